Context: an optimization exercise on an open-source flow, tuned for small area, a short achievable clock period and few clock cycles per item. The choices shown serve that exercise and are no tape-out recipe. RTL that was checked went through simulation tests only; none was proved equivalent to the original. The runs stand in the order in which they began. Some may have run side by side, so a run need not build on the results above it, and the first need not be the original design. Some runs may be left out. An edit can pass the tests and still lose a function that they never use. No functional check of the RTL was part of runs 6, 11, 12, 14, 15, 18, 21, 23, 26, 27, 30 and 32 to 37. Power and IR drop assume default switching activity.

===== design/flow/design.v =====
`timescale 1ns / 1ps
module mac_pe_8_bit #(
    parameter W = 8
)(
    input  wire clk,
    input  wire clear,
    input  wire signed [W-1:0] a,
    input  wire signed [W-1:0] b,
    output reg  signed [2*W-1:0] product
);
    wire signed [2*W-1:0] mul = a * b;
    wire signed [2*W-1:0] acc = clear ? {2*W{1'b0}} : product;
    always @(posedge clk)
        product <= acc + mul;
endmodule
`timescale 1ns / 1ps
module array #(
    parameter W = 8
)(
    input  wire clk,
    input  wire rst,
    input  wire start,
    input  wire signed [3*W-1:0] a,
    input  wire signed [3*W-1:0] b,
    output wire signed [9*2*W-1:0] result,
    output reg  result_valid
);
    reg beat1, beat2;
    always @(posedge clk) begin
        if (rst) begin
            beat1        <= 1'b0;
            beat2        <= 1'b0;
            result_valid <= 1'b0;
        end else begin
            beat1        <= start;
            beat2        <= beat1;
            result_valid <= beat2;
        end
    end
    genvar i, j;
    generate
        for (i = 0; i < 3; i = i + 1) begin : row
            for (j = 0; j < 3; j = j + 1) begin : col
                mac_pe_8_bit PE (
                    .clk    (clk),
                    .clear  (start),
                    .a      (a[i*W +: W]),
                    .b      (b[j*W +: W]),
                    .product(result[(i*3 + j)*2*W +: 2*W])
                );
            end
        end
    endgenerate
endmodule

===== design/flow/run.sh =====
#!/bin/bash
# synth_recipe.tcl (not shown) runs the flow's synth.tcl, then flattens the netlist and writes it again
# the make line also repeats each setting of config.mk as NAME=value (left out here)
make -C /OpenROAD-flow-scripts/flow DESIGN_CONFIG=/design/flow/config.mk WORK_HOME=/design/flow/orfs CLKGATE_MAP_FILE= SYNTH_SCRIPT=/design/flow/synth_recipe.tcl finish

===== design/flow/config.mk =====
export PLATFORM = sky130hd
export DESIGN_NAME = array
export DESIGN_NICKNAME = array
export VERILOG_FILES = /design/flow/design.v
export SDC_FILE = /design/flow/constraint.sdc
export NUM_CORES = 4
export LEC_CHECK = 0
export CAP_MARGIN = 20
export CORE_MARGIN = 2
export CORE_UTILIZATION = 40
export SLEW_MARGIN = 20

===== design/flow/constraint.sdc =====
create_clock -name core_clock -period 6.5 [get_ports {clk}]
set_input_delay 1.3000 -clock core_clock [delete_from_list [all_inputs] [get_ports {clk}]]
set_output_delay 1.3000 -clock core_clock [all_outputs]
set_load 0.01 [all_outputs]

==> qor.yml, run 1 <==
power_and_ir_drop:
  p_switching_mw: 9.70
  total_power_mw: 19.9
  pwr-share-comb_pct: 85.0
  power_density_mw_per_mm2: 574
  leakage_nw: 17.3
  pwr-share-seq_pct: 9.8
  ir_drop_v: 0.000354
  p_clk_share_pct: 5.2
  switching_share_pct: 48.7
  p_int_mw: 10.2
placement:
  portBuffers: 195
  place_area_sq_mm: 0.0342
  pre_cts_slack_ns: 0.0347
  dp_hpwl_um: 59600
  routabilityCongestion: 0.843
setup_path:
  slowest_stage: "a2111oi_1"
  start_kind: "primary input"
  crit_path_end_kind: "register"
  path_common_cell: "fa_1"
  path_class: "primary input to register"
  path_buf_inv: 5
  cp_max_fo: 8
  cpLargestDelayFamily: "adder cells"
  worstPathArrival_ns: 6.40
  crit_chain: "clkdlybuf4s50_1 > buf_4 > nand2_1 > fa_1 > inv_1 > fa_1 > inv_1 > fa_1 > fa_1 > fa_1 > inv_1 > ha_1 > o21a_1 > a2111oi_1 > o31ai_1 > o22ai_1 > xnor2_1"
  required_ns: 6.93
  cpPeakStageDelay_ns: 0.59
timing:
  timing.final.ws_setup_ns: 0.535
  tns_ns: 0
  fin_skew_ns: 0.0115
  slew_violations: 0
  final_hold_viol_count: 0
  min_period_ns: 5.97
  whs_ns: 0.443
  slew_headroom_pct: 62.2
  timing.fmax_mhz: 168
  setup_viol: 0
  rsz0062_at_grt: "no"
  period_share_pct: 91.8
  worst_pin_slew_ns: 0.566
synth:
  synth.avg_cell_area_sq_um: 9.69
  synthCells: 3112
  synth_most_common_cell: "fa_1"
  synth_area_leaders: "fa_1 (42%), ha_1 (14%), dfxtp_1 (9.8%), inv_1 (7.9%), and2_1 (5.8%)"
  ys_warn_count: 2
  yosysUniqueCellTypes: 49
  async_flop_share_pct: 0
  synth_enable_flop_cells: 0
  synthFlopType: "dfxtp_1"
  synthTopCellsByCount: "fa_1 (639), inv_1 (632), ha_1 (333)"
  mappedNetlistArea_sq_mm: 0.0301
  yosysSeqAreaShare_pct: 9.76
  yosysTopAreaCell: "fa_1"
  ys_ff_latch: 147
  post-synth-top-area-fraction_pct: 42.4
  synth_fp_nets: 4135
finish:
  syn2layout_area_growth_pct: 15.3
  drive_above_1_share_pct: 4.47
  multi_input_area_sq_mm: 0.0244
  antennaDiodeCount: 0
  stdcell_area_sq_mm: 0.0347
  final_nets: 4342
  seqCellArea_sq_mm: 0.00294
  fill_cells: 7127
drt:
  routedWlPerCell_um: 16.6
  post_drt_via_cell_ratio: 4.79
  drt_pass1_iterations: 5
  drc: 0
  ant_nets: 0
  wirelength_um: 71400
  vias: 20600
  drtIter0Drc: 838
cts:
  clk_transition_reported_paths_ns: 0.07
  cts_hold_buf: 0
  cts_resized: 0
  h-tree-depth: 4
  root_buffer: "clkbuf_16"
  clockBufferDepth: 2
  numCtsBuffers: 17
  clk_latency_ns: 0.50
  post_cts.repair.setup_buffers: 0
  cts_sinks: 147
  tritoncts: "yes"
outcome:
  status: "no timing/DRC/antenna violations"
floorplanning:
  fp.dieH_um: 279
  die_area_sq_mm: 0.0776
  start_util_pct: 40.4
  die_w_um: 279
  ioPinCount: 196
  rows: 100
  coreArea_sq_mm: 0.0746
worst_hold_path:
  hold_class: "register to register"
grt:
  grt_pass1_wl_um: 120000
  track_usage_pct: 19.8
  gr-total-overflow: 0
  antenna_found_initial: 3
  grt_max_degree: 35
  grt_pass1_vias: 22400
flow_run:
  cap_violations: 0
flip-flops by register name (all words and copies together) (netlist names):
signal and cells:
beat1 1, row.col.PE.product 144, result_valid 1, beat2 1
cells in the final DEF, fill, tap and decap left out, drive strengths merged, types with 7 or more instances in the layout:
cell type	Yosys	final
fa	639	639
inv	632	638
ha	333	333
and2	281	281
nand2	262	262
clkdlybuf4s50	0	194
xnor2	155	155
dfxtp	147	147
buf	4	105
nand2b	97	97
nor2b	96	96
nor2	86	86
a21oi	55	55
o21ai	36	36
xor2	22	22
a21o	19	19
a211oi	18	18
clkbuf	107	18
nor3	17	17
nand3	13	13
o21bai	13	13
a31oi	10	10
nor4	8	8
nand4	7	7
layer usage:
layer	routed length, um	global-route usage, %	part of all wire [%]
met5	28	0	0.039
met3	3170	3.44	4.4
met2	35700	34.1	50
met4	864	3.80	1.2
met1	31600	26.3	44
worst register-to-register path, cell delays in order (launching register included):
cell       delay [ns]
dfxtp_1          0.44
nand2b_1         0.12
fa_1             0.54
inv_1            0.05
fa_1             0.50
inv_1            0.06
fa_1             0.54
inv_1            0.06
fa_1             0.39
fa_1             0.47
ha_1             0.34
o21a_1           0.16
a2111oi_2        0.47
o31ai_1          0.21
o31ai_2          0.23
xnor2_1          0.10
final timing paths:
| kind | end | cells after the start | start | slack (ns) |
|---|---|---|---|---|
| hold reg to reg | beat2 | 1 | beat1 | 0.44 |
| setup reg to reg | row[0].col[2].PE.product[15] | 15 | row[0].col[2].PE.product[6] | 1.70 |
| hold / removal | beat2 | 1 | beat1 | 0.44 |
| setup / recovery | row[2].col[1].PE.product[15] | 17 | a[23] | 0.53 |
power groups by stage:
stage	Sequential [mW]	Combinational, mW	Clock, mW
3_5_place_dp	1.99	17.0	0
6_report	1.95	16.9	1.04
3_3_place_gp	2.00	16.8	0
5_1_grt	2.02	19.6	1.10
2_1_floorplan	2.05	12.7	0
4_1_cts	1.98	17.2	1.08
stage by stage:
step	instances	utilization (%)
2_1_floorplan	3112	-
3_3_place_gp	4269	45.8
3_5_place_dp	4269	45.8
4_1_cts	4301	46.6
5_1_grt	4301	46.6
6_report	4301	46.6
layout make-up:
class	instances	area share, %
Sequential cell	147	8.47
Inverter	633	6.84
Clock buffer	18	1.26
Timing Repair Buffer	299	9.30
Clock inverter	14	0.403
Multi-Input combinational cell	2221	70.2
Tap cell	969	3.49
cells by family (layout without fill, tap and decap cells):
group                    count (synthesis)  count (layout)  share of synthesized area [%]
AO/OA/AOI/OAI                          193             193                           4.23
flip-flops                             147             147                           9.76
XOR/XNOR                               177             177                           5.14
AND/OR/NAND/NOR                        876             876                           15.2
multiplexers                             3               3                          0.108
adder cells (fa/ha/maj)                972             972                           56.3
buffers and inverters                  744             964                           9.27
Testbench counts, summed over its fixed seeds: cycles 14,408, items 4,800.
==> run 2, diff against run 1 <==
==> design/flow/design.v (replaced) <==
`timescale 1ns / 1ps
module mac_pe_8_bit #(
    parameter W = 8
)(
    input  wire clk,
    input  wire clear,
    input  wire [W-1:0] a,
    input  wire [W-1:0] b,
    output reg  [2*W-1:0] product
);
    wire pp_0_0 = a[0] & b[0];
    wire pp_0_1 = a[0] & b[1];
    wire pp_0_2 = a[0] & b[2];
    wire pp_0_3 = a[0] & b[3];
    wire pp_0_4 = a[0] & b[4];
    wire pp_0_5 = a[0] & b[5];
    wire pp_0_6 = a[0] & b[6];
    wire pp_0_7 = ~(a[0] & b[7]);
    wire pp_1_0 = a[1] & b[0];
    wire pp_1_1 = a[1] & b[1];
    wire pp_1_2 = a[1] & b[2];
    wire pp_1_3 = a[1] & b[3];
    wire pp_1_4 = a[1] & b[4];
    wire pp_1_5 = a[1] & b[5];
    wire pp_1_6 = a[1] & b[6];
    wire pp_1_7 = ~(a[1] & b[7]);
    wire pp_2_0 = a[2] & b[0];
    wire pp_2_1 = a[2] & b[1];
    wire pp_2_2 = a[2] & b[2];
    wire pp_2_3 = a[2] & b[3];
    wire pp_2_4 = a[2] & b[4];
    wire pp_2_5 = a[2] & b[5];
    wire pp_2_6 = a[2] & b[6];
    wire pp_2_7 = ~(a[2] & b[7]);
    wire pp_3_0 = a[3] & b[0];
    wire pp_3_1 = a[3] & b[1];
    wire pp_3_2 = a[3] & b[2];
    wire pp_3_3 = a[3] & b[3];
    wire pp_3_4 = a[3] & b[4];
    wire pp_3_5 = a[3] & b[5];
    wire pp_3_6 = a[3] & b[6];
    wire pp_3_7 = ~(a[3] & b[7]);
    wire pp_4_0 = a[4] & b[0];
    wire pp_4_1 = a[4] & b[1];
    wire pp_4_2 = a[4] & b[2];
    wire pp_4_3 = a[4] & b[3];
    wire pp_4_4 = a[4] & b[4];
    wire pp_4_5 = a[4] & b[5];
    wire pp_4_6 = a[4] & b[6];
    wire pp_4_7 = ~(a[4] & b[7]);
    wire pp_5_0 = a[5] & b[0];
    wire pp_5_1 = a[5] & b[1];
    wire pp_5_2 = a[5] & b[2];
    wire pp_5_3 = a[5] & b[3];
    wire pp_5_4 = a[5] & b[4];
    wire pp_5_5 = a[5] & b[5];
    wire pp_5_6 = a[5] & b[6];
    wire pp_5_7 = ~(a[5] & b[7]);
    wire pp_6_0 = a[6] & b[0];
    wire pp_6_1 = a[6] & b[1];
    wire pp_6_2 = a[6] & b[2];
    wire pp_6_3 = a[6] & b[3];
    wire pp_6_4 = a[6] & b[4];
    wire pp_6_5 = a[6] & b[5];
    wire pp_6_6 = a[6] & b[6];
    wire pp_6_7 = ~(a[6] & b[7]);
    wire pp_7_0 = ~(a[7] & b[0]);
    wire pp_7_1 = ~(a[7] & b[1]);
    wire pp_7_2 = ~(a[7] & b[2]);
    wire pp_7_3 = ~(a[7] & b[3]);
    wire pp_7_4 = ~(a[7] & b[4]);
    wire pp_7_5 = ~(a[7] & b[5]);
    wire pp_7_6 = ~(a[7] & b[6]);
    wire pp_7_7 = a[7] & b[7];
    wire acc_0 = ~clear & product[0];
    wire acc_1 = ~clear & product[1];
    wire acc_2 = ~clear & product[2];
    wire acc_3 = ~clear & product[3];
    wire acc_4 = ~clear & product[4];
    wire acc_5 = ~clear & product[5];
    wire acc_6 = ~clear & product[6];
    wire acc_7 = ~clear & product[7];
    wire acc_8 = clear | product[8];
    wire acc_9 = clear | product[9];
    wire acc_10 = ~clear & product[10];
    wire acc_11 = ~clear & product[11];
    wire acc_12 = ~clear & product[12];
    wire acc_13 = ~clear & product[13];
    wire acc_14 = ~clear & product[14];
    wire acc_15 = clear | product[15];
    wire s0, c0;
    ha_cell u1 (.x(pp_0_5), .y(pp_1_4), .s(s0), .co(c0));
    wire s1, c1;
    fa_cell u2 (.x(pp_0_6), .y(pp_1_5), .z(pp_2_4), .s(s1), .co(c1));
    wire s2, c2;
    ha_cell u3 (.x(pp_3_3), .y(pp_4_2), .s(s2), .co(c2));
    wire s3, c3;
    fa_cell u4 (.x(pp_0_7), .y(pp_1_6), .z(pp_2_5), .s(s3), .co(c3));
    wire s4, c4;
    fa_cell u5 (.x(pp_3_4), .y(pp_4_3), .z(pp_5_2), .s(s4), .co(c4));
    wire s5, c5;
    ha_cell u6 (.x(pp_6_1), .y(pp_7_0), .s(s5), .co(c5));
    wire s6, c6;
    fa_cell u7 (.x(pp_1_7), .y(pp_2_6), .z(pp_3_5), .s(s6), .co(c6));
    wire s7, c7;
    fa_cell u8 (.x(pp_4_4), .y(pp_5_3), .z(pp_6_2), .s(s7), .co(c7));
    wire s8, c8;
    ha_cell u9 (.x(pp_7_1), .y(acc_8), .s(s8), .co(c8));
    wire s9, c9;
    fa_cell u10 (.x(pp_2_7), .y(pp_3_6), .z(pp_4_5), .s(s9), .co(c9));
    wire s10, c10;
    fa_cell u11 (.x(pp_5_4), .y(pp_6_3), .z(pp_7_2), .s(s10), .co(c10));
    wire s11, c11;
    fa_cell u12 (.x(pp_3_7), .y(pp_4_6), .z(pp_5_5), .s(s11), .co(c11));
    wire s12, c12;
    ha_cell u13 (.x(pp_0_3), .y(pp_1_2), .s(s12), .co(c12));
    wire s13, c13;
    fa_cell u14 (.x(pp_0_4), .y(pp_1_3), .z(pp_2_2), .s(s13), .co(c13));
    wire s14, c14;
    ha_cell u15 (.x(pp_3_1), .y(pp_4_0), .s(s14), .co(c14));
    wire s15, c15;
    fa_cell u16 (.x(pp_2_3), .y(pp_3_2), .z(pp_4_1), .s(s15), .co(c15));
    wire s16, c16;
    fa_cell u17 (.x(pp_5_0), .y(acc_5), .z(s0), .s(s16), .co(c16));
    wire s17, c17;
    fa_cell u18 (.x(pp_5_1), .y(pp_6_0), .z(acc_6), .s(s17), .co(c17));
    wire s18, c18;
    fa_cell u19 (.x(s1), .y(s2), .z(c0), .s(s18), .co(c18));
    wire s19, c19;
    fa_cell u20 (.x(acc_7), .y(s3), .z(s4), .s(s19), .co(c19));
    wire s20, c20;
    fa_cell u21 (.x(s5), .y(c1), .z(c2), .s(s20), .co(c20));
    wire s21, c21;
    fa_cell u22 (.x(s6), .y(s7), .z(s8), .s(s21), .co(c21));
    wire s22, c22;
    fa_cell u23 (.x(c3), .y(c4), .z(c5), .s(s22), .co(c22));
    wire s23, c23;
    fa_cell u24 (.x(acc_9), .y(s9), .z(s10), .s(s23), .co(c23));
    wire s24, c24;
    fa_cell u25 (.x(c6), .y(c7), .z(c8), .s(s24), .co(c24));
    wire s25, c25;
    fa_cell u26 (.x(pp_6_4), .y(pp_7_3), .z(acc_10), .s(s25), .co(c25));
    wire s26, c26;
    fa_cell u27 (.x(s11), .y(c9), .z(c10), .s(s26), .co(c26));
    wire s27, c27;
    fa_cell u28 (.x(pp_4_7), .y(pp_5_6), .z(pp_6_5), .s(s27), .co(c27));
    wire s28, c28;
    fa_cell u29 (.x(pp_7_4), .y(acc_11), .z(c11), .s(s28), .co(c28));
    wire s29, c29;
    fa_cell u30 (.x(pp_5_7), .y(pp_6_6), .z(pp_7_5), .s(s29), .co(c29));
    wire s30, c30;
    ha_cell u31 (.x(pp_0_2), .y(pp_1_1), .s(s30), .co(c30));
    wire s31, c31;
    fa_cell u32 (.x(pp_2_1), .y(pp_3_0), .z(acc_3), .s(s31), .co(c31));
    wire s32, c32;
    fa_cell u33 (.x(acc_4), .y(s13), .z(s14), .s(s32), .co(c32));
    wire s33, c33;
    fa_cell u34 (.x(s15), .y(s16), .z(c13), .s(s33), .co(c33));
    wire s34, c34;
    fa_cell u35 (.x(s17), .y(s18), .z(c15), .s(s34), .co(c34));
    wire s35, c35;
    fa_cell u36 (.x(s19), .y(s20), .z(c17), .s(s35), .co(c35));
    wire s36, c36;
    fa_cell u37 (.x(s21), .y(s22), .z(c19), .s(s36), .co(c36));
    wire s37, c37;
    fa_cell u38 (.x(s23), .y(s24), .z(c21), .s(s37), .co(c37));
    wire s38, c38;
    fa_cell u39 (.x(s25), .y(s26), .z(c23), .s(s38), .co(c38));
    wire s39, c39;
    fa_cell u40 (.x(s27), .y(s28), .z(c25), .s(s39), .co(c39));
    wire s40, c40;
    fa_cell u41 (.x(acc_12), .y(s29), .z(c27), .s(s40), .co(c40));
    wire s41, c41;
    fa_cell u42 (.x(pp_6_7), .y(pp_7_6), .z(acc_13), .s(s41), .co(c41));
    wire s42, c42;
    ha_cell u43 (.x(pp_0_1), .y(pp_1_0), .s(s42), .co(c42));
    wire s43, c43;
    fa_cell u44 (.x(pp_2_0), .y(acc_2), .z(s30), .s(s43), .co(c43));
    wire s44, c44;
    fa_cell u45 (.x(s12), .y(s31), .z(c30), .s(s44), .co(c44));
    wire s45, c45;
    fa_cell u46 (.x(c12), .y(s32), .z(c31), .s(s45), .co(c45));
    wire s46, c46;
    fa_cell u47 (.x(c14), .y(s33), .z(c32), .s(s46), .co(c46));
    wire s47, c47;
    fa_cell u48 (.x(c16), .y(s34), .z(c33), .s(s47), .co(c47));
    wire s48, c48;
    fa_cell u49 (.x(c18), .y(s35), .z(c34), .s(s48), .co(c48));
    wire s49, c49;
    fa_cell u50 (.x(c20), .y(s36), .z(c35), .s(s49), .co(c49));
    wire s50, c50;
    fa_cell u51 (.x(c22), .y(s37), .z(c36), .s(s50), .co(c50));
    wire s51, c51;
    fa_cell u52 (.x(c24), .y(s38), .z(c37), .s(s51), .co(c51));
    wire s52, c52;
    fa_cell u53 (.x(c26), .y(s39), .z(c38), .s(s52), .co(c52));
    wire s53, c53;
    fa_cell u54 (.x(c28), .y(s40), .z(c39), .s(s53), .co(c53));
    wire s54, c54;
    fa_cell u55 (.x(c29), .y(s41), .z(c40), .s(s54), .co(c54));
    wire s55, c55;
    fa_cell u56 (.x(pp_7_7), .y(acc_14), .z(c41), .s(s55), .co(c55));
    wire [15:0] row0 = {acc_15, s55, s54, s53, s52, s51, s50, s49, s48, s47, s46, s45, s44, s43, acc_1, pp_0_0};
    wire [15:0] row1 = {c55, c54, c53, c52, c51, c50, c49, c48, c47, c46, c45, c44, c43, c42, s42, acc_0};
    always @(posedge clk)
        product <= row0 + row1;
endmodule
module fa_cell (input wire x, input wire y, input wire z, output wire s, output wire co);
    assign s  = x ^ y ^ z;
    assign co = (x & y) | (x & z) | (y & z);
endmodule
module ha_cell (input wire x, input wire y, output wire s, output wire co);
    assign s  = x ^ y;
    assign co = x & y;
endmodule
`timescale 1ns / 1ps
module array #(
    parameter W = 8
)(
    input  wire clk,
    input  wire rst,
    input  wire start,
    input  wire signed [3*W-1:0] a,
    input  wire signed [3*W-1:0] b,
    output wire signed [9*2*W-1:0] result,
    output reg  result_valid
);
    reg beat1, beat2;
    reg accumulate;
    always @(posedge clk) begin
        if (rst) begin
            beat1        <= 1'b0;
            beat2        <= 1'b0;
            accumulate   <= 1'b0;
            result_valid <= 1'b0;
        end else begin
            beat1        <= start;
            beat2        <= beat1;
            accumulate   <= start | beat1;
            result_valid <= beat2;
        end
    end
    genvar i, j;
    generate
        for (i = 0; i < 3; i = i + 1) begin : row
            for (j = 0; j < 3; j = j + 1) begin : col
                mac_pe_8_bit PE (
                    .clk    (clk),
                    .clear  (~accumulate),
                    .a      (a[i*W +: W]),
                    .b      (b[j*W +: W]),
                    .product(result[(i*3 + j)*2*W +: 2*W])
                );
            end
        end
    endgenerate
endmodule
--- a/design/flow/config.mk
+++ b/design/flow/config.mk
@@ -9,3 +9,5 @@
 export CORE_MARGIN = 2
 export CORE_UTILIZATION = 40
 export SLEW_MARGIN = 20
+export SYNTH_HIERARCHICAL = 1
+export SYNTH_MINIMUM_KEEP_SIZE = 0
==> qor.yml, run 2 <==
synth:
  synth_fp_nets: 2976  # was 4135
  yosysTopAreaCell: "fa_1"  # unchanged
  yosysUniqueCellTypes: 33  # was 49
  synthFlopType: "dfxtp_1"  # unchanged
  ys_warn_count: 8  # was 2
  synth_enable_flop_cells: 0  # unchanged
  ys_ff_latch: 148  # was 147
  synth.avg_cell_area_sq_um: 10.2  # was 9.69 sq um
  synthCells: 2277  # was 3112
  synth_most_common_cell: "and2_1"  # was fa_1
  async_flop_share_pct: 0  # unchanged
  post-synth-top-area-fraction_pct: 38.1  # was 42.4%
  synthTopCellsByCount: "and2_1 (450), fa_1 (441), nand2_1 (252)"  # was fa_1 (639), inv_1 (632), ha_1 (333)
  mappedNetlistArea_sq_mm: 0.0232  # was 0.0301 sq mm
  yosysSeqAreaShare_pct: 12.8  # was 9.76%
  synth_area_leaders: "fa_1 (38%), dfxtp_1 (13%), and2_1 (12%), ha_1 (11%), nand2_1 (4.1%)"  # was fa_1 (42%), ha_1 (14%), dfxtp_1 (9.8%), inv_1 (7.9%), and2_1 (5.8%)
power_and_ir_drop:
  power_density_mw_per_mm2: 491  # was 574 mW/mm^2
  pwr-share-comb_pct: 78.9  # was 85.0%
  pwr-share-seq_pct: 13.6  # was 9.8%
  switching_share_pct: 48.5  # was 48.7%
  leakage_nw: 12.0  # was 17.3 nW
  total_power_mw: 13.4  # was 19.9 mW
  ir_drop_v: 0.000350  # was 0.000354 V
  p_clk_share_pct: 7.5  # was 5.2%
  p_int_mw: 6.88  # was 10.2 mW
  p_switching_mw: 6.48  # was 9.70 mW
timing:
  min_period_ns: 5.66  # was 5.97 ns
  rsz0062_at_grt: "no"  # unchanged
  tns_ns: 0  # unchanged
  timing.final.ws_setup_ns: 0.836  # was 0.535 ns
  period_share_pct: 87.1  # was 91.8%
  final_hold_viol_count: 0  # unchanged
  fin_skew_ns: 0.0121  # was 0.0115 ns
  slew_headroom_pct: 42.0  # was 62.2%
  slew_violations: 0  # unchanged
  whs_ns: 0.461  # was 0.443 ns
  timing.fmax_mhz: 177  # was 168 MHz
  setup_viol: 0  # unchanged
  worst_pin_slew_ns: 0.867  # was 0.566 ns
finish:
  final_util_pct: 47.3  # was 46.6%
  stdcell_area_sq_mm: 0.0272  # was 0.0347 sq mm
  final_common_cell: "and2_1"  # was fa_1
  largest_register: "row.col.PE.product"  # unchanged
  multi_input_area_sq_mm: 0.0201  # was 0.0244 sq mm
  final_nets: 3255  # was 4342
  final_cell_mix: "and2_1 (450), fa_1 (441), nand2_1 (252)"  # was fa_1 (639), inv_1 (632), ha_1 (333)
  largest_reg_flops: 144  # unchanged
  instances_no_fill: 3334  # was 4301
  drive_above_1_share_pct: 6.82  # was 4.47%
  fill_cells: 5481  # was 7127
  syn2layout_area_growth_pct: 17.4  # was 15.3%
  seqCellArea_sq_mm: 0.00296  # was 0.00294 sq mm
setup_path:
  path_class: "primary input to register"  # unchanged
  path_buf_inv: 1  # was 5
  worstPathArrival_ns: 6.03  # was 6.40 ns
  ff2ff_setup_slack_ns: 1.97  # was 1.70 ns
  cpLargestDelayFamily: "adder cells"  # unchanged
  crit_path_end_kind: "register"  # unchanged
  crit_chain: "clkdlybuf4s50_1 > and2_1 > fa_1 > fa_1 > fa_1 > fa_1 > ha_1 > nand2_1 > a211oi_1 > nor2_1 > o31ai_1 > xnor2_1"  # was clkdlybuf4s50_1 > buf_4 > nand2_1 > fa_1 > inv_1 > fa_1 > inv_1 > fa_1 > fa_1 > fa_1 > inv_1 > ha_1 > o21a_1 > a2111oi_1 > o31ai_1 > o22ai_1 > xnor2_1
  cp_max_fo: 15  # was 8
  path_common_cell: "fa_1"  # unchanged
  start_kind: "primary input"  # unchanged
  cpPeakStageDelay_ns: 0.87  # was 0.59 ns
  slowest_stage: "clkdlybuf4s50_1"  # was a2111oi_1
  required_ns: 6.87  # was 6.93 ns
drt:
  ant_nets: 0  # unchanged
  vias: 17400  # was 20600
  post_drt_via_cell_ratio: 5.23  # was 4.79
  wirelength_um: 64100  # was 71400 um
  routedWlPerCell_um: 19.2  # was 16.6 um
  drc: 0  # unchanged
  drtIter0Drc: 673  # was 838
  drt_pass1_iterations: 5  # unchanged
cts:
  clockBufferDepth: 2  # unchanged
  clk_latency_ns: 0.50  # about the same
  post_cts.repair.setup_buffers: 0  # unchanged
  h-tree-depth: 4  # unchanged
  cts_hold_buf: 0  # unchanged
  cts_resized: 0  # unchanged
  root_buffer: "clkbuf_16"  # unchanged
  clk_transition_reported_paths_ns: 0.06  # was 0.07 ns
  cts_sinks: 148  # was 147
  numCtsBuffers: 17  # unchanged
  tritoncts: "yes"  # unchanged
placement:
  dp_hpwl_um: 50000  # was 59600 um
  place_inst: 3302  # was 4269
  routabilityCongestion: 0.883  # was 0.843
  portBuffers: 195  # unchanged
  place_area_sq_mm: 0.0267  # was 0.0342 sq mm
  pre_cts_slack_ns: 0.327  # was 0.0347 ns
floorplanning:
  coreArea_sq_mm: 0.0575  # was 0.0746 sq mm
  start_util_pct: 40.3  # was 40.4%
  fp.dieH_um: 245  # was 279 um
  rows: 88  # was 100
  die_w_um: 245  # was 279 um
  die_area_sq_mm: 0.0599  # was 0.0776 sq mm
  ioPinCount: 196  # unchanged
grt:
  grt_max_degree: 47  # was 35
  gr-total-overflow: 0  # unchanged
  track_usage_pct: 22.4  # was 19.8%
  antenna_found_initial: 2  # was 3
  grt_pass1_vias: 19500  # was 22400
  grt_pass1_wl_um: 105000  # was 120000 um
flow_run:
  cap_violations: 0  # unchanged
outcome:
  status: "no timing/DRC/antenna violations"  # unchanged
worst_hold_path:
  hold_class: "register to register"  # unchanged
## run 2: logic make-up after synthesis
group,count (synthesis),share of synthesized area (%)
and+or+nand+nor,966,22.7
adders and majority gates,648,49.2
AOI/OAI and AO/OA,352,9.85
DFF,148,12.8
xor gates and xnor gates,117,4.42
buffers and inverters,37,0.599
muxes,9,0.437
## run 2: path summary, 6_finish.rpt
kind | end | depth (start not counted) | startpoint
setup / recovery | row[2].col[2].PE.product[15] | 12 | a[17]
hold / removal | result_valid | 1 | beat2
setup reg to reg | row[2].col[1].PE.product[14] | 13 | accumulate
hold reg to reg | result_valid | 1 | beat2
## run 2: layout make-up
cell class,count,area share (%)
timing repair buffer,278,9.51
multi-input combinational,2092,73.8
tap,765,3.52
inverter,19,0.271
antenna,2,0.0184
clock inverter,9,0.303
sequential,148,10.9
clock buffer,21,1.69
## run 2: power groups by stage
stage                     clock (mW)  combinational [mW]  sequential (mW)
after floorplan                    0                7.48             1.89
after global placement             0                10.4             1.85
after detailed placement           0                10.5             1.85
after CTS                       1.03                10.6             1.84
after global routing            1.05                11.9             1.87
final                          0.999                10.5             1.82
## run 2: Yosys stat by module (local to each module, per instance)
module | area, sq um | flops+latches
ha_cell | 12.5 | 0
mac_pe_8_bit | 1500 | 16
fa_cell | 20.0 | 0
array | 113 | 4
## run 2: worst register-to-register path, cell delays in order (launching register included)
cell and delay (ns):
dfxtp_1 0.32, inv_4 0.44, buf_12 0.38, or2_2 0.21
ha_1 0.25, fa_1 0.54, fa_1 0.45, fa_1 0.49
ha_1 0.37, nand2_1 0.06, o21ai_0 0.29, a21oi_1 0.18
a221oi_2 0.29, o311ai_1 0.14
## run 2: routing by layer
metal / GRT usage, % / wire [um] / up-vias
li1: - / - / 8172
met1: 29.1 / 28600 / 8913
met2: 38.6 / 32000 / 299
met3: 3.78 / 2370 / 60
met4: 6.06 / 1110 / 2
met5: 0 / 13 / -
Testbench counts for the RTL of run 2, summed over its fixed seeds: cycles 14,408, items 4,800.
==> run 3, diff against run 2 <==
==> design/flow/design.v (replaced) <==
`timescale 1ns / 1ps
module booth_enc #(
    parameter W = 8
)(
    input  wire [W-1:0]   b,
    output wire [W/2-1:0] one,
    output wire [W/2-1:0] two,
    output wire [W/2-1:0] neg
);
    wire [W:0] bx = {b, 1'b0};
    genvar i;
    generate
        for (i = 0; i < W/2; i = i + 1) begin : dig
            assign one[i] = bx[2*i+1] ^ bx[2*i];
            assign two[i] = (bx[2*i+2] & ~bx[2*i+1] & ~bx[2*i]) |
                            (~bx[2*i+2] & bx[2*i+1] & bx[2*i]);
            assign neg[i] = bx[2*i+2];
        end
    endgenerate
endmodule
module mac_pe_8_bit #(
    parameter W = 8
)(
    input  wire clk,
    input  wire clear,
    input  wire [W-1:0] a,
    input  wire [W/2-1:0] one,
    input  wire [W/2-1:0] two,
    input  wire [W/2-1:0] neg,
    output reg  [2*W-1:0] product
);
    wire pp_0_0 = ((one[0] & a[0])) ^ neg[0];
    wire pp_0_1 = ((one[0] & a[1]) | (two[0] & a[0])) ^ neg[0];
    wire pp_0_2 = ((one[0] & a[2]) | (two[0] & a[1])) ^ neg[0];
    wire pp_0_3 = ((one[0] & a[3]) | (two[0] & a[2])) ^ neg[0];
    wire pp_0_4 = ((one[0] & a[4]) | (two[0] & a[3])) ^ neg[0];
    wire pp_0_5 = ((one[0] & a[5]) | (two[0] & a[4])) ^ neg[0];
    wire pp_0_6 = ((one[0] & a[6]) | (two[0] & a[5])) ^ neg[0];
    wire pp_0_7 = ((one[0] & a[7]) | (two[0] & a[6])) ^ neg[0];
    wire pp_0_8 = ~(((one[0] & a[7]) | (two[0] & a[7])) ^ neg[0]);
    wire pp_1_0 = ((one[1] & a[0])) ^ neg[1];
    wire pp_1_1 = ((one[1] & a[1]) | (two[1] & a[0])) ^ neg[1];
    wire pp_1_2 = ((one[1] & a[2]) | (two[1] & a[1])) ^ neg[1];
    wire pp_1_3 = ((one[1] & a[3]) | (two[1] & a[2])) ^ neg[1];
    wire pp_1_4 = ((one[1] & a[4]) | (two[1] & a[3])) ^ neg[1];
    wire pp_1_5 = ((one[1] & a[5]) | (two[1] & a[4])) ^ neg[1];
    wire pp_1_6 = ((one[1] & a[6]) | (two[1] & a[5])) ^ neg[1];
    wire pp_1_7 = ((one[1] & a[7]) | (two[1] & a[6])) ^ neg[1];
    wire pp_1_8 = ~(((one[1] & a[7]) | (two[1] & a[7])) ^ neg[1]);
    wire pp_2_0 = ((one[2] & a[0])) ^ neg[2];
    wire pp_2_1 = ((one[2] & a[1]) | (two[2] & a[0])) ^ neg[2];
    wire pp_2_2 = ((one[2] & a[2]) | (two[2] & a[1])) ^ neg[2];
    wire pp_2_3 = ((one[2] & a[3]) | (two[2] & a[2])) ^ neg[2];
    wire pp_2_4 = ((one[2] & a[4]) | (two[2] & a[3])) ^ neg[2];
    wire pp_2_5 = ((one[2] & a[5]) | (two[2] & a[4])) ^ neg[2];
    wire pp_2_6 = ((one[2] & a[6]) | (two[2] & a[5])) ^ neg[2];
    wire pp_2_7 = ((one[2] & a[7]) | (two[2] & a[6])) ^ neg[2];
    wire pp_2_8 = ~(((one[2] & a[7]) | (two[2] & a[7])) ^ neg[2]);
    wire pp_3_0 = ((one[3] & a[0])) ^ neg[3];
    wire pp_3_1 = ((one[3] & a[1]) | (two[3] & a[0])) ^ neg[3];
    wire pp_3_2 = ((one[3] & a[2]) | (two[3] & a[1])) ^ neg[3];
    wire pp_3_3 = ((one[3] & a[3]) | (two[3] & a[2])) ^ neg[3];
    wire pp_3_4 = ((one[3] & a[4]) | (two[3] & a[3])) ^ neg[3];
    wire pp_3_5 = ((one[3] & a[5]) | (two[3] & a[4])) ^ neg[3];
    wire pp_3_6 = ((one[3] & a[6]) | (two[3] & a[5])) ^ neg[3];
    wire pp_3_7 = ((one[3] & a[7]) | (two[3] & a[6])) ^ neg[3];
    wire pp_3_8 = ~(((one[3] & a[7]) | (two[3] & a[7])) ^ neg[3]);
    wire acc_0 = ~clear & product[0];
    wire acc_1 = ~clear & product[1];
    wire acc_2 = ~clear & product[2];
    wire acc_3 = ~clear & product[3];
    wire acc_4 = ~clear & product[4];
    wire acc_5 = ~clear & product[5];
    wire acc_6 = ~clear & product[6];
    wire acc_7 = ~clear & product[7];
    wire acc_8 = clear | product[8];
    wire acc_9 = ~clear & product[9];
    wire acc_10 = ~clear & product[10];
    wire acc_11 = ~clear & product[11];
    wire acc_12 = ~clear & product[12];
    wire acc_13 = ~clear & product[13];
    wire acc_14 = ~clear & product[14];
    wire acc_15 = ~clear & product[15];
    wire s0, c0;
    ha_cell u1 (.x(pp_0_4), .y(pp_1_2), .s(s0), .co(c0));
    wire s1, c1;
    ha_cell u2 (.x(pp_0_5), .y(pp_1_3), .s(s1), .co(c1));
    wire s2, c2;
    fa_cell u3 (.x(pp_0_6), .y(pp_1_4), .z(pp_2_2), .s(s2), .co(c2));
    wire s3, c3;
    ha_cell u4 (.x(pp_3_0), .y(neg[3]), .s(s3), .co(c3));
    wire s4, c4;
    fa_cell u5 (.x(pp_0_7), .y(pp_1_5), .z(pp_2_3), .s(s4), .co(c4));
    wire s5, c5;
    ha_cell u6 (.x(pp_3_1), .y(acc_7), .s(s5), .co(c5));
    wire s6, c6;
    fa_cell u7 (.x(pp_0_8), .y(pp_1_6), .z(pp_2_4), .s(s6), .co(c6));
    wire s7, c7;
    ha_cell u8 (.x(pp_3_2), .y(acc_8), .s(s7), .co(c7));
    wire s8, c8;
    fa_cell u9 (.x(pp_1_7), .y(pp_2_5), .z(pp_3_3), .s(s8), .co(c8));
    wire s9, c9;
    ha_cell u10 (.x(pp_1_8), .y(pp_2_6), .s(s9), .co(c9));
    wire s10, c10;
    ha_cell u11 (.x(pp_0_2), .y(pp_1_0), .s(s10), .co(c10));
    wire s11, c11;
    ha_cell u12 (.x(pp_0_3), .y(pp_1_1), .s(s11), .co(c11));
    wire s12, c12;
    fa_cell u13 (.x(pp_2_0), .y(neg[2]), .z(acc_4), .s(s12), .co(c12));
    wire s13, c13;
    fa_cell u14 (.x(pp_2_1), .y(acc_5), .z(s1), .s(s13), .co(c13));
    wire s14, c14;
    fa_cell u15 (.x(acc_6), .y(s2), .z(s3), .s(s14), .co(c14));
    wire s15, c15;
    fa_cell u16 (.x(s4), .y(s5), .z(c2), .s(s15), .co(c15));
    wire s16, c16;
    fa_cell u17 (.x(s6), .y(s7), .z(c4), .s(s16), .co(c16));
    wire s17, c17;
    fa_cell u18 (.x(acc_9), .y(s8), .z(c6), .s(s17), .co(c17));
    wire s18, c18;
    fa_cell u19 (.x(pp_3_4), .y(acc_10), .z(s9), .s(s18), .co(c18));
    wire s19, c19;
    fa_cell u20 (.x(pp_2_7), .y(pp_3_5), .z(acc_11), .s(s19), .co(c19));
    wire s20, c20;
    ha_cell u21 (.x(pp_2_8), .y(pp_3_6), .s(s20), .co(c20));
    wire s21, c21;
    ha_cell u22 (.x(pp_0_0), .y(neg[0]), .s(s21), .co(c21));
    wire s22, c22;
    ha_cell u23 (.x(pp_0_1), .y(acc_1), .s(s22), .co(c22));
    wire s23, c23;
    fa_cell u24 (.x(neg[1]), .y(acc_2), .z(s10), .s(s23), .co(c23));
    wire s24, c24;
    fa_cell u25 (.x(acc_3), .y(s11), .z(c10), .s(s24), .co(c24));
    wire s25, c25;
    fa_cell u26 (.x(s0), .y(s12), .z(c11), .s(s25), .co(c25));
    wire s26, c26;
    fa_cell u27 (.x(c0), .y(s13), .z(c12), .s(s26), .co(c26));
    wire s27, c27;
    fa_cell u28 (.x(c1), .y(s14), .z(c13), .s(s27), .co(c27));
    wire s28, c28;
    fa_cell u29 (.x(c3), .y(s15), .z(c14), .s(s28), .co(c28));
    wire s29, c29;
    fa_cell u30 (.x(c5), .y(s16), .z(c15), .s(s29), .co(c29));
    wire s30, c30;
    fa_cell u31 (.x(c7), .y(s17), .z(c16), .s(s30), .co(c30));
    wire s31, c31;
    fa_cell u32 (.x(c8), .y(s18), .z(c17), .s(s31), .co(c31));
    wire s32, c32;
    fa_cell u33 (.x(c9), .y(s19), .z(c18), .s(s32), .co(c32));
    wire s33, c33;
    fa_cell u34 (.x(acc_12), .y(s20), .z(c19), .s(s33), .co(c33));
    wire s34, c34;
    fa_cell u35 (.x(pp_3_7), .y(acc_13), .z(c20), .s(s34), .co(c34));
    wire s35, c35;
    ha_cell u36 (.x(pp_3_8), .y(acc_14), .s(s35), .co(c35));
    wire [15:0] row0 = {acc_15, s35, s34, s33, s32, s31, s30, s29, s28, s27, s26, s25, s24, s23, s22, acc_0};
    wire [15:0] row1 = {c35, c34, c33, c32, c31, c30, c29, c28, c27, c26, c25, c24, c23, c22, c21, s21};
    always @(posedge clk)
        product <= row0 + row1;
endmodule
module fa_cell (input wire x, input wire y, input wire z, output wire s, output wire co);
    assign s  = x ^ y ^ z;
    assign co = (x & y) | (x & z) | (y & z);
endmodule
module ha_cell (input wire x, input wire y, output wire s, output wire co);
    assign s  = x ^ y;
    assign co = x & y;
endmodule
`timescale 1ns / 1ps
module array #(
    parameter W = 8
)(
    input  wire clk,
    input  wire rst,
    input  wire start,
    input  wire signed [3*W-1:0] a,
    input  wire signed [3*W-1:0] b,
    output wire signed [9*2*W-1:0] result,
    output reg  result_valid
);
    reg beat1, beat2;
    reg accumulate;
    always @(posedge clk) begin
        if (rst) begin
            beat1        <= 1'b0;
            beat2        <= 1'b0;
            accumulate   <= 1'b0;
            result_valid <= 1'b0;
        end else begin
            beat1        <= start;
            beat2        <= beat1;
            accumulate   <= start | beat1;
            result_valid <= beat2;
        end
    end
    genvar i, j;
    generate
        for (j = 0; j < 3; j = j + 1) begin : enc
            wire [W/2-1:0] one, two, neg;
            booth_enc #(.W(W)) E (
                .b  (b[j*W +: W]),
                .one(one),
                .two(two),
                .neg(neg)
            );
        end
        for (i = 0; i < 3; i = i + 1) begin : row
            for (j = 0; j < 3; j = j + 1) begin : col
                mac_pe_8_bit PE (
                    .clk    (clk),
                    .clear  (~accumulate),
                    .a      (a[i*W +: W]),
                    .one    (enc[j].one),
                    .two    (enc[j].two),
                    .neg    (enc[j].neg),
                    .product(result[(i*3 + j)*2*W +: 2*W])
                );
            end
        end
    endgenerate
endmodule
==> qor.yml, run 3 <==
grt:
  busiest_layer: "met2"  # unchanged
  use_met3_pct: 3.18  # was 3.78%
  gr-total-overflow: 0  # unchanged
  grt_pass1_wl_um: 101000  # was 105000 um
  track_usage_pct: 22.2  # was 22.4%
  grt_max_degree: 65  # was 47
  use_met1_pct: 29.9  # was 29.1%
  antenna_found_initial: 2  # unchanged
  grt_use_met2_pct: 36.0  # was 38.6%
  grt_pass1_vias: 18000  # was 19500
setup_path:
  startpoint: "b[2]"  # was a[17]
  r2r_cells: 12  # was 13
  crit_path_end_kind: "register"  # unchanged
  r2r_start: "accumulate"  # unchanged
  start_kind: "primary input"  # unchanged
  required_ns: 6.87  # about the same
  cpPeakStageDelay_ns: 0.52  # was 0.87 ns
  cp_max_fo: 24  # was 15
  worstReg2RegEnd: "row[0].col[0].PE.product[13]"  # was row[2].col[1].PE.product[14]
  crit_chain: "clkdlybuf4s50_1 > nand2b_1 > o22ai_1 > buf_4 > a22oi_1 > xnor2_1 > fa_1 > fa_1 > fa_1 > ha_1 > a21oi_1 > nand2_1 > a31oi_2 > o21bai_2 > xor2_1"  # was clkdlybuf4s50_1 > and2_1 > fa_1 > fa_1 > fa_1 > fa_1 > ha_1 > nand2_1 > a211oi_1 > nor2_1 > o31ai_1 > xnor2_1
  ff2ff_setup_slack_ns: 2.34  # was 1.97 ns
  path_common_cell: "fa_1"  # unchanged
  path_class: "primary input to register"  # unchanged
  endpoint: "row[0].col[0].PE.product[13]"  # was row[2].col[2].PE.product[15]
  slowest_stage: "fa_1"  # was clkdlybuf4s50_1
  worstPathArrival_ns: 5.72  # was 6.03 ns
finish:
  instances_no_fill: 3193  # was 3334
  final_cell_mix: "xnor2_1 (360), a22oi_1 (252), ha_1 (243)"  # was and2_1 (450), fa_1 (441), nand2_1 (252)
  final_nets: 2950  # was 3255
  syn2layout_area_growth_pct: 14.2  # was 17.4%
  largest_register: "row.col.PE.product"  # unchanged
  drive_above_1_share_pct: 8.76  # was 6.82%
  fill_cells: 5240  # was 5481
  largest_reg_flops: 144  # unchanged
  final_common_cell: "xnor2_1"  # was and2_1
drt:
  post_drt_via_cell_ratio: 5.51  # was 5.23
  drtIter0Drc: 1077  # was 673
  drt_pass1_iterations: 6  # was 5
  routedWlPerCell_um: 19.6  # was 19.2 um
  vias: 17600  # was 17400
  ant_nets: 0  # unchanged
  wirelength_um: 62600  # was 64100 um
  drc: 0  # unchanged
outcome:
  status: "no timing/DRC/antenna violations"  # unchanged
floorplanning:
  rows: 86  # was 88
  fp.dieH_um: 240  # was 245 um
  die_area_sq_mm: 0.0576  # was 0.0599 sq mm
  coreArea_sq_mm: 0.0551  # was 0.0575 sq mm
  start_util_pct: 40.4  # was 40.3%
  ioPinCount: 196  # unchanged
  die_w_um: 240  # was 245 um
synth:
  yosysUniqueCellTypes: 39  # was 33
  post-synth-top-area-fraction_pct: 20.2  # was 38.1%
  synth_enable_flop_cells: 0  # unchanged
  yosysTopAreaCell: "fa_1"  # unchanged
  yosysSeqAreaShare_pct: 13.3  # was 12.8%
  async_flop_share_pct: 0  # unchanged
  ys_ff_latch: 148  # unchanged
  synthTopCellsByCount: "xnor2_1 (360), a22oi_1 (252), ha_1 (243)"  # was and2_1 (450), fa_1 (441), nand2_1 (252)
  ys_warn_count: 8  # unchanged
  synth_area_leaders: "fa_1 (20%), xnor2_1 (14%), ha_1 (14%), dfxtp_1 (13%), a22oi_1 (8.5%)"  # was fa_1 (38%), dfxtp_1 (13%), and2_1 (12%), ha_1 (11%), nand2_1 (4.1%)
  synth_most_common_cell: "xnor2_1"  # was and2_1
  synth_fp_nets: 2877  # was 2976
  synthCells: 2358  # was 2277
  synth.avg_cell_area_sq_um: 9.45  # was 10.2 sq um
  mappedNetlistArea_sq_mm: 0.0223  # was 0.0232 sq mm
  synthFlopType: "dfxtp_1"  # unchanged
cts:
  clockBufferDepth: 2  # unchanged
  tritoncts: "yes"  # unchanged
  clk_latency_ns: 0.49  # was 0.50 ns
  cts_sinks: 148  # unchanged
  numCtsBuffers: 17  # unchanged
  clk_transition_reported_paths_ns: 0.06  # about the same
  cts_hold_buf: 0  # unchanged
  post_cts.repair.setup_buffers: 0  # unchanged
  cts_resized: 0  # unchanged
  root_buffer: "clkbuf_16"  # unchanged
  h-tree-depth: 4  # unchanged
placement:
  dp_hpwl_um: 46600  # was 50000 um
  place_inst: 3160  # was 3302
  portBuffers: 195  # unchanged
  routabilityCongestion: 0.879  # was 0.883
power_and_ir_drop:
  ir_drop_v: 0.000346  # was 0.000350 V
  leakage_nw: 10.5  # was 12.0 nW
  total_power_mw: 14.5  # was 13.4 mW
  power_density_mw_per_mm2: 570  # was 491 mW/mm^2
timing:
  slew_headroom_pct: 40.8  # was 42.0%
  worst_pin_slew_ns: 0.885  # was 0.867 ns
  whs_ns: 0.445  # was 0.461 ns
  rsz0062_at_grt: "no"  # unchanged
  timing.fmax_mhz: 187  # was 177 MHz
  final_hold_viol_count: 0  # unchanged
  min_period_ns: 5.35  # was 5.66 ns
  fin_skew_ns: 0.0105  # was 0.0121 ns
  slew_violations: 0  # unchanged
  setup_viol: 0  # unchanged
  tns_ns: 0  # unchanged
  period_share_pct: 82.3  # was 87.1%
worst_hold_path:
  hold_class: "register to register"  # unchanged
flow_run:
  cap_violations: 0  # unchanged
## run 3: cells by family (layout without fill, tap and decap cells)
| kind of cell | after synthesis | in the layout | synth area share (%) |
|---|---|---|---|
| AO/OA/AOI/OAI | 586 | 586 | 19.1 |
| XOR/XNOR | 459 | 459 | 18.0 |
| adder cells (fa/ha/maj) | 468 | 468 | 33.9 |
| buffers and inverters | 250 | 336 | 4.72 |
| flip-flops | 148 | 148 | 13.3 |
| multiplexers | 18 | 18 | 0.859 |
| other | 0 | 1 | 0 |
| AND/OR/NAND/NOR | 429 | 429 | 10.1 |
## run 3: where the power goes
part           total [mW]  internal [mW]  leakage (nW)  switching [mW]
clock                1.06          0.597         0.283           0.460
combinational        11.6           5.31          8.99            6.26
sequential           1.87           1.55          1.25           0.319
## run 3: worst min path at each step
stage	from	end	slack [ns]	depth (start not counted)
after CTS	beat2	result_valid	0.45	1
after floorplan	beat2	result_valid	0.41	1
final	beat2	result_valid	0.44	1
after global placement	beat2	result_valid	0.43	1
after global routing	beat2	result_valid	0.47	1
after detailed placement	beat2	result_valid	0.43	1
## run 3: worst max-delay path, delay by kind of cell
kind	cells	cell delay, ns
adders and majority gates	4	1.91
AOI/OAI and AO/OA	5	1.05
buffers and inverters	2	0.81
and+or+nand+nor	2	0.32
xor gates and xnor gates	2	0.32
## run 3: metrics by stage
step | cell area (sq um) | utilization (%) | worst slack [ns]
6_report | 25400 | 46.2 | 1.15
5_1_grt | 25400 | 46.2 | 0.917
4_1_cts | 25400 | 46.2 | 1.24
3_5_place_dp | 24800 | 45.1 | 0.713
3_3_place_gp | 24800 | 45.1 | 0.789
2_1_floorplan | 22300 | - | 1.59
## run 3: cell type report
class / count / area, sq um / area share, %
Multi-Input combinational cell: 1960 / 18300 / 72.1
Sequential cell: 148 / 2960 / 11.6
Timing Repair Buffer: 267 / 2470 / 9.71
Tap cell: 748 / 936 / 3.68
Clock buffer: 22 / 474 / 1.86
Inverter: 37 / 141 / 0.556
Clock inverter: 10 / 123 / 0.482
Antenna cell: 1 / 2.50 / 0.00984
## run 3: layer usage
layer / part of all wire [%] / vias up
met2: 47 / 536
li1: - / 8288
met1: 45 / 8704
met5: 0 / -
met4: 2.9 / 0
met3: 4.7 / 75
## run 3: per-module statistics from Yosys, one instance, submodules excluded, excerpt
module        copies in the design  area [sq um]  cells
mac_pe_8_bit                     9          1790    219
array                            1           113      9
fa_cell                        216          20.0      1
ha_cell                        108          12.5      1
Testbench counts for the RTL of run 3, summed over its fixed seeds: cycles 14,408, items 4,800.
==> run 4, diff against run 3 <==
--- a/design/flow/config.mk
+++ b/design/flow/config.mk
@@ -8,6 +8,7 @@
 export CAP_MARGIN = 20
 export CORE_MARGIN = 2
 export CORE_UTILIZATION = 40
+export SETUP_SLACK_MARGIN = 3
 export SLEW_MARGIN = 20
 export SYNTH_HIERARCHICAL = 1
 export SYNTH_MINIMUM_KEEP_SIZE = 0
==> qor.yml, run 4 <==
outcome:
  status: "no timing/DRC/antenna violations"  # unchanged
finish:
  multi_input_area_sq_mm: 0.0216  # was 0.0183 sq mm
  final_util_pct: 58.0  # was 46.2%
  drive_above_1_share_pct: 33.2  # was 8.76%
  final_common_cell: "xnor2_1"  # unchanged
  seqCellArea_sq_mm: 0.00296  # unchanged
  final_cell_mix: "xnor2_1 (322), fa_1 (195), a22oi_1 (185)"  # was xnor2_1 (360), a22oi_1 (252), ha_1 (243)
  syn2layout_area_growth_pct: 43.5  # was 14.2%
  antennaDiodeCount: 0  # was 1
  largest_register: "row.col.PE.product"  # unchanged
  instances_no_fill: 3423  # was 3193
  fill_cells: 4520  # was 5240
  final_nets: 3183  # was 2950
  largest_reg_flops: 144  # unchanged
  stdcell_area_sq_mm: 0.0320  # was 0.0254 sq mm
setup_path:
  ff2ff_setup_slack_ns: 2.54  # was 2.34 ns
  cpPeakStageDelay_ns: 0.54  # was 0.52 ns
  cpLargestDelayFamily: "adder cells"  # unchanged
  crit_path_end_kind: "register"  # unchanged
  path_class: "primary input to register"  # unchanged
  path_buf_inv: 4  # was 2
  start_kind: "primary input"  # unchanged
  worstReg2RegEnd: "row[0].col[0].PE.product[13]"  # unchanged
  crit_chain: "buf_16 > buf_12 > nand3b_1 > o21ai_4 > buf_12 > buf_16 > a22oi_2 > xnor2_1 > fa_1 > fa_1 > fa_1 > ha_4 > and3_4 > and2_4 > a31oi_4 > o21bai_2 > xor2_1"  # was clkdlybuf4s50_1 > nand2b_1 > o22ai_1 > buf_4 > a22oi_1 > xnor2_1 > fa_1 > fa_1 > fa_1 > ha_1 > a21oi_1 > nand2_1 > a31oi_2 > o21bai_2 > xor2_1
  r2r_start: "accumulate"  # unchanged
  required_ns: 6.90  # was 6.87 ns
  worstPathArrival_ns: 5.01  # was 5.72 ns
  cp_max_fo: 6  # was 24
  r2r_cells: 12  # unchanged
  path_common_cell: "fa_1"  # unchanged
  slowest_stage: "fa_1"  # unchanged
cts:
  clockBufferDepth: 2  # unchanged
  tritoncts: "yes"  # unchanged
  root_buffer: "clkbuf_16"  # unchanged
  clk_latency_ns: 0.51  # was 0.49 ns
  cts_sinks: 148  # unchanged
  cts_hold_buf: 0  # unchanged
  clk_transition_reported_paths_ns: 0.07  # was 0.06 ns
  numCtsBuffers: 17  # unchanged
  h-tree-depth: 4  # unchanged
grt:
  grt_pass1_wl_um: 119000  # was 101000 um
  gr-total-overflow: 0  # unchanged
  grt_max_degree: 62  # was 65
  track_usage_pct: 26.9  # was 22.2%
  antenna_found_initial: 0  # was 2
  grt_pass1_vias: 20300  # was 18000
timing:
  rsz0062_at_grt: "yes"  # was no
  slew_violations: 0  # unchanged
  whs_ns: 0.464  # was 0.445 ns
  timing.final.ws_setup_ns: 1.89  # was 1.15 ns
  final_hold_viol_count: 0  # unchanged
  timing.fmax_mhz: 217  # was 187 MHz
  tns_ns: 0  # unchanged
  period_share_pct: 70.8  # was 82.3%
  min_period_ns: 4.61  # was 5.35 ns
  setup_viol: 0  # unchanged
  worst_pin_slew_ns: 0.737  # was 0.885 ns
  fin_skew_ns: 0.0206  # was 0.0105 ns
  slew_headroom_pct: 50.9  # was 40.8%
synth:
  synth_most_common_cell: "xnor2_1"  # unchanged
  mappedNetlistArea_sq_mm: 0.0223  # unchanged
  yosysUniqueCellTypes: 39  # unchanged
  ys_ff_latch: 148  # unchanged
  synth_enable_flop_cells: 0  # unchanged
  ys_warn_count: 8  # unchanged
  post-synth-top-area-fraction_pct: 20.2  # unchanged
  yosysSeqAreaShare_pct: 13.3  # unchanged
  synthCells: 2358  # unchanged
  synth_area_leaders: "fa_1 (20%), xnor2_1 (14%), ha_1 (14%), dfxtp_1 (13%), a22oi_1 (8.5%)"  # unchanged
  async_flop_share_pct: 0  # unchanged
  synth_fp_nets: 2877  # unchanged
  synthTopCellsByCount: "xnor2_1 (360), a22oi_1 (252), ha_1 (243)"  # unchanged
  yosysTopAreaCell: "fa_1"  # unchanged
  synthFlopType: "dfxtp_1"  # unchanged
  synth.avg_cell_area_sq_um: 9.45  # unchanged
drt:
  drtIter0Drc: 1204  # was 1077
  drc: 0  # unchanged
  ant_nets: 0  # unchanged
  routedWlPerCell_um: 22.8  # was 19.6 um
  wirelength_um: 78000  # was 62600 um
  post_drt_via_cell_ratio: 5.68  # was 5.51
  drt_pass1_iterations: 5  # was 6
  vias: 19400  # was 17600
worst_hold_path:
  hp-start: "beat2"  # unchanged
  min_to: "result_valid"  # unchanged
  worstHoldPathCells: 1  # unchanged
  hold_class: "register to register"  # unchanged
placement:
  portBuffers: 195  # unchanged
  place_inst: 3167  # was 3160
  dp_hpwl_um: 48000  # was 46600 um
  place_area_sq_mm: 0.0261  # was 0.0248 sq mm
  pre_cts_slack_ns: 0.607  # was 0.713 ns
  routabilityCongestion: 0.873  # was 0.879
floorplanning:
  start_util_pct: 40.4  # unchanged
  ioPinCount: 196  # unchanged
  fp.dieH_um: 240  # unchanged
  die_area_sq_mm: 0.0576  # unchanged
  coreArea_sq_mm: 0.0551  # unchanged
  die_w_um: 240  # unchanged
  rows: 86  # unchanged
power_and_ir_drop:
  total_power_mw: 21.1  # was 14.5 mW
  ir_drop_v: 0.000321  # was 0.000346 V
  power_density_mw_per_mm2: 662  # was 570 mW/mm^2
  leakage_nw: 12.9  # was 10.5 nW
flow_run:
  cap_violations: 0  # unchanged
==> run 4: logic make-up after synthesis <==
family	after synthesis	share of synthesized area, %
muxes	18	0.859
buffers and inverters	250	4.72
AOI/OAI and AO/OA	586	19.1
DFF	148	13.3
xor gates and xnor gates	459	18.0
adders and majority gates	468	33.9
and+or+nand+nor	429	10.1
==> run 4: worst max path at each step <==
stage	from	to	slack [ns]	cells past startpoint
3_5_place_dp	b[18]	row[2].col[2].PE.product[13]	0.61	15
4_1_cts	b[19]	row[2].col[2].PE.product[11]	1.95	17
5_1_grt	b[3]	row[2].col[0].PE.product[13]	1.77	17
3_3_place_gp	b[18]	row[2].col[2].PE.product[13]	0.63	15
2_1_floorplan	b[4]	row[0].col[0].PE.product[13]	1.89	14
6_report	b[3]	row[2].col[0].PE.product[13]	1.89	17
==> run 4: per-module statistics from Yosys (local to each module, per instance), a selection <==
module        cells inside  cell area [sq um]  flip-flops and latches
mac_pe_8_bit           219               1790                      16
array                    9                113                       4
fa_cell                  1               20.0                       0
ha_cell                  1               12.5                       0
==> run 4: per-layer routing <==
| layer | share of wire (%) | routed length (um) | up-vias | track usage (%) |
|---|---|---|---|---|
| met3 | 7.6 | 5970 | 177 | 7.11 |
| met5 | 0 | 0 | - | 0 |
| met4 | 4.2 | 3310 | 0 | 10.4 |
| li1 | - | - | 8786 | - |
| met1 | 43 | 33300 | 9776 | 35.1 |
| met2 | 45 | 35500 | 704 | 42.5 |
==> run 4: where the power goes <==
| group | internal (mW) | leakage [nW] | switching (mW) | total [mW] |
|---|---|---|---|---|
| registers | 1.55 | 1.25 | 0.326 | 1.88 |
| clock network | 0.559 | 0.262 | 0.468 | 1.03 |
| logic | 9.51 | 11.4 | 8.73 | 18.2 |
==> run 4: worst register-to-register path: stages (launching register included) <==
cell      delay [ns]
dfxtp_1         0.32
inv_4           0.52
buf_12          0.38
or2_2           0.27
ha_1            0.25
fa_1            0.51
fa_1            0.56
ha_4            0.23
a21oi_2         0.16
o21ai_1         0.15
a31oi_4         0.23
o21bai_2        0.11
xor2_1          0.17
==> run 4: what timing repair did <==
action	CTS	global route
gates cloned	35	2
resized for setup	455	235
pin swaps	241	203
setup buffers	135	54
endpoints found under the setup margin	124	108
==> run 4: area by class of cell <==
class | count | share of cell area [%]
Clock inverter | 8 | 0.243
Multi-Input combinational cell | 1964 | 67.5
Clock buffer | 22 | 1.52
Inverter | 37 | 0.442
Timing Repair Buffer | 496 | 18.1
Tap cell | 748 | 2.93
Sequential cell | 148 | 9.27
==> run 5, diff against run 4 <==
--- a/design/flow/config.mk
+++ b/design/flow/config.mk
@@ -8,7 +8,7 @@
 export CAP_MARGIN = 20
 export CORE_MARGIN = 2
 export CORE_UTILIZATION = 40
-export SETUP_SLACK_MARGIN = 3
+export SETUP_SLACK_MARGIN = 1.5
 export SLEW_MARGIN = 20
 export SYNTH_HIERARCHICAL = 1
 export SYNTH_MINIMUM_KEEP_SIZE = 0
==> qor.yml, run 5 <==
synth:
  async_flop_share_pct: 0  # unchanged
  yosysUniqueCellTypes: 39  # unchanged
  synth_enable_flop_cells: 0  # unchanged
  yosysTopAreaCell: "fa_1"  # unchanged
  synth_fp_nets: 2877  # unchanged
  yosysSeqAreaShare_pct: 13.3  # unchanged
  synthTopCellsByCount: "xnor2_1 (360), a22oi_1 (252), ha_1 (243)"  # unchanged
  mappedNetlistArea_sq_mm: 0.0223  # unchanged
  synth_area_leaders: "fa_1 (20%), xnor2_1 (14%), ha_1 (14%), dfxtp_1 (13%), a22oi_1 (8.5%)"  # unchanged
  synthCells: 2358  # unchanged
  post-synth-top-area-fraction_pct: 20.2  # unchanged
  ys_ff_latch: 148  # unchanged
  synthFlopType: "dfxtp_1"  # unchanged
  synth.avg_cell_area_sq_um: 9.45  # unchanged
  synth_most_common_cell: "xnor2_1"  # unchanged
  ys_warn_count: 8  # unchanged
worst_hold_path:
  hold_class: "register to register"  # unchanged
  worstHoldPathCells: 1  # unchanged
floorplanning:
  coreArea_sq_mm: 0.0551  # unchanged
  die_w_um: 240  # unchanged
  rows: 86  # unchanged
  die_area_sq_mm: 0.0576  # unchanged
  fp.dieH_um: 240  # unchanged
  ioPinCount: 196  # unchanged
  start_util_pct: 40.4  # unchanged
timing:
  slew_violations: 0  # unchanged
  period_share_pct: 75.4  # was 70.8%
  tns_ns: 0  # unchanged
  timing.fmax_mhz: 204  # was 217 MHz
  setup_viol: 0  # unchanged
  rsz0062_at_grt: "yes"  # unchanged
  worst_pin_slew_ns: 0.925  # was 0.737 ns
  slew_headroom_pct: 38.3  # was 50.9%
  final_hold_viol_count: 0  # unchanged
  fin_skew_ns: 0.0104  # was 0.0206 ns
  min_period_ns: 4.90  # was 4.61 ns
power_and_ir_drop:
  ir_drop_v: 0.000372  # was 0.000321 V
  power_density_mw_per_mm2: 585  # was 662 mW/mm^2
  leakage_nw: 10.8  # was 12.9 nW
setup_path:
  worstPathArrival_ns: 5.29  # was 5.01 ns
  start_kind: "primary input"  # unchanged
  cpPeakStageDelay_ns: 0.52  # was 0.54 ns
  crit_chain: "clkbuf_4 > nand3b_1 > o21ai_4 > buf_6 > buf_4 > a22oi_1 > xnor2_1 > fa_1 > fa_1 > fa_1 > ha_1 > and3_1 > and2_1 > a31oi_4 > o21bai_2 > xor2_1"  # was buf_16 > buf_12 > nand3b_1 > o21ai_4 > buf_12 > buf_16 > a22oi_2 > xnor2_1 > fa_1 > fa_1 > fa_1 > ha_4 > and3_4 > and2_4 > a31oi_4 > o21bai_2 > xor2_1
  crit_path_end_kind: "register"  # unchanged
  r2r_cells: 12  # unchanged
  worst-path-stages: 16  # was 17
  path_common_cell: "fa_1"  # unchanged
  cp_max_fo: 16  # was 6
  required_ns: 6.89  # was 6.90 ns
  slowest_stage: "fa_1"  # unchanged
  ff2ff_setup_slack_ns: 2.42  # was 2.54 ns
  cpLargestDelayFamily: "adder cells"  # unchanged
  path_class: "primary input to register"  # unchanged
  path_buf_inv: 3  # was 4
grt:
  grt_max_degree: 65  # was 62
  gr-total-overflow: 0  # unchanged
  grt_pass1_vias: 18300  # was 20300
  grt_pass1_wl_um: 103000  # was 119000 um
  track_usage_pct: 22.9  # was 26.9%
  antenna_found_initial: 3  # was 0
placement:
  dp_hpwl_um: 46600  # was 48000 um
  routabilityCongestion: 0.879  # was 0.873
  portBuffers: 195  # unchanged
  place_inst: 3160  # was 3167
cts:
  root_buffer: "clkbuf_16"  # unchanged
  tritoncts: "yes"  # unchanged
  numCtsBuffers: 17  # unchanged
  clk_latency_ns: 0.49  # was 0.51 ns
  clockBufferDepth: 2  # unchanged
  cts_sinks: 148  # unchanged
  clk_transition_reported_paths_ns: 0.07  # about the same
  h-tree-depth: 4  # unchanged
drt:
  drc: 0  # unchanged
  ant_nets: 0  # unchanged
  drt_pass1_iterations: 5  # unchanged
  post_drt_via_cell_ratio: 5.53  # was 5.68
  drtIter0Drc: 1176  # was 1204
  wirelength_um: 65000  # was 78000 um
  vias: 17800  # was 19400
  routedWlPerCell_um: 20.2  # was 22.8 um
finish:
  final_nets: 2979  # was 3183
  largest_reg_flops: 144  # unchanged
  final_cell_mix: "xnor2_1 (360), a22oi_1 (251), fa_1 (224)"  # was xnor2_1 (322), fa_1 (195), a22oi_1 (185)
  largest_register: "row.col.PE.product"  # unchanged
  final_common_cell: "xnor2_1"  # unchanged
  syn2layout_area_growth_pct: 17.9  # was 43.5%
  drive_above_1_share_pct: 12.0  # was 33.2%
  instances_no_fill: 3223  # was 3423
outcome:
  status: "no timing/DRC/antenna violations"  # unchanged
flow_run:
  cap_violations: 0  # unchanged
==> run 5: stage by stage <==
step                      hold slack, ns  worst slack (ns)  instance area, sq um  power, mW  util, %
after global routing               0.465              1.50                 26300       16.9     47.7
after global placement             0.428             0.789                 24800       13.2     45.1
final                              0.445              1.60                 26300       15.4     47.7
after CTS                          0.448              1.48                 26000       15.1     47.2
after detailed placement           0.429             0.713                 24800       13.3     45.1
after floorplan                    0.414              1.59                 22300       10.3        -
==> run 5: worst paths after layout <==
kind,from,to
worst min-delay path,beat2,result_valid
worst max-delay path,b[13],row[2].col[1].PE.product[13]
worst max register to register,accumulate,row[0].col[0].PE.product[13]
worst min register to register,beat2,result_valid
==> run 5: modules after synthesis (local to each module, per instance), a selection <==
module	copies in the design	cells inside	flops+latches	area, sq um
fa_cell	216	1	0	20.0
mac_pe_8_bit	9	219	16	1790
array	1	9	4	113
ha_cell	108	1	0	12.5
==> run 5: final cells by class <==
cell class	instances	area [sq um]
sequential	148	2960
inverter	37	141
antenna	2	5.00
tap	748	936
timing repair buffer	296	2800
clock buffer	22	474
multi-input combinational	1960	18800
clock inverter	10	123
fill	5159	28800
==> run 5: kinds of logic after synthesis <==
group	after synthesis	share of synthesized area [%]
adders and majority gates	468	33.9
DFF	148	13.3
AOI/OAI and AO/OA	586	19.1
and+or+nand+nor	429	10.1
xor gates and xnor gates	459	18.0
muxes	18	0.859
buffers and inverters	250	4.72
==> run 5: power by group <==
part / total (mW) / switching, mW / internal [mW]
registers: 1.87 / 0.320 / 1.55
logic: 12.4 / 6.59 / 5.86
clock network: 1.06 / 0.461 / 0.597
total: 15.4 / 7.37 / 8.01
==> run 5: per-layer routing <==
layer	track usage [%]	wire length [um]	up-vias	part of all wire, %
li1	-	-	8348	-
met1	30.5	29000	8826	45
met2	37.3	30600	552	47
met3	3.38	3140	110	4.8
met4	9.00	2290	0	3.5
met5	0	0	-	0
==> run 5: what timing repair did <==
item | in CTS | in global routing
setup buffers | 13 | 2
pin swaps | 26 | 49
resized for setup | 76 | 57
setup endpoints to repair | 48 | 68
cloned | 12 | 2
hold buffers | 0 | 0
hold endpoints to repair | 0 | 0
==> run 6, diff against run 5 <==
--- a/design/flow/design.v
+++ b/design/flow/design.v
@@ -195,24 +195,22 @@
     end
     genvar i, j;
     generate
-        for (j = 0; j < 3; j = j + 1) begin : enc
-            wire [W/2-1:0] one, two, neg;
-            booth_enc #(.W(W)) E (
-                .b  (b[j*W +: W]),
-                .one(one),
-                .two(two),
-                .neg(neg)
-            );
-        end
         for (i = 0; i < 3; i = i + 1) begin : row
             for (j = 0; j < 3; j = j + 1) begin : col
+                wire [W/2-1:0] one, two, neg;
+                booth_enc #(.W(W)) E (
+                    .b  (b[j*W +: W]),
+                    .one(one),
+                    .two(two),
+                    .neg(neg)
+                );
                 mac_pe_8_bit PE (
                     .clk    (clk),
                     .clear  (~accumulate),
                     .a      (a[i*W +: W]),
-                    .one    (enc[j].one),
-                    .two    (enc[j].two),
-                    .neg    (enc[j].neg),
+                    .one    (one),
+                    .two    (two),
+                    .neg    (neg),
                     .product(result[(i*3 + j)*2*W +: 2*W])
                 );
             end
==> qor.yml, run 6 <==
drt:
  ant_nets: 0  # unchanged
  wirelength_um: 59500  # was 65000 um
  drc: 0  # unchanged
  routedWlPerCell_um: 17.9  # was 20.2 um
  post_drt_via_cell_ratio: 5.44  # was 5.53
  vias: 18000  # was 17800
  drtIter0Drc: 1082  # was 1176
  drt_pass1_iterations: 5  # unchanged
synth:
  synth_most_common_cell: "xnor2_1"  # unchanged
  synthTopCellsByCount: "xnor2_1 (360), a22oi_1 (252), ha_1 (243)"  # unchanged
  synth_enable_flop_cells: 0  # unchanged
  synth_fp_nets: 2985  # was 2877
  mappedNetlistArea_sq_mm: 0.0230  # was 0.0223 sq mm
  ys_warn_count: 8  # unchanged
  post-synth-top-area-fraction_pct: 19.6  # was 20.2%
  ys_ff_latch: 148  # unchanged
  async_flop_share_pct: 0  # unchanged
  synth_area_leaders: "fa_1 (20%), xnor2_1 (14%), ha_1 (13%), dfxtp_1 (13%), a22oi_1 (8.2%)"  # was fa_1 (20%), xnor2_1 (14%), ha_1 (14%), dfxtp_1 (13%), a22oi_1 (8.5%)
  yosysUniqueCellTypes: 39  # unchanged
  synthFlopType: "dfxtp_1"  # unchanged
  synth.avg_cell_area_sq_um: 9.33  # was 9.45 sq um
  synthCells: 2466  # was 2358
  yosysTopAreaCell: "fa_1"  # unchanged
  yosysSeqAreaShare_pct: 12.9  # was 13.3%
setup_path:
  ff2ff_setup_slack_ns: 2.33  # was 2.42 ns
  start_kind: "primary input"  # unchanged
  cpPeakStageDelay_ns: 0.53  # was 0.52 ns
  cp_max_fo: 24  # was 16
  slowest_stage: "fa_1"  # unchanged
  r2r_cells: 12  # unchanged
  cpLargestDelayFamily: "adder cells"  # unchanged
  worstPathArrival_ns: 5.25  # was 5.29 ns
  crit_path_end_kind: "register"  # unchanged
  path_buf_inv: 2  # was 3
  path_class: "primary input to register"  # unchanged
  crit_chain: "clkdlybuf4s50_1 > buf_4 > a22oi_1 > xnor2_1 > fa_1 > fa_1 > fa_1 > ha_1 > and3_1 > and2_1 > a31oi_4 > o21bai_2 > xor2_1"  # was clkbuf_4 > nand3b_1 > o21ai_4 > buf_6 > buf_4 > a22oi_1 > xnor2_1 > fa_1 > fa_1 > fa_1 > ha_1 > and3_1 > and2_1 > a31oi_4 > o21bai_2 > xor2_1
  path_common_cell: "fa_1"  # unchanged
  worstReg2RegEnd: "row[2].col[2].PE.product[13]"  # was row[0].col[0].PE.product[13]
  required_ns: 6.88  # was 6.89 ns
  r2r_start: "accumulate"  # unchanged
finish:
  final_util_pct: 47.1  # was 47.7%
  antennaDiodeCount: 0  # was 2
  final_cell_mix: "xnor2_1 (360), a22oi_1 (252), ha_1 (239)"  # was xnor2_1 (360), a22oi_1 (251), fa_1 (224)
  multi_input_area_sq_mm: 0.0192  # was 0.0188 sq mm
  syn2layout_area_growth_pct: 15.8  # was 17.9%
  drive_above_1_share_pct: 12.0  # about the same
  fill_cells: 5416  # was 5159
  largest_reg_flops: 144  # unchanged
  largest_register: "row.col.PE.product"  # unchanged
  final_common_cell: "xnor2_1"  # unchanged
  seqCellArea_sq_mm: 0.00296  # unchanged
  final_nets: 3067  # was 2979
power_and_ir_drop:
  power_density_mw_per_mm2: 554  # was 585 mW/mm^2
  leakage_nw: 11.0  # was 10.8 nW
  total_power_mw: 14.8  # was 15.4 mW
  ir_drop_v: 0.000262  # was 0.000372 V
cts:
  tritoncts: "yes"  # unchanged
  cts_sinks: 148  # unchanged
  numCtsBuffers: 17  # unchanged
  cts_hold_buf: 0  # unchanged
  clockBufferDepth: 2  # unchanged
  clk_latency_ns: 0.50  # was 0.49 ns
  h-tree-depth: 4  # unchanged
  clk_transition_reported_paths_ns: 0.07  # about the same
  root_buffer: "clkbuf_16"  # unchanged
floorplanning:
  rows: 87  # was 86
  fp.dieH_um: 244  # was 240 um
  die_w_um: 244  # was 240 um
  ioPinCount: 196  # unchanged
  coreArea_sq_mm: 0.0566  # was 0.0551 sq mm
  die_area_sq_mm: 0.0595  # was 0.0576 sq mm
  start_util_pct: 40.7  # was 40.4%
timing:
  worst_pin_slew_ns: 0.986  # was 0.925 ns
  tns_ns: 0  # unchanged
  timing.fmax_mhz: 206  # was 204 MHz
  slew_violations: 0  # unchanged
  rsz0062_at_grt: "yes"  # unchanged
  min_period_ns: 4.86  # was 4.90 ns
  setup_viol: 0  # unchanged
  fin_skew_ns: 0.00877  # was 0.0104 ns
  period_share_pct: 74.8  # was 75.4%
  final_hold_viol_count: 0  # unchanged
  slew_headroom_pct: 34.3  # was 38.3%
grt:
  track_usage_pct: 20.3  # was 22.9%
  antenna_found_initial: 0  # was 3
  grt_pass1_vias: 18300  # about the same
  grt_pass1_wl_um: 97200  # was 103000 um
  grt_max_degree: 69  # was 65
  gr-total-overflow: 0  # unchanged
placement:
  portBuffers: 195  # unchanged
  routabilityCongestion: 0.898  # was 0.879
  dp_hpwl_um: 47400  # was 46600 um
worst_hold_path:
  hp-start: "beat2"  # unchanged
  worstHoldPathCells: 1  # unchanged
  hold_class: "register to register"  # unchanged
  min_to: "result_valid"  # unchanged
outcome:
  status: "no timing/DRC/antenna violations"  # unchanged
flow_run:
  cap_violations: 0  # unchanged
-- run 6: cell count changes in the layout (fill, tap and decap cells not counted), sizes merged, moves of 12 or more --
cell and change:
buf +17, xor2 +18, nand3b +12, clkdlybuf4s50 -12
nand2b +18, o21ai +12
-- run 6: how the worst max path moves through the flow --
stage | endpoint | startpoint | slack, ns | cells after the start
3_5_place_dp | row[1].col[0].PE.product[13] | b[4] | 0.35 | 14
3_3_place_gp | row[1].col[0].PE.product[13] | b[4] | 0.44 | 14
4_1_cts | row[0].col[1].PE.product[13] | b[8] | 1.47 | 13
5_1_grt | row[0].col[1].PE.product[13] | b[13] | 1.47 | 16
6_report | row[2].col[2].PE.product[13] | a[19] | 1.64 | 13
2_1_floorplan | row[0].col[0].PE.product[13] | b[2] | 1.67 | 14
-- run 6: area by class of cell --
type,instances,area share [%]
flip-flops and latches,148,11.1
multi-input cells,2038,72.0
inverters,37,0.530
repair buffers,306,10.4
clock inverters,11,0.746
clock buffers,20,1.68
well taps,756,3.55
-- run 6: stage by stage --
stage	worst slack, ns	area, sq um	cells	hold WS [ns]
floorplan	1.67	23000	2466	0.414
global placement	0.440	25500	3279	0.420
detailed placement	0.354	25500	3279	0.438
CTS	1.47	26400	3312	0.453
global route	1.47	26700	3316	0.475
finish	1.64	26700	3316	0.447
-- run 6: cells by family (layout without fill, tap and decap cells) --
group / after synthesis / count (layout) / synth area share (%)
muxes: 18 / 18 / 0.832
DFF: 148 / 148 / 12.9
and+or+nand+nor: 471 / 471 / 10.9
buffers and inverters: 280 / 374 / 5.54
AOI/OAI and AO/OA: 604 / 604 / 18.9
xor gates and xnor gates: 477 / 477 / 18.2
adders and majority gates: 468 / 468 / 32.8
-- run 6: report_power, final --
group | total, mW | internal [mW] | switching [mW] | leakage (nW)
Clock | 1.15 | 0.691 | 0.464 | 0.304
Sequential | 1.83 | 1.55 | 0.275 | 1.25
Combinational | 11.8 | 5.41 | 6.37 | 9.49
-- run 6: layer usage --
metal  up-vias  part of all wire [%]  global-route usage, %
met4         0                   1.8                   5.69
met3        60                   4.1                   3.19
met1      8910                    46                   27.3
met2       435                    48                   33.6
met5         -                     0                      0
li1       8639                     -                      -
-- run 6: modules after synthesis, one instance, submodules excluded, a selection --
module        cells  flip-flops and latches  copies in the design
array             9                       4                     1
ha_cell           1                       0                   108
fa_cell           1                       0                   216
mac_pe_8_bit    219                      16                     9
-- run 6: what timing repair did --
| action | 4_1_cts | 5_1_grt |
|---|---|---|
| pin swaps | 2 | 18 |
| resized for setup | 94 | 96 |
| endpoints found under the setup margin | 76 | 55 |
| buffers inserted | 2 | 4 |
| hold endpoints to repair | 0 | 0 |
==> run 7, diff against run 6 <==
--- a/design/flow/design.v
+++ b/design/flow/design.v
@@ -195,22 +195,24 @@
     end
     genvar i, j;
     generate
+        for (j = 0; j < 3; j = j + 1) begin : enc
+            wire [W/2-1:0] one, two, neg;
+            booth_enc #(.W(W)) E (
+                .b  (b[j*W +: W]),
+                .one(one),
+                .two(two),
+                .neg(neg)
+            );
+        end
         for (i = 0; i < 3; i = i + 1) begin : row
             for (j = 0; j < 3; j = j + 1) begin : col
-                wire [W/2-1:0] one, two, neg;
-                booth_enc #(.W(W)) E (
-                    .b  (b[j*W +: W]),
-                    .one(one),
-                    .two(two),
-                    .neg(neg)
-                );
                 mac_pe_8_bit PE (
                     .clk    (clk),
                     .clear  (~accumulate),
                     .a      (a[i*W +: W]),
-                    .one    (one),
-                    .two    (two),
-                    .neg    (neg),
+                    .one    (enc[j].one),
+                    .two    (enc[j].two),
+                    .neg    (enc[j].neg),
                     .product(result[(i*3 + j)*2*W +: 2*W])
                 );
             end
--- a/design/flow/config.mk
+++ b/design/flow/config.mk
@@ -8,7 +8,7 @@
 export CAP_MARGIN = 20
 export CORE_MARGIN = 2
 export CORE_UTILIZATION = 40
-export SETUP_SLACK_MARGIN = 1.5
+export SETUP_SLACK_MARGIN = 2
 export SLEW_MARGIN = 20
 export SYNTH_HIERARCHICAL = 1
 export SYNTH_MINIMUM_KEEP_SIZE = 0
==> qor.yml, run 7 <==
outcome:
  status: "no timing/DRC/antenna violations"  # unchanged
setup_path:
  path_common_cell: "fa_1"  # unchanged
  worstPathArrival_ns: 4.99  # was 5.25 ns
  cpLargestDelayFamily: "adder cells"  # unchanged
  crit_path_end_kind: "register"  # unchanged
  path_class: "primary input to register"  # unchanged
  required_ns: 6.89  # was 6.88 ns
  start_kind: "primary input"  # unchanged
  slowest_stage: "fa_2"  # was fa_1
  cpPeakStageDelay_ns: 0.59  # was 0.53 ns
  crit_chain: "buf_8 > nand2b_4 > o21ai_4 > buf_6 > buf_4 > a22oi_2 > xnor2_1 > fa_1 > fa_1 > fa_2 > ha_4 > a21oi_2 > o211ai_2 > a31oi_4 > o21bai_2 > xor2_1"  # was clkdlybuf4s50_1 > buf_4 > a22oi_1 > xnor2_1 > fa_1 > fa_1 > fa_1 > ha_1 > and3_1 > and2_1 > a31oi_4 > o21bai_2 > xor2_1
  cp_max_fo: 4  # was 24
  path_buf_inv: 3  # was 2
synth:
  synthFlopType: "dfxtp_1"  # unchanged
  post-synth-top-area-fraction_pct: 20.2  # was 19.6%
  async_flop_share_pct: 0  # unchanged
  ys_warn_count: 8  # unchanged
  ys_ff_latch: 148  # unchanged
  yosysUniqueCellTypes: 39  # unchanged
  synthCells: 2358  # was 2466
  synthTopCellsByCount: "xnor2_1 (360), a22oi_1 (252), ha_1 (243)"  # unchanged
  yosysSeqAreaShare_pct: 13.3  # was 12.9%
  synth.avg_cell_area_sq_um: 9.45  # was 9.33 sq um
  yosysTopAreaCell: "fa_1"  # unchanged
  mappedNetlistArea_sq_mm: 0.0223  # was 0.0230 sq mm
  synth_area_leaders: "fa_1 (20%), xnor2_1 (14%), ha_1 (14%), dfxtp_1 (13%), a22oi_1 (8.5%)"  # was fa_1 (20%), xnor2_1 (14%), ha_1 (13%), dfxtp_1 (13%), a22oi_1 (8.2%)
  synth_enable_flop_cells: 0  # unchanged
  synth_fp_nets: 2877  # was 2985
  synth_most_common_cell: "xnor2_1"  # unchanged
floorplanning:
  start_util_pct: 40.4  # was 40.7%
  rows: 86  # was 87
  fp.dieH_um: 240  # was 244 um
  die_w_um: 240  # was 244 um
  die_area_sq_mm: 0.0576  # was 0.0595 sq mm
  ioPinCount: 196  # unchanged
  coreArea_sq_mm: 0.0551  # was 0.0566 sq mm
cts:
  numCtsBuffers: 17  # unchanged
  h-tree-depth: 4  # unchanged
  root_buffer: "clkbuf_16"  # unchanged
  clk_transition_reported_paths_ns: 0.07  # about the same
  cts_hold_buf: 0  # unchanged
  cts_sinks: 148  # unchanged
  clockBufferDepth: 2  # unchanged
  clk_latency_ns: 0.51  # was 0.50 ns
  tritoncts: "yes"  # unchanged
finish:
  multi_input_area_sq_mm: 0.0203  # was 0.0192 sq mm
  final_cell_mix: "xnor2_1 (335), a22oi_1 (212), fa_1 (204)"  # was xnor2_1 (360), a22oi_1 (252), ha_1 (239)
  seqCellArea_sq_mm: 0.00296  # unchanged
  largest_register: "row.col.PE.product"  # unchanged
  largest_reg_flops: 144  # unchanged
  final_common_cell: "xnor2_1"  # unchanged
  syn2layout_area_growth_pct: 32.6  # was 15.8%
  stdcell_area_sq_mm: 0.0295  # was 0.0267 sq mm
  fill_cells: 4931  # was 5416
  antennaDiodeCount: 0  # unchanged
  final_util_pct: 53.6  # was 47.1%
  drive_above_1_share_pct: 23.9  # was 12.0%
  final_nets: 3090  # was 3067
drt:
  routedWlPerCell_um: 21.8  # was 17.9 um
  drt_pass1_iterations: 6  # was 5
  drtIter0Drc: 1278  # was 1082
  vias: 18600  # was 18000
  ant_nets: 0  # unchanged
  drc: 0  # unchanged
  wirelength_um: 72800  # was 59500 um
  post_drt_via_cell_ratio: 5.59  # was 5.44
worst_hold_path:
  hold_class: "register to register"  # unchanged
grt:
  track_usage_pct: 24.7  # was 20.3%
  grt_max_degree: 73  # was 69
  gr-total-overflow: 0  # unchanged
  antenna_found_initial: 2  # was 0
  grt_pass1_wl_um: 109000  # was 97200 um
  grt_pass1_vias: 19100  # was 18300
power_and_ir_drop:
  ir_drop_v: 0.000332  # was 0.000262 V
  power_density_mw_per_mm2: 606  # was 554 mW/mm^2
  total_power_mw: 17.9  # was 14.8 mW
  leakage_nw: 12.0  # was 11.0 nW
timing:
  fin_skew_ns: 0.0133  # was 0.00877 ns
  period_share_pct: 70.8  # was 74.8%
  timing.fmax_mhz: 217  # was 206 MHz
  worst_pin_slew_ns: 0.717  # was 0.986 ns
  tns_ns: 0  # unchanged
  slew_violations: 0  # unchanged
  final_hold_viol_count: 0  # unchanged
  rsz0062_at_grt: "yes"  # unchanged
  slew_headroom_pct: 52.2  # was 34.3%
  min_period_ns: 4.60  # was 4.86 ns
  setup_viol: 0  # unchanged
placement:
  portBuffers: 195  # unchanged
  routabilityCongestion: 0.856  # was 0.898
  place_area_sq_mm: 0.0257  # was 0.0255 sq mm
  dp_hpwl_um: 46600  # was 47400 um
flow_run:
  cap_violations: 0  # unchanged
[run 7: cell count changes after synthesis, sizes merged]
cell    change
xor2       -18
nand2b     -18
nor2b       -6
buf        -30
nand3b     -12
o21ai      -12
nand2       -6
o22ai       -6
[run 7: Yosys stat by module, one instance, submodules excluded, excerpt]
module | cell area [sq um] | times used | cells inside
fa_cell | 20.0 | 216 | 1
array | 113 | 1 | 9
ha_cell | 12.5 | 108 | 1
mac_pe_8_bit | 1790 | 9 | 219
[run 7: metrics by stage]
stage | hold WS [ns] | setup slack (ns) | instances
floorplan | 0.414 | 1.89 | 2358
global placement | 0.422 | 0.799 | 3160
detailed placement | 0.436 | 0.724 | 3160
CTS | 0.454 | 2.00 | 3269
global route | 0.467 | 1.81 | 3332
finish | 0.448 | 1.90 | 3332
[run 7: worst reg2reg max path: stages, from the launching register on]
cell and delay (ns):
dfxtp_1 0.33, inv_4 0.32, buf_4 0.56, nor2b_1 0.18, ha_1 0.34, fa_1 0.56, fa_1 0.46, ha_4 0.27
and3_4 0.16, and2_4 0.16, a31oi_4 0.23, o21ai_2 0.09, xnor2_1 0.12
[run 7: repair_timing]
item	4_1_cts	5_1_grt
cloned	27	3
buffers inserted	50	60
pin swaps	70	177
endpoints found under the hold margin	0	0
resized for setup	231	185
endpoints found under the setup margin	90	70
[run 7: logic make-up after synthesis]
logic type | synth area share (%)
XOR/XNOR | 18.0
adder cells (fa/ha/maj) | 33.9
multiplexers | 0.859
flip-flops | 13.3
buffers and inverters | 4.72
AND/OR/NAND/NOR | 10.1
AO/OA/AOI/OAI | 19.1
[run 7: power breakdown]
group          total (mW)  leakage [nW]  internal (mW)  switching, mW
clock                1.03         0.257          0.537          0.496
sequential           1.85          1.25           1.55          0.302
combinational        15.0          10.5           7.56           7.43
total                17.9          12.0           9.65           8.23
[run 7: final timing paths]
check                  start                      endpoint  slack, ns  cells past startpoint
setup / recovery        b[4]  row[1].col[0].PE.product[13]       1.90                     16
setup reg to reg  accumulate  row[0].col[0].PE.product[15]       2.58                     12
hold / removal         beat2                  result_valid       0.45                      1
hold reg to reg        beat2                  result_valid       0.45                      1
[run 7: area by class of cell]
class | count | area share [%]
flip-flops and latches | 148 | 10.0
multi-input cells | 1963 | 68.6
well taps | 748 | 3.17
repair buffers | 404 | 15.7
inverters | 37 | 0.479
clock inverters | 14 | 0.445
clock buffers | 18 | 1.49
[run 7: per-layer routing]
metal / vias to the layer above / GRT usage [%] / share of wire, %
li1: 8606 / - / -
met1: 9218 / 32.0 / 43
met2: 638 / 40.0 / 47
met3: 162 / 4.91 / 5.8
met4: 4 / 10.8 / 4.4
met5: - / 0 / 0.037
Testbench counts for the RTL of run 7, summed over its fixed seeds: cycles 14,408, items 4,800.
==> run 8, diff against run 7 <==
--- a/design/flow/config.mk
+++ b/design/flow/config.mk
@@ -7,8 +7,8 @@
 export LEC_CHECK = 0
 export CAP_MARGIN = 20
 export CORE_MARGIN = 2
-export CORE_UTILIZATION = 40
-export SETUP_SLACK_MARGIN = 2
+export CORE_UTILIZATION = 60
+export SETUP_SLACK_MARGIN = 1.5
 export SLEW_MARGIN = 20
 export SYNTH_HIERARCHICAL = 1
 export SYNTH_MINIMUM_KEEP_SIZE = 0
==> qor.yml, run 8 <==
timing:
  tns_ns: 0  # unchanged
  final_hold_viol_count: 0  # unchanged
  rsz0062_at_grt: "no"  # was yes
  fin_skew_ns: 0.00836  # was 0.0133 ns
  slew_violations: 0  # unchanged
  setup_viol: 0  # unchanged
  period_share_pct: 75.8  # was 70.8%
  timing.fmax_mhz: 203  # was 217 MHz
  min_period_ns: 4.92  # was 4.60 ns
  worst_pin_slew_ns: 0.908  # was 0.717 ns
  slew_headroom_pct: 39.4  # was 52.2%
power_and_ir_drop:
  power_density_mw_per_mm2: 598  # was 606 mW/mm^2
  p_int_mw: 8.29  # was 9.65 mW
  pwr-share-comb_pct: 81.4  # was 83.8%
  p_switching_mw: 7.42  # was 8.23 mW
  p_clk_share_pct: 6.9  # was 5.8%
  pwr-share-seq_pct: 11.6  # was 10.4%
  total_power_mw: 15.7  # was 17.9 mW
  leakage_nw: 11.0  # was 12.0 nW
  switching_share_pct: 47.2  # was 46.0%
  ir_drop_v: 0.000599  # was 0.000332 V
finish:
  final_common_cell: "xnor2_1"  # unchanged
  drive_above_1_share_pct: 13.9  # was 23.9%
  final_cell_mix: "xnor2_1 (359), a22oi_1 (251), fa_1 (222)"  # was xnor2_1 (335), a22oi_1 (212), fa_1 (204)
  instances_no_fill: 2962  # was 3332
  largest_register: "row.col.PE.product"  # unchanged
  final_nets: 2998  # was 3090
  syn2layout_area_growth_pct: 17.9  # was 32.6%
  largest_reg_flops: 144  # unchanged
cts:
  clk_transition_reported_paths_ns: 0.06  # was 0.07 ns
  h-tree-depth: 4  # unchanged
  clockBufferDepth: 2  # unchanged
  numCtsBuffers: 17  # unchanged
  clk_latency_ns: 0.46  # was 0.51 ns
  cts_hold_buf: 0  # unchanged
  tritoncts: "yes"  # unchanged
  root_buffer: "clkbuf_16"  # unchanged
  cts_sinks: 148  # unchanged
synth:
  ys_warn_count: 8  # unchanged
  yosysTopAreaCell: "fa_1"  # unchanged
  yosysUniqueCellTypes: 39  # unchanged
  ys_ff_latch: 148  # unchanged
  synth_most_common_cell: "xnor2_1"  # unchanged
  synthFlopType: "dfxtp_1"  # unchanged
  async_flop_share_pct: 0  # unchanged
  synth.avg_cell_area_sq_um: 9.45  # unchanged
  synthTopCellsByCount: "xnor2_1 (360), a22oi_1 (252), ha_1 (243)"  # unchanged
  yosysSeqAreaShare_pct: 13.3  # unchanged
  synth_fp_nets: 2877  # unchanged
  synth_area_leaders: "fa_1 (20%), xnor2_1 (14%), ha_1 (14%), dfxtp_1 (13%), a22oi_1 (8.5%)"  # unchanged
  synth_enable_flop_cells: 0  # unchanged
  post-synth-top-area-fraction_pct: 20.2  # unchanged
  mappedNetlistArea_sq_mm: 0.0223  # unchanged
  synthCells: 2358  # unchanged
floorplanning:
  fp.dieH_um: 197  # was 240 um
  rows: 70  # was 86
  coreArea_sq_mm: 0.0366  # was 0.0551 sq mm
  ioPinCount: 196  # unchanged
  die_area_sq_mm: 0.0387  # was 0.0576 sq mm
  start_util_pct: 60.8  # was 40.4%
  die_w_um: 197  # was 240 um
setup_path:
  required_ns: 6.84  # was 6.89 ns
  r2r_cells: 12  # unchanged
  crit_path_end_kind: "register"  # unchanged
  worstPathArrival_ns: 5.26  # was 4.99 ns
  cpLargestDelayFamily: "adder cells"  # unchanged
  crit_chain: "clkdlybuf4s50_1 > buf_6 > a22oi_1 > xnor2_1 > fa_1 > fa_1 > fa_1 > ha_4 > and3_1 > and2_1 > a31oi_4 > o21bai_2 > xor2_1"  # was buf_8 > nand2b_4 > o21ai_4 > buf_6 > buf_4 > a22oi_2 > xnor2_1 > fa_1 > fa_1 > fa_2 > ha_4 > a21oi_2 > o211ai_2 > a31oi_4 > o21bai_2 > xor2_1
  r2r_start: "accumulate"  # unchanged
  start_kind: "primary input"  # unchanged
  path_buf_inv: 2  # was 3
  path_class: "primary input to register"  # unchanged
  cpPeakStageDelay_ns: 0.60  # was 0.59 ns
  cp_max_fo: 27  # was 4
  path_common_cell: "fa_1"  # unchanged
  ff2ff_setup_slack_ns: 2.44  # was 2.58 ns
  slowest_stage: "fa_1"  # was fa_2
  worstReg2RegEnd: "row[2].col[1].PE.product[13]"  # was row[0].col[0].PE.product[15]
drt:
  post_drt_via_cell_ratio: 6.09  # was 5.59
  drt_pass1_iterations: 6  # unchanged
  vias: 18000  # was 18600
  ant_nets: 0  # unchanged
  drc: 0  # unchanged
  routedWlPerCell_um: 20.7  # was 21.8 um
  drtIter0Drc: 1275  # was 1278
  wirelength_um: 61200  # was 72800 um
grt:
  grt_pass1_wl_um: 98300  # was 109000 um
  antenna_found_initial: 3  # was 2
  track_usage_pct: 31.7  # was 24.7%
  gr-total-overflow: 0  # unchanged
  grt_pass1_vias: 18500  # was 19100
  grt_max_degree: 75  # was 73
placement:
  routabilityCongestion: 0.933  # was 0.856
  place_inst: 2885  # was 3160
  portBuffers: 195  # unchanged
  dp_hpwl_um: 43000  # was 46600 um
flow_run:
  cap_violations: 0  # unchanged
outcome:
  status: "no timing/DRC/antenna violations"  # unchanged
worst_hold_path:
  hp-start: "beat2"  # unchanged
  worstHoldPathCells: 1  # unchanged
  hold_class: "register to register"  # unchanged
  min_to: "result_valid"  # unchanged
-- run 8: through the flow --
step,setup slack [ns],cell area (sq um),hold WS (ns),utilization [%]
final,1.58,26300,0.444,71.7
after global routing,1.48,26300,0.479,71.7
after floorplan,1.59,22300,0.414,-
after CTS,1.50,25800,0.451,70.4
after detailed placement,0.703,24500,0.435,66.9
after global placement,0.783,24500,0.433,66.9
-- run 8: cells by family after synthesis --
kind of cell               Yosys count  share of synthesized area [%]
AOI/OAI and AO/OA                  586                           19.1
muxes                               18                          0.859
xor gates and xnor gates           459                           18.0
buffers and inverters              250                           4.72
DFF                                148                           13.3
and+or+nand+nor                    429                           10.1
adders and majority gates          468                           33.9
-- run 8: worst max-delay path by stage --
stage,startpoint,endpoint,slack [ns],cells after the start
after floorplan,b[2],row[0].col[0].PE.product[13],1.59,14
after global placement,b[2],row[0].col[0].PE.product[13],0.78,15
after detailed placement,b[2],row[0].col[0].PE.product[13],0.70,15
after CTS,b[4],row[1].col[0].PE.product[13],1.50,15
after global routing,b[18],row[0].col[2].PE.product[13],1.48,15
final,b[0],row[0].col[0].PE.product[13],1.58,13
-- run 8: modules after synthesis, one instance, submodules excluded, a selection --
module        flip-flops and latches  copies in the design  area, sq um
mac_pe_8_bit                      16                     9         1790
ha_cell                            0                   108         12.5
array                              4                     1          113
fa_cell                            0                   216         20.0
-- run 8: worst register-to-register path: cells and delay by family, from the launching register on --
kind	cells	cell delay (ns)
compound gates	2	0.33
xor+xnor	1	0.13
fa+ha+maj	4	1.69
buf+inv	2	0.82
flops	1	0.32
simple gates	3	0.64
-- run 8: power groups by stage --
stage / combinational (mW) / clock (mW) / sequential (mW)
after global placement: 11.2 / 0 / 1.84
after detailed placement: 11.4 / 0 / 1.84
after global routing: 14.1 / 1.14 / 1.88
final: 12.8 / 1.09 / 1.83
after floorplan: 8.37 / 0 / 1.97
after CTS: 12.2 / 1.11 / 1.83
-- run 8: routing by layer --
layer  GRT usage, %  vias up  share of wire [%]
li1               -     8397                  -
met4           9.64        2                2.0
met3           4.84       84                6.5
met5              0        -              0.028
met1           44.3     8882                 45
met2           51.1      670                 46
-- run 8: area by class of cell --
class | count | area (sq um)
Inverter | 37 | 141
Clock buffer | 19 | 433
Timing Repair Buffer | 315 | 2910
Antenna cell | 2 | 5.00
Clock inverter | 13 | 183
Sequential cell | 148 | 2960
Multi-Input combinational cell | 1960 | 19000
Fill cell | 2777 | 10400
Tap cell | 468 | 586
-- run 8: what timing repair did --
action,4_1_cts,5_1_grt
buffers inserted,17,9
endpoints found under the hold margin,0,0
gates resized for setup,102,104
endpoints found under the setup margin,63,62
pin swaps,28,82
cloned,12,5
==> run 9, diff against run 8 <==
--- a/design/flow/config.mk
+++ b/design/flow/config.mk
@@ -7,8 +7,8 @@
 export LEC_CHECK = 0
 export CAP_MARGIN = 20
 export CORE_MARGIN = 2
-export CORE_UTILIZATION = 60
-export SETUP_SLACK_MARGIN = 1.5
+export CORE_UTILIZATION = 40
+export SETUP_SLACK_MARGIN = 1.0
 export SLEW_MARGIN = 20
 export SYNTH_HIERARCHICAL = 1
 export SYNTH_MINIMUM_KEEP_SIZE = 0
==> qor.yml, run 9 <==
synth:
  yosysTopAreaCell: "fa_1"  # unchanged
  synth_enable_flop_cells: 0  # unchanged
  post-synth-top-area-fraction_pct: 20.2  # unchanged
  synthCells: 2358  # unchanged
  ys_ff_latch: 148  # unchanged
  yosysSeqAreaShare_pct: 13.3  # unchanged
  synth_area_leaders: "fa_1 (20%), xnor2_1 (14%), ha_1 (14%), dfxtp_1 (13%), a22oi_1 (8.5%)"  # unchanged
  synth_fp_nets: 2877  # unchanged
  mappedNetlistArea_sq_mm: 0.0223  # unchanged
  ys_warn_count: 8  # unchanged
  synth_most_common_cell: "xnor2_1"  # unchanged
  synth.avg_cell_area_sq_um: 9.45  # unchanged
  synthFlopType: "dfxtp_1"  # unchanged
  async_flop_share_pct: 0  # unchanged
  synthTopCellsByCount: "xnor2_1 (360), a22oi_1 (252), ha_1 (243)"  # unchanged
  yosysUniqueCellTypes: 39  # unchanged
floorplanning:
  die_w_um: 240  # was 197 um
  fp.dieH_um: 240  # was 197 um
  rows: 86  # was 70
  die_area_sq_mm: 0.0576  # was 0.0387 sq mm
  coreArea_sq_mm: 0.0551  # was 0.0366 sq mm
  ioPinCount: 196  # unchanged
  start_util_pct: 40.4  # was 60.8%
drt:
  wirelength_um: 62700  # was 61200 um
  drt_pass1_iterations: 5  # was 6
  drtIter0Drc: 1155  # was 1275
  post_drt_via_cell_ratio: 5.48  # was 6.09
  vias: 17500  # was 18000
  routedWlPerCell_um: 19.6  # was 20.7 um
  ant_nets: 0  # unchanged
  drc: 0  # unchanged
setup_path:
  ff2ff_setup_slack_ns: 2.37  # was 2.44 ns
  worstPathArrival_ns: 5.64  # was 5.26 ns
  r2r_cells: 12  # unchanged
  cpPeakStageDelay_ns: 0.56  # was 0.60 ns
  path_class: "primary input to register"  # unchanged
  crit_chain: "clkdlybuf4s50_1 > xor2_2 > buf_4 > a22oi_1 > xnor2_1 > ha_1 > fa_1 > fa_1 > ha_1 > a21oi_1 > o21ai_0 > a31oi_2 > o21bai_2 > xor2_1"  # was clkdlybuf4s50_1 > buf_6 > a22oi_1 > xnor2_1 > fa_1 > fa_1 > fa_1 > ha_4 > and3_1 > and2_1 > a31oi_4 > o21bai_2 > xor2_1
  cp_max_fo: 12  # was 27
  slowest_stage: "xor2_2"  # was fa_1
  required_ns: 6.87  # was 6.84 ns
  crit_path_end_kind: "register"  # unchanged
  start_kind: "primary input"  # unchanged
grt:
  gr-total-overflow: 0  # unchanged
  track_usage_pct: 22.2  # was 31.7%
  busiest_layer: "met2"  # unchanged
  use_met3_pct: 3.18  # was 4.84%
  grt_pass1_wl_um: 101000  # was 98300 um
  grt_pass1_vias: 18000  # was 18500
  antenna_found_initial: 2  # was 3
  grt_use_met2_pct: 36.0  # was 51.1%
  grt_max_degree: 65  # was 75
  use_met1_pct: 29.9  # was 44.3%
timing:
  timing.fmax_mhz: 190  # was 203 MHz
  setup_viol: 0  # unchanged
  fin_skew_ns: 0.0105  # was 0.00836 ns
  slew_headroom_pct: 39.6  # was 39.4%
  tns_ns: 0  # unchanged
  slew_violations: 0  # unchanged
  worst_pin_slew_ns: 0.903  # was 0.908 ns
  rsz0062_at_grt: "no"  # unchanged
  min_period_ns: 5.27  # was 4.92 ns
  final_hold_viol_count: 0  # unchanged
  period_share_pct: 81.1  # was 75.8%
finish:
  seqCellArea_sq_mm: 0.00296  # unchanged
  largest_reg_flops: 144  # unchanged
  stdcell_area_sq_mm: 0.0255  # was 0.0263 sq mm
  final_nets: 2951  # was 2998
  largest_register: "row.col.PE.product"  # unchanged
  syn2layout_area_growth_pct: 14.5  # was 17.9%
  fill_cells: 5241  # was 2777
  final_common_cell: "xnor2_1"  # unchanged
  multi_input_area_sq_mm: 0.0184  # was 0.0190 sq mm
  drive_above_1_share_pct: 8.88  # was 13.9%
  final_cell_mix: "xnor2_1 (360), a22oi_1 (252), ha_1 (243)"  # was xnor2_1 (359), a22oi_1 (251), fa_1 (222)
placement:
  dp_hpwl_um: 46600  # was 43000 um
  portBuffers: 195  # unchanged
  place_area_sq_mm: 0.0248  # was 0.0245 sq mm
  routabilityCongestion: 0.879  # was 0.933
power_and_ir_drop:
  power_density_mw_per_mm2: 571  # was 598 mW/mm^2
  leakage_nw: 10.5  # was 11.0 nW
  ir_drop_v: 0.000355  # was 0.000599 V
cts:
  clk_latency_ns: 0.49  # was 0.46 ns
  clockBufferDepth: 2  # unchanged
  tritoncts: "yes"  # unchanged
  post_cts.repair.setup_buffers: 0  # was 17
  numCtsBuffers: 17  # unchanged
  root_buffer: "clkbuf_16"  # unchanged
  cts_hold_buf: 0  # unchanged
  h-tree-depth: 4  # unchanged
  cts_sinks: 148  # unchanged
  clk_transition_reported_paths_ns: 0.06  # about the same
flow_run:
  cap_violations: 0  # unchanged
worst_hold_path:
  worstHoldPathCells: 1  # unchanged
  hold_class: "register to register"  # unchanged
outcome:
  status: "no timing/DRC/antenna violations"  # unchanged
## run 9: changes by cell type in the layout (fill, tap and decap cells not counted), sizes merged, moves of 2 or more
cell,before,now
buf,129,85
bufinv,4,2
clkbuf,30,22
clkdlybuf4s50,158,183
clkinv,7,3
clkinvlp,1,3
dlygate4sd2,9,0
dlymetal6s2s,7,0
## run 9: per-layer routing
metal  vias up  share of wire [%]
met2       479                 47
met3        78                4.4
met1      8668                 45
met4         0                2.9
li1       8289                  -
met5         -                  0
## run 9: cells by family after synthesis
family / share of synthesized area, %
AOI/OAI and AO/OA: 19.1
muxes: 0.859
DFF: 13.3
xor gates and xnor gates: 18.0
adders and majority gates: 33.9
and+or+nand+nor: 10.1
buffers and inverters: 4.72
## run 9: per-module statistics from Yosys, one instance, submodules excluded, a selection
module / area (sq um) / copies in the design / flops+latches / cells
ha_cell: 12.5 / 108 / 0 / 1
array: 113 / 1 / 4 / 9
fa_cell: 20.0 / 216 / 0 / 1
mac_pe_8_bit: 1790 / 9 / 16 / 219
## run 9: where the power goes
part	internal, mW	total (mW)	leakage [nW]	switching [mW]
Clock	0.597	1.06	0.283	0.462
Combinational	5.33	11.6	9.00	6.30
Sequential	1.55	1.87	1.25	0.320
## run 9: layout make-up
| cell class | instances | area share (%) |
|---|---|---|
| Sequential cell | 148 | 11.6 |
| Multi-Input combinational cell | 1960 | 72.0 |
| Clock buffer | 22 | 1.86 |
| Tap cell | 748 | 3.67 |
| Timing Repair Buffer | 268 | 9.76 |
| Inverter | 37 | 0.554 |
| Clock inverter | 10 | 0.481 |
| Antenna cell | 1 | 0.00981 |
## run 9: through the flow
stage	util [%]	power (mW)	instances	setup slack, ns	hold slack (ns)
after floorplan	-	10.3	2358	1.59	0.414
after CTS	46.2	14.5	3192	1.24	0.448
after global routing	46.3	16.1	3193	1.01	0.465
after global placement	45.1	13.2	3160	0.789	0.428
after detailed placement	45.1	13.3	3160	0.713	0.429
final	46.3	14.6	3194	1.23	0.445
## run 9: final timing paths
check,end,start
worst max register to register,row[0].col[0].PE.product[13],accumulate
worst min-delay path,result_valid,beat2
worst min register to register,result_valid,beat2
worst max-delay path,row[2].col[0].PE.product[13],b[6]
## run 9: critical path: cells and delay by family
family | cells | cell delay, ns
AOI/OAI and AO/OA | 5 | 0.86
xor gates and xnor gates | 3 | 0.97
adders and majority gates | 4 | 1.67
buffers and inverters | 2 | 0.83
## run 9: repair_timing
action,in CTS,in global routing
gates resized for setup,0,10
endpoints found under the hold margin,0,0
setup endpoints to repair,0,9
==> run 10, diff against run 9 <==
==> design/flow/flow/run.sh (new file) <==
#!/bin/bash
# The standard layout (standard.sh, standard synthesis unchanged), with
# the port buffers that ORFS inserts before global placement made of the
# smallest plain buffer instead of ORFS's default choice; repair steps resize
# them where timing needs it.
set -euo pipefail
bash standard.sh "BUFFER_PORTS_ARGS=-buffer_cell sky130_fd_sc_hd__buf_1" finish > standard.log 2>&1
==> design/flow/standard.sh (new file) <==
#!/bin/bash
# synth_recipe.tcl (not shown) runs the flow's synth.tcl, then flattens the netlist and writes it again
# the make line also repeats each setting of config.mk as NAME=value (left out here)
make -C /OpenROAD-flow-scripts/flow DESIGN_CONFIG=/design/flow/config.mk WORK_HOME=/design/flow/orfs CLKGATE_MAP_FILE= SYNTH_SCRIPT=/design/flow/synth_recipe.tcl "${@:-finish}"
--- a/design/flow/config.mk
+++ b/design/flow/config.mk
@@ -8,7 +8,7 @@
 export CAP_MARGIN = 20
 export CORE_MARGIN = 2
 export CORE_UTILIZATION = 40
-export SETUP_SLACK_MARGIN = 1.0
+export SETUP_SLACK_MARGIN = 1.5
 export SLEW_MARGIN = 20
 export SYNTH_HIERARCHICAL = 1
 export SYNTH_MINIMUM_KEEP_SIZE = 0
removed: design/flow/run.sh
==> qor.yml, run 10 <==
synth:
  synthCells: 2358  # unchanged
  synthTopCellsByCount: "xnor2_1 (360), a22oi_1 (252), ha_1 (243)"  # unchanged
  synth.avg_cell_area_sq_um: 9.45  # unchanged
  synth_enable_flop_cells: 0  # unchanged
  synth_fp_nets: 2877  # unchanged
  mappedNetlistArea_sq_mm: 0.0223  # unchanged
  yosysTopAreaCell: "fa_1"  # unchanged
  yosysUniqueCellTypes: 39  # unchanged
  yosysSeqAreaShare_pct: 13.3  # unchanged
  synthFlopType: "dfxtp_1"  # unchanged
  synth_area_leaders: "fa_1 (20%), xnor2_1 (14%), ha_1 (14%), dfxtp_1 (13%), a22oi_1 (8.5%)"  # unchanged
  ys_ff_latch: 148  # unchanged
  ys_warn_count: 8  # unchanged
  post-synth-top-area-fraction_pct: 20.2  # unchanged
  synth_most_common_cell: "xnor2_1"  # unchanged
  async_flop_share_pct: 0  # unchanged
finish:
  syn2layout_area_growth_pct: 11.8  # was 14.5%
  stdcell_area_sq_mm: 0.0249  # was 0.0255 sq mm
  largest_register: "row.col.PE.product"  # unchanged
  final_common_cell: "xnor2_1"  # unchanged
  seqCellArea_sq_mm: 0.00296  # unchanged
  fill_cells: 5395  # was 5241
  antennaDiodeCount: 0  # was 1
  final_nets: 2988  # was 2951
  drive_above_1_share_pct: 11.1  # was 8.88%
  largest_reg_flops: 144  # unchanged
  instances_no_fill: 3230  # was 3194
  multi_input_area_sq_mm: 0.0185  # was 0.0184 sq mm
  final_cell_mix: "xnor2_1 (358), a22oi_1 (252), ha_1 (239)"  # was xnor2_1 (360), a22oi_1 (252), ha_1 (243)
  final_util_pct: 45.2  # was 46.3%
power_and_ir_drop:
  p_int_mw: 7.09  # was 7.48 mW
  p_switching_mw: 7.20  # was 7.09 mW
  ir_drop_v: 0.000224  # was 0.000355 V
  total_power_mw: 14.3  # was 14.6 mW
  pwr-share-comb_pct: 79.5  # was 79.9%
  leakage_nw: 10.3  # was 10.5 nW
  switching_share_pct: 50.4  # was 48.6%
  power_density_mw_per_mm2: 574  # was 571 mW/mm^2
  pwr-share-seq_pct: 12.8  # was 12.9%
  p_clk_share_pct: 7.7  # was 7.3%
grt:
  grt_pass1_vias: 18100  # was 18000
  grt_pass1_wl_um: 99300  # was 101000 um
  gr-total-overflow: 0  # unchanged
  track_usage_pct: 21.9  # was 22.2%
  grt_max_degree: 86  # was 65
  antenna_found_initial: 0  # was 2
outcome:
  status: "no timing/DRC/antenna violations"  # unchanged
timing:
  tns_ns: 0  # unchanged
  timing.fmax_mhz: 205  # was 190 MHz
  min_period_ns: 4.88  # was 5.27 ns
  slew_headroom_pct: 43.7  # was 39.6%
  slew_violations: 0  # unchanged
  setup_viol: 0  # unchanged
  worst_pin_slew_ns: 0.845  # was 0.903 ns
  final_hold_viol_count: 0  # unchanged
  fin_skew_ns: 0.0133  # was 0.0105 ns
  rsz0062_at_grt: "yes"  # was no
  period_share_pct: 75.0  # was 81.1%
  timing.final.ws_setup_ns: 1.62  # was 1.23 ns
  whs_ns: 0.463  # was 0.445 ns
placement:
  portBuffers: 195  # unchanged
  place_area_sq_mm: 0.0238  # was 0.0248 sq mm
  place_inst: 3181  # was 3160
  pre_cts_slack_ns: 0.741  # was 0.713 ns
  dp_hpwl_um: 47600  # was 46600 um
  routabilityCongestion: 0.929  # was 0.879
drt:
  vias: 17700  # was 17500
  post_drt_via_cell_ratio: 5.49  # was 5.48
  ant_nets: 0  # unchanged
  wirelength_um: 63200  # was 62700 um
  drt_pass1_iterations: 5  # unchanged
  drc: 0  # unchanged
  drtIter0Drc: 1049  # was 1155
  routedWlPerCell_um: 19.6  # about the same
cts:
  clk_transition_reported_paths_ns: 0.07  # was 0.06 ns
  cts_hold_buf: 0  # unchanged
  root_buffer: "clkbuf_16"  # unchanged
  clockBufferDepth: 2  # unchanged
  clk_latency_ns: 0.50  # was 0.49 ns
  cts_sinks: 148  # unchanged
  h-tree-depth: 4  # unchanged
  tritoncts: "yes"  # unchanged
  numCtsBuffers: 17  # unchanged
setup_path:
  worstPathArrival_ns: 5.26  # was 5.64 ns
  cpPeakStageDelay_ns: 0.52  # was 0.56 ns
  ff2ff_setup_slack_ns: 2.42  # was 2.37 ns
  crit_chain: "buf_1 > xor2_2 > buf_4 > a22oi_1 > xnor2_1 > fa_1 > fa_1 > fa_1 > ha_1 > and3_1 > and2_1 > a31oi_4 > o21bai_2 > xor2_1"  # was clkdlybuf4s50_1 > xor2_2 > buf_4 > a22oi_1 > xnor2_1 > ha_1 > fa_1 > fa_1 > ha_1 > a21oi_1 > o21ai_0 > a31oi_2 > o21bai_2 > xor2_1
  crit_path_end_kind: "register"  # unchanged
  cpLargestDelayFamily: "adder cells"  # unchanged
  path_buf_inv: 2  # unchanged
  start_kind: "primary input"  # unchanged
  path_common_cell: "fa_1"
  cp_max_fo: 7  # was 12
  slowest_stage: "fa_1"  # was xor2_2
  required_ns: 6.88  # was 6.87 ns
  path_class: "primary input to register"  # unchanged
floorplanning:
  ioPinCount: 196  # unchanged
  die_w_um: 240  # unchanged
  coreArea_sq_mm: 0.0551  # unchanged
  start_util_pct: 40.4  # unchanged
  fp.dieH_um: 240  # unchanged
  die_area_sq_mm: 0.0576  # unchanged
  rows: 86  # unchanged
flow_run:
  cap_violations: 0  # unchanged
worst_hold_path:
  hold_class: "register to register"  # unchanged
run 10: cell count changes in the layout (fill, tap and decap cells not counted), sizes merged:
| cell | before | now |
|---|---|---|
| clkbuf | 22 | 35 |
| bufinv | 2 | 4 |
| buf | 85 | 290 |
| clkdlybuf4s50 | 183 | 0 |
| inv | 39 | 38 |
| clkinvlp | 3 | 5 |
| diode | 1 | 0 |
| clkinv | 3 | 2 |
run 10: repair_timing:
action / in CTS / in global routing
endpoints found under the hold margin: 0 / 0
resized for setup: 13 / 62
setup endpoints to repair: 24 / 51
gates cloned: 0 / 3
setup buffers: 0 / 14
pin swaps: 0 / 7
run 10: final cells by class:
type | instances | area share (%)
Tap cell | 748 | 3.76
Clock buffer | 20 | 1.75
Sequential cell | 148 | 11.9
Timing Repair Buffer | 305 | 6.87
Clock inverter | 12 | 0.724
Inverter | 37 | 0.568
Multi-Input combinational cell | 1960 | 74.4
run 10: routing by layer:
layer,global-route usage (%),share of wire (%)
met4,8.56,3.2
met2,36.1,48
met5,0,0
met1,28.4,45
met3,4.02,4.5
run 10: cell families after synthesis:
group                      count (synthesis)  share of synthesized area [%]
AOI/OAI and AO/OA                        586                           19.1
xor gates and xnor gates                 459                           18.0
adders and majority gates                468                           33.9
buffers and inverters                    250                           4.72
DFF                                      148                           13.3
muxes                                     18                          0.859
and+or+nand+nor                          429                           10.1
run 10: final timing paths:
kind	depth (start not counted)	to	startpoint
worst min-delay path	1	result_valid	beat2
worst max-delay path	14	row[0].col[2].PE.product[13]	b[20]
worst max register to register	12	row[1].col[2].PE.product[13]	accumulate
worst min register to register	1	result_valid	beat2
run 10: Yosys stat by module, one instance, submodules excluded, excerpt:
module,area [sq um],flip-flops and latches,cells inside,copies in the design
mac_pe_8_bit,1790,16,219,9
array,113,4,9,1
fa_cell,20.0,0,1,216
ha_cell,12.5,0,1,108
run 10: power by group through the flow:
| stage | Clock (mW) | Combinational [mW] | Sequential (mW) |
|---|---|---|---|
| floorplan | 0 | 8.37 | 1.97 |
| global placement | 0 | 10.7 | 1.84 |
| detailed placement | 0 | 10.9 | 1.84 |
| CTS | 1.14 | 11.1 | 1.83 |
| global route | 1.16 | 12.7 | 1.88 |
| finish | 1.10 | 11.4 | 1.83 |
run 10: worst register-to-register path: cells and delay by family, from the launching register on:
kind | cells | cell delay, ns
adders and majority gates | 4 | 1.72
xor gates and xnor gates | 1 | 0.14
AOI/OAI and AO/OA | 2 | 0.29
and+or+nand+nor | 3 | 0.64
DFF | 1 | 0.32
buffers and inverters | 2 | 0.84
==> run 11, diff against run 10 <==
--- a/design/flow/design.v
+++ b/design/flow/design.v
@@ -82,78 +82,78 @@
     wire acc_14 = ~clear & product[14];
     wire acc_15 = ~clear & product[15];
     wire s0, c0;
-    ha_cell u1 (.x(pp_0_4), .y(pp_1_2), .s(s0), .co(c0));
+    ha_cell u0 (.x(acc_4), .y(neg[2]), .s(s0), .co(c0));
     wire s1, c1;
-    ha_cell u2 (.x(pp_0_5), .y(pp_1_3), .s(s1), .co(c1));
+    ha_cell u1 (.x(acc_5), .y(pp_0_5), .s(s1), .co(c1));
     wire s2, c2;
-    fa_cell u3 (.x(pp_0_6), .y(pp_1_4), .z(pp_2_2), .s(s2), .co(c2));
+    xfa_cell u2 (.x(acc_6), .y(neg[3]), .z(pp_0_6), .s(s2), .co(c2));
     wire s3, c3;
-    ha_cell u4 (.x(pp_3_0), .y(neg[3]), .s(s3), .co(c3));
+    ha_cell u3 (.x(pp_1_4), .y(pp_2_2), .s(s3), .co(c3));
     wire s4, c4;
-    fa_cell u5 (.x(pp_0_7), .y(pp_1_5), .z(pp_2_3), .s(s4), .co(c4));
+    xfa_cell u4 (.x(acc_7), .y(pp_0_7), .z(pp_1_5), .s(s4), .co(c4));
     wire s5, c5;
-    ha_cell u6 (.x(pp_3_1), .y(acc_7), .s(s5), .co(c5));
+    ha_cell u5 (.x(pp_2_3), .y(pp_3_1), .s(s5), .co(c5));
     wire s6, c6;
-    fa_cell u7 (.x(pp_0_8), .y(pp_1_6), .z(pp_2_4), .s(s6), .co(c6));
+    xfa_cell u6 (.x(acc_8), .y(pp_0_8), .z(pp_1_6), .s(s6), .co(c6));
     wire s7, c7;
-    ha_cell u8 (.x(pp_3_2), .y(acc_8), .s(s7), .co(c7));
+    ha_cell u7 (.x(pp_2_4), .y(pp_3_2), .s(s7), .co(c7));
     wire s8, c8;
-    fa_cell u9 (.x(pp_1_7), .y(pp_2_5), .z(pp_3_3), .s(s8), .co(c8));
+    fa_cell u8 (.x(acc_9), .y(pp_1_7), .z(pp_2_5), .s(s8), .co(c8));
     wire s9, c9;
-    ha_cell u10 (.x(pp_1_8), .y(pp_2_6), .s(s9), .co(c9));
+    ha_cell u9 (.x(acc_10), .y(pp_1_8), .s(s9), .co(c9));
     wire s10, c10;
-    ha_cell u11 (.x(pp_0_2), .y(pp_1_0), .s(s10), .co(c10));
+    ha_cell u10 (.x(acc_2), .y(neg[1]), .s(s10), .co(c10));
     wire s11, c11;
-    ha_cell u12 (.x(pp_0_3), .y(pp_1_1), .s(s11), .co(c11));
+    ha_cell u11 (.x(acc_3), .y(pp_0_3), .s(s11), .co(c11));
     wire s12, c12;
-    fa_cell u13 (.x(pp_2_0), .y(neg[2]), .z(acc_4), .s(s12), .co(c12));
+    xfa_cell u12 (.x(s0), .y(pp_0_4), .z(pp_1_2), .s(s12), .co(c12));
     wire s13, c13;
-    fa_cell u14 (.x(pp_2_1), .y(acc_5), .z(s1), .s(s13), .co(c13));
+    fa_cell u13 (.x(c0), .y(pp_1_3), .z(pp_2_1), .s(s13), .co(c13));
     wire s14, c14;
-    fa_cell u15 (.x(acc_6), .y(s2), .z(s3), .s(s14), .co(c14));
+    xfa_cell u14 (.x(pp_3_0), .y(s2), .z(c1), .s(s14), .co(c14));
     wire s15, c15;
-    fa_cell u16 (.x(s4), .y(s5), .z(c2), .s(s15), .co(c15));
+    xfa_cell u15 (.x(c3), .y(s4), .z(s5), .s(s15), .co(c15));
     wire s16, c16;
-    fa_cell u17 (.x(s6), .y(s7), .z(c4), .s(s16), .co(c16));
+    xfa_cell u16 (.x(c5), .y(s6), .z(s7), .s(s16), .co(c16));
     wire s17, c17;
-    fa_cell u18 (.x(acc_9), .y(s8), .z(c6), .s(s17), .co(c17));
+    xfa_cell u17 (.x(pp_3_3), .y(c7), .z(c6), .s(s17), .co(c17));
     wire s18, c18;
-    fa_cell u19 (.x(pp_3_4), .y(acc_10), .z(s9), .s(s18), .co(c18));
+    xfa_cell u18 (.x(pp_2_6), .y(pp_3_4), .z(s9), .s(s18), .co(c18));
     wire s19, c19;
-    fa_cell u20 (.x(pp_2_7), .y(pp_3_5), .z(acc_11), .s(s19), .co(c19));
+    fa_cell u19 (.x(acc_11), .y(pp_2_7), .z(pp_3_5), .s(s19), .co(c19));
     wire s20, c20;
-    ha_cell u21 (.x(pp_2_8), .y(pp_3_6), .s(s20), .co(c20));
+    ha_cell u20 (.x(acc_12), .y(pp_2_8), .s(s20), .co(c20));
     wire s21, c21;
-    ha_cell u22 (.x(pp_0_0), .y(neg[0]), .s(s21), .co(c21));
+    ha_cell u21 (.x(acc_0), .y(neg[0]), .s(s21), .co(c21));
     wire s22, c22;
-    ha_cell u23 (.x(pp_0_1), .y(acc_1), .s(s22), .co(c22));
+    ha_cell u22 (.x(acc_1), .y(pp_0_1), .s(s22), .co(c22));
     wire s23, c23;
-    fa_cell u24 (.x(neg[1]), .y(acc_2), .z(s10), .s(s23), .co(c23));
+    fa_cell u23 (.x(s10), .y(pp_0_2), .z(pp_1_0), .s(s23), .co(c23));
     wire s24, c24;
-    fa_cell u25 (.x(acc_3), .y(s11), .z(c10), .s(s24), .co(c24));
+    xfa_cell u24 (.x(c10), .y(pp_1_1), .z(s11), .s(s24), .co(c24));
     wire s25, c25;
-    fa_cell u26 (.x(s0), .y(s12), .z(c11), .s(s25), .co(c25));
+    fa_cell u25 (.x(pp_2_0), .y(c11), .z(s12), .s(s25), .co(c25));
     wire s26, c26;
-    fa_cell u27 (.x(c0), .y(s13), .z(c12), .s(s26), .co(c26));
+    xfa_cell u26 (.x(s1), .y(c12), .z(s13), .s(s26), .co(c26));
     wire s27, c27;
-    fa_cell u28 (.x(c1), .y(s14), .z(c13), .s(s27), .co(c27));
+    xfa_cell u27 (.x(s3), .y(c13), .z(s14), .s(s27), .co(c27));
     wire s28, c28;
-    fa_cell u29 (.x(c3), .y(s15), .z(c14), .s(s28), .co(c28));
+    xfa_cell u28 (.x(c2), .y(c14), .z(s15), .s(s28), .co(c28));
     wire s29, c29;
-    fa_cell u30 (.x(c5), .y(s16), .z(c15), .s(s29), .co(c29));
+    xfa_cell u29 (.x(c4), .y(s16), .z(c15), .s(s29), .co(c29));
     wire s30, c30;
-    fa_cell u31 (.x(c7), .y(s17), .z(c16), .s(s30), .co(c30));
+    xfa_cell u30 (.x(s8), .y(s17), .z(c16), .s(s30), .co(c30));
     wire s31, c31;
-    fa_cell u32 (.x(c8), .y(s18), .z(c17), .s(s31), .co(c31));
+    xfa_cell u31 (.x(c8), .y(s18), .z(c17), .s(s31), .co(c31));
     wire s32, c32;
-    fa_cell u33 (.x(c9), .y(s19), .z(c18), .s(s32), .co(c32));
+    xfa_cell u32 (.x(c9), .y(s19), .z(c18), .s(s32), .co(c32));
     wire s33, c33;
-    fa_cell u34 (.x(acc_12), .y(s20), .z(c19), .s(s33), .co(c33));
+    fa_cell u33 (.x(pp_3_6), .y(s20), .z(c19), .s(s33), .co(c33));
     wire s34, c34;
-    fa_cell u35 (.x(pp_3_7), .y(acc_13), .z(c20), .s(s34), .co(c34));
+    fa_cell u34 (.x(acc_13), .y(pp_3_7), .z(c20), .s(s34), .co(c34));
     wire s35, c35;
-    ha_cell u36 (.x(pp_3_8), .y(acc_14), .s(s35), .co(c35));
-    wire [15:0] row0 = {acc_15, s35, s34, s33, s32, s31, s30, s29, s28, s27, s26, s25, s24, s23, s22, acc_0};
+    ha_cell u35 (.x(acc_14), .y(pp_3_8), .s(s35), .co(c35));
+    wire [15:0] row0 = {acc_15, s35, s34, s33, s32, s31, s30, s29, s28, s27, s26, s25, s24, s23, s22, pp_0_0};
     wire [15:0] row1 = {c35, c34, c33, c32, c31, c30, c29, c28, c27, c26, c25, c24, c23, c22, c21, s21};
     always @(posedge clk)
         product <= row0 + row1;
@@ -165,6 +165,18 @@
 module ha_cell (input wire x, input wire y, output wire s, output wire co);
     assign s  = x ^ y;
     assign co = x & y;
+endmodule
+module xfa_cell (input wire x, input wire y, input wire z, output wire s, output wire co);
+    wire t;
+    xor_cell u0 (.x(x), .y(y), .o(t));
+    xor_cell u1 (.x(t), .y(z), .o(s));
+    maj_cell u2 (.x(x), .y(y), .z(z), .o(co));
+endmodule
+module xor_cell (input wire x, input wire y, output wire o);
+    assign o = x ^ y;
+endmodule
+module maj_cell (input wire x, input wire y, input wire z, output wire o);
+    assign o = (x & y) | (x & z) | (y & z);
 endmodule
 `timescale 1ns / 1ps
 module array #(
==> design/flow/run.sh (new file) <==
#!/bin/bash
# synth_recipe.tcl (not shown) runs the flow's synth.tcl, then flattens the netlist and writes it again
# the make line also repeats each setting of config.mk as NAME=value (left out here)
make -C /OpenROAD-flow-scripts/flow DESIGN_CONFIG=/design/flow/config.mk WORK_HOME=/design/flow/orfs CLKGATE_MAP_FILE= SYNTH_SCRIPT=/design/flow/synth_recipe.tcl finish
removed: design/flow/flow/run.sh
removed: design/flow/standard.sh
==> qor.yml, run 11 <==
outcome:
  status: "no timing/DRC/antenna violations"  # unchanged
setup_path:
  worstReg2RegEnd: "row[0].col[2].PE.product[13]"  # was row[1].col[2].PE.product[13]
  r2r_cells: 14  # was 12
  crit_path_end_kind: "register"  # unchanged
  start_kind: "primary input"  # unchanged
  cp_max_fo: 16  # was 7
  worstPathArrival_ns: 5.28  # was 5.26 ns
  required_ns: 6.94  # was 6.88 ns
  endpoint: "row[2].col[0].PE.product[13]"  # was row[0].col[2].PE.product[13]
  startpoint: "a[18]"  # was b[20]
  r2r_start: "accumulate"  # unchanged
  path_class: "primary input to register"  # unchanged
  ff2ff_setup_slack_ns: 2.30  # was 2.42 ns
placement:
  routabilityCongestion: 0.869  # was 0.929
  portBuffers: 195  # unchanged
  place_area_sq_mm: 0.0265  # was 0.0238 sq mm
  place_inst: 3506  # was 3181
  pre_cts_slack_ns: 0.816  # was 0.741 ns
  dp_hpwl_um: 51400  # was 47600 um
power_and_ir_drop:
  ir_drop_v: 0.000348  # was 0.000224 V
  power_density_mw_per_mm2: 588  # was 574 mW/mm^2
  leakage_nw: 11.1  # was 10.3 nW
synth:
  ys_warn_count: 8  # unchanged
  synthTopCellsByCount: "xnor2_1 (378), xor2_1 (378), a22oi_1 (252)"  # was xnor2_1 (360), a22oi_1 (252), ha_1 (243)
  synth.avg_cell_area_sq_um: 8.91  # was 9.45 sq um
  yosysTopAreaCell: "xnor2_1"  # was fa_1
  synthFlopType: "dfxtp_1"  # unchanged
  synth_fp_nets: 3039  # was 2877
  yosysUniqueCellTypes: 45  # was 39
  synth_enable_flop_cells: 0  # unchanged
  yosysSeqAreaShare_pct: 12.4  # was 13.3%
  synthCells: 2673  # was 2358
  mappedNetlistArea_sq_mm: 0.0238  # was 0.0223 sq mm
  synth_area_leaders: "xnor2_1 (14%), xor2_1 (14%), ha_1 (13%), dfxtp_1 (12%), a22oi_1 (7.9%)"  # was fa_1 (20%), xnor2_1 (14%), ha_1 (14%), dfxtp_1 (13%), a22oi_1 (8.5%)
  ys_ff_latch: 148  # unchanged
  async_flop_share_pct: 0  # unchanged
  post-synth-top-area-fraction_pct: 13.9  # was 20.2%
floorplanning:
  start_util_pct: 40.4  # about the same
  die_area_sq_mm: 0.0615  # was 0.0576 sq mm
  ioPinCount: 196  # unchanged
  coreArea_sq_mm: 0.0589  # was 0.0551 sq mm
  rows: 89  # was 86
  fp.dieH_um: 248  # was 240 um
  die_w_um: 248  # was 240 um
finish:
  drive_above_1_share_pct: 15.6  # was 11.1%
  final_cell_mix: "xnor2_1 (378), xor2_1 (369), a22oi_1 (252)"  # was xnor2_1 (358), a22oi_1 (252), ha_1 (239)
  instances_no_fill: 3560  # was 3230
  final_nets: 3138  # was 2988
  largest_register: "row.col.PE.product"  # unchanged
  largest_reg_flops: 144  # unchanged
  syn2layout_area_growth_pct: 15.3  # was 11.8%
  stdcell_area_sq_mm: 0.0275  # was 0.0249 sq mm
  fill_cells: 5577  # was 5395
  final_common_cell: "xnor2_1"  # unchanged
grt:
  use_met1_pct: 28.7  # was 28.4%
  antenna_found_initial: 2  # was 0
  grt_pass1_vias: 20100  # was 18100
  busiest_layer: "met2"  # unchanged
  track_usage_pct: 22.5  # was 21.9%
  gr-total-overflow: 0  # unchanged
  grt_use_met2_pct: 38.0  # was 36.1%
  grt_pass1_wl_um: 109000  # was 99300 um
  use_met3_pct: 3.19  # was 4.02%
  grt_max_degree: 53  # was 86
flow_run:
  cap_violations: 0  # unchanged
timing:
  setup_viol: 0  # unchanged
  slew_headroom_pct: 29.7  # was 43.7%
  timing.final.ws_setup_ns: 1.67  # was 1.62 ns
  timing.fmax_mhz: 207  # was 205 MHz
  period_share_pct: 74.4  # was 75.0%
  whs_ns: 0.464  # was 0.463 ns
  final_hold_viol_count: 0  # unchanged
  worst_pin_slew_ns: 1.05  # was 0.845 ns
  tns_ns: 0  # unchanged
  rsz0062_at_grt: "no"  # was yes
  fin_skew_ns: 0.0131  # was 0.0133 ns
  min_period_ns: 4.83  # was 4.88 ns
  slew_violations: 0  # unchanged
cts:
  cts_hold_buf: 0  # unchanged
  clk_latency_ns: 0.52  # was 0.50 ns
  root_buffer: "clkbuf_16"  # unchanged
  tritoncts: "yes"  # unchanged
  numCtsBuffers: 17  # unchanged
  clockBufferDepth: 2  # unchanged
  cts_sinks: 148  # unchanged
  clk_transition_reported_paths_ns: 0.06  # was 0.07 ns
  h-tree-depth: 4  # unchanged
drt:
  drt_pass1_iterations: 6  # was 5
  post_drt_via_cell_ratio: 5.66  # was 5.49
  drtIter0Drc: 1365  # was 1049
  wirelength_um: 69900  # was 63200 um
  vias: 20100  # was 17700
  drc: 0  # unchanged
  ant_nets: 0  # unchanged
  routedWlPerCell_um: 19.6  # about the same
worst_hold_path:
  worstHoldPathCells: 1  # unchanged
  hold_class: "register to register"  # unchanged
run 11: stage by stage:
stage	util (%)	power (mW)
finish	46.7	16.2
global route	46.7	17.5
CTS	46.1	16.0
detailed placement	45.0	14.8
global placement	45.0	14.5
floorplan	-	11.8
run 11: repair_timing:
| item | 4_1_cts | 5_1_grt |
|---|---|---|
| buffers inserted | 0 | 18 |
| resized for setup | 3 | 51 |
| cloned | 0 | 2 |
| endpoints found under the setup margin | 7 | 55 |
| pin swaps | 0 | 20 |
run 11: cells by family after synthesis:
family	synth area share [%]
xor gates and xnor gates	27.8
AOI/OAI and AO/OA	20.0
adders and majority gates	26.0
and+or+nand+nor	9.28
buffers and inverters	4.46
DFF	12.4
run 11: power by group:
group          leakage [nW]  internal [mW]  switching [mW]
Clock                 0.294          0.631           0.480
Sequential             1.25           1.56           0.315
Combinational          9.53           6.09            7.09
Total                  11.1           8.28            7.89
run 11: worst min path at each step:
stage,startpoint,to,slack (ns)
floorplan,beat2,result_valid,0.41
global placement,beat2,result_valid,0.43
detailed placement,beat2,result_valid,0.46
CTS,beat2,result_valid,0.47
global route,beat2,result_valid,0.48
finish,beat2,result_valid,0.46
run 11: critical path, cell delays in order:
cell	delay, ns
clkdlybuf4s50_1	1.10
a22oi_1	0.23
xnor2_1	0.22
ha_1	0.23
xor2_1	0.20
xor2_1	0.26
xor2_1	0.21
xor2_1	0.18
ha_1	0.33
a21oi_1	0.21
o21ai_1	0.18
a221oi_1	0.37
o311a_1	0.24
run 11: routing by layer:
metal,up-vias,share of wire [%],routed length [um]
met3,112,5.0,3520
li1,9584,-,-
met2,602,48,33500
met4,0,3.4,2360
met1,9838,44,30600
met5,-,0,0
run 11: layout make-up:
| class | instances | area (sq um) | share of cell area [%] |
|---|---|---|---|
| clock buffers | 20 | 467 | 1.70 |
| diodes | 2 | 5.00 | 0.0182 |
| flip-flops and latches | 148 | 2960 | 10.8 |
| repair buffers | 302 | 2800 | 10.2 |
| well taps | 773 | 967 | 3.52 |
| multi-input cells | 2266 | 20000 | 72.7 |
| clock inverters | 12 | 153 | 0.555 |
| inverters | 37 | 141 | 0.514 |
run 11: per-module statistics from Yosys, one instance, submodules excluded, excerpt:
module / cells inside / flops+latches / copies in the design / cell area, sq um
maj_cell: 1 / 0 / 153 / 11.3
xor_cell: 1 / 0 / 306 / 8.76
mac_pe_8_bit: 220 / 16 / 9 / 1810
array: 9 / 4 / 1 / 113
fa_cell: 1 / 0 / 63 / 20.0
ha_cell: 1 / 0 / 108 / 12.5
==> run 12, diff against run 11 <==
--- a/design/flow/design.v
+++ b/design/flow/design.v
@@ -14,7 +14,7 @@
             assign one[i] = bx[2*i+1] ^ bx[2*i];
             assign two[i] = (bx[2*i+2] & ~bx[2*i+1] & ~bx[2*i]) |
                             (~bx[2*i+2] & bx[2*i+1] & bx[2*i]);
-            assign neg[i] = bx[2*i+2];
+            assign neg[i] = bx[2*i+2] & ~(bx[2*i+1] & bx[2*i]);
         end
     endgenerate
 endmodule
@@ -29,42 +29,142 @@
     input  wire [W/2-1:0] neg,
     output reg  [2*W-1:0] product
 );
-    wire pp_0_0 = ((one[0] & a[0])) ^ neg[0];
-    wire pp_0_1 = ((one[0] & a[1]) | (two[0] & a[0])) ^ neg[0];
-    wire pp_0_2 = ((one[0] & a[2]) | (two[0] & a[1])) ^ neg[0];
-    wire pp_0_3 = ((one[0] & a[3]) | (two[0] & a[2])) ^ neg[0];
-    wire pp_0_4 = ((one[0] & a[4]) | (two[0] & a[3])) ^ neg[0];
-    wire pp_0_5 = ((one[0] & a[5]) | (two[0] & a[4])) ^ neg[0];
-    wire pp_0_6 = ((one[0] & a[6]) | (two[0] & a[5])) ^ neg[0];
-    wire pp_0_7 = ((one[0] & a[7]) | (two[0] & a[6])) ^ neg[0];
-    wire pp_0_8 = ~(((one[0] & a[7]) | (two[0] & a[7])) ^ neg[0]);
-    wire pp_1_0 = ((one[1] & a[0])) ^ neg[1];
-    wire pp_1_1 = ((one[1] & a[1]) | (two[1] & a[0])) ^ neg[1];
-    wire pp_1_2 = ((one[1] & a[2]) | (two[1] & a[1])) ^ neg[1];
-    wire pp_1_3 = ((one[1] & a[3]) | (two[1] & a[2])) ^ neg[1];
-    wire pp_1_4 = ((one[1] & a[4]) | (two[1] & a[3])) ^ neg[1];
-    wire pp_1_5 = ((one[1] & a[5]) | (two[1] & a[4])) ^ neg[1];
-    wire pp_1_6 = ((one[1] & a[6]) | (two[1] & a[5])) ^ neg[1];
-    wire pp_1_7 = ((one[1] & a[7]) | (two[1] & a[6])) ^ neg[1];
-    wire pp_1_8 = ~(((one[1] & a[7]) | (two[1] & a[7])) ^ neg[1]);
-    wire pp_2_0 = ((one[2] & a[0])) ^ neg[2];
-    wire pp_2_1 = ((one[2] & a[1]) | (two[2] & a[0])) ^ neg[2];
-    wire pp_2_2 = ((one[2] & a[2]) | (two[2] & a[1])) ^ neg[2];
-    wire pp_2_3 = ((one[2] & a[3]) | (two[2] & a[2])) ^ neg[2];
-    wire pp_2_4 = ((one[2] & a[4]) | (two[2] & a[3])) ^ neg[2];
-    wire pp_2_5 = ((one[2] & a[5]) | (two[2] & a[4])) ^ neg[2];
-    wire pp_2_6 = ((one[2] & a[6]) | (two[2] & a[5])) ^ neg[2];
-    wire pp_2_7 = ((one[2] & a[7]) | (two[2] & a[6])) ^ neg[2];
-    wire pp_2_8 = ~(((one[2] & a[7]) | (two[2] & a[7])) ^ neg[2]);
-    wire pp_3_0 = ((one[3] & a[0])) ^ neg[3];
-    wire pp_3_1 = ((one[3] & a[1]) | (two[3] & a[0])) ^ neg[3];
-    wire pp_3_2 = ((one[3] & a[2]) | (two[3] & a[1])) ^ neg[3];
-    wire pp_3_3 = ((one[3] & a[3]) | (two[3] & a[2])) ^ neg[3];
-    wire pp_3_4 = ((one[3] & a[4]) | (two[3] & a[3])) ^ neg[3];
-    wire pp_3_5 = ((one[3] & a[5]) | (two[3] & a[4])) ^ neg[3];
-    wire pp_3_6 = ((one[3] & a[6]) | (two[3] & a[5])) ^ neg[3];
-    wire pp_3_7 = ((one[3] & a[7]) | (two[3] & a[6])) ^ neg[3];
-    wire pp_3_8 = ~(((one[3] & a[7]) | (two[3] & a[7])) ^ neg[3]);
+    wire x_0_0;
+    xor_cell ux_0_0 (.x(a[0]), .y(neg[0]), .o(x_0_0));
+    wire x_0_1;
+    xor_cell ux_0_1 (.x(a[1]), .y(neg[0]), .o(x_0_1));
+    wire x_0_2;
+    xor_cell ux_0_2 (.x(a[2]), .y(neg[0]), .o(x_0_2));
+    wire x_0_3;
+    xor_cell ux_0_3 (.x(a[3]), .y(neg[0]), .o(x_0_3));
+    wire x_0_4;
+    xor_cell ux_0_4 (.x(a[4]), .y(neg[0]), .o(x_0_4));
+    wire x_0_5;
+    xor_cell ux_0_5 (.x(a[5]), .y(neg[0]), .o(x_0_5));
+    wire x_0_6;
+    xor_cell ux_0_6 (.x(a[6]), .y(neg[0]), .o(x_0_6));
+    wire x_0_7;
+    xor_cell ux_0_7 (.x(a[7]), .y(neg[0]), .o(x_0_7));
+    wire pp_0_0;
+    ao22_cell up_0_0 (.a1(one[0]), .a2(x_0_0), .b1(two[0]), .b2(neg[0]), .o(pp_0_0));
+    wire pp_0_1;
+    ao22_cell up_0_1 (.a1(one[0]), .a2(x_0_1), .b1(two[0]), .b2(x_0_0), .o(pp_0_1));
+    wire pp_0_2;
+    ao22_cell up_0_2 (.a1(one[0]), .a2(x_0_2), .b1(two[0]), .b2(x_0_1), .o(pp_0_2));
+    wire pp_0_3;
+    ao22_cell up_0_3 (.a1(one[0]), .a2(x_0_3), .b1(two[0]), .b2(x_0_2), .o(pp_0_3));
+    wire pp_0_4;
+    ao22_cell up_0_4 (.a1(one[0]), .a2(x_0_4), .b1(two[0]), .b2(x_0_3), .o(pp_0_4));
+    wire pp_0_5;
+    ao22_cell up_0_5 (.a1(one[0]), .a2(x_0_5), .b1(two[0]), .b2(x_0_4), .o(pp_0_5));
+    wire pp_0_6;
+    ao22_cell up_0_6 (.a1(one[0]), .a2(x_0_6), .b1(two[0]), .b2(x_0_5), .o(pp_0_6));
+    wire pp_0_7;
+    ao22_cell up_0_7 (.a1(one[0]), .a2(x_0_7), .b1(two[0]), .b2(x_0_6), .o(pp_0_7));
+    wire pp_0_8;
+    oai21_cell up_0_8 (.a1(one[0]), .a2(two[0]), .b1(x_0_7), .o(pp_0_8));
+    wire x_1_0;
+    xor_cell ux_1_0 (.x(a[0]), .y(neg[1]), .o(x_1_0));
+    wire x_1_1;
+    xor_cell ux_1_1 (.x(a[1]), .y(neg[1]), .o(x_1_1));
+    wire x_1_2;
+    xor_cell ux_1_2 (.x(a[2]), .y(neg[1]), .o(x_1_2));
+    wire x_1_3;
+    xor_cell ux_1_3 (.x(a[3]), .y(neg[1]), .o(x_1_3));
+    wire x_1_4;
+    xor_cell ux_1_4 (.x(a[4]), .y(neg[1]), .o(x_1_4));
+    wire x_1_5;
+    xor_cell ux_1_5 (.x(a[5]), .y(neg[1]), .o(x_1_5));
+    wire x_1_6;
+    xor_cell ux_1_6 (.x(a[6]), .y(neg[1]), .o(x_1_6));
+    wire x_1_7;
+    xor_cell ux_1_7 (.x(a[7]), .y(neg[1]), .o(x_1_7));
+    wire pp_1_0;
+    ao22_cell up_1_0 (.a1(one[1]), .a2(x_1_0), .b1(two[1]), .b2(neg[1]), .o(pp_1_0));
+    wire pp_1_1;
+    ao22_cell up_1_1 (.a1(one[1]), .a2(x_1_1), .b1(two[1]), .b2(x_1_0), .o(pp_1_1));
+    wire pp_1_2;
+    ao22_cell up_1_2 (.a1(one[1]), .a2(x_1_2), .b1(two[1]), .b2(x_1_1), .o(pp_1_2));
+    wire pp_1_3;
+    ao22_cell up_1_3 (.a1(one[1]), .a2(x_1_3), .b1(two[1]), .b2(x_1_2), .o(pp_1_3));
+    wire pp_1_4;
+    ao22_cell up_1_4 (.a1(one[1]), .a2(x_1_4), .b1(two[1]), .b2(x_1_3), .o(pp_1_4));
+    wire pp_1_5;
+    ao22_cell up_1_5 (.a1(one[1]), .a2(x_1_5), .b1(two[1]), .b2(x_1_4), .o(pp_1_5));
+    wire pp_1_6;
+    ao22_cell up_1_6 (.a1(one[1]), .a2(x_1_6), .b1(two[1]), .b2(x_1_5), .o(pp_1_6));
+    wire pp_1_7;
+    ao22_cell up_1_7 (.a1(one[1]), .a2(x_1_7), .b1(two[1]), .b2(x_1_6), .o(pp_1_7));
+    wire pp_1_8;
+    oai21_cell up_1_8 (.a1(one[1]), .a2(two[1]), .b1(x_1_7), .o(pp_1_8));
+    wire x_2_0;
+    xor_cell ux_2_0 (.x(a[0]), .y(neg[2]), .o(x_2_0));
+    wire x_2_1;
+    xor_cell ux_2_1 (.x(a[1]), .y(neg[2]), .o(x_2_1));
+    wire x_2_2;
+    xor_cell ux_2_2 (.x(a[2]), .y(neg[2]), .o(x_2_2));
+    wire x_2_3;
+    xor_cell ux_2_3 (.x(a[3]), .y(neg[2]), .o(x_2_3));
+    wire x_2_4;
+    xor_cell ux_2_4 (.x(a[4]), .y(neg[2]), .o(x_2_4));
+    wire x_2_5;
+    xor_cell ux_2_5 (.x(a[5]), .y(neg[2]), .o(x_2_5));
+    wire x_2_6;
+    xor_cell ux_2_6 (.x(a[6]), .y(neg[2]), .o(x_2_6));
+    wire x_2_7;
+    xor_cell ux_2_7 (.x(a[7]), .y(neg[2]), .o(x_2_7));
+    wire pp_2_0;
+    ao22_cell up_2_0 (.a1(one[2]), .a2(x_2_0), .b1(two[2]), .b2(neg[2]), .o(pp_2_0));
+    wire pp_2_1;
+    ao22_cell up_2_1 (.a1(one[2]), .a2(x_2_1), .b1(two[2]), .b2(x_2_0), .o(pp_2_1));
+    wire pp_2_2;
+    ao22_cell up_2_2 (.a1(one[2]), .a2(x_2_2), .b1(two[2]), .b2(x_2_1), .o(pp_2_2));
+    wire pp_2_3;
+    ao22_cell up_2_3 (.a1(one[2]), .a2(x_2_3), .b1(two[2]), .b2(x_2_2), .o(pp_2_3));
+    wire pp_2_4;
+    ao22_cell up_2_4 (.a1(one[2]), .a2(x_2_4), .b1(two[2]), .b2(x_2_3), .o(pp_2_4));
+    wire pp_2_5;
+    ao22_cell up_2_5 (.a1(one[2]), .a2(x_2_5), .b1(two[2]), .b2(x_2_4), .o(pp_2_5));
+    wire pp_2_6;
+    ao22_cell up_2_6 (.a1(one[2]), .a2(x_2_6), .b1(two[2]), .b2(x_2_5), .o(pp_2_6));
+    wire pp_2_7;
+    ao22_cell up_2_7 (.a1(one[2]), .a2(x_2_7), .b1(two[2]), .b2(x_2_6), .o(pp_2_7));
+    wire pp_2_8;
+    oai21_cell up_2_8 (.a1(one[2]), .a2(two[2]), .b1(x_2_7), .o(pp_2_8));
+    wire x_3_0;
+    xor_cell ux_3_0 (.x(a[0]), .y(neg[3]), .o(x_3_0));
+    wire x_3_1;
+    xor_cell ux_3_1 (.x(a[1]), .y(neg[3]), .o(x_3_1));
+    wire x_3_2;
+    xor_cell ux_3_2 (.x(a[2]), .y(neg[3]), .o(x_3_2));
+    wire x_3_3;
+    xor_cell ux_3_3 (.x(a[3]), .y(neg[3]), .o(x_3_3));
+    wire x_3_4;
+    xor_cell ux_3_4 (.x(a[4]), .y(neg[3]), .o(x_3_4));
+    wire x_3_5;
+    xor_cell ux_3_5 (.x(a[5]), .y(neg[3]), .o(x_3_5));
+    wire x_3_6;
+    xor_cell ux_3_6 (.x(a[6]), .y(neg[3]), .o(x_3_6));
+    wire x_3_7;
+    xor_cell ux_3_7 (.x(a[7]), .y(neg[3]), .o(x_3_7));
+    wire pp_3_0;
+    ao22_cell up_3_0 (.a1(one[3]), .a2(x_3_0), .b1(two[3]), .b2(neg[3]), .o(pp_3_0));
+    wire pp_3_1;
+    ao22_cell up_3_1 (.a1(one[3]), .a2(x_3_1), .b1(two[3]), .b2(x_3_0), .o(pp_3_1));
+    wire pp_3_2;
+    ao22_cell up_3_2 (.a1(one[3]), .a2(x_3_2), .b1(two[3]), .b2(x_3_1), .o(pp_3_2));
+    wire pp_3_3;
+    ao22_cell up_3_3 (.a1(one[3]), .a2(x_3_3), .b1(two[3]), .b2(x_3_2), .o(pp_3_3));
+    wire pp_3_4;
+    ao22_cell up_3_4 (.a1(one[3]), .a2(x_3_4), .b1(two[3]), .b2(x_3_3), .o(pp_3_4));
+    wire pp_3_5;
+    ao22_cell up_3_5 (.a1(one[3]), .a2(x_3_5), .b1(two[3]), .b2(x_3_4), .o(pp_3_5));
+    wire pp_3_6;
+    ao22_cell up_3_6 (.a1(one[3]), .a2(x_3_6), .b1(two[3]), .b2(x_3_5), .o(pp_3_6));
+    wire pp_3_7;
+    ao22_cell up_3_7 (.a1(one[3]), .a2(x_3_7), .b1(two[3]), .b2(x_3_6), .o(pp_3_7));
+    wire pp_3_8;
+    oai21_cell up_3_8 (.a1(one[3]), .a2(two[3]), .b1(x_3_7), .o(pp_3_8));
     wire acc_0 = ~clear & product[0];
     wire acc_1 = ~clear & product[1];
     wire acc_2 = ~clear & product[2];
@@ -172,6 +272,12 @@
     xor_cell u1 (.x(t), .y(z), .o(s));
     maj_cell u2 (.x(x), .y(y), .z(z), .o(co));
 endmodule
+module ao22_cell (input wire a1, input wire a2, input wire b1, input wire b2, output wire o);
+    assign o = (a1 & a2) | (b1 & b2);
+endmodule
+module oai21_cell (input wire a1, input wire a2, input wire b1, output wire o);
+    assign o = ~((a1 | a2) & b1);
+endmodule
 module xor_cell (input wire x, input wire y, output wire o);
     assign o = x ^ y;
 endmodule
==> design/flow/flow/run.sh (new file) <==
#!/bin/bash
# The standard layout (standard.sh, standard synthesis unchanged), with
# the port buffers that ORFS inserts before global placement made of the
# smallest plain buffer instead of ORFS's default choice; repair steps resize
# them where timing needs it.
set -euo pipefail
bash standard.sh "BUFFER_PORTS_ARGS=-buffer_cell sky130_fd_sc_hd__buf_1" finish > standard.log 2>&1
==> design/flow/standard.sh (new file) <==
#!/bin/bash
# synth_recipe.tcl (not shown) runs the flow's synth.tcl, then flattens the netlist and writes it again
# the make line also repeats each setting of config.mk as NAME=value (left out here)
make -C /OpenROAD-flow-scripts/flow DESIGN_CONFIG=/design/flow/config.mk WORK_HOME=/design/flow/orfs CLKGATE_MAP_FILE= SYNTH_SCRIPT=/design/flow/synth_recipe.tcl "${@:-finish}"
removed: design/flow/run.sh
==> qor.yml, run 12 <==
timing:
  slew_headroom_pct: 23.5  # was 29.7%
  final_hold_viol_count: 0  # unchanged
  setup_viol: 0  # unchanged
  timing.fmax_mhz: 208  # was 207 MHz
  rsz0062_at_grt: "no"  # unchanged
  worst_pin_slew_ns: 1.15  # was 1.05 ns
  slew_violations: 0  # unchanged
  timing.final.ws_setup_ns: 1.69  # was 1.67 ns
  fin_skew_ns: 0.0135  # was 0.0131 ns
  period_share_pct: 74.0  # was 74.4%
  min_period_ns: 4.81  # was 4.83 ns
  tns_ns: 0  # unchanged
  whs_ns: 0.448  # was 0.464 ns
synth:
  post-synth-top-area-fraction_pct: 24.8  # was 13.9%
  synth_fp_nets: 2832  # was 3039
  synth_xor_area_share_pct: 26.9  # was 27.8%
  synth_enable_flop_cells: 0  # unchanged
  ys_ff_latch: 148  # unchanged
  synth.area.mux_share_pct: 0  # unchanged
  synthFlopType: "dfxtp_1"  # unchanged
  async_flop_share_pct: 0  # unchanged
  synth.avg_cell_area_sq_um: 9.43  # was 8.91 sq um
  synthCells: 2457  # was 2673
  mappedNetlistArea_sq_mm: 0.0232  # was 0.0238 sq mm
  yosysSeqAreaShare_pct: 12.8  # was 12.4%
  ys_warn_count: 8  # unchanged
  synth_fa_ha_area_share_pct: 27.3  # was 26.0%
  synth_most_common_cell: "xor2_1"
  synth_top_family_by_area: "adder cells"  # was XOR/XNOR gates
  synth_area_leaders: "xor2_1 (25%), ha_1 (14%), dfxtp_1 (13%), a22o_1 (11%), maj3_2 (7.4%)"  # was xnor2_1 (14%), xor2_1 (14%), ha_1 (13%), dfxtp_1 (12%), a22oi_1 (7.9%)
  synth-compound-area-share_pct: 22.6  # was 20.0%
  yosysTopAreaCell: "xor2_1"  # was xnor2_1
  yosysUniqueCellTypes: 42  # was 45
  synthTopCellsByCount: "xor2_1 (657), a22o_1 (288), ha_1 (252)"  # was xnor2_1 (378), xor2_1 (378), a22oi_1 (252)
  synth-simple-area-share_pct: 9.84  # was 9.28%
drt:
  post_drt_via_cell_ratio: 5.68  # was 5.66
  drtIter0Drc: 1178  # was 1365
  drt_pass1_iterations: 5  # was 6
  ant_nets: 0  # unchanged
  wirelength_um: 69500  # was 69900 um
  routedWlPerCell_um: 19.7  # was 19.6 um
  drc: 0  # unchanged
  vias: 20000  # was 20100
finish:
  syn2layout_area_growth_pct: 13.5  # was 15.3%
  largest_register: "row.col.PE.product"  # unchanged
  seqCellArea_sq_mm: 0.00296  # unchanged
  final_util_pct: 45.8  # was 46.7%
  final_common_cell: "xor2_1"  # was xnor2_1
  final_nets: 3120  # was 3138
  final_cell_mix: "xor2_1 (657), a22o_1 (288), ha_1 (248)"  # was xnor2_1 (378), xor2_1 (369), a22oi_1 (252)
  drive_above_1_share_pct: 13.8  # was 15.6%
  largest_reg_flops: 144  # unchanged
  multi_input_area_sq_mm: 0.0202  # was 0.0200 sq mm
  fill_cells: 5632  # was 5577
floorplanning:
  fp.dieH_um: 245  # was 248 um
  ioPinCount: 196  # unchanged
  coreArea_sq_mm: 0.0575  # was 0.0589 sq mm
  die_w_um: 245  # was 248 um
  die_area_sq_mm: 0.0598  # was 0.0615 sq mm
  rows: 88  # was 89
  start_util_pct: 40.3  # was 40.4%
setup_path:
  start_kind: "primary input"  # unchanged
  slowest_stage: "nor2b_2"  # was clkdlybuf4s50_1
  startpoint: "b[2]"  # was a[18]
  cpPeakStageDelay_ns: 0.70  # was 1.10 ns
  path_buf_inv: 1  # unchanged
  required_ns: 6.87  # was 6.94 ns
  r2r_start: "accumulate"  # unchanged
  crit_path_end_kind: "register"  # unchanged
  path_common_cell: "xor2_1"  # unchanged
  cpLargestDelayFamily: "simple AND/OR/NAND/NOR gates"  # was compound AO/OA/AOI/OAI gates
  worstPathArrival_ns: 5.19  # was 5.28 ns
  crit_chain: "buf_1 > ha_1 > nor2b_2 > xor2_1 > a22o_1 > xor2_1 > xor2_1 > xor2_1 > maj3_2 > ha_1 > and3_1 > a221o_1 > nor4_2 > a211oi_2 > xor2_1"  # was clkdlybuf4s50_1 > a22oi_1 > xnor2_1 > ha_1 > xor2_1 > xor2_1 > xor2_1 > xor2_1 > ha_1 > a21oi_1 > o21ai_1 > a221oi_1 > o311a_1
  cp_max_fo: 10  # was 16
  path_class: "primary input to register"  # unchanged
power_and_ir_drop:
  leakage_nw: 12.1  # was 11.1 nW
  power_density_mw_per_mm2: 507  # was 588 mW/mm^2
  ir_drop_v: 0.000324  # was 0.000348 V
cts:
  clk_latency_ns: 0.50  # was 0.52 ns
  numCtsBuffers: 17  # unchanged
  h-tree-depth: 4  # unchanged
  cts_sinks: 148  # unchanged
  clockBufferDepth: 2  # unchanged
  clk_transition_reported_paths_ns: 0.06  # about the same
  root_buffer: "clkbuf_16"  # unchanged
  tritoncts: "yes"  # unchanged
grt:
  gr-total-overflow: 0  # unchanged
  track_usage_pct: 22.4  # was 22.5%
  antenna_found_initial: 7  # was 2
  grt_pass1_wl_um: 106000  # was 109000 um
  grt_pass1_vias: 19900  # was 20100
  grt_max_degree: 58  # was 53
placement:
  dp_hpwl_um: 52900  # was 51400 um
  pre_cts_slack_ns: 1.02  # was 0.816 ns
  portBuffers: 195  # unchanged
  routabilityCongestion: 0.880  # was 0.869
flow_run:
  cap_violations: 0  # unchanged
worst_hold_path:
  hold_class: "register to register"  # unchanged
  hp-start: "beat2"  # unchanged
outcome:
  status: "no timing/DRC/antenna violations"  # unchanged
## run 12: cell types whose count changed in the layout (fill, tap and decap cells not counted), sizes merged, moves of 33 or more
cell	change
a22o	+288
a22oi	-252
buf	+168
clkdlybuf4s50	-172
nand2	-33
xnor2	-324
xor2	+279
## run 12: cell families (layout without fill, tap and decap cells)
logic type | count (synthesis) | in the layout
simple gates | 393 | 397
buf+inv | 34 | 328
other cells | 0 | 5
compound gates | 694 | 694
flops | 148 | 148
fa+ha+maj | 477 | 477
xor+xnor | 711 | 711
## run 12: layout make-up
| class | instances | area share, % |
|---|---|---|
| flip-flops and latches | 148 | 11.3 |
| inverters | 10 | 0.152 |
| clock inverters | 9 | 0.595 |
| repair buffers | 289 | 5.72 |
| clock buffers | 20 | 1.70 |
| diodes | 5 | 0.0476 |
| well taps | 765 | 3.64 |
| multi-input cells | 2279 | 76.9 |
## run 12: final timing paths
check / slack (ns) / endpoint / cells past startpoint
max: 1.69 / row[2].col[0].PE.product[12] / 15
min: 0.45 / result_valid / 1
min reg2reg: 0.45 / result_valid / 1
max reg2reg: 2.33 / row[2].col[0].PE.product[12] / 15
## run 12: routing by layer
layer | GRT usage, % | share of wire [%] | vias up
met4 | 8.16 | 2.8 | 6
met5 | 0 | 0.059 | -
li1 | - | - | 9647
met2 | 37.6 | 47 | 554
met1 | 28.3 | 44 | 9727
met3 | 4.43 | 6.2 | 98
## run 12: Yosys stat by module (local to each module, per instance), excerpt
module	flip-flops and latches	cells
maj_cell	0	1
oai21_cell	0	1
ha_cell	0	1
ao22_cell	0	1
xor_cell	0	1
mac_pe_8_bit	16	128
fa_cell	0	1
array	4	9
## run 12: repair_timing
item / in CTS / in global routing
setup endpoints to repair: 2 / 41
resized for setup: 0 / 12
pin swaps: 0 / 0
setup buffers: 2 / 19
cloned: 0 / 4
hold buffers: 0 / 0
## run 12: power breakdown
part | total [mW] | switching, mW | leakage, nW | internal, mW
clock network | 1.10 | 0.460 | 0.284 | 0.644
logic | 10.4 | 5.89 | 10.5 | 4.52
registers | 1.84 | 0.331 | 1.25 | 1.50
## run 12: metrics by stage
stage	total power [mW]	std cells	cell area, sq um
final	13.3	3525	26300
after floorplan	9.92	2457	23300
after detailed placement	12.1	3466	25400
after global placement	11.9	3466	25400
after global routing	14.6	3520	26300
after CTS	13.3	3497	26000
## run 12: worst reg2reg max path: stages (launching register included)
cell	delay [ns]
dfxtp_1	0.32
inv_4	0.53
buf_4	0.43
or2_2	0.19
xor2_1	0.18
xor2_1	0.24
xor2_1	0.21
xor2_1	0.24
xor2_1	0.19
xor2_1	0.19
ha_1	0.33
and3_1	0.21
a221o_1	0.38
nor4_2	0.18
a211oi_2	0.08
xor2_1	0.14
==> run 13, diff against run 12 <==
==> design/flow/design.v: back to that of run 3 <==
--- a/design/flow/config.mk
+++ b/design/flow/config.mk
@@ -8,7 +8,7 @@
 export CAP_MARGIN = 20
 export CORE_MARGIN = 2
 export CORE_UTILIZATION = 40
-export SETUP_SLACK_MARGIN = 1.5
+export SETUP_SLACK_MARGIN = 2.0
 export SLEW_MARGIN = 20
 export SYNTH_HIERARCHICAL = 1
 export SYNTH_MINIMUM_KEEP_SIZE = 0
==> qor.yml, run 13 <==
synth:
  post-synth-top-area-fraction_pct: 20.2  # was 24.8%
  yosysTopAreaCell: "fa_1"  # was xor2_1
  synth_most_common_cell: "xnor2_1"  # was xor2_1
  synth.avg_cell_area_sq_um: 9.45  # was 9.43 sq um
  ys_warn_count: 8  # unchanged
  synthCells: 2358  # was 2457
  synthTopCellsByCount: "xnor2_1 (360), a22oi_1 (252), ha_1 (243)"  # was xor2_1 (657), a22o_1 (288), ha_1 (252)
  yosysUniqueCellTypes: 39  # was 42
  synthFlopType: "dfxtp_1"  # unchanged
  ys_ff_latch: 148  # unchanged
  yosysSeqAreaShare_pct: 13.3  # was 12.8%
  synth_enable_flop_cells: 0  # unchanged
  mappedNetlistArea_sq_mm: 0.0223  # was 0.0232 sq mm
  async_flop_share_pct: 0  # unchanged
  synth_fp_nets: 2877  # was 2832
  synth_area_leaders: "fa_1 (20%), xnor2_1 (14%), ha_1 (14%), dfxtp_1 (13%), a22oi_1 (8.5%)"  # was xor2_1 (25%), ha_1 (14%), dfxtp_1 (13%), a22o_1 (11%), maj3_2 (7.4%)
outcome:
  status: "no timing/DRC/antenna violations"  # unchanged
timing:
  fin_skew_ns: 0.0194  # was 0.0135 ns
  timing.final.ws_setup_ns: 1.97  # was 1.69 ns
  worst_pin_slew_ns: 0.675  # was 1.15 ns
  period_share_pct: 69.6  # was 74.0%
  rsz0062_at_grt: "yes"  # was no
  min_period_ns: 4.53  # was 4.81 ns
  slew_violations: 0  # unchanged
  final_hold_viol_count: 0  # unchanged
  tns_ns: 0  # unchanged
  setup_viol: 0  # unchanged
  slew_headroom_pct: 55.0  # was 23.5%
  timing.fmax_mhz: 221  # was 208 MHz
setup_path:
  r2r_cells: 12  # was 15
  path_class: "primary input to register"  # unchanged
  worstPathArrival_ns: 4.92  # was 5.19 ns
  required_ns: 6.89  # was 6.87 ns
  cp_max_fo: 14  # was 10
  start_kind: "primary input"  # unchanged
  crit_path_end_kind: "register"  # unchanged
finish:
  final_nets: 3073  # was 3120
  fill_cells: 4950  # was 5632
  final_common_cell: "xnor2_1"  # was xor2_1
  largest_reg_flops: 144  # unchanged
  final_util_pct: 50.4  # was 45.8%
  syn2layout_area_growth_pct: 24.7  # was 13.5%
  final_cell_mix: "xnor2_1 (338), a22oi_1 (217), fa_1 (209)"  # was xor2_1 (657), a22o_1 (288), ha_1 (248)
  drive_above_1_share_pct: 22.8  # was 13.8%
  antennaDiodeCount: 0  # was 5
  multi_input_area_sq_mm: 0.0202  # about the same
  seqCellArea_sq_mm: 0.00296  # unchanged
  largest_register: "row.col.PE.product"  # unchanged
cts:
  h-tree-depth: 4  # unchanged
  numCtsBuffers: 17  # unchanged
  clk_transition_reported_paths_ns: 0.07  # was 0.06 ns
  clockBufferDepth: 2  # unchanged
  clk_latency_ns: 0.51  # was 0.50 ns
  tritoncts: "yes"  # unchanged
  root_buffer: "clkbuf_16"  # unchanged
  cts_hold_buf: 0  # unchanged
  cts_sinks: 148  # unchanged
grt:
  grt_pass1_wl_um: 102000  # was 106000 um
  grt_pass1_vias: 18800  # was 19900
  track_usage_pct: 22.7  # was 22.4%
  antenna_found_initial: 1  # was 7
  grt_max_degree: 78  # was 58
  gr-total-overflow: 0  # unchanged
drt:
  wirelength_um: 66800  # was 69500 um
  routedWlPerCell_um: 20.2  # was 19.7 um
  vias: 18300  # was 20000
  drc: 0  # unchanged
  drt_pass1_iterations: 5  # unchanged
  post_drt_via_cell_ratio: 5.51  # was 5.68
  drtIter0Drc: 972  # was 1178
  ant_nets: 0  # unchanged
placement:
  portBuffers: 195  # unchanged
  dp_hpwl_um: 46400  # was 52900 um
  pre_cts_slack_ns: 0.824  # was 1.02 ns
  routabilityCongestion: 0.885  # was 0.880
floorplanning:
  die_w_um: 240  # was 245 um
  ioPinCount: 196  # unchanged
  fp.dieH_um: 240  # was 245 um
  start_util_pct: 40.4  # was 40.3%
  die_area_sq_mm: 0.0576  # was 0.0598 sq mm
  rows: 86  # was 88
  coreArea_sq_mm: 0.0551  # was 0.0575 sq mm
power_and_ir_drop:
  leakage_nw: 11.2  # was 12.1 nW
  power_density_mw_per_mm2: 600  # was 507 mW/mm^2
  ir_drop_v: 0.000302  # was 0.000324 V
flow_run:
  cap_violations: 0  # unchanged
worst_hold_path:
  hold_class: "register to register"  # unchanged
  worstHoldPathCells: 1  # unchanged
-- run 13: cell count changes after synthesis, moves of 153 or more --
| cell | delta |
|---|---|
| maj3_2 | -153 |
| a22oi_1 | +252 |
| fa_1 | +153 |
| xnor2_1 | +306 |
| a22o_1 | -288 |
| xor2_1 | -558 |
-- run 13: area by class of cell --
class                           count  area share [%]
Inverter                           37           0.509
Multi-Input combinational cell   1962            72.7
Clock inverter                     11           0.297
Clock buffer                       21            1.62
Timing Repair Buffer              388            10.9
Tap cell                          748            3.37
Sequential cell                   148            10.7
-- run 13: through the flow --
stage / std cells / hold WS, ns / power, mW / cell area (sq um)
2_1_floorplan: 2358 / 0.414 / 11.9 / 23300
3_3_place_gp: 3159 / 0.422 / 14.2 / 24600
3_5_place_dp: 3159 / 0.440 / 14.4 / 24600
4_1_cts: 3241 / 0.454 / 15.7 / 26200
5_1_grt: 3315 / 0.471 / 18.2 / 27800
6_report: 3315 / 0.451 / 16.7 / 27800
-- run 13: critical path, cell delays in order --
cell	delay, ns
clkbuf_16	0.14
buf_12	0.13
xor2_4	0.23
buf_12	0.19
a22oi_1	0.09
xnor2_1	0.27
fa_1	0.50
fa_1	0.53
fa_1	0.46
ha_4	0.26
and3_4	0.19
and2_4	0.16
a31oi_4	0.22
o21bai_2	0.09
xor2_1	0.15
-- run 13: final timing paths --
kind                            startpoint                            to  slack [ns]
worst min-delay path                 beat2                  result_valid        0.45
worst min register to register       beat2                  result_valid        0.45
worst max-delay path                 b[11]  row[1].col[1].PE.product[13]        1.97
worst max register to register  accumulate  row[1].col[2].PE.product[13]        2.61
-- run 13: cell families after synthesis --
logic type	synth area share (%)
AOI/OAI and AO/OA	19.1
adders and majority gates	33.9
and+or+nand+nor	10.1
muxes	0.859
xor gates and xnor gates	18.0
buffers and inverters	4.72
DFF	13.3
-- run 13: modules after synthesis, one instance, submodules excluded, a selection --
module / cell area [sq um] / copies in the design / cells inside / flops+latches
array: 113 / 1 / 9 / 4
fa_cell: 20.0 / 216 / 1 / 0
ha_cell: 12.5 / 108 / 1 / 0
mac_pe_8_bit: 1790 / 9 / 219 / 16
-- run 13: power breakdown --
part           leakage (nW)  internal (mW)  switching (mW)
registers              1.25           1.55           0.275
logic                  9.67           6.70            7.17
clock network         0.245          0.496           0.478
-- run 13: repair_timing --
item,in CTS,in global routing
setup buffers,41,65
setup endpoints to repair,84,65
gates cloned,9,9
pin swaps,48,156
gates resized for setup,106,216
-- run 13: routing by layer --
| metal | part of all wire [%] | global-route usage [%] |
|---|---|---|
| met5 | 0.016 | 0 |
| met4 | 3.4 | 9.43 |
| met3 | 5.4 | 3.95 |
| met2 | 47 | 36.9 |
| met1 | 44 | 29.7 |
Testbench counts for the RTL of run 13, summed over its fixed seeds: cycles 14,408, items 4,800.
==> run 14, diff against run 13 <==
==> design/flow/design.v: back to that of run 11 <==
==> qor.yml, run 14 <==
drt:
  routedWlPerCell_um: 20.0  # was 20.2 um
  wirelength_um: 72400  # was 66800 um
  drt_pass1_iterations: 6  # was 5
  post_drt_via_cell_ratio: 5.70  # was 5.51
  drc: 0  # unchanged
  drtIter0Drc: 1446  # was 972
  ant_nets: 0  # unchanged
  vias: 20600  # was 18300
finish:
  fill_cells: 5571  # was 4950
  drive_above_1_share_pct: 20.1  # was 22.8%
  syn2layout_area_growth_pct: 15.7  # was 24.7%
  largest_register: "row.col.PE.product"  # unchanged
  final_common_cell: "xnor2_1"  # unchanged
  final_cell_mix: "xnor2_1 (374), xor2_1 (363), a22oi_1 (252)"  # was xnor2_1 (338), a22oi_1 (217), fa_1 (209)
  final_nets: 3189  # was 3073
  seqCellArea_sq_mm: 0.00296  # unchanged
  multi_input_area_sq_mm: 0.0205  # was 0.0202 sq mm
  largest_reg_flops: 144  # unchanged
floorplanning:
  start_util_pct: 40.4  # about the same
  ioPinCount: 196  # unchanged
  rows: 89  # was 86
  fp.dieH_um: 248  # was 240 um
  die_area_sq_mm: 0.0615  # was 0.0576 sq mm
  coreArea_sq_mm: 0.0589  # was 0.0551 sq mm
  die_w_um: 248  # was 240 um
cts:
  root_buffer: "clkbuf_16"  # unchanged
  tritoncts: "yes"  # unchanged
  clockBufferDepth: 2  # unchanged
  h-tree-depth: 4  # unchanged
  cts_sinks: 148  # unchanged
  clk_latency_ns: 0.51  # about the same
  clk_transition_reported_paths_ns: 0.07  # about the same
  cts_hold_buf: 0  # unchanged
  numCtsBuffers: 17  # unchanged
timing:
  slew_headroom_pct: 46.0  # was 55.0%
  final_hold_viol_count: 0  # unchanged
  timing.fmax_mhz: 226  # was 221 MHz
  period_share_pct: 68.0  # was 69.6%
  rsz0062_at_grt: "yes"  # unchanged
  worst_pin_slew_ns: 0.810  # was 0.675 ns
  whs_ns: 0.459  # was 0.451 ns
  min_period_ns: 4.42  # was 4.53 ns
  slew_violations: 0  # unchanged
  tns_ns: 0  # unchanged
  setup_viol: 0  # unchanged
  timing.final.ws_setup_ns: 2.08  # was 1.97 ns
  fin_skew_ns: 0.0199  # was 0.0194 ns
worst_hold_path:
  hold_class: "register to register"  # unchanged
synth:
  synth_area_leaders: "xnor2_1 (14%), xor2_1 (14%), ha_1 (13%), dfxtp_1 (12%), a22oi_1 (7.9%)"  # was fa_1 (20%), xnor2_1 (14%), ha_1 (14%), dfxtp_1 (13%), a22oi_1 (8.5%)
  async_flop_share_pct: 0  # unchanged
  synth.avg_cell_area_sq_um: 8.91  # was 9.45 sq um
  synthFlopType: "dfxtp_1"  # unchanged
  ys_warn_count: 8  # unchanged
  synth_fp_nets: 3039  # was 2877
  yosysUniqueCellTypes: 45  # was 39
  synthCells: 2673  # was 2358
  synth_enable_flop_cells: 0  # unchanged
  mappedNetlistArea_sq_mm: 0.0238  # was 0.0223 sq mm
  yosysTopAreaCell: "xnor2_1"  # was fa_1
  ys_ff_latch: 148  # unchanged
  post-synth-top-area-fraction_pct: 13.9  # was 20.2%
  synthTopCellsByCount: "xnor2_1 (378), xor2_1 (378), a22oi_1 (252)"  # was xnor2_1 (360), a22oi_1 (252), ha_1 (243)
  yosysSeqAreaShare_pct: 12.4  # was 13.3%
setup_path:
  slowest_stage: "a221o_1"  # was fa_1
  cpPeakStageDelay_ns: 0.36  # was 0.53 ns
  r2r_start: "accumulate"  # unchanged
  crit_chain: "buf_2 > nand2b_1 > o22ai_4 > buf_8 > a22oi_1 > xnor2_1 > buf_4 > maj3_2 > maj3_2 > maj3_2 > ha_2 > a21o_2 > a21o_1 > a221o_1 > a21oi_2 > xnor2_1"  # was clkbuf_16 > buf_12 > xor2_4 > buf_12 > a22oi_1 > xnor2_1 > fa_1 > fa_1 > fa_1 > ha_4 > and3_4 > and2_4 > a31oi_4 > o21bai_2 > xor2_1
  cp_max_fo: 16  # was 14
  path_class: "primary input to register"  # unchanged
  endpoint: "row[1].col[0].PE.product[14]"  # was row[1].col[1].PE.product[13]
  start_kind: "primary input"  # unchanged
  worstReg2RegEnd: "row[0].col[1].PE.product[11]"  # was row[1].col[2].PE.product[13]
  worstPathArrival_ns: 4.84  # was 4.92 ns
  startpoint: "b[2]"  # was b[11]
  path_buf_inv: 3  # unchanged
  r2r_cells: 13  # was 12
  worst-path-stages: 16  # was 15
  required_ns: 6.92  # was 6.89 ns
  crit_path_end_kind: "register"  # unchanged
  ff2ff_setup_slack_ns: 2.45  # was 2.61 ns
  cpLargestDelayFamily: "adder cells"  # unchanged
  path_common_cell: "maj3_2"  # was fa_1
grt:
  antenna_found_initial: 2  # was 1
  use_met3_pct: 3.54  # was 3.95%
  grt_pass1_wl_um: 107000  # was 102000 um
  grt_pass1_vias: 19700  # was 18800
  busiest_layer: "met2"  # unchanged
  grt_max_degree: 55  # was 78
  track_usage_pct: 21.9  # was 22.7%
  gr-total-overflow: 0  # unchanged
  grt_use_met2_pct: 36.0  # was 36.9%
  use_met1_pct: 28.7  # was 29.7%
power_and_ir_drop:
  ir_drop_v: 0.000302  # about the same
  leakage_nw: 11.0  # was 11.2 nW
  power_density_mw_per_mm2: 585  # was 600 mW/mm^2
outcome:
  status: "no timing/DRC/antenna violations"  # unchanged
placement:
  dp_hpwl_um: 50400  # was 46400 um
  routabilityCongestion: 0.867  # was 0.885
  pre_cts_slack_ns: 0.747  # was 0.824 ns
  portBuffers: 195  # unchanged
flow_run:
  cap_violations: 0  # unchanged
-- run 14: changes by cell type after synthesis, sizes merged, moves of 27 or more --
cell and change:
fa -153, nand2 -27, maj3 +153, xor2 +279, nand2b -27, clkbuf +36, buf -27
-- run 14: how the worst min path moves through the flow --
stage / startpoint / depth (start not counted) / slack [ns] / end
2_1_floorplan: beat2 / 1 / 0.41 / result_valid
3_3_place_gp: beat2 / 1 / 0.43 / result_valid
3_5_place_dp: beat2 / 1 / 0.44 / result_valid
4_1_cts: beat2 / 1 / 0.46 / result_valid
5_1_grt: beat2 / 1 / 0.49 / result_valid
6_report: beat2 / 1 / 0.46 / result_valid
-- run 14: final cells by class --
class / count / area share, %
clock buffers: 22 / 1.72
clock inverters: 9 / 0.463
well taps: 773 / 3.51
inverters: 37 / 0.513
diodes: 1 / 0.00908
multi-input cells: 2268 / 74.3
flip-flops and latches: 148 / 10.7
repair buffers: 351 / 8.77
-- run 14: cell families (layout without fill, tap and decap cells) --
family | count (synthesis) | count (layout) | share of synthesized area (%)
other | 0 | 1 | 0
adders and majority gates | 468 | 468 | 26.0
and+or+nand+nor | 393 | 393 | 9.28
xor gates and xnor gates | 756 | 758 | 27.8
buffers and inverters | 259 | 419 | 4.46
AOI/OAI and AO/OA | 649 | 649 | 20.0
DFF | 148 | 148 | 12.4
-- run 14: what timing repair did --
action                     4_1_cts  5_1_grt
pin swaps                       13       58
setup endpoints to repair       66       64
cloned                           3       16
setup buffers                   15       48
gates resized for setup         74      153
-- run 14: Yosys stat by module, one instance, submodules excluded, excerpt --
module / flip-flops and latches / area [sq um] / copies in the design
maj_cell: 0 / 11.3 / 153
xor_cell: 0 / 8.76 / 306
fa_cell: 0 / 20.0 / 63
mac_pe_8_bit: 16 / 1810 / 9
array: 4 / 113 / 1
ha_cell: 0 / 12.5 / 108
-- run 14: metrics by stage --
| step | instance area [sq um] | total power [mW] | util, % | cells |
|---|---|---|---|---|
| 2_1_floorplan | 23800 | 11.8 | - | 2673 |
| 3_3_place_gp | 25300 | 13.9 | 43.0 | 3495 |
| 3_5_place_dp | 25300 | 14.2 | 43.0 | 3495 |
| 4_1_cts | 26500 | 15.5 | 45.0 | 3544 |
| 5_1_grt | 27600 | 17.5 | 46.8 | 3609 |
| 6_report | 27600 | 16.1 | 46.8 | 3609 |
-- run 14: metal layers --
layer  part of all wire [%]  vias up  wire length, um
met1                     44    10100            31900
li1                       -     9708                -
met3                    5.3      134             3810
met4                    3.6        0             2630
met2                     47      654            34000
met5                      0        -                0
-- run 14: power breakdown --
group / switching (mW) / leakage (nW) / total, mW / internal [mW]
Sequential: 0.287 / 1.25 / 1.85 / 1.56
Combinational: 7.31 / 9.47 / 13.2 / 5.88
Clock: 0.472 / 0.288 / 1.10 / 0.629
==> run 15: too many edits to list; what changed since run 14 <==
design/flow/design.v: 233 -> 339 lines; modules unchanged: 6
  booth_enc: edited, 19 -> 19 lines
  mac_pe_8_bit: edited, 140 -> 240 lines, shown in part
  ao22_cell: new, 3 lines
  oai21_cell: new, 3 lines
==> module booth_enc, changes in run 15 <==
@@ -13,7 +13,7 @@
             assign one[i] = bx[2*i+1] ^ bx[2*i];
             assign two[i] = (bx[2*i+2] & ~bx[2*i+1] & ~bx[2*i]) |
                             (~bx[2*i+2] & bx[2*i+1] & bx[2*i]);
-            assign neg[i] = bx[2*i+2];
+            assign neg[i] = bx[2*i+2] & ~(bx[2*i+1] & bx[2*i]);
         end
     endgenerate
 endmodule
==> module mac_pe_8_bit as of run 15, first 30 of 240 lines <==
module mac_pe_8_bit #(
    parameter W = 8
)(
    input  wire clk,
    input  wire clear,
    input  wire [W-1:0] a,
    input  wire [W/2-1:0] one,
    input  wire [W/2-1:0] two,
    input  wire [W/2-1:0] neg,
    output reg  [2*W-1:0] product
);
    wire x_0_0;
    xor_cell ux_0_0 (.x(a[0]), .y(neg[0]), .o(x_0_0));
    wire x_0_1;
    xor_cell ux_0_1 (.x(a[1]), .y(neg[0]), .o(x_0_1));
    wire x_0_2;
    xor_cell ux_0_2 (.x(a[2]), .y(neg[0]), .o(x_0_2));
    wire x_0_3;
    xor_cell ux_0_3 (.x(a[3]), .y(neg[0]), .o(x_0_3));
    wire x_0_4;
    xor_cell ux_0_4 (.x(a[4]), .y(neg[0]), .o(x_0_4));
    wire x_0_5;
    xor_cell ux_0_5 (.x(a[5]), .y(neg[0]), .o(x_0_5));
    wire x_0_6;
    xor_cell ux_0_6 (.x(a[6]), .y(neg[0]), .o(x_0_6));
    wire x_0_7;
    xor_cell ux_0_7 (.x(a[7]), .y(neg[0]), .o(x_0_7));
    wire pp_0_0;
    ao22_cell up_0_0 (.a1(one[0]), .a2(x_0_0), .b1(two[0]), .b2(neg[0]), .o(pp_0_0));
    wire pp_0_1;
==> module ao22_cell as of run 15 <==
module ao22_cell (input wire a1, input wire a2, input wire b1, input wire b2, output wire o);
    assign o = (a1 & a2) | (b1 & b2);
endmodule
==> module oai21_cell as of run 15 <==
module oai21_cell (input wire a1, input wire a2, input wire b1, output wire o);
    assign o = ~((a1 | a2) & b1);
endmodule
--- a/design/flow/config.mk
+++ b/design/flow/config.mk
@@ -8,7 +8,7 @@
 export CAP_MARGIN = 20
 export CORE_MARGIN = 2
 export CORE_UTILIZATION = 40
-export SETUP_SLACK_MARGIN = 2.0
+export SETUP_SLACK_MARGIN = 1.5
 export SLEW_MARGIN = 20
 export SYNTH_HIERARCHICAL = 1
 export SYNTH_MINIMUM_KEEP_SIZE = 0
==> qor.yml, run 15 <==
placement:
  pre_cts_slack_ns: 0.811  # was 0.747 ns
  dp_hpwl_um: 49200  # was 50400 um
  portBuffers: 195  # unchanged
  routabilityCongestion: 0.887  # was 0.867
timing:
  worst_pin_slew_ns: 1.10  # was 0.810 ns
  setup_viol: 0  # unchanged
  slew_violations: 0  # unchanged
  rsz0062_at_grt: "no"  # was yes
  period_share_pct: 76.2  # was 68.0%
  timing.fmax_mhz: 202  # was 226 MHz
  slew_headroom_pct: 26.7  # was 46.0%
  tns_ns: 0  # unchanged
  fin_skew_ns: 0.00944  # was 0.0199 ns
  timing.final.ws_setup_ns: 1.55  # was 2.08 ns
  min_period_ns: 4.95  # was 4.42 ns
  final_hold_viol_count: 0  # unchanged
cts:
  cts_sinks: 148  # unchanged
  clk_transition_reported_paths_ns: 0.06  # was 0.07 ns
  h-tree-depth: 4  # unchanged
  numCtsBuffers: 17  # unchanged
  clk_latency_ns: 0.50  # was 0.51 ns
  cts_hold_buf: 0  # unchanged
  root_buffer: "clkbuf_16"  # unchanged
  clockBufferDepth: 2  # unchanged
  tritoncts: "yes"  # unchanged
worst_hold_path:
  hold_class: "register to register"  # unchanged
flow_run:
  cap_violations: 0  # unchanged
power_and_ir_drop:
  ir_drop_v: 0.000315  # was 0.000302 V
  power_density_mw_per_mm2: 521  # was 585 mW/mm^2
  total_power_mw: 13.3  # was 16.1 mW
  leakage_nw: 11.2  # was 11.0 nW
finish:
  drive_above_1_share_pct: 12.3  # was 20.1%
  largest_reg_flops: 144  # unchanged
  fill_cells: 5092  # was 5571
  largest_register: "row.col.PE.product"  # unchanged
  syn2layout_area_growth_pct: 17.3  # was 15.7%
  antennaDiodeCount: 0  # was 1
  final_common_cell: "xor2_1"  # was xnor2_1
  final_cell_mix: "xor2_1 (351), a22o_1 (288), fa_1 (204), ha_1 (204), buf_1 (190)"  # was xnor2_1 (374), xor2_1 (363), a22oi_1 (252)
  final_util_pct: 47.5  # was 46.8%
  final_nets: 2969  # was 3189
floorplanning:
  start_util_pct: 40.5  # was 40.4%
  die_w_um: 238  # was 248 um
  coreArea_sq_mm: 0.0539  # was 0.0589 sq mm
  fp.dieH_um: 238  # was 248 um
  rows: 85  # was 89
  ioPinCount: 196  # unchanged
  die_area_sq_mm: 0.0564  # was 0.0615 sq mm
drt:
  drt_pass1_iterations: 5  # was 6
  wirelength_um: 62700  # was 72400 um
  vias: 18100  # was 20600
  drc: 0  # unchanged
  routedWlPerCell_um: 19.9  # was 20.0 um
  ant_nets: 0  # unchanged
  drtIter0Drc: 1166  # was 1446
  post_drt_via_cell_ratio: 5.74  # was 5.70
grt:
  grt_pass1_vias: 18300  # was 19700
  antenna_found_initial: 0  # was 2
  grt_max_degree: 52  # was 55
  gr-total-overflow: 0  # unchanged
  track_usage_pct: 22.5  # was 21.9%
  grt_pass1_wl_um: 99800  # was 107000 um
synth:
  synth_fp_nets: 2679  # was 3039
  synth.area.mux_share_pct: 0  # unchanged
  synth-simple-area-share_pct: 10.4  # was 9.28%
  synthTopCellsByCount: "xor2_1 (351), a22o_1 (288), ha_1 (252)"  # was xnor2_1 (378), xor2_1 (378), a22oi_1 (252)
  synth_xor_area_share_pct: 16.3  # was 27.8%
  synth_area_leaders: "fa_1 (21%), ha_1 (14%), xor2_1 (14%), dfxtp_1 (14%), a22o_1 (12%)"  # was xnor2_1 (14%), xor2_1 (14%), ha_1 (13%), dfxtp_1 (12%), a22oi_1 (7.9%)
  synthFlopType: "dfxtp_1"  # unchanged
  mappedNetlistArea_sq_mm: 0.0218  # was 0.0238 sq mm
  yosysUniqueCellTypes: 41  # was 45
  yosysTopAreaCell: "fa_1"  # was xnor2_1
  synthCells: 2151  # was 2673
  synth_most_common_cell: "xor2_1"
  synth-compound-area-share_pct: 24.0  # was 20.0%
  yosysSeqAreaShare_pct: 13.6  # was 12.4%
  async_flop_share_pct: 0  # unchanged
  ys_ff_latch: 148  # unchanged
  synth_fa_ha_area_share_pct: 35.1  # was 26.0%
  synth_enable_flop_cells: 0  # unchanged
  post-synth-top-area-fraction_pct: 20.6  # was 13.9%
  synth_top_family_by_area: "adder cells"  # was XOR/XNOR gates
  synth.avg_cell_area_sq_um: 10.1  # was 8.91 sq um
  ys_warn_count: 8  # unchanged
setup_path:
  ff2ff_setup_slack_ns: 2.08  # was 2.45 ns
  start_kind: "primary input"  # unchanged
  worstPathArrival_ns: 5.32  # was 4.84 ns
  cp_max_fo: 7  # was 16
  required_ns: 6.87  # was 6.92 ns
  path_class: "primary input to register"  # unchanged
  crit_path_end_kind: "register"  # unchanged
outcome:
  status: "no timing/DRC/antenna violations"  # unchanged
## run 15: changes by cell type after synthesis, sizes merged, moves of 27 or more
cell    previous run  this run
xor2             378       351
inv               37        10
fa                72       225
nand2            102        69
a22o               0       288
buf               33         6
clkbuf           189        18
a22oi            252         0
maj3             153         0
a21oi             99       126
xnor2            378        54
and3               9        36
## run 15: routing by layer
| layer | up-vias | wire (um) | GRT usage [%] |
|---|---|---|---|
| li1 | 8563 | - | - |
| met1 | 8897 | 27600 | 29.0 |
| met2 | 533 | 29900 | 37.4 |
| met3 | 86 | 3690 | 4.89 |
| met4 | 0 | 1470 | 7.39 |
| met5 | - | 0 | 0 |
## run 15: power breakdown
| part | internal (mW) | switching (mW) |
|---|---|---|
| Sequential | 1.50 | 0.259 |
| Combinational | 4.86 | 5.64 |
| Clock | 0.639 | 0.448 |
| Total | 7.00 | 6.34 |
## run 15: worst paths after layout
| kind | start | end | cells past startpoint |
|---|---|---|---|
| max reg2reg | accumulate | row[0].col[0].PE.product[12] | 12 |
| max | a[5] | row[0].col[1].PE.product[12] | 13 |
| min reg2reg | beat2 | result_valid | 1 |
| min | beat2 | result_valid | 1 |
## run 15: cells by family (layout without fill, tap and decap cells)
| logic type | Yosys count | in the layout |
|---|---|---|
| compound gates | 694 | 694 |
| fa+ha+maj | 477 | 477 |
| flops | 148 | 148 |
| xor+xnor | 405 | 405 |
| simple gates | 393 | 395 |
| buf+inv | 34 | 335 |
## run 15: critical path, stage by stage
cell and delay, ns:
buf_1 0.69, buf_4 0.27, xor2_1 0.09, a22o_1 0.26, fa_2 0.36, fa_2 0.54, fa_1 0.45, ha_4 0.29
and3_4 0.15, a221o_1 0.35, nor4_2 0.34, a211oi_2 0.07, xor2_1 0.15
## run 15: metrics by stage
| stage | cells | cell area, sq um | hold WS, ns |
|---|---|---|---|
| after floorplan | 2151 | 22600 | 0.414 |
| after global placement | 3098 | 24700 | 0.421 |
| after detailed placement | 3098 | 24700 | 0.429 |
| after CTS | 3135 | 25400 | 0.445 |
| final | 3150 | 25600 | 0.440 |
| after global routing | 3150 | 25600 | 0.463 |
## run 15: cell type report
type	count	area [sq um]	share of cell area (%)
clock buffer	19	433	1.69
clock inverter	13	184	0.719
inverter	10	40.0	0.156
multi-input combinational	1971	19500	76.3
sequential	148	2960	11.6
tap	696	871	3.40
timing repair buffer	293	1560	6.11
## run 15: repair_timing
item | 4_1_cts | 5_1_grt
endpoints found under the setup margin | 9 | 47
gates cloned | 2 | 0
hold endpoints to repair | 0 | 0
gates resized for setup | 1 | 14
buffers inserted | 3 | 15
pin swaps | 0 | 0
==> run 16, diff against run 15 <==
==> design/flow/design.v: back to that of run 3 <==
--- a/design/flow/config.mk
+++ b/design/flow/config.mk
@@ -8,7 +8,7 @@
 export CAP_MARGIN = 20
 export CORE_MARGIN = 2
 export CORE_UTILIZATION = 40
-export SETUP_SLACK_MARGIN = 1.5
+export SETUP_SLACK_MARGIN = 1.75
 export SLEW_MARGIN = 20
 export SYNTH_HIERARCHICAL = 1
 export SYNTH_MINIMUM_KEEP_SIZE = 0
==> qor.yml, run 16 <==
outcome:
  status: "no timing/DRC/antenna violations"  # unchanged
floorplanning:
  ioPinCount: 196  # unchanged
  die_w_um: 240  # was 238 um
  die_area_sq_mm: 0.0576  # was 0.0564 sq mm
  fp.dieH_um: 240  # was 238 um
  rows: 86  # was 85
  coreArea_sq_mm: 0.0551  # was 0.0539 sq mm
  start_util_pct: 40.4  # was 40.5%
grt:
  track_usage_pct: 21.9  # was 22.5%
  gr-total-overflow: 0  # unchanged
  grt_pass1_vias: 18100  # was 18300
  grt_pass1_wl_um: 99000  # was 99800 um
  grt_max_degree: 52  # unchanged
  antenna_found_initial: 2  # was 0
finish:
  drive_above_1_share_pct: 13.8  # was 12.3%
  final_cell_mix: "xnor2_1 (360), a22oi_1 (252), fa_1 (224)"  # was xor2_1 (351), a22o_1 (288), fa_1 (204), ha_1 (204), buf_1 (190)
  antennaDiodeCount: 0  # unchanged
  final_nets: 2991  # was 2969
  final_common_cell: "xnor2_1"  # was xor2_1
  largest_register: "row.col.PE.product"  # unchanged
  largest_reg_flops: 144  # unchanged
  syn2layout_area_growth_pct: 14.6  # was 17.3%
timing:
  slew_violations: 0  # unchanged
  min_period_ns: 4.71  # was 4.95 ns
  rsz0062_at_grt: "yes"  # was no
  final_hold_viol_count: 0  # unchanged
  whs_ns: 0.444  # was 0.440 ns
  fin_skew_ns: 0.0242  # was 0.00944 ns
  setup_viol: 0  # unchanged
  tns_ns: 0  # unchanged
  timing.fmax_mhz: 212  # was 202 MHz
  slew_headroom_pct: 25.5  # was 26.7%
  period_share_pct: 72.4  # was 76.2%
  worst_pin_slew_ns: 1.12  # was 1.10 ns
synth:
  synth-simple-area-share_pct: 10.1  # was 10.4%
  mappedNetlistArea_sq_mm: 0.0223  # was 0.0218 sq mm
  synth_fp_nets: 2877  # was 2679
  synthTopCellsByCount: "xnor2_1 (360), a22oi_1 (252), ha_1 (243)"  # was xor2_1 (351), a22o_1 (288), ha_1 (252)
  synth_area_leaders: "fa_1 (20%), xnor2_1 (14%), ha_1 (14%), dfxtp_1 (13%), a22oi_1 (8.5%)"  # was fa_1 (21%), ha_1 (14%), xor2_1 (14%), dfxtp_1 (14%), a22o_1 (12%)
  synth_xor_area_share_pct: 18.0  # was 16.3%
  ys_warn_count: 8  # unchanged
  synth_top_family_by_area: "adder cells"  # unchanged
  synth_fa_ha_area_share_pct: 33.9  # was 35.1%
  synthFlopType: "dfxtp_1"  # unchanged
  yosysTopAreaCell: "fa_1"  # unchanged
  synthCells: 2358  # was 2151
  ys_ff_latch: 148  # unchanged
  synth.area.mux_share_pct: 0.859  # was 0%
  synth_most_common_cell: "xnor2_1"  # was xor2_1
  synth-compound-area-share_pct: 19.1  # was 24.0%
  synth_enable_flop_cells: 0  # unchanged
  synth.avg_cell_area_sq_um: 9.45  # was 10.1 sq um
  async_flop_share_pct: 0  # unchanged
  yosysUniqueCellTypes: 39  # was 41
  post-synth-top-area-fraction_pct: 20.2  # was 20.6%
  yosysSeqAreaShare_pct: 13.3  # was 13.6%
power_and_ir_drop:
  leakage_nw: 10.3  # was 11.2 nW
  ir_drop_v: 0.000313  # was 0.000315 V
  power_density_mw_per_mm2: 595  # was 521 mW/mm^2
drt:
  drc: 0  # unchanged
  post_drt_via_cell_ratio: 5.51  # was 5.74
  vias: 17800  # was 18100
  drtIter0Drc: 943  # was 1166
  drt_pass1_iterations: 5  # unchanged
  wirelength_um: 64000  # was 62700 um
  ant_nets: 0  # unchanged
  routedWlPerCell_um: 19.8  # was 19.9 um
setup_path:
  startpoint: "b[5]"  # was a[5]
  crit_path_end_kind: "register"  # unchanged
  worstPathArrival_ns: 5.08  # was 5.32 ns
  path_buf_inv: 2  # unchanged
  endpoint: "row[1].col[0].PE.product[13]"  # was row[0].col[1].PE.product[12]
  path_common_cell: "fa_1"
  worst-path-stages: 15  # was 13
  cpLargestDelayFamily: "adder cells"  # unchanged
  ff2ff_setup_slack_ns: 2.39  # was 2.08 ns
  worstReg2RegEnd: "row[1].col[0].PE.product[13]"  # was row[0].col[0].PE.product[12]
  cpPeakStageDelay_ns: 0.60  # was 0.69 ns
  start_kind: "primary input"  # unchanged
  slowest_stage: "fa_1"  # was buf_1
  crit_chain: "clkbuf_4 > nand3b_1 > o21ai_4 > buf_4 > a22oi_1 > xnor2_1 > fa_1 > fa_1 > fa_1 > ha_4 > a21oi_2 > nand2_1 > a31oi_4 > o21bai_2 > xor2_1"  # was buf_1 > buf_4 > xor2_1 > a22o_1 > fa_2 > fa_2 > fa_1 > ha_4 > and3_4 > a221o_1 > nor4_2 > a211oi_2 > xor2_1
  r2r_start: "accumulate"  # unchanged
  path_class: "primary input to register"  # unchanged
  cp_max_fo: 6  # was 7
  r2r_cells: 12  # unchanged
  required_ns: 6.87  # about the same
placement:
  routabilityCongestion: 0.874  # was 0.887
  dp_hpwl_um: 46500  # was 49200 um
  portBuffers: 195  # unchanged
cts:
  numCtsBuffers: 17  # unchanged
  cts_resized: 41  # was 1
  tritoncts: "yes"  # unchanged
  cts_sinks: 148  # unchanged
  h-tree-depth: 4  # unchanged
  root_buffer: "clkbuf_16"  # unchanged
  clk_transition_reported_paths_ns: 0.06  # about the same
  clk_latency_ns: 0.51  # was 0.50 ns
  cts_hold_buf: 0  # unchanged
  clockBufferDepth: 2  # unchanged
  post_cts.repair.setup_buffers: 9  # was 3
flow_run:
  cap_violations: 0  # unchanged
worst_hold_path:
  hold_class: "register to register"  # unchanged
run 16: cell types whose count changed in the layout (fill, tap and decap cells not counted), moves of 20 or more:
| cell | before | now |
|---|---|---|
| a22o_1 | 288 | 0 |
| inv_1 | 9 | 36 |
| a22oi_1 | 0 | 252 |
| xor2_1 | 351 | 90 |
| xnor2_1 | 54 | 360 |
| o21ai_1 | 65 | 25 |
| nand2_1 | 69 | 129 |
| a21oi_1 | 126 | 79 |
| fa_2 | 21 | 1 |
| fa_1 | 204 | 224 |
| nand2b_1 | 9 | 32 |
| o211ai_2 | 0 | 27 |
run 16: worst min-delay path by stage:
stage	start	slack, ns	depth (start not counted)	endpoint
final	beat2	0.44	1	result_valid
after global routing	beat2	0.47	1	result_valid
after CTS	beat2	0.45	1	result_valid
after detailed placement	beat2	0.43	1	result_valid
after global placement	beat2	0.42	1	result_valid
after floorplan	beat2	0.41	1	result_valid
run 16: report_power, final:
group / internal (mW) / leakage (nW) / switching, mW
Combinational: 5.66 / 8.84 / 6.69
Sequential: 1.55 / 1.25 / 0.291
Clock: 0.521 / 0.243 / 0.468
Total: 7.74 / 10.3 / 7.45
run 16: stage by stage:
| stage | worst slack, ns | utilization [%] | cells | area (sq um) | power (mW) |
|---|---|---|---|---|---|
| after detailed placement | 0.797 | 43.7 | 3167 | 24100 | 13.5 |
| final | 1.79 | 46.3 | 3232 | 25500 | 15.2 |
| after global routing | 1.68 | 46.3 | 3232 | 25500 | 16.7 |
| after global placement | 0.839 | 43.7 | 3167 | 24100 | 13.2 |
| after floorplan | 1.77 | - | 2358 | 22700 | 11.0 |
| after CTS | 1.75 | 45.3 | 3211 | 24900 | 14.6 |
run 16: cell type report:
cell class | instances | area [sq um]
repair buffers | 308 | 1860
well taps | 748 | 936
fillers | 5312 | 29600
flip-flops and latches | 148 | 2960
inverters | 37 | 141
clock buffers | 19 | 433
clock inverters | 12 | 110
multi-input cells | 1960 | 19100
run 16: cells by family (layout without fill, tap and decap cells):
family          after synthesis  after routing
compound gates              586            586
xor+xnor                    459            459
fa+ha+maj                   468            468
buf+inv                     250            376
flops                       148            148
mux                          18             18
simple gates                429            429
run 16: Yosys stat by module, one instance, submodules excluded, a selection:
| module | cells inside | flops+latches | cell area [sq um] | copies in the design |
|---|---|---|---|---|
| ha_cell | 1 | 0 | 12.5 | 108 |
| array | 9 | 4 | 113 | 1 |
| fa_cell | 1 | 0 | 20.0 | 216 |
| mac_pe_8_bit | 219 | 16 | 1790 | 9 |
run 16: per-layer routing:
layer	vias to the layer above	global-route usage, %	share of wire (%)
met5	-	0	0.042
met4	4	9.19	3.8
met3	106	3.86	5.2
met2	520	35.4	46
met1	8822	28.8	45
li1	8372	-	-
Testbench counts for the RTL of run 16, summed over its fixed seeds: cycles 14,408, items 4,800.
==> run 17, diff against run 16 <==
--- a/design/flow/config.mk
+++ b/design/flow/config.mk
@@ -8,7 +8,8 @@
 export CAP_MARGIN = 20
 export CORE_MARGIN = 2
 export CORE_UTILIZATION = 40
-export SETUP_SLACK_MARGIN = 1.75
+export CTS_BUF_LIST = sky130_fd_sc_hd__clkbuf_4 sky130_fd_sc_hd__clkbuf_8
+export SETUP_SLACK_MARGIN = 1.5
 export SLEW_MARGIN = 20
 export SYNTH_HIERARCHICAL = 1
 export SYNTH_MINIMUM_KEEP_SIZE = 0
==> qor.yml, run 17 <==
grt:
  gr-total-overflow: 0  # unchanged
  grt_max_degree: 86  # was 52
  antenna_found_initial: 1  # was 2
  track_usage_pct: 21.9  # about the same
  grt_pass1_wl_um: 99000  # about the same
  grt_pass1_vias: 18000  # was 18100
drt:
  ant_nets: 0  # unchanged
  routedWlPerCell_um: 19.4  # was 19.8 um
  wl_met1_um: 27800  # was 28600 um
  wl_met2_um: 29600  # about the same
  topRoutingLayerUsed: "met4"  # was met5
  wirelength_um: 62400  # was 64000 um
  route.met3.wl_um: 3130  # was 3310 um
  drt_pass1_iterations: 7  # was 5
  drc: 0  # unchanged
  drtIter0Drc: 960  # was 943
  vias: 17500  # was 17800
  post_drt_via_cell_ratio: 5.45  # was 5.51
power_and_ir_drop:
  leakage_nw: 10.1  # was 10.3 nW
  power_density_mw_per_mm2: 568  # was 595 mW/mm^2
  ir_drop_v: 0.000279  # was 0.000313 V
  total_power_mw: 13.9  # was 15.2 mW
worst_hold_path:
  hp-start: "beat2"  # unchanged
  hold_class: "register to register"  # unchanged
cts:
  tritoncts: "yes"  # unchanged
  numCtsBuffers: 17  # unchanged
  clk_latency_ns: 0.59  # was 0.51 ns
  cts_sinks: 148  # unchanged
  clockBufferDepth: 2  # unchanged
  clk_transition_reported_paths_ns: 0.09  # was 0.06 ns
  h-tree-depth: 4  # unchanged
  root_buffer: "clkbuf_8"  # was clkbuf_16
setup_path:
  startpoint: "b[5]"  # unchanged
  slowest_stage: "fa_1"  # unchanged
  r2r_start: "accumulate"  # unchanged
  crit_path_end_kind: "register"  # unchanged
  crit_chain: "clkbuf_2 > buf_6 > xor2_2 > buf_4 > a22oi_1 > xnor2_1 > fa_1 > fa_1 > fa_1 > ha_1 > and3_1 > and2_1 > a31oi_4 > o21bai_2 > xor2_1"  # was clkbuf_4 > nand3b_1 > o21ai_4 > buf_4 > a22oi_1 > xnor2_1 > fa_1 > fa_1 > fa_1 > ha_4 > a21oi_2 > nand2_1 > a31oi_4 > o21bai_2 > xor2_1
  cp_max_fo: 27  # was 6
  required_ns: 7.00  # was 6.87 ns
  path_buf_inv: 3  # was 2
  start_kind: "primary input"  # unchanged
  worstPathArrival_ns: 5.35  # was 5.08 ns
  cpLargestDelayFamily: "adder cells"  # unchanged
  path_common_cell: "fa_1"  # unchanged
  path_class: "primary input to register"  # unchanged
  ff2ff_setup_slack_ns: 2.41  # was 2.39 ns
  cpPeakStageDelay_ns: 0.52  # was 0.60 ns
finish:
  final_common_cell: "xnor2_1"  # unchanged
  syn2layout_area_growth_pct: 9.98  # was 14.6%
  largest_register: "row.col.PE.product"  # unchanged
  final_nets: 2974  # was 2991
  drive_above_1_share_pct: 10.0  # was 13.8%
  stdcell_area_sq_mm: 0.0245  # was 0.0255 sq mm
  final_cell_mix: "xnor2_1 (359), a22oi_1 (252), ha_1 (243)"  # was xnor2_1 (360), a22oi_1 (252), fa_1 (224)
  fill_cells: 5423  # was 5312
  largest_reg_flops: 144  # unchanged
synth:
  synth.avg_cell_area_sq_um: 9.45  # unchanged
  synth_enable_flop_cells: 0  # unchanged
  yosysUniqueCellTypes: 39  # unchanged
  synth_fp_nets: 2877  # unchanged
  ys_ff_latch: 148  # unchanged
  synth_area_leaders: "fa_1 (20%), xnor2_1 (14%), ha_1 (14%), dfxtp_1 (13%), a22oi_1 (8.5%)"  # unchanged
  mappedNetlistArea_sq_mm: 0.0223  # unchanged
  ys_warn_count: 8  # unchanged
  synthTopCellsByCount: "xnor2_1 (360), a22oi_1 (252), ha_1 (243)"  # unchanged
  synth_most_common_cell: "xnor2_1"  # unchanged
  synthFlopType: "dfxtp_1"  # unchanged
  yosysTopAreaCell: "fa_1"  # unchanged
  async_flop_share_pct: 0  # unchanged
  yosysSeqAreaShare_pct: 13.3  # unchanged
  post-synth-top-area-fraction_pct: 20.2  # unchanged
  synthCells: 2358  # unchanged
timing:
  slew_violations: 0  # unchanged
  slew_headroom_pct: 33.7  # was 25.5%
  period_share_pct: 74.7  # was 72.4%
  tns_ns: 0  # unchanged
  worst_pin_slew_ns: 0.994  # was 1.12 ns
  rsz0062_at_grt: "no"  # was yes
  final_hold_viol_count: 0  # unchanged
  setup_viol: 0  # unchanged
  min_period_ns: 4.85  # was 4.71 ns
  timing.fmax_mhz: 206  # was 212 MHz
  fin_skew_ns: 0.0168  # was 0.0242 ns
floorplanning:
  die_w_um: 240  # unchanged
  fp.dieH_um: 240  # unchanged
  ioPinCount: 196  # unchanged
  die_area_sq_mm: 0.0576  # unchanged
  start_util_pct: 40.4  # unchanged
  rows: 86  # unchanged
  coreArea_sq_mm: 0.0551  # unchanged
placement:
  routabilityCongestion: 0.929  # was 0.874
  place_area_sq_mm: 0.0238  # was 0.0241 sq mm
  dp_hpwl_um: 47600  # was 46500 um
  portBuffers: 195  # unchanged
flow_run:
  cap_violations: 0  # unchanged
outcome:
  status: "no timing/DRC/antenna violations"  # unchanged
## run 17: cell count changes in the layout (fill, tap and decap cells not counted), sizes merged
cell	change
bufinv	+3
clkbuf	-6
clkinvlp	-2
diode	+1
bufbuf	-1
clkdlybuf4s15	-4
clkinv	-1
buf	-5
## run 17: per-module statistics from Yosys (local to each module, per instance), excerpt
module,area (sq um),flops+latches
ha_cell,12.5,0
array,113,4
fa_cell,20.0,0
mac_pe_8_bit,1790,16
## run 17: final cells by class
type	instances	area, sq um	share of cell area (%)
antenna	1	2.50	0.0102
tap	748	936	3.82
timing repair buffer	291	1550	6.33
sequential	148	2960	12.1
clock inverter	12	180	0.735
multi-input combinational	1960	18500	75.4
inverter	37	141	0.577
clock buffer	20	256	1.05
## run 17: through the flow
step / hold slack [ns] / util, % / cells / setup slack [ns]
final: 0.466 / 44.5 / 3217 / 1.65
after global routing: 0.481 / 44.5 / 3217 / 1.48
after CTS: 0.472 / 44.1 / 3213 / 1.51
after detailed placement: 0.453 / 43.3 / 3181 / 0.741
after global placement: 0.428 / 43.3 / 3181 / 0.889
after floorplan: 0.414 / - / 2358 / 1.59
## run 17: final timing paths
kind | to | cells after the start
setup reg to reg | row[0].col[2].PE.product[12] | 12
hold / removal | result_valid | 1
hold reg to reg | result_valid | 1
setup / recovery | row[1].col[0].PE.product[13] | 15
## run 17: cell families after synthesis
family	share of synthesized area, %
AOI/OAI and AO/OA	19.1
xor gates and xnor gates	18.0
adders and majority gates	33.9
buffers and inverters	4.72
DFF	13.3
muxes	0.859
and+or+nand+nor	10.1
## run 17: routing by layer
| metal | GRT usage [%] | vias to the layer above |
|---|---|---|
| li1 | - | 8325 |
| met1 | 28.4 | 8672 |
| met2 | 35.9 | 455 |
| met3 | 4.29 | 82 |
| met4 | 8.26 | 0 |
| met5 | 0 | - |
## run 17: power by group
| group | switching [mW] | internal [mW] |
|---|---|---|
| Combinational | 6.39 | 4.83 |
| Sequential | 0.272 | 1.55 |
| Clock | 0.434 | 0.430 |
## run 17: repair_timing
action	in CTS	in global routing
endpoints found under the setup margin	4	48
pin swaps	0	4
resized for setup	4	38
hold buffers	0	0
buffers inserted	0	3
endpoints found under the hold margin	0	0
==> run 18, diff against run 17 <==
==> design/flow/design.v: back to that of run 11 <==
--- a/design/flow/config.mk
+++ b/design/flow/config.mk
@@ -8,8 +8,7 @@
 export CAP_MARGIN = 20
 export CORE_MARGIN = 2
 export CORE_UTILIZATION = 40
-export CTS_BUF_LIST = sky130_fd_sc_hd__clkbuf_4 sky130_fd_sc_hd__clkbuf_8
-export SETUP_SLACK_MARGIN = 1.5
+export SETUP_SLACK_MARGIN = 2.5
 export SLEW_MARGIN = 20
 export SYNTH_HIERARCHICAL = 1
 export SYNTH_MINIMUM_KEEP_SIZE = 0
==> qor.yml, run 18 <==
synth:
  yosysSeqAreaShare_pct: 12.4  # was 13.3%
  ys_warn_count: 8  # unchanged
  synth_fp_nets: 3039  # was 2877
  ys_ff_latch: 148  # unchanged
  synthCells: 2673  # was 2358
  synth_enable_flop_cells: 0  # unchanged
  yosysTopAreaCell: "xnor2_1"  # was fa_1
  mappedNetlistArea_sq_mm: 0.0238  # was 0.0223 sq mm
  synthTopCellsByCount: "xnor2_1 (378), xor2_1 (378), a22oi_1 (252)"  # was xnor2_1 (360), a22oi_1 (252), ha_1 (243)
  synth.avg_cell_area_sq_um: 8.91  # was 9.45 sq um
  post-synth-top-area-fraction_pct: 13.9  # was 20.2%
  async_flop_share_pct: 0  # unchanged
  yosysUniqueCellTypes: 45  # was 39
  synthFlopType: "dfxtp_1"  # unchanged
  synth_area_leaders: "xnor2_1 (14%), xor2_1 (14%), ha_1 (13%), dfxtp_1 (12%), a22oi_1 (7.9%)"  # was fa_1 (20%), xnor2_1 (14%), ha_1 (14%), dfxtp_1 (13%), a22oi_1 (8.5%)
setup_path:
  path_class: "primary input to register"  # unchanged
  worstPathArrival_ns: 4.77  # was 5.35 ns
  r2r_cells: 15  # was 12
  worst-path-stages: 16  # was 15
  slowest_stage: "ha_1"  # was fa_1
  cpPeakStageDelay_ns: 0.33  # was 0.52 ns
  crit_path_end_kind: "register"  # unchanged
  ff2ff_setup_slack_ns: 2.42  # was 2.41 ns
  path_common_cell: "xor2_1"  # was fa_1
  crit_chain: "clkbuf_16 > nor2b_4 > buf_6 > a22oi_1 > xnor2_1 > xor2_1 > xor2_1 > xor2_1 > xor2_1 > xor2_1 > ha_1 > a21oi_2 > o211ai_1 > a221o_1 > a21oi_2 > xnor2_1"  # was clkbuf_2 > buf_6 > xor2_2 > buf_4 > a22oi_1 > xnor2_1 > fa_1 > fa_1 > fa_1 > ha_1 > and3_1 > and2_1 > a31oi_4 > o21bai_2 > xor2_1
  required_ns: 6.94  # was 7.00 ns
  cpLargestDelayFamily: "XOR/XNOR gates"  # was adder cells
  start_kind: "primary input"  # unchanged
  cp_max_fo: 8  # was 27
  path_buf_inv: 2  # was 3
placement:
  portBuffers: 195  # unchanged
  dp_hpwl_um: 51000  # was 47600 um
  pre_cts_slack_ns: 0.997  # was 0.741 ns
  routabilityCongestion: 0.849  # was 0.929
  place_area_sq_mm: 0.0257  # was 0.0238 sq mm
finish:
  final_cell_mix: "xnor2_1 (340), xor2_1 (331), buf_4 (316)"  # was xnor2_1 (359), a22oi_1 (252), ha_1 (243)
  final_nets: 3438  # was 2974
  drive_above_1_share_pct: 36.3  # was 10.0%
  fill_cells: 4989  # was 5423
  largest_register: "row.col.PE.product"  # unchanged
  final_common_cell: "xnor2_1"  # unchanged
  syn2layout_area_growth_pct: 36.1  # was 9.98%
  antennaDiodeCount: 0  # was 1
  stdcell_area_sq_mm: 0.0324  # was 0.0245 sq mm
  largest_reg_flops: 144  # unchanged
timing:
  setup_viol: 0  # unchanged
  tns_ns: 0  # unchanged
  period_share_pct: 66.6  # was 74.7%
  timing.final.ws_setup_ns: 2.17  # was 1.65 ns
  rsz0062_at_grt: "yes"  # was no
  fin_skew_ns: 0.0102  # was 0.0168 ns
  final_hold_viol_count: 0  # unchanged
  slew_headroom_pct: 57.2  # was 33.7%
  min_period_ns: 4.33  # was 4.85 ns
  slew_violations: 0  # unchanged
  worst_pin_slew_ns: 0.643  # was 0.994 ns
  timing.fmax_mhz: 231  # was 206 MHz
cts:
  cts_hold_buf: 0  # unchanged
  clk_transition_reported_paths_ns: 0.07  # was 0.09 ns
  tritoncts: "yes"  # unchanged
  numCtsBuffers: 17  # unchanged
  cts_sinks: 148  # unchanged
  clk_latency_ns: 0.51  # was 0.59 ns
  root_buffer: "clkbuf_16"  # was clkbuf_8
  h-tree-depth: 4  # unchanged
  clockBufferDepth: 2  # unchanged
drt:
  vias: 22000  # was 17500
  ant_nets: 0  # unchanged
  drt_pass1_iterations: 5  # was 7
  wirelength_um: 81100  # was 62400 um
  post_drt_via_cell_ratio: 5.71  # was 5.45
  routedWlPerCell_um: 21.0  # was 19.4 um
  drtIter0Drc: 1342  # was 960
  drc: 0  # unchanged
grt:
  grt_pass1_wl_um: 118000  # was 99000 um
  grt_pass1_vias: 22200  # was 18000
  antenna_found_initial: 0  # was 1
  grt_max_degree: 73  # was 86
  track_usage_pct: 24.3  # was 21.9%
  gr-total-overflow: 0  # unchanged
power_and_ir_drop:
  p_clk_share_pct: 5.0  # was 6.2%
  switching_share_pct: 47.7  # was 51.1%
  pwr-share-seq_pct: 8.8  # was 13.1%
  pwr-share-comb_pct: 86.3  # was 80.7%
  p_switching_mw: 10.2  # was 7.10 mW
  ir_drop_v: 0.000384  # was 0.000279 V
  power_density_mw_per_mm2: 660  # was 568 mW/mm^2
  p_int_mw: 11.2  # was 6.81 mW
  leakage_nw: 12.9  # was 10.1 nW
outcome:
  status: "no timing/DRC/antenna violations"  # unchanged
floorplanning:
  ioPinCount: 196  # unchanged
  rows: 89  # was 86
  start_util_pct: 40.4  # about the same
  die_area_sq_mm: 0.0615  # was 0.0576 sq mm
  die_w_um: 248  # was 240 um
  coreArea_sq_mm: 0.0589  # was 0.0551 sq mm
  fp.dieH_um: 248  # was 240 um
worst_hold_path:
  worstHoldPathCells: 1  # unchanged
  hold_class: "register to register"  # unchanged
flow_run:
  cap_violations: 0  # unchanged
==> run 18: logic make-up after synthesis <==
| logic type | Yosys count | synth area share, % |
|---|---|---|
| xor gates and xnor gates | 756 | 27.8 |
| AOI/OAI and AO/OA | 649 | 20.0 |
| DFF | 148 | 12.4 |
| and+or+nand+nor | 393 | 9.28 |
| adders and majority gates | 468 | 26.0 |
| buffers and inverters | 259 | 4.46 |
==> run 18: power groups by stage <==
stage / Sequential (mW) / Combinational, mW / Clock (mW)
after floorplan: 1.98 / 10.5 / 0
after global placement: 1.89 / 12.5 / 0
after detailed placement: 1.89 / 12.8 / 0
after CTS: 1.88 / 14.9 / 1.09
after global routing: 1.93 / 19.9 / 1.12
final: 1.88 / 18.5 / 1.06
==> run 18: worst reg2reg max path: stages (launching register included) <==
cell and delay [ns]:
dfxtp_1 0.34, inv_6 0.34, buf_12 0.34, or2_2 0.37, xor2_1 0.20, xor2_1 0.25
xor2_1 0.27, xor2_1 0.16, buf_4 0.16, buf_6 0.10, maj3_2 0.32, ha_4 0.33
nand4_1 0.18, a211oi_2 0.34, o32ai_2 0.13, xnor2_1 0.14
==> run 18: timing repair <==
item / in CTS / in global routing
pin swaps: 264 / 398
hold endpoints to repair: 0 / 0
setup endpoints to repair: 98 / 76
setup buffers: 192 / 121
gates cloned: 21 / 3
gates resized for setup: 331 / 345
==> run 18: path summary, 6_finish.rpt <==
check / end / startpoint
worst max-delay path: row[2].col[2].PE.product[14] / b[17]
worst min-delay path: result_valid / beat2
worst max register to register: row[1].col[2].PE.product[12] / accumulate
worst min register to register: result_valid / beat2
==> run 18: final cells by class <==
class	count	area [sq um]	share of cell area (%)
inverters	37	144	0.444
clock inverters	8	101	0.313
multi-input cells	2272	23000	70.9
repair buffers	596	4790	14.8
well taps	773	967	2.98
clock buffers	22	474	1.46
flip-flops and latches	148	2960	9.14
==> run 18: routing by layer <==
| layer | up-vias | track usage, % | part of all wire [%] | wire [um] |
|---|---|---|---|---|
| met3 | 191 | 5.01 | 6.0 | 4860 |
| met2 | 747 | 42.3 | 50 | 40200 |
| met5 | - | 0 | 0 | 0 |
| met4 | 0 | 10.0 | 3.5 | 2800 |
| li1 | 10200 | - | - | - |
| met1 | 10900 | 29.0 | 41 | 33200 |
==> run 18: stage by stage <==
stage	total power, mW	hold slack, ns	utilization, %	cells
after global routing	22.9	0.458	55.0	3856
after detailed placement	14.7	0.431	43.6	3489
after floorplan	12.5	0.414	-	2673
final	21.4	0.439	55.0	3856
after global placement	14.4	0.420	43.5	3488
after CTS	17.8	0.446	50.2	3732
==> run 19, diff against run 18 <==
==> design/flow/design.v: back to that of run 3 <==
--- a/design/flow/config.mk
+++ b/design/flow/config.mk
@@ -8,7 +8,8 @@
 export CAP_MARGIN = 20
 export CORE_MARGIN = 2
 export CORE_UTILIZATION = 40
-export SETUP_SLACK_MARGIN = 2.5
+export CTS_BUF_LIST = sky130_fd_sc_hd__clkbuf_4 sky130_fd_sc_hd__clkbuf_8
+export SETUP_SLACK_MARGIN = 2.0
 export SLEW_MARGIN = 20
 export SYNTH_HIERARCHICAL = 1
 export SYNTH_MINIMUM_KEEP_SIZE = 0
==> qor.yml, run 19 <==
cts:
  clk_transition_reported_paths_ns: 0.09  # was 0.07 ns
  clockBufferDepth: 2  # unchanged
  cts_hold_buf: 0  # unchanged
  cts_sinks: 148  # unchanged
  root_buffer: "clkbuf_8"  # was clkbuf_16
  tritoncts: "yes"  # unchanged
  clk_latency_ns: 0.59  # was 0.51 ns
  numCtsBuffers: 17  # unchanged
  h-tree-depth: 4  # unchanged
timing:
  slew_headroom_pct: 54.4  # was 57.2%
  tns_ns: 0  # unchanged
  slew_violations: 0  # unchanged
  rsz0062_at_grt: "yes"  # unchanged
  fin_skew_ns: 0.0320  # was 0.0102 ns
  whs_ns: 0.456  # was 0.439 ns
  timing.final.ws_setup_ns: 2.00  # was 2.17 ns
  period_share_pct: 69.3  # was 66.6%
  min_period_ns: 4.50  # was 4.33 ns
  setup_viol: 0  # unchanged
  final_hold_viol_count: 0  # unchanged
  worst_pin_slew_ns: 0.683  # was 0.643 ns
  timing.fmax_mhz: 222  # was 231 MHz
setup_path:
  start_kind: "primary input"  # unchanged
  cpLargestDelayFamily: "adder cells"  # was XOR/XNOR gates
  ff2ff_setup_slack_ns: 2.62  # was 2.42 ns
  required_ns: 6.97  # was 6.94 ns
  crit_chain: "buf_4 > nand2b_4 > o21ai_4 > buf_4 > clkbuf_16 > a22oi_1 > xnor2_1 > fa_1 > fa_1 > fa_1 > ha_4 > and3_4 > and2_4 > a31oi_4 > o21ai_2 > xnor2_1"  # was clkbuf_16 > nor2b_4 > buf_6 > a22oi_1 > xnor2_1 > xor2_1 > xor2_1 > xor2_1 > xor2_1 > xor2_1 > ha_1 > a21oi_2 > o211ai_1 > a221o_1 > a21oi_2 > xnor2_1
  crit_path_end_kind: "register"  # unchanged
  path_buf_inv: 3  # was 2
  cpPeakStageDelay_ns: 0.55  # was 0.33 ns
  startpoint: "b[20]"  # was b[17]
  r2r_cells: 12  # was 15
  slowest_stage: "fa_1"  # was ha_1
  cp_max_fo: 6  # was 8
  r2r_start: "accumulate"  # unchanged
  path_common_cell: "fa_1"  # was xor2_1
  worstReg2RegEnd: "row[2].col[2].PE.product[12]"  # was row[1].col[2].PE.product[12]
  path_class: "primary input to register"  # unchanged
  worstPathArrival_ns: 4.98  # was 4.77 ns
floorplanning:
  die_area_sq_mm: 0.0576  # was 0.0615 sq mm
  fp.dieH_um: 240  # was 248 um
  ioPinCount: 196  # unchanged
  coreArea_sq_mm: 0.0551  # was 0.0589 sq mm
  die_w_um: 240  # was 248 um
  start_util_pct: 40.4  # about the same
  rows: 86  # was 89
drt:
  vias: 18100  # was 22000
  drc: 0  # unchanged
  drt_pass1_iterations: 5  # unchanged
  post_drt_via_cell_ratio: 5.51  # was 5.71
  drtIter0Drc: 1034  # was 1342
  ant_nets: 0  # unchanged
  routedWlPerCell_um: 19.8  # was 21.0 um
  wirelength_um: 65300  # was 81100 um
synth:
  mappedNetlistArea_sq_mm: 0.0223  # was 0.0238 sq mm
  synthTopCellsByCount: "xnor2_1 (360), a22oi_1 (252), ha_1 (243)"  # was xnor2_1 (378), xor2_1 (378), a22oi_1 (252)
  yosysSeqAreaShare_pct: 13.3  # was 12.4%
  synth_fp_nets: 2877  # was 3039
  async_flop_share_pct: 0  # unchanged
  synth.avg_cell_area_sq_um: 9.45  # was 8.91 sq um
  ys_ff_latch: 148  # unchanged
  synth_enable_flop_cells: 0  # unchanged
  yosysTopAreaCell: "fa_1"  # was xnor2_1
  post-synth-top-area-fraction_pct: 20.2  # was 13.9%
  synth_most_common_cell: "xnor2_1"
  synthCells: 2358  # was 2673
  synthFlopType: "dfxtp_1"  # unchanged
  ys_warn_count: 8  # unchanged
  yosysUniqueCellTypes: 39  # was 45
  synth_area_leaders: "fa_1 (20%), xnor2_1 (14%), ha_1 (14%), dfxtp_1 (13%), a22oi_1 (8.5%)"  # was xnor2_1 (14%), xor2_1 (14%), ha_1 (13%), dfxtp_1 (12%), a22oi_1 (7.9%)
worst_hold_path:
  worstHoldPathCells: 1  # unchanged
  hp-start: "beat2"  # unchanged
  min_to: "result_valid"  # unchanged
  hold_class: "register to register"  # unchanged
placement:
  pre_cts_slack_ns: 0.824  # was 0.997 ns
  dp_hpwl_um: 46400  # was 51000 um
  place_area_sq_mm: 0.0246  # was 0.0257 sq mm
  place_inst: 3159  # was 3489
  routabilityCongestion: 0.885  # was 0.849
  portBuffers: 195  # unchanged
grt:
  gr-total-overflow: 0  # unchanged
  antenna_found_initial: 2  # was 0
  grt_pass1_wl_um: 101000  # was 118000 um
  grt_max_degree: 78  # was 73
  track_usage_pct: 22.2  # was 24.3%
  grt_pass1_vias: 18600  # was 22200
power_and_ir_drop:
  power_density_mw_per_mm2: 592  # was 660 mW/mm^2
  ir_drop_v: 0.000247  # was 0.000384 V
  leakage_nw: 10.8  # was 12.9 nW
  total_power_mw: 15.8  # was 21.4 mW
finish:
  largest_register: "row.col.PE.product"  # unchanged
  stdcell_area_sq_mm: 0.0268  # was 0.0324 sq mm
  final_nets: 3051  # was 3438
  largest_reg_flops: 144  # unchanged
  final_util_pct: 48.6  # was 55.0%
  syn2layout_area_growth_pct: 20.1  # was 36.1%
  drive_above_1_share_pct: 19.6  # was 36.3%
  instances_no_fill: 3294  # was 3856
  final_cell_mix: "xnor2_1 (348), a22oi_1 (234), fa_1 (213)"  # was xnor2_1 (340), xor2_1 (331), buf_4 (316)
  final_common_cell: "xnor2_1"  # unchanged
outcome:
  status: "no timing/DRC/antenna violations"  # unchanged
flow_run:
  cap_violations: 0  # unchanged
run 19: per-layer routing:
metal / track usage (%) / part of all wire (%)
met1: 29.3 / 45
met2: 35.9 / 47
met3: 4.01 / 4.9
met4: 9.05 / 3.5
met5: 0 / 0.024
run 19: timing repair:
action | 4_1_cts | 5_1_grt
setup endpoints to repair | 82 | 56
endpoints found under the hold margin | 0 | 0
setup buffers | 15 | 73
cloned | 4 | 10
resized for setup | 59 | 148
pin swaps | 9 | 105
run 19: logic make-up after synthesis:
family          count (synthesis)  share of synthesized area, %
fa+ha+maj                     468                          33.9
compound gates                586                          19.1
buf+inv                       250                          4.72
simple gates                  429                          10.1
xor+xnor                      459                          18.0
flops                         148                          13.3
mux                            18                         0.859
run 19: area by class of cell:
class	count	area, sq um
antenna	1	2.50
timing repair buffer	366	2610
tap	748	936
inverter	37	141
clock buffer	21	270
clock inverter	11	82.6
fill	5089	28300
multi-input combinational	1962	19800
sequential	148	2960
run 19: worst max-delay path by stage:
stage               cells past startpoint                      endpoint  slack, ns
global route                           15  row[0].col[1].PE.product[13]       1.97
detailed placement                     14  row[1].col[1].PE.product[13]       0.82
floorplan                              14  row[0].col[0].PE.product[13]       1.89
global placement                       13  row[1].col[1].PE.product[13]       0.91
CTS                                    15  row[0].col[1].PE.product[13]       2.00
finish                                 16  row[1].col[2].PE.product[15]       2.00
run 19: report_power, final:
group	internal [mW]	switching [mW]
Clock	0.286	0.441
Sequential	1.55	0.276
Combinational	6.33	6.95
Total	8.16	7.67
run 19: modules after synthesis, one instance, submodules excluded, a selection:
module        cell area (sq um)  copies in the design  cells  flip-flops and latches
mac_pe_8_bit               1790                     9    219                      16
array                       113                     1      9                       4
fa_cell                    20.0                   216      1                       0
ha_cell                    12.5                   108      1                       0
Testbench counts for the RTL of run 19, summed over its fixed seeds: cycles 14,408, items 4,800.
==> run 20, diff against run 19 <==
--- a/design/flow/config.mk
+++ b/design/flow/config.mk
@@ -9,7 +9,7 @@
 export CORE_MARGIN = 2
 export CORE_UTILIZATION = 40
 export CTS_BUF_LIST = sky130_fd_sc_hd__clkbuf_4 sky130_fd_sc_hd__clkbuf_8
-export SETUP_SLACK_MARGIN = 2.0
+export SETUP_SLACK_MARGIN = 1.75
 export SLEW_MARGIN = 20
 export SYNTH_HIERARCHICAL = 1
 export SYNTH_MINIMUM_KEEP_SIZE = 0
==> qor.yml, run 20 <==
power_and_ir_drop:
  p_int_mw: 7.31  # was 8.16 mW
  leakage_nw: 10.2  # was 10.8 nW
  p_clk_share_pct: 5.1  # was 4.6%
  power_density_mw_per_mm2: 584  # was 592 mW/mm^2
  pwr-share-seq_pct: 12.6  # was 11.5%
  total_power_mw: 14.6  # was 15.8 mW
  pwr-share-comb_pct: 82.3  # was 83.9%
  switching_share_pct: 50.1  # was 48.4%
  p_switching_mw: 7.34  # was 7.67 mW
  ir_drop_v: 0.000249  # was 0.000247 V
cts:
  clockBufferDepth: 2  # unchanged
  h-tree-depth: 4  # unchanged
  cts_sinks: 148  # unchanged
  numCtsBuffers: 17  # unchanged
  tritoncts: "yes"  # unchanged
  clk_transition_reported_paths_ns: 0.09  # about the same
  clk_latency_ns: 0.59  # about the same
  root_buffer: "clkbuf_8"  # unchanged
timing:
  worst_pin_slew_ns: 1.10  # was 0.683 ns
  rsz0062_at_grt: "no"  # was yes
  tns_ns: 0  # unchanged
  whs_ns: 0.451  # was 0.456 ns
  setup_viol: 0  # unchanged
  timing.final.ws_setup_ns: 1.82  # was 2.00 ns
  min_period_ns: 4.68  # was 4.50 ns
  final_hold_viol_count: 0  # unchanged
  slew_violations: 0  # unchanged
  slew_headroom_pct: 26.9  # was 54.4%
  period_share_pct: 72.1  # was 69.3%
  timing.fmax_mhz: 214  # was 222 MHz
  fin_skew_ns: 0.0378  # was 0.0320 ns
drt:
  drt_pass1_iterations: 5  # unchanged
  wl_met2_um: 29500  # was 30600 um
  wirelength_um: 63500  # was 65300 um
  route.met3.wl_um: 3190  # about the same
  topRoutingLayerUsed: "met5"  # unchanged
  drtIter0Drc: 968  # was 1034
  vias: 17800  # was 18100
  post_drt_via_cell_ratio: 5.50  # was 5.51
  drc: 0  # unchanged
  wl_met1_um: 28400  # was 29200 um
  ant_nets: 0  # unchanged
  routedWlPerCell_um: 19.7  # was 19.8 um
grt:
  gr-total-overflow: 0  # unchanged
  grt_pass1_wl_um: 97800  # was 101000 um
  grt_max_degree: 52  # was 78
  track_usage_pct: 21.5  # was 22.2%
  grt_pass1_vias: 18000  # was 18600
  antenna_found_initial: 3  # was 2
floorplanning:
  start_util_pct: 40.4  # unchanged
  die_area_sq_mm: 0.0576  # unchanged
  coreArea_sq_mm: 0.0551  # unchanged
  ioPinCount: 196  # unchanged
  fp.dieH_um: 240  # unchanged
  rows: 86  # unchanged
  die_w_um: 240  # unchanged
finish:
  final_util_pct: 45.5  # was 48.6%
  final_nets: 2985  # was 3051
  largest_register: "row.col.PE.product"  # unchanged
  final_common_cell: "xnor2_1"  # unchanged
  instances_no_fill: 3227  # was 3294
  stdcell_area_sq_mm: 0.0251  # was 0.0268 sq mm
  syn2layout_area_growth_pct: 12.6  # was 20.1%
  drive_above_1_share_pct: 12.7  # was 19.6%
  largest_reg_flops: 144  # unchanged
  final_cell_mix: "xnor2_1 (360), a22oi_1 (252), fa_1 (225)"  # was xnor2_1 (348), a22oi_1 (234), fa_1 (213)
synth:
  yosysSeqAreaShare_pct: 13.3  # unchanged
  synth_fp_nets: 2877  # unchanged
  synth.avg_cell_area_sq_um: 9.45  # unchanged
  async_flop_share_pct: 0  # unchanged
  synth_most_common_cell: "xnor2_1"  # unchanged
  synth_enable_flop_cells: 0  # unchanged
  synth_area_leaders: "fa_1 (20%), xnor2_1 (14%), ha_1 (14%), dfxtp_1 (13%), a22oi_1 (8.5%)"  # unchanged
  synthTopCellsByCount: "xnor2_1 (360), a22oi_1 (252), ha_1 (243)"  # unchanged
  ys_warn_count: 8  # unchanged
  synthCells: 2358  # unchanged
  synthFlopType: "dfxtp_1"  # unchanged
  post-synth-top-area-fraction_pct: 20.2  # unchanged
  ys_ff_latch: 148  # unchanged
  yosysUniqueCellTypes: 39  # unchanged
  mappedNetlistArea_sq_mm: 0.0223  # unchanged
  yosysTopAreaCell: "fa_1"  # unchanged
placement:
  place_inst: 3167  # was 3159
  dp_hpwl_um: 46500  # was 46400 um
  portBuffers: 195  # unchanged
  place_area_sq_mm: 0.0241  # was 0.0246 sq mm
  routabilityCongestion: 0.874  # was 0.885
  pre_cts_slack_ns: 0.797  # was 0.824 ns
setup_path:
  worstReg2RegEnd: "row[1].col[0].PE.product[13]"  # was row[2].col[2].PE.product[12]
  r2r_start: "accumulate"  # unchanged
  ff2ff_setup_slack_ns: 2.39  # was 2.62 ns
  path_class: "primary input to register"  # unchanged
  r2r_cells: 12  # unchanged
  worstPathArrival_ns: 5.14  # was 4.98 ns
  required_ns: 6.96  # was 6.97 ns
  start_kind: "primary input"  # unchanged
  cp_max_fo: 6  # unchanged
  crit_path_end_kind: "register"  # unchanged
worst_hold_path:
  hold_class: "register to register"  # unchanged
  hp-start: "beat2"  # unchanged
  min_to: "result_valid"  # unchanged
  worstHoldPathCells: 1  # unchanged
flow_run:
  cap_violations: 0  # unchanged
outcome:
  status: "no timing/DRC/antenna violations"  # unchanged
run 20: worst max path at each step:
stage	start	slack, ns	end	depth (start not counted)
after floorplan	b[4]	1.77	row[0].col[0].PE.product[13]	14
after global placement	b[11]	0.84	row[1].col[1].PE.product[13]	14
after detailed placement	b[11]	0.80	row[1].col[1].PE.product[13]	14
after CTS	b[17]	1.76	row[1].col[2].PE.product[13]	16
after global routing	b[5]	1.71	row[2].col[0].PE.product[12]	15
final	b[12]	1.82	row[1].col[1].PE.product[13]	15
run 20: area by class of cell:
type	instances	area [sq um]
multi-input cells	1960	18900
fillers	5355	30000
diodes	1	2.50
flip-flops and latches	148	2960
well taps	748	936
clock buffers	19	249
clock inverters	12	110
repair buffers	302	1740
inverters	37	141
run 20: per-module statistics from Yosys (local to each module, per instance), a selection:
module | cells inside | flops+latches
fa_cell | 1 | 0
ha_cell | 1 | 0
mac_pe_8_bit | 219 | 16
array | 9 | 4
run 20: per-layer routing:
layer	up-vias	global-route usage, %
met2	490	34.8
met4	4	8.87
met5	-	0
li1	8362	-
met3	103	3.88
met1	8793	28.3
run 20: kinds of logic (layout without fill, tap and decap cells):
| group | Yosys count | after routing | synth area share (%) |
|---|---|---|---|
| flip-flops | 148 | 148 | 13.3 |
| AO/OA/AOI/OAI | 586 | 586 | 19.1 |
| other | 0 | 1 | 0 |
| AND/OR/NAND/NOR | 429 | 429 | 10.1 |
| multiplexers | 18 | 18 | 0.859 |
| XOR/XNOR | 459 | 459 | 18.0 |
| adder cells (fa/ha/maj) | 468 | 468 | 33.9 |
| buffers and inverters | 250 | 370 | 4.72 |
run 20: what timing repair did:
item                                    CTS  global route
hold buffers                              0             0
endpoints found under the setup margin   44            57
setup buffers                             2            18
gates cloned                              0             8
pin swaps                                 1            40
gates resized for setup                  19            82
run 20: critical path, cell delays in order:
cell	delay [ns]
clkbuf_2	0.17
nand2b_1	0.22
o21ai_4	0.23
buf_4	0.20
a22oi_1	0.11
xnor2_1	0.18
fa_1	0.55
fa_1	0.52
fa_1	0.60
ha_4	0.23
and3_4	0.18
and2_1	0.18
a31oi_4	0.25
o21bai_2	0.08
xor2_1	0.14
run 20: power groups by stage:
stage / Clock (mW) / Combinational [mW] / Sequential (mW)
2_1_floorplan: 0 / 9.03 / 1.97
3_3_place_gp: 0 / 11.4 / 1.86
3_5_place_dp: 0 / 11.6 / 1.86
4_1_cts: 0.774 / 11.7 / 1.85
5_1_grt: 0.802 / 13.4 / 1.89
6_report: 0.745 / 12.1 / 1.84
==> run 21, diff against run 20 <==
==> design/flow/design.v: back to that of run 11 <==
--- a/design/flow/config.mk
+++ b/design/flow/config.mk
@@ -9,7 +9,7 @@
 export CORE_MARGIN = 2
 export CORE_UTILIZATION = 40
 export CTS_BUF_LIST = sky130_fd_sc_hd__clkbuf_4 sky130_fd_sc_hd__clkbuf_8
-export SETUP_SLACK_MARGIN = 1.75
+export SETUP_SLACK_MARGIN = 2.0
 export SLEW_MARGIN = 20
 export SYNTH_HIERARCHICAL = 1
 export SYNTH_MINIMUM_KEEP_SIZE = 0
==> qor.yml, run 21 <==
cts:
  clockBufferDepth: 2  # unchanged
  numCtsBuffers: 17  # unchanged
  clk_transition_reported_paths_ns: 0.09  # about the same
  cts_hold_buf: 0  # unchanged
  root_buffer: "clkbuf_8"  # unchanged
  clk_latency_ns: 0.60  # was 0.59 ns
  tritoncts: "yes"  # unchanged
  h-tree-depth: 4  # unchanged
  cts_sinks: 148  # unchanged
drt:
  drt_pass1_iterations: 5  # unchanged
  post_drt_via_cell_ratio: 5.65  # was 5.50
  wirelength_um: 70300  # was 63500 um
  ant_nets: 0  # unchanged
  drtIter0Drc: 1549  # was 968
  drc: 0  # unchanged
  vias: 20200  # was 17800
  routedWlPerCell_um: 19.6  # was 19.7 um
setup_path:
  crit_chain: "clkbuf_2 > nor2b_1 > buf_6 > o21ai_0 > xor2_1 > xor2_1 > xor2_1 > xor2_1 > xor2_1 > xor2_1 > xor2_1 > ha_1 > a21oi_1 > o21ai_1 > a31oi_1 > o31ai_2 > xnor2_1"  # was clkbuf_2 > nand2b_1 > o21ai_4 > buf_4 > a22oi_1 > xnor2_1 > fa_1 > fa_1 > fa_1 > ha_4 > and3_4 > and2_1 > a31oi_4 > o21bai_2 > xor2_1
  cpLargestDelayFamily: "XOR/XNOR gates"  # was adder cells
  path_buf_inv: 2  # unchanged
  cp_max_fo: 16  # was 6
  path_common_cell: "xor2_1"  # was fa_1
  worstPathArrival_ns: 4.88  # was 5.14 ns
  crit_path_end_kind: "register"  # unchanged
  slowest_stage: "ha_1"  # was fa_1
  path_class: "primary input to register"  # unchanged
  required_ns: 6.98  # was 6.96 ns
  start_kind: "primary input"  # unchanged
  cpPeakStageDelay_ns: 0.34  # was 0.60 ns
synth:
  synth_xor_area_share_pct: 27.8  # was 18.0%
  ys_warn_count: 8  # unchanged
  synth_fp_nets: 3039  # was 2877
  yosysTopAreaCell: "xnor2_1"  # was fa_1
  synth_enable_flop_cells: 0  # unchanged
  yosysSeqAreaShare_pct: 12.4  # was 13.3%
  yosysUniqueCellTypes: 45  # was 39
  synthTopCellsByCount: "xnor2_1 (378), xor2_1 (378), a22oi_1 (252)"  # was xnor2_1 (360), a22oi_1 (252), ha_1 (243)
  synthCells: 2673  # was 2358
  synthFlopType: "dfxtp_1"  # unchanged
  synth.avg_cell_area_sq_um: 8.91  # was 9.45 sq um
  mappedNetlistArea_sq_mm: 0.0238  # was 0.0223 sq mm
  ys_ff_latch: 148  # unchanged
  post-synth-top-area-fraction_pct: 13.9  # was 20.2%
  async_flop_share_pct: 0  # unchanged
  synth_area_leaders: "xnor2_1 (14%), xor2_1 (14%), ha_1 (13%), dfxtp_1 (12%), a22oi_1 (7.9%)"  # was fa_1 (20%), xnor2_1 (14%), ha_1 (14%), dfxtp_1 (13%), a22oi_1 (8.5%)
  synth-simple-area-share_pct: 9.28  # was 10.1%
  synth_top_family_by_area: "XOR/XNOR gates"  # was adder cells
  synth.area.mux_share_pct: 0  # was 0.859%
  synth-compound-area-share_pct: 20.0  # was 19.1%
  synth_fa_ha_area_share_pct: 26.0  # was 33.9%
finish:
  final_cell_mix: "xnor2_1 (376), xor2_1 (368), a22oi_1 (252)"  # was xnor2_1 (360), a22oi_1 (252), fa_1 (225)
  largest_reg_flops: 144  # unchanged
  syn2layout_area_growth_pct: 12.5  # was 12.6%
  largest_register: "row.col.PE.product"  # unchanged
  final_util_pct: 45.5  # about the same
  stdcell_area_sq_mm: 0.0268  # was 0.0251 sq mm
  drive_above_1_share_pct: 17.8  # was 12.7%
  final_nets: 3159  # was 2985
  final_common_cell: "xnor2_1"  # unchanged
  fill_cells: 5648  # was 5355
floorplanning:
  rows: 89  # was 86
  die_area_sq_mm: 0.0615  # was 0.0576 sq mm
  coreArea_sq_mm: 0.0589  # was 0.0551 sq mm
  start_util_pct: 40.4  # about the same
  fp.dieH_um: 248  # was 240 um
  ioPinCount: 196  # unchanged
  die_w_um: 248  # was 240 um
placement:
  pre_cts_slack_ns: 0.747  # was 0.797 ns
  place_area_sq_mm: 0.0253  # was 0.0241 sq mm
  portBuffers: 195  # unchanged
  routabilityCongestion: 0.867  # was 0.874
  dp_hpwl_um: 50400  # was 46500 um
power_and_ir_drop:
  power_density_mw_per_mm2: 579  # was 584 mW/mm^2
  ir_drop_v: 0.000301  # was 0.000249 V
  leakage_nw: 10.7  # was 10.2 nW
timing:
  final_hold_viol_count: 0  # unchanged
  slew_violations: 0  # unchanged
  whs_ns: 0.463  # was 0.451 ns
  slew_headroom_pct: 43.9  # was 26.9%
  timing.final.ws_setup_ns: 2.10  # was 1.82 ns
  period_share_pct: 67.7  # was 72.1%
  fin_skew_ns: 0.0295  # was 0.0378 ns
  min_period_ns: 4.40  # was 4.68 ns
  worst_pin_slew_ns: 0.842  # was 1.10 ns
  setup_viol: 0  # unchanged
  rsz0062_at_grt: "yes"  # was no
  timing.fmax_mhz: 227  # was 214 MHz
  tns_ns: 0  # unchanged
grt:
  grt_max_degree: 55  # was 52
  grt_pass1_vias: 19600  # was 18000
  gr-total-overflow: 0  # unchanged
  track_usage_pct: 21.7  # was 21.5%
  grt_pass1_wl_um: 106000  # was 97800 um
  antenna_found_initial: 3  # unchanged
worst_hold_path:
  hold_class: "register to register"  # unchanged
flow_run:
  cap_violations: 0  # unchanged
outcome:
  status: "no timing/DRC/antenna violations"  # unchanged
-- run 21: worst reg2reg max path: stages, from the launching register on --
cell      delay [ns]
dfxtp_1         0.33
inv_4           0.50
buf_12          0.37
nor2b_1         0.14
ha_1            0.32
xor2_1          0.18
xor2_1          0.23
fa_1            0.46
ha_1            0.34
a21oi_1         0.29
o21ai_2         0.15
a31oi_4         0.32
o21bai_1        0.14
xor2_1          0.17
-- run 21: area by class of cell --
type	count	area, sq um	share of cell area [%]
sequential	148	2960	11.1
multi-input combinational	2268	20200	75.5
inverter	37	141	0.528
tap	773	967	3.61
clock buffer	22	290	1.08
clock inverter	9	128	0.476
timing repair buffer	321	2080	7.76
antenna	2	5.00	0.0187
-- run 21: cell families after synthesis --
group                      count (synthesis)
xor gates and xnor gates                 756
AOI/OAI and AO/OA                        649
buffers and inverters                    259
adders and majority gates                468
DFF                                      148
and+or+nand+nor                          393
-- run 21: repair_timing --
action                     CTS  global route
setup endpoints to repair   51            57
gates cloned                 1            12
gates resized for setup     49           101
pin swaps                    8            36
buffers inserted             8            31
-- run 21: layer usage --
metal  part of all wire [%]  vias up  track usage (%)
li1                       -     9652                -
met3                    5.2      104             3.66
met5                      0        -                0
met2                     47      575             35.6
met1                     45     9905             28.5
met4                    3.0        0             7.96
-- run 21: where the power goes --
part,total [mW],internal (mW),switching (mW),leakage [nW]
Clock,0.857,0.414,0.443,0.208
Sequential,1.85,1.56,0.290,1.25
Combinational,12.8,5.66,7.14,9.24
-- run 21: final timing paths --
kind         startpoint                      endpoint  slack (ns)  cells past startpoint
min               beat2                  result_valid        0.46                      1
max reg2reg  accumulate  row[0].col[1].PE.product[11]        2.44                     13
max               b[17]  row[2].col[2].PE.product[15]        2.10                     17
min reg2reg       beat2                  result_valid        0.46                      1
-- run 21: through the flow --
stage	power [mW]	std cells
5_1_grt	16.9	3580
4_1_cts	15.2	3535
3_3_place_gp	13.9	3495
2_1_floorplan	11.8	2673
3_5_place_dp	14.2	3495
6_report	15.5	3580
-- run 21: Yosys stat by module (local to each module, per instance), excerpt --
module	cell area, sq um	cells
array	113	9
mac_pe_8_bit	1810	220
xor_cell	8.76	1
fa_cell	20.0	1
ha_cell	12.5	1
maj_cell	11.3	1
==> run 22, diff against run 21 <==
==> design/flow/design.v: back to that of run 3 <==
==> design/flow/config.mk (replaced) <==
export PLATFORM = sky130hd
export DESIGN_NAME = array
export DESIGN_NICKNAME = array
export VERILOG_FILES = /design/flow/design.v
export SDC_FILE = /design/flow/constraint.sdc
export NUM_CORES = 4
export LEC_CHECK = 0
export CAP_MARGIN = 0
export CORE_MARGIN = 2
export CORE_UTILIZATION = 40
export CTS_BUF_LIST = sky130_fd_sc_hd__clkbuf_4 sky130_fd_sc_hd__clkbuf_8
export SETUP_SLACK_MARGIN = 1.75
export SLEW_MARGIN = 0
export SYNTH_HIERARCHICAL = 1
export SYNTH_MINIMUM_KEEP_SIZE = 0
==> qor.yml, run 22 <==
synth:
  synth_area_leaders: "fa_1 (20%), xnor2_1 (14%), ha_1 (14%), dfxtp_1 (13%), a22oi_1 (8.5%)"  # was xnor2_1 (14%), xor2_1 (14%), ha_1 (13%), dfxtp_1 (12%), a22oi_1 (7.9%)
  synth_fa_ha_area_share_pct: 33.9  # was 26.0%
  ys_ff_latch: 148  # unchanged
  synth_top_family_by_area: "adder cells"  # was XOR/XNOR gates
  yosysTopAreaCell: "fa_1"  # was xnor2_1
  synth.area.mux_share_pct: 0.859  # was 0%
  synth-compound-area-share_pct: 19.1  # was 20.0%
  mappedNetlistArea_sq_mm: 0.0223  # was 0.0238 sq mm
  synthCells: 2358  # was 2673
  async_flop_share_pct: 0  # unchanged
  yosysSeqAreaShare_pct: 13.3  # was 12.4%
  synth.avg_cell_area_sq_um: 9.45  # was 8.91 sq um
  synth_enable_flop_cells: 0  # unchanged
  synth_fp_nets: 2877  # was 3039
  synth-simple-area-share_pct: 10.1  # was 9.28%
  ys_warn_count: 8  # unchanged
setup_path:
  ff2ff_setup_slack_ns: 2.39  # was 2.44 ns
  r2r_start: "accumulate"  # unchanged
  crit_chain: "clkbuf_2 > nand2b_1 > o21ai_4 > buf_4 > a22oi_1 > xnor2_1 > fa_1 > fa_1 > fa_1 > ha_4 > and3_4 > and2_1 > a31oi_4 > o21bai_2 > xor2_1"  # was clkbuf_2 > nor2b_1 > buf_6 > o21ai_0 > xor2_1 > xor2_1 > xor2_1 > xor2_1 > xor2_1 > xor2_1 > xor2_1 > ha_1 > a21oi_1 > o21ai_1 > a31oi_1 > o31ai_2 > xnor2_1
  cpLargestDelayFamily: "adder cells"  # was XOR/XNOR gates
  crit_path_end_kind: "register"  # unchanged
  required_ns: 6.96  # was 6.98 ns
  worstReg2RegEnd: "row[1].col[0].PE.product[13]"  # was row[0].col[1].PE.product[11]
  start_kind: "primary input"  # unchanged
  path_common_cell: "fa_1"  # was xor2_1
  cpPeakStageDelay_ns: 0.60  # was 0.34 ns
  worst-path-stages: 15  # was 17
finish:
  largest_reg_flops: 144  # unchanged
  seqCellArea_sq_mm: 0.00296  # unchanged
  final_cell_mix: "xnor2_1 (360), a22oi_1 (252), fa_1 (225)"  # was xnor2_1 (376), xor2_1 (368), a22oi_1 (252)
  instances_no_fill: 3227  # was 3580
  drive_above_1_share_pct: 12.7  # was 17.8%
  stdcell_area_sq_mm: 0.0251  # was 0.0268 sq mm
  syn2layout_area_growth_pct: 12.6  # was 12.5%
  largest_register: "row.col.PE.product"  # unchanged
  final_nets: 2985  # was 3159
  fill_cells: 5355  # was 5648
drt:
  drt_pass1_iterations: 5  # unchanged
  drc: 0  # unchanged
  wirelength_um: 63500  # was 70300 um
  routedWlPerCell_um: 19.7  # was 19.6 um
  ant_nets: 0  # unchanged
timing:
  rsz0062_at_grt: "no"  # was yes
  setup_viol: 0  # unchanged
  slew_headroom_pct: 26.9  # was 43.9%
  slew_violations: 0  # unchanged
  tns_ns: 0  # unchanged
  period_share_pct: 72.1  # was 67.7%
  worst_pin_slew_ns: 1.10  # was 0.842 ns
placement:
  place_inst: 3167  # was 3495
  dp_hpwl_um: 46500  # was 50400 um
  place_area_sq_mm: 0.0241  # was 0.0253 sq mm
floorplanning:
  die_w_um: 240  # was 248 um
  die_area_sq_mm: 0.0576  # was 0.0615 sq mm
  ioPinCount: 196  # unchanged
  fp.dieH_um: 240  # was 248 um
  start_util_pct: 40.4  # about the same
  coreArea_sq_mm: 0.0551  # was 0.0589 sq mm
cts:
  numCtsBuffers: 17  # unchanged
  clk_transition_reported_paths_ns: 0.09  # about the same
  clk_latency_ns: 0.59  # was 0.60 ns
  clockBufferDepth: 2  # unchanged
power_and_ir_drop:
  p_int_mw: 7.31  # was 7.64 mW
  pwr-share-comb_pct: 82.3  # was 82.5%
  p_clk_share_pct: 5.1  # was 5.5%
grt:
  grt_pass1_wl_um: 97800  # was 106000 um
  gr-total-overflow: 0  # unchanged
  grt_pass1_vias: 18000  # was 19600
  antenna_found_initial: 3  # unchanged
outcome:
  status: "no timing/DRC/antenna violations"  # unchanged
flow_run:
  cap_violations: 0  # unchanged
[run 22: cell count changes after synthesis, sizes merged, moves of 27 or more]
cell,delta
nand2,+27
buf,+27
xor2,-279
fa,+153
nand2b,+27
maj3,-153
clkbuf,-36
[run 22: Yosys stat by module (local to each module, per instance), excerpt]
| module | cells inside | flops+latches |
|---|---|---|
| fa_cell | 1 | 0 |
| ha_cell | 1 | 0 |
| mac_pe_8_bit | 219 | 16 |
| array | 9 | 4 |
[run 22: worst min-delay path by stage]
| stage | start | endpoint | slack (ns) | depth (start not counted) |
|---|---|---|---|---|
| final | beat2 | result_valid | 0.45 | 1 |
| after detailed placement | beat2 | result_valid | 0.43 | 1 |
| after global placement | beat2 | result_valid | 0.42 | 1 |
| after global routing | beat2 | result_valid | 0.47 | 1 |
| after floorplan | beat2 | result_valid | 0.41 | 1 |
| after CTS | beat2 | result_valid | 0.45 | 1 |
[run 22: cell type report]
cell class / instances / share of cell area (%)
multi-input combinational: 1960 / 75.5
sequential: 148 / 11.8
timing repair buffer: 302 / 6.95
tap: 748 / 3.73
clock buffer: 19 / 0.992
inverter: 37 / 0.564
clock inverter: 12 / 0.439
antenna: 1 / 0.00997
[run 22: cells by family (layout without fill, tap and decap cells)]
kind of cell               Yosys count  in the layout
buffers and inverters              250            370
and+or+nand+nor                    429            429
other                                0              1
DFF                                148            148
xor gates and xnor gates           459            459
adders and majority gates          468            468
muxes                               18             18
AOI/OAI and AO/OA                  586            586
[run 22: what timing repair did]
action,4_1_cts,5_1_grt
setup buffers,2,18
endpoints found under the setup margin,44,57
cloned,0,8
pin swaps,1,40
hold endpoints to repair,0,0
resized for setup,19,82
[run 22: through the flow]
step / setup WS (ns) / hold slack, ns / util [%] / power, mW
final: 1.82 / 0.451 / 45.5 / 14.6
after global routing: 1.71 / 0.473 / 45.5 / 16.1
after CTS: 1.76 / 0.451 / 44.6 / 14.3
after detailed placement: 0.797 / 0.431 / 43.7 / 13.5
after global placement: 0.839 / 0.424 / 43.7 / 13.2
after floorplan: 1.77 / 0.414 / - / 11.0
[run 22: layer usage]
| layer | wire length [um] | GRT usage [%] |
|---|---|---|
| met5 | 27 | 0 |
| met4 | 2350 | 8.87 |
| met1 | 28400 | 28.3 |
| met2 | 29500 | 34.8 |
| met3 | 3190 | 3.88 |
[run 22: power by group through the flow]
stage	Combinational, mW	Clock [mW]	Sequential, mW
5_1_grt	13.4	0.802	1.89
4_1_cts	11.7	0.774	1.85
2_1_floorplan	9.03	0	1.97
3_5_place_dp	11.6	0	1.86
3_3_place_gp	11.4	0	1.86
6_report	12.1	0.745	1.84
Testbench counts for the RTL of run 22, summed over its fixed seeds: cycles 14,408, items 4,800.
==> run 23, diff against run 22 <==
--- a/design/flow/design.v
+++ b/design/flow/design.v
@@ -195,24 +195,22 @@
     end
     genvar i, j;
     generate
-        for (j = 0; j < 3; j = j + 1) begin : enc
-            wire [W/2-1:0] one, two, neg;
-            booth_enc #(.W(W)) E (
-                .b  (b[j*W +: W]),
-                .one(one),
-                .two(two),
-                .neg(neg)
-            );
-        end
         for (i = 0; i < 3; i = i + 1) begin : row
             for (j = 0; j < 3; j = j + 1) begin : col
+                wire [W/2-1:0] one, two, neg;
+                booth_enc #(.W(W)) E (
+                    .b  (b[j*W +: W]),
+                    .one(one),
+                    .two(two),
+                    .neg(neg)
+                );
                 mac_pe_8_bit PE (
                     .clk    (clk),
                     .clear  (~accumulate),
                     .a      (a[i*W +: W]),
-                    .one    (enc[j].one),
-                    .two    (enc[j].two),
-                    .neg    (enc[j].neg),
+                    .one    (one),
+                    .two    (two),
+                    .neg    (neg),
                     .product(result[(i*3 + j)*2*W +: 2*W])
                 );
             end
==> design/flow/config.mk (replaced) <==
export PLATFORM = sky130hd
export DESIGN_NAME = array
export DESIGN_NICKNAME = array
export VERILOG_FILES = /design/flow/design.v
export SDC_FILE = /design/flow/constraint.sdc
export NUM_CORES = 4
export LEC_CHECK = 0
export CAP_MARGIN = 20
export CORE_MARGIN = 2
export CORE_UTILIZATION = 40
export CTS_BUF_LIST = sky130_fd_sc_hd__clkbuf_4 sky130_fd_sc_hd__clkbuf_8
export SETUP_SLACK_MARGIN = 1.75
export SLEW_MARGIN = 20
export SYNTH_HIERARCHICAL = 1
export SYNTH_MINIMUM_KEEP_SIZE = 0
==> qor.yml, run 23 <==
cts:
  tritoncts: "yes"  # unchanged
  clockBufferDepth: 2  # unchanged
  clk_latency_ns: 0.57  # was 0.59 ns
  numCtsBuffers: 17  # unchanged
  clk_transition_reported_paths_ns: 0.09  # about the same
  cts_sinks: 148  # unchanged
  cts_hold_buf: 0  # unchanged
  root_buffer: "clkbuf_8"  # unchanged
  h-tree-depth: 4  # unchanged
grt:
  grt_pass1_wl_um: 95100  # was 97800 um
  track_usage_pct: 19.8  # was 21.5%
  grt_pass1_vias: 18200  # was 18000
  gr-total-overflow: 0  # unchanged
  antenna_found_initial: 1  # was 3
  grt_max_degree: 62  # was 52
floorplanning:
  die_w_um: 244  # was 240 um
  coreArea_sq_mm: 0.0566  # was 0.0551 sq mm
  rows: 87  # was 86
  die_area_sq_mm: 0.0595  # was 0.0576 sq mm
  ioPinCount: 196  # unchanged
  start_util_pct: 40.7  # was 40.4%
  fp.dieH_um: 244  # was 240 um
timing:
  rsz0062_at_grt: "yes"  # was no
  timing.fmax_mhz: 214  # about the same
  slew_headroom_pct: 40.7  # was 26.9%
  fin_skew_ns: 0.0135  # was 0.0378 ns
  period_share_pct: 71.7  # was 72.1%
  final_hold_viol_count: 0  # unchanged
  tns_ns: 0  # unchanged
  whs_ns: 0.445  # was 0.451 ns
  setup_viol: 0  # unchanged
  min_period_ns: 4.66  # was 4.68 ns
  worst_pin_slew_ns: 0.890  # was 1.10 ns
  slew_violations: 0  # unchanged
synth:
  post-synth-top-area-fraction_pct: 19.6  # was 20.2%
  synth_fa_ha_area_share_pct: 32.8  # was 33.9%
  ys_ff_latch: 148  # unchanged
  mappedNetlistArea_sq_mm: 0.0230  # was 0.0223 sq mm
  yosysSeqAreaShare_pct: 12.9  # was 13.3%
  synthCells: 2466  # was 2358
  async_flop_share_pct: 0  # unchanged
  synth_fp_nets: 2985  # was 2877
  synth_most_common_cell: "xnor2_1"  # unchanged
  synth.avg_cell_area_sq_um: 9.33  # was 9.45 sq um
  synth_area_leaders: "fa_1 (20%), xnor2_1 (14%), ha_1 (13%), dfxtp_1 (13%), a22oi_1 (8.2%)"  # was fa_1 (20%), xnor2_1 (14%), ha_1 (14%), dfxtp_1 (13%), a22oi_1 (8.5%)
  synth-compound-area-share_pct: 18.9  # was 19.1%
  synth_top_family_by_area: "adder cells"  # unchanged
  synthTopCellsByCount: "xnor2_1 (360), a22oi_1 (252), ha_1 (243)"  # unchanged
  synthFlopType: "dfxtp_1"  # unchanged
  yosysTopAreaCell: "fa_1"  # unchanged
  synth.area.mux_share_pct: 0.832  # was 0.859%
  yosysUniqueCellTypes: 39  # unchanged
  synth_enable_flop_cells: 0  # unchanged
  synth-simple-area-share_pct: 10.9  # was 10.1%
  ys_warn_count: 8  # unchanged
  synth_xor_area_share_pct: 18.2  # was 18.0%
drt:
  drtIter0Drc: 1185  # was 968
  wirelength_um: 58900  # was 63500 um
  vias: 17900  # was 17800
  drt_pass1_iterations: 6  # was 5
  drc: 0  # unchanged
  ant_nets: 0  # unchanged
  routedWlPerCell_um: 17.8  # was 19.7 um
  post_drt_via_cell_ratio: 5.41  # was 5.50
setup_path:
  start_kind: "primary input"  # unchanged
  cpPeakStageDelay_ns: 0.61  # was 0.60 ns
  worstPathArrival_ns: 5.12  # was 5.14 ns
  slowest_stage: "fa_1"  # unchanged
  path_class: "primary input to register"  # unchanged
  ff2ff_setup_slack_ns: 2.37  # was 2.39 ns
  path_common_cell: "fa_1"  # unchanged
  r2r_cells: 12  # unchanged
  r2r_start: "accumulate"  # unchanged
  cp_max_fo: 9  # was 6
  crit_path_end_kind: "register"  # unchanged
  required_ns: 6.96  # about the same
  worstReg2RegEnd: "row[2].col[0].PE.product[13]"  # was row[1].col[0].PE.product[13]
  crit_chain: "buf_4 > nand2b_1 > o21ai_4 > a22oi_1 > xnor2_1 > fa_1 > fa_1 > fa_1 > ha_4 > and3_1 > and2_1 > a31oi_4 > o21bai_2 > xor2_1"  # was clkbuf_2 > nand2b_1 > o21ai_4 > buf_4 > a22oi_1 > xnor2_1 > fa_1 > fa_1 > fa_1 > ha_4 > and3_4 > and2_1 > a31oi_4 > o21bai_2 > xor2_1
power_and_ir_drop:
  leakage_nw: 10.5  # was 10.2 nW
  p_switching_mw: 7.13  # was 7.34 mW
  pwr-share-seq_pct: 12.9  # was 12.6%
  power_density_mw_per_mm2: 546  # was 584 mW/mm^2
  ir_drop_v: 0.000358  # was 0.000249 V
  p_clk_share_pct: 5.6  # was 5.1%
  p_int_mw: 6.96  # was 7.31 mW
  pwr-share-comb_pct: 81.6  # was 82.3%
  switching_share_pct: 50.6  # was 50.1%
worst_hold_path:
  hp-start: "beat2"  # unchanged
  worstHoldPathCells: 1  # unchanged
  min_to: "result_valid"  # unchanged
  hold_class: "register to register"  # unchanged
finish:
  final_nets: 3057  # was 2985
  syn2layout_area_growth_pct: 12.1  # was 12.6%
  largest_register: "row.col.PE.product"  # unchanged
  drive_above_1_share_pct: 13.2  # was 12.7%
  final_common_cell: "xnor2_1"  # unchanged
  final_cell_mix: "xnor2_1 (360), a22oi_1 (251), ha_1 (229)"  # was xnor2_1 (360), a22oi_1 (252), fa_1 (225)
  largest_reg_flops: 144  # unchanged
  antennaDiodeCount: 0  # was 1
placement:
  portBuffers: 195  # unchanged
  routabilityCongestion: 0.916  # was 0.874
  dp_hpwl_um: 46800  # was 46500 um
outcome:
  status: "no timing/DRC/antenna violations"  # unchanged
flow_run:
  cap_violations: 0  # unchanged
==> run 23: cell types whose count changed after synthesis <==
cell / change
buf_4: +30
nand2b_1: +18
xor2_1: +18
nand3b_1: +12
o21ai_1: +12
nand2_1: +6
nor2b_1: +6
o22ai_1: +6
==> run 23: worst max path at each step <==
stage / start / to / slack [ns] / cells past startpoint
after floorplan: b[2] / row[0].col[0].PE.product[13] / 1.75 / 14
after detailed placement: b[3] / row[0].col[0].PE.product[13] / 0.55 / 13
final: b[12] / row[1].col[1].PE.product[13] / 1.84 / 14
after CTS: b[4] / row[0].col[0].PE.product[13] / 1.74 / 14
after global placement: b[3] / row[0].col[0].PE.product[13] / 0.57 / 13
after global routing: b[12] / row[1].col[1].PE.product[13] / 1.72 / 14
==> run 23: area by class of cell <==
type                            instances  area (sq um)
Sequential cell                       148          2960
Fill cell                            5505         30800
Clock inverter                         11           129
Clock buffer                           21           270
Inverter                               37           141
Tap cell                              756           946
Multi-Input combinational cell       2038         19600
Timing Repair Buffer                  296          1740
==> run 23: repair_timing <==
| item | CTS | global route |
|---|---|---|
| gates resized for setup | 117 | 104 |
| pin swaps | 1 | 42 |
| endpoints found under the hold margin | 0 | 0 |
| setup buffers | 0 | 19 |
| endpoints found under the setup margin | 78 | 55 |
==> run 23: through the flow <==
step                util (%)  power (mW)  area, sq um  setup slack (ns)  cells
finish                  45.6        14.1        25800              1.84   3307
CTS                     44.4        13.7        25100              1.74   3288
global route            45.6        15.6        25800              1.72   3307
detailed placement      42.8        12.7        24200             0.548   3256
global placement        42.8        12.5        24200             0.569   3256
floorplan                  -        10.4        23100              1.75   2466
==> run 23: power groups by stage <==
stage          registers [mW]  logic, mW  clock network (mW)
3_3_place_gp             1.82       10.7                   0
6_report                 1.81       11.5               0.783
5_1_grt                  1.87       12.9               0.848
3_5_place_dp             1.83       10.8                   0
4_1_cts                  1.81       11.1               0.817
2_1_floorplan            1.97       8.40                   0
==> run 23: critical path: cells and delay by family <==
kind | cells | cell delay, ns
AO/OA/AOI/OAI | 4 | 0.79
AND/OR/NAND/NOR | 3 | 0.61
buffers and inverters | 1 | 0.20
adder cells (fa/ha/maj) | 4 | 1.83
XOR/XNOR | 2 | 0.39
==> run 23: routing by layer <==
metal | track usage (%) | share of wire [%] | vias to the layer above
li1 | - | - | 8610
met1 | 26.6 | 46 | 8745
met2 | 32.2 | 47 | 465
met3 | 3.49 | 4.9 | 74
met4 | 6.67 | 2.2 | 2
met5 | 0 | 0.022 | -
==> run 23: Yosys stat by module, one instance, submodules excluded, excerpt <==
module        flops+latches  cells  times used
fa_cell                   0      1         216
mac_pe_8_bit             16    219           9
array                     4      9           1
ha_cell                   0      1         108
==> run 24, diff against run 23 <==
--- a/design/flow/design.v
+++ b/design/flow/design.v
@@ -195,22 +195,24 @@
     end
     genvar i, j;
     generate
+        for (j = 0; j < 3; j = j + 1) begin : enc
+            wire [W/2-1:0] one, two, neg;
+            booth_enc #(.W(W)) E (
+                .b  (b[j*W +: W]),
+                .one(one),
+                .two(two),
+                .neg(neg)
+            );
+        end
         for (i = 0; i < 3; i = i + 1) begin : row
             for (j = 0; j < 3; j = j + 1) begin : col
-                wire [W/2-1:0] one, two, neg;
-                booth_enc #(.W(W)) E (
-                    .b  (b[j*W +: W]),
-                    .one(one),
-                    .two(two),
-                    .neg(neg)
-                );
                 mac_pe_8_bit PE (
                     .clk    (clk),
                     .clear  (~accumulate),
                     .a      (a[i*W +: W]),
-                    .one    (one),
-                    .two    (two),
-                    .neg    (neg),
+                    .one    (enc[j].one),
+                    .two    (enc[j].two),
+                    .neg    (enc[j].neg),
                     .product(result[(i*3 + j)*2*W +: 2*W])
                 );
             end
--- a/design/flow/config.mk
+++ b/design/flow/config.mk
@@ -9,6 +9,7 @@
 export CORE_MARGIN = 2
 export CORE_UTILIZATION = 40
 export CTS_BUF_LIST = sky130_fd_sc_hd__clkbuf_4 sky130_fd_sc_hd__clkbuf_8
+export PLACE_DENSITY = 0.7
 export SETUP_SLACK_MARGIN = 1.75
 export SLEW_MARGIN = 20
 export SYNTH_HIERARCHICAL = 1
==> qor.yml, run 24 <==
drt:
  wl_met2_um: 30400  # was 27500 um
  route.met3.wl_um: 4270  # was 2890 um
  wirelength_um: 63200  # was 58900 um
  vias: 18100  # was 17900
  post_drt_via_cell_ratio: 5.57  # was 5.41
  routedWlPerCell_um: 19.5  # was 17.8 um
  wl_met1_um: 26800  # was 27200 um
  drtIter0Drc: 1176  # was 1185
  ant_nets: 0  # unchanged
  drt_pass1_iterations: 5  # was 6
  topRoutingLayerUsed: "met5"  # unchanged
  drc: 0  # unchanged
power_and_ir_drop:
  ir_drop_v: 0.000250  # was 0.000358 V
  total_power_mw: 14.8  # was 14.1 mW
  leakage_nw: 10.4  # was 10.5 nW
  power_density_mw_per_mm2: 581  # was 546 mW/mm^2
synth:
  ys_warn_count: 8  # unchanged
  mappedNetlistArea_sq_mm: 0.0223  # was 0.0230 sq mm
  synth_enable_flop_cells: 0  # unchanged
  synthTopCellsByCount: "xnor2_1 (360), a22oi_1 (252), ha_1 (243)"  # unchanged
  synth.avg_cell_area_sq_um: 9.45  # was 9.33 sq um
  yosysSeqAreaShare_pct: 13.3  # was 12.9%
  synthFlopType: "dfxtp_1"  # unchanged
  synth_fp_nets: 2877  # was 2985
  yosysUniqueCellTypes: 39  # unchanged
  async_flop_share_pct: 0  # unchanged
  post-synth-top-area-fraction_pct: 20.2  # was 19.6%
  ys_ff_latch: 148  # unchanged
  synth_area_leaders: "fa_1 (20%), xnor2_1 (14%), ha_1 (14%), dfxtp_1 (13%), a22oi_1 (8.5%)"  # was fa_1 (20%), xnor2_1 (14%), ha_1 (13%), dfxtp_1 (13%), a22oi_1 (8.2%)
  synth_most_common_cell: "xnor2_1"  # unchanged
  synthCells: 2358  # was 2466
  yosysTopAreaCell: "fa_1"  # unchanged
cts:
  tritoncts: "yes"  # unchanged
  h-tree-depth: 4  # unchanged
  numCtsBuffers: 17  # unchanged
  clk_latency_ns: 0.59  # was 0.57 ns
  cts_sinks: 148  # unchanged
  clk_transition_reported_paths_ns: 0.11  # was 0.09 ns
  root_buffer: "clkbuf_8"  # unchanged
  clockBufferDepth: 2  # unchanged
  cts_hold_buf: 0  # unchanged
floorplanning:
  rows: 86  # was 87
  die_w_um: 240  # was 244 um
  fp.dieH_um: 240  # was 244 um
  coreArea_sq_mm: 0.0551  # was 0.0566 sq mm
  ioPinCount: 196  # unchanged
  start_util_pct: 40.4  # was 40.7%
  die_area_sq_mm: 0.0576  # was 0.0595 sq mm
timing:
  min_period_ns: 4.66  # about the same
  rsz0062_at_grt: "yes"  # unchanged
  slew_violations: 0  # unchanged
  worst_pin_slew_ns: 1.00  # was 0.890 ns
  setup_viol: 0  # unchanged
  final_hold_viol_count: 0  # unchanged
  fin_skew_ns: 0.0239  # was 0.0135 ns
  slew_headroom_pct: 33.0  # was 40.7%
  period_share_pct: 71.6  # was 71.7%
  whs_ns: 0.470  # was 0.445 ns
  timing.fmax_mhz: 215  # was 214 MHz
  tns_ns: 0  # unchanged
  timing.final.ws_setup_ns: 1.84  # about the same
placement:
  place_inst: 3173  # was 3256
  portBuffers: 195  # unchanged
  place_area_sq_mm: 0.0241  # was 0.0242 sq mm
  routabilityCongestion: 0.908  # was 0.916
  pre_cts_slack_ns: 0.610  # was 0.548 ns
  dp_hpwl_um: 47300  # was 46800 um
setup_path:
  cp_max_fo: 7  # was 9
  endpoint: "row[0].col[2].PE.product[13]"  # was row[1].col[1].PE.product[13]
  path_class: "primary input to register"  # unchanged
  ff2ff_setup_slack_ns: 2.37  # about the same
  worstReg2RegEnd: "row[1].col[2].PE.product[13]"  # was row[2].col[0].PE.product[13]
  r2r_cells: 12  # unchanged
  r2r_start: "accumulate"  # unchanged
  worstPathArrival_ns: 5.13  # was 5.12 ns
  required_ns: 6.98  # was 6.96 ns
  startpoint: "b[22]"  # was b[12]
  start_kind: "primary input"  # unchanged
  crit_path_end_kind: "register"  # unchanged
finish:
  final_common_cell: "xnor2_1"  # unchanged
  largest_reg_flops: 144  # unchanged
  largest_register: "row.col.PE.product"  # unchanged
  drive_above_1_share_pct: 13.7  # was 13.2%
  instances_no_fill: 3249  # was 3307
  final_cell_mix: "xnor2_1 (360), a22oi_1 (251), fa_1 (224)"  # was xnor2_1 (360), a22oi_1 (251), ha_1 (229)
  stdcell_area_sq_mm: 0.0255  # was 0.0258 sq mm
  syn2layout_area_growth_pct: 14.4  # was 12.1%
  final_util_pct: 46.3  # was 45.6%
  final_nets: 3006  # was 3057
grt:
  grt_pass1_wl_um: 99700  # was 95100 um
  gr-total-overflow: 0  # unchanged
  antenna_found_initial: 3  # was 1
  grt_max_degree: 60  # was 62
  grt_pass1_vias: 18700  # was 18200
  track_usage_pct: 21.9  # was 19.8%
worst_hold_path:
  worstHoldPathCells: 1  # unchanged
  hold_class: "register to register"  # unchanged
flow_run:
  cap_violations: 0  # unchanged
outcome:
  status: "no timing/DRC/antenna violations"  # unchanged
[run 24: logic make-up after synthesis]
| family | count (synthesis) | share of synthesized area [%] |
|---|---|---|
| AO/OA/AOI/OAI | 586 | 19.1 |
| AND/OR/NAND/NOR | 429 | 10.1 |
| buffers and inverters | 250 | 4.72 |
| XOR/XNOR | 459 | 18.0 |
| multiplexers | 18 | 0.859 |
| flip-flops | 148 | 13.3 |
| adder cells (fa/ha/maj) | 468 | 33.9 |
[run 24: what timing repair did]
item | CTS | global route
endpoints found under the setup margin | 76 | 61
cloned | 2 | 2
setup buffers | 8 | 31
pin swaps | 8 | 34
resized for setup | 51 | 64
[run 24: worst min path at each step]
stage | start | to | slack (ns)
6_report | beat2 | result_valid | 0.47
5_1_grt | beat1 | beat2 | 0.50
4_1_cts | beat2 | result_valid | 0.47
2_1_floorplan | beat2 | result_valid | 0.41
3_5_place_dp | beat2 | result_valid | 0.44
3_3_place_gp | beat2 | result_valid | 0.43
[run 24: area by class of cell]
class	instances	area, sq um
sequential	148	2960
clock buffer	18	241
clock inverter	14	203
multi-input combinational	1960	19000
fill	5205	29600
timing repair buffer	323	2000
antenna	1	2.50
tap	748	936
inverter	37	141
[run 24: per-layer routing]
layer | vias to the layer above | track usage, %
li1 | 8394 | -
met1 | 9030 | 27.7
met2 | 549 | 36.4
met3 | 104 | 5.58
met4 | 4 | 7.51
met5 | - | 0
[run 24: power breakdown]
| group | internal, mW | total, mW | switching (mW) | leakage (nW) |
|---|---|---|---|---|
| registers | 1.55 | 1.81 | 0.258 | 1.25 |
| clock network | 0.426 | 0.866 | 0.440 | 0.210 |
| logic | 5.46 | 12.1 | 6.67 | 8.94 |
| total | 7.44 | 14.8 | 7.37 | 10.4 |
[run 24: Yosys stat by module, one instance, submodules excluded, a selection]
| module | cell area [sq um] | times used | cells | flops+latches |
|---|---|---|---|---|
| array | 113 | 1 | 9 | 4 |
| fa_cell | 20.0 | 216 | 1 | 0 |
| ha_cell | 12.5 | 108 | 1 | 0 |
| mac_pe_8_bit | 1790 | 9 | 219 | 16 |
[run 24: critical path, stage by stage]
cell	delay (ns)
buf_1	0.28
nand2b_1	0.20
o21ai_4	0.08
buf_12	0.14
buf_4	0.15
a22oi_1	0.20
xnor2_1	0.18
ha_1	0.29
fa_1	0.51
fa_1	0.54
ha_1	0.37
and3_1	0.21
and2_1	0.19
a31oi_4	0.25
o21bai_2	0.09
xor2_1	0.14
Testbench counts for the RTL of run 24, summed over its fixed seeds: cycles 14,408, items 4,800.
==> run 25, diff against run 24 <==
--- a/design/flow/config.mk
+++ b/design/flow/config.mk
@@ -7,9 +7,8 @@
 export LEC_CHECK = 0
 export CAP_MARGIN = 20
 export CORE_MARGIN = 2
-export CORE_UTILIZATION = 40
+export CORE_UTILIZATION = 30
 export CTS_BUF_LIST = sky130_fd_sc_hd__clkbuf_4 sky130_fd_sc_hd__clkbuf_8
-export PLACE_DENSITY = 0.7
 export SETUP_SLACK_MARGIN = 1.75
 export SLEW_MARGIN = 20
 export SYNTH_HIERARCHICAL = 1
==> qor.yml, run 25 <==
power_and_ir_drop:
  pwr-share-comb_pct: 82.1  # was 81.9%
  power_density_mw_per_mm2: 574  # was 581 mW/mm^2
  p_int_mw: 7.33  # was 7.44 mW
  p_clk_share_pct: 5.4  # was 5.8%
  total_power_mw: 14.7  # was 14.8 mW
  switching_share_pct: 50.2  # was 49.8%
  pwr-share-seq_pct: 12.5  # was 12.2%
  p_switching_mw: 7.38  # was 7.37 mW
  leakage_nw: 10.3  # was 10.4 nW
  ir_drop_v: 0.000222  # was 0.000250 V
timing:
  slew_headroom_pct: 43.7  # was 33.0%
  slew_violations: 0  # unchanged
  period_share_pct: 72.4  # was 71.6%
  timing.fmax_mhz: 212  # was 215 MHz
  min_period_ns: 4.71  # was 4.66 ns
  rsz0062_at_grt: "no"  # was yes
  tns_ns: 0  # unchanged
  final_hold_viol_count: 0  # unchanged
  fin_skew_ns: 0.0206  # was 0.0239 ns
  worst_pin_slew_ns: 0.845  # was 1.00 ns
  setup_viol: 0  # unchanged
setup_path:
  cp_max_fo: 9  # was 7
  path_class: "primary input to register"  # unchanged
  crit_path_end_kind: "register"  # unchanged
  r2r_cells: 12  # unchanged
  slowest_stage: "fa_1"  # unchanged
  start_kind: "primary input"  # unchanged
  cpPeakStageDelay_ns: 0.52  # was 0.54 ns
  path_common_cell: "fa_1"
  worstPathArrival_ns: 5.17  # was 5.13 ns
  required_ns: 6.96  # was 6.98 ns
  crit_chain: "clkbuf_4 > buf_12 > nand3b_1 > o21ai_4 > buf_6 > a22oi_1 > xnor2_1 > fa_1 > fa_1 > fa_1 > ha_4 > and3_1 > and2_1 > a31oi_4 > o21bai_2 > xor2_1"  # was buf_1 > nand2b_1 > o21ai_4 > buf_12 > buf_4 > a22oi_1 > xnor2_1 > ha_1 > fa_1 > fa_1 > ha_1 > and3_1 > and2_1 > a31oi_4 > o21bai_2 > xor2_1
grt:
  antenna_found_initial: 2  # was 3
  grt_pass1_wl_um: 102000  # was 99700 um
  grt_pass1_vias: 17700  # was 18700
  gr-total-overflow: 0  # unchanged
  grt_max_degree: 74  # was 60
  track_usage_pct: 16.9  # was 21.9%
synth:
  synth_enable_flop_cells: 0  # unchanged
  yosysSeqAreaShare_pct: 13.3  # unchanged
  synth.area.mux_share_pct: 0.859  # unchanged
  synth_xor_area_share_pct: 18.0  # unchanged
  synth-simple-area-share_pct: 10.1  # unchanged
  ys_ff_latch: 148  # unchanged
  synth.avg_cell_area_sq_um: 9.45  # unchanged
  ys_warn_count: 8  # unchanged
  yosysUniqueCellTypes: 39  # unchanged
  synth_top_family_by_area: "adder cells"  # unchanged
  yosysTopAreaCell: "fa_1"  # unchanged
  synthFlopType: "dfxtp_1"  # unchanged
  synth_fa_ha_area_share_pct: 33.9  # unchanged
  mappedNetlistArea_sq_mm: 0.0223  # unchanged
  async_flop_share_pct: 0  # unchanged
  synth_fp_nets: 2877  # unchanged
  synth_area_leaders: "fa_1 (20%), xnor2_1 (14%), ha_1 (14%), dfxtp_1 (13%), a22oi_1 (8.5%)"  # unchanged
  synth_most_common_cell: "xnor2_1"  # unchanged
  synth-compound-area-share_pct: 19.1  # unchanged
  synthTopCellsByCount: "xnor2_1 (360), a22oi_1 (252), ha_1 (243)"  # unchanged
  synthCells: 2358  # unchanged
  post-synth-top-area-fraction_pct: 20.2  # unchanged
floorplanning:
  start_util_pct: 30.4  # was 40.4%
  ioPinCount: 196  # unchanged
  coreArea_sq_mm: 0.0732  # was 0.0551 sq mm
  fp.dieH_um: 276  # was 240 um
  die_w_um: 276  # was 240 um
  die_area_sq_mm: 0.0764  # was 0.0576 sq mm
  rows: 99  # was 86
placement:
  routabilityCongestion: 0.827  # was 0.908
  dp_hpwl_um: 48200  # was 47300 um
  place_area_sq_mm: 0.0244  # was 0.0241 sq mm
  portBuffers: 195  # unchanged
finish:
  final_common_cell: "xnor2_1"  # unchanged
  largest_reg_flops: 144  # unchanged
  largest_register: "row.col.PE.product"  # unchanged
  seqCellArea_sq_mm: 0.00296  # unchanged
  stdcell_area_sq_mm: 0.0256  # was 0.0255 sq mm
  final_cell_mix: "xnor2_1 (360), a22oi_1 (249), fa_1 (224)"  # was xnor2_1 (360), a22oi_1 (251), fa_1 (224)
  syn2layout_area_growth_pct: 15.1  # was 14.4%
  drive_above_1_share_pct: 13.4  # was 13.7%
  final_nets: 2996  # was 3006
  multi_input_area_sq_mm: 0.0190  # about the same
  fill_cells: 7434  # was 5205
outcome:
  status: "no timing/DRC/antenna violations"  # unchanged
worst_hold_path:
  hold_class: "register to register"  # unchanged
  worstHoldPathCells: 1  # unchanged
cts:
  numCtsBuffers: 17  # unchanged
  cts_hold_buf: 0  # unchanged
  clk_transition_reported_paths_ns: 0.11  # about the same
  tritoncts: "yes"  # unchanged
  root_buffer: "clkbuf_8"  # unchanged
  h-tree-depth: 4  # unchanged
  clk_latency_ns: 0.58  # was 0.59 ns
  cts_sinks: 148  # unchanged
  clockBufferDepth: 2  # unchanged
flow_run:
  cap_violations: 0  # unchanged
drt:
  post_drt_via_cell_ratio: 5.06  # was 5.57
  wirelength_um: 65200  # was 63200 um
  drtIter0Drc: 1007  # was 1176
  drc: 0  # unchanged
  ant_nets: 0  # unchanged
  drt_pass1_iterations: 5  # unchanged
  routedWlPerCell_um: 18.9  # was 19.5 um
  vias: 17500  # was 18100
[run 25: cell counts after synthesis]
No cell type changed its count.
[run 25: cells by family (layout without fill, tap and decap cells)]
family                     after synthesis  in the layout
and+or+nand+nor                        429            429
other                                    0              1
muxes                                   18             18
xor gates and xnor gates               459            459
DFF                                    148            148
buffers and inverters                  250            381
adders and majority gates              468            468
AOI/OAI and AO/OA                      586            587
[run 25: Yosys stat by module, one instance, submodules excluded, a selection]
module        cells inside  flops+latches  copies in the design
fa_cell                  1              0                   216
mac_pe_8_bit           219             16                     9
array                    9              4                     1
ha_cell                  1              0                   108
[run 25: power by group through the flow]
| stage | combinational (mW) | clock [mW] | sequential (mW) |
|---|---|---|---|
| after global placement | 11.5 | 0 | 1.86 |
| final | 12.1 | 0.792 | 1.84 |
| after floorplan | 9.03 | 0 | 1.97 |
| after global routing | 13.6 | 0.866 | 1.90 |
| after detailed placement | 11.6 | 0 | 1.86 |
| after CTS | 11.7 | 0.833 | 1.85 |
[run 25: worst max-delay path, delay by kind of cell]
kind                       cells  cell delay (ns)
adders and majority gates      4             1.77
AOI/OAI and AO/OA              4             0.59
and+or+nand+nor                3             0.55
buffers and inverters          3             0.52
xor gates and xnor gates       2             0.43
[run 25: layer usage]
layer	global-route usage, %	routed length (um)
met1	22.5	30100
met2	27.5	30300
met5	0	13
met3	3.56	3440
met4	4.93	1360
[run 25: cell type report]
class	instances	area share [%]
Antenna cell	1	0.00976
Clock buffer	17	0.913
Clock inverter	15	0.620
Inverter	37	0.552
Multi-Input combinational cell	1961	74.2
Sequential cell	148	11.6
Tap cell	959	4.68
Timing Repair Buffer	312	7.44
[run 25: final timing paths]
| path | slack (ns) | to | startpoint |
|---|---|---|---|
| min | 0.45 | result_valid | beat2 |
| min reg2reg | 0.45 | result_valid | beat2 |
| max | 1.79 | row[1].col[2].PE.product[13] | b[19] |
| max reg2reg | 2.41 | row[1].col[2].PE.product[13] | accumulate |
[run 25: repair_timing]
action                     CTS  global route
resized for setup           27            83
gates cloned                 2             6
setup buffers                2            30
pin swaps                    3            42
setup endpoints to repair   65            59
hold endpoints to repair     0             0
[run 25: stage by stage]
stage,hold WS [ns],util (%),setup slack [ns],instances
2_1_floorplan,0.414,-,1.77,2358
3_3_place_gp,0.421,33.3,0.795,3377
3_5_place_dp,0.431,33.3,0.746,3377
4_1_cts,0.459,34.1,1.73,3413
5_1_grt,0.475,35.0,1.70,3450
6_report,0.450,35.0,1.79,3450
==> run 26, diff against run 25 <==
--- a/design/flow/design.v
+++ b/design/flow/design.v
@@ -82,78 +82,78 @@
     wire acc_14 = ~clear & product[14];
     wire acc_15 = ~clear & product[15];
     wire s0, c0;
-    ha_cell u1 (.x(pp_0_4), .y(pp_1_2), .s(s0), .co(c0));
+    ha_cell u0 (.x(acc_4), .y(neg[2]), .s(s0), .co(c0));
     wire s1, c1;
-    ha_cell u2 (.x(pp_0_5), .y(pp_1_3), .s(s1), .co(c1));
+    ha_cell u1 (.x(acc_5), .y(pp_0_5), .s(s1), .co(c1));
     wire s2, c2;
-    fa_cell u3 (.x(pp_0_6), .y(pp_1_4), .z(pp_2_2), .s(s2), .co(c2));
+    xfa_cell u2 (.x(acc_6), .y(neg[3]), .z(pp_0_6), .s(s2), .co(c2));
     wire s3, c3;
-    ha_cell u4 (.x(pp_3_0), .y(neg[3]), .s(s3), .co(c3));
+    ha_cell u3 (.x(pp_1_4), .y(pp_2_2), .s(s3), .co(c3));
     wire s4, c4;
-    fa_cell u5 (.x(pp_0_7), .y(pp_1_5), .z(pp_2_3), .s(s4), .co(c4));
+    xfa_cell u4 (.x(acc_7), .y(pp_0_7), .z(pp_1_5), .s(s4), .co(c4));
     wire s5, c5;
-    ha_cell u6 (.x(pp_3_1), .y(acc_7), .s(s5), .co(c5));
+    ha_cell u5 (.x(pp_2_3), .y(pp_3_1), .s(s5), .co(c5));
     wire s6, c6;
-    fa_cell u7 (.x(pp_0_8), .y(pp_1_6), .z(pp_2_4), .s(s6), .co(c6));
+    fa_cell u6 (.x(acc_8), .y(pp_0_8), .z(pp_1_6), .s(s6), .co(c6));
     wire s7, c7;
-    ha_cell u8 (.x(pp_3_2), .y(acc_8), .s(s7), .co(c7));
+    ha_cell u7 (.x(pp_2_4), .y(pp_3_2), .s(s7), .co(c7));
     wire s8, c8;
-    fa_cell u9 (.x(pp_1_7), .y(pp_2_5), .z(pp_3_3), .s(s8), .co(c8));
+    fa_cell u8 (.x(acc_9), .y(pp_1_7), .z(pp_2_5), .s(s8), .co(c8));
     wire s9, c9;
-    ha_cell u10 (.x(pp_1_8), .y(pp_2_6), .s(s9), .co(c9));
+    ha_cell u9 (.x(acc_10), .y(pp_1_8), .s(s9), .co(c9));
     wire s10, c10;
-    ha_cell u11 (.x(pp_0_2), .y(pp_1_0), .s(s10), .co(c10));
+    ha_cell u10 (.x(acc_2), .y(neg[1]), .s(s10), .co(c10));
     wire s11, c11;
-    ha_cell u12 (.x(pp_0_3), .y(pp_1_1), .s(s11), .co(c11));
+    ha_cell u11 (.x(acc_3), .y(pp_0_3), .s(s11), .co(c11));
     wire s12, c12;
-    fa_cell u13 (.x(pp_2_0), .y(neg[2]), .z(acc_4), .s(s12), .co(c12));
+    xfa_cell u12 (.x(s0), .y(pp_0_4), .z(pp_1_2), .s(s12), .co(c12));
     wire s13, c13;
-    fa_cell u14 (.x(pp_2_1), .y(acc_5), .z(s1), .s(s13), .co(c13));
+    xfa_cell u13 (.x(c0), .y(pp_1_3), .z(pp_2_1), .s(s13), .co(c13));
     wire s14, c14;
-    fa_cell u15 (.x(acc_6), .y(s2), .z(s3), .s(s14), .co(c14));
+    xfa_cell u14 (.x(pp_3_0), .y(c1), .z(s2), .s(s14), .co(c14));
     wire s15, c15;
-    fa_cell u16 (.x(s4), .y(s5), .z(c2), .s(s15), .co(c15));
+    xfa_cell u15 (.x(c3), .y(s5), .z(c2), .s(s15), .co(c15));
     wire s16, c16;
-    fa_cell u17 (.x(s6), .y(s7), .z(c4), .s(s16), .co(c16));
+    xfa_cell u16 (.x(c5), .y(s7), .z(c4), .s(s16), .co(c16));
     wire s17, c17;
-    fa_cell u18 (.x(acc_9), .y(s8), .z(c6), .s(s17), .co(c17));
+    xfa_cell u17 (.x(pp_3_3), .y(c7), .z(c6), .s(s17), .co(c17));
     wire s18, c18;
-    fa_cell u19 (.x(pp_3_4), .y(acc_10), .z(s9), .s(s18), .co(c18));
+    xfa_cell u18 (.x(pp_2_6), .y(pp_3_4), .z(s9), .s(s18), .co(c18));
     wire s19, c19;
-    fa_cell u20 (.x(pp_2_7), .y(pp_3_5), .z(acc_11), .s(s19), .co(c19));
+    fa_cell u19 (.x(acc_11), .y(pp_2_7), .z(pp_3_5), .s(s19), .co(c19));
     wire s20, c20;
-    ha_cell u21 (.x(pp_2_8), .y(pp_3_6), .s(s20), .co(c20));
+    ha_cell u20 (.x(acc_12), .y(pp_2_8), .s(s20), .co(c20));
     wire s21, c21;
-    ha_cell u22 (.x(pp_0_0), .y(neg[0]), .s(s21), .co(c21));
+    ha_cell u21 (.x(acc_0), .y(neg[0]), .s(s21), .co(c21));
     wire s22, c22;
-    ha_cell u23 (.x(pp_0_1), .y(acc_1), .s(s22), .co(c22));
+    ha_cell u22 (.x(acc_1), .y(pp_0_1), .s(s22), .co(c22));
     wire s23, c23;
-    fa_cell u24 (.x(neg[1]), .y(acc_2), .z(s10), .s(s23), .co(c23));
+    fa_cell u23 (.x(s10), .y(pp_0_2), .z(pp_1_0), .s(s23), .co(c23));
     wire s24, c24;
-    fa_cell u25 (.x(acc_3), .y(s11), .z(c10), .s(s24), .co(c24));
+    fa_cell u24 (.x(c10), .y(pp_1_1), .z(s11), .s(s24), .co(c24));
     wire s25, c25;
-    fa_cell u26 (.x(s0), .y(s12), .z(c11), .s(s25), .co(c25));
+    fa_cell u25 (.x(pp_2_0), .y(c11), .z(s12), .s(s25), .co(c25));
     wire s26, c26;
-    fa_cell u27 (.x(c0), .y(s13), .z(c12), .s(s26), .co(c26));
+    fa_cell u26 (.x(s1), .y(c12), .z(s13), .s(s26), .co(c26));
     wire s27, c27;
-    fa_cell u28 (.x(c1), .y(s14), .z(c13), .s(s27), .co(c27));
+    xfa_cell u27 (.x(s3), .y(c13), .z(s14), .s(s27), .co(c27));
     wire s28, c28;
-    fa_cell u29 (.x(c3), .y(s15), .z(c14), .s(s28), .co(c28));
+    xfa_cell u28 (.x(s4), .y(c14), .z(s15), .s(s28), .co(c28));
     wire s29, c29;
-    fa_cell u30 (.x(c5), .y(s16), .z(c15), .s(s29), .co(c29));
+    xfa_cell u29 (.x(s6), .y(s16), .z(c15), .s(s29), .co(c29));
     wire s30, c30;
-    fa_cell u31 (.x(c7), .y(s17), .z(c16), .s(s30), .co(c30));
+    xfa_cell u30 (.x(s8), .y(s17), .z(c16), .s(s30), .co(c30));
     wire s31, c31;
-    fa_cell u32 (.x(c8), .y(s18), .z(c17), .s(s31), .co(c31));
+    xfa_cell u31 (.x(c8), .y(s18), .z(c17), .s(s31), .co(c31));
     wire s32, c32;
-    fa_cell u33 (.x(c9), .y(s19), .z(c18), .s(s32), .co(c32));
+    fa_cell u32 (.x(c9), .y(s19), .z(c18), .s(s32), .co(c32));
     wire s33, c33;
-    fa_cell u34 (.x(acc_12), .y(s20), .z(c19), .s(s33), .co(c33));
+    fa_cell u33 (.x(pp_3_6), .y(s20), .z(c19), .s(s33), .co(c33));
     wire s34, c34;
-    fa_cell u35 (.x(pp_3_7), .y(acc_13), .z(c20), .s(s34), .co(c34));
+    fa_cell u34 (.x(acc_13), .y(pp_3_7), .z(c20), .s(s34), .co(c34));
     wire s35, c35;
-    ha_cell u36 (.x(pp_3_8), .y(acc_14), .s(s35), .co(c35));
-    wire [15:0] row0 = {acc_15, s35, s34, s33, s32, s31, s30, s29, s28, s27, s26, s25, s24, s23, s22, acc_0};
+    ha_cell u35 (.x(acc_14), .y(pp_3_8), .s(s35), .co(c35));
+    wire [15:0] row0 = {acc_15, s35, s34, s33, s32, s31, s30, s29, s28, s27, s26, s25, s24, s23, s22, pp_0_0};
     wire [15:0] row1 = {c35, c34, c33, c32, c31, c30, c29, c28, c27, c26, c25, c24, c23, c22, c21, s21};
     always @(posedge clk)
         product <= row0 + row1;
@@ -165,6 +165,16 @@
 module ha_cell (input wire x, input wire y, output wire s, output wire co);
     assign s  = x ^ y;
     assign co = x & y;
+endmodule
+module xfa_cell (input wire x, input wire y, input wire z, output wire s, output wire co);
+    xor3_cell u0 (.x(x), .y(y), .z(z), .o(s));
+    maj_cell  u1 (.x(x), .y(y), .z(z), .o(co));
+endmodule
+module xor3_cell (input wire x, input wire y, input wire z, output wire o);
+    assign o = x ^ y ^ z;
+endmodule
+module maj_cell (input wire x, input wire y, input wire z, output wire o);
+    assign o = (x & y) | (x & z) | (y & z);
 endmodule
 `timescale 1ns / 1ps
 module array #(
--- a/design/flow/config.mk
+++ b/design/flow/config.mk
@@ -7,9 +7,9 @@
 export LEC_CHECK = 0
 export CAP_MARGIN = 20
 export CORE_MARGIN = 2
-export CORE_UTILIZATION = 30
+export CORE_UTILIZATION = 40
 export CTS_BUF_LIST = sky130_fd_sc_hd__clkbuf_4 sky130_fd_sc_hd__clkbuf_8
-export SETUP_SLACK_MARGIN = 1.75
+export SETUP_SLACK_MARGIN = 2.0
 export SLEW_MARGIN = 20
 export SYNTH_HIERARCHICAL = 1
 export SYNTH_MINIMUM_KEEP_SIZE = 0
==> qor.yml, run 26 <==
outcome:
  status: "no timing/DRC/antenna violations"  # unchanged
finish:
  stdcell_area_sq_mm: 0.0275  # was 0.0256 sq mm
  final_common_cell: "xnor2_1"  # unchanged
  final_nets: 3016  # was 2996
  largest_reg_flops: 144  # unchanged
  seqCellArea_sq_mm: 0.00296  # unchanged
  syn2layout_area_growth_pct: 12.7  # was 15.1%
  multi_input_area_sq_mm: 0.0209  # was 0.0190 sq mm
  final_cell_mix: "xnor2_1 (376), a22oi_1 (252), ha_1 (229)"  # was xnor2_1 (360), a22oi_1 (249), fa_1 (224)
  drive_above_1_share_pct: 18.3  # was 13.4%
  largest_register: "row.col.PE.product"  # unchanged
  fill_cells: 5758  # was 7434
power_and_ir_drop:
  pwr-share-comb_pct: 83.0  # was 82.1%
  power.group.top: "combinational cells"  # unchanged
  leakage_nw: 11.2  # was 10.3 nW
  ir_drop_v: 0.000224  # was 0.000222 V
  clk-power_mw: 0.843  # was 0.792 mW
  p_int_mw: 8.26  # was 7.33 mW
  p_clk_share_pct: 5.3  # was 5.4%
  total_power_mw: 15.8  # was 14.7 mW
  pwr-share-seq_pct: 11.7  # was 12.5%
  power_density_mw_per_mm2: 575  # was 574 mW/mm^2
  p_comb_mw: 13.1  # was 12.1 mW
  switching_share_pct: 47.8  # was 50.2%
  p_switching_mw: 7.55  # was 7.38 mW
  seq-power_mw: 1.85  # was 1.84 mW
floorplanning:
  die_area_sq_mm: 0.0629  # was 0.0764 sq mm
  start_util_pct: 40.4  # was 30.4%
  fp.dieH_um: 251  # was 276 um
  coreArea_sq_mm: 0.0604  # was 0.0732 sq mm
  rows: 90  # was 99
  ioPinCount: 196  # unchanged
  die_w_um: 251  # was 276 um
timing:
  rsz0062_at_grt: "no"  # unchanged
  timing.final.ws_setup_ns: 2.08  # was 1.79 ns
  min_period_ns: 4.42  # was 4.71 ns
  slew_violations: 0  # unchanged
  slew_headroom_pct: 37.6  # was 43.7%
  tns_ns: 0  # unchanged
  period_share_pct: 67.9  # was 72.4%
  final_hold_viol_count: 0  # unchanged
  fin_skew_ns: 0.0173  # was 0.0206 ns
  setup_viol: 0  # unchanged
  timing.fmax_mhz: 226  # was 212 MHz
  worst_pin_slew_ns: 0.936  # was 0.845 ns
placement:
  dp_hpwl_um: 51500  # was 48200 um
  portBuffers: 195  # unchanged
  place_area_sq_mm: 0.0260  # was 0.0244 sq mm
  pre_cts_slack_ns: 0.851  # was 0.746 ns
  routabilityCongestion: 0.894  # was 0.827
cts:
  cts_sinks: 148  # unchanged
  tritoncts: "yes"  # unchanged
  clockBufferDepth: 2  # unchanged
  numCtsBuffers: 17  # unchanged
  clk_latency_ns: 0.58  # about the same
  root_buffer: "clkbuf_8"  # unchanged
  h-tree-depth: 4  # unchanged
  clk_transition_reported_paths_ns: 0.10  # was 0.11 ns
synth:
  ys_ff_latch: 148  # unchanged
  yosysUniqueCellTypes: 46  # was 39
  synth.avg_cell_area_sq_um: 9.78  # was 9.45 sq um
  synth_fp_nets: 2886  # was 2877
  synthCells: 2493  # was 2358
  synth_most_common_cell: "xnor2_1"  # unchanged
  yosysSeqAreaShare_pct: 12.2  # was 13.3%
  synthTopCellsByCount: "xnor2_1 (378), a22oi_1 (252), ha_1 (243)"  # was xnor2_1 (360), a22oi_1 (252), ha_1 (243)
  yosysTopAreaCell: "xnor2_1"  # was fa_1
  post-synth-top-area-fraction_pct: 13.6  # was 20.2%
  synthFlopType: "dfxtp_1"  # unchanged
  ys_warn_count: 8  # unchanged
  synth_enable_flop_cells: 0  # unchanged
  async_flop_share_pct: 0  # unchanged
  synth_area_leaders: "xnor2_1 (14%), ha_1 (12%), xor3_1 (12%), dfxtp_1 (12%), fa_1 (8.1%)"  # was fa_1 (20%), xnor2_1 (14%), ha_1 (14%), dfxtp_1 (13%), a22oi_1 (8.5%)
  mappedNetlistArea_sq_mm: 0.0244  # was 0.0223 sq mm
setup_path:
  start_kind: "primary input"  # unchanged
  worstPathArrival_ns: 4.91  # was 5.17 ns
  crit_path_end_kind: "register"  # unchanged
  path_class: "primary input to register"  # unchanged
  cp_max_fo: 16  # was 9
  required_ns: 7.00  # was 6.96 ns
worst_hold_path:
  hold_class: "register to register"  # unchanged
grt:
  grt_max_degree: 57  # was 74
  gr-total-overflow: 0  # unchanged
  antenna_found_initial: 6  # was 2
  grt_pass1_wl_um: 108000  # was 102000 um
  grt_pass1_vias: 19600  # was 17700
  track_usage_pct: 21.5  # was 16.9%
drt:
  vias: 19500  # was 17500
  post_drt_via_cell_ratio: 5.69  # was 5.06
  drtIter0Drc: 1342  # was 1007
  routedWlPerCell_um: 20.3  # was 18.9 um
  wirelength_um: 69300  # was 65200 um
  ant_nets: 0  # unchanged
  drt_pass1_iterations: 6  # was 5
  drc: 0  # unchanged
flow_run:
  cap_violations: 0  # unchanged
[run 26: changes by cell type after synthesis, sizes merged, moves of 27 or more]
cell	change
nand2b	-27
xor3	+126
buf	-27
nand2	-27
maj3	+126
clkbuf	+36
xor2	-27
fa	-126
[run 26: metal layers]
metal | global-route usage, % | up-vias | routed length [um]
met4 | 8.98 | 6 | 2150
li1 | - | 9231 | -
met2 | 34.8 | 543 | 32100
met5 | 0 | - | 37
met3 | 4.09 | 110 | 3460
met1 | 28.0 | 9598 | 31500
[run 26: area by class of cell]
class | instances | share of cell area, %
Timing Repair Buffer | 332 | 7.64
Clock buffer | 18 | 0.902
Antenna cell | 4 | 0.0364
Multi-Input combinational cell | 2087 | 75.9
Inverter | 37 | 0.515
Sequential cell | 148 | 10.8
Tap cell | 782 | 3.56
Clock inverter | 14 | 0.651
[run 26: cells by family (layout without fill, tap and decap cells)]
kind of cell               count (synthesis)  after routing  share of synthesized area, %
adders and majority gates                468            468                          26.4
xor gates and xnor gates                 576            576                          28.5
and+or+nand+nor                          393            393                          9.07
DFF                                      148            148                          12.2
other                                      0              4                             0
AOI/OAI and AO/OA                        649            650                          19.5
buffers and inverters                    259            401                          4.36
[run 26: critical path, cell delays in order]
cell and delay, ns:
clkbuf_4 0.19, buf_12 0.21, nor2b_2 0.21, buf_6 0.20
buf_4 0.14, a22oi_1 0.09, xnor2_1 0.26, xor3_1 0.47
fa_1 0.47, ha_1 0.36, a21oi_2 0.24, and2b_1 0.21
a21oi_2 0.11, a41oi_1 0.28, xnor2_1 0.16
[run 26: repair_timing]
| action | CTS | global route |
|---|---|---|
| gates cloned | 1 | 4 |
| gates resized for setup | 49 | 75 |
| hold buffers | 0 | 0 |
| setup buffers | 24 | 29 |
| setup endpoints to repair | 71 | 68 |
| pin swaps | 16 | 15 |
[run 26: final timing paths]
kind	start	endpoint	slack, ns	depth (start not counted)
setup / recovery	b[1]	row[0].col[0].PE.product[10]	2.08	15
hold / removal	beat2	result_valid	0.46	1
setup reg to reg	accumulate	row[2].col[2].PE.product[14]	2.40	12
hold reg to reg	beat2	result_valid	0.46	1
[run 26: modules after synthesis, one instance, submodules excluded, a selection]
module	cell area [sq um]	cells	flip-flops and latches	times used
array	113	9	4	1
fa_cell	20.0	1	0	90
ha_cell	12.5	1	0	108
mac_pe_8_bit	1810	220	16	9
xor3_cell	23.8	1	0	126
maj_cell	11.3	1	0	126
[run 26: stage by stage]
| stage | instances | hold WS (ns) | utilization [%] |
|---|---|---|---|
| after CTS | 3385 | 0.467 | 44.6 |
| after floorplan | 2493 | 0.414 | - |
| final | 3422 | 0.462 | 45.5 |
| after detailed placement | 3328 | 0.455 | 43.1 |
| after global routing | 3421 | 0.484 | 45.5 |
| after global placement | 3328 | 0.437 | 43.1 |
==> run 27, diff against run 26 <==
--- a/design/flow/config.mk
+++ b/design/flow/config.mk
@@ -9,7 +9,7 @@
 export CORE_MARGIN = 2
 export CORE_UTILIZATION = 40
 export CTS_BUF_LIST = sky130_fd_sc_hd__clkbuf_4 sky130_fd_sc_hd__clkbuf_8
-export SETUP_SLACK_MARGIN = 2.0
+export SETUP_SLACK_MARGIN = 1.75
 export SLEW_MARGIN = 20
 export SYNTH_HIERARCHICAL = 1
 export SYNTH_MINIMUM_KEEP_SIZE = 0
==> qor.yml, run 27 <==
synth:
  synth_enable_flop_cells: 0  # unchanged
  yosysUniqueCellTypes: 46  # unchanged
  yosysSeqAreaShare_pct: 12.2  # unchanged
  ys_warn_count: 8  # unchanged
  async_flop_share_pct: 0  # unchanged
  yosysTopAreaCell: "xnor2_1"  # unchanged
  synth_fp_nets: 2886  # unchanged
  synth_area_leaders: "xnor2_1 (14%), ha_1 (12%), xor3_1 (12%), dfxtp_1 (12%), fa_1 (8.1%)"  # unchanged
  synthCells: 2493  # unchanged
  synthTopCellsByCount: "xnor2_1 (378), a22oi_1 (252), ha_1 (243)"  # unchanged
  mappedNetlistArea_sq_mm: 0.0244  # unchanged
  synthFlopType: "dfxtp_1"  # unchanged
  post-synth-top-area-fraction_pct: 13.6  # unchanged
  synth.avg_cell_area_sq_um: 9.78  # unchanged
  synth_most_common_cell: "xnor2_1"  # unchanged
  ys_ff_latch: 148  # unchanged
placement:
  portBuffers: 195  # unchanged
  routabilityCongestion: 0.862  # was 0.894
  place_inst: 3327  # was 3328
  dp_hpwl_um: 51700  # was 51500 um
  place_area_sq_mm: 0.0259  # was 0.0260 sq mm
timing:
  final_hold_viol_count: 0  # unchanged
  worst_pin_slew_ns: 1.06  # was 0.936 ns
  tns_ns: 0  # unchanged
  slew_violations: 0  # unchanged
  timing.fmax_mhz: 216  # was 226 MHz
  setup_viol: 0  # unchanged
  fin_skew_ns: 0.0216  # was 0.0173 ns
  period_share_pct: 71.1  # was 67.9%
  rsz0062_at_grt: "yes"  # was no
  slew_headroom_pct: 29.6  # was 37.6%
  min_period_ns: 4.62  # was 4.42 ns
drt:
  drtIter0Drc: 1458  # was 1342
  post_drt_via_cell_ratio: 5.71  # was 5.69
  ant_nets: 0  # unchanged
  routedWlPerCell_um: 20.6  # was 20.3 um
  vias: 19300  # was 19500
  drt_pass1_iterations: 5  # was 6
  wirelength_um: 69700  # was 69300 um
  drc: 0  # unchanged
grt:
  grt_pass1_wl_um: 108000  # about the same
  grt_max_degree: 61  # was 57
  antenna_found_initial: 2  # was 6
  track_usage_pct: 21.9  # was 21.5%
  gr-total-overflow: 0  # unchanged
  grt_pass1_vias: 19300  # was 19600
power_and_ir_drop:
  switching_share_pct: 47.8  # about the same
  pwr-share-comb_pct: 82.4  # was 83.0%
  leakage_nw: 10.9  # was 11.2 nW
  power_density_mw_per_mm2: 576  # was 575 mW/mm^2
  p_clk_share_pct: 5.8  # was 5.3%
  p_int_mw: 8.04  # was 8.26 mW
  ir_drop_v: 0.000263  # was 0.000224 V
  p_switching_mw: 7.37  # was 7.55 mW
  pwr-share-seq_pct: 11.8  # was 11.7%
cts:
  clk_transition_reported_paths_ns: 0.09  # was 0.10 ns
  cts_hold_buf: 0  # unchanged
  cts_sinks: 148  # unchanged
  tritoncts: "yes"  # unchanged
  post_cts.repair.setup_buffers: 0  # was 24
  h-tree-depth: 4  # unchanged
  numCtsBuffers: 17  # unchanged
  cts_resized: 14  # was 49
  clockBufferDepth: 2  # unchanged
  clk_latency_ns: 0.58  # about the same
  root_buffer: "clkbuf_8"  # unchanged
floorplanning:
  die_w_um: 251  # unchanged
  ioPinCount: 196  # unchanged
  fp.dieH_um: 251  # unchanged
  rows: 90  # unchanged
  start_util_pct: 40.4  # unchanged
  coreArea_sq_mm: 0.0604  # unchanged
  die_area_sq_mm: 0.0629  # unchanged
finish:
  stdcell_area_sq_mm: 0.0268  # was 0.0275 sq mm
  drive_above_1_share_pct: 15.6  # was 18.3%
  final_cell_mix: "xnor2_1 (378), a22oi_1 (252), ha_1 (243)"  # was xnor2_1 (376), a22oi_1 (252), ha_1 (229)
  final_util_pct: 44.3  # was 45.5%
  largest_register: "row.col.PE.product"  # unchanged
  fill_cells: 5793  # was 5758
  instances_no_fill: 3378  # was 3422
  final_nets: 2976  # was 3016
  syn2layout_area_growth_pct: 9.78  # was 12.7%
  final_common_cell: "xnor2_1"  # unchanged
  largest_reg_flops: 144  # unchanged
flow_run:
  cap_violations: 0  # unchanged
setup_path:
  cp_max_fo: 17  # was 16
  crit_path_end_kind: "register"  # unchanged
  worstPathArrival_ns: 5.08  # was 4.91 ns
  start_kind: "primary input"  # unchanged
  required_ns: 6.96  # was 7.00 ns
  path_class: "primary input to register"  # unchanged
outcome:
  status: "no timing/DRC/antenna violations"  # unchanged
worst_hold_path:
  hold_class: "register to register"  # unchanged
run 27: cell counts after synthesis:
No cell type changed its count.
run 27: final timing paths:
| check | from | to | slack, ns | cells after the start |
|---|---|---|---|---|
| worst max-delay path | b[11] | row[1].col[1].PE.product[13] | 1.88 | 16 |
| worst min-delay path | beat2 | result_valid | 0.44 | 1 |
| worst max register to register | accumulate | row[0].col[0].PE.product[9] | 2.03 | 12 |
| worst min register to register | beat2 | result_valid | 0.44 | 1 |
run 27: metal layers:
metal  vias up  GRT usage [%]  part of all wire, %
met3        98           3.74                  4.7
met2       521           36.0                   47
met5         -              0                    0
met4         0           7.43                  2.7
li1       9136              -                    -
met1      9527           29.1                   45
run 27: through the flow:
stage | power, mW | hold WS, ns | worst slack [ns]
final | 15.4 | 0.445 | 1.88
after floorplan | 11.9 | 0.414 | 1.93
after global routing | 16.9 | 0.471 | 1.72
after CTS | 15.3 | 0.453 | 1.75
after detailed placement | 14.3 | 0.431 | 0.822
after global placement | 14.0 | 0.423 | 0.880
run 27: power by group through the flow:
stage / clock network, mW / registers, mW / logic [mW]
floorplan: 0 / 1.98 / 9.91
global placement: 0 / 1.84 / 12.1
detailed placement: 0 / 1.85 / 12.4
CTS: 0.939 / 1.83 / 12.5
global route: 0.962 / 1.88 / 14.0
finish: 0.898 / 1.82 / 12.7
run 27: logic make-up (layout without fill, tap and decap cells):
family                   count (synthesis)  count (layout)  share of synthesized area [%]
AO/OA/AOI/OAI                          649             649                           19.5
XOR/XNOR                               576             576                           28.5
adder cells (fa/ha/maj)                468             468                           26.4
buffers and inverters                  259             361                           4.36
flip-flops                             148             148                           12.2
other                                    0               1                              0
AND/OR/NAND/NOR                        393             393                           9.07
run 27: cell type report:
cell class	instances	area, sq um	share of cell area, %
inverters	37	141	0.528
clock buffers	23	310	1.16
clock inverters	8	146	0.547
flip-flops and latches	148	2960	11.1
multi-input cells	2086	20600	76.9
diodes	1	2.50	0.00935
repair buffers	293	1650	6.18
well taps	782	978	3.66
run 27: critical path, stage by stage:
cell      delay, ns
clkbuf_2       0.23
buf_12         0.23
nand3b_1       0.12
o21ai_2        0.13
buf_6          0.22
a22oi_1        0.12
xnor2_1        0.16
ha_1           0.32
xor3_1         0.43
xor3_1         0.43
ha_1           0.39
a21oi_1        0.20
o21ai_0        0.23
nor3b_1        0.28
o21ai_0        0.14
o311a_1        0.15
run 27: per-module statistics from Yosys (local to each module, per instance), excerpt:
| module | cell area [sq um] | times used |
|---|---|---|
| maj_cell | 11.3 | 126 |
| array | 113 | 1 |
| fa_cell | 20.0 | 90 |
| mac_pe_8_bit | 1810 | 9 |
| xor3_cell | 23.8 | 126 |
| ha_cell | 12.5 | 108 |
==> run 28, diff against run 27 <==
==> design/flow/design.v: back to that of run 3 <==
--- a/design/flow/config.mk
+++ b/design/flow/config.mk
@@ -9,7 +9,7 @@
 export CORE_MARGIN = 2
 export CORE_UTILIZATION = 40
 export CTS_BUF_LIST = sky130_fd_sc_hd__clkbuf_4 sky130_fd_sc_hd__clkbuf_8
-export SETUP_SLACK_MARGIN = 1.75
+export SETUP_SLACK_MARGIN = 1.85
 export SLEW_MARGIN = 20
 export SYNTH_HIERARCHICAL = 1
 export SYNTH_MINIMUM_KEEP_SIZE = 0
==> qor.yml, run 28 <==
finish:
  final_nets: 3021  # was 2976
  final_common_cell: "xnor2_1"  # unchanged
  instances_no_fill: 3267  # was 3378
  fill_cells: 5262  # was 5793
  final_util_pct: 47.4  # was 44.3%
  syn2layout_area_growth_pct: 17.2  # was 9.78%
  final_cell_mix: "xnor2_1 (354), a22oi_1 (242), fa_1 (215)"  # was xnor2_1 (378), a22oi_1 (252), ha_1 (243)
  drive_above_1_share_pct: 16.5  # was 15.6%
  largest_register: "row.col.PE.product"  # unchanged
  largest_reg_flops: 144  # unchanged
timing:
  min_period_ns: 4.60  # was 4.62 ns
  timing.fmax_mhz: 217  # was 216 MHz
  setup_viol: 0  # unchanged
  slew_violations: 0  # unchanged
  timing.final.ws_setup_ns: 1.90  # was 1.88 ns
  worst_pin_slew_ns: 0.876  # was 1.06 ns
  period_share_pct: 70.8  # was 71.1%
  fin_skew_ns: 0.0159  # was 0.0216 ns
  tns_ns: 0  # unchanged
  rsz0062_at_grt: "yes"  # unchanged
  whs_ns: 0.471  # was 0.445 ns
  final_hold_viol_count: 0  # unchanged
  slew_headroom_pct: 41.6  # was 29.6%
synth:
  synth.avg_cell_area_sq_um: 9.45  # was 9.78 sq um
  ys_ff_latch: 148  # unchanged
  ys_warn_count: 8  # unchanged
  synth_top_family_by_area: "adder cells"  # was XOR/XNOR gates
  synth_fa_ha_area_share_pct: 33.9  # was 26.4%
  synthFlopType: "dfxtp_1"  # unchanged
  async_flop_share_pct: 0  # unchanged
  synth-simple-area-share_pct: 10.1  # was 9.07%
  post-synth-top-area-fraction_pct: 20.2  # was 13.6%
  synth_most_common_cell: "xnor2_1"  # unchanged
  synthCells: 2358  # was 2493
  synth_enable_flop_cells: 0  # unchanged
  synthTopCellsByCount: "xnor2_1 (360), a22oi_1 (252), ha_1 (243)"  # was xnor2_1 (378), a22oi_1 (252), ha_1 (243)
  synth.area.mux_share_pct: 0.859  # was 0%
  synth-compound-area-share_pct: 19.1  # was 19.5%
  synth_fp_nets: 2877  # was 2886
  synth_xor_area_share_pct: 18.0  # was 28.5%
  yosysSeqAreaShare_pct: 13.3  # was 12.2%
  yosysUniqueCellTypes: 39  # was 46
  yosysTopAreaCell: "fa_1"  # was xnor2_1
  synth_area_leaders: "fa_1 (20%), xnor2_1 (14%), ha_1 (14%), dfxtp_1 (13%), a22oi_1 (8.5%)"  # was xnor2_1 (14%), ha_1 (12%), xor3_1 (12%), dfxtp_1 (12%), fa_1 (8.1%)
  mappedNetlistArea_sq_mm: 0.0223  # was 0.0244 sq mm
setup_path:
  crit_path_end_kind: "register"  # unchanged
  startpoint: "b[1]"  # was b[11]
  cp_max_fo: 16  # was 17
  worstPathArrival_ns: 5.12  # was 5.08 ns
  required_ns: 7.01  # was 6.96 ns
  path_class: "primary input to register"  # unchanged
  ff2ff_setup_slack_ns: 2.39  # was 2.03 ns
  start_kind: "primary input"  # unchanged
  r2r_start: "accumulate"  # unchanged
drt:
  drc: 0  # unchanged
  wirelength_um: 64100  # was 69700 um
  drtIter0Drc: 1075  # was 1458
  post_drt_via_cell_ratio: 5.50  # was 5.71
  drt_pass1_iterations: 7  # was 5
  vias: 18000  # was 19300
  routedWlPerCell_um: 19.6  # was 20.6 um
  ant_nets: 0  # unchanged
grt:
  gr-total-overflow: 0  # unchanged
  grt_pass1_wl_um: 101000  # was 108000 um
  grt_max_degree: 66  # was 61
  antenna_found_initial: 7  # was 2
  grt_pass1_vias: 18700  # was 19300
  track_usage_pct: 22.3  # was 21.9%
power_and_ir_drop:
  power_density_mw_per_mm2: 592  # was 576 mW/mm^2
  leakage_nw: 10.6  # was 10.9 nW
  ir_drop_v: 0.000214  # was 0.000263 V
floorplanning:
  start_util_pct: 40.4  # about the same
  coreArea_sq_mm: 0.0551  # was 0.0604 sq mm
  die_area_sq_mm: 0.0576  # was 0.0629 sq mm
  fp.dieH_um: 240  # was 251 um
  ioPinCount: 196  # unchanged
  die_w_um: 240  # was 251 um
  rows: 86  # was 90
flow_run:
  cap_violations: 0  # unchanged
placement:
  pre_cts_slack_ns: 0.596  # was 0.822 ns
  dp_hpwl_um: 47400  # was 51700 um
  routabilityCongestion: 0.906  # was 0.862
  place_inst: 3169  # was 3327
  portBuffers: 195  # unchanged
cts:
  root_buffer: "clkbuf_8"  # unchanged
  clk_transition_reported_paths_ns: 0.10  # was 0.09 ns
  clockBufferDepth: 2  # unchanged
  h-tree-depth: 4  # unchanged
  tritoncts: "yes"  # unchanged
  clk_latency_ns: 0.59  # was 0.58 ns
  numCtsBuffers: 17  # unchanged
  cts_sinks: 148  # unchanged
worst_hold_path:
  hold_class: "register to register"  # unchanged
  hp-start: "beat2"  # unchanged
outcome:
  status: "no timing/DRC/antenna violations"  # unchanged
run 28: metal layers:
layer,track usage (%),wire length [um]
met4,8.98,1900
met5,0,34
met2,36.3,30100
met3,4.63,3440
met1,29.0,28700
run 28: final timing paths:
path | endpoint | cells past startpoint
worst max-delay path | row[0].col[0].PE.product[12] | 15
worst min-delay path | result_valid | 1
worst max register to register | row[1].col[1].PE.product[13] | 12
worst min register to register | result_valid | 1
run 28: worst max-delay path: stages:
cell      delay (ns)
clkbuf_4        0.19
buf_12          0.19
nor2b_2         0.17
buf_6           0.16
buf_4           0.13
o21ai_0         0.18
xor2_1          0.24
fa_1            0.47
fa_1            0.52
fa_1            0.45
ha_4            0.32
and3_4          0.20
o211ai_2        0.09
mux2_1          0.33
nor2_1          0.16
run 28: final cells by class:
class | count | area (sq um) | area share (%)
clock buffer | 21 | 277 | 1.06
tap | 748 | 936 | 3.59
inverter | 37 | 141 | 0.542
sequential | 148 | 2960 | 11.4
timing repair buffer | 335 | 2190 | 8.40
antenna | 4 | 10.0 | 0.0384
multi-input combinational | 1963 | 19400 | 74.3
clock inverter | 11 | 199 | 0.762
run 28: through the flow:
stage                     cell area (sq um)  total power, mW
after floorplan                       23200             11.6
after global placement                24500             13.9
after detailed placement              24500             14.2
after CTS                             25400             15.2
after global routing                  26100             16.9
final                                 26100             15.4
run 28: kinds of logic after synthesis:
family	count (synthesis)
XOR/XNOR	459
AND/OR/NAND/NOR	429
adder cells (fa/ha/maj)	468
multiplexers	18
buffers and inverters	250
AO/OA/AOI/OAI	586
flip-flops	148
run 28: power by group:
group | internal [mW] | switching, mW
Combinational | 5.89 | 6.79
Clock | 0.487 | 0.433
Sequential | 1.55 | 0.289
run 28: timing repair:
action / CTS / global route
resized for setup: 44 / 69
endpoints found under the setup margin: 74 / 61
cloned: 7 / 5
buffers inserted: 8 / 42
hold buffers: 0 / 0
pin swaps: 7 / 35
run 28: modules after synthesis (local to each module, per instance), excerpt:
module,flops+latches,copies in the design,cell area (sq um)
array,4,1,113
ha_cell,0,108,12.5
fa_cell,0,216,20.0
mac_pe_8_bit,16,9,1790
Testbench counts for the RTL of run 28, summed over its fixed seeds: cycles 14,408, items 4,800.
==> run 29, diff against run 28 <==
--- a/design/flow/config.mk
+++ b/design/flow/config.mk
@@ -9,7 +9,7 @@
 export CORE_MARGIN = 2
 export CORE_UTILIZATION = 40
 export CTS_BUF_LIST = sky130_fd_sc_hd__clkbuf_4 sky130_fd_sc_hd__clkbuf_8
-export SETUP_SLACK_MARGIN = 1.85
+export SETUP_SLACK_MARGIN = 1.65
 export SLEW_MARGIN = 20
 export SYNTH_HIERARCHICAL = 1
 export SYNTH_MINIMUM_KEEP_SIZE = 0
==> qor.yml, run 29 <==
outcome:
  status: "no timing/DRC/antenna violations"  # unchanged
timing:
  slew_headroom_pct: 38.0  # was 41.6%
  setup_viol: 0  # unchanged
  slew_violations: 0  # unchanged
  timing.fmax_mhz: 212  # was 217 MHz
  worst_pin_slew_ns: 0.930  # was 0.876 ns
  rsz0062_at_grt: "no"  # was yes
  period_share_pct: 72.5  # was 70.8%
  min_period_ns: 4.72  # was 4.60 ns
  final_hold_viol_count: 0  # unchanged
  fin_skew_ns: 0.0375  # was 0.0159 ns
  tns_ns: 0  # unchanged
synth:
  synth_enable_flop_cells: 0  # unchanged
  yosysSeqAreaShare_pct: 13.3  # unchanged
  yosysTopAreaCell: "fa_1"  # unchanged
  synthTopCellsByCount: "xnor2_1 (360), a22oi_1 (252), ha_1 (243)"  # unchanged
  synthCells: 2358  # unchanged
  ys_ff_latch: 148  # unchanged
  synth_area_leaders: "fa_1 (20%), xnor2_1 (14%), ha_1 (14%), dfxtp_1 (13%), a22oi_1 (8.5%)"  # unchanged
  synthFlopType: "dfxtp_1"  # unchanged
  synth_fp_nets: 2877  # unchanged
  post-synth-top-area-fraction_pct: 20.2  # unchanged
  async_flop_share_pct: 0  # unchanged
  synth_most_common_cell: "xnor2_1"  # unchanged
  ys_warn_count: 8  # unchanged
  mappedNetlistArea_sq_mm: 0.0223  # unchanged
  synth.avg_cell_area_sq_um: 9.45  # unchanged
  yosysUniqueCellTypes: 39  # unchanged
placement:
  routabilityCongestion: 0.871  # was 0.906
  dp_hpwl_um: 46500  # was 47400 um
  place_inst: 3165  # was 3169
  portBuffers: 195  # unchanged
  place_area_sq_mm: 0.0237  # was 0.0245 sq mm
grt:
  grt_pass1_wl_um: 97600  # was 101000 um
  track_usage_pct: 21.5  # was 22.3%
  antenna_found_initial: 0  # was 7
  gr-total-overflow: 0  # unchanged
  grt_max_degree: 81  # was 66
  grt_pass1_vias: 17700  # was 18700
setup_path:
  worstPathArrival_ns: 5.17  # was 5.12 ns
  slowest_stage: "fa_1"  # unchanged
  r2r_start: "accumulate"  # unchanged
  crit_chain: "buf_4 > buf_12 > nand3b_1 > o21ai_1 > buf_4 > a22oi_1 > xnor2_1 > fa_1 > fa_1 > fa_1 > ha_4 > and3_1 > and2_1 > a31oi_4 > o21bai_2 > xor2_1"  # was clkbuf_4 > buf_12 > nor2b_2 > buf_6 > buf_4 > o21ai_0 > xor2_1 > fa_1 > fa_1 > fa_1 > ha_4 > and3_4 > o211ai_2 > mux2_1 > nor2_1
  endpoint: "row[2].col[2].PE.product[13]"  # was row[0].col[0].PE.product[12]
  worstReg2RegEnd: "row[0].col[0].PE.product[13]"  # was row[1].col[1].PE.product[13]
  start_kind: "primary input"  # unchanged
  ff2ff_setup_slack_ns: 2.58  # was 2.39 ns
  path_common_cell: "fa_1"  # unchanged
  path_class: "primary input to register"  # unchanged
  crit_path_end_kind: "register"  # unchanged
  cpPeakStageDelay_ns: 0.63  # was 0.52 ns
  r2r_cells: 12  # unchanged
  startpoint: "b[21]"  # was b[1]
  cp_max_fo: 18  # was 16
  required_ns: 6.95  # was 7.01 ns
finish:
  drive_above_1_share_pct: 10.8  # was 16.5%
  final_common_cell: "xnor2_1"  # unchanged
  largest_register: "row.col.PE.product"  # unchanged
  syn2layout_area_growth_pct: 10.6  # was 17.2%
  multi_input_area_sq_mm: 0.0186  # was 0.0194 sq mm
  fill_cells: 5352  # was 5262
  antennaDiodeCount: 0  # was 4
  instances_no_fill: 3209  # was 3267
  final_cell_mix: "xnor2_1 (359), a22oi_1 (252), ha_1 (232)"  # was xnor2_1 (354), a22oi_1 (242), fa_1 (215)
  stdcell_area_sq_mm: 0.0246  # was 0.0261 sq mm
  largest_reg_flops: 144  # unchanged
  seqCellArea_sq_mm: 0.00296  # unchanged
  final_nets: 2967  # was 3021
cts:
  cts_hold_buf: 0  # unchanged
  clk_transition_reported_paths_ns: 0.09  # was 0.10 ns
  h-tree-depth: 4  # unchanged
  clk_latency_ns: 0.60  # was 0.59 ns
  cts_sinks: 148  # unchanged
  root_buffer: "clkbuf_8"  # unchanged
  clockBufferDepth: 2  # unchanged
  tritoncts: "yes"  # unchanged
  numCtsBuffers: 17  # unchanged
drt:
  wirelength_um: 62200  # was 64100 um
  vias: 17600  # was 18000
  drtIter0Drc: 942  # was 1075
  routedWlPerCell_um: 19.4  # was 19.6 um
  post_drt_via_cell_ratio: 5.47  # was 5.50
  ant_nets: 0  # unchanged
  drt_pass1_iterations: 5  # was 7
  drc: 0  # unchanged
floorplanning:
  rows: 86  # unchanged
  ioPinCount: 196  # unchanged
  die_area_sq_mm: 0.0576  # unchanged
  die_w_um: 240  # unchanged
  fp.dieH_um: 240  # unchanged
  start_util_pct: 40.4  # unchanged
  coreArea_sq_mm: 0.0551  # unchanged
power_and_ir_drop:
  p_int_mw: 6.94  # was 7.93 mW
  p_clk_share_pct: 6.1  # was 6.0%
  p_switching_mw: 7.15  # was 7.51 mW
  pwr-share-comb_pct: 81.0  # was 82.1%
  power_density_mw_per_mm2: 572  # was 592 mW/mm^2
  leakage_nw: 10.1  # was 10.6 nW
  ir_drop_v: 0.000284  # was 0.000214 V
  switching_share_pct: 50.8  # was 48.7%
  pwr-share-seq_pct: 12.8  # was 11.9%
  total_power_mw: 14.1  # was 15.4 mW
flow_run:
  cap_violations: 0  # unchanged
worst_hold_path:
  hold_class: "register to register"  # unchanged
run 29: cell counts after synthesis:
Identical to the previous run, type by type.
run 29: modules after synthesis, one instance, submodules excluded, a selection:
module | cell area, sq um | cells inside | flops+latches | times used
mac_pe_8_bit | 1790 | 219 | 16 | 9
array | 113 | 9 | 4 | 1
fa_cell | 20.0 | 1 | 0 | 216
ha_cell | 12.5 | 1 | 0 | 108
run 29: worst min-delay path by stage:
| stage | start | to | slack, ns | cells after the start |
|---|---|---|---|---|
| 6_report | beat2 | result_valid | 0.45 | 1 |
| 3_5_place_dp | beat2 | result_valid | 0.44 | 1 |
| 2_1_floorplan | beat2 | result_valid | 0.41 | 1 |
| 5_1_grt | beat2 | result_valid | 0.47 | 1 |
| 3_3_place_gp | beat2 | result_valid | 0.42 | 1 |
| 4_1_cts | beat2 | result_valid | 0.46 | 1 |
run 29: power groups by stage:
stage	Sequential, mW	Combinational (mW)	Clock (mW)
after floorplan	1.97	8.37	0
after global placement	1.83	10.7	0
after detailed placement	1.83	10.9	0
after CTS	1.82	11.0	0.901
after global routing	1.87	12.8	0.920
final	1.81	11.4	0.864
run 29: cell families after synthesis:
group | synth area share [%]
XOR/XNOR | 18.0
AND/OR/NAND/NOR | 10.1
flip-flops | 13.3
multiplexers | 0.859
AO/OA/AOI/OAI | 19.1
adder cells (fa/ha/maj) | 33.9
buffers and inverters | 4.72
run 29: what timing repair did:
item / 4_1_cts / 5_1_grt
pin swaps: 0 / 9
endpoints found under the setup margin: 25 / 52
buffers inserted: 0 / 7
resized for setup: 13 / 72
gates cloned: 0 / 5
run 29: cell type report:
class	count	share of cell area, %
Tap cell	748	3.80
Timing Repair Buffer	284	6.30
Inverter	37	0.574
Sequential cell	148	12.0
Clock inverter	10	0.600
Clock buffer	22	1.18
Multi-Input combinational cell	1960	75.5
run 29: layer usage:
layer | up-vias | track usage [%] | routed length, um
li1 | 8308 | - | -
met1 | 8659 | 28.1 | 27300
met2 | 512 | 35.4 | 29700
met3 | 77 | 4.06 | 3420
met4 | 0 | 7.94 | 1770
met5 | - | 0 | 0
run 29: worst max-delay path: cells and delay by family:
kind / cells / cell delay [ns]
adder cells (fa/ha/maj): 4 / 1.88
AND/OR/NAND/NOR: 3 / 0.48
XOR/XNOR: 2 / 0.35
AO/OA/AOI/OAI: 4 / 0.52
buffers and inverters: 3 / 0.62
run 29: stage by stage:
step                      util (%)  hold slack [ns]  setup WS, ns
after CTS                     44.0            0.464          1.66
after global routing          44.7            0.470          1.65
after floorplan                  -            0.414          1.65
final                         44.7            0.452          1.78
after global placement        43.1            0.420         0.933
after detailed placement      43.1            0.442         0.872
==> run 30, diff against run 29 <==
--- a/design/flow/design.v
+++ b/design/flow/design.v
@@ -82,78 +82,78 @@
     wire acc_14 = ~clear & product[14];
     wire acc_15 = ~clear & product[15];
     wire s0, c0;
-    ha_cell u1 (.x(pp_0_4), .y(pp_1_2), .s(s0), .co(c0));
+    ha_cell u0 (.x(neg[2]), .y(acc_4), .s(s0), .co(c0));
     wire s1, c1;
-    ha_cell u2 (.x(pp_0_5), .y(pp_1_3), .s(s1), .co(c1));
+    ha_cell u1 (.x(pp_0_5), .y(acc_5), .s(s1), .co(c1));
     wire s2, c2;
-    fa_cell u3 (.x(pp_0_6), .y(pp_1_4), .z(pp_2_2), .s(s2), .co(c2));
+    fa_cell u2 (.x(pp_0_6), .y(neg[3]), .z(acc_6), .s(s2), .co(c2));
     wire s3, c3;
-    ha_cell u4 (.x(pp_3_0), .y(neg[3]), .s(s3), .co(c3));
+    ha_cell u3 (.x(pp_2_2), .y(pp_1_4), .s(s3), .co(c3));
     wire s4, c4;
-    fa_cell u5 (.x(pp_0_7), .y(pp_1_5), .z(pp_2_3), .s(s4), .co(c4));
+    fa_cell u4 (.x(pp_1_5), .y(pp_0_7), .z(acc_7), .s(s4), .co(c4));
     wire s5, c5;
-    ha_cell u6 (.x(pp_3_1), .y(acc_7), .s(s5), .co(c5));
+    ha_cell u5 (.x(pp_3_1), .y(pp_2_3), .s(s5), .co(c5));
     wire s6, c6;
-    fa_cell u7 (.x(pp_0_8), .y(pp_1_6), .z(pp_2_4), .s(s6), .co(c6));
+    fa_cell u6 (.x(pp_1_6), .y(pp_0_8), .z(acc_8), .s(s6), .co(c6));
     wire s7, c7;
-    ha_cell u8 (.x(pp_3_2), .y(acc_8), .s(s7), .co(c7));
+    ha_cell u7 (.x(pp_3_2), .y(pp_2_4), .s(s7), .co(c7));
     wire s8, c8;
-    fa_cell u9 (.x(pp_1_7), .y(pp_2_5), .z(pp_3_3), .s(s8), .co(c8));
+    fa_cell u8 (.x(pp_2_5), .y(pp_1_7), .z(acc_9), .s(s8), .co(c8));
     wire s9, c9;
-    ha_cell u10 (.x(pp_1_8), .y(pp_2_6), .s(s9), .co(c9));
+    ha_cell u9 (.x(pp_1_8), .y(acc_10), .s(s9), .co(c9));
     wire s10, c10;
-    ha_cell u11 (.x(pp_0_2), .y(pp_1_0), .s(s10), .co(c10));
+    ha_cell u10 (.x(neg[1]), .y(acc_2), .s(s10), .co(c10));
     wire s11, c11;
-    ha_cell u12 (.x(pp_0_3), .y(pp_1_1), .s(s11), .co(c11));
+    ha_cell u11 (.x(pp_0_3), .y(acc_3), .s(s11), .co(c11));
     wire s12, c12;
-    fa_cell u13 (.x(pp_2_0), .y(neg[2]), .z(acc_4), .s(s12), .co(c12));
+    fa_cell u12 (.x(pp_1_2), .y(pp_0_4), .z(s0), .s(s12), .co(c12));
     wire s13, c13;
-    fa_cell u14 (.x(pp_2_1), .y(acc_5), .z(s1), .s(s13), .co(c13));
+    fa_cell u13 (.x(pp_2_1), .y(pp_1_3), .z(c0), .s(s13), .co(c13));
     wire s14, c14;
-    fa_cell u15 (.x(acc_6), .y(s2), .z(s3), .s(s14), .co(c14));
+    fa_cell u14 (.x(s3), .y(c1), .z(pp_3_0), .s(s14), .co(c14));
     wire s15, c15;
-    fa_cell u16 (.x(s4), .y(s5), .z(c2), .s(s15), .co(c15));
+    fa_cell u15 (.x(c2), .y(s5), .z(c3), .s(s15), .co(c15));
     wire s16, c16;
-    fa_cell u17 (.x(s6), .y(s7), .z(c4), .s(s16), .co(c16));
+    fa_cell u16 (.x(c4), .y(s7), .z(c5), .s(s16), .co(c16));
     wire s17, c17;
-    fa_cell u18 (.x(acc_9), .y(s8), .z(c6), .s(s17), .co(c17));
+    fa_cell u17 (.x(c6), .y(c7), .z(pp_3_3), .s(s17), .co(c17));
     wire s18, c18;
-    fa_cell u19 (.x(pp_3_4), .y(acc_10), .z(s9), .s(s18), .co(c18));
+    fa_cell u18 (.x(s9), .y(pp_3_4), .z(pp_2_6), .s(s18), .co(c18));
     wire s19, c19;
-    fa_cell u20 (.x(pp_2_7), .y(pp_3_5), .z(acc_11), .s(s19), .co(c19));
+    fa_cell u19 (.x(pp_3_5), .y(pp_2_7), .z(acc_11), .s(s19), .co(c19));
     wire s20, c20;
-    ha_cell u21 (.x(pp_2_8), .y(pp_3_6), .s(s20), .co(c20));
+    ha_cell u20 (.x(pp_2_8), .y(acc_12), .s(s20), .co(c20));
     wire s21, c21;
-    ha_cell u22 (.x(pp_0_0), .y(neg[0]), .s(s21), .co(c21));
+    ha_cell u21 (.x(neg[0]), .y(acc_0), .s(s21), .co(c21));
     wire s22, c22;
-    ha_cell u23 (.x(pp_0_1), .y(acc_1), .s(s22), .co(c22));
+    ha_cell u22 (.x(pp_0_1), .y(acc_1), .s(s22), .co(c22));
     wire s23, c23;
-    fa_cell u24 (.x(neg[1]), .y(acc_2), .z(s10), .s(s23), .co(c23));
+    fa_cell u23 (.x(pp_1_0), .y(pp_0_2), .z(s10), .s(s23), .co(c23));
     wire s24, c24;
-    fa_cell u25 (.x(acc_3), .y(s11), .z(c10), .s(s24), .co(c24));
+    fa_cell u24 (.x(s11), .y(pp_1_1), .z(c10), .s(s24), .co(c24));
     wire s25, c25;
-    fa_cell u26 (.x(s0), .y(s12), .z(c11), .s(s25), .co(c25));
+    fa_cell u25 (.x(s12), .y(c11), .z(pp_2_0), .s(s25), .co(c25));
     wire s26, c26;
-    fa_cell u27 (.x(c0), .y(s13), .z(c12), .s(s26), .co(c26));
+    fa_cell u26 (.x(s13), .y(c12), .z(s1), .s(s26), .co(c26));
     wire s27, c27;
-    fa_cell u28 (.x(c1), .y(s14), .z(c13), .s(s27), .co(c27));
+    fa_cell u27 (.x(s14), .y(s2), .z(c13), .s(s27), .co(c27));
     wire s28, c28;
-    fa_cell u29 (.x(c3), .y(s15), .z(c14), .s(s28), .co(c28));
+    fa_cell u28 (.x(s15), .y(c14), .z(s4), .s(s28), .co(c28));
     wire s29, c29;
-    fa_cell u30 (.x(c5), .y(s16), .z(c15), .s(s29), .co(c29));
+    fa_cell u29 (.x(s16), .y(c15), .z(s6), .s(s29), .co(c29));
     wire s30, c30;
-    fa_cell u31 (.x(c7), .y(s17), .z(c16), .s(s30), .co(c30));
+    fa_cell u30 (.x(s17), .y(c16), .z(s8), .s(s30), .co(c30));
     wire s31, c31;
-    fa_cell u32 (.x(c8), .y(s18), .z(c17), .s(s31), .co(c31));
+    fa_cell u31 (.x(c17), .y(s18), .z(c8), .s(s31), .co(c31));
     wire s32, c32;
-    fa_cell u33 (.x(c9), .y(s19), .z(c18), .s(s32), .co(c32));
+    fa_cell u32 (.x(c18), .y(s19), .z(c9), .s(s32), .co(c32));
     wire s33, c33;
-    fa_cell u34 (.x(acc_12), .y(s20), .z(c19), .s(s33), .co(c33));
+    fa_cell u33 (.x(c19), .y(s20), .z(pp_3_6), .s(s33), .co(c33));
     wire s34, c34;
-    fa_cell u35 (.x(pp_3_7), .y(acc_13), .z(c20), .s(s34), .co(c34));
+    fa_cell u34 (.x(c20), .y(pp_3_7), .z(acc_13), .s(s34), .co(c34));
     wire s35, c35;
-    ha_cell u36 (.x(pp_3_8), .y(acc_14), .s(s35), .co(c35));
-    wire [15:0] row0 = {acc_15, s35, s34, s33, s32, s31, s30, s29, s28, s27, s26, s25, s24, s23, s22, acc_0};
+    ha_cell u35 (.x(pp_3_8), .y(acc_14), .s(s35), .co(c35));
+    wire [15:0] row0 = {acc_15, s35, s34, s33, s32, s31, s30, s29, s28, s27, s26, s25, s24, s23, s22, pp_0_0};
     wire [15:0] row1 = {c35, c34, c33, c32, c31, c30, c29, c28, c27, c26, c25, c24, c23, c22, c21, s21};
     always @(posedge clk)
         product <= row0 + row1;
@@ -165,6 +165,18 @@
 module ha_cell (input wire x, input wire y, output wire s, output wire co);
     assign s  = x ^ y;
     assign co = x & y;
+endmodule
+module xfa_cell (input wire x, input wire y, input wire z, output wire s, output wire co);
+    wire t;
+    xor_cell u0 (.x(x), .y(y), .o(t));
+    xor_cell u1 (.x(t), .y(z), .o(s));
+    maj_cell u2 (.x(x), .y(y), .z(z), .o(co));
+endmodule
+module xor_cell (input wire x, input wire y, output wire o);
+    assign o = x ^ y;
+endmodule
+module maj_cell (input wire x, input wire y, input wire z, output wire o);
+    assign o = (x & y) | (x & z) | (y & z);
 endmodule
 `timescale 1ns / 1ps
 module array #(
--- a/design/flow/config.mk
+++ b/design/flow/config.mk
@@ -9,7 +9,7 @@
 export CORE_MARGIN = 2
 export CORE_UTILIZATION = 40
 export CTS_BUF_LIST = sky130_fd_sc_hd__clkbuf_4 sky130_fd_sc_hd__clkbuf_8
-export SETUP_SLACK_MARGIN = 1.65
+export SETUP_SLACK_MARGIN = 1.75
 export SLEW_MARGIN = 20
 export SYNTH_HIERARCHICAL = 1
 export SYNTH_MINIMUM_KEEP_SIZE = 0
==> qor.yml, run 30 <==
outcome:
  status: "no timing/DRC/antenna violations"  # unchanged
setup_path:
  ff2ff_setup_slack_ns: 2.14  # was 2.58 ns
  crit_chain: "clkbuf_2 > buf_12 > nand2b_1 > o22ai_2 > buf_6 > o21ai_0 > xor2_1 > ha_1 > fa_1 > fa_1 > ha_1 > a21o_2 > a21o_1 > a221o_1 > a21oi_2 > xnor2_1"  # was buf_4 > buf_12 > nand3b_1 > o21ai_1 > buf_4 > a22oi_1 > xnor2_1 > fa_1 > fa_1 > fa_1 > ha_4 > and3_1 > and2_1 > a31oi_4 > o21bai_2 > xor2_1
  cp_max_fo: 16  # was 18
  required_ns: 7.00  # was 6.95 ns
  start_kind: "primary input"  # unchanged
  cpPeakStageDelay_ns: 0.50  # was 0.63 ns
  worstPathArrival_ns: 5.15  # was 5.17 ns
  crit_path_end_kind: "register"  # unchanged
  slowest_stage: "fa_1"  # unchanged
  path_class: "primary input to register"  # unchanged
placement:
  portBuffers: 195  # unchanged
  routabilityCongestion: 0.854  # was 0.871
  pre_cts_slack_ns: 0.792  # was 0.872 ns
  dp_hpwl_um: 47800  # was 46500 um
  place_area_sq_mm: 0.0239  # was 0.0237 sq mm
drt:
  wirelength_um: 64400  # was 62200 um
  drtIter0Drc: 1050  # was 942
  post_drt_via_cell_ratio: 5.64  # was 5.47
  drt_pass1_iterations: 7  # was 5
  routedWlPerCell_um: 20.0  # was 19.4 um
  vias: 18100  # was 17600
  ant_nets: 0  # unchanged
  drc: 0  # unchanged
power_and_ir_drop:
  p_switching_mw: 7.24  # was 7.15 mW
  pwr-share-seq_pct: 12.7  # was 12.8%
  power_density_mw_per_mm2: 582  # was 572 mW/mm^2
  ir_drop_v: 0.000294  # was 0.000284 V
  total_power_mw: 14.3  # was 14.1 mW
  pwr-share-comb_pct: 81.7  # was 81.0%
  p_clk_share_pct: 5.6  # was 6.1%
  switching_share_pct: 50.6  # was 50.8%
  leakage_nw: 9.59  # was 10.1 nW
  p_int_mw: 7.08  # was 6.94 mW
cts:
  clk_transition_reported_paths_ns: 0.08  # was 0.09 ns
  root_buffer: "clkbuf_8"  # unchanged
  cts_sinks: 148  # unchanged
  numCtsBuffers: 17  # unchanged
  tritoncts: "yes"  # unchanged
  clk_latency_ns: 0.58  # was 0.60 ns
  clockBufferDepth: 2  # unchanged
  h-tree-depth: 4  # unchanged
floorplanning:
  die_area_sq_mm: 0.0581  # was 0.0576 sq mm
  ioPinCount: 196  # unchanged
  fp.dieH_um: 241  # was 240 um
  rows: 86  # unchanged
  coreArea_sq_mm: 0.0553  # was 0.0551 sq mm
  start_util_pct: 40.7  # was 40.4%
  die_w_um: 241  # was 240 um
synth:
  synthFlopType: "dfxtp_1"  # unchanged
  synth_fp_nets: 2886  # was 2877
  synthTopCellsByCount: "xnor2_1 (378), a22oi_1 (252), ha_1 (243)"  # was xnor2_1 (360), a22oi_1 (252), ha_1 (243)
  yosysUniqueCellTypes: 44  # was 39
  synth.avg_cell_area_sq_um: 9.50  # was 9.45 sq um
  synth_most_common_cell: "xnor2_1"  # unchanged
  post-synth-top-area-fraction_pct: 20.0  # was 20.2%
  yosysTopAreaCell: "fa_1"  # unchanged
  async_flop_share_pct: 0  # unchanged
  synth_enable_flop_cells: 0  # unchanged
  yosysSeqAreaShare_pct: 13.2  # was 13.3%
  synth_area_leaders: "fa_1 (20%), xnor2_1 (15%), ha_1 (14%), dfxtp_1 (13%), a22oi_1 (8.4%)"  # was fa_1 (20%), xnor2_1 (14%), ha_1 (14%), dfxtp_1 (13%), a22oi_1 (8.5%)
  synthCells: 2367  # was 2358
  mappedNetlistArea_sq_mm: 0.0225  # was 0.0223 sq mm
  ys_warn_count: 8  # unchanged
  ys_ff_latch: 148  # unchanged
grt:
  grt_max_degree: 59  # was 81
  antenna_found_initial: 1  # was 0
  grt_pass1_wl_um: 101000  # was 97600 um
  grt_pass1_vias: 18600  # was 17700
  track_usage_pct: 22.3  # was 21.5%
  gr-total-overflow: 0  # unchanged
finish:
  drive_above_1_share_pct: 11.3  # was 10.8%
  syn2layout_area_growth_pct: 9.53  # was 10.6%
  largest_reg_flops: 144  # unchanged
  final_common_cell: "xnor2_1"  # unchanged
  final_cell_mix: "xnor2_1 (378), a22oi_1 (252), ha_1 (239)"  # was xnor2_1 (359), a22oi_1 (252), ha_1 (232)
  stdcell_area_sq_mm: 0.0246  # about the same
  largest_register: "row.col.PE.product"  # unchanged
  final_nets: 2972  # was 2967
timing:
  timing.fmax_mhz: 215  # was 212 MHz
  final_hold_viol_count: 0  # unchanged
  fin_skew_ns: 0.0205  # was 0.0375 ns
  worst_pin_slew_ns: 0.892  # was 0.930 ns
  slew_headroom_pct: 40.5  # was 38.0%
  slew_violations: 0  # unchanged
  setup_viol: 0  # unchanged
  min_period_ns: 4.65  # was 4.72 ns
  period_share_pct: 71.5  # was 72.5%
  tns_ns: 0  # unchanged
  timing.final.ws_setup_ns: 1.85  # was 1.78 ns
  rsz0062_at_grt: "no"  # unchanged
worst_hold_path:
  hold_class: "register to register"  # unchanged
flow_run:
  cap_violations: 0  # unchanged
[run 30: cell types whose count changed after synthesis, sizes merged, moves of 27 or more]
cell,delta
xor2,-27
buf,-27
nand2,-27
nand2b,-27
clkbuf,+36
[run 30: metrics by stage]
stage          utilization (%)  hold slack (ns)  instances
3_3_place_gp              43.2            0.423       3165
3_5_place_dp              43.2            0.427       3165
5_1_grt                   44.5            0.468       3213
6_report                  44.5            0.446       3213
2_1_floorplan                -            0.414       2367
4_1_cts                   44.1            0.449       3199
[run 30: critical path, delay by kind of cell]
family	cells	cell delay (ns)
AOI/OAI and AO/OA	6	1.18
adders and majority gates	4	1.67
buffers and inverters	3	0.60
and+or+nand+nor	1	0.09
xor gates and xnor gates	2	0.30
[run 30: final timing paths]
| kind | end | cells past startpoint | startpoint |
|---|---|---|---|
| setup / recovery | row[0].col[1].PE.product[14] | 16 | b[11] |
| hold / removal | result_valid | 1 | beat2 |
| setup reg to reg | row[2].col[0].PE.product[9] | 12 | accumulate |
| hold reg to reg | result_valid | 1 | beat2 |
[run 30: cells by family (layout without fill, tap and decap cells)]
kind of cell / Yosys count / in the layout / synth area share (%)
other cells: 0 / 1 / 0
fa+ha+maj: 468 / 468 / 33.6
flops: 148 / 148 / 13.2
simple gates: 393 / 393 / 9.83
compound gates: 649 / 649 / 21.2
xor+xnor: 450 / 450 / 17.5
buf+inv: 259 / 356 / 4.72
[run 30: routing by layer]
layer  vias up  track usage, %  part of all wire (%)
met1      9000            29.5                    44
met3        89            5.33                   6.3
li1       8476               -                     -
met2       569            35.5                    47
met4         0            7.76                   2.9
met5         -               0                     0
[run 30: area by class of cell]
type / count / area, sq um
fillers: 5421 / 30700
multi-input cells: 1960 / 18600
flip-flops and latches: 148 / 2960
repair buffers: 289 / 1550
well taps: 748 / 936
clock buffers: 22 / 290
inverters: 37 / 141
clock inverters: 8 / 103
diodes: 1 / 2.50
[run 30: what timing repair did]
item                       in CTS  in global routing
gates resized for setup        16                 49
setup endpoints to repair      36                 47
hold endpoints to repair        0                  0
pin swaps                       4                  5
gates cloned                    0                  4
hold buffers                    0                  0
buffers inserted                4                  9
[run 30: Yosys stat by module, one instance, submodules excluded, excerpt]
| module | cells | flops+latches | copies in the design |
|---|---|---|---|
| fa_cell | 1 | 0 | 216 |
| array | 9 | 4 | 1 |
| mac_pe_8_bit | 220 | 16 | 9 |
| ha_cell | 1 | 0 | 108 |
[run 30: power by group through the flow]
stage	logic, mW	clock network [mW]	registers (mW)
after CTS	11.5	0.838	1.83
after floorplan	8.85	0	1.98
after global placement	11.1	0	1.84
final	11.7	0.803	1.82
after detailed placement	11.4	0	1.85
after global routing	13.1	0.862	1.87
==> run 31, diff against run 30 <==
==> design/flow/design.v: back to that of run 3 <==
==> design/flow/flow/run.sh (replaced) <==
#!/bin/bash
# The standard layout (standard.sh, standard synthesis unchanged), with
# the port buffers that ORFS inserts before global placement made of the
# smallest plain buffer instead of ORFS's default choice (repair steps resize
# them where timing needs it), and with ORFS's power recovery after global
# routing, which downsizes cells on paths with slack to spare.
set -euo pipefail
bash standard.sh "BUFFER_PORTS_ARGS=-buffer_cell sky130_fd_sc_hd__buf_1" "RECOVER_POWER=100" finish > standard.log 2>&1
==> qor.yml, run 31 <==
synth:
  mappedNetlistArea_sq_mm: 0.0223  # was 0.0225 sq mm
  async_flop_share_pct: 0  # unchanged
  post-synth-top-area-fraction_pct: 20.2  # was 20.0%
  synth_most_common_cell: "xnor2_1"  # unchanged
  synth_enable_flop_cells: 0  # unchanged
  yosysSeqAreaShare_pct: 13.3  # was 13.2%
  yosysUniqueCellTypes: 39  # was 44
  ys_warn_count: 8  # unchanged
  ys_ff_latch: 148  # unchanged
  synthTopCellsByCount: "xnor2_1 (360), a22oi_1 (252), ha_1 (243)"  # was xnor2_1 (378), a22oi_1 (252), ha_1 (243)
  synth_fp_nets: 2877  # was 2886
  synth.avg_cell_area_sq_um: 9.45  # was 9.50 sq um
  synthCells: 2358  # was 2367
  synthFlopType: "dfxtp_1"  # unchanged
  yosysTopAreaCell: "fa_1"  # unchanged
  synth_area_leaders: "fa_1 (20%), xnor2_1 (14%), ha_1 (14%), dfxtp_1 (13%), a22oi_1 (8.5%)"  # was fa_1 (20%), xnor2_1 (15%), ha_1 (14%), dfxtp_1 (13%), a22oi_1 (8.4%)
finish:
  drive_above_1_share_pct: 11.7  # was 11.3%
  largest_reg_flops: 144  # unchanged
  syn2layout_area_growth_pct: 12.1  # was 9.53%
  final_common_cell: "xnor2_1"  # unchanged
  final_cell_mix: "xnor2_1 (360), a22oi_1 (252), fa_1 (225)"  # was xnor2_1 (378), a22oi_1 (252), ha_1 (239)
  final_nets: 2985  # was 2972
  final_util_pct: 45.3  # was 44.5%
  largest_register: "row.col.PE.product"  # unchanged
setup_path:
  path_common_cell: "fa_1"
  cp_max_fo: 12  # was 16
  cpPeakStageDelay_ns: 0.60  # was 0.50 ns
  cpLargestDelayFamily: "adder cells"  # unchanged
  slowest_stage: "fa_1"  # unchanged
  worstPathArrival_ns: 5.92  # was 5.15 ns
  required_ns: 6.95  # was 7.00 ns
  path_class: "primary input to register"  # unchanged
  path_buf_inv: 2  # was 3
  start_kind: "primary input"  # unchanged
  crit_chain: "clkbuf_1 > nand2b_4 > o21ai_4 > clkbuf_1 > a22oi_1 > xnor2_1 > fa_1 > fa_1 > fa_1 > ha_4 > a21oi_2 > o211ai_1 > a31oi_4 > o21bai_2 > xor2_1"  # was clkbuf_2 > buf_12 > nand2b_1 > o22ai_2 > buf_6 > o21ai_0 > xor2_1 > ha_1 > fa_1 > fa_1 > ha_1 > a21o_2 > a21o_1 > a221o_1 > a21oi_2 > xnor2_1
  crit_path_end_kind: "register"  # unchanged
floorplanning:
  fp.dieH_um: 240  # was 241 um
  start_util_pct: 40.4  # was 40.7%
  rows: 86  # unchanged
  ioPinCount: 196  # unchanged
  die_w_um: 240  # was 241 um
  die_area_sq_mm: 0.0576  # was 0.0581 sq mm
  coreArea_sq_mm: 0.0551  # was 0.0553 sq mm
grt:
  grt_max_degree: 52  # was 59
  antenna_found_initial: 3  # was 1
  grt_pass1_wl_um: 97800  # was 101000 um
  track_usage_pct: 21.5  # was 22.3%
  gr-total-overflow: 0  # unchanged
  grt_pass1_vias: 18000  # was 18600
drt:
  post_drt_via_cell_ratio: 5.50  # was 5.64
  wirelength_um: 63400  # was 64400 um
  routedWlPerCell_um: 19.6  # was 20.0 um
  drc: 0  # unchanged
  vias: 17800  # was 18100
  drt_pass1_iterations: 5  # was 7
  ant_nets: 0  # unchanged
  drtIter0Drc: 1022  # was 1050
cts:
  clk_latency_ns: 0.59  # was 0.58 ns
  clk_transition_reported_paths_ns: 0.09  # was 0.08 ns
  tritoncts: "yes"  # unchanged
  clockBufferDepth: 2  # unchanged
  h-tree-depth: 4  # unchanged
  root_buffer: "clkbuf_8"  # unchanged
  cts_hold_buf: 0  # unchanged
  numCtsBuffers: 17  # unchanged
  cts_sinks: 148  # unchanged
timing:
  tns_ns: 0  # unchanged
  worst_pin_slew_ns: 1.59  # was 0.892 ns
  setup_viol: 0  # unchanged
  rsz0062_at_grt: "no"  # unchanged
  slew_headroom_pct: -5.71  # was 40.5%
  slew_violations: 25  # was 0
  whs_ns: 0.452  # was 0.446 ns
  final_hold_viol_count: 0  # unchanged
  fin_skew_ns: 0.0374  # was 0.0205 ns
  min_period_ns: 5.48  # was 4.65 ns
  timing.fmax_mhz: 183  # was 215 MHz
  timing.final.ws_setup_ns: 1.02  # was 1.85 ns
  period_share_pct: 84.3  # was 71.5%
power_and_ir_drop:
  ir_drop_v: 0.000248  # was 0.000294 V
  leakage_nw: 10.1  # was 9.59 nW
  power_density_mw_per_mm2: 584  # was 582 mW/mm^2
worst_hold_path:
  hold_class: "register to register"  # unchanged
flow_run:
  cap_violations: 1  # was 0
placement:
  pre_cts_slack_ns: 0.797  # was 0.792 ns
  dp_hpwl_um: 46500  # was 47800 um
  portBuffers: 195  # unchanged
  routabilityCongestion: 0.874  # was 0.854
outcome:
  so.violations: "capacitance limit, slew limit"
  status: "finished with violations"  # was no timing/DRC/antenna violations
-- run 31: cell count changes after synthesis, sizes merged, moves of 27 or more --
| cell | change |
|---|---|
| nand2b | +27 |
| clkbuf | -36 |
| nand2 | +27 |
| buf | +27 |
| xor2 | +27 |
-- run 31: routing by layer --
metal | up-vias | track usage, % | wire length (um)
met5 | - | 0 | 27
met4 | 4 | 8.87 | 2400
met3 | 104 | 3.88 | 3330
met2 | 508 | 34.8 | 29400
met1 | 8782 | 28.3 | 28200
li1 | 8365 | - | -
-- run 31: report_power, final --
part	total (mW)	switching (mW)	internal (mW)
registers	1.84	0.290	1.55
clock network	0.746	0.439	0.307
logic	12.0	6.57	5.42
-- run 31: repair_timing --
item                                    CTS  global route
gates cloned                              0             8
endpoints found under the setup margin   44            57
resized for setup                        19            82
setup buffers                             2            18
pin swaps                                 1            40
-- run 31: layout make-up --
class                   instances  area, sq um
diodes                          1         2.50
clock buffers                  19          249
clock inverters                12          110
fillers                      5391        30100
inverters                      37          141
multi-input cells            1960        18900
flip-flops and latches        148         2960
well taps                     748          936
repair buffers                302         1690
-- run 31: kinds of logic after synthesis --
family,synth area share [%]
AOI/OAI and AO/OA,19.1
adders and majority gates,33.9
xor gates and xnor gates,18.0
and+or+nand+nor,10.1
buffers and inverters,4.72
DFF,13.3
muxes,0.859
-- run 31: worst paths after layout --
kind / from / end / slack, ns / cells after the start
worst min-delay path: beat2 / result_valid / 0.45 / 1
worst max-delay path: b[5] / row[1].col[0].PE.product[13] / 1.02 / 15
worst max register to register: accumulate / row[1].col[0].PE.product[13] / 2.39 / 12
worst min register to register: beat2 / result_valid / 0.45 / 1
-- run 31: per-stage QoR --
step / total power, mW / area (sq um) / instances
detailed placement: 13.5 / 24100 / 3167
floorplan: 11.0 / 22700 / 2358
CTS: 14.3 / 24500 / 3200
global placement: 13.2 / 24100 / 3167
global route: 16.1 / 25000 / 3227
finish: 14.6 / 25000 / 3227
-- run 31: worst reg2reg max path, stage by stage (launching register included) --
cell      delay (ns)
dfxtp_1         0.34
inv_4           0.48
buf_4           0.50
nor2b_1         0.11
ha_1            0.34
fa_1            0.53
fa_1            0.60
ha_4            0.23
and3_1          0.22
and2_1          0.19
a31oi_4         0.21
o21bai_2        0.10
xor2_1          0.15
-- run 31: per-module statistics from Yosys (local to each module, per instance), a selection --
module | area (sq um) | cells
mac_pe_8_bit | 1790 | 219
array | 113 | 9
ha_cell | 12.5 | 1
fa_cell | 20.0 | 1
Testbench counts for the RTL of run 31, summed over its fixed seeds: cycles 14,408, items 4,800.
==> run 32, diff against run 31 <==
==> design/flow/design.v: back to that of run 30 <==
==> design/flow/flow/run.sh (replaced) <==
#!/bin/bash
# The standard layout (standard.sh, standard synthesis unchanged), with
# the port buffers that ORFS inserts before global placement made of the
# smallest plain buffer instead of ORFS's default choice; repair steps resize
# them where timing needs it.
set -euo pipefail
bash standard.sh "BUFFER_PORTS_ARGS=-buffer_cell sky130_fd_sc_hd__buf_1" finish > standard.log 2>&1
--- a/design/flow/config.mk
+++ b/design/flow/config.mk
@@ -9,7 +9,7 @@
 export CORE_MARGIN = 2
 export CORE_UTILIZATION = 40
 export CTS_BUF_LIST = sky130_fd_sc_hd__clkbuf_4 sky130_fd_sc_hd__clkbuf_8
-export SETUP_SLACK_MARGIN = 1.75
+export SETUP_SLACK_MARGIN = 1.65
 export SLEW_MARGIN = 20
 export SYNTH_HIERARCHICAL = 1
 export SYNTH_MINIMUM_KEEP_SIZE = 0
==> qor.yml, run 32 <==
timing:
  rsz0062_at_grt: "yes"  # was no
  slew_headroom_pct: 29.8  # was -5.71%
  setup_viol: 0  # unchanged
  min_period_ns: 4.71  # was 5.48 ns
  final_hold_viol_count: 0  # unchanged
  tns_ns: 0  # unchanged
  fin_skew_ns: 0.0178  # was 0.0374 ns
  slew_violations: 0  # was 25
  timing.fmax_mhz: 212  # was 183 MHz
  timing.final.ws_setup_ns: 1.79  # was 1.02 ns
  period_share_pct: 72.4  # was 84.3%
  worst_pin_slew_ns: 1.05  # was 1.59 ns
drt:
  drc: 0  # unchanged
  wirelength_um: 63800  # was 63400 um
  vias: 18100  # was 17800
  drtIter0Drc: 1071  # was 1022
  routedWlPerCell_um: 19.9  # was 19.6 um
  ant_nets: 0  # unchanged
  drt_pass1_iterations: 7  # was 5
  post_drt_via_cell_ratio: 5.64  # was 5.50
grt:
  grt_pass1_wl_um: 101000  # was 97800 um
  grt_pass1_vias: 18600  # was 18000
  antenna_found_initial: 1  # was 3
  track_usage_pct: 22.3  # was 21.5%
  grt_max_degree: 59  # was 52
  gr-total-overflow: 0  # unchanged
finish:
  stdcell_area_sq_mm: 0.0245  # was 0.0250 sq mm
  final_common_cell: "xnor2_1"  # unchanged
  final_cell_mix: "xnor2_1 (378), a22oi_1 (252), ha_1 (243)"  # was xnor2_1 (360), a22oi_1 (252), fa_1 (225)
  drive_above_1_share_pct: 10.4  # was 11.7%
  syn2layout_area_growth_pct: 8.80  # was 12.1%
  instances_no_fill: 3202  # was 3227
  largest_register: "row.col.PE.product"  # unchanged
  final_util_pct: 44.2  # was 45.3%
  final_nets: 2961  # was 2985
  largest_reg_flops: 144  # unchanged
setup_path:
  crit_path_end_kind: "register"  # unchanged
  start_kind: "primary input"  # unchanged
  required_ns: 7.02  # was 6.95 ns
  cpPeakStageDelay_ns: 0.51  # was 0.60 ns
  path_buf_inv: 3  # was 2
  crit_chain: "clkbuf_2 > buf_6 > nand2b_1 > o22ai_2 > buf_6 > a22oi_1 > xnor2_1 > fa_1 > fa_1 > fa_1 > ha_1 > a21oi_1 > o21ai_1 > a221oi_1 > o311a_1"  # was clkbuf_1 > nand2b_4 > o21ai_4 > clkbuf_1 > a22oi_1 > xnor2_1 > fa_1 > fa_1 > fa_1 > ha_4 > a21oi_2 > o211ai_1 > a31oi_4 > o21bai_2 > xor2_1
  path_class: "primary input to register"  # unchanged
  path_common_cell: "fa_1"  # unchanged
  cp_max_fo: 16  # was 12
  worstPathArrival_ns: 5.23  # was 5.92 ns
  cpLargestDelayFamily: "adder cells"  # unchanged
  slowest_stage: "fa_1"  # unchanged
placement:
  pre_cts_slack_ns: 0.792  # was 0.797 ns
  place_inst: 3165  # was 3167
  portBuffers: 195  # unchanged
  routabilityCongestion: 0.854  # was 0.874
  place_area_sq_mm: 0.0239  # was 0.0241 sq mm
  dp_hpwl_um: 47800  # was 46500 um
synth:
  synthCells: 2367  # was 2358
  synth.avg_cell_area_sq_um: 9.50  # was 9.45 sq um
  synth_most_common_cell: "xnor2_1"  # unchanged
  async_flop_share_pct: 0  # unchanged
  synth_xor_area_share_pct: 17.5  # was 18.0%
  yosysSeqAreaShare_pct: 13.2  # was 13.3%
  synth_top_family_by_area: "adder cells"  # unchanged
  synth_fp_nets: 2886  # was 2877
  mappedNetlistArea_sq_mm: 0.0225  # was 0.0223 sq mm
  synthFlopType: "dfxtp_1"  # unchanged
  yosysTopAreaCell: "fa_1"  # unchanged
  ys_ff_latch: 148  # unchanged
  ys_warn_count: 8  # unchanged
  synthTopCellsByCount: "xnor2_1 (378), a22oi_1 (252), ha_1 (243)"  # was xnor2_1 (360), a22oi_1 (252), ha_1 (243)
  synth_enable_flop_cells: 0  # unchanged
  post-synth-top-area-fraction_pct: 20.0  # was 20.2%
  synth_fa_ha_area_share_pct: 33.6  # was 33.9%
  synth.area.mux_share_pct: 0  # was 0.859%
  yosysUniqueCellTypes: 44  # was 39
  synth_area_leaders: "fa_1 (20%), xnor2_1 (15%), ha_1 (14%), dfxtp_1 (13%), a22oi_1 (8.4%)"  # was fa_1 (20%), xnor2_1 (14%), ha_1 (14%), dfxtp_1 (13%), a22oi_1 (8.5%)
  synth-compound-area-share_pct: 21.2  # was 19.1%
  synth-simple-area-share_pct: 9.83  # was 10.1%
worst_hold_path:
  hold_class: "register to register"  # unchanged
floorplanning:
  rows: 86  # unchanged
  die_w_um: 241  # was 240 um
  fp.dieH_um: 241  # was 240 um
  coreArea_sq_mm: 0.0553  # was 0.0551 sq mm
  ioPinCount: 196  # unchanged
  start_util_pct: 40.7  # was 40.4%
  die_area_sq_mm: 0.0581  # was 0.0576 sq mm
power_and_ir_drop:
  power_density_mw_per_mm2: 580  # was 584 mW/mm^2
  leakage_nw: 9.51  # was 10.1 nW
  ir_drop_v: 0.000294  # was 0.000248 V
cts:
  clk_latency_ns: 0.58  # was 0.59 ns
  clockBufferDepth: 2  # unchanged
  numCtsBuffers: 17  # unchanged
  cts_sinks: 148  # unchanged
  clk_transition_reported_paths_ns: 0.08  # was 0.09 ns
  tritoncts: "yes"  # unchanged
  cts_hold_buf: 0  # unchanged
  root_buffer: "clkbuf_8"  # unchanged
  h-tree-depth: 4  # unchanged
outcome:
  status: "no timing/DRC/antenna violations"  # was finished with violations
flow_run:
  cap_violations: 0  # was 1
==> run 32: changes by cell type after synthesis, sizes merged, moves of 27 or more <==
cell    previous run  this run
clkbuf           153       189
nand2b            36         9
xor2              99        72
buf               60        33
nand2            129       102
==> run 32: cell families (layout without fill, tap and decap cells) <==
family | count (synthesis) | in the layout
flip-flops | 148 | 148
adder cells (fa/ha/maj) | 468 | 468
AO/OA/AOI/OAI | 649 | 649
XOR/XNOR | 450 | 450
AND/OR/NAND/NOR | 393 | 393
buffers and inverters | 259 | 345
other | 0 | 1
==> run 32: power by group <==
group          total [mW]  internal (mW)  switching, mW
clock               0.802          0.375          0.427
sequential           1.82           1.56          0.261
combinational        11.6           5.07           6.51
total                14.2           7.00           7.20
==> run 32: modules after synthesis, one instance, submodules excluded, a selection <==
| module | cells inside | times used |
|---|---|---|
| mac_pe_8_bit | 220 | 9 |
| fa_cell | 1 | 216 |
| ha_cell | 1 | 108 |
| array | 9 | 1 |
==> run 32: repair_timing <==
item | CTS | global route
hold endpoints to repair | 0 | 0
pin swaps | 0 | 5
resized for setup | 8 | 33
setup buffers | 0 | 4
setup endpoints to repair | 14 | 42
cloned | 0 | 2
==> run 32: path summary, 6_finish.rpt <==
path                            slack [ns]                            to  cells past startpoint        from
worst max-delay path                  1.79  row[1].col[1].PE.product[13]                     15       b[11]
worst min-delay path                  0.45                  result_valid                      1       beat2
worst max register to register        2.14   row[2].col[0].PE.product[9]                     12  accumulate
worst min register to register        0.45                  result_valid                      1       beat2
==> run 32: worst register-to-register path, stage by stage, from the launching register on <==
cell,delay (ns)
dfxtp_1,0.33
inv_4,0.52
buf_4,0.53
nor2b_1,0.18
ha_1,0.34
fa_1,0.53
fa_1,0.41
ha_1,0.35
a21oi_1,0.28
o21ai_2,0.15
a31oi_4,0.32
o21ai_1,0.14
xor2_1,0.16
==> run 32: routing by layer <==
layer | vias up | wire (um) | GRT usage, %
met5 | - | 0 | 0
met4 | 0 | 1870 | 7.76
met3 | 93 | 4190 | 5.33
met2 | 579 | 29500 | 35.5
met1 | 8927 | 28200 | 29.5
li1 | 8456 | - | -
==> run 32: layout make-up <==
class	count	area, sq um
well taps	748	936
repair buffers	278	1430
clock buffers	22	290
diodes	1	2.50
flip-flops and latches	148	2960
fillers	5424	30800
multi-input cells	1960	18600
clock inverters	8	103
inverters	37	141
==> run 32: stage by stage <==
step	hold WS, ns	total power [mW]
finish	0.445	14.2
global route	0.468	15.7
CTS	0.449	14.2
detailed placement	0.427	13.2
global placement	0.423	12.9
floorplan	0.414	10.8
==> run 33, diff against run 32 <==
--- a/design/flow/config.mk
+++ b/design/flow/config.mk
@@ -9,7 +9,7 @@
 export CORE_MARGIN = 2
 export CORE_UTILIZATION = 40
 export CTS_BUF_LIST = sky130_fd_sc_hd__clkbuf_4 sky130_fd_sc_hd__clkbuf_8
-export SETUP_SLACK_MARGIN = 1.65
+export SETUP_SLACK_MARGIN = 1.85
 export SLEW_MARGIN = 20
 export SYNTH_HIERARCHICAL = 1
 export SYNTH_MINIMUM_KEEP_SIZE = 0
==> qor.yml, run 33 <==
synth:
  synth_area_leaders: "fa_1 (20%), xnor2_1 (15%), ha_1 (14%), dfxtp_1 (13%), a22oi_1 (8.4%)"  # unchanged
  synth_most_common_cell: "xnor2_1"  # unchanged
  yosysTopAreaCell: "fa_1"  # unchanged
  synthFlopType: "dfxtp_1"  # unchanged
  async_flop_share_pct: 0  # unchanged
  synthTopCellsByCount: "xnor2_1 (378), a22oi_1 (252), ha_1 (243)"  # unchanged
  ys_warn_count: 8  # unchanged
  synth_top_family_by_area: "adder cells"  # unchanged
  post-synth-top-area-fraction_pct: 20.0  # unchanged
  synth-simple-area-share_pct: 9.83  # unchanged
  synth_xor_area_share_pct: 17.5  # unchanged
  synth_fp_nets: 2886  # unchanged
  yosysSeqAreaShare_pct: 13.2  # unchanged
  synth_fa_ha_area_share_pct: 33.6  # unchanged
  mappedNetlistArea_sq_mm: 0.0225  # unchanged
  synthCells: 2367  # unchanged
  synth.area.mux_share_pct: 0  # unchanged
  synth_enable_flop_cells: 0  # unchanged
  yosysUniqueCellTypes: 44  # unchanged
  synth-compound-area-share_pct: 21.2  # unchanged
  synth.avg_cell_area_sq_um: 9.50  # unchanged
  ys_ff_latch: 148  # unchanged
grt:
  grt_pass1_wl_um: 101000  # about the same
  gr-total-overflow: 0  # unchanged
  track_usage_pct: 22.3  # about the same
  antenna_found_initial: 1  # unchanged
  grt_pass1_vias: 18600  # about the same
  grt_max_degree: 59  # unchanged
setup_path:
  start_kind: "primary input"  # unchanged
  required_ns: 7.00  # was 7.02 ns
  crit_path_end_kind: "register"  # unchanged
  path_buf_inv: 3  # unchanged
  path_class: "primary input to register"  # unchanged
  crit_chain: "clkbuf_2 > buf_12 > nand2b_1 > o22ai_2 > buf_6 > o21ai_0 > xor2_1 > ha_1 > fa_1 > fa_1 > ha_2 > a21o_2 > a21o_1 > a221o_1 > a21oi_2 > xnor2_1"  # was clkbuf_2 > buf_6 > nand2b_1 > o22ai_2 > buf_6 > a22oi_1 > xnor2_1 > fa_1 > fa_1 > fa_1 > ha_1 > a21oi_1 > o21ai_1 > a221oi_1 > o311a_1
  worstPathArrival_ns: 5.05  # was 5.23 ns
  cp_max_fo: 16  # unchanged
  path_common_cell: "fa_1"  # unchanged
  cpLargestDelayFamily: "adder cells"  # unchanged
  slowest_stage: "fa_1"  # unchanged
  cpPeakStageDelay_ns: 0.49  # was 0.51 ns
  ff2ff_setup_slack_ns: 2.15  # was 2.14 ns
finish:
  syn2layout_area_growth_pct: 10.2  # was 8.80%
  drive_above_1_share_pct: 12.3  # was 10.4%
  final_common_cell: "xnor2_1"  # unchanged
  largest_reg_flops: 144  # unchanged
  fill_cells: 5408  # was 5424
  final_nets: 2978  # was 2961
  final_cell_mix: "xnor2_1 (378), a22oi_1 (252), ha_1 (230)"  # was xnor2_1 (378), a22oi_1 (252), ha_1 (243)
  stdcell_area_sq_mm: 0.0248  # was 0.0245 sq mm
  largest_register: "row.col.PE.product"  # unchanged
placement:
  routabilityCongestion: 0.854  # unchanged
  place_area_sq_mm: 0.0239  # unchanged
  dp_hpwl_um: 47800  # unchanged
  portBuffers: 195  # unchanged
timing:
  slew_violations: 0  # unchanged
  rsz0062_at_grt: "yes"  # unchanged
  min_period_ns: 4.55  # was 4.71 ns
  worst_pin_slew_ns: 0.758  # was 1.05 ns
  setup_viol: 0  # unchanged
  period_share_pct: 70.0  # was 72.4%
  slew_headroom_pct: 49.5  # was 29.8%
  whs_ns: 0.446  # was 0.445 ns
  final_hold_viol_count: 0  # unchanged
  fin_skew_ns: 0.0159  # was 0.0178 ns
  timing.fmax_mhz: 220  # was 212 MHz
  tns_ns: 0  # unchanged
floorplanning:
  coreArea_sq_mm: 0.0553  # unchanged
  die_area_sq_mm: 0.0581  # unchanged
  ioPinCount: 196  # unchanged
  start_util_pct: 40.7  # unchanged
  fp.dieH_um: 241  # unchanged
  die_w_um: 241  # unchanged
  rows: 86  # unchanged
flow_run:
  cap_violations: 0  # unchanged
power_and_ir_drop:
  leakage_nw: 9.64  # was 9.51 nW
  p_int_mw: 7.16  # was 7.00 mW
  total_power_mw: 14.4  # was 14.2 mW
  pwr-share-seq_pct: 12.6  # was 12.8%
  switching_share_pct: 50.4  # was 50.7%
  p_clk_share_pct: 5.5  # was 5.6%
  ir_drop_v: 0.000297  # was 0.000294 V
  power_density_mw_per_mm2: 583  # was 580 mW/mm^2
  pwr-share-comb_pct: 81.9  # was 81.6%
  p_switching_mw: 7.27  # was 7.20 mW
cts:
  numCtsBuffers: 17  # unchanged
  clk_latency_ns: 0.58  # about the same
  clk_transition_reported_paths_ns: 0.08  # about the same
  cts_sinks: 148  # unchanged
  tritoncts: "yes"  # unchanged
  cts_hold_buf: 0  # unchanged
  h-tree-depth: 4  # unchanged
  root_buffer: "clkbuf_8"  # unchanged
  clockBufferDepth: 2  # unchanged
drt:
  ant_nets: 0  # unchanged
  drc: 0  # unchanged
  post_drt_via_cell_ratio: 5.65  # was 5.64
  vias: 18200  # was 18100
  drtIter0Drc: 1179  # was 1071
  wirelength_um: 64900  # was 63800 um
  drt_pass1_iterations: 5  # was 7
  routedWlPerCell_um: 20.1  # was 19.9 um
worst_hold_path:
  hold_class: "register to register"  # unchanged
outcome:
  status: "no timing/DRC/antenna violations"  # unchanged
## run 33: cell counts after synthesis
Identical to the previous run, type by type.
## run 33: logic make-up (layout without fill, tap and decap cells)
kind of cell	count (synthesis)	count (layout)
adder cells (fa/ha/maj)	468	468
flip-flops	148	148
other	0	1
XOR/XNOR	450	450
AO/OA/AOI/OAI	649	649
buffers and inverters	259	362
AND/OR/NAND/NOR	393	393
## run 33: layer usage
layer  vias up  share of wire [%]  GRT usage (%)
li1       8496                  -              -
met1      9059                 44           29.6
met2       550                 46           35.4
met3        93                6.3           5.40
met4         0                3.1           7.97
met5         -                  0              0
## run 33: Yosys stat by module (local to each module, per instance), excerpt
module / times used / flip-flops and latches / cells / area, sq um
ha_cell: 108 / 0 / 1 / 12.5
array: 1 / 4 / 9 / 113
mac_pe_8_bit: 9 / 16 / 220 / 1810
fa_cell: 216 / 0 / 1 / 20.0
## run 33: path summary, 6_finish.rpt
path	end	depth (start not counted)	startpoint
max	row[0].col[1].PE.product[14]	16	b[11]
min	result_valid	1	beat2
max reg2reg	row[2].col[0].PE.product[9]	12	accumulate
min reg2reg	result_valid	1	beat2
## run 33: power groups by stage
stage,Clock [mW],Combinational [mW],Sequential (mW)
6_report,0.800,11.8,1.82
5_1_grt,0.862,13.2,1.87
4_1_cts,0.838,11.5,1.83
3_5_place_dp,0,11.4,1.85
3_3_place_gp,0,11.1,1.84
2_1_floorplan,0,8.85,1.98
## run 33: layout make-up
class / count / area [sq um] / area share (%)
Multi-Input combinational cell: 1960 / 18700 / 75.5
Sequential cell: 148 / 2960 / 12.0
Timing Repair Buffer: 295 / 1640 / 6.61
Tap cell: 748 / 936 / 3.78
Clock buffer: 22 / 290 / 1.17
Inverter: 37 / 141 / 0.571
Clock inverter: 8 / 103 / 0.414
Antenna cell: 1 / 2.50 / 0.0101
## run 33: timing repair
item,in CTS,in global routing
gates resized for setup,27,74
cloned,1,5
setup buffers,4,13
pin swaps,7,7
setup endpoints to repair,49,53
## run 33: stage by stage
step | util [%] | worst slack [ns] | instances
3_5_place_dp | 43.2 | 0.792 | 3165
2_1_floorplan | - | 1.83 | 2367
4_1_cts | 44.2 | 1.85 | 3200
6_report | 44.8 | 1.95 | 3219
3_3_place_gp | 43.2 | 0.957 | 3165
5_1_grt | 44.8 | 1.85 | 3219
==> run 34, diff against run 33 <==
==> design/flow/flow/run.sh (replaced) <==
#!/bin/bash
# The standard layout (standard.sh, standard synthesis unchanged), with
# the port buffers that ORFS inserts before global placement made of the
# smallest plain buffer instead of ORFS's default choice; flow/pre_resize.tcl
# then gives the input-port buffers a buf_4's drive before the first repair.
# Repair steps resize any of them further where timing needs it.
set -euo pipefail
bash standard.sh "BUFFER_PORTS_ARGS=-buffer_cell sky130_fd_sc_hd__buf_1" "PRE_RESIZE_TCL=$PWD/flow/pre_resize.tcl" finish > standard.log 2>&1
==> design/flow/flow/pre_resize.tcl (new file) <==
# Before ORFS's first repair_design: give every input-port buffer (inserted
# as buf_1 by buffer_ports) the drive strength of a buf_4, since each input
# fans out to many gates. Output-port buffers stay buf_1.
set n 0
foreach bt [[ord::get_db_block] getBTerms] {
  if {[$bt getIoType] ne "INPUT"} { continue }
  set net [$bt getNet]
  if {$net eq "NULL"} { continue }
  foreach it [$net getITerms] {
    set inst [$it getInst]
    if {[[$inst getMaster] getName] eq "sky130_fd_sc_hd__buf_1"} {
      replace_cell [get_cells [$inst getName]] sky130_fd_sc_hd__buf_4
      incr n
    }
  }
}
puts "pre_resize: $n input buffers set to buf_4"
--- a/design/flow/config.mk
+++ b/design/flow/config.mk
@@ -9,7 +9,7 @@
 export CORE_MARGIN = 2
 export CORE_UTILIZATION = 40
 export CTS_BUF_LIST = sky130_fd_sc_hd__clkbuf_4 sky130_fd_sc_hd__clkbuf_8
-export SETUP_SLACK_MARGIN = 1.85
+export SETUP_SLACK_MARGIN = 1.75
 export SLEW_MARGIN = 20
 export SYNTH_HIERARCHICAL = 1
 export SYNTH_MINIMUM_KEEP_SIZE = 0
==> qor.yml, run 34 <==
synth:
  synthCells: 2367  # unchanged
  async_flop_share_pct: 0  # unchanged
  synthTopCellsByCount: "xnor2_1 (378), a22oi_1 (252), ha_1 (243)"  # unchanged
  yosysUniqueCellTypes: 44  # unchanged
  synthFlopType: "dfxtp_1"  # unchanged
  post-synth-top-area-fraction_pct: 20.0  # unchanged
  synth.avg_cell_area_sq_um: 9.50  # unchanged
  yosysTopAreaCell: "fa_1"  # unchanged
  ys_warn_count: 8  # unchanged
  synth_enable_flop_cells: 0  # unchanged
  synth_fp_nets: 2886  # unchanged
  yosysSeqAreaShare_pct: 13.2  # unchanged
  synth_area_leaders: "fa_1 (20%), xnor2_1 (15%), ha_1 (14%), dfxtp_1 (13%), a22oi_1 (8.4%)"  # unchanged
  synth_most_common_cell: "xnor2_1"  # unchanged
  mappedNetlistArea_sq_mm: 0.0225  # unchanged
  ys_ff_latch: 148  # unchanged
drt:
  drc: 0  # unchanged
  post_drt_via_cell_ratio: 5.65  # about the same
  ant_nets: 0  # unchanged
  routedWlPerCell_um: 20.0  # was 20.1 um
  drt_pass1_iterations: 6  # was 5
  vias: 18200  # about the same
  drtIter0Drc: 1159  # was 1179
  wirelength_um: 64300  # was 64900 um
timing:
  min_period_ns: 4.63  # was 4.55 ns
  setup_viol: 0  # unchanged
  worst_pin_slew_ns: 0.738  # was 0.758 ns
  timing.fmax_mhz: 216  # was 220 MHz
  fin_skew_ns: 0.0250  # was 0.0159 ns
  final_hold_viol_count: 0  # unchanged
  tns_ns: 0  # unchanged
  rsz0062_at_grt: "yes"  # unchanged
  slew_headroom_pct: 50.8  # was 49.5%
  slew_violations: 0  # unchanged
  period_share_pct: 71.3  # was 70.0%
  timing.final.ws_setup_ns: 1.87  # was 1.95 ns
floorplanning:
  die_w_um: 241  # unchanged
  coreArea_sq_mm: 0.0553  # unchanged
  die_area_sq_mm: 0.0581  # unchanged
  fp.dieH_um: 241  # unchanged
  start_util_pct: 40.7  # unchanged
  rows: 86  # unchanged
  ioPinCount: 196  # unchanged
flow_run:
  cap_violations: 0  # unchanged
worst_hold_path:
  worstHoldPathCells: 1  # unchanged
  hold_class: "register to register"  # unchanged
placement:
  portBuffers: 195  # unchanged
  routabilityCongestion: 0.854  # unchanged
  dp_hpwl_um: 47900  # was 47800 um
  pre_cts_slack_ns: 0.771  # was 0.792 ns
  place_inst: 3165  # unchanged
finish:
  syn2layout_area_growth_pct: 10.1  # was 10.2%
  final_common_cell: "xnor2_1"  # unchanged
  multi_input_area_sq_mm: 0.0186  # was 0.0187 sq mm
  seqCellArea_sq_mm: 0.00296  # unchanged
  final_cell_mix: "xnor2_1 (378), a22oi_1 (252), ha_1 (243)"  # was xnor2_1 (378), a22oi_1 (252), ha_1 (230)
  final_util_pct: 44.8  # about the same
  largest_reg_flops: 144  # unchanged
  final_nets: 2973  # was 2978
  instances_no_fill: 3216  # was 3219
  largest_register: "row.col.PE.product"  # unchanged
  drive_above_1_share_pct: 12.6  # was 12.3%
  fill_cells: 5382  # was 5408
setup_path:
  cp_max_fo: 16  # unchanged
  worstPathArrival_ns: 5.10  # was 5.05 ns
  ff2ff_setup_slack_ns: 2.13  # was 2.15 ns
  r2r_start: "accumulate"  # unchanged
  startpoint: "b[11]"  # unchanged
  worstReg2RegEnd: "row[2].col[0].PE.product[9]"  # unchanged
  path_class: "primary input to register"  # unchanged
  start_kind: "primary input"  # unchanged
  required_ns: 6.97  # was 7.00 ns
  endpoint: "row[0].col[1].PE.product[15]"  # was row[0].col[1].PE.product[14]
  r2r_cells: 12  # unchanged
  crit_path_end_kind: "register"  # unchanged
power_and_ir_drop:
  ir_drop_v: 0.000295  # was 0.000297 V
  power_density_mw_per_mm2: 579  # was 583 mW/mm^2
  leakage_nw: 9.73  # was 9.64 nW
grt:
  grt_pass1_vias: 18500  # was 18600
  grt_max_degree: 59  # unchanged
  grt_pass1_wl_um: 101000  # about the same
  antenna_found_initial: 1  # unchanged
  track_usage_pct: 22.3  # about the same
  gr-total-overflow: 0  # unchanged
cts:
  cts_sinks: 148  # unchanged
  h-tree-depth: 4  # unchanged
  tritoncts: "yes"  # unchanged
  numCtsBuffers: 17  # unchanged
  root_buffer: "clkbuf_8"  # unchanged
  clk_latency_ns: 0.59  # was 0.58 ns
  clockBufferDepth: 2  # unchanged
  clk_transition_reported_paths_ns: 0.09  # was 0.08 ns
outcome:
  status: "no timing/DRC/antenna violations"  # unchanged
## run 34: cell counts after synthesis
Identical to the previous run, type by type.
## run 34: final cells by class
| cell class | count | area share [%] |
|---|---|---|
| Sequential cell | 148 | 12.0 |
| Timing Repair Buffer | 290 | 6.77 |
| Antenna cell | 1 | 0.0101 |
| Multi-Input combinational cell | 1960 | 75.2 |
| Clock buffer | 21 | 1.07 |
| Clock inverter | 11 | 0.616 |
| Inverter | 37 | 0.571 |
| Tap cell | 748 | 3.78 |
## run 34: cells by family after synthesis
| group | Yosys count | synth area share [%] |
|---|---|---|
| buffers and inverters | 259 | 4.72 |
| XOR/XNOR | 450 | 17.5 |
| flip-flops | 148 | 13.2 |
| AO/OA/AOI/OAI | 649 | 21.2 |
| AND/OR/NAND/NOR | 393 | 9.83 |
| adder cells (fa/ha/maj) | 468 | 33.6 |
## run 34: worst min-delay path by stage
stage	start	to
CTS	beat2	result_valid
detailed placement	beat2	result_valid
global placement	beat2	result_valid
finish	beat2	result_valid
floorplan	beat2	result_valid
global route	beat2	result_valid
## run 34: per-stage QoR
step | hold WS (ns) | power [mW] | instance area [sq um]
global placement | 0.423 | 12.9 | 23900
detailed placement | 0.427 | 13.2 | 24100
floorplan | 0.414 | 10.8 | 22500
global route | 0.466 | 15.8 | 24800
finish | 0.447 | 14.3 | 24800
CTS | 0.450 | 14.2 | 24500
## run 34: worst max-delay path, stage by stage
cell and delay [ns]:
clkbuf_2 0.19, buf_8 0.22, nand2b_1 0.09, o22ai_2 0.16, buf_6 0.20, a22oi_1 0.11
xnor2_1 0.18, fa_1 0.40, fa_1 0.52, fa_1 0.42, ha_1 0.40, a21oi_1 0.24
o21ai_1 0.19, a31oi_1 0.24, o31ai_2 0.10, xnor2_1 0.13
## run 34: where the power goes
part	switching [mW]	internal [mW]	total, mW
Sequential	0.262	1.56	1.82
Clock	0.447	0.397	0.844
Combinational	6.53	5.15	11.7
## run 34: metal layers
layer,wire length [um],vias up,track usage (%)
li1,-,8475,-
met1,28600,9040,29.6
met2,29800,575,35.5
met3,4160,88,5.11
met4,1730,0,7.63
met5,0,-,0
## run 34: per-module statistics from Yosys, one instance, submodules excluded, a selection
| module | flip-flops and latches | cell area [sq um] | copies in the design | cells inside |
|---|---|---|---|---|
| array | 4 | 113 | 1 | 9 |
| fa_cell | 0 | 20.0 | 216 | 1 |
| ha_cell | 0 | 12.5 | 108 | 1 |
| mac_pe_8_bit | 16 | 1810 | 9 | 220 |
## run 34: what timing repair did
action                                  4_1_cts  5_1_grt
setup buffers                                 0       14
hold buffers                                  0        0
pin swaps                                     0       10
resized for setup                            10       42
endpoints found under the setup margin       29       48
cloned                                        0        4
==> run 35, diff against run 34 <==
==> design/flow/flow/run.sh (replaced) <==
#!/bin/bash
# The standard layout (standard.sh, standard synthesis unchanged), with
# the port buffers that ORFS inserts before global placement made of the
# smallest plain buffer instead of ORFS's default choice; repair steps resize
# them where timing needs it.
set -euo pipefail
bash standard.sh "BUFFER_PORTS_ARGS=-buffer_cell sky130_fd_sc_hd__buf_1" finish > standard.log 2>&1
--- a/design/flow/config.mk
+++ b/design/flow/config.mk
@@ -9,7 +9,7 @@
 export CORE_MARGIN = 2
 export CORE_UTILIZATION = 40
 export CTS_BUF_LIST = sky130_fd_sc_hd__clkbuf_4 sky130_fd_sc_hd__clkbuf_8
-export SETUP_SLACK_MARGIN = 1.75
+export SETUP_SLACK_MARGIN = 1.95
 export SLEW_MARGIN = 20
 export SYNTH_HIERARCHICAL = 1
 export SYNTH_MINIMUM_KEEP_SIZE = 0
removed: design/flow/flow/pre_resize.tcl
==> qor.yml, run 35 <==
outcome:
  status: "no timing/DRC/antenna violations"  # unchanged
setup_path:
  path_common_cell: "fa_1"  # unchanged
  crit_chain: "clkbuf_2 > buf_12 > nand2_1 > o22ai_4 > buf_12 > a22oi_1 > xnor2_1 > fa_1 > fa_1 > fa_1 > ha_2 > a21oi_1 > o21ai_1 > nor3b_1 > o21ai_0 > o311a_1"  # was clkbuf_2 > buf_8 > nand2b_1 > o22ai_2 > buf_6 > a22oi_1 > xnor2_1 > fa_1 > fa_1 > fa_1 > ha_1 > a21oi_1 > o21ai_1 > a31oi_1 > o31ai_2 > xnor2_1
  start_kind: "primary input"  # unchanged
  cpLargestDelayFamily: "adder cells"  # unchanged
  r2r_cells: 12  # unchanged
  slowest_stage: "fa_1"  # unchanged
  cp_max_fo: 13  # was 16
  ff2ff_setup_slack_ns: 2.23  # was 2.13 ns
  path_buf_inv: 3  # unchanged
  worstPathArrival_ns: 4.95  # was 5.10 ns
  worstReg2RegEnd: "row[1].col[2].PE.product[10]"  # was row[2].col[0].PE.product[9]
  required_ns: 6.97  # about the same
  cpPeakStageDelay_ns: 0.50  # was 0.52 ns
  path_class: "primary input to register"  # unchanged
  r2r_start: "accumulate"  # unchanged
  crit_path_end_kind: "register"  # unchanged
cts:
  tritoncts: "yes"  # unchanged
  h-tree-depth: 4  # unchanged
  clockBufferDepth: 2  # unchanged
  cts_hold_buf: 0  # unchanged
  clk_transition_reported_paths_ns: 0.08  # was 0.09 ns
  cts_sinks: 148  # unchanged
  clk_latency_ns: 0.58  # was 0.59 ns
  numCtsBuffers: 17  # unchanged
  root_buffer: "clkbuf_8"  # unchanged
timing:
  timing.fmax_mhz: 223  # was 216 MHz
  fin_skew_ns: 0.0182  # was 0.0250 ns
  slew_headroom_pct: 45.7  # was 50.8%
  min_period_ns: 4.48  # was 4.63 ns
  setup_viol: 0  # unchanged
  period_share_pct: 68.9  # was 71.3%
  worst_pin_slew_ns: 0.814  # was 0.738 ns
  whs_ns: 0.462  # was 0.447 ns
  slew_violations: 0  # unchanged
  rsz0062_at_grt: "yes"  # unchanged
  tns_ns: 0  # unchanged
  final_hold_viol_count: 0  # unchanged
synth:
  synth_fp_nets: 2886  # unchanged
  mappedNetlistArea_sq_mm: 0.0225  # unchanged
  post-synth-top-area-fraction_pct: 20.0  # unchanged
  synth_enable_flop_cells: 0  # unchanged
  synth_area_leaders: "fa_1 (20%), xnor2_1 (15%), ha_1 (14%), dfxtp_1 (13%), a22oi_1 (8.4%)"  # unchanged
  yosysUniqueCellTypes: 44  # unchanged
  yosysSeqAreaShare_pct: 13.2  # unchanged
  synth-simple-area-share_pct: 9.83  # unchanged
  synth_top_family_by_area: "adder cells"  # unchanged
  synth_xor_area_share_pct: 17.5  # unchanged
  synth-compound-area-share_pct: 21.2  # unchanged
  synth.avg_cell_area_sq_um: 9.50  # unchanged
  ys_warn_count: 8  # unchanged
  synth_most_common_cell: "xnor2_1"  # unchanged
  yosysTopAreaCell: "fa_1"  # unchanged
  synthCells: 2367  # unchanged
  ys_ff_latch: 148  # unchanged
  async_flop_share_pct: 0  # unchanged
  synth_fa_ha_area_share_pct: 33.6  # unchanged
  synthTopCellsByCount: "xnor2_1 (378), a22oi_1 (252), ha_1 (243)"  # unchanged
  synthFlopType: "dfxtp_1"  # unchanged
  synth.area.mux_share_pct: 0  # unchanged
floorplanning:
  start_util_pct: 40.7  # unchanged
  rows: 86  # unchanged
  coreArea_sq_mm: 0.0553  # unchanged
  die_w_um: 241  # unchanged
  fp.dieH_um: 241  # unchanged
  ioPinCount: 196  # unchanged
  die_area_sq_mm: 0.0581  # unchanged
finish:
  final_util_pct: 46.2  # was 44.8%
  drive_above_1_share_pct: 14.9  # was 12.6%
  instances_no_fill: 3239  # was 3216
  final_cell_mix: "xnor2_1 (378), a22oi_1 (251), fa_1 (225)"  # was xnor2_1 (378), a22oi_1 (252), ha_1 (243)
  final_common_cell: "xnor2_1"  # unchanged
  largest_register: "row.col.PE.product"  # unchanged
  final_nets: 2997  # was 2973
  syn2layout_area_growth_pct: 13.7  # was 10.1%
  largest_reg_flops: 144  # unchanged
placement:
  routabilityCongestion: 0.898  # was 0.854
  portBuffers: 195  # unchanged
  dp_hpwl_um: 48200  # was 47900 um
  place_inst: 3170  # was 3165
drt:
  vias: 18200  # about the same
  ant_nets: 0  # unchanged
  drt_pass1_iterations: 5  # was 6
  routedWlPerCell_um: 19.9  # was 20.0 um
  drtIter0Drc: 1402  # was 1159
  wirelength_um: 64500  # was 64300 um
  drc: 0  # unchanged
  post_drt_via_cell_ratio: 5.62  # was 5.65
worst_hold_path:
  hp-start: "beat2"  # unchanged
  hold_class: "register to register"  # unchanged
  worstHoldPathCells: 1  # unchanged
  min_to: "result_valid"  # unchanged
power_and_ir_drop:
  ir_drop_v: 0.000425  # was 0.000295 V
  leakage_nw: 9.84  # was 9.73 nW
  power_density_mw_per_mm2: 599  # was 579 mW/mm^2
  total_power_mw: 15.3  # was 14.3 mW
grt:
  gr-total-overflow: 0  # unchanged
  track_usage_pct: 22.2  # was 22.3%
  antenna_found_initial: 1  # unchanged
  grt_pass1_wl_um: 101000  # about the same
  grt_pass1_vias: 18400  # was 18500
  grt_max_degree: 61  # was 59
flow_run:
  cap_violations: 0  # unchanged
[run 35: stage by stage]
step | area (sq um) | setup WS, ns
after floorplan | 22800 | 1.96
after global placement | 24200 | 1.03
after detailed placement | 24200 | 0.901
after CTS | 25000 | 1.89
after global routing | 25600 | 1.89
final | 25600 | 2.02
[run 35: cell families (layout without fill, tap and decap cells)]
logic type,after synthesis,count (layout)
xor+xnor,450,450
fa+ha+maj,468,468
buf+inv,259,382
compound gates,649,649
flops,148,148
other cells,0,1
simple gates,393,393
[run 35: cell type report]
class / instances / area, sq um
inverter: 37 / 141
sequential: 148 / 2960
clock buffer: 23 / 304
timing repair buffer: 314 / 1930
fill: 5256 / 29700
antenna: 1 / 2.50
clock inverter: 8 / 124
tap: 748 / 936
multi-input combinational: 1960 / 19200
[run 35: worst register-to-register path, stage by stage, from the launching register on]
cell	delay, ns
dfxtp_1	0.33
inv_4	0.54
buf_4	0.43
nor2b_1	0.12
ha_1	0.33
fa_1	0.54
fa_1	0.44
ha_1	0.34
a21oi_1	0.32
and2b_1	0.25
a21oi_2	0.12
a41oi_1	0.30
xnor2_1	0.14
[run 35: per-layer routing]
metal	global-route usage, %	up-vias	wire length, um
met3	4.30	89	3620
met4	8.02	0	1810
li1	-	8532	-
met5	0	-	0
met1	29.3	9026	28500
met2	36.0	545	30500
[run 35: how the worst max path moves through the flow]
stage,start,to,cells after the start
after floorplan,b[1],row[0].col[0].PE.product[15],13
after global placement,b[11],row[1].col[1].PE.product[12],14
after detailed placement,b[11],row[0].col[1].PE.product[12],14
after CTS,b[11],row[0].col[1].PE.product[12],14
after global routing,b[1],row[1].col[0].PE.product[11],16
final,b[1],row[2].col[0].PE.product[13],16
[run 35: power by group]
part           switching [mW]  internal (mW)  leakage, nW  total (mW)
logic                    6.77           5.87         8.38        12.6
registers               0.275           1.56         1.25        1.83
clock network           0.421          0.426        0.215       0.847
[run 35: per-module statistics from Yosys (local to each module, per instance), a selection]
module	area (sq um)	copies in the design
mac_pe_8_bit	1810	9
fa_cell	20.0	216
array	113	1
ha_cell	12.5	108
[run 35: what timing repair did]
| action | in CTS | in global routing |
|---|---|---|
| cloned | 1 | 6 |
| gates resized for setup | 45 | 104 |
| endpoints found under the setup margin | 61 | 63 |
| buffers inserted | 11 | 19 |
| pin swaps | 11 | 17 |
==> run 36, diff against run 35 <==
--- a/design/flow/config.mk
+++ b/design/flow/config.mk
@@ -9,7 +9,7 @@
 export CORE_MARGIN = 2
 export CORE_UTILIZATION = 40
 export CTS_BUF_LIST = sky130_fd_sc_hd__clkbuf_4 sky130_fd_sc_hd__clkbuf_8
-export SETUP_SLACK_MARGIN = 1.95
+export SETUP_SLACK_MARGIN = 2.05
 export SLEW_MARGIN = 20
 export SYNTH_HIERARCHICAL = 1
 export SYNTH_MINIMUM_KEEP_SIZE = 0
==> qor.yml, run 36 <==
placement:
  dp_hpwl_um: 47800  # was 48200 um
  routabilityCongestion: 0.884  # was 0.898
  pre_cts_slack_ns: 0.935  # was 0.901 ns
  portBuffers: 195  # unchanged
  place_inst: 3165  # was 3170
  place_area_sq_mm: 0.0243  # was 0.0242 sq mm
timing:
  whs_ns: 0.457  # was 0.462 ns
  setup_viol: 0  # unchanged
  timing.final.ws_setup_ns: 2.12  # was 2.02 ns
  tns_ns: 0  # unchanged
  final_hold_viol_count: 0  # unchanged
  slew_headroom_pct: 61.4  # was 45.7%
  rsz0062_at_grt: "yes"  # unchanged
  min_period_ns: 4.38  # was 4.48 ns
  timing.fmax_mhz: 228  # was 223 MHz
  slew_violations: 0  # unchanged
  period_share_pct: 67.3  # was 68.9%
  worst_pin_slew_ns: 0.580  # was 0.814 ns
  fin_skew_ns: 0.0221  # was 0.0182 ns
finish:
  stdcell_area_sq_mm: 0.0257  # was 0.0256 sq mm
  final_common_cell: "xnor2_1"  # unchanged
  final_cell_mix: "xnor2_1 (378), a22oi_1 (252), ha_1 (206)"  # was xnor2_1 (378), a22oi_1 (251), fa_1 (225)
  instances_no_fill: 3251  # was 3239
  final_util_pct: 46.5  # was 46.2%
  syn2layout_area_growth_pct: 14.2  # was 13.7%
  largest_reg_flops: 144  # unchanged
  largest_register: "row.col.PE.product"  # unchanged
  drive_above_1_share_pct: 16.8  # was 14.9%
  final_nets: 3008  # was 2997
  fill_cells: 5198  # was 5256
cts:
  root_buffer: "clkbuf_8"  # unchanged
  h-tree-depth: 4  # unchanged
  clk_transition_reported_paths_ns: 0.11  # was 0.08 ns
  clk_latency_ns: 0.59  # was 0.58 ns
  numCtsBuffers: 17  # unchanged
  clockBufferDepth: 2  # unchanged
  cts_sinks: 148  # unchanged
  tritoncts: "yes"  # unchanged
grt:
  busiest_layer: "met2"  # unchanged
  use_met3_pct: 4.92  # was 4.30%
  antenna_found_initial: 4  # was 1
  grt_pass1_wl_um: 99400  # was 101000 um
  track_usage_pct: 21.7  # was 22.2%
  grt_use_met2_pct: 35.1  # was 36.0%
  grt_pass1_vias: 18500  # was 18400
  use_met1_pct: 28.6  # was 29.3%
  gr-total-overflow: 0  # unchanged
  grt_max_degree: 78  # was 61
drt:
  vias: 18100  # was 18200
  ant_nets: 0  # unchanged
  drtIter0Drc: 1141  # was 1402
  routedWlPerCell_um: 19.3  # was 19.9 um
  drt_pass1_iterations: 5  # unchanged
  drc: 0  # unchanged
  wirelength_um: 62800  # was 64500 um
  post_drt_via_cell_ratio: 5.56  # was 5.62
synth:
  synthTopCellsByCount: "xnor2_1 (378), a22oi_1 (252), ha_1 (243)"  # unchanged
  mappedNetlistArea_sq_mm: 0.0225  # unchanged
  synth_xor_area_share_pct: 17.5  # unchanged
  ys_ff_latch: 148  # unchanged
  yosysTopAreaCell: "fa_1"  # unchanged
  synthFlopType: "dfxtp_1"  # unchanged
  synth_fa_ha_area_share_pct: 33.6  # unchanged
  synth.area.mux_share_pct: 0  # unchanged
  synth_top_family_by_area: "adder cells"  # unchanged
  yosysUniqueCellTypes: 44  # unchanged
  synth-compound-area-share_pct: 21.2  # unchanged
  synthCells: 2367  # unchanged
  synth_most_common_cell: "xnor2_1"  # unchanged
  synth_area_leaders: "fa_1 (20%), xnor2_1 (15%), ha_1 (14%), dfxtp_1 (13%), a22oi_1 (8.4%)"  # unchanged
  async_flop_share_pct: 0  # unchanged
  synth_enable_flop_cells: 0  # unchanged
  synth-simple-area-share_pct: 9.83  # unchanged
  ys_warn_count: 8  # unchanged
  synth.avg_cell_area_sq_um: 9.50  # unchanged
  post-synth-top-area-fraction_pct: 20.0  # unchanged
  yosysSeqAreaShare_pct: 13.2  # unchanged
  synth_fp_nets: 2886  # unchanged
power_and_ir_drop:
  power_density_mw_per_mm2: 592  # was 599 mW/mm^2
  p_clk_share_pct: 5.0  # was 5.5%
  p_switching_mw: 7.49  # was 7.47 mW
  total_power_mw: 15.2  # was 15.3 mW
  leakage_nw: 9.87  # was 9.84 nW
  pwr-share-seq_pct: 12.1  # was 11.9%
  switching_share_pct: 49.3  # was 48.8%
  p_int_mw: 7.71  # was 7.85 mW
  pwr-share-comb_pct: 82.9  # was 82.5%
  ir_drop_v: 0.000246  # was 0.000425 V
setup_path:
  required_ns: 7.00  # was 6.97 ns
  path_class: "primary input to register"  # unchanged
  cpPeakStageDelay_ns: 0.51  # was 0.50 ns
  slowest_stage: "fa_1"  # unchanged
  cp_max_fo: 16  # was 13
  worstPathArrival_ns: 4.88  # was 4.95 ns
  crit_path_end_kind: "register"  # unchanged
  crit_chain: "clkbuf_8 > nand2_1 > o22ai_4 > buf_12 > a22oi_1 > xnor2_1 > fa_2 > fa_1 > fa_1 > ha_2 > nand3_1 > o211ai_1 > a221o_1 > a21oi_2 > xnor2_1"  # was clkbuf_2 > buf_12 > nand2_1 > o22ai_4 > buf_12 > a22oi_1 > xnor2_1 > fa_1 > fa_1 > fa_1 > ha_2 > a21oi_1 > o21ai_1 > nor3b_1 > o21ai_0 > o311a_1
  start_kind: "primary input"  # unchanged
floorplanning:
  ioPinCount: 196  # unchanged
  die_w_um: 241  # unchanged
  fp.dieH_um: 241  # unchanged
  coreArea_sq_mm: 0.0553  # unchanged
  rows: 86  # unchanged
  die_area_sq_mm: 0.0581  # unchanged
  start_util_pct: 40.7  # unchanged
flow_run:
  cap_violations: 0  # unchanged
worst_hold_path:
  hold_class: "register to register"  # unchanged
outcome:
  status: "no timing/DRC/antenna violations"  # unchanged
-- run 36: cell counts after synthesis --
No cell type changed its count.
-- run 36: timing repair --
action                     CTS  global route
buffers inserted            33            18
pin swaps                   18            14
setup endpoints to repair   79            66
cloned                       0             2
resized for setup           43            96
hold buffers                 0             0
-- run 36: power groups by stage --
stage	logic [mW]	registers [mW]	clock network [mW]
after floorplan	9.40	1.98	0
after detailed placement	11.8	1.86	0
after global placement	11.6	1.85	0
final	12.6	1.83	0.765
after global routing	13.9	1.89	0.829
after CTS	12.1	1.84	0.809
-- run 36: worst max-delay path, delay by kind of cell --
kind | cells | cell delay (ns)
fa+ha+maj | 4 | 1.72
compound gates | 5 | 0.90
buf+inv | 2 | 0.39
xor+xnor | 2 | 0.33
simple gates | 2 | 0.22
-- run 36: path summary, 6_finish.rpt --
check	from	endpoint	slack [ns]	depth (start not counted)
hold / removal	beat2	result_valid	0.46	1
setup / recovery	b[9]	row[1].col[1].PE.product[14]	2.12	15
hold reg to reg	beat2	result_valid	0.46	1
setup reg to reg	accumulate	row[0].col[1].PE.product[11]	2.33	12
-- run 36: cells by family after synthesis --
group,Yosys count
AO/OA/AOI/OAI,649
XOR/XNOR,450
adder cells (fa/ha/maj),468
buffers and inverters,259
flip-flops,148
AND/OR/NAND/NOR,393
-- run 36: layout make-up --
class	count	area, sq um	share of cell area, %
repair buffers	325	2040	7.93
flip-flops and latches	148	2960	11.5
clock buffers	20	269	1.05
inverters	37	141	0.550
well taps	748	936	3.64
multi-input cells	1960	19200	74.9
clock inverters	11	103	0.399
diodes	2	5.00	0.0195
-- run 36: Yosys stat by module, one instance, submodules excluded, a selection --
module | flip-flops and latches | cell area (sq um)
array | 4 | 113
fa_cell | 0 | 20.0
ha_cell | 0 | 12.5
mac_pe_8_bit | 16 | 1810
-- run 36: routing by layer --
metal / wire (um) / vias up
met5: 18 / -
met4: 1470 / 4
met3: 3690 / 85
met2: 29700 / 486
met1: 27900 / 8951
li1: - / 8555
==> run 37, diff against run 36 <==
--- a/design/flow/config.mk
+++ b/design/flow/config.mk
@@ -9,7 +9,7 @@
 export CORE_MARGIN = 2
 export CORE_UTILIZATION = 40
 export CTS_BUF_LIST = sky130_fd_sc_hd__clkbuf_4 sky130_fd_sc_hd__clkbuf_8
-export SETUP_SLACK_MARGIN = 2.05
+export SETUP_SLACK_MARGIN = 2.15
 export SLEW_MARGIN = 20
 export SYNTH_HIERARCHICAL = 1
 export SYNTH_MINIMUM_KEEP_SIZE = 0
==> qor.yml, run 37 <==
outcome:
  status: "no timing/DRC/antenna violations"  # unchanged
drt:
  post_drt_via_cell_ratio: 5.64  # was 5.56
  vias: 18800  # was 18100
  wirelength_um: 68100  # was 62800 um
  drtIter0Drc: 1264  # was 1141
  ant_nets: 0  # unchanged
  drc: 0  # unchanged
  routedWlPerCell_um: 20.5  # was 19.3 um
  drt_pass1_iterations: 6  # was 5
timing:
  slew_headroom_pct: 59.6  # was 61.4%
  period_share_pct: 67.4  # was 67.3%
  timing.fmax_mhz: 228  # about the same
  fin_skew_ns: 0.0248  # was 0.0221 ns
  tns_ns: 0  # unchanged
  min_period_ns: 4.38  # about the same
  rsz0062_at_grt: "yes"  # unchanged
  worst_pin_slew_ns: 0.606  # was 0.580 ns
  setup_viol: 0  # unchanged
  final_hold_viol_count: 0  # unchanged
  slew_violations: 0  # unchanged
synth:
  synth-simple-area-share_pct: 9.83  # unchanged
  yosysUniqueCellTypes: 44  # unchanged
  mappedNetlistArea_sq_mm: 0.0225  # unchanged
  synthTopCellsByCount: "xnor2_1 (378), a22oi_1 (252), ha_1 (243)"  # unchanged
  synth_fa_ha_area_share_pct: 33.6  # unchanged
  synth.area.mux_share_pct: 0  # unchanged
  synth_fp_nets: 2886  # unchanged
  synth_enable_flop_cells: 0  # unchanged
  synth_most_common_cell: "xnor2_1"  # unchanged
  synth_area_leaders: "fa_1 (20%), xnor2_1 (15%), ha_1 (14%), dfxtp_1 (13%), a22oi_1 (8.4%)"  # unchanged
  synth.avg_cell_area_sq_um: 9.50  # unchanged
  yosysTopAreaCell: "fa_1"  # unchanged
  synth-compound-area-share_pct: 21.2  # unchanged
  yosysSeqAreaShare_pct: 13.2  # unchanged
  ys_warn_count: 8  # unchanged
  ys_ff_latch: 148  # unchanged
  synthFlopType: "dfxtp_1"  # unchanged
  synth_top_family_by_area: "adder cells"  # unchanged
  async_flop_share_pct: 0  # unchanged
  synthCells: 2367  # unchanged
  post-synth-top-area-fraction_pct: 20.0  # unchanged
  synth_xor_area_share_pct: 17.5  # unchanged
cts:
  tritoncts: "yes"  # unchanged
  cts_hold_buf: 0  # unchanged
  cts_sinks: 148  # unchanged
  clockBufferDepth: 2  # unchanged
  h-tree-depth: 4  # unchanged
  clk_latency_ns: 0.61  # was 0.59 ns
  root_buffer: "clkbuf_8"  # unchanged
  numCtsBuffers: 17  # unchanged
  clk_transition_reported_paths_ns: 0.09  # was 0.11 ns
floorplanning:
  fp.dieH_um: 241  # unchanged
  coreArea_sq_mm: 0.0553  # unchanged
  start_util_pct: 40.7  # unchanged
  die_w_um: 241  # unchanged
  rows: 86  # unchanged
  die_area_sq_mm: 0.0581  # unchanged
  ioPinCount: 196  # unchanged
finish:
  largest_register: "row.col.PE.product"  # unchanged
  final_nets: 3086  # was 3008
  syn2layout_area_growth_pct: 22.3  # was 14.2%
  instances_no_fill: 3328  # was 3251
  drive_above_1_share_pct: 22.3  # was 16.8%
  largest_reg_flops: 144  # unchanged
  final_util_pct: 49.7  # was 46.5%
  stdcell_area_sq_mm: 0.0275  # was 0.0257 sq mm
  final_common_cell: "xnor2_1"  # unchanged
  final_cell_mix: "xnor2_1 (376), a22oi_1 (230), ha_1 (196)"  # was xnor2_1 (378), a22oi_1 (252), ha_1 (206)
setup_path:
  path_class: "primary input to register"  # unchanged
  cp_max_fo: 7  # was 16
  slowest_stage: "fa_1"  # unchanged
  cpLargestDelayFamily: "adder cells"  # unchanged
  path_common_cell: "buf_12"
  path_buf_inv: 4  # was 2
  required_ns: 6.97  # was 7.00 ns
  start_kind: "primary input"  # unchanged
  crit_path_end_kind: "register"  # unchanged
  ff2ff_setup_slack_ns: 2.46  # was 2.33 ns
  worstPathArrival_ns: 4.85  # was 4.88 ns
  cpPeakStageDelay_ns: 0.44  # was 0.51 ns
  crit_chain: "buf_12 > buf_12 > xor2_4 > buf_12 > buf_4 > o21ai_2 > xor2_1 > ha_1 > fa_1 > fa_1 > ha_1 > a21oi_1 > o21ai_0 > a31oi_2 > o31ai_4 > xnor2_1"  # was clkbuf_8 > nand2_1 > o22ai_4 > buf_12 > a22oi_1 > xnor2_1 > fa_2 > fa_1 > fa_1 > ha_2 > nand3_1 > o211ai_1 > a221o_1 > a21oi_2 > xnor2_1
power_and_ir_drop:
  leakage_nw: 10.6  # was 9.87 nW
  power_density_mw_per_mm2: 603  # was 592 mW/mm^2
  ir_drop_v: 0.000295  # was 0.000246 V
  total_power_mw: 16.6  # was 15.2 mW
grt:
  grt_pass1_vias: 19100  # was 18500
  antenna_found_initial: 2  # was 4
  gr-total-overflow: 0  # unchanged
  grt_pass1_wl_um: 104000  # was 99400 um
  track_usage_pct: 23.0  # was 21.7%
  grt_max_degree: 72  # was 78
worst_hold_path:
  hold_class: "register to register"  # unchanged
placement:
  dp_hpwl_um: 47600  # was 47800 um
  place_area_sq_mm: 0.0244  # was 0.0243 sq mm
  portBuffers: 195  # unchanged
  place_inst: 3157  # was 3165
  routabilityCongestion: 0.886  # was 0.884
flow_run:
  cap_violations: 0  # unchanged
==> run 37: cell count changes in the layout (fill, tap and decap cells not counted), sizes merged, moves of 2 or more <==
| cell | delta |
|---|---|
| clkinvlp | -2 |
| bufinv | +7 |
| buf | +70 |
| clkinv | -2 |
| clkbuf | -6 |
| clkdlybuf4s15 | +3 |
| o21ai | +3 |
| bufbuf | +3 |
| o22ai | +3 |
==> run 37: path summary, 6_finish.rpt <==
| check | depth (start not counted) | end | from |
|---|---|---|---|
| setup / recovery | 16 | row[1].col[1].PE.product[15] | b[9] |
| hold / removal | 1 | result_valid | beat2 |
| setup reg to reg | 12 | row[1].col[1].PE.product[11] | accumulate |
| hold reg to reg | 1 | result_valid | beat2 |
==> run 37: kinds of logic (layout without fill, tap and decap cells) <==
logic type | after synthesis | after routing
xor gates and xnor gates | 450 | 450
and+or+nand+nor | 393 | 393
AOI/OAI and AO/OA | 649 | 655
buffers and inverters | 259 | 465
other | 0 | 1
DFF | 148 | 148
adders and majority gates | 468 | 468
==> run 37: routing by layer <==
layer	track usage (%)	vias to the layer above	part of all wire (%)
li1	-	8728	-
met1	30.5	9368	44
met4	7.99	2	2.4
met5	0	-	0.019
met3	6.31	92	6.8
met2	35.9	565	46
==> run 37: cell type report <==
type	instances	area [sq um]
clock inverters	13	279
repair buffers	397	3000
well taps	748	936
flip-flops and latches	148	2960
fillers	5116	27800
clock buffers	18	241
multi-input cells	1966	19900
diodes	1	2.50
inverters	37	141
==> run 37: repair_timing <==
item	in CTS	in global routing
gates resized for setup	93	194
setup endpoints to repair	90	75
pin swaps	30	89
cloned	10	6
setup buffers	44	79
==> run 37: per-module statistics from Yosys (local to each module, per instance), a selection <==
| module | cell area (sq um) | cells inside |
|---|---|---|
| array | 113 | 9 |
| mac_pe_8_bit | 1810 | 220 |
| fa_cell | 20.0 | 1 |
| ha_cell | 12.5 | 1 |
==> run 37: through the flow <==
| stage | hold slack, ns | setup slack, ns |
|---|---|---|
| final | 0.466 | 2.12 |
| after global routing | 0.472 | 2.05 |
| after CTS | 0.469 | 2.11 |
| after detailed placement | 0.450 | 0.812 |
| after global placement | 0.431 | 0.885 |
| after floorplan | 0.414 | 2.02 |
==> run 37: power breakdown <==
part / switching [mW] / total (mW) / internal (mW)
clock network: 0.438 / 1.01 / 0.576
registers: 0.296 / 1.85 / 1.56
logic: 7.19 / 13.7 / 6.53
==> run 38, diff against run 37 <==
--- a/design/flow/design.v
+++ b/design/flow/design.v
@@ -124,9 +124,9 @@
     wire s20, c20;
     ha_cell u20 (.x(pp_2_8), .y(acc_12), .s(s20), .co(c20));
     wire s21, c21;
-    ha_cell u21 (.x(neg[0]), .y(acc_0), .s(s21), .co(c21));
+    fa_cell u21 (.x(pp_0_0), .y(neg[0]), .z(acc_0), .s(s21), .co(c21));
     wire s22, c22;
-    ha_cell u22 (.x(pp_0_1), .y(acc_1), .s(s22), .co(c22));
+    fa_cell u22 (.x(c21), .y(pp_0_1), .z(acc_1), .s(s22), .co(c22));
     wire s23, c23;
     fa_cell u23 (.x(pp_1_0), .y(pp_0_2), .z(s10), .s(s23), .co(c23));
     wire s24, c24;
@@ -153,8 +153,8 @@
     fa_cell u34 (.x(c20), .y(pp_3_7), .z(acc_13), .s(s34), .co(c34));
     wire s35, c35;
     ha_cell u35 (.x(pp_3_8), .y(acc_14), .s(s35), .co(c35));
-    wire [15:0] row0 = {acc_15, s35, s34, s33, s32, s31, s30, s29, s28, s27, s26, s25, s24, s23, s22, pp_0_0};
-    wire [15:0] row1 = {c35, c34, c33, c32, c31, c30, c29, c28, c27, c26, c25, c24, c23, c22, c21, s21};
+    wire [15:0] row0 = {acc_15, s35, s34, s33, s32, s31, s30, s29, s28, s27, s26, s25, s24, s23, s22, s21};
+    wire [15:0] row1 = {c35, c34, c33, c32, c31, c30, c29, c28, c27, c26, c25, c24, c23, c22, 1'b0, 1'b0};
     always @(posedge clk)
         product <= row0 + row1;
 endmodule
--- a/design/flow/config.mk
+++ b/design/flow/config.mk
@@ -9,7 +9,7 @@
 export CORE_MARGIN = 2
 export CORE_UTILIZATION = 40
 export CTS_BUF_LIST = sky130_fd_sc_hd__clkbuf_4 sky130_fd_sc_hd__clkbuf_8
-export SETUP_SLACK_MARGIN = 2.15
+export SETUP_SLACK_MARGIN = 1.85
 export SLEW_MARGIN = 20
 export SYNTH_HIERARCHICAL = 1
 export SYNTH_MINIMUM_KEEP_SIZE = 0
==> qor.yml, run 38 <==
setup_path:
  start_kind: "primary input"  # unchanged
  slowest_stage: "fa_1"  # unchanged
  worstPathArrival_ns: 5.05  # was 4.85 ns
  worstReg2RegEnd: "row[1].col[2].PE.product[15]"  # was row[1].col[1].PE.product[11]
  r2r_cells: 12  # unchanged
  startpoint: "b[6]"  # was b[9]
  crit_path_end_kind: "register"  # unchanged
  ff2ff_setup_slack_ns: 2.21  # was 2.46 ns
  path_buf_inv: 2  # was 4
  crit_chain: "buf_1 > nand2b_1 > o21ai_4 > buf_8 > a22oi_1 > xnor2_1 > ha_1 > fa_1 > fa_1 > ha_1 > o211ai_1 > a21oi_1 > nor2b_1 > o21ai_0 > xor2_1"  # was buf_12 > buf_12 > xor2_4 > buf_12 > buf_4 > o21ai_2 > xor2_1 > ha_1 > fa_1 > fa_1 > ha_1 > a21oi_1 > o21ai_0 > a31oi_2 > o31ai_4 > xnor2_1
  required_ns: 7.00  # was 6.97 ns
  cp_max_fo: 16  # was 7
  cpLargestDelayFamily: "adder cells"  # unchanged
  path_class: "primary input to register"  # unchanged
  r2r_start: "accumulate"  # unchanged
worst_hold_path:
  min_to: "result_valid"  # unchanged
  hp-start: "beat2"  # unchanged
  worstHoldPathCells: 1  # unchanged
power_and_ir_drop:
  p_switching_mw: 6.96  # was 7.92 mW
  power_density_mw_per_mm2: 574  # was 603 mW/mm^2
  total_power_mw: 14.0  # was 16.6 mW
  p_int_mw: 7.01  # was 8.66 mW
  switching_share_pct: 49.8  # was 47.8%
  p_clk_share_pct: 5.2  # was 6.1%
  pwr-share-seq_pct: 13.2  # was 11.2%
  pwr-share-comb_pct: 81.6  # was 82.7%
  ir_drop_v: 0.000334  # was 0.000295 V
  leakage_nw: 9.82  # was 10.6 nW
drt:
  wirelength_um: 63100  # was 68100 um
  post_drt_via_cell_ratio: 5.58  # was 5.64
  drtIter0Drc: 1207  # was 1264
  vias: 17500  # was 18800
  routedWlPerCell_um: 20.1  # was 20.5 um
  drc: 0  # unchanged
  ant_nets: 0  # unchanged
  drt_pass1_iterations: 6  # unchanged
synth:
  yosysTopAreaCell: "fa_1"  # unchanged
  synthFlopType: "dfxtp_1"  # unchanged
  synth_xor_area_share_pct: 17.8  # was 17.5%
  post-synth-top-area-fraction_pct: 22.5  # was 20.0%
  yosysUniqueCellTypes: 36  # was 44
  synth_enable_flop_cells: 0  # unchanged
  synth_area_leaders: "fa_1 (22%), xnor2_1 (14%), dfxtp_1 (14%), ha_1 (12%), a22oi_1 (8.7%)"  # was fa_1 (20%), xnor2_1 (15%), ha_1 (14%), dfxtp_1 (13%), a22oi_1 (8.4%)
  ys_warn_count: 8  # unchanged
  synth_fp_nets: 2814  # was 2886
  synthCells: 2313  # was 2367
  synth_fa_ha_area_share_pct: 34.4  # was 33.6%
  synth-compound-area-share_pct: 18.2  # was 21.2%
  synth_top_family_by_area: "adder cells"  # unchanged
  synth-simple-area-share_pct: 10.8  # was 9.83%
  synth.avg_cell_area_sq_um: 9.36  # was 9.50 sq um
  async_flop_share_pct: 0  # unchanged
  synth_most_common_cell: "xnor2_1"  # unchanged
  mappedNetlistArea_sq_mm: 0.0217  # was 0.0225 sq mm
  ys_ff_latch: 148  # unchanged
  synthTopCellsByCount: "xnor2_1 (351), a22oi_1 (252), fa_1 (243)"  # was xnor2_1 (378), a22oi_1 (252), ha_1 (243)
  synth.area.mux_share_pct: 0  # unchanged
cts:
  root_buffer: "clkbuf_8"  # unchanged
  numCtsBuffers: 17  # unchanged
  h-tree-depth: 4  # unchanged
  clk_transition_reported_paths_ns: 0.09  # about the same
  clockBufferDepth: 2  # unchanged
  cts_sinks: 148  # unchanged
  tritoncts: "yes"  # unchanged
finish:
  seqCellArea_sq_mm: 0.00296  # unchanged
  final_nets: 2929  # was 3086
  fill_cells: 5167  # was 5116
  multi_input_area_sq_mm: 0.0182  # was 0.0199 sq mm
  drive_above_1_share_pct: 11.0  # was 22.3%
  final_util_pct: 45.3  # was 49.7%
  largest_reg_flops: 144  # unchanged
  syn2layout_area_growth_pct: 12.3  # was 22.3%
  stdcell_area_sq_mm: 0.0243  # was 0.0275 sq mm
  final_common_cell: "xnor2_1"  # unchanged
  final_cell_mix: "xnor2_1 (348), a22oi_1 (252), fa_1 (241)"  # was xnor2_1 (376), a22oi_1 (230), ha_1 (196)
placement:
  dp_hpwl_um: 47200  # was 47600 um
  portBuffers: 195  # unchanged
  place_area_sq_mm: 0.0233  # was 0.0244 sq mm
  pre_cts_slack_ns: 0.884  # was 0.812 ns
  routabilityCongestion: 0.895  # was 0.886
floorplanning:
  ioPinCount: 196  # unchanged
  die_w_um: 237  # was 241 um
  die_area_sq_mm: 0.0560  # was 0.0581 sq mm
  rows: 85  # was 86
  coreArea_sq_mm: 0.0537  # was 0.0553 sq mm
timing:
  timing.final.ws_setup_ns: 1.95  # was 2.12 ns
  slew_headroom_pct: 46.6  # was 59.6%
  timing.fmax_mhz: 220  # was 228 MHz
  tns_ns: 0  # unchanged
  fin_skew_ns: 0.0269  # was 0.0248 ns
  final_hold_viol_count: 0  # unchanged
  worst_pin_slew_ns: 0.801  # was 0.606 ns
  rsz0062_at_grt: "no"  # was yes
  min_period_ns: 4.55  # was 4.38 ns
  period_share_pct: 70.1  # was 67.4%
outcome:
  status: "no timing/DRC/antenna violations"  # unchanged
grt:
  gr-total-overflow: 0  # unchanged
  grt_pass1_wl_um: 99800  # was 104000 um
  grt_pass1_vias: 17900  # was 19100
  antenna_found_initial: 1  # was 2
  track_usage_pct: 22.6  # was 23.0%
flow_run:
  cap_violations: 0  # unchanged
-- run 38: changes by cell type in the layout (fill, tap and decap cells not counted), sizes merged, moves of 27 or more --
cell	previous run	this run
ha	243	207
xnor2	378	351
nand2b	9	45
buf	366	281
a21oi	99	144
a211oi	27	0
-- run 38: kinds of logic (layout without fill, tap and decap cells) --
family,count (synthesis),count (layout)
compound gates,595,595
fa+ha+maj,450,450
xor+xnor,441,441
simple gates,420,420
buf+inv,259,385
flops,148,148
other cells,0,1
-- run 38: power by group through the flow --
| stage | Combinational (mW) | Sequential [mW] | Clock (mW) |
|---|---|---|---|
| 6_report | 11.4 | 1.84 | 0.720 |
| 5_1_grt | 12.8 | 1.90 | 0.777 |
| 4_1_cts | 11.1 | 1.85 | 0.753 |
| 3_5_place_dp | 10.9 | 1.87 | 0 |
| 3_3_place_gp | 10.8 | 1.86 | 0 |
| 2_1_floorplan | 8.54 | 1.97 | 0 |
-- run 38: final cells by class --
type | count | share of cell area, %
diodes | 1 | 0.0103
clock buffers | 20 | 1.11
clock inverters | 10 | 0.252
inverters | 55 | 0.859
multi-input cells | 1906 | 74.8
flip-flops and latches | 148 | 12.2
well taps | 696 | 3.58
repair buffers | 300 | 7.22
-- run 38: worst max path at each step --
stage                                        end  slack, ns  cells past startpoint
global placement    row[0].col[2].PE.product[15]       1.03                     15
detailed placement  row[0].col[2].PE.product[15]       0.88                     15
CTS                 row[1].col[1].PE.product[15]       1.85                     16
finish              row[0].col[0].PE.product[10]       1.95                     15
floorplan           row[0].col[0].PE.product[15]       1.86                     14
global route        row[0].col[1].PE.product[15]       1.84                     16
-- run 38: metal layers --
layer  global-route usage, %  vias up  wire [um]
met3                    4.03       76       3380
met2                    36.7      528      30000
met1                    30.4     8724      28200
met5                       0        -          0
met4                    7.67        0       1510
li1                        -     8169          -
-- run 38: timing repair --
item	in CTS	in global routing
gates resized for setup	25	123
pin swaps	1	14
hold buffers	0	0
cloned	2	5
endpoints found under the setup margin	51	60
setup buffers	2	14
-- run 38: per-module statistics from Yosys (local to each module, per instance), a selection --
module / flops+latches / cell area [sq um] / cells / times used
mac_pe_8_bit: 16 / 1710 / 214 / 9
ha_cell: 0 / 12.5 / 1 / 90
array: 4 / 113 / 9 / 1
fa_cell: 0 / 20.0 / 1 / 234
-- run 38: stage by stage --
step / instances / hold slack [ns]
floorplan: 2313 / 0.414
global placement: 3082 / 0.434
detailed placement: 3082 / 0.448
CTS: 3116 / 0.458
global route: 3136 / 0.490
finish: 3136 / 0.456
Testbench counts for the RTL of run 38, summed over its fixed seeds: cycles 14,408, items 4,800.
==> run 39, diff against run 38 <==
--- a/design/flow/config.mk
+++ b/design/flow/config.mk
@@ -9,7 +9,7 @@
 export CORE_MARGIN = 2
 export CORE_UTILIZATION = 40
 export CTS_BUF_LIST = sky130_fd_sc_hd__clkbuf_4 sky130_fd_sc_hd__clkbuf_8
-export SETUP_SLACK_MARGIN = 1.85
+export SETUP_SLACK_MARGIN = 2.05
 export SLEW_MARGIN = 20
 export SYNTH_HIERARCHICAL = 1
 export SYNTH_MINIMUM_KEEP_SIZE = 0
==> qor.yml, run 39 <==
floorplanning:
  ioPinCount: 196  # unchanged
  rows: 85  # unchanged
  coreArea_sq_mm: 0.0537  # unchanged
  die_w_um: 237  # unchanged
  die_area_sq_mm: 0.0560  # unchanged
  start_util_pct: 40.3  # unchanged
  fp.dieH_um: 237  # unchanged
cts:
  numCtsBuffers: 17  # unchanged
  clk_latency_ns: 0.59  # about the same
  clockBufferDepth: 2  # unchanged
  clk_transition_reported_paths_ns: 0.08  # was 0.09 ns
  h-tree-depth: 4  # unchanged
  cts_hold_buf: 0  # unchanged
  root_buffer: "clkbuf_8"  # unchanged
  cts_sinks: 148  # unchanged
  tritoncts: "yes"  # unchanged
synth:
  synthTopCellsByCount: "xnor2_1 (351), a22oi_1 (252), fa_1 (243)"  # unchanged
  yosysSeqAreaShare_pct: 13.7  # unchanged
  mappedNetlistArea_sq_mm: 0.0217  # unchanged
  synth_enable_flop_cells: 0  # unchanged
  synth.avg_cell_area_sq_um: 9.36  # unchanged
  synthCells: 2313  # unchanged
  synth_fp_nets: 2814  # unchanged
  synth_most_common_cell: "xnor2_1"  # unchanged
  post-synth-top-area-fraction_pct: 22.5  # unchanged
  synth_area_leaders: "fa_1 (22%), xnor2_1 (14%), dfxtp_1 (14%), ha_1 (12%), a22oi_1 (8.7%)"  # unchanged
  yosysUniqueCellTypes: 36  # unchanged
  yosysTopAreaCell: "fa_1"  # unchanged
  ys_warn_count: 8  # unchanged
  async_flop_share_pct: 0  # unchanged
  ys_ff_latch: 148  # unchanged
  synthFlopType: "dfxtp_1"  # unchanged
timing:
  timing.final.ws_setup_ns: 2.07  # was 1.95 ns
  timing.fmax_mhz: 226  # was 220 MHz
  rsz0062_at_grt: "yes"  # was no
  tns_ns: 0  # unchanged
  worst_pin_slew_ns: 0.799  # was 0.801 ns
  slew_violations: 0  # unchanged
  period_share_pct: 68.1  # was 70.1%
  slew_headroom_pct: 46.7  # was 46.6%
  setup_viol: 0  # unchanged
  whs_ns: 0.445  # was 0.456 ns
  final_hold_viol_count: 0  # unchanged
  min_period_ns: 4.43  # was 4.55 ns
  fin_skew_ns: 0.0248  # was 0.0269 ns
setup_path:
  r2r_start: "accumulate"  # unchanged
  ff2ff_setup_slack_ns: 2.27  # was 2.21 ns
  path_buf_inv: 4  # was 2
  crit_chain: "clkbuf_4 > buf_12 > nor2b_4 > buf_4 > clkbuf_4 > a22oi_1 > xnor2_1 > ha_1 > fa_1 > fa_1 > ha_4 > and2_1 > nand3_1 > a2111oi_1 > or3b_1 > xnor2_1"  # was buf_1 > nand2b_1 > o21ai_4 > buf_8 > a22oi_1 > xnor2_1 > ha_1 > fa_1 > fa_1 > ha_1 > o211ai_1 > a21oi_1 > nor2b_1 > o21ai_0 > xor2_1
  path_class: "primary input to register"  # unchanged
  slowest_stage: "fa_1"  # unchanged
  worstPathArrival_ns: 4.93  # was 5.05 ns
  cp_max_fo: 7  # was 16
  startpoint: "b[1]"  # was b[6]
  crit_path_end_kind: "register"  # unchanged
  cpLargestDelayFamily: "adder cells"  # unchanged
  worst-path-stages: 16  # was 15
  start_kind: "primary input"  # unchanged
  endpoint: "row[2].col[0].PE.product[15]"  # was row[0].col[0].PE.product[10]
  cpPeakStageDelay_ns: 0.55  # was 0.58 ns
  r2r_cells: 12  # unchanged
  required_ns: 7.01  # was 7.00 ns
  worstReg2RegEnd: "row[2].col[1].PE.product[15]"  # was row[1].col[2].PE.product[15]
grt:
  grt_pass1_wl_um: 99700  # was 99800 um
  antenna_found_initial: 0  # was 1
  grt_pass1_vias: 18000  # was 17900
  track_usage_pct: 22.7  # was 22.6%
  gr-total-overflow: 0  # unchanged
  grt_max_degree: 63  # was 85
drt:
  drc: 0  # unchanged
  drtIter0Drc: 1206  # was 1207
  post_drt_via_cell_ratio: 5.66  # was 5.58
  ant_nets: 0  # unchanged
  vias: 18000  # was 17500
  routedWlPerCell_um: 20.3  # was 20.1 um
  wirelength_um: 64800  # was 63100 um
  drt_pass1_iterations: 6  # unchanged
finish:
  final_cell_mix: "xnor2_1 (349), a22oi_1 (237), fa_1 (231)"  # was xnor2_1 (348), a22oi_1 (252), fa_1 (241)
  largest_reg_flops: 144  # unchanged
  final_nets: 2981  # was 2929
  fill_cells: 4935  # was 5167
  drive_above_1_share_pct: 15.6  # was 11.0%
  multi_input_area_sq_mm: 0.0189  # was 0.0182 sq mm
  largest_register: "row.col.PE.product"  # unchanged
  seqCellArea_sq_mm: 0.00296  # unchanged
  final_common_cell: "xnor2_1"  # unchanged
  syn2layout_area_growth_pct: 19.4  # was 12.3%
  antennaDiodeCount: 0  # was 1
power_and_ir_drop:
  leakage_nw: 10.3  # was 9.82 nW
  ir_drop_v: 0.000338  # was 0.000334 V
  p_clk_share_pct: 5.6  # was 5.2%
  power_density_mw_per_mm2: 577  # was 574 mW/mm^2
  p_switching_mw: 7.24  # was 6.96 mW
  pwr-share-seq_pct: 12.3  # was 13.2%
  switching_share_pct: 48.5  # was 49.8%
  p_int_mw: 7.68  # was 7.01 mW
  pwr-share-comb_pct: 82.1  # was 81.6%
outcome:
  status: "no timing/DRC/antenna violations"  # unchanged
placement:
  portBuffers: 195  # unchanged
  dp_hpwl_um: 45500  # was 47200 um
  pre_cts_slack_ns: 0.647  # was 0.884 ns
  routabilityCongestion: 0.898  # was 0.895
flow_run:
  cap_violations: 0  # unchanged
worst_hold_path:
  hold_class: "register to register"  # unchanged
-- run 39: cell counts after synthesis --
No cell type changed its count.
-- run 39: per-layer routing --
| metal | track usage (%) | routed length (um) |
|---|---|---|
| met4 | 9.51 | 2250 |
| met5 | 0 | 0 |
| met2 | 36.8 | 30700 |
| met3 | 5.02 | 4330 |
| met1 | 29.3 | 27500 |
-- run 39: per-module statistics from Yosys (local to each module, per instance), a selection --
module,area (sq um),flops+latches,cells inside
mac_pe_8_bit,1710,16,214
array,113,4,9
fa_cell,20.0,0,1
ha_cell,12.5,0,1
-- run 39: worst min path at each step --
stage / startpoint / cells after the start / slack (ns) / to
after floorplan: beat2 / 1 / 0.41 / result_valid
after global routing: beat2 / 1 / 0.46 / result_valid
after global placement: beat2 / 1 / 0.42 / result_valid
after CTS: beat2 / 1 / 0.45 / result_valid
final: beat2 / 1 / 0.44 / result_valid
after detailed placement: beat2 / 1 / 0.43 / result_valid
-- run 39: per-stage QoR --
step	cells	power [mW]	util, %	area (sq um)
2_1_floorplan	2313	10.8	-	22300
3_3_place_gp	3073	13.0	43.8	23500
3_5_place_dp	3073	13.1	43.8	23500
4_1_cts	3136	14.3	46.1	24700
5_1_grt	3186	16.4	48.1	25900
6_report	3186	14.9	48.1	25900
-- run 39: power by group through the flow --
| stage | clock network [mW] | logic (mW) | registers [mW] |
|---|---|---|---|
| floorplan | 0 | 8.86 | 1.97 |
| global placement | 0 | 11.2 | 1.84 |
| detailed placement | 0 | 11.3 | 1.85 |
| CTS | 0.879 | 11.5 | 1.84 |
| global route | 0.902 | 13.7 | 1.88 |
| finish | 0.840 | 12.2 | 1.83 |
-- run 39: area by class of cell --
cell class | count | area share (%)
clock inverter | 10 | 0.615
clock buffer | 19 | 0.987
sequential | 148 | 11.5
timing repair buffer | 347 | 9.82
inverter | 55 | 0.808
multi-input combinational | 1911 | 72.9
tap | 696 | 3.37
-- run 39: timing repair --
| item | CTS | global route |
|---|---|---|
| resized for setup | 92 | 162 |
| pin swaps | 16 | 50 |
| setup endpoints to repair | 81 | 62 |
| setup buffers | 26 | 44 |
| cloned | 8 | 6 |
-- run 39: cell families (layout without fill, tap and decap cells) --
| logic type | after synthesis | in the layout | share of synthesized area, % |
|---|---|---|---|
| flops | 148 | 148 | 13.7 |
| simple gates | 420 | 420 | 10.8 |
| compound gates | 595 | 600 | 18.2 |
| fa+ha+maj | 450 | 450 | 34.4 |
| buf+inv | 259 | 431 | 5.06 |
| xor+xnor | 441 | 441 | 17.8 |
==> run 40, diff against run 39 <==
--- a/design/flow/config.mk
+++ b/design/flow/config.mk
@@ -9,7 +9,7 @@
 export CORE_MARGIN = 2
 export CORE_UTILIZATION = 40
 export CTS_BUF_LIST = sky130_fd_sc_hd__clkbuf_4 sky130_fd_sc_hd__clkbuf_8
-export SETUP_SLACK_MARGIN = 2.05
+export SETUP_SLACK_MARGIN = 1.95
 export SLEW_MARGIN = 20
 export SYNTH_HIERARCHICAL = 1
 export SYNTH_MINIMUM_KEEP_SIZE = 0
==> qor.yml, run 40 <==
outcome:
  status: "no timing/DRC/antenna violations"  # unchanged
timing:
  slew_headroom_pct: 55.0  # was 46.7%
  final_hold_viol_count: 0  # unchanged
  fin_skew_ns: 0.0273  # was 0.0248 ns
  period_share_pct: 70.2  # was 68.1%
  setup_viol: 0  # unchanged
  tns_ns: 0  # unchanged
  slew_violations: 0  # unchanged
  rsz0062_at_grt: "yes"  # unchanged
  timing.fmax_mhz: 219  # was 226 MHz
  min_period_ns: 4.56  # was 4.43 ns
  worst_pin_slew_ns: 0.675  # was 0.799 ns
drt:
  vias: 17800  # was 18000
  ant_nets: 0  # unchanged
  drt_pass1_iterations: 7  # was 6
  wirelength_um: 64000  # was 64800 um
  drtIter0Drc: 1151  # was 1206
  post_drt_via_cell_ratio: 5.62  # was 5.66
  routedWlPerCell_um: 20.2  # was 20.3 um
  drc: 0  # unchanged
synth:
  synth_fp_nets: 2814  # unchanged
  yosysUniqueCellTypes: 36  # unchanged
  synthFlopType: "dfxtp_1"  # unchanged
  synth_area_leaders: "fa_1 (22%), xnor2_1 (14%), dfxtp_1 (14%), ha_1 (12%), a22oi_1 (8.7%)"  # unchanged
  post-synth-top-area-fraction_pct: 22.5  # unchanged
  synth_enable_flop_cells: 0  # unchanged
  async_flop_share_pct: 0  # unchanged
  ys_warn_count: 8  # unchanged
  yosysTopAreaCell: "fa_1"  # unchanged
  synth.avg_cell_area_sq_um: 9.36  # unchanged
  mappedNetlistArea_sq_mm: 0.0217  # unchanged
  synth_most_common_cell: "xnor2_1"  # unchanged
  synthCells: 2313  # unchanged
  ys_ff_latch: 148  # unchanged
  yosysSeqAreaShare_pct: 13.7  # unchanged
  synthTopCellsByCount: "xnor2_1 (351), a22oi_1 (252), fa_1 (243)"  # unchanged
finish:
  largest_register: "row.col.PE.product"  # unchanged
  final_common_cell: "xnor2_1"  # unchanged
  seqCellArea_sq_mm: 0.00296  # unchanged
  final_nets: 2956  # was 2981
  instances_no_fill: 3165  # was 3186
  stdcell_area_sq_mm: 0.0251  # was 0.0259 sq mm
  syn2layout_area_growth_pct: 15.9  # was 19.4%
  largest_reg_flops: 144  # unchanged
  final_cell_mix: "xnor2_1 (349), a22oi_1 (244), fa_1 (239)"  # was xnor2_1 (349), a22oi_1 (237), fa_1 (231)
  drive_above_1_share_pct: 13.0  # was 15.6%
  multi_input_area_sq_mm: 0.0184  # was 0.0189 sq mm
  fill_cells: 5034  # was 4935
cts:
  h-tree-depth: 4  # unchanged
  cts_hold_buf: 0  # unchanged
  root_buffer: "clkbuf_8"  # unchanged
  clk_transition_reported_paths_ns: 0.10  # was 0.08 ns
  cts_sinks: 148  # unchanged
  numCtsBuffers: 17  # unchanged
  clk_latency_ns: 0.58  # was 0.59 ns
  tritoncts: "yes"  # unchanged
  clockBufferDepth: 2  # unchanged
floorplanning:
  die_area_sq_mm: 0.0560  # unchanged
  start_util_pct: 40.3  # unchanged
  die_w_um: 237  # unchanged
  fp.dieH_um: 237  # unchanged
  coreArea_sq_mm: 0.0537  # unchanged
  rows: 85  # unchanged
  ioPinCount: 196  # unchanged
grt:
  track_usage_pct: 22.5  # was 22.7%
  grt_max_degree: 58  # was 63
  antenna_found_initial: 1  # was 0
  grt_pass1_wl_um: 98800  # was 99700 um
  grt_pass1_vias: 18000  # about the same
  gr-total-overflow: 0  # unchanged
power_and_ir_drop:
  power_density_mw_per_mm2: 578  # was 577 mW/mm^2
  leakage_nw: 10.1  # was 10.3 nW
  ir_drop_v: 0.000267  # was 0.000338 V
  total_power_mw: 14.5  # was 14.9 mW
setup_path:
  worstPathArrival_ns: 5.02  # was 4.93 ns
  crit_path_end_kind: "register"  # unchanged
  cp_max_fo: 27  # was 7
  start_kind: "primary input"  # unchanged
  cpPeakStageDelay_ns: 0.59  # was 0.55 ns
  path_class: "primary input to register"  # unchanged
  path_buf_inv: 3  # was 4
  worst-path-stages: 15  # was 16
  crit_chain: "clkbuf_2 > buf_12 > xor2_2 > buf_12 > o21ai_0 > xor2_1 > ha_1 > fa_1 > fa_1 > ha_4 > a21oi_2 > o21ai_1 > and2b_1 > or3b_1 > xnor2_1"  # was clkbuf_4 > buf_12 > nor2b_4 > buf_4 > clkbuf_4 > a22oi_1 > xnor2_1 > ha_1 > fa_1 > fa_1 > ha_4 > and2_1 > nand3_1 > a2111oi_1 > or3b_1 > xnor2_1
  cpLargestDelayFamily: "adder cells"  # unchanged
  slowest_stage: "fa_1"  # unchanged
  r2r_cells: 12  # unchanged
  required_ns: 6.96  # was 7.01 ns
placement:
  portBuffers: 195  # unchanged
  dp_hpwl_um: 46100  # was 45500 um
  routabilityCongestion: 0.871  # was 0.898
  place_inst: 3075  # was 3073
  place_area_sq_mm: 0.0234  # was 0.0235 sq mm
worst_hold_path:
  hold_class: "register to register"  # unchanged
  worstHoldPathCells: 1  # unchanged
flow_run:
  cap_violations: 0  # unchanged
-- run 40: cell count changes in the layout (fill, tap and decap cells not counted), sizes merged --
| cell | before | now |
|---|---|---|
| diode | 0 | 1 |
| o22ai | 5 | 3 |
| bufbuf | 2 | 3 |
| clkinvlp | 2 | 4 |
| clkbuf | 39 | 32 |
| inv | 55 | 56 |
| clkdlybuf4s15 | 2 | 3 |
| buf | 323 | 306 |
| o21ai | 108 | 107 |
-- run 40: final cells by class --
cell class	count	share of cell area [%]
antenna	1	0.00997
sequential	148	11.8
inverter	55	0.833
clock buffer	19	0.992
timing repair buffer	325	8.65
multi-input combinational	1908	73.5
clock inverter	13	0.728
tap	696	3.47
-- run 40: cells by family after synthesis --
group                      count (synthesis)  share of synthesized area, %
DFF                                      148                          13.7
buffers and inverters                    259                          5.06
AOI/OAI and AO/OA                        595                          18.2
and+or+nand+nor                          420                          10.8
adders and majority gates                450                          34.4
xor gates and xnor gates                 441                          17.8
-- run 40: where the power goes --
group          internal (mW)  total, mW  switching (mW)
registers               1.55       1.84           0.291
logic                   5.45       11.8            6.37
clock network          0.425      0.860           0.435
total                   7.42       14.5            7.09
-- run 40: repair_timing --
action	CTS	global route
pin swaps	6	27
setup endpoints to repair	75	63
buffers inserted	14	35
resized for setup	57	112
gates cloned	4	4
-- run 40: Yosys stat by module (local to each module, per instance), excerpt --
module	times used	cells inside	flip-flops and latches
array	1	9	4
fa_cell	234	1	0
mac_pe_8_bit	9	214	16
ha_cell	90	1	0
-- run 40: final timing paths --
check	from	endpoint	slack (ns)
setup reg to reg	accumulate	row[1].col[2].PE.product[13]	2.28
setup / recovery	b[9]	row[0].col[1].PE.product[15]	1.94
hold / removal	beat2	result_valid	0.46
hold reg to reg	beat2	result_valid	0.46
-- run 40: through the flow --
| step | util (%) | setup slack, ns | hold slack, ns |
|---|---|---|---|
| floorplan | - | 1.94 | 0.414 |
| global placement | 43.6 | 0.919 | 0.431 |
| detailed placement | 43.6 | 0.787 | 0.446 |
| CTS | 45.3 | 1.95 | 0.468 |
| global route | 46.7 | 1.88 | 0.484 |
| finish | 46.7 | 1.94 | 0.464 |
-- run 40: metal layers --
layer / track usage (%) / share of wire, % / vias to the layer above
li1: - / - / 8238
met1: 28.8 / 43 / 8979
met2: 37.4 / 49 / 493
met3: 4.50 / 5.5 / 80
met4: 8.61 / 2.7 / 0
met5: 0 / 0 / -
==> run 41, diff against run 40 <==
--- a/design/flow/config.mk
+++ b/design/flow/config.mk
@@ -9,7 +9,7 @@
 export CORE_MARGIN = 2
 export CORE_UTILIZATION = 40
 export CTS_BUF_LIST = sky130_fd_sc_hd__clkbuf_4 sky130_fd_sc_hd__clkbuf_8
-export SETUP_SLACK_MARGIN = 1.95
+export SETUP_SLACK_MARGIN = 1.8
 export SLEW_MARGIN = 20
 export SYNTH_HIERARCHICAL = 1
 export SYNTH_MINIMUM_KEEP_SIZE = 0
==> qor.yml, run 41 <==
outcome:
  status: "no timing/DRC/antenna violations"  # unchanged
synth:
  synth_most_common_cell: "xnor2_1"  # unchanged
  synth-compound-area-share_pct: 18.2  # unchanged
  synth_enable_flop_cells: 0  # unchanged
  ys_ff_latch: 148  # unchanged
  synth_xor_area_share_pct: 17.8  # unchanged
  synth_top_family_by_area: "adder cells"  # unchanged
  post-synth-top-area-fraction_pct: 22.5  # unchanged
  mappedNetlistArea_sq_mm: 0.0217  # unchanged
  yosysUniqueCellTypes: 36  # unchanged
  synth_fp_nets: 2814  # unchanged
  async_flop_share_pct: 0  # unchanged
  synth.avg_cell_area_sq_um: 9.36  # unchanged
  yosysTopAreaCell: "fa_1"  # unchanged
  synth_area_leaders: "fa_1 (22%), xnor2_1 (14%), dfxtp_1 (14%), ha_1 (12%), a22oi_1 (8.7%)"  # unchanged
  synth.area.mux_share_pct: 0  # unchanged
  synthTopCellsByCount: "xnor2_1 (351), a22oi_1 (252), fa_1 (243)"  # unchanged
  ys_warn_count: 8  # unchanged
  synth-simple-area-share_pct: 10.8  # unchanged
  synth_fa_ha_area_share_pct: 34.4  # unchanged
  synthCells: 2313  # unchanged
  synthFlopType: "dfxtp_1"  # unchanged
  yosysSeqAreaShare_pct: 13.7  # unchanged
floorplanning:
  ioPinCount: 196  # unchanged
  fp.dieH_um: 237  # unchanged
  rows: 85  # unchanged
  coreArea_sq_mm: 0.0537  # unchanged
  die_w_um: 237  # unchanged
  start_util_pct: 40.3  # unchanged
  die_area_sq_mm: 0.0560  # unchanged
setup_path:
  r2r_cells: 12  # unchanged
  crit_path_end_kind: "register"  # unchanged
  path_class: "primary input to register"  # unchanged
  cp_max_fo: 24  # was 27
  required_ns: 6.96  # about the same
  worstPathArrival_ns: 5.09  # was 5.02 ns
  start_kind: "primary input"  # unchanged
worst_hold_path:
  hold_class: "register to register"  # unchanged
  worstHoldPathCells: 1  # unchanged
finish:
  multi_input_area_sq_mm: 0.0179  # was 0.0184 sq mm
  largest_register: "row.col.PE.product"  # unchanged
  final_cell_mix: "xnor2_1 (351), a22oi_1 (251), fa_1 (243)"  # was xnor2_1 (349), a22oi_1 (244), fa_1 (239)
  fill_cells: 5160  # was 5034
  syn2layout_area_growth_pct: 11.2  # was 15.9%
  largest_reg_flops: 144  # unchanged
  drive_above_1_share_pct: 10.0  # was 13.0%
  seqCellArea_sq_mm: 0.00296  # unchanged
  final_nets: 2921  # was 2956
  final_common_cell: "xnor2_1"  # unchanged
  instances_no_fill: 3130  # was 3165
drt:
  routedWlPerCell_um: 19.7  # was 20.2 um
  post_drt_via_cell_ratio: 5.53  # was 5.62
  drc: 0  # unchanged
  wirelength_um: 61600  # was 64000 um
  drt_pass1_iterations: 5  # was 7
  vias: 17300  # was 17800
  drtIter0Drc: 1022  # was 1151
  ant_nets: 0  # unchanged
cts:
  clk_transition_reported_paths_ns: 0.09  # was 0.10 ns
  root_buffer: "clkbuf_8"  # unchanged
  tritoncts: "yes"  # unchanged
  clk_latency_ns: 0.58  # about the same
  cts_sinks: 148  # unchanged
  h-tree-depth: 4  # unchanged
  clockBufferDepth: 2  # unchanged
  numCtsBuffers: 17  # unchanged
placement:
  dp_hpwl_um: 46700  # was 46100 um
  portBuffers: 195  # unchanged
  place_inst: 3079  # was 3075
  pre_cts_slack_ns: 0.778  # was 0.787 ns
  routabilityCongestion: 0.855  # was 0.871
timing:
  slew_violations: 0  # unchanged
  setup_viol: 0  # unchanged
  timing.fmax_mhz: 216  # was 219 MHz
  period_share_pct: 71.3  # was 70.2%
  fin_skew_ns: 0.0229  # was 0.0273 ns
  slew_headroom_pct: 41.4  # was 55.0%
  tns_ns: 0  # unchanged
  min_period_ns: 4.63  # was 4.56 ns
  rsz0062_at_grt: "yes"  # unchanged
  whs_ns: 0.460  # was 0.464 ns
  timing.final.ws_setup_ns: 1.87  # was 1.94 ns
  final_hold_viol_count: 0  # unchanged
  worst_pin_slew_ns: 0.879  # was 0.675 ns
grt:
  gr-total-overflow: 0  # unchanged
  antenna_found_initial: 3  # was 1
  grt_max_degree: 67  # was 58
  grt_pass1_wl_um: 97500  # was 98800 um
  track_usage_pct: 22.0  # was 22.5%
  grt_pass1_vias: 17700  # was 18000
flow_run:
  cap_violations: 0  # unchanged
power_and_ir_drop:
  ir_drop_v: 0.000222  # was 0.000267 V
  switching_share_pct: 50.8  # was 48.9%
  total_power_mw: 13.4  # was 14.5 mW
  p_switching_mw: 6.80  # was 7.09 mW
  pwr-share-seq_pct: 13.7  # was 12.7%
  power_density_mw_per_mm2: 556  # was 578 mW/mm^2
  pwr-share-comb_pct: 80.5  # was 81.4%
  p_int_mw: 6.59  # was 7.42 mW
  p_clk_share_pct: 5.8  # was 5.9%
  leakage_nw: 9.81  # was 10.1 nW
## run 41: cell counts after synthesis
Identical to the previous run, type by type.
## run 41: power by group through the flow
stage               Sequential (mW)  Combinational [mW]  Clock [mW]
finish                         1.83                10.8       0.780
global route                   1.89                12.1       0.841
CTS                            1.84                10.6       0.809
detailed placement             1.86                10.4           0
global placement               1.85                10.3           0
floorplan                      1.97                8.07           0
## run 41: per-stage QoR
stage	util (%)	cell area, sq um
finish	44.8	24100
global route	44.8	24100
CTS	44.1	23700
detailed placement	43.0	23100
global placement	43.0	23100
floorplan	-	21700
## run 41: layer usage
metal,vias up,wire [um],track usage (%)
met1,8558,27600,29.2
li1,8150,-,-
met2,518,29100,35.8
met5,-,23,0
met4,4,1470,7.21
met3,77,3410,4.50
## run 41: cell families (layout without fill, tap and decap cells)
kind of cell,after synthesis,count (layout)
compound gates,595,595
xor+xnor,441,441
fa+ha+maj,450,450
buf+inv,259,379
flops,148,148
other cells,0,1
simple gates,420,420
## run 41: final cells by class
type | instances | share of cell area, %
Multi-Input combinational cell | 1906 | 74.4
Tap cell | 696 | 3.62
Antenna cell | 1 | 0.0104
Timing Repair Buffer | 292 | 7.10
Sequential cell | 148 | 12.3
Inverter | 55 | 0.868
Clock inverter | 12 | 0.535
Clock buffer | 20 | 1.12
## run 41: repair_timing
action | 4_1_cts | 5_1_grt
hold endpoints to repair | 0 | 0
pin swaps | 3 | 6
buffers inserted | 6 | 9
gates cloned | 0 | 3
resized for setup | 25 | 97
endpoints found under the setup margin | 45 | 59
hold buffers | 0 | 0
## run 41: worst paths after layout
path               from  slack, ns                            to
max                b[9]       1.87  row[0].col[1].PE.product[15]
min               beat2       0.46                  result_valid
max reg2reg  accumulate       2.13  row[2].col[0].PE.product[15]
min reg2reg       beat2       0.46                  result_valid
## run 41: critical path, stage by stage
cell and delay (ns):
buf_2 0.19, nor2b_1 0.22, buf_6 0.27, a22oi_1 0.12, xnor2_1 0.18, fa_1 0.48
fa_1 0.53, fa_1 0.43, ha_1 0.39, a21oi_1 0.19, o21ai_1 0.09, and2b_1 0.16
or3b_1 0.39, xnor2_1 0.14
## run 41: modules after synthesis (local to each module, per instance), excerpt
module | flops+latches | cells | cell area, sq um
fa_cell | 0 | 1 | 20.0
array | 4 | 9 | 113
ha_cell | 0 | 1 | 12.5
mac_pe_8_bit | 16 | 214 | 1710
==> run 42, diff against run 41 <==
--- a/design/flow/config.mk
+++ b/design/flow/config.mk
@@ -9,7 +9,8 @@
 export CORE_MARGIN = 2
 export CORE_UTILIZATION = 40
 export CTS_BUF_LIST = sky130_fd_sc_hd__clkbuf_4 sky130_fd_sc_hd__clkbuf_8
-export SETUP_SLACK_MARGIN = 1.8
+export GPL_ROUTABILITY_DRIVEN = 0
+export SETUP_SLACK_MARGIN = 1.85
 export SLEW_MARGIN = 20
 export SYNTH_HIERARCHICAL = 1
 export SYNTH_MINIMUM_KEEP_SIZE = 0
==> qor.yml, run 42 <==
synth:
  synth_top_family_by_area: "adder cells"  # unchanged
  synthCells: 2313  # unchanged
  synthFlopType: "dfxtp_1"  # unchanged
  ys_warn_count: 8  # unchanged
  synth.area.mux_share_pct: 0  # unchanged
  yosysSeqAreaShare_pct: 13.7  # unchanged
  yosysUniqueCellTypes: 36  # unchanged
  mappedNetlistArea_sq_mm: 0.0217  # unchanged
  ys_ff_latch: 148  # unchanged
  synth-simple-area-share_pct: 10.8  # unchanged
  synth-compound-area-share_pct: 18.2  # unchanged
  synth_xor_area_share_pct: 17.8  # unchanged
  synthTopCellsByCount: "xnor2_1 (351), a22oi_1 (252), fa_1 (243)"  # unchanged
  post-synth-top-area-fraction_pct: 22.5  # unchanged
  synth_enable_flop_cells: 0  # unchanged
  synth.avg_cell_area_sq_um: 9.36  # unchanged
  async_flop_share_pct: 0  # unchanged
  synth_area_leaders: "fa_1 (22%), xnor2_1 (14%), dfxtp_1 (14%), ha_1 (12%), a22oi_1 (8.7%)"  # unchanged
  synth_most_common_cell: "xnor2_1"  # unchanged
  synth_fa_ha_area_share_pct: 34.4  # unchanged
  yosysTopAreaCell: "fa_1"  # unchanged
  synth_fp_nets: 2814  # unchanged
timing:
  fin_skew_ns: 0.0209  # was 0.0229 ns
  tns_ns: 0  # unchanged
  worst_pin_slew_ns: 0.803  # was 0.879 ns
  rsz0062_at_grt: "yes"  # unchanged
  setup_viol: 0  # unchanged
  slew_headroom_pct: 46.5  # was 41.4%
  timing.fmax_mhz: 219  # was 216 MHz
  min_period_ns: 4.56  # was 4.63 ns
  period_share_pct: 70.1  # was 71.3%
  final_hold_viol_count: 0  # unchanged
  slew_violations: 0  # unchanged
power_and_ir_drop:
  p_int_mw: 7.17  # was 6.59 mW
  pwr-share-seq_pct: 13.0  # was 13.7%
  power_density_mw_per_mm2: 577  # was 556 mW/mm^2
  ir_drop_v: 0.000414  # was 0.000222 V
  p_switching_mw: 6.97  # was 6.80 mW
  leakage_nw: 9.92  # was 9.81 nW
  p_clk_share_pct: 6.4  # was 5.8%
  pwr-share-comb_pct: 80.5  # about the same
  switching_share_pct: 49.3  # was 50.8%
drt:
  drc: 0  # unchanged
  vias: 17700  # was 17300
  post_drt_via_cell_ratio: 5.63  # was 5.53
  ant_nets: 0  # unchanged
  wirelength_um: 63400  # was 61600 um
  routedWlPerCell_um: 20.1  # was 19.7 um
  drtIter0Drc: 1238  # was 1022
  drt_pass1_iterations: 6  # was 5
cts:
  numCtsBuffers: 17  # unchanged
  tritoncts: "yes"  # unchanged
  cts_hold_buf: 0  # unchanged
  clk_transition_reported_paths_ns: 0.08  # was 0.09 ns
  cts_sinks: 148  # unchanged
  clk_latency_ns: 0.58  # about the same
  clockBufferDepth: 2  # unchanged
  root_buffer: "clkbuf_8"  # unchanged
  h-tree-depth: 4  # unchanged
floorplanning:
  coreArea_sq_mm: 0.0537  # unchanged
  fp.dieH_um: 237  # unchanged
  die_w_um: 237  # unchanged
  die_area_sq_mm: 0.0560  # unchanged
  start_util_pct: 40.3  # unchanged
  rows: 85  # unchanged
  ioPinCount: 196  # unchanged
grt:
  grt_max_degree: 76  # was 67
  gr-total-overflow: 0  # unchanged
  track_usage_pct: 22.5  # was 22.0%
  grt_pass1_wl_um: 99500  # was 97500 um
  grt_pass1_vias: 17800  # was 17700
  antenna_found_initial: 0  # was 3
finish:
  final_common_cell: "xnor2_1"  # unchanged
  largest_reg_flops: 144  # unchanged
  stdcell_area_sq_mm: 0.0245  # was 0.0241 sq mm
  largest_register: "row.col.PE.product"  # unchanged
  final_cell_mix: "xnor2_1 (351), a22oi_1 (252), fa_1 (243)"  # was xnor2_1 (351), a22oi_1 (251), fa_1 (243)
  final_nets: 2938  # was 2921
  drive_above_1_share_pct: 11.1  # was 10.0%
  syn2layout_area_growth_pct: 13.1  # was 11.2%
setup_path:
  crit_path_end_kind: "register"  # unchanged
  startpoint: "b[21]"  # was b[9]
  ff2ff_setup_slack_ns: 2.23  # was 2.13 ns
  worstPathArrival_ns: 5.02  # was 5.09 ns
  cp_max_fo: 7  # was 24
  required_ns: 6.96  # about the same
  r2r_start: "accumulate"  # unchanged
  path_class: "primary input to register"  # unchanged
  start_kind: "primary input"  # unchanged
  r2r_cells: 12  # unchanged
worst_hold_path:
  worstHoldPathCells: 1  # unchanged
  hp-start: "beat2"  # unchanged
  hold_class: "register to register"  # unchanged
outcome:
  status: "no timing/DRC/antenna violations"  # unchanged
placement:
  portBuffers: 195  # unchanged
  dp_hpwl_um: 46300  # was 46700 um
  place_area_sq_mm: 0.0233  # was 0.0231 sq mm
flow_run:
  cap_violations: 0  # unchanged
[run 42: cell counts after synthesis]
No cell type changed its count.
[run 42: layout make-up]
cell class / count / area (sq um)
fill: 5142 / 29200
multi-input combinational: 1906 / 18100
sequential: 148 / 2960
timing repair buffer: 309 / 1840
tap: 696 / 871
clock buffer: 22 / 284
inverter: 55 / 209
clock inverter: 9 / 176
antenna: 1 / 2.50
[run 42: worst paths after layout]
kind,endpoint
worst min-delay path,result_valid
worst max register to register,row[1].col[2].PE.product[15]
worst min register to register,result_valid
worst max-delay path,row[1].col[2].PE.product[15]
[run 42: kinds of logic after synthesis]
kind of cell / Yosys count
DFF: 148
and+or+nand+nor: 420
adders and majority gates: 450
AOI/OAI and AO/OA: 595
buffers and inverters: 259
xor gates and xnor gates: 441
[run 42: timing repair]
| action | CTS | global route |
|---|---|---|
| resized for setup | 43 | 88 |
| buffers inserted | 2 | 24 |
| endpoints found under the setup margin | 61 | 63 |
| pin swaps | 1 | 8 |
| gates cloned | 1 | 6 |
| endpoints found under the hold margin | 0 | 0 |
[run 42: critical path, stage by stage]
cell and delay [ns]:
buf_4 0.18, buf_12 0.13, nand2b_1 0.08, o21ai_4 0.29, buf_12 0.17, a22oi_1 0.09, xnor2_1 0.16, ha_1 0.33
fa_1 0.56, fa_1 0.45, ha_4 0.27, a21oi_1 0.19, o21ai_1 0.11, and2b_1 0.17, or3b_1 0.39, xnor2_1 0.14
[run 42: stage by stage]
stage | total power, mW | instances | util, % | hold slack (ns) | setup WS, ns
floorplan | 10.5 | 2313 | - | 0.414 | 1.86
global placement | 12.7 | 3080 | 43.4 | 0.421 | 0.913
detailed placement | 12.8 | 3080 | 43.4 | 0.460 | 0.805
CTS | 13.9 | 3114 | 44.6 | 0.471 | 1.83
global route | 15.6 | 3145 | 45.6 | 0.473 | 1.82
finish | 14.1 | 3146 | 45.6 | 0.464 | 1.94
[run 42: power by group through the flow]
stage | Combinational, mW | Clock, mW | Sequential [mW]
3_5_place_dp | 10.9 | 0 | 1.87
5_1_grt | 12.8 | 0.966 | 1.89
4_1_cts | 11.1 | 0.942 | 1.85
6_report | 11.4 | 0.912 | 1.84
3_3_place_gp | 10.8 | 0 | 1.87
2_1_floorplan | 8.54 | 0 | 1.97
[run 42: layer usage]
metal  share of wire, %  track usage (%)  wire, um  up-vias
met5                  0                0         0        -
met4                2.4             7.29      1530        0
met3                6.0             3.66      3810       81
met2                 47             36.4     29900      634
met1                 44             30.8     28100     8806
li1                   -                -         -     8192
[run 42: modules after synthesis (local to each module, per instance), a selection]
module	flip-flops and latches	cell area, sq um	times used	cells
ha_cell	0	12.5	90	1
array	4	113	1	9
fa_cell	0	20.0	234	1
mac_pe_8_bit	16	1710	9	214
==> run 43, diff against run 42 <==
--- a/design/flow/config.mk
+++ b/design/flow/config.mk
@@ -7,9 +7,8 @@
 export LEC_CHECK = 0
 export CAP_MARGIN = 20
 export CORE_MARGIN = 2
-export CORE_UTILIZATION = 40
+export CORE_UTILIZATION = 50
 export CTS_BUF_LIST = sky130_fd_sc_hd__clkbuf_4 sky130_fd_sc_hd__clkbuf_8
-export GPL_ROUTABILITY_DRIVEN = 0
 export SETUP_SLACK_MARGIN = 1.85
 export SLEW_MARGIN = 20
 export SYNTH_HIERARCHICAL = 1
==> qor.yml, run 43 <==
cts:
  clk_transition_reported_paths_ns: 0.09  # was 0.08 ns
  numCtsBuffers: 17  # unchanged
  tritoncts: "yes"  # unchanged
  clockBufferDepth: 2  # unchanged
  cts_sinks: 148  # unchanged
  h-tree-depth: 4  # unchanged
  cts_hold_buf: 0  # unchanged
  clk_latency_ns: 0.60  # was 0.58 ns
  root_buffer: "clkbuf_8"  # unchanged
synth:
  synth_top_family_by_area: "adder cells"  # unchanged
  yosysUniqueCellTypes: 36  # unchanged
  synth_enable_flop_cells: 0  # unchanged
  ys_warn_count: 8  # unchanged
  ys_ff_latch: 148  # unchanged
  synth_xor_area_share_pct: 17.8  # unchanged
  synth-simple-area-share_pct: 10.8  # unchanged
  synth_fp_nets: 2814  # unchanged
  synthTopCellsByCount: "xnor2_1 (351), a22oi_1 (252), fa_1 (243)"  # unchanged
  synth_fa_ha_area_share_pct: 34.4  # unchanged
  synth.avg_cell_area_sq_um: 9.36  # unchanged
  yosysTopAreaCell: "fa_1"  # unchanged
  yosysSeqAreaShare_pct: 13.7  # unchanged
  async_flop_share_pct: 0  # unchanged
  mappedNetlistArea_sq_mm: 0.0217  # unchanged
  synthCells: 2313  # unchanged
  synth_area_leaders: "fa_1 (22%), xnor2_1 (14%), dfxtp_1 (14%), ha_1 (12%), a22oi_1 (8.7%)"  # unchanged
  synth_most_common_cell: "xnor2_1"  # unchanged
  synthFlopType: "dfxtp_1"  # unchanged
  post-synth-top-area-fraction_pct: 22.5  # unchanged
  synth.area.mux_share_pct: 0  # unchanged
  synth-compound-area-share_pct: 18.2  # unchanged
finish:
  largest_reg_flops: 144  # unchanged
  stdcell_area_sq_mm: 0.0245  # about the same
  drive_above_1_share_pct: 11.9  # was 11.1%
  final_cell_mix: "xnor2_1 (349), a22oi_1 (250), fa_1 (239)"  # was xnor2_1 (351), a22oi_1 (252), fa_1 (243)
  syn2layout_area_growth_pct: 13.2  # was 13.1%
  fill_cells: 3849  # was 5142
  final_common_cell: "xnor2_1"  # unchanged
  final_nets: 2947  # was 2938
  multi_input_area_sq_mm: 0.0182  # was 0.0181 sq mm
  largest_register: "row.col.PE.product"  # unchanged
  seqCellArea_sq_mm: 0.00296  # unchanged
  antennaDiodeCount: 0  # was 1
placement:
  portBuffers: 195  # unchanged
  place_area_sq_mm: 0.0232  # was 0.0233 sq mm
  dp_hpwl_um: 44500  # was 46300 um
  routabilityCongestion: 0.887
setup_path:
  startpoint: "a[12]"  # was b[21]
  r2r_start: "accumulate"  # unchanged
  cp_max_fo: 15  # was 7
  path_class: "primary input to register"  # unchanged
  crit_path_end_kind: "register"  # unchanged
  start_kind: "primary input"  # unchanged
  required_ns: 6.97  # was 6.96 ns
  worstPathArrival_ns: 5.02  # about the same
timing:
  period_share_pct: 70.0  # was 70.1%
  rsz0062_at_grt: "yes"  # unchanged
  fin_skew_ns: 0.0213  # was 0.0209 ns
  slew_violations: 0  # unchanged
  final_hold_viol_count: 0  # unchanged
  slew_headroom_pct: 58.8  # was 46.5%
  timing.fmax_mhz: 220  # was 219 MHz
  worst_pin_slew_ns: 0.617  # was 0.803 ns
  setup_viol: 0  # unchanged
  min_period_ns: 4.55  # was 4.56 ns
  tns_ns: 0  # unchanged
worst_hold_path:
  hp-start: "beat2"  # unchanged
  hold_class: "register to register"  # unchanged
power_and_ir_drop:
  power_density_mw_per_mm2: 570  # was 577 mW/mm^2
  leakage_nw: 9.98  # was 9.92 nW
  ir_drop_v: 0.000411  # was 0.000414 V
  total_power_mw: 14.0  # was 14.1 mW
drt:
  ant_nets: 0  # unchanged
  wirelength_um: 61500  # was 63400 um
  vias: 17600  # was 17700
  drt_pass1_iterations: 5  # was 6
  routedWlPerCell_um: 20.2  # was 20.1 um
  drtIter0Drc: 1277  # was 1238
  post_drt_via_cell_ratio: 5.79  # was 5.63
  drc: 0  # unchanged
grt:
  grt_pass1_wl_um: 97100  # was 99500 um
  grt_max_degree: 100  # was 76
  grt_pass1_vias: 17900  # was 17800
  gr-total-overflow: 0  # unchanged
  track_usage_pct: 27.9  # was 22.5%
  antenna_found_initial: 0  # unchanged
floorplanning:
  start_util_pct: 50.5  # was 40.3%
  fp.dieH_um: 212  # was 237 um
  coreArea_sq_mm: 0.0429  # was 0.0537 sq mm
  die_area_sq_mm: 0.0450  # was 0.0560 sq mm
  rows: 76  # was 85
  ioPinCount: 196  # unchanged
  die_w_um: 212  # was 237 um
outcome:
  status: "no timing/DRC/antenna violations"  # unchanged
flow_run:
  cap_violations: 0  # unchanged
[run 43: power breakdown]
part,leakage (nW),switching (mW),total [mW],internal [mW]
Clock,0.199,0.427,0.813,0.386
Combinational,8.53,6.20,11.3,5.14
Sequential,1.25,0.268,1.81,1.54
[run 43: path summary, 6_finish.rpt]
path	end	slack, ns	cells past startpoint
max reg2reg	row[2].col[1].PE.product[15]	2.30	12
min reg2reg	result_valid	0.45	1
max	row[1].col[1].PE.product[13]	1.95	13
min	result_valid	0.45	1
[run 43: routing by layer]
| metal | part of all wire [%] | up-vias | track usage [%] |
|---|---|---|---|
| li1 | - | 8214 | - |
| met1 | 45 | 8705 | 38.3 |
| met2 | 45 | 615 | 43.1 |
| met3 | 6.7 | 103 | 5.64 |
| met4 | 3.3 | 0 | 11.1 |
| met5 | 0 | - | 0 |
[run 43: critical path, cell delays in order]
cell and delay [ns]:
clkdlybuf4s15_2 0.49, buf_4 0.31, a22oi_1 0.11, xnor2_1 0.15, ha_1 0.32, fa_1 0.51, fa_1 0.43, ha_1 0.35
and2_1 0.17, a41o_1 0.22, o21ai_0 0.31, a21oi_1 0.16, xor2_1 0.17
[run 43: kinds of logic after synthesis]
group / Yosys count
AOI/OAI and AO/OA: 595
xor gates and xnor gates: 441
adders and majority gates: 450
buffers and inverters: 259
DFF: 148
and+or+nand+nor: 420
[run 43: what timing repair did]
item | 4_1_cts | 5_1_grt
pin swaps | 2 | 14
setup buffers | 7 | 31
endpoints found under the setup margin | 68 | 63
cloned | 3 | 3
hold endpoints to repair | 0 | 0
resized for setup | 54 | 112
[run 43: cell type report]
cell class	instances	area share [%]
multi-input combinational	1907	74.3
sequential	148	12.1
timing repair buffer	317	8.12
clock inverter	13	0.643
inverter	55	0.853
clock buffer	19	1.02
tap	585	2.99
[run 43: per-module statistics from Yosys (local to each module, per instance), excerpt]
| module | cell area (sq um) | times used | cells | flops+latches |
|---|---|---|---|---|
| mac_pe_8_bit | 1710 | 9 | 214 | 16 |
| fa_cell | 20.0 | 234 | 1 | 0 |
| array | 113 | 1 | 9 | 4 |
| ha_cell | 12.5 | 90 | 1 | 0 |
[run 43: metrics by stage]
step	util (%)	worst slack, ns	hold WS [ns]	instances
final	57.1	1.95	0.453	3044
after detailed placement	54.0	0.719	0.451	2968
after floorplan	-	1.86	0.414	2313
after CTS	55.8	1.85	0.460	3010
after global placement	54.0	0.827	0.433	2968
after global routing	57.1	1.84	0.464	3044
==> run 44, diff against run 43 <==
--- a/design/flow/config.mk
+++ b/design/flow/config.mk
@@ -7,9 +7,9 @@
 export LEC_CHECK = 0
 export CAP_MARGIN = 20
 export CORE_MARGIN = 2
-export CORE_UTILIZATION = 50
+export CORE_UTILIZATION = 45
 export CTS_BUF_LIST = sky130_fd_sc_hd__clkbuf_4 sky130_fd_sc_hd__clkbuf_8
-export SETUP_SLACK_MARGIN = 1.85
+export SETUP_SLACK_MARGIN = 1.95
 export SLEW_MARGIN = 20
 export SYNTH_HIERARCHICAL = 1
 export SYNTH_MINIMUM_KEEP_SIZE = 0
==> qor.yml, run 44 <==
outcome:
  status: "no timing/DRC/antenna violations"  # unchanged
worst_hold_path:
  hold_class: "register to register"  # unchanged
  min_to: "result_valid"  # unchanged
  hp-start: "beat2"  # unchanged
  worstHoldPathCells: 1  # unchanged
cts:
  clk_latency_ns: 0.59  # was 0.60 ns
  clockBufferDepth: 2  # unchanged
  root_buffer: "clkbuf_8"  # unchanged
  tritoncts: "yes"  # unchanged
  cts_sinks: 148  # unchanged
  h-tree-depth: 4  # unchanged
  clk_transition_reported_paths_ns: 0.10  # was 0.09 ns
  numCtsBuffers: 17  # unchanged
synth:
  synth.avg_cell_area_sq_um: 9.36  # unchanged
  synth_most_common_cell: "xnor2_1"  # unchanged
  yosysTopAreaCell: "fa_1"  # unchanged
  post-synth-top-area-fraction_pct: 22.5  # unchanged
  yosysSeqAreaShare_pct: 13.7  # unchanged
  synth_area_leaders: "fa_1 (22%), xnor2_1 (14%), dfxtp_1 (14%), ha_1 (12%), a22oi_1 (8.7%)"  # unchanged
  mappedNetlistArea_sq_mm: 0.0217  # unchanged
  synthTopCellsByCount: "xnor2_1 (351), a22oi_1 (252), fa_1 (243)"  # unchanged
  async_flop_share_pct: 0  # unchanged
  yosysUniqueCellTypes: 36  # unchanged
  ys_warn_count: 8  # unchanged
  synth_fp_nets: 2814  # unchanged
  ys_ff_latch: 148  # unchanged
  synth_enable_flop_cells: 0  # unchanged
  synthCells: 2313  # unchanged
  synthFlopType: "dfxtp_1"  # unchanged
setup_path:
  crit_path_end_kind: "register"  # unchanged
  r2r_start: "accumulate"  # unchanged
  slowest_stage: "fa_1"  # unchanged
  ff2ff_setup_slack_ns: 2.45  # was 2.30 ns
  cp_max_fo: 6  # was 15
  cpPeakStageDelay_ns: 0.48  # was 0.51 ns
  worstReg2RegEnd: "row[1].col[0].PE.product[15]"  # was row[2].col[1].PE.product[15]
  start_kind: "primary input"  # unchanged
  r2r_cells: 12  # unchanged
  worstPathArrival_ns: 4.95  # was 5.02 ns
  cpLargestDelayFamily: "adder cells"  # unchanged
  crit_chain: "clkbuf_2 > buf_12 > nand3b_1 > buf_4 > buf_4 > o21ai_4 > a22oi_1 > xnor2_1 > fa_1 > fa_1 > ha_4 > a21oi_2 > nor2_1 > a2111oi_1 > a21oi_1 > xor2_1"  # was clkdlybuf4s15_2 > buf_4 > a22oi_1 > xnor2_1 > ha_1 > fa_1 > fa_1 > ha_1 > and2_1 > a41o_1 > o21ai_0 > a21oi_1 > xor2_1
  path_class: "primary input to register"  # unchanged
  path_buf_inv: 4  # was 2
  required_ns: 6.97  # about the same
grt:
  grt_max_degree: 70  # was 100
  grt_pass1_vias: 18000  # was 17900
  grt_pass1_wl_um: 97100  # about the same
  gr-total-overflow: 0  # unchanged
  antenna_found_initial: 2  # was 0
  track_usage_pct: 24.7  # was 27.9%
drt:
  ant_nets: 0  # unchanged
  drc: 0  # unchanged
  vias: 17600  # unchanged
  drt_pass1_iterations: 6  # was 5
  drtIter0Drc: 1204  # was 1277
  wirelength_um: 61100  # was 61500 um
  post_drt_via_cell_ratio: 5.74  # was 5.79
  routedWlPerCell_um: 19.9  # was 20.2 um
timing:
  period_share_pct: 69.0  # was 70.0%
  worst_pin_slew_ns: 0.863  # was 0.617 ns
  tns_ns: 0  # unchanged
  rsz0062_at_grt: "yes"  # unchanged
  slew_violations: 0  # unchanged
  setup_viol: 0  # unchanged
  min_period_ns: 4.49  # was 4.55 ns
  fin_skew_ns: 0.0214  # was 0.0213 ns
  slew_headroom_pct: 42.5  # was 58.8%
  timing.fmax_mhz: 223  # was 220 MHz
  final_hold_viol_count: 0  # unchanged
finish:
  largest_register: "row.col.PE.product"  # unchanged
  final_cell_mix: "xnor2_1 (351), a22oi_1 (252), fa_1 (239)"  # was xnor2_1 (349), a22oi_1 (250), fa_1 (239)
  final_common_cell: "xnor2_1"  # unchanged
  final_nets: 2945  # was 2947
  drive_above_1_share_pct: 12.4  # was 11.9%
  seqCellArea_sq_mm: 0.00296  # unchanged
  multi_input_area_sq_mm: 0.0184  # was 0.0182 sq mm
  fill_cells: 4417  # was 3849
  largest_reg_flops: 144  # unchanged
  stdcell_area_sq_mm: 0.0248  # was 0.0245 sq mm
  syn2layout_area_growth_pct: 14.6  # was 13.2%
power_and_ir_drop:
  leakage_nw: 10.0  # was 9.98 nW
  ir_drop_v: 0.000244  # was 0.000411 V
  power_density_mw_per_mm2: 572  # was 570 mW/mm^2
floorplanning:
  ioPinCount: 196  # unchanged
  die_area_sq_mm: 0.0499  # was 0.0450 sq mm
  fp.dieH_um: 223  # was 212 um
  coreArea_sq_mm: 0.0476  # was 0.0429 sq mm
  die_w_um: 223  # was 212 um
  start_util_pct: 45.4  # was 50.5%
  rows: 80  # was 76
placement:
  dp_hpwl_um: 44100  # was 44500 um
  portBuffers: 195  # unchanged
  routabilityCongestion: 0.867  # was 0.887
  place_area_sq_mm: 0.0233  # was 0.0232 sq mm
flow_run:
  cap_violations: 0  # unchanged
run 44: worst max path at each step:
stage,startpoint,end,slack [ns],depth (start not counted)
after floorplan,b[4],row[1].col[0].PE.product[15],1.94,14
after global placement,b[3],row[2].col[0].PE.product[15],0.70,14
after detailed placement,b[3],row[1].col[0].PE.product[15],0.64,14
after CTS,b[2],row[1].col[0].PE.product[15],1.91,15
after global routing,b[21],row[0].col[2].PE.product[15],1.91,15
final,b[23],row[1].col[2].PE.product[13],2.01,16
run 44: layout make-up:
cell class / instances / area share, %
clock buffers: 22 / 1.22
repair buffers: 312 / 8.37
flip-flops and latches: 148 / 11.9
clock inverters: 10 / 0.303
diodes: 1 / 0.0101
inverters: 55 / 0.842
multi-input cells: 1910 / 74.2
well taps: 615 / 3.10
run 44: power breakdown:
group          switching, mW  internal, mW  leakage (nW)  total, mW
Clock                  0.437         0.314         0.171      0.750
Sequential             0.274          1.55          1.25       1.82
Combinational           6.25          5.37          8.61       11.6
run 44: timing repair:
action	CTS	global route
hold buffers	0	0
cloned	7	2
buffers inserted	11	27
gates resized for setup	59	98
setup endpoints to repair	80	61
pin swaps	6	17
run 44: through the flow:
stage                     worst slack [ns]  util [%]  total power, mW  cells  hold slack [ns]
final                                 2.01      52.1             14.2   3073            0.458
after global routing                  1.91      52.1             15.7   3072            0.490
after CTS                             1.91      50.8             13.9   3043            0.462
after detailed placement             0.641      48.9             13.0   2993            0.430
after global placement               0.701      48.9             12.9   2993            0.437
after floorplan                       1.94         -             10.8   2313            0.414
run 44: modules after synthesis, one instance, submodules excluded, a selection:
| module | flops+latches | cell area [sq um] | cells inside | times used |
|---|---|---|---|---|
| array | 4 | 113 | 9 | 1 |
| fa_cell | 0 | 20.0 | 1 | 234 |
| mac_pe_8_bit | 16 | 1710 | 214 | 9 |
| ha_cell | 0 | 12.5 | 1 | 90 |
run 44: kinds of logic (layout without fill, tap and decap cells):
logic type	after synthesis	after routing	synth area share [%]
AND/OR/NAND/NOR	420	420	10.8
XOR/XNOR	441	441	17.8
other	0	1	0
adder cells (fa/ha/maj)	450	450	34.4
buffers and inverters	259	399	5.06
flip-flops	148	148	13.7
AO/OA/AOI/OAI	595	599	18.2
run 44: metal layers:
layer	wire length, um	GRT usage [%]
met1	27600	33.6
met4	1600	8.17
met3	3840	5.40
met5	11	0
met2	28000	39.0
==> run 45, diff against run 44 <==
--- a/design/flow/config.mk
+++ b/design/flow/config.mk
@@ -9,7 +9,7 @@
 export CORE_MARGIN = 2
 export CORE_UTILIZATION = 45
 export CTS_BUF_LIST = sky130_fd_sc_hd__clkbuf_4 sky130_fd_sc_hd__clkbuf_8
-export SETUP_SLACK_MARGIN = 1.95
+export SETUP_SLACK_MARGIN = 1.85
 export SLEW_MARGIN = 20
 export SYNTH_HIERARCHICAL = 1
 export SYNTH_MINIMUM_KEEP_SIZE = 0
==> qor.yml, run 45 <==
finish:
  final_common_cell: "xnor2_1"  # unchanged
  largest_reg_flops: 144  # unchanged
  final_cell_mix: "xnor2_1 (349), a22oi_1 (250), fa_1 (243)"  # was xnor2_1 (351), a22oi_1 (252), fa_1 (239)
  final_util_pct: 50.4  # was 52.1%
  instances_no_fill: 3041  # was 3073
  largest_register: "row.col.PE.product"  # unchanged
  final_nets: 2915  # was 2945
  syn2layout_area_growth_pct: 10.9  # was 14.6%
  drive_above_1_share_pct: 9.81  # was 12.4%
placement:
  dp_hpwl_um: 45400  # was 44100 um
  place_inst: 2997  # was 2993
  pre_cts_slack_ns: 0.892  # was 0.641 ns
  routabilityCongestion: 0.852  # was 0.867
  portBuffers: 195  # unchanged
setup_path:
  required_ns: 7.01  # was 6.97 ns
  r2r_cells: 12  # unchanged
  worstPathArrival_ns: 5.06  # was 4.95 ns
  start_kind: "primary input"  # unchanged
  cpPeakStageDelay_ns: 0.50  # was 0.48 ns
  cp_max_fo: 16  # was 6
  slowest_stage: "fa_1"  # unchanged
  r2r_start: "accumulate"  # unchanged
  crit_path_end_kind: "register"  # unchanged
  startpoint: "b[21]"  # was b[23]
  crit_chain: "buf_4 > nand2b_1 > o21ai_2 > buf_6 > a22oi_1 > xnor2_1 > ha_1 > fa_1 > fa_1 > ha_1 > and2_1 > nand3_1 > a2111oi_1 > or3b_1 > xnor2_1"  # was clkbuf_2 > buf_12 > nand3b_1 > buf_4 > buf_4 > o21ai_4 > a22oi_1 > xnor2_1 > fa_1 > fa_1 > ha_4 > a21oi_2 > nor2_1 > a2111oi_1 > a21oi_1 > xor2_1
  endpoint: "row[1].col[2].PE.product[15]"  # was row[1].col[2].PE.product[13]
  worstReg2RegEnd: "row[0].col[0].PE.product[14]"  # was row[1].col[0].PE.product[15]
  path_class: "primary input to register"  # unchanged
  ff2ff_setup_slack_ns: 2.24  # was 2.45 ns
synth:
  yosysSeqAreaShare_pct: 13.7  # unchanged
  ys_warn_count: 8  # unchanged
  synth_fp_nets: 2814  # unchanged
  yosysTopAreaCell: "fa_1"  # unchanged
  synthTopCellsByCount: "xnor2_1 (351), a22oi_1 (252), fa_1 (243)"  # unchanged
  post-synth-top-area-fraction_pct: 22.5  # unchanged
  synth_area_leaders: "fa_1 (22%), xnor2_1 (14%), dfxtp_1 (14%), ha_1 (12%), a22oi_1 (8.7%)"  # unchanged
  synth_enable_flop_cells: 0  # unchanged
  mappedNetlistArea_sq_mm: 0.0217  # unchanged
  synth.avg_cell_area_sq_um: 9.36  # unchanged
  synth_most_common_cell: "xnor2_1"  # unchanged
  synthFlopType: "dfxtp_1"  # unchanged
  async_flop_share_pct: 0  # unchanged
  synthCells: 2313  # unchanged
  yosysUniqueCellTypes: 36  # unchanged
  ys_ff_latch: 148  # unchanged
grt:
  grt_pass1_wl_um: 98000  # was 97100 um
  track_usage_pct: 25.0  # was 24.7%
  grt_max_degree: 54  # was 70
  gr-total-overflow: 0  # unchanged
  antenna_found_initial: 1  # was 2
  grt_pass1_vias: 17600  # was 18000
cts:
  clk_latency_ns: 0.59  # about the same
  cts_sinks: 148  # unchanged
  tritoncts: "yes"  # unchanged
  root_buffer: "clkbuf_8"  # unchanged
  numCtsBuffers: 17  # unchanged
  h-tree-depth: 4  # unchanged
  clk_transition_reported_paths_ns: 0.09  # was 0.10 ns
  clockBufferDepth: 2  # unchanged
timing:
  setup_viol: 0  # unchanged
  slew_headroom_pct: 47.1  # was 42.5%
  timing.fmax_mhz: 220  # was 223 MHz
  period_share_pct: 70.0  # was 69.0%
  rsz0062_at_grt: "yes"  # unchanged
  timing.final.ws_setup_ns: 1.95  # was 2.01 ns
  final_hold_viol_count: 0  # unchanged
  fin_skew_ns: 0.0167  # was 0.0214 ns
  worst_pin_slew_ns: 0.794  # was 0.863 ns
  tns_ns: 0  # unchanged
  slew_violations: 0  # unchanged
  min_period_ns: 4.55  # was 4.49 ns
flow_run:
  cap_violations: 0  # unchanged
floorplanning:
  start_util_pct: 45.4  # unchanged
  die_area_sq_mm: 0.0499  # unchanged
  fp.dieH_um: 223  # unchanged
  coreArea_sq_mm: 0.0476  # unchanged
  die_w_um: 223  # unchanged
  rows: 80  # unchanged
  ioPinCount: 196  # unchanged
power_and_ir_drop:
  switching_share_pct: 49.7  # was 49.1%
  power_density_mw_per_mm2: 579  # was 572 mW/mm^2
  leakage_nw: 9.75  # was 10.0 nW
  p_clk_share_pct: 5.8  # was 5.3%
  total_power_mw: 13.9  # was 14.2 mW
  pwr-share-seq_pct: 13.3  # was 12.8%
  p_int_mw: 7.00  # was 7.23 mW
  pwr-share-comb_pct: 81.0  # was 81.9%
  ir_drop_v: 0.000251  # was 0.000244 V
  p_switching_mw: 6.91  # was 6.97 mW
drt:
  routedWlPerCell_um: 20.3  # was 19.9 um
  wirelength_um: 61800  # was 61100 um
  drc: 0  # unchanged
  vias: 17200  # was 17600
  post_drt_via_cell_ratio: 5.67  # was 5.74
  ant_nets: 0  # unchanged
  drt_pass1_iterations: 6  # unchanged
  drtIter0Drc: 1386  # was 1204
outcome:
  status: "no timing/DRC/antenna violations"  # unchanged
worst_hold_path:
  hold_class: "register to register"  # unchanged
## run 45: cells by family (layout without fill, tap and decap cells)
family | after synthesis | after routing | synth area share (%)
buf+inv | 259 | 371 | 5.06
compound gates | 595 | 595 | 18.2
fa+ha+maj | 450 | 450 | 34.4
simple gates | 420 | 420 | 10.8
other cells | 0 | 1 | 0
flops | 148 | 148 | 13.7
xor+xnor | 441 | 441 | 17.8
## run 45: worst min-delay path by stage
stage                      from      endpoint  slack (ns)  cells after the start
after floorplan           beat2  result_valid        0.41                      1
after global routing      beat2  result_valid        0.50                      1
after global placement    beat2  result_valid        0.43                      1
final                     beat2  result_valid        0.47                      1
after detailed placement  beat2  result_valid        0.45                      1
after CTS                 beat2  result_valid        0.47                      1
## run 45: power by group through the flow
stage / Clock (mW) / Combinational (mW) / Sequential [mW]
CTS: 0.833 / 11.0 / 1.85
global placement: 0 / 10.8 / 1.86
floorplan: 0 / 8.54 / 1.97
finish: 0.800 / 11.3 / 1.85
detailed placement: 0 / 10.9 / 1.87
global route: 0.865 / 12.6 / 1.90
## run 45: repair_timing
action,4_1_cts,5_1_grt
cloned,0,7
setup buffers,0,6
pin swaps,0,5
hold buffers,0,0
endpoints found under the setup margin,58,61
resized for setup,20,99
## run 45: per-module statistics from Yosys (local to each module, per instance), a selection
module        cells inside  cell area (sq um)  flip-flops and latches
fa_cell                  1               20.0                       0
ha_cell                  1               12.5                       0
array                    9                113                       4
mac_pe_8_bit           214               1710                      16
## run 45: area by class of cell
class | count | area, sq um
clock buffer | 26 | 320
multi-input combinational | 1906 | 18100
sequential | 148 | 2960
timing repair buffer | 286 | 1580
tap | 615 | 769
antenna | 1 | 2.50
fill | 4512 | 23600
clock inverter | 4 | 72.6
inverter | 55 | 209
## run 45: metal layers
layer	GRT usage, %	up-vias	part of all wire, %
met3	4.43	68	6.0
li1	-	8130	-
met4	7.85	0	2.4
met5	0	-	0
met2	40.4	543	47
met1	34.2	8496	45
## run 45: per-stage QoR
stage / area [sq um] / hold slack [ns]
floorplan: 21900 / 0.414
global placement: 23200 / 0.432
detailed placement: 23200 / 0.450
CTS: 23600 / 0.469
global route: 24000 / 0.497
finish: 24000 / 0.468
## run 45: critical path, delay by kind of cell
family,cells,cell delay (ns)
AO/OA/AOI/OAI,3,0.81
buffers and inverters,2,0.46
AND/OR/NAND/NOR,4,0.60
XOR/XNOR,2,0.28
adder cells (fa/ha/maj),4,1.61
==> run 46, diff against run 45 <==
--- a/design/flow/config.mk
+++ b/design/flow/config.mk
@@ -9,7 +9,7 @@
 export CORE_MARGIN = 2
 export CORE_UTILIZATION = 45
 export CTS_BUF_LIST = sky130_fd_sc_hd__clkbuf_4 sky130_fd_sc_hd__clkbuf_8
-export SETUP_SLACK_MARGIN = 1.85
+export SETUP_SLACK_MARGIN = 1.8
 export SLEW_MARGIN = 20
 export SYNTH_HIERARCHICAL = 1
 export SYNTH_MINIMUM_KEEP_SIZE = 0
==> qor.yml, run 46 <==
floorplanning:
  die_w_um: 223  # unchanged
  fp.dieH_um: 223  # unchanged
  rows: 80  # unchanged
  start_util_pct: 45.4  # unchanged
  ioPinCount: 196  # unchanged
  die_area_sq_mm: 0.0499  # unchanged
  coreArea_sq_mm: 0.0476  # unchanged
drt:
  drtIter0Drc: 1278  # was 1386
  post_drt_via_cell_ratio: 5.68  # was 5.67
  routedWlPerCell_um: 19.9  # was 20.3 um
  drc: 0  # unchanged
  ant_nets: 0  # unchanged
  drt_pass1_iterations: 8  # was 6
  wirelength_um: 60800  # was 61800 um
  vias: 17400  # was 17200
finish:
  syn2layout_area_growth_pct: 10.8  # was 10.9%
  multi_input_area_sq_mm: 0.0178  # was 0.0181 sq mm
  antennaDiodeCount: 0  # was 1
  fill_cells: 4489  # was 4512
  stdcell_area_sq_mm: 0.0240  # about the same
  drive_above_1_share_pct: 9.59  # was 9.81%
  instances_no_fill: 3054  # was 3041
  final_nets: 2927  # was 2915
  final_common_cell: "xnor2_1"  # unchanged
  largest_reg_flops: 144  # unchanged
  final_cell_mix: "xnor2_1 (351), a22oi_1 (252), fa_1 (243)"  # was xnor2_1 (349), a22oi_1 (250), fa_1 (243)
  largest_register: "row.col.PE.product"  # unchanged
  seqCellArea_sq_mm: 0.00296  # unchanged
placement:
  place_inst: 3001  # was 2997
  routabilityCongestion: 0.894  # was 0.852
  place_area_sq_mm: 0.0230  # was 0.0232 sq mm
  portBuffers: 195  # unchanged
  dp_hpwl_um: 45200  # was 45400 um
  pre_cts_slack_ns: 0.893  # was 0.892 ns
power_and_ir_drop:
  ir_drop_v: 0.000465  # was 0.000251 V
  power_density_mw_per_mm2: 562  # was 579 mW/mm^2
  leakage_nw: 9.88  # was 9.75 nW
  total_power_mw: 13.5  # was 13.9 mW
flow_run:
  cap_violations: 0  # unchanged
timing:
  timing.final.ws_setup_ns: 1.92  # was 1.95 ns
  period_share_pct: 70.4  # was 70.0%
  min_period_ns: 4.58  # was 4.55 ns
  worst_pin_slew_ns: 0.766  # was 0.794 ns
  setup_viol: 0  # unchanged
  slew_violations: 0  # unchanged
  slew_headroom_pct: 48.9  # was 47.1%
  fin_skew_ns: 0.0203  # was 0.0167 ns
  tns_ns: 0  # unchanged
  rsz0062_at_grt: "yes"  # unchanged
  timing.fmax_mhz: 219  # was 220 MHz
  final_hold_viol_count: 0  # unchanged
setup_path:
  worstPathArrival_ns: 5.04  # was 5.06 ns
  crit_path_end_kind: "register"  # unchanged
  startpoint: "b[21]"  # unchanged
  r2r_start: "accumulate"  # unchanged
  start_kind: "primary input"  # unchanged
  path_class: "primary input to register"  # unchanged
  cp_max_fo: 15  # was 16
  required_ns: 6.97  # was 7.01 ns
cts:
  root_buffer: "clkbuf_8"  # unchanged
  h-tree-depth: 4  # unchanged
  numCtsBuffers: 17  # unchanged
  tritoncts: "yes"  # unchanged
  clk_transition_reported_paths_ns: 0.08  # was 0.09 ns
  cts_sinks: 148  # unchanged
  clockBufferDepth: 2  # unchanged
  clk_latency_ns: 0.59  # about the same
worst_hold_path:
  hp-start: "beat2"  # unchanged
  hold_class: "register to register"  # unchanged
outcome:
  status: "no timing/DRC/antenna violations"  # unchanged
synth:
  synthFlopType: "dfxtp_1"  # unchanged
  async_flop_share_pct: 0  # unchanged
  ys_warn_count: 8  # unchanged
  yosysTopAreaCell: "fa_1"  # unchanged
  synth_area_leaders: "fa_1 (22%), xnor2_1 (14%), dfxtp_1 (14%), ha_1 (12%), a22oi_1 (8.7%)"  # unchanged
  yosysUniqueCellTypes: 36  # unchanged
  synth.avg_cell_area_sq_um: 9.36  # unchanged
  synth_fp_nets: 2814  # unchanged
  synthCells: 2313  # unchanged
  synth_enable_flop_cells: 0  # unchanged
  yosysSeqAreaShare_pct: 13.7  # unchanged
  synth_most_common_cell: "xnor2_1"  # unchanged
  post-synth-top-area-fraction_pct: 22.5  # unchanged
  mappedNetlistArea_sq_mm: 0.0217  # unchanged
  ys_ff_latch: 148  # unchanged
  synthTopCellsByCount: "xnor2_1 (351), a22oi_1 (252), fa_1 (243)"  # unchanged
grt:
  gr-total-overflow: 0  # unchanged
  track_usage_pct: 24.6  # was 25.0%
  grt_max_degree: 66  # was 54
  antenna_found_initial: 0  # was 1
  grt_pass1_vias: 17500  # was 17600
  grt_pass1_wl_um: 96400  # was 98000 um
[run 46: report_power, final]
group	leakage [nW]	total, mW	switching [mW]	internal, mW
clock network	0.257	0.979	0.420	0.560
registers	1.25	1.82	0.270	1.54
logic	8.37	10.7	6.00	4.68
total	9.88	13.5	6.69	6.78
[run 46: timing repair]
action                     in CTS  in global routing
cloned                          0                  6
gates resized for setup        17                 89
buffers inserted                0                 15
hold buffers                    0                  0
setup endpoints to repair      42                 60
pin swaps                       0                  7
[run 46: through the flow]
| stage | util, % | hold slack (ns) |
|---|---|---|
| 2_1_floorplan | - | 0.414 |
| 3_3_place_gp | 48.3 | 0.433 |
| 3_5_place_dp | 48.3 | 0.452 |
| 4_1_cts | 49.5 | 0.464 |
| 5_1_grt | 50.4 | 0.478 |
| 6_report | 50.4 | 0.454 |
[run 46: worst paths after layout]
path | to | slack [ns] | depth (start not counted)
worst max register to register | row[2].col[2].PE.product[15] | 2.26 | 12
worst max-delay path | row[2].col[2].PE.product[15] | 1.92 | 16
worst min register to register | result_valid | 0.45 | 1
worst min-delay path | result_valid | 0.45 | 1
[run 46: cell type report]
| cell class | instances | share of cell area [%] |
|---|---|---|
| Clock buffer | 20 | 1.12 |
| Tap cell | 615 | 3.21 |
| Clock inverter | 12 | 1.04 |
| Timing Repair Buffer | 298 | 7.28 |
| Inverter | 55 | 0.871 |
| Multi-Input combinational cell | 1906 | 74.1 |
| Sequential cell | 148 | 12.3 |
[run 46: cell families after synthesis]
family          count (synthesis)  synth area share, %
xor+xnor                      441                 17.8
buf+inv                       259                 5.06
compound gates                595                 18.2
simple gates                  420                 10.8
fa+ha+maj                     450                 34.4
flops                         148                 13.7
[run 46: per-module statistics from Yosys (local to each module, per instance), excerpt]
| module | cells | area (sq um) | times used | flip-flops and latches |
|---|---|---|---|---|
| mac_pe_8_bit | 214 | 1710 | 9 | 16 |
| array | 9 | 113 | 1 | 4 |
| fa_cell | 1 | 20.0 | 234 | 0 |
| ha_cell | 1 | 12.5 | 90 | 0 |
[run 46: worst max-delay path: stages]
cell and delay, ns:
buf_8 0.18, buf_8 0.18, nand2b_1 0.08, o21ai_2 0.17
buf_6 0.19, a22oi_1 0.11, xnor2_1 0.17, ha_1 0.34
fa_1 0.56, fa_1 0.41, ha_1 0.37, a21oi_1 0.20
o21ai_1 0.10, and2b_1 0.16, or3b_1 0.38, xnor2_1 0.13
[run 46: per-layer routing]
metal | track usage (%) | wire length, um | share of wire (%) | up-vias
li1 | - | - | - | 8166
met1 | 33.8 | 27600 | 45 | 8529
met2 | 38.9 | 27600 | 45 | 582
met3 | 4.73 | 4250 | 7.0 | 78
met4 | 7.87 | 1370 | 2.2 | 0
met5 | 0 | 0 | 0 | -
==> run 47, diff against run 46 <==
--- a/design/flow/config.mk
+++ b/design/flow/config.mk
@@ -9,7 +9,7 @@
 export CORE_MARGIN = 2
 export CORE_UTILIZATION = 45
 export CTS_BUF_LIST = sky130_fd_sc_hd__clkbuf_4 sky130_fd_sc_hd__clkbuf_8
-export SETUP_SLACK_MARGIN = 1.8
+export SETUP_SLACK_MARGIN = 1.9
 export SLEW_MARGIN = 20
 export SYNTH_HIERARCHICAL = 1
 export SYNTH_MINIMUM_KEEP_SIZE = 0
==> qor.yml, run 47 <==
outcome:
  status: "no timing/DRC/antenna violations"  # unchanged
timing:
  rsz0062_at_grt: "yes"  # unchanged
  timing.fmax_mhz: 222  # was 219 MHz
  period_share_pct: 69.4  # was 70.4%
  fin_skew_ns: 0.0152  # was 0.0203 ns
  tns_ns: 0  # unchanged
  setup_viol: 0  # unchanged
  final_hold_viol_count: 0  # unchanged
  worst_pin_slew_ns: 0.781  # was 0.766 ns
  timing.final.ws_setup_ns: 1.99  # was 1.92 ns
  slew_violations: 0  # unchanged
  min_period_ns: 4.51  # was 4.58 ns
  slew_headroom_pct: 48.0  # was 48.9%
cts:
  clk_latency_ns: 0.59  # about the same
  cts_sinks: 148  # unchanged
  clk_transition_reported_paths_ns: 0.09  # was 0.08 ns
  h-tree-depth: 4  # unchanged
  clockBufferDepth: 2  # unchanged
  numCtsBuffers: 17  # unchanged
  root_buffer: "clkbuf_8"  # unchanged
  tritoncts: "yes"  # unchanged
floorplanning:
  ioPinCount: 196  # unchanged
  fp.dieH_um: 223  # unchanged
  die_area_sq_mm: 0.0499  # unchanged
  coreArea_sq_mm: 0.0476  # unchanged
  die_w_um: 223  # unchanged
  start_util_pct: 45.4  # unchanged
  rows: 80  # unchanged
drt:
  routedWlPerCell_um: 19.9  # about the same
  vias: 17600  # was 17400
  drc: 0  # unchanged
  post_drt_via_cell_ratio: 5.73  # was 5.68
  drtIter0Drc: 1249  # was 1278
  ant_nets: 0  # unchanged
  drt_pass1_iterations: 8  # unchanged
  wirelength_um: 61100  # was 60800 um
finish:
  final_cell_mix: "xnor2_1 (351), a22oi_1 (251), fa_1 (241)"  # was xnor2_1 (351), a22oi_1 (252), fa_1 (243)
  largest_reg_flops: 144  # unchanged
  final_common_cell: "xnor2_1"  # unchanged
  final_util_pct: 51.7  # was 50.4%
  largest_register: "row.col.PE.product"  # unchanged
  final_nets: 2942  # was 2927
  drive_above_1_share_pct: 11.6  # was 9.59%
  stdcell_area_sq_mm: 0.0246  # was 0.0240 sq mm
  syn2layout_area_growth_pct: 13.8  # was 10.8%
setup_path:
  path_class: "primary input to register"  # unchanged
  start_kind: "primary input"  # unchanged
  r2r_cells: 12  # unchanged
  ff2ff_setup_slack_ns: 2.37  # was 2.26 ns
  crit_path_end_kind: "register"  # unchanged
  worstPathArrival_ns: 5.00  # was 5.04 ns
  startpoint: "b[1]"  # was b[21]
  endpoint: "row[1].col[0].PE.product[15]"  # was row[2].col[2].PE.product[15]
  required_ns: 6.98  # was 6.97 ns
  worstReg2RegEnd: "row[0].col[1].PE.product[15]"  # was row[2].col[2].PE.product[15]
  r2r_start: "accumulate"  # unchanged
  cp_max_fo: 16  # was 15
worst_hold_path:
  hold_class: "register to register"  # unchanged
synth:
  synthCells: 2313  # unchanged
  mappedNetlistArea_sq_mm: 0.0217  # unchanged
  post-synth-top-area-fraction_pct: 22.5  # unchanged
  synth_most_common_cell: "xnor2_1"  # unchanged
  synth.avg_cell_area_sq_um: 9.36  # unchanged
  yosysTopAreaCell: "fa_1"  # unchanged
  yosysUniqueCellTypes: 36  # unchanged
  yosysSeqAreaShare_pct: 13.7  # unchanged
  synth_area_leaders: "fa_1 (22%), xnor2_1 (14%), dfxtp_1 (14%), ha_1 (12%), a22oi_1 (8.7%)"  # unchanged
  async_flop_share_pct: 0  # unchanged
  ys_warn_count: 8  # unchanged
  synth_fp_nets: 2814  # unchanged
  synth_enable_flop_cells: 0  # unchanged
  synthTopCellsByCount: "xnor2_1 (351), a22oi_1 (252), fa_1 (243)"  # unchanged
  synthFlopType: "dfxtp_1"  # unchanged
  ys_ff_latch: 148  # unchanged
grt:
  grt_pass1_wl_um: 96700  # was 96400 um
  gr-total-overflow: 0  # unchanged
  grt_pass1_vias: 17900  # was 17500
  antenna_found_initial: 1  # was 0
  grt_max_degree: 79  # was 66
  track_usage_pct: 24.6  # about the same
placement:
  routabilityCongestion: 0.882  # was 0.894
  dp_hpwl_um: 44800  # was 45200 um
  pre_cts_slack_ns: 0.636  # was 0.893 ns
  portBuffers: 195  # unchanged
  place_area_sq_mm: 0.0233  # was 0.0230 sq mm
power_and_ir_drop:
  total_power_mw: 14.3  # was 13.5 mW
  leakage_nw: 9.98  # was 9.88 nW
  ir_drop_v: 0.000361  # was 0.000465 V
  power_density_mw_per_mm2: 580  # was 562 mW/mm^2
flow_run:
  cap_violations: 0  # unchanged
-- run 47: Yosys stat by module, one instance, submodules excluded, excerpt --
module / cells / flops+latches / area [sq um]
array: 9 / 4 / 113
fa_cell: 1 / 0 / 20.0
ha_cell: 1 / 0 / 12.5
mac_pe_8_bit: 214 / 16 / 1710
-- run 47: cell families after synthesis --
family / share of synthesized area [%]
DFF: 13.7
AOI/OAI and AO/OA: 18.2
adders and majority gates: 34.4
xor gates and xnor gates: 17.8
and+or+nand+nor: 10.8
buffers and inverters: 5.06
-- run 47: worst min-delay path by stage --
stage,depth (start not counted),startpoint,endpoint,slack (ns)
detailed placement,1,beat2,result_valid,0.46
global route,1,beat2,result_valid,0.48
finish,1,beat2,result_valid,0.47
global placement,1,beat2,result_valid,0.44
CTS,1,beat2,result_valid,0.47
floorplan,1,beat2,result_valid,0.41
-- run 47: stage by stage --
stage / cells / hold slack, ns
after floorplan: 2313 / 0.414
after global placement: 2996 / 0.443
after detailed placement: 2998 / 0.461
after CTS: 3037 / 0.473
after global routing: 3070 / 0.478
final: 3070 / 0.466
-- run 47: layer usage --
layer  wire length [um]  GRT usage [%]  part of all wire, %
met3               4410           5.79                  7.2
met2              28700           39.6                   47
met4               1500           8.19                  2.5
met5                  0              0                    0
met1              26500           32.7                   43
-- run 47: cell type report --
class                           instances  area (sq um)
Clock buffer                           19           255
Antenna cell                            1          2.50
Timing Repair Buffer                  313          1960
Tap cell                              615           769
Multi-Input combinational cell       1906         18300
Sequential cell                       148          2960
Inverter                               55           211
Fill cell                            4428         23000
Clock inverter                         13           183
-- run 47: critical path, cell delays in order --
cell and delay, ns:
buf_8 0.20, nand2_1 0.13, o22ai_4 0.25, buf_6 0.21
o21ai_0 0.12, xor2_1 0.23, ha_1 0.28, fa_1 0.47
fa_1 0.61, ha_4 0.24, a21oi_2 0.17, o21ai_1 0.11
and2b_1 0.16, or3b_1 0.38, xnor2_1 0.13
-- run 47: timing repair --
item,4_1_cts,5_1_grt
pin swaps,2,9
setup endpoints to repair,71,60
cloned,1,6
gates resized for setup,47,87
setup buffers,6,26
hold buffers,0,0
-- run 47: report_power, final --
group / internal (mW) / total [mW] / switching, mW
clock network: 0.430 / 0.848 / 0.418
logic: 5.33 / 11.6 / 6.31
registers: 1.55 / 1.81 / 0.264
==> run 48, diff against run 47 <==
--- a/design/flow/config.mk
+++ b/design/flow/config.mk
@@ -7,9 +7,9 @@
 export LEC_CHECK = 0
 export CAP_MARGIN = 20
 export CORE_MARGIN = 2
-export CORE_UTILIZATION = 45
+export CORE_UTILIZATION = 42
 export CTS_BUF_LIST = sky130_fd_sc_hd__clkbuf_4 sky130_fd_sc_hd__clkbuf_8
-export SETUP_SLACK_MARGIN = 1.9
+export SETUP_SLACK_MARGIN = 1.85
 export SLEW_MARGIN = 20
 export SYNTH_HIERARCHICAL = 1
 export SYNTH_MINIMUM_KEEP_SIZE = 0
==> qor.yml, run 48 <==
outcome:
  status: "no timing/DRC/antenna violations"  # unchanged
setup_path:
  cpPeakStageDelay_ns: 0.57  # was 0.61 ns
  cp_max_fo: 31  # was 16
  crit_path_end_kind: "register"  # unchanged
  start_kind: "primary input"  # unchanged
  path_class: "primary input to register"  # unchanged
  slowest_stage: "fa_1"  # unchanged
  required_ns: 7.00  # was 6.98 ns
  worstPathArrival_ns: 5.07  # was 5.00 ns
  cpLargestDelayFamily: "adder cells"  # unchanged
  crit_chain: "clkbuf_2 > buf_12 > o21ai_4 > buf_6 > a22oi_1 > xnor2_1 > ha_1 > fa_1 > fa_1 > ha_1 > o211ai_1 > a21oi_1 > nor2b_1 > o21ai_0 > xor2_1"  # was buf_8 > nand2_1 > o22ai_4 > buf_6 > o21ai_0 > xor2_1 > ha_1 > fa_1 > fa_1 > ha_4 > a21oi_2 > o21ai_1 > and2b_1 > or3b_1 > xnor2_1
  path_buf_inv: 3  # was 2
grt:
  grt_pass1_wl_um: 99800  # was 96700 um
  grt_pass1_vias: 18000  # was 17900
  gr-total-overflow: 0  # unchanged
  track_usage_pct: 23.8  # was 24.6%
  grt_max_degree: 61  # was 79
  antenna_found_initial: 1  # unchanged
synth:
  synthFlopType: "dfxtp_1"  # unchanged
  synth.area.mux_share_pct: 0  # unchanged
  synth_area_leaders: "fa_1 (22%), xnor2_1 (14%), dfxtp_1 (14%), ha_1 (12%), a22oi_1 (8.7%)"  # unchanged
  synth_fa_ha_area_share_pct: 34.4  # unchanged
  yosysSeqAreaShare_pct: 13.7  # unchanged
  ys_warn_count: 8  # unchanged
  post-synth-top-area-fraction_pct: 22.5  # unchanged
  synth_fp_nets: 2814  # unchanged
  async_flop_share_pct: 0  # unchanged
  ys_ff_latch: 148  # unchanged
  synth_xor_area_share_pct: 17.8  # unchanged
  synth_top_family_by_area: "adder cells"  # unchanged
  yosysTopAreaCell: "fa_1"  # unchanged
  synth_most_common_cell: "xnor2_1"  # unchanged
  synth.avg_cell_area_sq_um: 9.36  # unchanged
  yosysUniqueCellTypes: 36  # unchanged
  synthCells: 2313  # unchanged
  synth_enable_flop_cells: 0  # unchanged
  synth-simple-area-share_pct: 10.8  # unchanged
  synth-compound-area-share_pct: 18.2  # unchanged
  synthTopCellsByCount: "xnor2_1 (351), a22oi_1 (252), fa_1 (243)"  # unchanged
  mappedNetlistArea_sq_mm: 0.0217  # unchanged
timing:
  final_hold_viol_count: 0  # unchanged
  timing.fmax_mhz: 219  # was 222 MHz
  slew_headroom_pct: 47.3  # was 48.0%
  rsz0062_at_grt: "no"  # was yes
  whs_ns: 0.442  # was 0.466 ns
  min_period_ns: 4.57  # was 4.51 ns
  slew_violations: 0  # unchanged
  worst_pin_slew_ns: 0.790  # was 0.781 ns
  tns_ns: 0  # unchanged
  fin_skew_ns: 0.0166  # was 0.0152 ns
  period_share_pct: 70.4  # was 69.4%
  setup_viol: 0  # unchanged
finish:
  final_common_cell: "xnor2_1"  # unchanged
  final_cell_mix: "xnor2_1 (351), a22oi_1 (252), fa_1 (243)"  # was xnor2_1 (351), a22oi_1 (251), fa_1 (241)
  drive_above_1_share_pct: 9.97  # was 11.6%
  syn2layout_area_growth_pct: 11.9  # was 13.8%
  largest_register: "row.col.PE.product"  # unchanged
  largest_reg_flops: 144  # unchanged
  final_nets: 2916  # was 2942
cts:
  root_buffer: "clkbuf_8"  # unchanged
  clk_transition_reported_paths_ns: 0.10  # was 0.09 ns
  clockBufferDepth: 2  # unchanged
  cts_hold_buf: 0  # unchanged
  numCtsBuffers: 17  # unchanged
  h-tree-depth: 4  # unchanged
  cts_sinks: 148  # unchanged
  clk_latency_ns: 0.58  # was 0.59 ns
  tritoncts: "yes"  # unchanged
drt:
  routedWlPerCell_um: 20.4  # was 19.9 um
  drtIter0Drc: 1343  # was 1249
  vias: 17500  # was 17600
  post_drt_via_cell_ratio: 5.63  # was 5.73
  drc: 0  # unchanged
  drt_pass1_iterations: 9  # was 8
  wirelength_um: 63500  # was 61100 um
  ant_nets: 0  # unchanged
floorplanning:
  die_area_sq_mm: 0.0534  # was 0.0499 sq mm
  fp.dieH_um: 231  # was 223 um
  ioPinCount: 196  # unchanged
  coreArea_sq_mm: 0.0511  # was 0.0476 sq mm
  rows: 83  # was 80
  start_util_pct: 42.4  # was 45.4%
  die_w_um: 231  # was 223 um
power_and_ir_drop:
  p_clk_share_pct: 6.8  # was 5.9%
  switching_share_pct: 49.2  # was 48.9%
  leakage_nw: 9.81  # was 9.98 nW
  pwr-share-comb_pct: 80.2  # was 81.4%
  power_density_mw_per_mm2: 580  # about the same
  ir_drop_v: 0.000283  # was 0.000361 V
  pwr-share-seq_pct: 13.1  # was 12.7%
  p_int_mw: 7.14  # was 7.31 mW
  p_switching_mw: 6.92  # was 7.00 mW
worst_hold_path:
  hold_class: "register to register"  # unchanged
flow_run:
  cap_violations: 0  # unchanged
placement:
  portBuffers: 195  # unchanged
  dp_hpwl_um: 45500  # was 44800 um
  routabilityCongestion: 0.899  # was 0.882
[run 48: what timing repair did]
| item | 4_1_cts | 5_1_grt |
|---|---|---|
| endpoints found under the setup margin | 56 | 61 |
| gates resized for setup | 24 | 83 |
| setup buffers | 0 | 10 |
| pin swaps | 0 | 5 |
| cloned | 2 | 6 |
[run 48: routing by layer]
| metal | up-vias | wire length, um | global-route usage [%] |
|---|---|---|---|
| li1 | 8145 | - | - |
| met5 | - | 0 | 0 |
| met4 | 0 | 1600 | 8.53 |
| met3 | 68 | 4570 | 5.91 |
| met1 | 8687 | 28800 | 32.4 |
| met2 | 615 | 28500 | 36.7 |
[run 48: power by group through the flow]
stage / clock network [mW] / registers (mW) / logic, mW
2_1_floorplan: 0 / 1.97 / 8.54
6_report: 0.953 / 1.84 / 11.3
3_5_place_dp: 0 / 1.86 / 10.9
4_1_cts: 0.988 / 1.85 / 11.1
5_1_grt: 1.01 / 1.89 / 12.7
3_3_place_gp: 0 / 1.85 / 10.8
[run 48: worst paths after layout]
path / slack, ns / to / depth (start not counted) / start
hold / removal: 0.44 / result_valid / 1 / beat2
hold reg to reg: 0.44 / result_valid / 1 / beat2
setup reg to reg: 2.18 / row[2].col[1].PE.product[15] / 12 / accumulate
setup / recovery: 1.93 / row[1].col[0].PE.product[10] / 15 / b[5]
[run 48: kinds of logic (layout without fill, tap and decap cells)]
logic type	after synthesis	after routing
compound gates	595	595
fa+ha+maj	450	450
xor+xnor	441	441
simple gates	420	420
buf+inv	259	374
flops	148	148
other cells	0	1
[run 48: modules after synthesis, one instance, submodules excluded, excerpt]
module / flip-flops and latches / cells / area, sq um / times used
fa_cell: 0 / 1 / 20.0 / 234
mac_pe_8_bit: 16 / 214 / 1710 / 9
array: 4 / 9 / 113 / 1
ha_cell: 0 / 1 / 12.5 / 90
[run 48: final cells by class]
| class | count | area [sq um] |
|---|---|---|
| fill | 4875 | 26900 |
| multi-input combinational | 1906 | 18100 |
| sequential | 148 | 2960 |
| timing repair buffer | 287 | 1630 |
| tap | 680 | 851 |
| clock buffer | 19 | 249 |
| clock inverter | 13 | 230 |
| inverter | 55 | 209 |
| antenna | 1 | 2.50 |
[run 48: per-stage QoR]
step | setup slack, ns | instances | instance area, sq um | total power, mW | utilization (%)
after floorplan | 1.86 | 2313 | 21900 | 10.5 | -
after global placement | 0.915 | 3058 | 23200 | 12.7 | 45.5
after detailed placement | 0.909 | 3058 | 23200 | 12.8 | 45.5
after CTS | 1.83 | 3092 | 23800 | 13.9 | 46.7
after global routing | 1.80 | 3109 | 24200 | 15.6 | 47.4
final | 1.93 | 3109 | 24200 | 14.1 | 47.4
==> run 49, diff against run 48 <==
--- a/design/flow/config.mk
+++ b/design/flow/config.mk
@@ -7,7 +7,7 @@
 export LEC_CHECK = 0
 export CAP_MARGIN = 20
 export CORE_MARGIN = 2
-export CORE_UTILIZATION = 42
+export CORE_UTILIZATION = 48
 export CTS_BUF_LIST = sky130_fd_sc_hd__clkbuf_4 sky130_fd_sc_hd__clkbuf_8
 export SETUP_SLACK_MARGIN = 1.85
 export SLEW_MARGIN = 20
==> qor.yml, run 49 <==
drt:
  drtIter0Drc: 1298  # was 1343
  drc: 0  # unchanged
  post_drt_via_cell_ratio: 5.75  # was 5.63
  wirelength_um: 60400  # was 63500 um
  ant_nets: 0  # unchanged
  routedWlPerCell_um: 20.0  # was 20.4 um
  drt_pass1_iterations: 6  # was 9
  vias: 17400  # was 17500
timing:
  setup_viol: 0  # unchanged
  tns_ns: 0  # unchanged
  timing.final.ws_setup_ns: 1.95  # was 1.93 ns
  slew_headroom_pct: 35.5  # was 47.3%
  min_period_ns: 4.55  # was 4.57 ns
  final_hold_viol_count: 0  # unchanged
  fin_skew_ns: 0.0147  # was 0.0166 ns
  period_share_pct: 70.1  # was 70.4%
  worst_pin_slew_ns: 0.968  # was 0.790 ns
  timing.fmax_mhz: 220  # was 219 MHz
  rsz0062_at_grt: "no"  # unchanged
  slew_violations: 0  # unchanged
synth:
  synth.avg_cell_area_sq_um: 9.36  # unchanged
  post-synth-top-area-fraction_pct: 22.5  # unchanged
  ys_warn_count: 8  # unchanged
  mappedNetlistArea_sq_mm: 0.0217  # unchanged
  synth_most_common_cell: "xnor2_1"  # unchanged
  ys_ff_latch: 148  # unchanged
  yosysUniqueCellTypes: 36  # unchanged
  async_flop_share_pct: 0  # unchanged
  synth_area_leaders: "fa_1 (22%), xnor2_1 (14%), dfxtp_1 (14%), ha_1 (12%), a22oi_1 (8.7%)"  # unchanged
  synth_fp_nets: 2814  # unchanged
  synthTopCellsByCount: "xnor2_1 (351), a22oi_1 (252), fa_1 (243)"  # unchanged
  synthFlopType: "dfxtp_1"  # unchanged
  yosysSeqAreaShare_pct: 13.7  # unchanged
  synthCells: 2313  # unchanged
  synth_enable_flop_cells: 0  # unchanged
  yosysTopAreaCell: "fa_1"  # unchanged
power_and_ir_drop:
  pwr-share-seq_pct: 13.0  # was 13.1%
  ir_drop_v: 0.000336  # was 0.000283 V
  p_int_mw: 7.01  # was 7.14 mW
  p_switching_mw: 6.89  # was 6.92 mW
  pwr-share-comb_pct: 81.2  # was 80.2%
  power_density_mw_per_mm2: 579  # was 580 mW/mm^2
  switching_share_pct: 49.6  # was 49.2%
  p_clk_share_pct: 5.8  # was 6.8%
  leakage_nw: 9.76  # was 9.81 nW
flow_run:
  cap_violations: 0  # unchanged
floorplanning:
  coreArea_sq_mm: 0.0444  # was 0.0511 sq mm
  ioPinCount: 196  # unchanged
  die_area_sq_mm: 0.0468  # was 0.0534 sq mm
  fp.dieH_um: 216  # was 231 um
  start_util_pct: 48.8  # was 42.4%
  die_w_um: 216  # was 231 um
  rows: 77  # was 83
worst_hold_path:
  hp-start: "beat2"  # unchanged
  hold_class: "register to register"  # unchanged
  worstHoldPathCells: 1  # unchanged
  min_to: "result_valid"  # unchanged
setup_path:
  start_kind: "primary input"  # unchanged
  path_class: "primary input to register"  # unchanged
  ff2ff_setup_slack_ns: 2.23  # was 2.18 ns
  r2r_cells: 12  # unchanged
  r2r_start: "accumulate"  # unchanged
  required_ns: 6.97  # was 7.00 ns
  worstReg2RegEnd: "row[2].col[0].PE.product[15]"  # was row[2].col[1].PE.product[15]
  worstPathArrival_ns: 5.02  # was 5.07 ns
  startpoint: "b[5]"  # unchanged
  cp_max_fo: 12  # was 31
  crit_path_end_kind: "register"  # unchanged
grt:
  track_usage_pct: 25.6  # was 23.8%
  grt_max_degree: 48  # was 61
  grt_pass1_vias: 17500  # was 18000
  grt_pass1_wl_um: 95200  # was 99800 um
  gr-total-overflow: 0  # unchanged
  antenna_found_initial: 0  # was 1
finish:
  final_util_pct: 54.1  # was 47.4%
  largest_register: "row.col.PE.product"  # unchanged
  final_nets: 2916  # unchanged
  final_cell_mix: "xnor2_1 (351), a22oi_1 (252), fa_1 (243)"  # unchanged
  syn2layout_area_growth_pct: 10.9  # was 11.9%
  drive_above_1_share_pct: 10.2  # was 9.97%
  final_common_cell: "xnor2_1"  # unchanged
  largest_reg_flops: 144  # unchanged
  antennaDiodeCount: 0  # was 1
placement:
  pre_cts_slack_ns: 1.01  # was 0.909 ns
  routabilityCongestion: 0.915  # was 0.899
  dp_hpwl_um: 44300  # was 45500 um
  portBuffers: 195  # unchanged
cts:
  clk_latency_ns: 0.59  # was 0.58 ns
  cts_sinks: 148  # unchanged
  clockBufferDepth: 2  # unchanged
  root_buffer: "clkbuf_8"  # unchanged
  h-tree-depth: 4  # unchanged
  tritoncts: "yes"  # unchanged
  numCtsBuffers: 17  # unchanged
  clk_transition_reported_paths_ns: 0.09  # was 0.10 ns
outcome:
  status: "no timing/DRC/antenna violations"  # unchanged
==> run 49: worst max-delay path by stage <==
stage	to	cells after the start
finish	row[2].col[0].PE.product[13]	16
global route	row[2].col[1].PE.product[13]	15
CTS	row[0].col[1].PE.product[15]	13
detailed placement	row[0].col[1].PE.product[15]	14
global placement	row[1].col[1].PE.product[15]	14
floorplan	row[0].col[0].PE.product[15]	14
==> run 49: power by group through the flow <==
stage	clock network (mW)	logic, mW	registers [mW]
final	0.810	11.3	1.81
after floorplan	0	8.54	1.97
after global placement	0	10.8	1.82
after detailed placement	0	10.9	1.83
after CTS	0.845	11.0	1.81
after global routing	0.873	12.7	1.86
==> run 49: what timing repair did <==
action | 4_1_cts | 5_1_grt
cloned | 0 | 9
hold buffers | 0 | 0
resized for setup | 16 | 101
pin swaps | 0 | 4
endpoints found under the setup margin | 47 | 64
setup buffers | 0 | 5
==> run 49: per-module statistics from Yosys (local to each module, per instance), excerpt <==
module | cells | flip-flops and latches
ha_cell | 1 | 0
mac_pe_8_bit | 214 | 16
array | 9 | 4
fa_cell | 1 | 0
==> run 49: cells by family (layout without fill, tap and decap cells) <==
| group | count (synthesis) | in the layout | synth area share (%) |
|---|---|---|---|
| fa+ha+maj | 450 | 450 | 34.4 |
| compound gates | 595 | 595 | 18.2 |
| buf+inv | 259 | 374 | 5.06 |
| simple gates | 420 | 420 | 10.8 |
| flops | 148 | 148 | 13.7 |
| xor+xnor | 441 | 441 | 17.8 |
==> run 49: critical path, stage by stage <==
cell and delay [ns]:
clkbuf_4 0.19, buf_12 0.17, nand3b_1 0.16, o21ai_2 0.11, buf_6 0.20, a22oi_1 0.11, xnor2_1 0.15, ha_1 0.31
fa_1 0.51, fa_1 0.42, ha_1 0.36, and2_1 0.18, a41o_1 0.22, o21ai_0 0.28, a21oi_1 0.16, xor2_1 0.17
==> run 49: cell type report <==
cell class / instances / area (sq um)
clock buffer: 20 / 256
clock inverter: 12 / 158
fill: 4110 / 20400
inverter: 55 / 209
multi-input combinational: 1906 / 18100
sequential: 148 / 2960
tap: 592 / 741
timing repair buffer: 287 / 1610
==> run 49: layer usage <==
layer | share of wire (%) | routed length (um) | GRT usage (%)
met5 | 0 | 0 | 0
met4 | 2.8 | 1680 | 9.84
met3 | 5.6 | 3380 | 4.86
met2 | 46 | 27500 | 39.9
met1 | 46 | 27800 | 35.3
==> run 49: metrics by stage <==
stage | total power, mW | std cells | hold WS, ns | area [sq um]
after floorplan | 10.5 | 2313 | 0.414 | 21900
after global placement | 12.7 | 2974 | 0.464 | 23200
after detailed placement | 12.7 | 2974 | 0.463 | 23200
after CTS | 13.7 | 3006 | 0.492 | 23600
after global routing | 15.4 | 3020 | 0.494 | 24000
final | 13.9 | 3020 | 0.476 | 24000

[what the ideal ports hide]
The results above use ideal ports. As a check the final layouts listed here were re-extracted and re-timed, cells and wires unchanged.
Step 1, drivers: a clkbuf_16 drives clk and a buf_2 each remaining input, both assumed.
Step 2 adds t to the input delays and takes it off the output delays; t is the mean of the earliest and latest rising clock arrival at the registers after step 1. Input paths then give back, and output paths get back, about the clock's delay inside the block.
a / b / c = ideal / step 1 / step 2; a / b = the first two.
run	t (ns)	setup slack, ns	clock arrival spread, ns	worst register clock-pin slew, ns
run 1	0.556	0.535 / 0.569 / 0.013	0.017 / 0.017	0.08 / 0.08
run 2	0.554	0.836 / 0.871 / 0.317	0.016 / 0.015	0.08 / 0.08
run 3	0.545	1.154 / 1.170 / 0.625	0.014 / 0.014	0.07 / 0.07
run 4	0.562	1.895 / 1.836 / 1.273	0.023 / 0.023	0.08 / 0.08
run 5	0.548	1.598 / 1.621 / 1.073	0.011 / 0.011	0.07 / 0.07
run 6	0.556	1.636 / 1.654 / 1.098	0.017 / 0.016	0.07 / 0.07
run 7	0.557	1.898 / 1.913 / 1.355	0.013 / 0.013	0.08 / 0.08
run 8	0.510	1.575 / 1.571 / 1.061	0.009 / 0.009	0.07 / 0.07
run 9	0.546	1.230 / 1.206 / 0.660	0.013 / 0.013	0.07 / 0.07
run 10	0.542	1.624 / 1.652 / 1.110	0.016 / 0.017	0.07 / 0.07
run 11	0.570	1.666 / 1.706 / 1.136	0.014 / 0.014	0.07 / 0.07
run 12	0.551	1.688 / 1.725 / 1.174	0.016 / 0.016	0.07 / 0.07
run 13	0.558	1.975 / 1.924 / 1.365	0.020 / 0.019	0.08 / 0.08
run 14	0.556	2.080 / 2.104 / 1.548	0.021 / 0.021	0.07 / 0.07
run 15	0.555	1.548 / 1.581 / 1.026	0.010 / 0.010	0.07 / 0.07
run 16	0.550	1.791 / 1.809 / 1.259	0.025 / 0.024	0.08 / 0.08
run 17	0.629	1.647 / 1.644 / 1.015	0.023 / 0.023	0.10 / 0.10
run 18	0.565	2.168 / 2.158 / 1.594	0.013 / 0.013	0.07 / 0.07
run 19	0.627	1.996 / 2.028 / 1.401	0.032 / 0.032	0.11 / 0.11
run 20	0.623	1.816 / 1.842 / 1.219	0.038 / 0.037	0.12 / 0.12
run 21	0.647	2.101 / 2.136 / 1.489	0.030 / 0.030	0.11 / 0.11
run 22	0.623	1.816 / 1.842 / 1.219	0.038 / 0.037	0.12 / 0.12
run 23	0.623	1.838 / 1.838 / 1.215	0.017 / 0.017	0.10 / 0.10
run 24	0.630	1.843 / 1.865 / 1.235	0.024 / 0.024	0.11 / 0.11
run 25	0.629	1.791 / 1.824 / 1.195	0.021 / 0.020	0.11 / 0.11
run 26	0.627	2.084 / 2.060 / 1.432	0.017 / 0.017	0.10 / 0.10
run 27	0.623	1.879 / 1.912 / 1.289	0.026 / 0.027	0.10 / 0.10
run 28	0.631	1.896 / 1.860 / 1.229	0.023 / 0.023	0.10 / 0.10
run 29	0.629	1.785 / 1.810 / 1.181	0.037 / 0.037	0.12 / 0.12
run 30	0.625	1.853 / 1.883 / 1.258	0.029 / 0.029	0.10 / 0.10
run 31	0.624	1.023 / 1.047 / 0.423	0.038 / 0.038	0.12 / 0.12
run 32	0.625	1.792 / 1.805 / 1.180	0.026 / 0.026	0.10 / 0.10
run 33	0.625	1.953 / 1.973 / 1.348	0.026 / 0.026	0.10 / 0.10
run 34	0.633	1.866 / 1.881 / 1.249	0.035 / 0.035	0.11 / 0.11
run 35	0.631	2.019 / 2.032 / 1.400	0.019 / 0.019	0.10 / 0.10
run 36	0.639	2.123 / 2.097 / 1.458	0.024 / 0.024	0.11 / 0.11
run 37	0.643	2.122 / 2.114 / 1.472	0.033 / 0.033	0.11 / 0.11
run 38	0.625	1.946 / 1.972 / 1.347	0.033 / 0.033	0.12 / 0.12
run 39	0.629	2.074 / 2.097 / 1.468	0.030 / 0.029	0.10 / 0.10
run 40	0.629	1.937 / 1.971 / 1.341	0.027 / 0.027	0.11 / 0.11
run 41	0.621	1.865 / 1.898 / 1.277	0.024 / 0.024	0.11 / 0.11
run 42	0.621	1.942 / 1.966 / 1.344	0.021 / 0.021	0.10 / 0.10
run 43	0.635	1.948 / 1.950 / 1.314	0.028 / 0.029	0.11 / 0.11
run 44	0.633	2.015 / 2.047 / 1.413	0.022 / 0.023	0.10 / 0.10
run 45	0.631	1.948 / 1.953 / 1.322	0.018 / 0.018	0.09 / 0.09
run 46	0.625	1.925 / 1.908 / 1.282	0.023 / 0.023	0.10 / 0.10
run 47	0.630	1.988 / 1.974 / 1.344	0.020 / 0.020	0.10 / 0.10
run 48	0.635	1.925 / 1.961 / 1.325	0.019 / 0.019	0.10 / 0.10
run 49	0.638	1.946 / 1.967 / 1.329	0.018 / 0.018	0.10 / 0.10
The setup slack of run 28, which loses most, moves by -0.036 ns with the drivers and by -0.667 ns with both steps.
